From an optimization exercise on the open Yosys and OpenROAD flow, aimed at small area and a short achievable clock period; shortcuts taken in it are not production practice.
At most, simulation tests tie the RTL to the original design; equivalence was not proved.
Order is by start time. A run may have started before the one above it ended, and the first run may already hold edits.
Some runs may be left out. An edit can pass the tests and still lose a function that they never use.
For runs 2 to 22, 24 to 30, 33, 34, 36, 37 and 44 to 51, only the layout was checked, not whether the RTL still works.
No activity file was given, so power comes from the tool's default toggle rates.

==> flow/design.v <==
module PE #(
    parameter DATA_WIDTH = 16,
    parameter SPARSITY_THRESHOLD = 16'h0010   
)(
    input wire clk,
    input wire rst,
    input wire en,
    input wire mode_residual,  
    input wire signed [DATA_WIDTH-1:0] input_data,
    input wire signed [DATA_WIDTH-1:0] weight_data,
    input wire signed [DATA_WIDTH-1:0] residual_data,
    output reg signed [DATA_WIDTH-1:0] output_data,
    output wire input_sparse,
    output wire weight_sparse,
    output wire computation_skipped,
    output reg [15:0] sparse_count,
    output reg [15:0] total_count
);
    wire input_is_zero, weight_is_zero;
    wire input_is_sparse, weight_is_sparse;
    wire skip_computation;
    wire [DATA_WIDTH-1:0] abs_input_data, abs_weight_data;
    assign abs_input_data = (input_data[DATA_WIDTH-1]) ? -input_data : input_data;
    assign abs_weight_data = (weight_data[DATA_WIDTH-1]) ? -weight_data : weight_data;
    assign input_is_zero = (input_data == 0);
    assign weight_is_zero = (weight_data == 0);
    assign input_is_sparse = (abs_input_data < SPARSITY_THRESHOLD) || input_is_zero;
    assign weight_is_sparse = (abs_weight_data < SPARSITY_THRESHOLD) || weight_is_zero;
    assign skip_computation = input_is_sparse || weight_is_sparse;
    assign input_sparse = input_is_sparse;
    assign weight_sparse = weight_is_sparse;
    assign computation_skipped = skip_computation;
    reg signed [DATA_WIDTH-1:0] mac_result;
    wire signed [DATA_WIDTH-1:0] mult_result;
    assign mult_result = skip_computation ? 0 : input_data * weight_data;
    always @(posedge clk or posedge rst) begin
        if (rst) begin
            mac_result <= 0;
            output_data <= 0;
            sparse_count <= 0;
            total_count <= 0;
        end else if (en) begin
            total_count <= total_count + 1;
            if (skip_computation)
                sparse_count <= sparse_count + 1;
            if (!skip_computation) begin
                mac_result <= mac_result + mult_result;
            end
            if (mode_residual)
                output_data <= mac_result[DATA_WIDTH-1:0] + residual_data;
            else
                output_data <= mac_result[DATA_WIDTH-1:0];
        end
    end
endmodule
module sparse_detection_unit #(
    parameter DATA_WIDTH = 16,
    parameter THRESHOLD = 16'h0010
)(
    input wire signed [DATA_WIDTH-1:0] data_in,
    output wire is_sparse,
    output wire is_zero,
    output wire [DATA_WIDTH-1:0] abs_value
);
    assign abs_value = (data_in[DATA_WIDTH-1]) ? -data_in : data_in;
    assign is_zero = (data_in == 0);
    assign is_sparse = (abs_value < THRESHOLD) || is_zero;
endmodule
==> flow/constraint.sdc <==
create_clock -name core_clock -period 8.0 [get_ports {clk}]
set_input_delay 1.6000 -clock core_clock [delete_from_list [all_inputs] [get_ports {clk}]]
set_output_delay 1.6000 -clock core_clock [all_outputs]
set_load 0.01 [all_outputs]
==> flow/run.sh <==
#!/bin/bash
# synth_recipe.tcl (not shown) runs the flow's synth.tcl, then flattens the netlist and writes it again
# the make line also repeats each setting of config.mk as NAME=value (left out here)
make -C /OpenROAD-flow-scripts/flow DESIGN_CONFIG=/design/flow/config.mk WORK_HOME=/design/flow/orfs CLKGATE_MAP_FILE= SYNTH_SCRIPT=/design/flow/synth_recipe.tcl finish
==> flow/config.mk <==
export PLATFORM = sky130hd
export DESIGN_NAME = PE
export DESIGN_NICKNAME = PE
export VERILOG_FILES = /design/flow/design.v
export SDC_FILE = /design/flow/constraint.sdc
export NUM_CORES = 4
export LEC_CHECK = 0
export CAP_MARGIN = 20
export CORE_MARGIN = 2
export CORE_UTILIZATION = 40
export PLACE_DENSITY = 0.6
export SLEW_MARGIN = 20
==> impl_results.md, run 1 <==
- Die H: 150 µm
- CP arrival: 7.87 ns
- Via/cell ratio: between 4 and 5
- Run status: timing/DRC/antenna clean
- Ys flop type: dfrtp_1
- Gr ovfl total: 0
- EDFF count, synth: 0
- Final min period: roughly 7.7 ns
- Nets: 1353
- Final HPWL DP: between 15000 and 20000 µm
- Most used cell, CP: fa_1
- Worst path slowest cell: fa_1
- Initial antenna violation count: 0
- Postcts setup bufs: 0
- Detail Route Antenna Nets: 0
- Slew Viols, Final: 0
- Drt drc: 0
- Largest net degree at the start of global routing: between 60 and 70
- CTS Buf Count: 9
- CP Max Fanout: 14
- CTS tree: yes
- Largest area contributor in the synthesized netlist: fa_1
- Synth top area share: between 10% and 20%
- Post-synthesis cell count: roughly 980
- MaxCap Viol Count: 0
- Total Routed Length: 20300 µm
- Dpl cells: 1391
- Static Leak: between 0.005 and 0.006 µW
- DP Area: 10300 µm²
- Final setup viols: 0
- Kind of critical path: input port to flip-flop
- Post-route cell area: between 10000 and 15000 µm²
- RePlAce Congestion: between 0.8 and 0.9
- Synth async-reset ratio: between 90% and 100%
- CP max stage delay: 0.56 ns
- Library cells used by synthesis: between 60 and 70
- Avg Cell Area, Syn: roughly 9 µm²
- Final core utilization: 50.7%
- Via count: between 6000 and 7000
- Worst hold path class: flip-flop to flip-flop
- H-tree depth: 3
- Crit. End Element: flip-flop
- Chip width: approximately 150 µm
- Sink Count: 64
- Total negative slack: 0 ns
- Clk Latency, worst-skew pair: roughly 0.33 ns
- Clk buf depth: 2
- Fmax: 131 MHz
- Final Cycle Share: between 90% and 100%
- Drt first pass iters: 7
- # fillers: around 2000
- Synth-to-layout area growth: 24.5%
- Clock transition at path regs: roughly 0.06 ns
- Initial DRC Count: around 390
- CTS Root Cell: clkbuf_16
- Worst VDD drop: roughly 0.43 mV
- Max Clock Skew: between 0.006 and 0.007 ns
- Non-Filler Instances: 1406
- WL/cell: around 14 µm
- GRT Total Usage: 18.7%
- Global-route wire length before repair: ~34000 µm
- Final hold viol count: 0
- Core ar.: 21000 µm²
- Number of cell rows: 53
- IO Count: just over 100
- Die area: between 20000 and 25000 µm²
- IO Port Bufs: between 100 and 150
- Vias in the first global route: 6770
- Power density cells: between 400 and 500 nW/µm²
- Post-Syn Area: ~8600 µm²
- Initial core utilization: about two fifths
- Register area share after synthesis: 18.7%
- Slew headroom: 36.2%
- Yosys reg bits: between 60 and 70
- Synth Warn #: 1
- Most area-consuming cells after synthesis: fa_1 (19%), dfrtp_1 (19%), ha_1 (14%)
- Worst-Margin Slew: 0.955 ns
- Worst setup SP type: input port
- Share of cells above drive strength 1: between 10 and 15%
- CP required: ~8.2 ns
- Diodes inserted: 0
==> metrics by stage <==
stage / setup slack (ns) / hold slack [ns] / total power (µW)
6_report: 0.344 / 0.469 / 4970
5_1_grt: -0.0214 / 0.503 / 5590
4_1_cts: 0.119 / 0.481 / 4960
3_5_place_dp: -0.229 / 0.473 / 4580
3_3_place_gp: -0.136 / 0.461 / 4530
2_1_floorplan: 0.338 / 0.450 / 3470
==> what timing repair did <==
action,CTS,global route
endpoints found under the setup margin,0,3
hold buffers,0,0
gates resized for setup,0,18
==> area by class of cell <==
| class | count | area [µm²] | area share, % |
|---|---|---|---|
| timing repair buffer | 175 | 1590 | 15.0 |
| sequential | 64 | 1600 | 15.0 |
| clock inverter | 5 | 33.8 | 0.317 |
| inverter | 145 | 544 | 5.11 |
| tap | 275 | 344 | 3.23 |
| multi-input combinational | 732 | 6300 | 59.1 |
| clock buffer | 10 | 239 | 2.24 |
==> report_power, final <==
| group | switching (µW) | internal [µW] | leakage, µW |
|---|---|---|---|
| sequential | 94.6 | 442 | 0.000806 |
| clock | 147 | 215 | 0.000130 |
| combinational | 1940 | 2130 | 0.00433 |
| total | 2190 | 2780 | 0.00527 |
==> critical path, delay by kind of cell <==
kind | cells | cell delay, ns
AO/OA/AOI/OAI | 2 | 0.49
XOR/XNOR | 4 | 0.54
adder cells (fa/ha/maj) | 8 | 3.26
buffers and inverters | 5 | 0.98
AND/OR/NAND/NOR | 7 | 0.98
==> registers in the layout (all words and copies together), names as in the netlist <==
name,flops
output_data,16
sparse_count,16
total_count,16
mac_result,16
==> routing by layer <==
layer	wire [µm]	global-route usage, %	up-vias
met5	0	0	-
met4	204	3.40	0
met3	1280	3.91	17
met2	8910	28.8	185
met1	9890	27.2	3265
li1	-	-	3455
==> logic make-up after synthesis <==
family | count (synthesis) | synth area share (%)
compound gates | 121 | 9.15
buf+inv | 180 | 8.02
xor+xnor | 92 | 9.66
mux | 17 | 2.06
fa+ha+maj | 174 | 32.5
flops | 64 | 18.7
simple gates | 328 | 19.9
==> layout by cell type (no fill, tap or decap), drive strengths merged, types with 46 or more instances in the layout <==
cell type and instances:
and2 72, ha 93, dfrtp 64, clkdlybuf4s50 92
nand2 115, fa 81, xnor2 67, buf 73
nor2 46, inv 145
==> cells in the mapped netlist, drive strengths merged (6+ instances only) <==
library cell and count:
nand3 18, xnor2 67, nor3 11, nor2 46, a21o 14, mux2i 12
dfrtp 64, inv 145, and2 72, clkbuf 28, or2 6, xor2 24
ha 93, fa 81, o21ai 26, buf 7, nor2b 12, nand2 115
and3 12, a21oi 39, nand4 10, or3 7
==> final timing paths <==
check | start | end | cells past startpoint | slack [ns]
setup / recovery | input_data[2] | mac_result[15] | 26 | 0.34
hold / removal | total_count[15] | total_count[15] | 1 | 0.47
setup reg to reg | mac_result[0] | output_data[14] | 12 | 5.03
hold reg to reg | total_count[15] | total_count[15] | 1 | 0.47
max in group asynchronous | rst | output_data[10] | 3 | 5.64
min in group asynchronous | rst | sparse_count[0] | 3 | 1.83
## Run 2: large edit since run 1, in outline
flow/design.v: 68 -> 408 lines; modules unchanged: 0
  fa: new, 4 lines
  ha: new, 4 lines
  PE: edited, 55 -> 400 lines, shown in part
  removed: sparse_detection_unit
==> module fa as of run 2 <==
module fa (input wire a, input wire b, input wire c, output wire s, output wire co);
    assign s = a ^ b ^ c;
    assign co = (a & b) | (a & c) | (b & c);
endmodule
==> module ha as of run 2 <==
module ha (input wire a, input wire b, output wire s, output wire co);
    assign s = a ^ b;
    assign co = a & b;
endmodule
==> module PE, changes in run 2, first 22 of 450 lines <==
@@ -1,55 +1,400 @@
-module PE #(
-    parameter DATA_WIDTH = 16,
-    parameter SPARSITY_THRESHOLD = 16'h0010   
-)(
-    input wire clk,
-    input wire rst,
-    input wire en,
-    input wire mode_residual,  
-    input wire signed [DATA_WIDTH-1:0] input_data,
-    input wire signed [DATA_WIDTH-1:0] weight_data,
-    input wire signed [DATA_WIDTH-1:0] residual_data,
-    output reg signed [DATA_WIDTH-1:0] output_data,
-    output wire input_sparse,
-    output wire weight_sparse,
-    output wire computation_skipped,
-    output reg [15:0] sparse_count,
-    output reg [15:0] total_count
+module PE (
+    input  wire               clk,
+    input  wire               rst,
+    input  wire               en,
--- a/flow/config.mk
+++ b/flow/config.mk
@@ -10,3 +10,5 @@
 export CORE_UTILIZATION = 40
 export PLACE_DENSITY = 0.6
 export SLEW_MARGIN = 20
+export SYNTH_HIERARCHICAL = 1
+export SYNTH_MINIMUM_KEEP_SIZE = 0
==> run 2 against run 1 <==
Effect of this change:
- clock skew down 0.00051 ns
- register-to-register slack worse by 3.7 ns
- fmax down 1.8%
- clock-buffer cell count up 2
- design area down 19%
- via count down 26%
- combinational power down 28%
- setup slack worse by 0.14 ns
==> impl_results.md, run 2 <==
- Run status: timing/DRC/antenna clean
- RePlAce Congestion: 0.882
- RSZ-0062 raised after global routing: no
- Share of cells above drive strength 1: between 10% and 20%
- Kind of critical path: input port to flip-flop
- CP max stage delay: between 0.5 and 0.6 ns
- Clock buffers: 12
- IO Count: between 100 and 150
- Worst path slowest cell: fa_1
- Initial antenna violation count: 0
- Sequential cell area: 1600 µm²
- Sink Count: 64
- ClkCell Share: under 10%
- Final HPWL DP: ~15000 µm
- IO Port Bufs: between 100 and 150
- CP required: about 8.2 ns
- Library cells used by synthesis: 41
- EDFF count, synth: 0
- Number of cell rows: 47
- Reg2reg path depth: 21
- Post-Syn Area: 6880 µm²
- Clock transition at path regs: about 0.050 ns
- Multi-input combinational area share: roughly three fifths
- Postcts setup bufs: 0
- Critical Path, Cell by Cell: dlygate4sd2_1, and2_1, fa_1, fa_2, fa_2, fa_2, fa_2, fa_2, fa_2, fa_2, fa_2, fa_2, fa_2, fa_2, fa_2, xnor2_2, xnor2_1, xnor2_1, xnor2_1, xnor2_1, xnor2_1, a21oi_1
- Final Cycle Share: a little over nine tenths
- CTS Root Cell: clkbuf_16
- Global-route wire length before repair: 29900 µm
- Gr ovfl total: 0
- Power density cells: 448 nW/µm²
- Largest area contributor in the synthesized netlist: fa_1
- GRT Total Usage: 21.4%
- Cts hold-fix bufs: 0
- Synth Warn #: 7
- Fin Hold WS: 0.467 ns
- Top-count cell post-synth: and2_1
- Final min period: between 7 and 8 ns
- # fillers: about 1500
- H-tree depth: 3
- Initial core utilization: between 40% and 50%
- Worst-Margin Slew: ~0.85 ns
- Worst setup SP type: input port
- Synth async-reset ratio: 100%
- Slew Viols, Final: 0
- Chip width: about 140 µm
- Worst VDD drop: approximately 0.5 mV
- R2R setup slack: about 1.3 ns
- Most used cell, CP: fa_2
- CP Max Fanout: 4
- Static Leak: between 0.003 and 0.004 µW
- Yosys reg bits: 64
- Detail Route Antenna Nets: 0
- Core ar.: 16700 µm²
- Largest class: multi-input gates
- Vias in the first global route: 5743
- MaxCap Viol Count: 0
- Nets: 947
- CTS tree: yes
- Final hold viol count: 0
- Worst r2r src: acc[2]
- WL/cell: ~18 µm
- Worst hold path class: flip-flop to flip-flop
- Ys flop type: dfrtp_1
- Avg Cell Area, Syn: between 10 and 15 µm²
- Via/cell ratio: about 5.1
- Fmax: 128 MHz
- Max Clock Skew: about 0.0056 ns
- Top post-synthesis cells by count: and2_1 (136), fa_1 (106), dfrtp_1 (64)
- Multi-input gate area: about 5200 µm²
- CP top delay family: adder cells
- Clk Latency, worst-skew pair: 0.33 ns
- Sequential cell area share: a little under a fifth
- Commonest non-fill, non-tap cell in the layout: and2_1
- Via count: just over 5000
- Slew headroom: 43.3%
- CP arrival: approximately 8 ns
- Register area share after synthesis: 23.3%
- Non-clk bufs: 133
- Non-clock buffer share: between 10% and 20%
- Synth-to-layout area growth: 26.1%
- Multi-input gates: 550
- Crit path buf inv count: 1
- Post-synthesis cell count: between 600 and 700
- Stages on worst setup path: 22
- CTS Buf Count: 9
- Clk buf depth: 2
- Critical register-to-register path endpoint: acc[15]
- Final setup viols: 0
- Die H: ~140 µm
- Drt drc: 0
- Worst setup path startpoint: weight_data[4]
- Synth top area share: a little under a third
- Drt first pass iters: 5
- Total negative slack: 0 ns
- N_taps: 220
- Diodes inserted: 0
- Die area: around 18000 µm²
- Initial DRC Count: approximately 300
- Most area-consuming cells after synthesis: fa_1 (31%), dfrtp_1 (23%), and2_1 (12%)
- Largest net degree at the start of global routing: 65
- Most frequent cells in the layout: and2_1 (134), clkdlybuf4s50_1 (92), fa_1 (90)
- Total Routed Length: 18100 µm
- Crit. End Element: flip-flop
- Non-clk invs: 10
- Seq cells: between 60 and 70
- Crit path to: acc[15]
## run 2: cell types whose count changed after synthesis, moves of 12 or more
cell / delta
mux2i_1: -12
nor2_1: -14
a21oi_1: -12
o21ai_0: -19
fa_1: +25
ha_1: -72
nor4_1: +13
inv_1: -135
nand2_1: -80
and2_1: +64
## run 2: through the flow
stage	cell area [µm²]	utilization, %	power [µW]	cells	setup slack [ns]
floorplan	6910	-	2700	647	0.00830
global placement	8320	49.8	3410	977	-0.613
detailed placement	8320	49.8	3450	977	-0.644
CTS	8680	52.0	3960	993	-0.0245
global route	8680	52.0	4310	993	0.0144
finish	8680	52.0	3890	993	0.206
## run 2: what timing repair did
action | 4_1_cts | 5_1_grt
gates resized for setup | 38 | 3
pin swaps | 24 | 21
gates cloned | 0 | 0
endpoints found under the setup margin | 1 | 1
## run 2: modules after synthesis, one instance, submodules excluded
module	cells	copies in the design	flip-flops and latches
fa	1	105	0
PE	542	1	64
## run 2: cells by family (layout without fill, tap and decap cells)
kind of cell | after synthesis | after routing | share of synthesized area (%)
buf+inv | 33 | 159 | 2.22
compound gates | 59 | 59 | 5.31
mux | 13 | 13 | 2.13
xor+xnor | 85 | 85 | 10.8
fa+ha+maj | 127 | 127 | 34.7
flops | 64 | 64 | 23.3
simple gates | 266 | 266 | 21.6
## run 2: worst min-delay path by stage
| stage | start | endpoint | cells after the start |
|---|---|---|---|
| 2_1_floorplan | acc[0] | acc[0] | 1 |
| 3_3_place_gp | total_count[15] | total_count[15] | 1 |
| 3_5_place_dp | total_count[15] | total_count[15] | 1 |
| 4_1_cts | total_count[15] | total_count[15] | 1 |
| 5_1_grt | total_count[15] | total_count[15] | 1 |
| 6_report | total_count[15] | total_count[15] | 1 |
## run 2: power by group
group	internal, µW	switching (µW)	total (µW)
clock network	290	138	428
logic	1570	1350	2920
registers	440	101	542
## run 2: routing by layer
layer	track usage [%]	wire length, µm	up-vias	share of wire (%)
met5	0	0	-	0
met4	6.89	497	0	2.7
met3	3.74	796	25	4.4
met2	37.1	9410	123	52
met1	27.3	7410	2594	41
li1	-	-	2365	-
==> run 3: changes to the inputs <==
--- a/flow/design.v
+++ b/flow/design.v
@@ -391,7 +391,65 @@
     wire fs119 = fc103 ^ fs118 ^ fc104;
     wire [15:0] row0 = {fs119, fs104, fs90, fs77, fs65, fs54, fs44, fs35, fs27, fs20, fs14, fs9, fs5, fs2, fs0, acc[0]};
     wire [15:0] row1 = {1'b0, 1'b0, 1'b0, 1'b0, 1'b0, 1'b0, 1'b0, 1'b0, 1'b0, 1'b0, 1'b0, 1'b0, 1'b0, 1'b0, 1'b0, pp_0_0};
-    wire [15:0] acc_nx = row0 + row1;
+    wire [15:0] g0 = row0 & row1;
+    wire [15:0] p0 = row0 ^ row1;
+    wire G0_1 = g0[1] | (p0[1] & g0[0]);
+    wire P0_1 = p0[1] & p0[0];
+    wire G0_3 = g0[3] | (p0[3] & g0[2]);
+    wire P0_3 = p0[3] & p0[2];
+    wire G0_5 = g0[5] | (p0[5] & g0[4]);
+    wire P0_5 = p0[5] & p0[4];
+    wire G0_7 = g0[7] | (p0[7] & g0[6]);
+    wire P0_7 = p0[7] & p0[6];
+    wire G0_9 = g0[9] | (p0[9] & g0[8]);
+    wire P0_9 = p0[9] & p0[8];
+    wire G0_11 = g0[11] | (p0[11] & g0[10]);
+    wire P0_11 = p0[11] & p0[10];
+    wire G0_13 = g0[13] | (p0[13] & g0[12]);
+    wire P0_13 = p0[13] & p0[12];
+    wire G1_2 = g0[2] | (p0[2] & G0_1);
+    wire P1_2 = p0[2] & P0_1;
+    wire G1_3 = G0_3 | (P0_3 & G0_1);
+    wire P1_3 = P0_3 & P0_1;
+    wire G1_6 = g0[6] | (p0[6] & G0_5);
+    wire P1_6 = p0[6] & P0_5;
+    wire G1_7 = G0_7 | (P0_7 & G0_5);
+    wire P1_7 = P0_7 & P0_5;
+    wire G1_10 = g0[10] | (p0[10] & G0_9);
+    wire P1_10 = p0[10] & P0_9;
+    wire G1_11 = G0_11 | (P0_11 & G0_9);
+    wire P1_11 = P0_11 & P0_9;
+    wire G1_14 = g0[14] | (p0[14] & G0_13);
+    wire P1_14 = p0[14] & P0_13;
+    wire G2_4 = g0[4] | (p0[4] & G1_3);
+    wire P2_4 = p0[4] & P1_3;
+    wire G2_5 = G0_5 | (P0_5 & G1_3);
+    wire P2_5 = P0_5 & P1_3;
+    wire G2_6 = G1_6 | (P1_6 & G1_3);
+    wire P2_6 = P1_6 & P1_3;
+    wire G2_7 = G1_7 | (P1_7 & G1_3);
+    wire P2_7 = P1_7 & P1_3;
+    wire G2_12 = g0[12] | (p0[12] & G1_11);
+    wire P2_12 = p0[12] & P1_11;
+    wire G2_13 = G0_13 | (P0_13 & G1_11);
+    wire P2_13 = P0_13 & P1_11;
+    wire G2_14 = G1_14 | (P1_14 & G1_11);
+    wire P2_14 = P1_14 & P1_11;
+    wire G3_8 = g0[8] | (p0[8] & G2_7);
+    wire P3_8 = p0[8] & P2_7;
+    wire G3_9 = G0_9 | (P0_9 & G2_7);
+    wire P3_9 = P0_9 & P2_7;
+    wire G3_10 = G1_10 | (P1_10 & G2_7);
+    wire P3_10 = P1_10 & P2_7;
+    wire G3_11 = G1_11 | (P1_11 & G2_7);
+    wire P3_11 = P1_11 & P2_7;
+    wire G3_12 = G2_12 | (P2_12 & G2_7);
+    wire P3_12 = P2_12 & P2_7;
+    wire G3_13 = G2_13 | (P2_13 & G2_7);
+    wire P3_13 = P2_13 & P2_7;
+    wire G3_14 = G2_14 | (P2_14 & G2_7);
+    wire P3_14 = P2_14 & P2_7;
+    wire [15:0] acc_nx = {p0[15] ^ G3_14, p0[14] ^ G3_13, p0[13] ^ G3_12, p0[12] ^ G3_11, p0[11] ^ G3_10, p0[10] ^ G3_9, p0[9] ^ G3_8, p0[8] ^ G2_7, p0[7] ^ G2_6, p0[6] ^ G2_5, p0[5] ^ G2_4, p0[4] ^ G1_3, p0[3] ^ G1_2, p0[2] ^ G0_1, p0[1] ^ g0[0], p0[0]};
     always @(posedge clk or posedge rst) begin
         if (rst) begin
             acc <= 16'd0;
==> run 3 against run 2 <==
Effect of this change:
- sequential power about the same
- critical path type unchanged
- die area decreased by 0.51%
- worst hold slack improved by 0.0037 ns
- combinational power about the same
- via count increased by 0.12%
- clock-buffer cell count decreased by 2
- non-clock buffer count increased by 5
- synthesized area decreased by 0.53%
- critical endpoint unchanged
- first-iteration DRC count decreased by 24%
- core utilization increased by 0.38 points
==> impl_results.md, run 3 <==
- CP top delay family: adder cells
- Run status: timing/DRC/antenna clean
- Final setup viols: 0
- CP arrival: between 8 and 9 ns
- IO Port Bufs: roughly 100
- Initial DRC Count: around 230
- Final hold viol count: 0
- Clock buffers: 10
- Non-clk invs: 10
- WL/cell: roughly 19 µm
- Detail Route Antenna Nets: 0
- Via count: about 5100
- Initial core utilization: around two fifths
- Final HPWL DP: about 15000 µm
- Dpl cells: slightly below 1000
- Diodes inserted: 1
- Pre-CTS WS: -0.747 ns
- Most used cell, CP: fa_2
- Synth Warn #: 7
- Slew headroom: between 30% and 40%
- Max Clock Skew: 0.00525 ns
- Fin Hold WS: 0.471 ns
- Clk buf depth: 2
- Sequential cell area: 1600 µm²
- Top post-synthesis cells by count: and2_1 (140), fa_1 (106), dfrtp_1 (64)
- Drt drc: 0
- CP required: 8.26 ns
- CTS tree: yes
- GRT Total Usage: a little over a fifth
- Most area-consuming cells after synthesis: fa_1 (31%), dfrtp_1 (23%), and2_1 (13%)
- Sink Count: 64
- Postcts setup bufs: 0
- Kind of critical path: input port to flip-flop
- Vias in the first global route: between 5000 and 6000
- Non-Filler Instances: 986
- Power Total: just under 4000 µW
- MaxCap Viol Count: 0
- Commonest non-fill, non-tap cell in the layout: and2_1
- N_taps: 220
- # fillers: about 1500
- Synth top area share: a little under a third
- Largest area contributor in the synthesized netlist: fa_1
- Share of cells above drive strength 1: 12.2%
- Worst path slowest cell: fa_1
- Global-route wire length before repair: 29500 µm
- Gr ovfl total: 0
- Power density cells: about 450 nW/µm²
- Crit. End Element: flip-flop
- Non-clock buffer share: 14.9%
- Worst hold path class: flip-flop to flip-flop
- Library cells used by synthesis: 36
- CP Max Fanout: 14
- Total Routed Length: approximately 18000 µm
- Final Cycle Share: a little over nine tenths
- Static Leak: ~0.0037 µW
- Fmax: approximately 130 MHz
- Die H: between 100 and 150 µm
- Clock transition at path regs: ~0.05 ns
- DP Area: about 8300 µm²
- Worst VDD drop: between 0.4 and 0.5 mV
- Multi-input gate area: 5160 µm²
- Register area share after synthesis: a little under a quarter
- Synth async-reset ratio: 100%
- Via/cell ratio: about 5.2
- Final core utilization: a little over half
- Final min period: a little under 8 ns
- Total negative slack: 0 ns
- Avg Cell Area, Syn: about 11 µm²
- Most frequent cells in the layout: and2_1 (140), clkdlybuf4s50_1 (93), fa_1 (90)
- ClkCell Share: around 3.9%
- Final worst slack: a little under 0.2 ns
- IO Count: 103
- Synth-to-layout area growth: 27.3%
- Largest class: multi-input gates
- Crit path buf inv count: 2
- Sequential cell area share: a little under a fifth
- CTS Root Cell: clkbuf_16
- Initial antenna violation count: 0
- Non-clk bufs: roughly 140
- CP max stage delay: roughly 0.56 ns
- Worst setup SP type: input port
- Yosys reg bits: 64
- Number of cell rows: 47
- Multi-input combinational area share: between 50 and 60%
- CTS Buf Count: 9
- Chip width: 135 µm
- Worst-Margin Slew: 0.940 ns
- Post-route cell area: between 8000 and 9000 µm²
- Die area: 18200 µm²
- Largest net degree at the start of global routing: 65
- Multi-input gates: 537
- H-tree depth: 3
- Ys flop type: dfrtp_1
- Post-synthesis cell count: around 640
- EDFF count, synth: 0
- Nets: between 900 and 1000
- Seq cells: 64
- RSZ-0062 raised after global routing: yes
- RePlAce Congestion: 0.964
- Cts hold-fix bufs: 0
- Clk Latency, worst-skew pair: between 0.3 and 0.4 ns
- Critical Path, Cell by Cell: dlygate4sd2_1, buf_6, and2_1, fa_1, fa_2, fa_2, fa_2, fa_2, fa_2, fa_2, fa_2, fa_2, fa_2, fa_2, fa_2, fa_2, xnor2_2, xnor2_1, xnor2_1, xnor2_1, xnor3_1, a21oi_2
- Post-Syn Area: just under 7000 µm²
- Top-count cell post-synth: and2_1
- Core ar.: 16600 µm²
- Slew Viols, Final: 0
- Drt first pass iters: 5
## run 3: cell count changes in the layout (fill, tap and decap cells not counted), moves of 4 or more
cell | before | now
a21o_1 | 9 | 5
buf_4 | 29 | 34
xor2_1 | 25 | 20
nand3_1 | 17 | 10
nand2_1 | 35 | 41
mux2_2 | 12 | 16
o21a_1 | 4 | 0
nor2_1 | 31 | 26
o21ai_0 | 7 | 3
and2_1 | 134 | 140
nand4_1 | 11 | 15
## run 3: metal layers
| metal | track usage [%] | vias to the layer above | part of all wire [%] |
|---|---|---|---|
| met4 | 7.78 | 0 | 2.6 |
| met1 | 27.9 | 2604 | 42 |
| met2 | 36.2 | 161 | 51 |
| met5 | 0 | - | 0 |
| li1 | - | 2318 | - |
| met3 | 3.23 | 30 | 4.6 |
## run 3: worst paths after layout
| check | endpoint | slack (ns) | from | cells past startpoint |
|---|---|---|---|---|
| worst min register to register | sparse_count[15] | 0.47 | sparse_count[15] | 1 |
| worst max-delay path | acc[15] | 0.20 | weight_data[2] | 22 |
| worst max register to register | acc[15] | 1.43 | acc[2] | 20 |
| worst min-delay path | sparse_count[15] | 0.47 | sparse_count[15] | 1 |
| min in group asynchronous | sparse_count[15] | 1.84 | rst | 3 |
| max in group asynchronous | total_count[2] | 5.64 | rst | 3 |
## run 3: cells by family (layout without fill, tap and decap cells)
family | after synthesis | after routing | share of synthesized area, %
xor+xnor | 83 | 83 | 10.8
other cells | 0 | 1 | 0
simple gates | 259 | 259 | 21.0
compound gates | 49 | 49 | 4.75
mux | 16 | 16 | 2.63
flops | 64 | 64 | 23.4
buf+inv | 34 | 164 | 1.96
fa+ha+maj | 130 | 130 | 35.4
## run 3: what timing repair did
| item | in CTS | in global routing |
|---|---|---|
| endpoints found under the setup margin | 2 | 1 |
| hold endpoints to repair | 0 | 0 |
| gates cloned | 0 | 0 |
| resized for setup | 14 | 10 |
| pin swaps | 3 | 4 |
## run 3: per-module statistics from Yosys (local to each module, per instance)
module	copies in the design	cells
PE	1	530
fa	105	1
## run 3: power breakdown
group          internal (µW)  switching, µW  leakage (µW)
Combinational           1610           1340       0.00277
Sequential               441            103      0.000800
Clock                    303            142      0.000162
Total                   2350           1590       0.00374
## Run 4: large edit since run 3, in outline
flow/design.v: 466 -> 466 lines; modules unchanged: 2
  PE: edited, 458 -> 458 lines, not shown
==> run 4 against run 3 <==
Effect of this change:
- via count increased by 0.66%
- flip-flop and latch count unchanged
- worst hold slack got worse by 0.0047 ns
- sequential power decreased by 1%
- still clean
- routed wire length decreased by 7.6%
- combinational power decreased by 26%
- sequential share of layout area increased by 0.22 points
- synthesized area increased by 2.9%
- critical path depth decreased by 9
==> impl_results.md, run 4 <==
- Run status: timing/DRC/antenna clean
- Hold path cells: 1
- Commonest non-fill, non-tap cell in the layout: and2_1
- Drt first pass iters: 4
- Library cells used by synthesis: between 40 and 50
- Worst hold path class: flip-flop to flip-flop
- Drt drc: 0
- Clock power frac: 13.7%
- Largest area contributor in the synthesized netlist: fa_1
- Slew headroom: 46.7%
- Critical Path, Cell by Cell: clkdlybuf4s50_1, and2_1, fa_1, fa_1, fa_1, fa_1, fa_1, fa_1, ha_1, and3_1, a221oi_1, xnor2_1, o21ai_0
- Share of power burned in registers: roughly 17%
- Worst-Margin Slew: 0.800 ns
- Clock transition at path regs: about 0.05 ns
- Top sig layer: met4
- WL/cell: between 15 and 20 µm
- Most frequent cells in the layout: and2_1 (137), clkdlybuf4s50_1 (102), fa_1 (96)
- Sink Count: 64
- Final setup viols: 0
- Slew Viols, Final: 0
- R2R setup slack: between 3 and 4 ns
- Kind of critical path: input port to flip-flop
- Static Leak: 0.00378 µW
- Detail Route Antenna Nets: 0
- Most area-consuming cells after synthesis: fa_1 (27%), dfrtp_1 (23%), and2_1 (12%)
- Fmax: 156 MHz
- Final HPWL DP: ~14000 µm
- Synth-to-layout area growth: 22.2%
- Top-count cell post-synth: and2_1
- CP top delay family: adder cells
- CP arrival: ~6.6 ns
- Final min period: approximately 6.4 ns
- Via count: between 5000 and 6000
- Die area: about 19000 µm²
- Total negative slack: 0 ns
- Most used cell, CP: fa_1
- Clk Latency, worst-skew pair: between 0.3 and 0.4 ns
- Met2 Usage GRT: 33.1%
- Via/cell ratio: approximately 5.2
- Initial core utilization: between 40% and 50%
- Wire length on met1: between 7000 and 8000 µm
- Initial antenna violation count: 0
- Min-delay src: sparse_count[15]
- Top post-synthesis cells by count: and2_1 (137), fa_1 (96), dfrtp_1 (64)
- Yosys reg bits: 64
- GRT Total Usage: between 10% and 20%
- Chip width: ~140 µm
- Reg2reg path depth: 12
- Stages on worst setup path: 13
- Met3 global-route usage: under 10%
- WHS Endpoint: sparse_count[15]
- Share of cells above drive strength 1: approximately 4.3%
- CTS resizes: 0
- Ys flop type: dfrtp_1
- Logic pwr share: between 60% and 70%
- Max Clock Skew: about 0.008 ns
- Initial DRC Count: around 170
- Nets: approximately 960
- MaxCap Viol Count: 0
- Synth top area share: 27.3%
- Pre-CTS WS: around 1.3 ns
- Met2 routed WL: approximately 8000 µm
- CTS Root Cell: clkbuf_16
- Postcts setup bufs: 0
- P_sw: approximately 1300 µW
- EDFF count, synth: 0
- Worst setup SP type: input port
- CP max stage delay: around 0.67 ns
- Worst VDD drop: around 0.26 mV
- Post-synthesis cell count: 675
- CTS tree: yes
- Largest net degree at the start of global routing: between 60 and 70
- Worst setup path startpoint: input_data[0]
- Wire length on met3: approximately 770 µm
- Crit. End Element: flip-flop
- # fillers: ~1600
- Critical register-to-register path endpoint: acc[15]
- Synth async-reset ratio: between 90% and 100%
- CP required: between 8 and 9 ns
- Post-Syn Area: a little over 7000 µm²
- Worst path slowest cell: clkdlybuf4s50_1
- IO Count: around 100
- Final Cycle Share: approximately four fifths
- Number of cell rows: 48
- Final worst slack: ~1.6 ns
- Crit path buf inv count: 1
- Worst r2r src: acc[8]
- Synth Warn #: 7
- Die H: roughly 140 µm
- Gr ovfl total: 0
- Grt met1 use: about a quarter
- Core ar.: around 17000 µm²
- Total Routed Length: ~17000 µm
- IO Port Bufs: ~100
- RSZ-0062 raised after global routing: no
- Power density cells: roughly 370 nW/µm²
- CTS Buf Count: 9
- Sw Ratio: about two fifths
- Internal Pwr Total: 1830 µW
- Final hold viol count: 0
- Clk buf depth: 2
- Crit path to: acc[15]
- RePlAce Congestion: 0.845
- Global-route wire length before repair: between 20000 and 30000 µm
- GRT Max-Usage Layer: met2
- Vias in the first global route: approximately 5600
- Diodes inserted: 0
- Cts hold-fix bufs: 0
- H-tree depth: 3
- Avg Cell Area, Syn: roughly 10 µm²
- CP Max Fanout: 17
- Register area share after synthesis: a little under a quarter
run 4: cell count changes after synthesis, sizes merged, moves of 6 or more:
| cell | previous run | this run |
|---|---|---|
| nand2 | 41 | 54 |
| ha | 24 | 47 |
| a21oi | 26 | 12 |
| fa | 106 | 96 |
| xnor2 | 62 | 56 |
| nor2 | 26 | 15 |
| nor2b | 0 | 6 |
| inv | 10 | 20 |
| o21ai | 5 | 28 |
run 4: cell families after synthesis:
| family | count (synthesis) | share of synthesized area [%] |
|---|---|---|
| buffers and inverters | 43 | 2.33 |
| AND/OR/NAND/NOR | 268 | 21.2 |
| flip-flops | 64 | 22.7 |
| XOR/XNOR | 79 | 9.82 |
| AO/OA/AOI/OAI | 66 | 6.38 |
| multiplexers | 12 | 1.92 |
| adder cells (fa/ha/maj) | 143 | 35.6 |
run 4: metrics by stage:
| stage | utilization [%] | hold WS [ns] | power [µW] | instance area [µm²] | std cells |
|---|---|---|---|---|---|
| final | 49.9 | 0.466 | 3150 | 8610 | 997 |
| after global routing | 49.9 | 0.503 | 3470 | 8610 | 997 |
| after CTS | 49.9 | 0.473 | 3170 | 8610 | 997 |
| after detailed placement | 48.0 | 0.463 | 2720 | 8270 | 981 |
| after global placement | 48.0 | 0.462 | 2630 | 8270 | 981 |
| after floorplan | - | 0.478 | 2150 | 7050 | 675 |
run 4: area by class of cell:
cell class                 count  area, µm²  share of cell area (%)
clock buffer                  14        274                    3.18
clock inverter                 2       60.1                   0.698
inverter                      20       75.1                   0.872
multi-input combinational    568       5280                    61.3
sequential                    64       1600                    18.6
tap                          225        282                    3.27
timing repair buffer         104       1040                    12.0
run 4: power by group through the flow:
stage	Sequential [µW]	Clock (µW)	Combinational [µW]
6_report	539	432	2180
5_1_grt	557	458	2450
4_1_cts	543	441	2190
3_5_place_dp	548	0	2170
3_3_place_gp	543	0	2090
2_1_floorplan	538	0	1610
run 4: modules after synthesis, one instance, submodules excluded:
module	area, µm²	cells inside	copies in the design	flip-flops and latches
fa	20.0	1	91	0
PE	5050	570	1	64
ha	12.5	1	14	0
==> run 5: changes to the inputs <==
--- a/flow/design.v
+++ b/flow/design.v
@@ -391,65 +391,7 @@
     wire fs104 = fc89 ^ fs90 ^ fs77;
     wire [15:0] row0 = {fc103, fc102, fc101, fc100, fc99, fc98, fc97, fs97, fc95, fc94, fc93, fc92, fc91, hc14, acc[1], acc[0]};
     wire [15:0] row1 = {fs104, fs103, fs102, fs101, fs100, fs99, fs98, fc96, fs96, fs95, fs94, fs93, fs92, fs91, hs14, pp_0_0};
-    wire [15:0] g0 = row0 & row1;
-    wire [15:0] p0 = row0 ^ row1;
-    wire G0_1 = g0[1] | (p0[1] & g0[0]);
-    wire P0_1 = p0[1] & p0[0];
-    wire G0_3 = g0[3] | (p0[3] & g0[2]);
-    wire P0_3 = p0[3] & p0[2];
-    wire G0_5 = g0[5] | (p0[5] & g0[4]);
-    wire P0_5 = p0[5] & p0[4];
-    wire G0_7 = g0[7] | (p0[7] & g0[6]);
-    wire P0_7 = p0[7] & p0[6];
-    wire G0_9 = g0[9] | (p0[9] & g0[8]);
-    wire P0_9 = p0[9] & p0[8];
-    wire G0_11 = g0[11] | (p0[11] & g0[10]);
-    wire P0_11 = p0[11] & p0[10];
-    wire G0_13 = g0[13] | (p0[13] & g0[12]);
-    wire P0_13 = p0[13] & p0[12];
-    wire G1_2 = g0[2] | (p0[2] & G0_1);
-    wire P1_2 = p0[2] & P0_1;
-    wire G1_3 = G0_3 | (P0_3 & G0_1);
-    wire P1_3 = P0_3 & P0_1;
-    wire G1_6 = g0[6] | (p0[6] & G0_5);
-    wire P1_6 = p0[6] & P0_5;
-    wire G1_7 = G0_7 | (P0_7 & G0_5);
-    wire P1_7 = P0_7 & P0_5;
-    wire G1_10 = g0[10] | (p0[10] & G0_9);
-    wire P1_10 = p0[10] & P0_9;
-    wire G1_11 = G0_11 | (P0_11 & G0_9);
-    wire P1_11 = P0_11 & P0_9;
-    wire G1_14 = g0[14] | (p0[14] & G0_13);
-    wire P1_14 = p0[14] & P0_13;
-    wire G2_4 = g0[4] | (p0[4] & G1_3);
-    wire P2_4 = p0[4] & P1_3;
-    wire G2_5 = G0_5 | (P0_5 & G1_3);
-    wire P2_5 = P0_5 & P1_3;
-    wire G2_6 = G1_6 | (P1_6 & G1_3);
-    wire P2_6 = P1_6 & P1_3;
-    wire G2_7 = G1_7 | (P1_7 & G1_3);
-    wire P2_7 = P1_7 & P1_3;
-    wire G2_12 = g0[12] | (p0[12] & G1_11);
-    wire P2_12 = p0[12] & P1_11;
-    wire G2_13 = G0_13 | (P0_13 & G1_11);
-    wire P2_13 = P0_13 & P1_11;
-    wire G2_14 = G1_14 | (P1_14 & G1_11);
-    wire P2_14 = P1_14 & P1_11;
-    wire G3_8 = g0[8] | (p0[8] & G2_7);
-    wire P3_8 = p0[8] & P2_7;
-    wire G3_9 = G0_9 | (P0_9 & G2_7);
-    wire P3_9 = P0_9 & P2_7;
-    wire G3_10 = G1_10 | (P1_10 & G2_7);
-    wire P3_10 = P1_10 & P2_7;
-    wire G3_11 = G1_11 | (P1_11 & G2_7);
-    wire P3_11 = P1_11 & P2_7;
-    wire G3_12 = G2_12 | (P2_12 & G2_7);
-    wire P3_12 = P2_12 & P2_7;
-    wire G3_13 = G2_13 | (P2_13 & G2_7);
-    wire P3_13 = P2_13 & P2_7;
-    wire G3_14 = G2_14 | (P2_14 & G2_7);
-    wire P3_14 = P2_14 & P2_7;
-    wire [15:0] acc_nx = {p0[15] ^ G3_14, p0[14] ^ G3_13, p0[13] ^ G3_12, p0[12] ^ G3_11, p0[11] ^ G3_10, p0[10] ^ G3_9, p0[9] ^ G3_8, p0[8] ^ G2_7, p0[7] ^ G2_6, p0[6] ^ G2_5, p0[5] ^ G2_4, p0[4] ^ G1_3, p0[3] ^ G1_2, p0[2] ^ G0_1, p0[1] ^ g0[0], p0[0]};
+    wire [15:0] acc_nx = row0 + row1;
     always @(posedge clk or posedge rst) begin
         if (rst) begin
             acc <= 16'd0;
==> run 5 against run 4 <==
Effect of this change:
- still clean
- via count up 1.3%
- die area rose by 1.4%
- sequential power grew 0.9%
- sequential share of layout area decreased by 0.10 points
- non-clock buffer count did not move
- core utilization is 0.064 points lower
- design area increased by 0.57%
- synthesized cell count increased by 1.3%
- final cell count rose by 0.90%
- fmax increased by 2.5%
- synthesized area is 1.5% higher
==> impl_results.md, run 5 <==
- Static Leak: about 0.0038 µW
- Nets: slightly below 1000
- Initial DRC Count: around 250
- Worst path slowest cell: clkdlybuf4s50_1
- Worst-Margin Slew: approximately 0.78 ns
- Avg Cell Area, Syn: about 10 µm²
- Via/cell ratio: 5.18
- Postcts setup bufs: 0
- EDFF count, synth: 0
- Fmax: around 160 MHz
- Die H: roughly 140 µm
- Initial antenna violation count: 0
- Final hold viol count: 0
- Crit path buf inv count: 1
- Gr ovfl total: 0
- P_sw: 1430 µW
- Critical Path, Cell by Cell: clkdlybuf4s50_1, and2_1, fa_1, fa_1, fa_1, fa_1, fa_1, fa_1, xnor2_1, xnor2_1, xnor2_1, xnor2_1, xnor2_1, xnor2_1, o21ai_1
- Power Total: around 3300 µW
- Sequential cell area: 1600 µm²
- # fillers: ~1600
- Via count: 5215
- Vias in the first global route: about 5400
- IO Port Bufs: around 100
- Library cells used by synthesis: 51
- Largest area contributor in the synthesized netlist: fa_1
- Yosys reg bits: 64
- Core ar.: between 15000 and 20000 µm²
- Share of cells above drive strength 1: between 6 and 7%
- Cts hold-fix bufs: 0
- CP max stage delay: 0.67 ns
- Dpl cells: approximately 990
- Chip width: 138 µm
- Worst hold path class: flip-flop to flip-flop
- Sink Count: 64
- Worst setup SP type: input port
- IO Count: around 100
- Internal Pwr Total: roughly 1900 µW
- Diodes inserted: 0
- Share of power burned in registers: 16.5%
- Power density cells: 380 nW/µm²
- Clk Latency, worst-skew pair: roughly 0.33 ns
- Post-synthesis cell count: 684
- CP top delay family: adder cells
- Slew headroom: 47.7%
- Largest net degree at the start of global routing: between 60 and 70
- RSZ-0062 raised after global routing: no
- Final HPWL DP: around 14000 µm
- Fin Hold WS: roughly 0.47 ns
- Final min period: 6.26 ns
- Clock power frac: a little under an eighth
- RePlAce Congestion: approximately 0.84
- Max Clock Skew: ~0.0083 ns
- CTS tree: yes
- CP Max Fanout: 17
- Total negative slack: 0 ns
- CTS resizes: 0
- Final Cycle Share: between 70% and 80%
- Logic pwr share: around 72%
- Clock transition at path regs: around 0.060 ns
- Synth async-reset ratio: 100%
- R2R setup slack: 4.20 ns
- Multi-input gate area: roughly 5400 µm²
- Commonest non-fill, non-tap cell in the layout: and2_1
- Synth top area share: 26.0%
- WL/cell: around 17 µm
- Top-count cell post-synth: and2_1
- Drt first pass iters: 5
- Initial core utilization: ~40%
- Most area-consuming cells after synthesis: fa_1 (26%), dfrtp_1 (22%), and2_1 (12%)
- CTS Root Cell: clkbuf_16
- Worst VDD drop: roughly 0.26 mV
- GRT Total Usage: about 19%
- Post-route cell area: 8660 µm²
- Number of cell rows: 48
- Top post-synthesis cells by count: and2_1 (136), fa_1 (93), dfrtp_1 (64)
- Non-Filler Instances: just over 1000
- CP arrival: ~6.5 ns
- Synth Warn #: 7
- CP required: 8.19 ns
- MaxCap Viol Count: 0
- Final setup viols: 0
- Final core utilization: 49.9%
- Total Routed Length: about 17000 µm
- Die area: 19000 µm²
- Detail Route Antenna Nets: 0
- Post-Syn Area: 7150 µm²
- Register area share after synthesis: ~22%
- DP Area: about 8400 µm²
- Ys flop type: dfrtp_1
- Pre-CTS WS: around 1.4 ns
- Global-route wire length before repair: about 28000 µm
- Drt drc: 0
- Sw Ratio: a little over two fifths
- Most frequent cells in the layout: and2_1 (136), clkdlybuf4s50_1 (102), fa_1 (93)
- Run status: timing/DRC/antenna clean
- CTS Buf Count: 9
- Slew Viols, Final: 0
- Final worst slack: about 1.7 ns
- Kind of critical path: input port to flip-flop
- Crit. End Element: flip-flop
- Synth-to-layout area growth: 21.1%
- H-tree depth: 3
- Clk buf depth: 2
## run 5: changes by cell type after synthesis, moves of 3 or more
cell / before / now
inv_1: 20 / 9
o21ai_0: 23 / 12
o21ai_1: 5 / 9
nor2_1: 15 / 19
fa_1: 96 / 93
nand2_1: 54 / 49
a21o_1: 6 / 14
a21oi_1: 11 / 19
nor3_1: 1 / 5
a21o_2: 0 / 3
a211o_1: 3 / 0
## run 5: layer usage
| metal | GRT usage (%) | vias up | part of all wire (%) |
|---|---|---|---|
| met5 | 0 | - | 0 |
| met4 | 6.07 | 0 | 1.9 |
| met3 | 2.76 | 24 | 5.2 |
| met2 | 30.3 | 157 | 44 |
| met1 | 27.9 | 2563 | 49 |
| li1 | - | 2471 | - |
## run 5: cells by family after synthesis
family / count (synthesis) / share of synthesized area (%)
AO/OA/AOI/OAI: 82 / 7.79
XOR/XNOR: 82 / 10.3
adder cells (fa/ha/maj): 141 / 34.4
buffers and inverters: 33 / 1.93
flip-flops: 64 / 22.4
multiplexers: 14 / 2.26
AND/OR/NAND/NOR: 268 / 20.9
## run 5: cell type report
class                           count  area share [%]
Multi-Input combinational cell    587            62.5
Sequential cell                    64            18.5
Timing Repair Buffer              104            12.0
Tap cell                          225            3.25
Clock buffer                       10            2.64
Clock inverter                      5           0.679
Inverter                           11           0.477
## run 5: modules after synthesis, one instance, submodules excluded
module  flops+latches  cells inside  copies in the design
PE                 64           579                     1
ha                  0             1                    14
fa                  0             1                    91
## run 5: worst paths after layout
path                                  from              end  cells past startpoint
max reg2reg                         acc[8]          acc[14]                     12
min in group asynchronous              rst  total_count[14]                      3
min reg2reg                total_count[15]  total_count[15]                      1
max in group asynchronous              rst           acc[7]                      3
max                          input_data[0]          acc[15]                     15
min                        total_count[15]  total_count[15]                      1
## run 5: power groups by stage
stage          clock network [µW]  logic [µW]  registers, µW
6_report                      375        2370            544
5_1_grt                       396        2680            561
3_3_place_gp                    0        2330            549
4_1_cts                       383        2400            546
3_5_place_dp                    0        2390            550
2_1_floorplan                   0        1830            541
--- run 6: outline of the changes from run 5 ---
flow/design.v: 408 -> 351 lines; modules unchanged: 2
  PE: edited, 400 -> 340 lines, shown in part
  bsel: new, 3 lines
==> module PE as of run 6, first 24 of 340 lines <==
module PE (
    input  wire               clk,
    input  wire               rst,
    input  wire               en,
    input  wire               mode_residual,
    input  wire signed [15:0] input_data,
    input  wire signed [15:0] weight_data,
    input  wire signed [15:0] residual_data,
    output reg  signed [15:0] output_data,
    output wire               input_sparse,
    output wire               weight_sparse,
    output wire               computation_skipped,
    output reg         [15:0] sparse_count,
    output reg         [15:0] total_count
);
    assign input_sparse  = (input_data[15:4] == 12'h000) |
                           ((input_data[15:4] == 12'hfff) & (input_data[3:0] != 4'h0));
    assign weight_sparse = (weight_data[15:4] == 12'h000) |
                           ((weight_data[15:4] == 12'hfff) & (weight_data[3:0] != 4'h0));
    assign computation_skipped = input_sparse | weight_sparse;
    wire mac = en & ~computation_skipped;
    reg  [15:0] acc;
    wire [16:0] bx = {weight_data, 1'b0};
    wire [16:0] ax = {input_data, 1'b0};
==> module bsel as of run 6 <==
module bsel (input wire one, input wire two, input wire neg, input wire a1, input wire a0, output wire p);
    assign p = ((one & a1) | (two & a0)) ^ neg;
endmodule
==> run 6 against run 5 <==
Effect of this change:
- clock power fell by 4%
- flip-flop and latch count did not move
- final cell count rose by 2.2%
- first-iteration DRC count rose by 22%
- highest routed layer unchanged
- fmax fell by 13%
==> impl_results.md, run 6 <==
- GRT Total Usage: about 20%
- Postcts setup bufs: 0
- Min-delay src: total_count[15]
- RePlAce Congestion: 0.927
- Fin Hold WS: approximately 0.47 ns
- Post-route cell area: ~9000 µm²
- Final hold viol count: 0
- Post-Syn Area: between 7000 and 8000 µm²
- Final worst slack: just under 0.8 ns
- Run status: timing/DRC/antenna clean
- Static Leak: 0.00345 µW
- Kind of critical path: input port to flip-flop
- Largest net degree at the start of global routing: 65
- Clk buf depth: 2
- Ys flop type: dfrtp_1
- IO Count: between 100 and 150
- Clk Latency, worst-skew pair: about 0.32 ns
- IO Port Bufs: a little over 100
- Nets: ~950
- Worst-Margin Slew: between 1 and 1.5 ns
- Total Routed Length: 18400 µm
- # fillers: 1526
- Power Total: 3540 µW
- Fmax: about 140 MHz
- Met3 global-route usage: ~2.6%
- Cts hold-fix bufs: 0
- WL/cell: about 18 µm
- Post-synthesis cell count: between 600 and 700
- CTS Root Cell: clkbuf_16
- Total negative slack: 0 ns
- Largest area contributor in the synthesized netlist: dfrtp_1
- Power density cells: approximately 400 nW/µm²
- Reg2reg path depth: 9
- Worst setup SP type: input port
- Max Clock Skew: 0.00675 ns
- H-tree depth: 3
- Initial antenna violation count: 1
- Pre-CTS WS: 0.478 ns
- Met2 Usage GRT: roughly 34%
- Final min period: around 7.2 ns
- MaxCap Viol Count: 0
- Register area share after synthesis: 22.8%
- Slew Viols, Final: 0
- Synth Warn #: 7
- Dpl cells: 1011
- Final core utilization: roughly half
- Yosys reg bits: 64
- Most area-consuming cells after synthesis: dfrtp_1 (23%), xnor2_1 (15%), fa_1 (15%)
- Top-count cell post-synth: xnor2_1
- Library cells used by synthesis: 58
- Sink Count: 64
- CTS Buf Count: 9
- Via/cell ratio: 5.38
- Core ar.: about 17000 µm²
- Global-route wire length before repair: 29800 µm
- Chip width: approximately 140 µm
- Worst setup path startpoint: input_data[8]
- Crit. End Element: flip-flop
- DP Area: around 8500 µm²
- Vias in the first global route: around 5700
- Synth top area share: a little under a quarter
- Via count: around 5500
- Gr ovfl total: 0
- Drt drc: 0
- Initial DRC Count: about 300
- Multi-input gate area: about 5300 µm²
- Share of cells above drive strength 1: 16.6%
- RSZ-0062 raised after global routing: no
- Slew headroom: around a third
- CP required: ~8 ns
- GRT Max-Usage Layer: met2
- Die H: roughly 140 µm
- Sequential cell area: ~1600 µm²
- Worst r2r src: acc[10]
- CTS tree: yes
- Worst hold path class: flip-flop to flip-flop
- Hold path cells: 1
- Worst VDD drop: 0.235 mV
- R2R setup slack: 4.37 ns
- Clock transition at path regs: roughly 0.050 ns
- Detail Route Antenna Nets: 0
- CP Max Fanout: 16
- CP arrival: around 7.4 ns
- Grt met1 use: a little over a quarter
- Initial core utilization: between 40 and 50%
- Commonest non-fill, non-tap cell in the layout: xnor2_1
- CTS resizes: 0
- Final setup viols: 0
- Synth-to-layout area growth: 24.6%
- Non-Filler Instances: between 1000 and 1500
- Drt first pass iters: 4
- Most frequent cells in the layout: xnor2_1 (123), clkdlybuf4s50_1 (102), a22oi_2 (71)
- Final Cycle Share: 90.2%
- Avg Cell Area, Syn: roughly 11 µm²
- Synth async-reset ratio: 100%
- EDFF count, synth: 0
- Final HPWL DP: 15000 µm
- Number of cell rows: 48
- Die area: about 19000 µm²
- Top post-synthesis cells by count: xnor2_1 (123), a22oi_2 (71), dfrtp_1 (64)
run 6: cell count changes after synthesis, sizes merged, moves of 8 or more:
cell / delta
and2: -113
a22oi: +72
xnor2: +66
fa: -42
nand2: -18
nor2: +17
clkbuf: -16
inv: +10
a21oi: +8
o21ai: -8
run 6: routing by layer:
| metal | part of all wire (%) | wire [µm] |
|---|---|---|
| met1 | 46 | 8380 |
| met2 | 48 | 8820 |
| met3 | 4.4 | 803 |
| met4 | 1.9 | 350 |
| met5 | 0 | 0 |
run 6: logic make-up after synthesis:
kind of cell	synth area share [%]
DFF	22.8
muxes	1.28
other	0.0534
buffers and inverters	1.51
adders and majority gates	23.2
AOI/OAI and AO/OA	20.7
and+or+nand+nor	12.9
xor gates and xnor gates	17.6
run 6: power by group:
group / internal [µW] / switching, µW / total, µW
Clock: 225 / 135 / 360
Combinational: 1260 / 1350 / 2620
Sequential: 468 / 90.2 / 558
Total: 1960 / 1580 / 3540
run 6: worst paths after layout:
| check | end |
|---|---|
| worst max-delay path | acc[13] |
| worst min register to register | total_count[15] |
| worst min-delay path | total_count[15] |
| max in group asynchronous | acc[6] |
| worst max register to register | acc[13] |
| min in group asynchronous | sparse_count[15] |
run 6: final cells by class:
type	instances	area share, %
flip-flops and latches	64	18.3
repair buffers	122	13.4
clock inverters	5	0.357
well taps	225	3.21
inverters	20	0.857
diodes	1	0.0286
multi-input cells	580	61.0
clock buffers	11	2.89
run 6: modules after synthesis (local to each module, per instance):
module	cells	flip-flops and latches	times used	cell area (µm²)
PE	462	64	1	4380
bsel	2	0	70	21.3
fa	1	0	49	20.0
ha	1	0	14	12.5
run 6: critical path, cell delays in order:
cell             delay (ns)
clkdlybuf4s50_1        0.87
nor4_1                 0.15
a31oi_2                0.33
nand2_1                0.16
nor2_4                 0.17
and2_4                 0.17
nor2b_4                0.56
a22oi_2                0.12
xnor2_1                0.21
fa_1                   0.46
fa_1                   0.39
fa_1                   0.50
fa_1                   0.41
ha_1                   0.38
nand2_1                0.14
o311ai_1               0.46
a21oi_1                0.17
xnor2_1                0.15
==> run 7: changes to the inputs <==
--- a/flow/design.v
+++ b/flow/design.v
@@ -22,9 +22,9 @@
     reg  [15:0] acc;
     wire [16:0] bx = {weight_data, 1'b0};
     wire [16:0] ax = {input_data, 1'b0};
-    wire one0 = (bx[1] ^ bx[0]) & mac;
-    wire two0 = ((bx[2] & ~bx[1] & ~bx[0]) | (~bx[2] & bx[1] & bx[0])) & mac;
-    wire neg0 = bx[2] & mac;
+    wire one0 = (bx[1] ^ bx[0]);
+    wire two0 = ((bx[2] & ~bx[1] & ~bx[0]) | (~bx[2] & bx[1] & bx[0]));
+    wire neg0 = bx[2];
     wire bp_0_0;
     bsel u_bs0_0 (.one(one0), .two(two0), .neg(neg0), .a1(ax[1]), .a0(ax[0]), .p(bp_0_0));
     wire bp_0_1;
@@ -57,9 +57,9 @@
     bsel u_bs0_14 (.one(one0), .two(two0), .neg(neg0), .a1(ax[15]), .a0(ax[14]), .p(bp_0_14));
     wire bp_0_15;
     bsel u_bs0_15 (.one(one0), .two(two0), .neg(neg0), .a1(ax[16]), .a0(ax[15]), .p(bp_0_15));
-    wire one1 = (bx[3] ^ bx[2]) & mac;
-    wire two1 = ((bx[4] & ~bx[3] & ~bx[2]) | (~bx[4] & bx[3] & bx[2])) & mac;
-    wire neg1 = bx[4] & mac;
+    wire one1 = (bx[3] ^ bx[2]);
+    wire two1 = ((bx[4] & ~bx[3] & ~bx[2]) | (~bx[4] & bx[3] & bx[2]));
+    wire neg1 = bx[4];
     wire bp_1_0;
     bsel u_bs1_0 (.one(one1), .two(two1), .neg(neg1), .a1(ax[1]), .a0(ax[0]), .p(bp_1_0));
     wire bp_1_1;
@@ -88,9 +88,9 @@
     bsel u_bs1_12 (.one(one1), .two(two1), .neg(neg1), .a1(ax[13]), .a0(ax[12]), .p(bp_1_12));
     wire bp_1_13;
     bsel u_bs1_13 (.one(one1), .two(two1), .neg(neg1), .a1(ax[14]), .a0(ax[13]), .p(bp_1_13));
-    wire one2 = (bx[5] ^ bx[4]) & mac;
-    wire two2 = ((bx[6] & ~bx[5] & ~bx[4]) | (~bx[6] & bx[5] & bx[4])) & mac;
-    wire neg2 = bx[6] & mac;
+    wire one2 = (bx[5] ^ bx[4]);
+    wire two2 = ((bx[6] & ~bx[5] & ~bx[4]) | (~bx[6] & bx[5] & bx[4]));
+    wire neg2 = bx[6];
     wire bp_2_0;
     bsel u_bs2_0 (.one(one2), .two(two2), .neg(neg2), .a1(ax[1]), .a0(ax[0]), .p(bp_2_0));
     wire bp_2_1;
@@ -115,9 +115,9 @@
     bsel u_bs2_10 (.one(one2), .two(two2), .neg(neg2), .a1(ax[11]), .a0(ax[10]), .p(bp_2_10));
     wire bp_2_11;
     bsel u_bs2_11 (.one(one2), .two(two2), .neg(neg2), .a1(ax[12]), .a0(ax[11]), .p(bp_2_11));
-    wire one3 = (bx[7] ^ bx[6]) & mac;
-    wire two3 = ((bx[8] & ~bx[7] & ~bx[6]) | (~bx[8] & bx[7] & bx[6])) & mac;
-    wire neg3 = bx[8] & mac;
+    wire one3 = (bx[7] ^ bx[6]);
+    wire two3 = ((bx[8] & ~bx[7] & ~bx[6]) | (~bx[8] & bx[7] & bx[6]));
+    wire neg3 = bx[8];
     wire bp_3_0;
     bsel u_bs3_0 (.one(one3), .two(two3), .neg(neg3), .a1(ax[1]), .a0(ax[0]), .p(bp_3_0));
     wire bp_3_1;
@@ -138,9 +138,9 @@
     bsel u_bs3_8 (.one(one3), .two(two3), .neg(neg3), .a1(ax[9]), .a0(ax[8]), .p(bp_3_8));
     wire bp_3_9;
     bsel u_bs3_9 (.one(one3), .two(two3), .neg(neg3), .a1(ax[10]), .a0(ax[9]), .p(bp_3_9));
-    wire one4 = (bx[9] ^ bx[8]) & mac;
-    wire two4 = ((bx[10] & ~bx[9] & ~bx[8]) | (~bx[10] & bx[9] & bx[8])) & mac;
-    wire neg4 = bx[10] & mac;
+    wire one4 = (bx[9] ^ bx[8]);
+    wire two4 = ((bx[10] & ~bx[9] & ~bx[8]) | (~bx[10] & bx[9] & bx[8]));
+    wire neg4 = bx[10];
     wire bp_4_0;
     bsel u_bs4_0 (.one(one4), .two(two4), .neg(neg4), .a1(ax[1]), .a0(ax[0]), .p(bp_4_0));
     wire bp_4_1;
@@ -157,9 +157,9 @@
     bsel u_bs4_6 (.one(one4), .two(two4), .neg(neg4), .a1(ax[7]), .a0(ax[6]), .p(bp_4_6));
     wire bp_4_7;
     bsel u_bs4_7 (.one(one4), .two(two4), .neg(neg4), .a1(ax[8]), .a0(ax[7]), .p(bp_4_7));
-    wire one5 = (bx[11] ^ bx[10]) & mac;
-    wire two5 = ((bx[12] & ~bx[11] & ~bx[10]) | (~bx[12] & bx[11] & bx[10])) & mac;
-    wire neg5 = bx[12] & mac;
+    wire one5 = (bx[11] ^ bx[10]);
+    wire two5 = ((bx[12] & ~bx[11] & ~bx[10]) | (~bx[12] & bx[11] & bx[10]));
+    wire neg5 = bx[12];
     wire bp_5_0;
     bsel u_bs5_0 (.one(one5), .two(two5), .neg(neg5), .a1(ax[1]), .a0(ax[0]), .p(bp_5_0));
     wire bp_5_1;
@@ -172,9 +172,9 @@
     bsel u_bs5_4 (.one(one5), .two(two5), .neg(neg5), .a1(ax[5]), .a0(ax[4]), .p(bp_5_4));
     wire bp_5_5;
     bsel u_bs5_5 (.one(one5), .two(two5), .neg(neg5), .a1(ax[6]), .a0(ax[5]), .p(bp_5_5));
-    wire one6 = (bx[13] ^ bx[12]) & mac;
-    wire two6 = ((bx[14] & ~bx[13] & ~bx[12]) | (~bx[14] & bx[13] & bx[12])) & mac;
-    wire neg6 = bx[14] & mac;
+    wire one6 = (bx[13] ^ bx[12]);
+    wire two6 = ((bx[14] & ~bx[13] & ~bx[12]) | (~bx[14] & bx[13] & bx[12]));
+    wire neg6 = bx[14];
     wire bp_6_0;
     bsel u_bs6_0 (.one(one6), .two(two6), .neg(neg6), .a1(ax[1]), .a0(ax[0]), .p(bp_6_0));
     wire bp_6_1;
@@ -183,9 +183,9 @@
     bsel u_bs6_2 (.one(one6), .two(two6), .neg(neg6), .a1(ax[3]), .a0(ax[2]), .p(bp_6_2));
     wire bp_6_3;
     bsel u_bs6_3 (.one(one6), .two(two6), .neg(neg6), .a1(ax[4]), .a0(ax[3]), .p(bp_6_3));
-    wire one7 = (bx[15] ^ bx[14]) & mac;
-    wire two7 = ((bx[16] & ~bx[15] & ~bx[14]) | (~bx[16] & bx[15] & bx[14])) & mac;
-    wire neg7 = bx[16] & mac;
+    wire one7 = (bx[15] ^ bx[14]);
+    wire two7 = ((bx[16] & ~bx[15] & ~bx[14]) | (~bx[16] & bx[15] & bx[14]));
+    wire neg7 = bx[16];
     wire bp_7_0 = one7 & ax[1];
     wire bp_7_1 = ((one7 & ax[2]) | (two7 & ax[1])) ^ (neg7 & one7 & ax[1]);
     wire hs0, hc0;
@@ -333,7 +333,7 @@
         end else begin
             total_count  <= total_count + {15'd0, en};
             sparse_count <= sparse_count + {15'd0, en & computation_skipped};
-            acc <= acc_nx;
+            if (mac) acc <= acc_nx;
             if (en) output_data <= acc + (mode_residual ? residual_data : 16'd0);
         end
     end
==> run 7 against run 6 <==
Effect of this change:
- total power is 14% higher
- global-route usage decreased by 0.67 points
- final cell count decreased by 0.49%
- synthesized cell count rose by 0.30%
- via count shrank 0.83%
- sequential share of layout area barely moved
- core utilization fell by 0.22 points
- clock skew is 0.0019 ns lower
==> impl_results.md, run 7 <==
- Synth async-reset ratio: 100%
- Drt drc: 0
- RSZ-0062 raised after global routing: no
- Largest family of logic cells by synthesized area: adder cells
- Kind of critical path: input port to flip-flop
- Die H: between 100 and 150 µm
- Number of cell rows: 48
- Core ar.: ~17000 µm²
- Share of power burned in registers: 13.7%
- Sink Count: between 60 and 70
- Post-synthesis compound-gate area fraction: 21.6%
- Adder-cell area share of the yosys netlist: 23.1%
- Run status: timing/DRC/antenna clean
- Largest area contributor in the synthesized netlist: dfrtp_1
- Initial core utilization: approximately two fifths
- Final setup viols: 0
- Top-count cell post-synth: xnor2_1
- Critical Path, Cell by Cell: clkdlybuf4s50_1, buf_4, xor2_1, a22oi_2, xnor2_1, fa_1, fa_1, fa_1, ha_1, a21o_1, o21a_1, o21ai_0, o21ai_0, o31a_1, o31ai_1
- Clock transition at path regs: about 0.050 ns
- Via count: 5484
- Worst VDD drop: between 0.3 and 0.4 mV
- Met2 routed WL: approximately 8000 µm
- Register area share after synthesis: 22.6%
- Clk Latency, worst-skew pair: roughly 0.32 ns
- Synth Warn #: 7
- Final hold viol count: 0
- WL/cell: about 17 µm
- Post-synthesis cell count: between 600 and 700
- Final min period: approximately 6.5 ns
- Commonest non-fill, non-tap cell in the layout: xnor2_1
- MaxCap Viol Count: 0
- Chip width: between 100 and 150 µm
- Worst r2r src: acc[8]
- Diodes inserted: 0
- RePlAce Congestion: between 0.8 and 0.9
- Logic pwr share: between 70% and 80%
- IO Count: around 100
- Most frequent cells in the layout: xnor2_1 (117), clkdlybuf4s50_1 (102), a22oi_2 (70)
- Library cells used by synthesis: 59
- Final HPWL DP: around 14000 µm
- Vias in the first global route: 5689
- Worst hold path class: flip-flop to flip-flop
- Yosys reg bits: 64
- Ys flop type: dfrtp_1
- CTS Root Cell: clkbuf_16
- Max Clock Skew: about 0.005 ns
- Wire length on met1: about 8300 µm
- Postcts setup bufs: 0
- Initial antenna violation count: 0
- Most area-consuming cells after synthesis: dfrtp_1 (23%), xnor2_1 (14%), fa_1 (14%)
- Synth top area share: between 20% and 30%
- Cts hold-fix bufs: 0
- Synth-to-layout area growth: 23.7%
- GRT Total Usage: between 10% and 20%
- Clock power frac: 8.8%
- Crit. End Element: flip-flop
- Largest net degree at the start of global routing: 65
- Fmax: approximately 150 MHz
- Clk buf depth: 2
- Gr ovfl total: 0
- Worst setup SP type: input port
- CP Max Fanout: 17
- Worst path slowest cell: xor2_1
- Most used cell, CP: fa_1
- H-tree depth: 3
- Total negative slack: 0 ns
- CTS tree: yes
- Static Leak: between 0.003 and 0.004 µW
- P_sw: roughly 1900 µW
- Top post-synthesis cells by count: xnor2_1 (117), a22oi_2 (70), dfrtp_1 (64)
- R2R setup slack: between 4 and 5 ns
- Internal Pwr Total: about 2200 µW
- CTS Buf Count: 9
- Slew headroom: between 20% and 30%
- Share of cells above drive strength 1: ~16%
- Top sig layer: met4
- Sw Ratio: a little under half
- Global-route wire length before repair: 29300 µm
- Detail Route Antenna Nets: 0
- IO Port Bufs: approximately 100
- Nets: around 940
- Power Total: roughly 4000 µW
- Wire length on met3: ~820 µm
- EDFF count, synth: 0
- Via/cell ratio: 5.36
- Final Cycle Share: 80.7%
- Avg Cell Area, Syn: 10.6 µm²
- Post-Syn Area: approximately 7100 µm²
- CP max stage delay: around 0.9 ns
- Worst-Margin Slew: roughly 1.1 ns
- Drt first pass iters: 4
- CP arrival: roughly 6.7 ns
- Xor-xnor portion of the synthesized cell area: between 10% and 20%
- Die area: ~19000 µm²
- Slew Viols, Final: 0
- Synth Area in Simple Gates: about 11%
- Worst setup path startpoint: weight_data[7]
- Power density cells: 462 nW/µm²
- Min-delay src: sparse_count[15]
- Initial DRC Count: between 200 and 300
- Total Routed Length: 17500 µm
- CTS resizes: 0
- CP required: between 8 and 9 ns
- Mux share of post-synthesis cell area: about 1.9%
## run 7: worst max-delay path: cells and delay by family
family / cells / cell delay [ns]
fa+ha+maj: 4 / 1.82
compound gates: 7 / 1.40
xor+xnor: 2 / 1.16
buf+inv: 2 / 0.72
## run 7: area by class of cell
cell class	instances	area, µm²
clock buffers	10	239
clock inverters	6	43.8
inverters	17	63.8
flip-flops and latches	64	1600
repair buffers	117	1130
fillers	1593	8550
multi-input cells	584	5390
well taps	225	282
## run 7: cells by family (layout without fill, tap and decap cells)
family | count (synthesis) | count (layout)
flops | 64 | 64
fa+ha+maj | 100 | 100
other cells | 1 | 7
compound gates | 163 | 163
xor+xnor | 144 | 144
simple gates | 158 | 158
buf+inv | 25 | 150
mux | 12 | 12
## run 7: modules after synthesis (local to each module, per instance)
module | times used | cell area, µm² | flip-flops and latches
PE | 1 | 4430 | 64
bsel | 70 | 21.3 | 0
fa | 49 | 20.0 | 0
ha | 14 | 12.5 | 0
## run 7: worst paths after layout
path / end / cells past startpoint
setup / recovery: acc[14] / 15
hold / removal: sparse_count[15] / 1
setup reg to reg: acc[14] / 11
hold reg to reg: sparse_count[15] / 1
max in group asynchronous: acc[12] / 3
min in group asynchronous: output_data[2] / 3
## run 7: power groups by stage
stage | combinational (µW) | clock, µW | sequential [µW]
5_1_grt | 3540 | 384 | 570
3_5_place_dp | 3120 | 0 | 559
6_report | 3130 | 356 | 553
4_1_cts | 3140 | 367 | 554
3_3_place_gp | 3070 | 0 | 556
2_1_floorplan | 2410 | 0 | 545
## run 7: metal layers
metal / vias up / GRT usage (%)
li1: 2658 / -
met1: 2640 / 27.6
met2: 162 / 32.4
met3: 24 / 1.89
met4: 0 / 6.07
met5: - / 0
## run 7: stage by stage
stage	setup slack, ns	instances	utilization, %	cell area (µm²)	hold WS (ns)
floorplan	1.66	673	-	7090	0.481
global placement	1.32	1007	49.0	8470	0.463
detailed placement	1.24	1007	49.0	8470	0.468
CTS	1.58	1023	50.6	8750	0.475
global route	1.19	1023	50.6	8750	0.508
finish	1.55	1023	50.6	8750	0.469
==> run 8: changes to the inputs <==
==> flow/design.v: back to that of run 6 <==
==> flow/flow/run.sh (new file) <==
#!/bin/bash
# Standard ORFS layout, with port buffers of the smallest buffer cell
# (instead of buffer_ports' default pick, clkdlybuf4s50_1).
set -euo pipefail
export BUFFER_PORTS_ARGS="-buffer_cell sky130_fd_sc_hd__buf_1"
bash standard.sh finish > standard_flow.log 2>&1
==> flow/standard.sh (new file) <==
#!/bin/bash
# synth_recipe.tcl (not shown) runs the flow's synth.tcl, then flattens the netlist and writes it again
# the make line also repeats each setting of config.mk as NAME=value (left out here)
make -C /OpenROAD-flow-scripts/flow DESIGN_CONFIG=/design/flow/config.mk WORK_HOME=/design/flow/orfs CLKGATE_MAP_FILE= SYNTH_SCRIPT=/design/flow/synth_recipe.tcl "${@:-finish}"
removed: flow/run.sh
==> run 8 against run 7 <==
Effect of this change:
- critical endpoint is now acc[15]
- sequential share of layout area grew 1.5 points
- fmax shrank 7.7%
- setup slack lost 0.54 ns
- die area shrank 0.61%
- critical path type unchanged
- flip-flop and latch count is the same
- largest power group unchanged
==> impl_results.md, run 8 <==
- Run status: timing/DRC/antenna clean
- Clk buf depth: 2
- CP Max Fanout: 18
- Crit. End Element: flip-flop
- Final worst slack: about 1 ns
- Largest net degree at the start of global routing: 65
- Max Clock Skew: around 0.0066 ns
- Kind of critical path: input port to flip-flop
- Final Cycle Share: slightly below 90%
- Initial antenna violation count: 0
- Post-synthesis compound-gate area fraction: between 20 and 25%
- Commonest non-fill, non-tap cell in the layout: xnor2_1
- Synth async-reset ratio: 100%
- Synth top area share: between 20% and 30%
- Critical register-to-register path endpoint: acc[15]
- Yosys reg bits: 64
- Reg2reg path depth: 9
- Clk Latency, worst-skew pair: roughly 0.33 ns
- Synth-to-layout area growth: 15.3%
- Sw Ratio: roughly 44%
- IO Count: a little over 100
- MaxCap Viol Count: 0
- Global-route wire length before repair: approximately 28000 µm
- Drt drc: 0
- Clock power frac: 11.4%
- Power density cells: approximately 420 nW/µm²
- Most frequent cells in the layout: xnor2_1 (123), buf_1 (102), a22oi_2 (71)
- Most area-consuming cells after synthesis: dfrtp_1 (23%), xnor2_1 (15%), fa_1 (15%)
- RSZ-0062 raised after global routing: no
- Crit path buf inv count: 2
- CTS Buf Count: 9
- Worst setup SP type: input port
- Gr ovfl total: 0
- Vias in the first global route: between 5000 and 6000
- Share of power burned in registers: between 10% and 20%
- Post-synthesis cell count: around 670
- Dpl cells: around 1000
- Detail Route Antenna Nets: 0
- Register area share after synthesis: a little under a quarter
- EDFF count, synth: 0
- Post-Syn Area: roughly 7000 µm²
- Chip width: 137 µm
- Wire length on met1: roughly 8100 µm
- Fmax: 143 MHz
- Adder-cell area share of the yosys netlist: approximately 23%
- Internal Pwr Total: approximately 1900 µW
- Initial core utilization: around 41%
- WHS Endpoint: sparse_count[15]
- Final setup viols: 0
- H-tree depth: 3
- CP arrival: 7.20 ns
- CTS tree: yes
- Die area: around 19000 µm²
- Top sig layer: met4
- Final HPWL DP: 13700 µm
- Met2 routed WL: slightly below 8000 µm
- Hold path cells: 1
- Initial DRC Count: 264
- Critical Path, Cell by Cell: buf_1, nor4_1, a31oi_2, nand2_1, nor2_4, and2_4, nor2b_4, buf_4, a22oi_2, xnor2_1, fa_1, fa_1, fa_1, ha_1, a21o_1, a21o_1, a21oi_2, a2bb2oi_2, o311ai_1, o22a_1, xnor2_1
- P_sw: ~1500 µW
- GRT Total Usage: about a fifth
- Largest area contributor in the synthesized netlist: dfrtp_1
- Core ar.: approximately 17000 µm²
- CP max stage delay: around 0.65 ns
- IO Port Bufs: ~100
- Met3 global-route usage: around 2.1%
- Wire length on met3: 867 µm
- Diodes inserted: 0
- Met2 Usage GRT: between 30% and 40%
- CTS Root Cell: clkbuf_16
- Drt first pass iters: 4
- Postcts setup bufs: 0
- Largest family of logic cells by synthesized area: adder cells
- Slew headroom: around 27%
- CP top delay family: adder cells
- R2R setup slack: ~4.4 ns
- Worst-Margin Slew: approximately 1.1 ns
- Via count: 5474
- Sink Count: 64
- Most used cell, CP: fa_1
- RePlAce Congestion: around 0.88
- Logic pwr share: 72.1%
- Worst r2r src: acc[10]
- Via/cell ratio: around 5.4
- Pre-CTS WS: just under 0.7 ns
- Ys flop type: dfrtp_1
- Worst path slowest cell: buf_1
- Avg Cell Area, Syn: between 10 and 15 µm²
- Share of cells above drive strength 1: between 10% and 20%
- Top-count cell post-synth: xnor2_1
- Min-delay src: sparse_count[15]
- Cts hold-fix bufs: 0
- Static Leak: around 0.0032 µW
- Grt met1 use: 27.5%
- Top post-synthesis cells by count: xnor2_1 (123), a22oi_2 (71), dfrtp_1 (64)
- Slew Viols, Final: 0
- Total Routed Length: 16900 µm
- Mux share of post-synthesis cell area: 1.28%
- Synth Area in Simple Gates: between 10% and 20%
- WL/cell: approximately 17 µm
- Worst VDD drop: 0.235 mV
- CTS resizes: 0
- Library cells used by synthesis: 58
- Total negative slack: 0 ns
- Xor-xnor portion of the synthesized cell area: 17.6%
- Final min period: 6.99 ns
- CP required: slightly above 8 ns
- Nets: 944
- Number of cell rows: 48
- Worst hold path class: flip-flop to flip-flop
- Synth Warn #: 7
- Clock transition at path regs: 0.05 ns
- Final hold viol count: 0
- GRT Max-Usage Layer: met2
- Die H: 137 µm
- Non-Filler Instances: 1023
==> run 8: cell count changes in the layout (fill, tap and decap cells not counted), moves of 5 or more <==
cell,change
a21oi_1,+11
buf_1,+102
clkdlybuf4s50_1,-102
nand2_1,-15
nand3b_1,+5
nor2_1,+10
nor3_1,+6
o21ai_0,-11
o21ai_1,-5
xnor2_1,+6
xor2_1,-9
==> run 8: how the worst max path moves through the flow <==
stage,start,slack (ns),cells past startpoint,to
2_1_floorplan,input_data[1],1.46,16,acc[15]
3_3_place_gp,input_data[5],0.82,21,acc[15]
3_5_place_dp,input_data[5],0.69,21,acc[15]
4_1_cts,input_data[5],1.03,21,acc[15]
5_1_grt,input_data[5],0.62,21,acc[15]
6_report,input_data[5],1.01,21,acc[15]
==> run 8: final cells by class <==
| class | count | area [µm²] |
|---|---|---|
| tap | 225 | 282 |
| timing repair buffer | 118 | 503 |
| fill | 1635 | 9130 |
| sequential | 64 | 1600 |
| clock inverter | 5 | 56.3 |
| clock buffer | 11 | 243 |
| inverter | 20 | 75.1 |
| multi-input combinational | 580 | 5340 |
==> run 8: Yosys stat by module, one instance, submodules excluded <==
module / area (µm²) / cells inside / copies in the design
bsel: 21.3 / 2 / 70
fa: 20.0 / 1 / 49
PE: 4380 / 462 / 1
ha: 12.5 / 1 / 14
==> run 8: kinds of logic after synthesis <==
logic type                 Yosys count
muxes                                8
other                                1
xor gates and xnor gates           141
AOI/OAI and AO/OA                  154
and+or+nand+nor                    170
adders and majority gates          100
DFF                                 64
buffers and inverters               27
==> run 8: stage by stage <==
stage          instance area [µm²]  utilization, %  total power, µW  hold WS, ns
2_1_floorplan                 7050               -             2530        0.504
3_3_place_gp                  7800            45.3             2950        0.455
3_5_place_dp                  7800            45.3             3000        0.460
4_1_cts                       8100            47.0             3410        0.470
5_1_grt                       8100            47.0             3750        0.485
6_report                      8100            47.0             3370        0.468
==> run 8: power by group through the flow <==
stage	sequential [µW]	combinational, µW	clock, µW
finish	556	2430	386
global route	574	2760	410
CTS	558	2450	399
detailed placement	563	2440	0
global placement	560	2390	0
floorplan	562	1970	0
==> run 9: changes to the inputs <==
==> flow/design.v: back to that of run 7 <==
--- a/flow/config.mk
+++ b/flow/config.mk
@@ -9,6 +9,7 @@
 export CORE_MARGIN = 2
 export CORE_UTILIZATION = 40
 export PLACE_DENSITY = 0.6
+export SETUP_SLACK_MARGIN = 3
 export SLEW_MARGIN = 20
 export SYNTH_HIERARCHICAL = 1
 export SYNTH_MINIMUM_KEEP_SIZE = 0
==> run 9 against run 8 <==
Effect of this change:
- critical path depth fell by 3
- final cell count grew 5.0%
- combinational power up 62%
- sequential share of layout area down 2.6 points
- clock-buffer cell count unchanged
- design area is 15% higher
- worst hold slack better by 0.0013 ns
- critical path type unchanged
- critical endpoint is now acc[14]
- highest routed layer unchanged
==> impl_results.md, run 9 <==
- Run status: timing/DRC/antenna clean
- Static Leak: 0.00368 µW
- CP required: 8.23 ns
- Xor-xnor portion of the synthesized cell area: between 10% and 20%
- Synth Warn #: 7
- Logic pwr share: about four fifths
- Met3 global-route usage: under 10%
- Final hold viol count: 0
- Kind of critical path: input port to flip-flop
- R2R setup slack: 4.45 ns
- Die area: 18800 µm²
- Fmax: ~190 MHz
- H-tree depth: 3
- Synth top area share: between 20% and 30%
- Synth-to-layout area growth: 31.6%
- Clk Latency, worst-skew pair: around 0.33 ns
- EDFF count, synth: 0
- Core ar.: 17300 µm²
- Final Cycle Share: 65.0%
- Largest family of logic cells by synthesized area: adder cells
- Initial antenna violation count: 0
- # fillers: between 1500 and 2000
- Commonest non-fill, non-tap cell in the layout: xnor2_1
- Grt met1 use: about 29%
- Hold path cells: 1
- CTS Buf Count: 9
- RePlAce Congestion: around 0.86
- Worst VDD drop: 0.495 mV
- Crit. End Element: flip-flop
- WHS Endpoint: total_count[15]
- CP arrival: 5.43 ns
- Critical register-to-register path endpoint: acc[14]
- Min-delay src: total_count[15]
- CTS tree: yes
- Diodes inserted: 0
- Mux share of post-synthesis cell area: 1.91%
- Top-count cell post-synth: xnor2_1
- Total negative slack: 0 ns
- Sink Count: 64
- Adder-cell area share of the yosys netlist: a little under a quarter
- Synth async-reset ratio: 100%
- Most area-consuming cells after synthesis: dfrtp_1 (23%), xnor2_1 (14%), fa_1 (14%)
- Internal Pwr Total: about 2700 µW
- Largest area contributor in the synthesized netlist: dfrtp_1
- CP Max Fanout: 6
- Clock transition at path regs: roughly 0.05 ns
- CTS Root Cell: clkbuf_16
- Met2 Usage GRT: roughly 33%
- Slew Viols, Final: 0
- Final min period: between 5 and 6 ns
- Worst setup SP type: input port
- Share of power burned in registers: 11.3%
- Vias in the first global route: between 5000 and 6000
- Chip width: between 100 and 150 µm
- Synth Area in Simple Gates: 11.4%
- Die H: between 100 and 150 µm
- Initial core utilization: between 40 and 50%
- Drt drc: 0
- Non-Filler Instances: around 1100
- Final core utilization: a little over half
- Total Routed Length: around 19000 µm
- Nets: 995
- Fin Hold WS: ~0.47 ns
- MaxCap Viol Count: 0
- GRT Total Usage: 20.5%
- Library cells used by synthesis: 59
- Max Clock Skew: around 0.0083 ns
- Avg Cell Area, Syn: approximately 11 µm²
- Detail Route Antenna Nets: 0
- Global-route wire length before repair: approximately 30000 µm
- Share of cells above drive strength 1: 31.3%
- Worst r2r src: acc[8]
- Clk buf depth: 2
- Final setup viols: 0
- Post-synthesis cell count: roughly 670
- Sw Ratio: about 44%
- Power density cells: 525 nW/µm²
- Worst-Margin Slew: about 0.81 ns
- Register area share after synthesis: between 20% and 30%
- Drt first pass iters: 5
- Dpl cells: 1001
- Number of cell rows: between 40 and 50
- Clock power frac: roughly 8.2%
- Final HPWL DP: between 10000 and 15000 µm
- Gr ovfl total: 0
- Yosys reg bits: 64
- P_clk: roughly 400 µW
- Reg2reg path depth: 11
- GRT Max-Usage Layer: met2
- Via count: ~5800
- Ys flop type: dfrtp_1
- IO Count: 103
- P_sw: roughly 2200 µW
- Most frequent cells in the layout: xnor2_1 (106), buf_1 (83), a22oi_2 (70)
- Post-synthesis compound-gate area fraction: between 20% and 30%
- Initial DRC Count: between 200 and 250
- Top power group: combinational logic
- Via/cell ratio: 5.43
- Combinational Power: 3930 µW
- IO Port Bufs: roughly 100
- RSZ-0062 raised after global routing: yes
- Post-Syn Area: 7070 µm²
- Slew headroom: around 46%
- Top post-synthesis cells by count: xnor2_1 (117), a22oi_2 (70), dfrtp_1 (64)
- Worst hold path class: flip-flop to flip-flop
- WL/cell: roughly 17 µm
- Largest net degree at the start of global routing: 65
- P_seq: approximately 550 µW
run 9: cell types whose count changed after synthesis, moves of 3 or more:
cell	delta
nand2_1	+15
o21ai_0	+13
a21oi_1	-11
nor2_1	-10
xor2_1	+9
nor3_1	-6
xnor2_1	-6
nand3b_1	-5
mux2_2	+4
a211o_1	-3
inv_1	-3
o21ai_1	+3
run 9: what timing repair did:
action,in CTS,in global routing
resized for setup,91,27
setup buffers,54,1
hold buffers,0,0
pin swaps,33,20
endpoints found under the setup margin,14,9
gates cloned,2,0
run 9: worst max-delay path by stage:
stage	endpoint	startpoint	slack, ns	cells after the start
floorplan	acc[14]	weight_data[2]	2.78	13
global placement	acc[15]	weight_data[7]	1.50	15
detailed placement	acc[15]	weight_data[1]	1.67	17
CTS	acc[15]	weight_data[5]	2.80	18
global route	acc[15]	weight_data[3]	2.64	18
finish	acc[14]	weight_data[5]	2.80	18
run 9: through the flow:
step,cell area (µm²),setup WS (ns),total power [µW]
after floorplan,7280,2.78,3160
after global placement,7970,1.50,3730
after detailed placement,7970,1.67,3790
after CTS,9170,2.80,4680
after global routing,9300,2.64,5330
final,9300,2.80,4890
run 9: area by class of cell:
class | count | area [µm²] | area share (%)
Multi-Input combinational cell | 584 | 5890 | 63.3
Sequential cell | 64 | 1600 | 17.2
Timing Repair Buffer | 168 | 1150 | 12.3
Tap cell | 225 | 282 | 3.03
Clock buffer | 11 | 253 | 2.72
Inverter | 17 | 63.8 | 0.686
Clock inverter | 5 | 62.6 | 0.672
run 9: worst max-delay path, cell delays in order:
cell and delay (ns):
buf_6 0.10, buf_12 0.13, nand3b_1 0.19, o21ai_4 0.10
buf_6 0.12, buf_12 0.10, a22oi_2 0.07, xnor2_2 0.16
fa_2 0.55, fa_2 0.44, fa_1 0.53, ha_4 0.22
a21o_1 0.21, a211o_1 0.30, nand2_1 0.08, o21ai_1 0.09
o31a_1 0.24, o31ai_1 0.18
run 9: routing by layer:
layer	wire length (µm)	vias to the layer above
li1	-	2756
met1	8650	2849
met2	8650	194
met3	1070	29
met4	365	0
met5	0	-
run 9: Yosys stat by module, one instance, submodules excluded:
module  times used  area, µm²
PE               1       4430
bsel            70       21.3
fa              49       20.0
ha              14       12.5
==> run 10: changes to the inputs <==
--- a/flow/config.mk
+++ b/flow/config.mk
@@ -9,7 +9,7 @@
 export CORE_MARGIN = 2
 export CORE_UTILIZATION = 40
 export PLACE_DENSITY = 0.6
-export SETUP_SLACK_MARGIN = 3
+export SETUP_SLACK_MARGIN = 2
 export SLEW_MARGIN = 20
 export SYNTH_HIERARCHICAL = 1
 export SYNTH_MINIMUM_KEEP_SIZE = 0
==> run 10 against run 9 <==
Effect of this change:
- die area unchanged
- worst hold slack better by 0.018 ns
- routed wire length down 11%
- register-to-register slack worse by 0.21 ns
- setup slack worse by 0.49 ns
- critical path depth unchanged
- via count down 7.3%
- combinational power down 23%
- sequential share of layout area up 2.3 points
- non-clock buffer count down 42
- fmax down 8.6%
==> impl_results.md, run 10 <==
- Top sig layer: met4
- Static Leak: 0.00321 µW
- Met2 Usage GRT: 29.7%
- Combinational Power: about 3000 µW
- Cts hold-fix bufs: 0
- R2R setup slack: roughly 4.2 ns
- Final hold viol count: 0
- Kind of critical path: input port to flip-flop
- Synth top area share: between 20% and 30%
- Post-Syn Area: 7070 µm²
- Diodes inserted: 0
- P_sw: 1860 µW
- Largest area contributor in the synthesized netlist: dfrtp_1
- Via/cell ratio: approximately 5.2
- Fmax: 176 MHz
- Core ar.: roughly 17000 µm²
- Largest net degree at the start of global routing: 65
- Min-delay src: sparse_count[15]
- Top power group: combinational logic
- Nets: between 900 and 1000
- Final min period: 5.69 ns
- Worst hold path class: flip-flop to flip-flop
- Top post-synthesis cells by count: xnor2_1 (117), a22oi_2 (70), dfrtp_1 (64)
- Final HPWL DP: about 13000 µm
- Critical register-to-register path endpoint: acc[14]
- EDFF count, synth: 0
- Library cells used by synthesis: ~60
- CTS Buf Count: 9
- Register area share after synthesis: a little under a quarter
- Drt first pass iters: 4
- Worst setup path startpoint: weight_data[5]
- Dpl cells: approximately 1000
- Clk Latency, worst-skew pair: between 0.3 and 0.4 ns
- Drt drc: 0
- Worst-Margin Slew: just over 0.9 ns
- GRT Max-Usage Layer: met2
- Non-Filler Instances: 1030
- MaxCap Viol Count: 0
- CP arrival: between 5 and 6 ns
- Chip width: between 100 and 150 µm
- Synth-to-layout area growth: 16.0%
- Initial antenna violation count: 0
- Share of cells above drive strength 1: between 10% and 20%
- CP Max Fanout: 14
- Via count: 5400
- Crit path to: acc[14]
- Crit. End Element: flip-flop
- Internal Pwr Total: around 2100 µW
- Share of power burned in registers: between 10% and 20%
- IO Count: about 100
- Initial DRC Count: about 210
- Number of cell rows: 48
- Total Routed Length: 16800 µm
- Clk buf depth: 2
- GRT Total Usage: a little under a fifth
- Clock power frac: 8.7%
- Wire length on met3: 602 µm
- Worst setup SP type: input port
- CTS tree: yes
- Worst r2r src: acc[8]
- Gr ovfl total: 0
- RePlAce Congestion: ~0.83
- Slew headroom: 39.3%
- Final Cycle Share: between 70% and 80%
- Most area-consuming cells after synthesis: dfrtp_1 (23%), xnor2_1 (14%), fa_1 (14%)
- CP required: approximately 8.2 ns
- RSZ-0062 raised after global routing: yes
- Avg Cell Area, Syn: about 11 µm²
- Sink Count: 64
- Worst VDD drop: approximately 0.35 mV
- H-tree depth: 3
- Yosys reg bits: between 60 and 70
- Detail Route Antenna Nets: 0
- Max Clock Skew: 0.00881 ns
- Total negative slack: 0 ns
- Sw Ratio: 47.2%
- Met3 global-route usage: under 10%
- Reg2reg path depth: 11
- Final setup viols: 0
- Power density cells: 479 nW/µm²
- Slew Viols, Final: 0
- Logic pwr share: between 70 and 80%
- Global-route wire length before repair: between 20000 and 30000 µm
- WL/cell: roughly 16 µm
- Top-count cell post-synth: xnor2_1
- IO Port Bufs: 102
- P_seq: about 550 µW
- Post-synthesis cell count: approximately 670
- Clock transition at path regs: roughly 0.05 ns
- Die area: 18800 µm²
- Vias in the first global route: ~5200
- CTS Root Cell: clkbuf_16
- Met2 routed WL: 7340 µm
- Synth async-reset ratio: 100%
- Wire length on met1: 8510 µm
- P_clk: between 300 and 400 µW
- Commonest non-fill, non-tap cell in the layout: xnor2_1
- Most frequent cells in the layout: xnor2_1 (117), buf_1 (101), a22oi_2 (70)
- Initial core utilization: approximately two fifths
- Grt met1 use: between 20% and 30%
- Ys flop type: dfrtp_1
- Die H: 137 µm
- Run status: timing/DRC/antenna clean
- Synth Warn #: 7
[run 10: area by class of cell]
cell class                 count  area (µm²)
clock buffer                  11         243
clock inverter                 3        20.0
fill                        1726        9100
inverter                      17        63.8
multi-input combinational    584        5420
sequential                    64        1600
tap                          225         282
timing repair buffer         126         573
[run 10: what timing repair did]
| item | in CTS | in global routing |
|---|---|---|
| setup buffers | 0 | 3 |
| hold endpoints to repair | 0 | 0 |
| resized for setup | 1 | 9 |
| setup endpoints to repair | 2 | 4 |
[run 10: worst min path at each step]
stage | cells past startpoint | endpoint | slack (ns)
floorplan | 2 | acc[0] | 0.48
global placement | 1 | sparse_count[15] | 0.46
detailed placement | 1 | total_count[15] | 0.46
CTS | 1 | sparse_count[15] | 0.49
global route | 1 | sparse_count[13] | 0.50
finish | 1 | sparse_count[15] | 0.49
[run 10: cell families (layout without fill, tap and decap cells)]
logic type	count (synthesis)	in the layout	share of synthesized area, %
DFF	64	64	22.6
other	1	7	0.0530
adders and majority gates	100	100	23.1
AOI/OAI and AO/OA	163	163	21.6
muxes	12	12	1.91
xor gates and xnor gates	144	144	17.8
buffers and inverters	25	157	1.49
and+or+nand+nor	158	158	11.4
[run 10: worst max-delay path, stage by stage]
cell	delay (ns)
buf_1	0.29
buf_6	0.26
nor2_1	0.10
nand2_1	0.07
o21ai_0	0.07
buf_4	0.21
a22oi_2	0.17
xnor2_1	0.11
fa_1	0.53
fa_1	0.54
fa_1	0.41
ha_1	0.35
a21o_1	0.23
o21a_1	0.18
o21ai_0	0.19
o21ai_0	0.15
o31a_1	0.26
o31ai_1	0.19
[run 10: modules after synthesis (local to each module, per instance)]
module	copies in the design	cells	flip-flops and latches	cell area [µm²]
fa	49	1	0	20.0
bsel	70	2	0	21.3
ha	14	1	0	12.5
PE	1	464	64	4430
[run 10: stage by stage]
stage	worst slack, ns	cell area, µm²	hold slack (ns)	total power, µW	util, %
after floorplan	2.05	7090	0.481	2960	-
after global placement	1.63	7880	0.459	3540	45.5
after detailed placement	1.54	7880	0.462	3580	45.5
after CTS	2.03	8140	0.489	3950	47.1
after global routing	1.97	8200	0.502	4370	47.4
final	2.31	8200	0.487	3930	47.4
--- run 11: outline of the changes from run 10 ---
flow/design.v: 351 -> 411 lines; modules unchanged: 3
  PE: edited, 340 -> 400 lines, shown in part
==> module PE as of run 11, first 27 of 400 lines <==
module PE (
    input  wire               clk,
    input  wire               rst,
    input  wire               en,
    input  wire               mode_residual,
    input  wire signed [15:0] input_data,
    input  wire signed [15:0] weight_data,
    input  wire signed [15:0] residual_data,
    output reg  signed [15:0] output_data,
    output wire               input_sparse,
    output wire               weight_sparse,
    output wire               computation_skipped,
    output reg         [15:0] sparse_count,
    output reg         [15:0] total_count
);
    assign input_sparse  = (input_data[15:4] == 12'h000) |
                           ((input_data[15:4] == 12'hfff) & (input_data[3:0] != 4'h0));
    assign weight_sparse = (weight_data[15:4] == 12'h000) |
                           ((weight_data[15:4] == 12'hfff) & (weight_data[3:0] != 4'h0));
    assign computation_skipped = input_sparse | weight_sparse;
    wire mac = en & ~computation_skipped;
    reg  [15:0] acc;
    wire pp_0_0 = input_data[0] & weight_data[0];
    wire pp_0_1 = input_data[0] & weight_data[1];
    wire pp_0_2 = input_data[0] & weight_data[2];
    wire pp_0_3 = input_data[0] & weight_data[3];
    wire pp_0_4 = input_data[0] & weight_data[4];
==> run 11 against run 10 <==
Effect of this change:
- still clean on timing, DRC and antenna
- fmax decreased by 1.1%
- first-iteration DRC count grew 40%
- final cell count is 1.5% higher
- clock-buffer cell count decreased by 2
- combinational power fell by 17%
- worst hold slack worse by 0.016 ns
- largest cell class unchanged
- highest routed layer unchanged
==> impl_results.md, run 11 <==
- CP required: approximately 8 ns
- Die area: just under 20000 µm²
- EDFF count, synth: 0
- Largest net degree at the start of global routing: 59
- Nets: roughly 1000
- Commonest non-fill, non-tap cell in the layout: and2_1
- Worst VDD drop: between 0.2 and 0.25 mV
- Sink Count: 64
- Slew Viols, Final: 0
- MaxCap Viol Count: 0
- Core ar.: roughly 18000 µm²
- Synth-to-layout area growth: 13.1%
- Non-Filler Instances: between 1000 and 1500
- IO Port Bufs: slightly above 100
- RePlAce Congestion: between 0.8 and 0.9
- Min-delay src: total_count[15]
- CP max stage delay: approximately 0.53 ns
- Largest area contributor in the synthesized netlist: fa_1
- P_sw: roughly 1600 µW
- Final min period: 5.75 ns
- Multi-input gate area: 5500 µm²
- Synth Warn #: 7
- Via/cell ratio: roughly 5.1
- Most area-consuming cells after synthesis: fa_1 (26%), dfrtp_1 (22%), and2_1 (12%)
- Number of cell rows: ~50
- Drt drc: 0
- Most frequent cells in the layout: and2_1 (138), fa_1 (93), buf_1 (92)
- Post-Syn Area: between 7000 and 8000 µm²
- Chip width: 139 µm
- Internal Pwr Total: 1950 µW
- Sw Ratio: 44.3%
- Worst setup SP type: input port
- Sequential cell area: roughly 1600 µm²
- Fin Hold WS: 0.470 ns
- Critical Path, Cell by Cell: buf_1, and2_1, fa_1, fa_1, fa_1, fa_1, fa_1, ha_1, and3_1, a21o_1, a31oi_1, o21ai_0, xnor2_1, o21ai_1
- Initial core utilization: about two fifths
- WL/cell: 16.8 µm
- P_seq: 538 µW
- Postcts setup bufs: 0
- Run status: timing/DRC/antenna clean
- Initial antenna violation count: 0
- CTS tree: yes
- P_clk: 452 µW
- Final hold viol count: 0
- Vias in the first global route: approximately 5400
- Dpl cells: roughly 1000
- Worst r2r src: acc[12]
- Worst path slowest cell: fa_1
- Ys flop type: dfrtp_1
- Worst hold path class: flip-flop to flip-flop
- Synth async-reset ratio: 100%
- CTS Buf Count: 9
- Clock transition at path regs: 0.05 ns
- Final HPWL DP: around 13000 µm
- Total Routed Length: 17500 µm
- Fmax: approximately 170 MHz
- Clock power frac: 12.9%
- Die H: ~140 µm
- WHS Endpoint: total_count[15]
- Crit path to: acc[15]
- Detail Route Antenna Nets: 0
- Avg Cell Area, Syn: 10.1 µm²
- Register area share after synthesis: between 20% and 30%
- Diodes inserted: 0
- Drt first pass iters: 5
- Cts hold-fix bufs: 0
- Logic pwr share: a little under three quarters
- Static Leak: ~0.0036 µW
- Worst-Margin Slew: 0.995 ns
- Slew headroom: ~33%
- Share of power burned in registers: 15.4%
- CP Max Fanout: 13
- Most used cell, CP: fa_1
- Final setup viols: 0
- Clk Latency, worst-skew pair: approximately 0.33 ns
- H-tree depth: 3
- IO Count: slightly above 100
- Power density cells: between 400 and 500 nW/µm²
- Worst setup path startpoint: input_data[5]
- Final Cycle Share: about 72%
- R2R setup slack: 3.65 ns
- Top-count cell post-synth: and2_1
- Share of cells above drive strength 1: about 6.1%
- Kind of critical path: input port to flip-flop
- Initial DRC Count: slightly below 300
- Combinational Power: between 2000 and 3000 µW
- Hold path cells: 1
- Top post-synthesis cells by count: and2_1 (138), fa_1 (93), dfrtp_1 (64)
- Reg2reg path depth: 13
- Total negative slack: 0 ns
- Library cells used by synthesis: 51
- Synth top area share: roughly 26%
- Post-synthesis cell count: approximately 700
- Critical register-to-register path endpoint: acc[15]
- CP arrival: 5.93 ns
- CTS Root Cell: clkbuf_16
- GRT Total Usage: between 10% and 20%
- # fillers: 1729
- Yosys reg bits: 64
- Clk buf depth: 2
- RSZ-0062 raised after global routing: no
- Gr ovfl total: 0
- Crit. End Element: flip-flop
- Top power group: combinational logic
- Via count: 5367
- Global-route wire length before repair: between 20000 and 30000 µm
- Max Clock Skew: roughly 0.0040 ns
- Power Total: 3500 µW
-- run 11: changes by cell type after synthesis, moves of 4 or more --
cell / previous run / this run
xnor2_1: 117 / 53
mux2i_1: 0 / 4
nor2_1: 24 / 29
o21ai_1: 9 / 2
a31oi_1: 1 / 6
a21oi_2: 4 / 0
a21o_1: 9 / 5
nand2_1: 48 / 62
fa_1: 51 / 93
a22oi_2: 70 / 0
clkbuf_1: 3 / 20
o21ai_0: 21 / 28
and2_1: 21 / 138
-- run 11: through the flow --
stage | util [%] | area [µm²] | setup slack (ns)
finish | 45.8 | 8200 | 2.25
global route | 45.8 | 8200 | 2.02
CTS | 45.7 | 8190 | 2.10
detailed placement | 43.8 | 7840 | 1.76
global placement | 43.8 | 7840 | 1.80
floorplan | - | 7250 | 2.37
-- run 11: kinds of logic (layout without fill, tap and decap cells) --
group	count (synthesis)	in the layout	share of synthesized area, %
buffers and inverters	38	134	2.02
AND/OR/NAND/NOR	299	299	22.6
adder cells (fa/ha/maj)	141	141	34.0
flip-flops	64	64	22.1
multiplexers	14	14	2.10
XOR/XNOR	79	79	9.73
AO/OA/AOI/OAI	85	85	7.47
-- run 11: metal layers --
| layer | global-route usage [%] | wire [µm] | up-vias |
|---|---|---|---|
| li1 | - | - | 2589 |
| met1 | 27.5 | 8420 | 2606 |
| met2 | 28.3 | 7880 | 145 |
| met3 | 3.31 | 953 | 27 |
| met4 | 5.05 | 269 | 0 |
| met5 | 0 | 0 | - |
-- run 11: repair_timing --
item                                    4_1_cts  5_1_grt
endpoints found under the setup margin        0        1
endpoints found under the hold margin         0        0
resized for setup                             0       10
-- run 11: cell type report --
cell class,instances,share of cell area [%]
Sequential cell,64,19.5
Timing Repair Buffer,104,5.01
Multi-Input combinational cell,618,67.1
Tap cell,229,3.49
Clock buffer,9,2.75
Clock inverter,7,1.45
Inverter,14,0.641
-- run 11: worst max-delay path: cells and delay by family --
kind / cells / cell delay (ns)
xor+xnor: 1 / 0.17
buf+inv: 1 / 0.48
fa+ha+maj: 6 / 2.59
simple gates: 2 / 0.47
compound gates: 4 / 0.60
-- run 11: Yosys stat by module, one instance, submodules excluded --
module / cells inside / flops+latches
fa: 1 / 0
ha: 1 / 0
PE: 615 / 64
==> run 12: changes to the inputs <==
--- a/flow/config.mk
+++ b/flow/config.mk
@@ -9,7 +9,7 @@
 export CORE_MARGIN = 2
 export CORE_UTILIZATION = 40
 export PLACE_DENSITY = 0.6
-export SETUP_SLACK_MARGIN = 2
+export SETUP_SLACK_MARGIN = 3
 export SLEW_MARGIN = 20
 export SYNTH_HIERARCHICAL = 1
 export SYNTH_MINIMUM_KEEP_SIZE = 0
==> run 12 against run 11 <==
Effect of this change:
- still clean
- via count increased by 2.3%
- non-clock buffer count increased by 12
- clock skew increased by 0.0035 ns
- core utilization increased by 2.7 points
- total power increased by 19%
- clock-buffer cell count increased by 3
- clock power decreased by 6.6%
==> impl_results.md, run 12 <==
- Commonest non-fill, non-tap cell in the layout: and2_1
- Top-count cell post-synth: and2_1
- CTS tree: yes
- Core ar.: 17900 µm²
- DP Area: slightly below 8000 µm²
- Post-route cell area: between 8000 and 9000 µm²
- Clk buf depth: 2
- Max Clock Skew: ~0.0074 ns
- Slew Viols, Final: 0
- Via/cell ratio: 5.20
- Final Cycle Share: roughly two thirds
- Post-synthesis compound-gate area fraction: 7.47%
- Final worst slack: between 2 and 3 ns
- MaxCap Viol Count: 0
- Worst hold path class: flip-flop to flip-flop
- Chip width: between 100 and 150 µm
- CP required: between 8 and 9 ns
- Gr ovfl total: 0
- CP arrival: around 5.5 ns
- Most frequent cells in the layout: and2_1 (130), fa_1 (81), buf_1 (76)
- Yosys reg bits: 64
- Post-synthesis cell count: approximately 700
- Clock transition at path regs: 0.05 ns
- Dpl cells: between 1000 and 1500
- IO Port Bufs: slightly above 100
- Worst path slowest cell: fa_1
- Final core utilization: around half
- H-tree depth: 3
- Total Routed Length: 18000 µm
- Total negative slack: 0 ns
- Avg Cell Area, Syn: 10.1 µm²
- Most used cell, CP: xnor2_1
- Initial DRC Count: about 240
- Power density cells: slightly below 500 nW/µm²
- Detail Route Antenna Nets: 0
- Initial antenna violation count: 0
- CTS Root Cell: clkbuf_16
- Final hold viol count: 0
- Worst-Margin Slew: 0.809 ns
- Final min period: between 5 and 6 ns
- Share of cells above drive strength 1: between 10% and 20%
- EDFF count, synth: 0
- Die H: 139 µm
- Drt first pass iters: 5
- Register area share after synthesis: between 20 and 25%
- RSZ-0062 raised after global routing: yes
- Clk Latency, worst-skew pair: roughly 0.33 ns
- Synth async-reset ratio: between 90% and 100%
- CP Max Fanout: 2
- Xor-xnor portion of the synthesized cell area: under 10%
- Sink Count: 64
- Post-Syn Area: 7250 µm²
- Drt drc: 0
- Synth-to-layout area growth: 19.7%
- CTS Buf Count: 9
- Adder-cell area share of the yosys netlist: 34.0%
- Static Leak: 0.00381 µW
- Crit. End Element: flip-flop
- Run status: timing/DRC/antenna clean
- Pre-CTS WS: just under 2 ns
- Diodes inserted: 0
- Nets: 1016
- Global-route wire length before repair: approximately 30000 µm
- Initial core utilization: around two fifths
- Synth top area share: approximately 26%
- GRT Total Usage: 19.3%
- Fmax: ~190 MHz
- CP max stage delay: roughly 0.54 ns
- Critical Path, Cell by Cell: buf_8, and2_4, ha_4, fa_1, fa_1, fa_2, fa_1, fa_2, xnor2_2, xnor2_1, xnor2_1, xnor2_1, xnor3_1, xnor2_1, o21ai_1
- Final HPWL DP: roughly 14000 µm
- Worst setup SP type: input port
- Mux share of post-synthesis cell area: approximately 2.1%
- Slew headroom: between 40% and 50%
- Synth Warn #: 7
- Ys flop type: dfrtp_1
- Final setup viols: 0
- Largest family of logic cells by synthesized area: adder cells
- Library cells used by synthesis: 51
- Most area-consuming cells after synthesis: fa_1 (26%), dfrtp_1 (22%), and2_1 (12%)
- Largest net degree at the start of global routing: 65
- Die area: roughly 19000 µm²
- IO Count: 103
- Via count: ~5500
- Top post-synthesis cells by count: and2_1 (138), fa_1 (93), dfrtp_1 (64)
- Largest area contributor in the synthesized netlist: fa_1
- # fillers: around 1700
- Kind of critical path: input port to flip-flop
- Synth Area in Simple Gates: 22.6%
- Vias in the first global route: approximately 5700
- WL/cell: approximately 17 µm
- Number of cell rows: between 40 and 50
- Cts hold-fix bufs: 0
- RePlAce Congestion: 0.831
- Non-Filler Instances: roughly 1100
- Worst VDD drop: ~0.27 mV
-- run 12: cell counts after synthesis --
No cell type changed its count.
-- run 12: repair_timing --
item,4_1_cts,5_1_grt
resized for setup,91,17
buffers inserted,12,0
endpoints found under the setup margin,7,6
pin swaps,34,8
hold endpoints to repair,0,0
-- run 12: through the flow --
step	hold slack, ns	total power, µW
2_1_floorplan	0.484	2700
3_3_place_gp	0.460	3250
3_5_place_dp	0.469	3290
4_1_cts	0.476	4050
5_1_grt	0.489	4590
6_report	0.467	4180
-- run 12: area by class of cell --
cell class                      instances  area (µm²)  area share [%]
Clock buffer                           12         256            2.95
Timing Repair Buffer                  116         679            7.82
Sequential cell                        64        1600            18.4
Clock inverter                          3        65.1           0.749
Inverter                               14        52.6           0.605
Multi-Input combinational cell        618        5740            66.1
Tap cell                              229         287            3.30
-- run 12: power by group --
group          internal (µW)  leakage [µW]  switching [µW]
Combinational           1630       0.00283            1580
Clock                    287      0.000159             135
Sequential               440      0.000818             103
-- run 12: cells by family after synthesis --
| logic type | Yosys count |
|---|---|
| multiplexers | 14 |
| AND/OR/NAND/NOR | 299 |
| flip-flops | 64 |
| XOR/XNOR | 79 |
| adder cells (fa/ha/maj) | 141 |
| buffers and inverters | 38 |
| AO/OA/AOI/OAI | 85 |
-- run 12: critical path, delay by kind of cell --
kind	cells	cell delay, ns
AOI/OAI and AO/OA	1	0.07
xor gates and xnor gates	6	1.09
adders and majority gates	6	2.44
buffers and inverters	1	0.10
and+or+nand+nor	1	0.15
-- run 12: path summary, 6_finish.rpt --
| path | end | slack [ns] | startpoint | cells past startpoint |
|---|---|---|---|---|
| min in group asynchronous | sparse_count[15] | 1.48 | rst | 3 |
| worst min register to register | total_count[15] | 0.47 | total_count[15] | 1 |
| max in group asynchronous | output_data[14] | 5.98 | rst | 3 |
| worst max-delay path | acc[15] | 2.74 | input_data[12] | 15 |
| worst min-delay path | total_count[15] | 0.47 | total_count[15] | 1 |
| worst max register to register | acc[15] | 3.84 | acc[14] | 12 |
-- run 12: layer usage --
metal,up-vias,routed length [µm],GRT usage (%)
li1,2621,-,-
met1,2670,8460,27.7
met2,175,8260,31.3
met3,22,1020,2.69
met4,0,269,4.84
met5,-,0,0
## Run 13: large edit since run 12, in outline
flow/design.v: 411 -> 428 lines; modules unchanged: 3
  PE: edited, 400 -> 417 lines, shown in part
==> module PE as of run 13, first 29 of 417 lines <==
module PE (
    input  wire               clk,
    input  wire               rst,
    input  wire               en,
    input  wire               mode_residual,
    input  wire signed [15:0] input_data,
    input  wire signed [15:0] weight_data,
    input  wire signed [15:0] residual_data,
    output reg  signed [15:0] output_data,
    output wire               input_sparse,
    output wire               weight_sparse,
    output wire               computation_skipped,
    output reg         [15:0] sparse_count,
    output reg         [15:0] total_count
);
    assign input_sparse  = (input_data[15:4] == 12'h000) |
                           ((input_data[15:4] == 12'hfff) & (input_data[3:0] != 4'h0));
    assign weight_sparse = (weight_data[15:4] == 12'h000) |
                           ((weight_data[15:4] == 12'hfff) & (weight_data[3:0] != 4'h0));
    assign computation_skipped = input_sparse | weight_sparse;
    wire mac = en & ~computation_skipped;
    reg  [15:0] acc_s;
    reg  [15:0] acc_c;    
    wire [16:0] bx = {weight_data, 1'b0};
    wire [16:0] ax = {input_data, 1'b0};
    wire one0 = (bx[1] ^ bx[0]);
    wire two0 = ((bx[2] & ~bx[1] & ~bx[0]) | (~bx[2] & bx[1] & bx[0]));
    wire neg0 = bx[2];
    wire bp_0_0;
==> run 13 against run 12 <==
Effect of this change:
- flip-flop and latch count increased by 15
- combinational power shrank 12%
- synthesized cell count fell by 13%
- non-clock buffer count increased by 31
- global-route usage down 0.95 points
- clock power grew 9.2%
- worst hold slack better by 0.0022 ns
- via count increased by 0.44%
- total power decreased by 4.4%
- critical endpoint is now acc_s[15]
- largest cell class unchanged
- highest routed layer unchanged
==> impl_results.md, run 13 <==
- Run status: timing/DRC/antenna clean
- Kind of critical path: input port to flip-flop
- Post-synthesis cell count: roughly 630
- Power density cells: 422 nW/µm²
- Pre-CTS WS: roughly 1.9 ns
- Top sig layer: met4
- Initial core utilization: between 40% and 50%
- H-tree depth: 3
- CTS Root Cell: clkbuf_16
- Critical Path, Cell by Cell: buf_8, buf_12, nand2b_4, o21ai_4, a22oi_2, xnor2_2, fa_2, fa_2, fa_1, fa_2, xnor2_2, xnor2_1, xnor2_1, xnor2_1, xnor2_1, o21ai_1
- Commonest non-fill, non-tap cell in the layout: xnor2_1
- Initial antenna violation count: 0
- GRT Max-Usage Layer: met2
- Non-Filler Instances: roughly 1000
- Vias in the first global route: about 5800
- Nets: 945
- CP required: 8.20 ns
- Fin Hold WS: 0.469 ns
- Synth top area share: approximately a quarter
- Drt drc: 0
- Global-route wire length before repair: about 30000 µm
- CP arrival: a little over 5 ns
- Top-count cell post-synth: xnor2_1
- Postcts setup bufs: 18
- Share of cells above drive strength 1: about 29%
- Worst setup path startpoint: weight_data[3]
- Diodes inserted: 0
- MaxCap Viol Count: 0
- Most area-consuming cells after synthesis: dfrtp_1 (26%), fa_1 (21%), xnor2_1 (13%)
- Via count: roughly 5500
- WL/cell: roughly 18 µm
- Min-delay src: total_count[15]
- EDFF count, synth: 0
- CP max stage delay: around 0.5 ns
- Sink Count: a little under 80
- Yosys reg bits: between 70 and 80
- # fillers: between 1500 and 2000
- Drt first pass iters: 4
- Grt met1 use: ~24%
- Worst r2r src: acc_c[13]
- Total negative slack: 0 ns
- Largest area contributor in the synthesized netlist: dfrtp_1
- Slew Viols, Final: 0
- Number of cell rows: 50
- Library cells used by synthesis: 47
- Wire length on met1: just over 8000 µm
- Avg Cell Area, Syn: 12.3 µm²
- Clk Latency, worst-skew pair: 0.33 ns
- Max Clock Skew: between 0.008 and 0.009 ns
- Final HPWL DP: about 14000 µm
- Detail Route Antenna Nets: 0
- Final min period: about 5.0 ns
- CP Max Fanout: 7
- Worst path slowest cell: fa_1
- Most frequent cells in the layout: xnor2_1 (105), buf_1 (84), dfrtp_1 (79)
- CTS tree: yes
- Reg2reg path depth: 11
- Final core utilization: approximately half
- CTS resizes: 33
- Die area: a little over 20000 µm²
- Total Routed Length: about 18000 µm
- Cts hold-fix bufs: 0
- Most used cell, CP: xnor2_1
- Clk buf depth: 2
- Final hold viol count: 0
- RSZ-0062 raised after global routing: yes
- IO Port Bufs: between 100 and 150
- CTS Buf Count: 9
- Core ar.: 18800 µm²
- Power Total: 3990 µW
- Worst VDD drop: slightly below 0.3 mV
- Initial DRC Count: roughly 180
- Gr ovfl total: 0
- Critical register-to-register path endpoint: acc_s[15]
- Worst hold path class: flip-flop to flip-flop
- Ys flop type: dfrtp_1
- Clock transition at path regs: 0.06 ns
- Static Leak: 0.00379 µW
- Final worst slack: 3.04 ns
- Worst setup SP type: input port
- Met3 global-route usage: between 2 and 3%
- RePlAce Congestion: approximately 0.83
- Post-Syn Area: 7670 µm²
- Worst-Margin Slew: 0.705 ns
- IO Count: slightly above 100
- R2R setup slack: ~4.4 ns
- Crit. End Element: flip-flop
- DP Area: between 8000 and 9000 µm²
- Synth Warn #: 7
- Synth async-reset ratio: 100%
- GRT Total Usage: around 18%
- Die H: 142 µm
- Top post-synthesis cells by count: xnor2_1 (115), dfrtp_1 (79), fa_1 (79)
- Synth-to-layout area growth: 23.2%
- Chip width: around 140 µm
- Slew headroom: 53.0%
- Met2 Usage GRT: between 30% and 40%
- Largest net degree at the start of global routing: 80
- Final setup viols: 0
- Hold path cells: 1
- Fmax: just over 200 MHz
- Register area share after synthesis: around a quarter
- Dpl cells: approximately 970
- Post-route cell area: approximately 9400 µm²
- Met2 routed WL: about 8600 µm
- Via/cell ratio: between 5 and 6
- Wire length on met3: 896 µm
- WHS Endpoint: total_count[15]
- Final Cycle Share: between 60% and 70%
==> run 13: changes by cell type in the layout (fill, tap and decap cells not counted), sizes merged, moves of 16 or more <==
| cell | previous run | this run |
|---|---|---|
| nand2 | 62 | 31 |
| a22oi | 0 | 70 |
| buf | 113 | 137 |
| o21ai | 30 | 14 |
| xnor2 | 53 | 115 |
| mux2 | 10 | 40 |
| and2 | 138 | 17 |
==> run 13: cell families after synthesis <==
group | Yosys count | synth area share (%)
AOI/OAI and AO/OA | 115 | 15.7
xor gates and xnor gates | 133 | 15.2
adders and majority gates | 113 | 26.1
buffers and inverters | 20 | 1.31
DFF | 79 | 25.8
muxes | 41 | 7.37
other | 1 | 0.0489
and+or+nand+nor | 124 | 8.50
==> run 13: report_power, final <==
| part | total (µW) | switching (µW) | internal [µW] | leakage [µW] |
|---|---|---|---|---|
| combinational | 2810 | 1300 | 1510 | 0.00264 |
| sequential | 719 | 153 | 566 | 0.000992 |
| clock | 461 | 157 | 304 | 0.000163 |
| total | 3990 | 1610 | 2380 | 0.00379 |
==> run 13: final cells by class <==
type | instances | area [µm²] | share of cell area (%)
multi-input cells | 533 | 5920 | 62.7
flip-flops and latches | 79 | 1980 | 20.9
repair buffers | 147 | 878 | 9.30
well taps | 234 | 293 | 3.10
clock buffers | 10 | 229 | 2.42
clock inverters | 5 | 108 | 1.14
inverters | 11 | 42.5 | 0.450
==> run 13: worst max path at each step <==
| stage | to | slack, ns | cells after the start |
|---|---|---|---|
| after global placement | acc_s[15] | 1.96 | 15 |
| after global routing | acc_s[15] | 2.86 | 16 |
| after floorplan | acc_s[15] | 3.00 | 13 |
| after CTS | acc_s[15] | 3.00 | 16 |
| after detailed placement | acc_s[15] | 1.85 | 15 |
| final | acc_s[15] | 3.04 | 16 |
==> run 13: critical path, delay by kind of cell <==
family                     cells  cell delay (ns)
buffers and inverters          2             0.23
adders and majority gates      4             1.77
xor gates and xnor gates       6             0.99
and+or+nand+nor                1             0.14
AOI/OAI and AO/OA              3             0.41
==> run 13: modules after synthesis, one instance, submodules excluded <==
module  cells  flip-flops and latches  copies in the design  cell area [µm²]
ha          1                       0                    15             12.5
bsel        2                       0                    70             21.3
fa          1                       0                    78             20.0
PE        393                      79                     1             4430
## Run 14: large edit since run 13, in outline
flow/design.v: 428 -> 492 lines; modules unchanged: 2
  PE: edited, 417 -> 484 lines, shown in part
  removed: bsel
==> module PE as of run 14, first 27 of 484 lines <==
module PE (
    input  wire               clk,
    input  wire               rst,
    input  wire               en,
    input  wire               mode_residual,
    input  wire signed [15:0] input_data,
    input  wire signed [15:0] weight_data,
    input  wire signed [15:0] residual_data,
    output reg  signed [15:0] output_data,
    output wire               input_sparse,
    output wire               weight_sparse,
    output wire               computation_skipped,
    output reg         [15:0] sparse_count,
    output reg         [15:0] total_count
);
    assign input_sparse  = (input_data[15:4] == 12'h000) |
                           ((input_data[15:4] == 12'hfff) & (input_data[3:0] != 4'h0));
    assign weight_sparse = (weight_data[15:4] == 12'h000) |
                           ((weight_data[15:4] == 12'hfff) & (weight_data[3:0] != 4'h0));
    assign computation_skipped = input_sparse | weight_sparse;
    wire mac = en & ~computation_skipped;
    reg  [15:0] acc_s;
    reg  [15:0] acc_c;    
    wire pp_0_0 = input_data[0] & weight_data[0];
    wire pp_0_1 = input_data[0] & weight_data[1];
    wire pp_0_2 = input_data[0] & weight_data[2];
    wire pp_0_3 = input_data[0] & weight_data[3];
==> run 14 against run 13 <==
Effect of this change:
- still clean
- synthesized area is 2.5% higher
- combinational power is 11% lower
- final cell count is 1.7% higher
- die area is 2.4% higher
- synthesized cell count is 8.1% higher
- global-route usage is 0.74 points higher
- sequential power hardly changed
- setup slack worse by 0.19 ns
- worst hold slack better by 0.0088 ns
- sequential share of layout area is 1.5 points higher
- critical path type unchanged
==> impl_results.md, run 14 <==
- Register area share after synthesis: 25.2%
- Crit. End Element: flip-flop
- Dpl cells: roughly 1000
- DP Area: roughly 8500 µm²
- Final min period: approximately 5 ns
- Die area: slightly above 20000 µm²
- Final worst slack: 2.85 ns
- Final Cycle Share: approximately 64%
- Most frequent cells in the layout: and2_1 (136), fa_1 (118), buf_1 (81)
- Sink Count: 79
- Via count: about 5200
- Nets: around 970
- Gr ovfl total: 0
- Final core utilization: between 40% and 50%
- Top-count cell post-synth: and2_1
- Ys flop type: dfrtp_1
- Number of cell rows: slightly above 50
- Combinational Power: 2490 µW
- Yosys reg bits: just under 80
- Power Total: around 3600 µW
- Initial core utilization: between 40% and 50%
- Avg Cell Area, Syn: roughly 12 µm²
- Kind of critical path: input port to flip-flop
- Initial DRC Count: 200
- Most area-consuming cells after synthesis: fa_1 (31%), dfrtp_1 (25%), and2_1 (11%)
- # fillers: approximately 1800
- P_seq: 719 µW
- Max Clock Skew: a little over 0.007 ns
- Internal Pwr Total: around 2100 µW
- Cts hold-fix bufs: 0
- Fmax: slightly below 200 MHz
- Largest net degree at the start of global routing: 80
- CTS tree: yes
- Final hold viol count: 0
- Top post-synthesis cells by count: and2_1 (136), fa_1 (121), dfrtp_1 (79)
- RePlAce Congestion: 0.867
- Total Routed Length: approximately 18000 µm
- Post-Syn Area: between 7000 and 8000 µm²
- Synth async-reset ratio: between 90% and 100%
- Static Leak: slightly below 0.004 µW
- Final HPWL DP: 14200 µm
- Final setup viols: 0
- Commonest non-fill, non-tap cell in the layout: and2_1
- CTS Buf Count: 9
- Pre-CTS WS: 2.05 ns
- Sw Ratio: between 40% and 50%
- Clk buf depth: 2
- H-tree depth: 3
- Global-route wire length before repair: roughly 30000 µm
- Vias in the first global route: between 5000 and 6000
- MaxCap Viol Count: 0
- Via/cell ratio: ~5.0
- Power density cells: between 400 and 500 nW/µm²
- CP Max Fanout: 5
- Logic pwr share: 68.7%
- P_sw: 1510 µW
- CP required: between 8 and 9 ns
- Diodes inserted: 0
- Slew headroom: between 50 and 60%
- IO Port Bufs: roughly 100
- Share of power burned in registers: between 10% and 20%
- WL/cell: about 18 µm
- P_clk: roughly 420 µW
- Synth top area share: 30.8%
- Top power group: combinational logic
- Worst setup SP type: input port
- Non-Filler Instances: roughly 1000
- IO Count: roughly 100
- Worst-Margin Slew: 0.719 ns
- Run status: timing/DRC/antenna clean
- Synth-to-layout area growth: 12.2%
- Slew Viols, Final: 0
- Synth Warn #: 7
- Core ar.: around 19000 µm²
- Detail Route Antenna Nets: 0
- Drt drc: 0
- Chip width: 144 µm
- RSZ-0062 raised after global routing: yes
- CTS Root Cell: clkbuf_16
- Library cells used by synthesis: 44
- Total negative slack: 0 ns
- Initial antenna violation count: 0
- Drt first pass iters: 4
- Worst hold path class: flip-flop to flip-flop
- Post-synthesis cell count: around 680
- EDFF count, synth: 0
- Largest area contributor in the synthesized netlist: fa_1
- Worst VDD drop: 0.169 mV
- Share of cells above drive strength 1: under 10%
- CP arrival: between 5 and 6 ns
- Clk Latency, worst-skew pair: 0.34 ns
- Post-route cell area: just under 9000 µm²
- GRT Total Usage: a little under a fifth
- Clock transition at path regs: about 0.060 ns
- Die H: about 140 µm
- Fin Hold WS: roughly 0.48 ns
- Clock power frac: a little under an eighth
-- run 14: layout make-up --
| class | count | area [µm²] | share of cell area (%) |
|---|---|---|---|
| timing repair buffer | 104 | 437 | 4.95 |
| multi-input combinational | 562 | 5730 | 64.9 |
| tap | 265 | 332 | 3.76 |
| clock buffer | 10 | 239 | 2.71 |
| inverter | 10 | 38.8 | 0.440 |
| clock inverter | 6 | 68.8 | 0.780 |
| sequential | 79 | 1980 | 22.4 |
-- run 14: cells by family after synthesis --
family	Yosys count	synth area share (%)
flops	79	25.2
buf+inv	36	2.05
xor+xnor	65	7.42
compound gates	56	4.81
simple gates	251	18.4
mux	36	6.11
fa+ha+maj	154	36.1
-- run 14: worst max-delay path, cell delays in order --
cell and delay [ns]:
buf_2 0.14, and2_1 0.17, fa_1 0.45, fa_1 0.51
fa_1 0.43, fa_2 0.35, fa_1 0.45, fa_2 0.35
xor2_1 0.15, xnor2_1 0.14, xnor2_1 0.19, xnor2_1 0.15
xnor3_1 0.23, o21ai_1 0.12
-- run 14: modules after synthesis, one instance, submodules excluded --
module	cells inside	cell area, µm²	copies in the design
ha	1	12.5	15
PE	542	5270	1
fa	1	20.0	120
-- run 14: worst paths after layout --
kind	end	slack [ns]	startpoint	depth (start not counted)
worst max-delay path	acc_s[15]	2.85	weight_data[13]	14
worst min register to register	total_count[15]	0.48	total_count[15]	1
worst min-delay path	total_count[15]	0.48	total_count[15]	1
min in group asynchronous	total_count[11]	1.43	rst	3
worst max register to register	acc_s[15]	3.88	acc_c[13]	12
max in group asynchronous	acc_s[7]	6.08	rst	3
-- run 14: metal layers --
| metal | share of wire, % | vias up | routed length [µm] | global-route usage, % |
|---|---|---|---|---|
| li1 | - | 2433 | - | - |
| met1 | 49 | 2630 | 8980 | 28.2 |
| met2 | 45 | 140 | 8320 | 30.3 |
| met3 | 3.8 | 19 | 697 | 1.92 |
| met4 | 1.8 | 0 | 331 | 5.47 |
| met5 | 0 | - | 0 | 0 |
-- run 14: repair_timing --
action / CTS / global route
buffers inserted: 0 / 0
pin swaps: 0 / 1
endpoints found under the setup margin: 2 / 1
gates resized for setup: 19 / 7
==> run 15: too many edits to list; what changed since run 14 <==
flow/design.v: 492 -> 423 lines; modules unchanged: 2
  PE: edited, 484 -> 415 lines, shown in part
==> module PE, changes in run 15, first 26 of 468 lines <==
@@ -19,8 +19,7 @@
                            ((weight_data[15:4] == 12'hfff) & (weight_data[3:0] != 4'h0));
     assign computation_skipped = input_sparse | weight_sparse;
     wire mac = en & ~computation_skipped;
-    reg  [15:0] acc_s;
-    reg  [15:0] acc_c;    
+    reg  [15:0] acc_s;    
     wire pp_0_0 = input_data[0] & weight_data[0];
     wire pp_0_1 = input_data[0] & weight_data[1];
     wire pp_0_2 = input_data[0] & weight_data[2];
@@ -158,245 +157,215 @@
     wire pp_14_1 = input_data[14] & weight_data[1];
     wire pp_15_0 = input_data[15] & weight_data[0];
     wire hs0, hc0;
-    ha u_ha0 (.a(acc_c[11]), .b(acc_s[11]), .s(hs0), .co(hc0));
+    ha u_ha0 (.a(acc_s[12]), .b(pp_0_12), .s(hs0), .co(hc0));
     wire fs0, fc0;
-    fa u_fa0 (.a(acc_c[12]), .b(acc_s[12]), .c(pp_0_12), .s(fs0), .co(fc0));
+    fa u_fa0 (.a(acc_s[13]), .b(pp_0_13), .c(pp_10_3), .s(fs0), .co(fc0));
     wire hs1, hc1;
-    ha u_ha1 (.a(pp_10_2), .b(pp_11_1), .s(hs1), .co(hc1));
+    ha u_ha1 (.a(pp_11_2), .b(pp_12_1), .s(hs1), .co(hc1));
     wire fs1, fc1;
-    fa u_fa1 (.a(acc_c[13]), .b(acc_s[13]), .c(pp_0_13), .s(fs1), .co(fc1));
+    fa u_fa1 (.a(acc_s[14]), .b(pp_0_14), .c(pp_10_4), .s(fs1), .co(fc1));
     wire fs2, fc2;
==> run 15 against run 14 <==
Effect of this change:
- clock power is 3% lower
- sequential power is 23% lower
- still clean on timing, DRC and antenna
- largest cell class unchanged
- critical endpoint unchanged
- flip-flop and latch count decreased by 15
- design area is 3.3% lower
- core utilization is 3.5 points higher
- highest routed layer unchanged
==> impl_results.md, run 15 <==
- Run status: timing/DRC/antenna clean
- RSZ-0062 raised after global routing: yes
- Clk buf depth: 2
- WL/cell: between 15 and 20 µm
- Clk Latency, worst-skew pair: about 0.33 ns
- Most used cell, CP: xnor2_1
- Adder-cell area share of the yosys netlist: 34.3%
- Avg Cell Area, Syn: roughly 10 µm²
- Crit. End Element: flip-flop
- CP Max Fanout: 7
- # fillers: approximately 1600
- Wire length on met3: 988 µm
- Final core utilization: about half
- Vias in the first global route: roughly 5600
- Cts hold-fix bufs: 0
- Post-synthesis compound-gate area fraction: 8.79%
- Total Routed Length: 18300 µm
- Max Clock Skew: about 0.0086 ns
- Clock transition at path regs: roughly 0.05 ns
- Critical Path, Cell by Cell: buf_2, and2_1, ha_1, fa_1, fa_1, fa_2, fa_1, fa_2, xnor2_2, xnor2_1, xnor2_1, xnor2_1, xnor3_1, xnor2_1, o21ai_1
- Ys flop type: dfrtp_1
- Final hold viol count: 0
- Most frequent cells in the layout: and2_1 (128), fa_1 (82), buf_1 (76)
- IO Port Bufs: between 100 and 150
- Synth async-reset ratio: 100%
- Most area-consuming cells after synthesis: fa_1 (26%), dfrtp_1 (22%), and2_1 (12%)
- Synth-to-layout area growth: 18.8%
- CP required: between 8 and 9 ns
- Met2 routed WL: between 8000 and 9000 µm
- GRT Max-Usage Layer: met2
- Die H: about 140 µm
- Met2 Usage GRT: roughly 32%
- R2R setup slack: about 3.9 ns
- Drt first pass iters: 4
- Power density cells: 491 nW/µm²
- IO Count: 103
- Wire length on met1: 8570 µm
- Largest area contributor in the synthesized netlist: fa_1
- Fmax: 189 MHz
- Number of cell rows: 48
- Via/cell ratio: 5.22
- Library cells used by synthesis: 43
- CTS tree: yes
- Initial antenna violation count: 0
- Mux share of post-synthesis cell area: between 1.5 and 2%
- GRT Total Usage: about 20%
- Register area share after synthesis: between 20 and 25%
- CP arrival: 5.48 ns
- Yosys reg bits: 64
- Largest family of logic cells by synthesized area: adder cells
- Drt drc: 0
- Worst-Margin Slew: around 0.93 ns
- H-tree depth: 3
- Diodes inserted: 0
- Via count: about 5400
- Slew Viols, Final: 0
- RePlAce Congestion: about 0.84
- Core ar.: 17400 µm²
- Power Total: between 4000 and 5000 µW
- Grt met1 use: slightly below 30%
- Chip width: 138 µm
- Worst path slowest cell: fa_1
- Xor-xnor portion of the synthesized cell area: about a tenth
- Final HPWL DP: between 10000 and 15000 µm
- EDFF count, synth: 0
- Total negative slack: 0 ns
- Synth Warn #: 7
- Met3 global-route usage: under 10%
- CTS Root Cell: clkbuf_16
- Final min period: roughly 5.3 ns
- Largest net degree at the start of global routing: 44
- Multi-input gate area: ~5600 µm²
- MaxCap Viol Count: 0
- Gr ovfl total: 0
- Kind of critical path: input port to flip-flop
- Final setup viols: 0
- Sequential cell area: approximately 1600 µm²
- Share of cells above drive strength 1: 14.0%
- Commonest non-fill, non-tap cell in the layout: and2_1
- Top sig layer: met4
- Post-Syn Area: around 7200 µm²
- Static Leak: 0.00376 µW
- Initial DRC Count: 274
- Synth top area share: about a quarter
- Die area: around 19000 µm²
- CTS Buf Count: 9
- Top post-synthesis cells by count: and2_1 (137), fa_1 (93), dfrtp_1 (64)
- Initial core utilization: 41.2%
- Global-route wire length before repair: about 30000 µm
- Nets: between 900 and 1000
- Post-synthesis cell count: roughly 700
- Detail Route Antenna Nets: 0
- Worst VDD drop: 0.348 mV
- Synth Area in Simple Gates: 20.9%
- Sink Count: 64
- Worst setup SP type: input port
- Worst hold path class: flip-flop to flip-flop
- Slew headroom: 38.0%
- Final Cycle Share: 66.3%
- Top-count cell post-synth: and2_1
- CP max stage delay: 0.52 ns
## run 15: cell types whose count changed in the layout (fill, tap and decap cells not counted), sizes merged, moves of 7 or more
cell,previous run,this run
a21o,3,13
a21oi,11,19
buf,101,111
dfrtp,79,64
fa,121,93
ha,33,48
mux2,36,11
nand2,40,58
nor2,12,22
o21ai,14,25
xnor2,50,57
xor2,14,22
## run 15: cell families after synthesis
| kind of cell | count (synthesis) |
|---|---|
| xor+xnor | 80 |
| buf+inv | 37 |
| mux | 11 |
| simple gates | 275 |
| flops | 64 |
| fa+ha+maj | 141 |
| compound gates | 93 |
## run 15: worst max-delay path: cells and delay by family
family          cells  cell delay [ns]
compound gates      1             0.07
xor+xnor            6             1.05
fa+ha+maj           6             2.47
buf+inv             1             0.15
simple gates        1             0.16
## run 15: final timing paths
| check | startpoint | end | depth (start not counted) |
|---|---|---|---|
| max | input_data[11] | acc_s[15] | 15 |
| min | total_count[15] | total_count[15] | 1 |
| max reg2reg | acc_s[14] | acc_s[15] | 12 |
| min reg2reg | total_count[15] | total_count[15] | 1 |
| max in group asynchronous | rst | acc_s[12] | 3 |
| min in group asynchronous | rst | total_count[2] | 2 |
## run 15: cell type report
class / count / area share (%)
timing repair buffer: 113 / 7.41
clock buffer: 12 / 3.13
multi-input combinational: 600 / 66.2
tap: 225 / 3.30
clock inverter: 4 / 0.602
inverter: 14 / 0.616
sequential: 64 / 18.8
## run 15: power by group
part	internal [µW]	switching (µW)
Combinational	1660	1570
Clock	266	139
Sequential	441	114
Total	2370	1820
## run 15: Yosys stat by module (local to each module, per instance)
module  cell area [µm²]  flops+latches  cells
ha                 12.5              0      1
PE                 5180             64    596
fa                 20.0              0      1
## run 15: what timing repair did
action                                  CTS  global route
cloned                                    1             0
pin swaps                                32            20
endpoints found under the setup margin    7             7
resized for setup                        76            17
buffers inserted                          7             1
hold endpoints to repair                  0             0
## run 15: per-stage QoR
stage / worst slack (ns) / std cells / cell area, µm² / hold WS, ns
finish: 2.70 / 1032 / 8530 / 0.475
global route: 2.52 / 1032 / 8530 / 0.503
CTS: 2.69 / 1031 / 8460 / 0.484
detailed placement: 1.99 / 1007 / 7840 / 0.471
global placement: 2.05 / 1007 / 7840 / 0.462
floorplan: 2.59 / 701 / 7270 / 0.484
## Run 16: large edit since run 15, in outline
flow/design.v: 423 -> 447 lines; modules unchanged: 2
  PE: edited, 415 -> 433 lines, shown in part
  xo2: new, 3 lines
  bsel: new, 3 lines
==> module PE as of run 16, first 21 of 433 lines <==
module PE (
    input  wire               clk,
    input  wire               rst,
    input  wire               en,
    input  wire               mode_residual,
    input  wire signed [15:0] input_data,
    input  wire signed [15:0] weight_data,
    input  wire signed [15:0] residual_data,
    output reg  signed [15:0] output_data,
    output wire               input_sparse,
    output wire               weight_sparse,
    output wire               computation_skipped,
    output reg         [15:0] sparse_count,
    output reg         [15:0] total_count
);
    assign input_sparse  = (input_data[15:4] == 12'h000) |
                           ((input_data[15:4] == 12'hfff) & (input_data[3:0] != 4'h0));
    assign weight_sparse = (weight_data[15:4] == 12'h000) |
                           ((weight_data[15:4] == 12'hfff) & (weight_data[3:0] != 4'h0));
    assign computation_skipped = input_sparse | weight_sparse;
    wire mac = en & ~computation_skipped;
==> module xo2 as of run 16 <==
module xo2 (input wire a, input wire b, output wire y);
    assign y = a ^ b;
endmodule
==> module bsel as of run 16 <==
module bsel (input wire one, input wire two, input wire neg, input wire a1, input wire a0, output wire p);
    assign p = ((one & a1) | (two & a0)) ^ neg;
endmodule
==> run 16 against run 15 <==
Effect of this change:
- still clean
- total power decreased by 10%
- setup slack improved by 0.41 ns
- final cell count decreased by 2.0%
- clock skew increased by 0.0018 ns
- combinational power decreased by 18%
- global-route usage decreased by 2.4 points
- synthesized area increased by 7.0%
==> impl_results.md, run 16 <==
- Fmax: 204 MHz
- CTS Buf Count: 9
- Core ar.: 18800 µm²
- Static Leak: 0.00362 µW
- Synth top area share: between 20 and 30%
- Largest area contributor in the synthesized netlist: dfrtp_1
- Critical register-to-register path endpoint: acc_s[15]
- Cts hold-fix bufs: 0
- Register area share after synthesis: 25.7%
- Worst setup SP type: input port
- CP max stage delay: approximately 0.69 ns
- Crit path buf inv count: 2
- CTS Root Cell: clkbuf_16
- Power density cells: 414 nW/µm²
- Largest net degree at the start of global routing: 80
- Via/cell ratio: approximately 5.4
- H-tree depth: 3
- Avg Cell Area, Syn: ~12 µm²
- Synth async-reset ratio: 100%
- Most area-consuming cells after synthesis: dfrtp_1 (26%), fa_1 (21%), xnor2_1 (12%)
- Worst-Margin Slew: a little over 1 ns
- WL/cell: around 18 µm
- Worst VDD drop: 0.215 mV
- Chip width: 143 µm
- Share of cells above drive strength 1: 24.1%
- Slew Viols, Final: 0
- Crit. End Element: output pin
- Worst hold path class: flip-flop to flip-flop
- Pre-CTS WS: 1.88 ns
- RePlAce Congestion: 0.893
- Max Clock Skew: between 0.01 and 0.015 ns
- Final core utilization: 48.3%
- Post-synthesis cell count: 627
- WHS Endpoint: total_count[15]
- Diodes inserted: 0
- Top-count cell post-synth: xnor2_1
- CP top delay family: buffers and inverters
- Total Routed Length: about 18000 µm
- GRT Total Usage: 17.8%
- Total negative slack: 0 ns
- Initial antenna violation count: 0
- Nets: approximately 940
- Final worst slack: 3.10 ns
- R2R setup slack: ~4.8 ns
- Die H: between 100 and 150 µm
- Drt drc: 0
- Kind of critical path: input port to output pin
- Clk Latency, worst-skew pair: 0.33 ns
- CTS tree: yes
- Synth Warn #: 7
- Vias in the first global route: approximately 5700
- Ys flop type: dfrtp_1
- IO Count: approximately 100
- Final HPWL DP: ~14000 µm
- Clock transition at path regs: approximately 0.060 ns
- Number of cell rows: 50
- Final min period: approximately 5 ns
- Final Cycle Share: 61.2%
- RSZ-0062 raised after global routing: no
- Initial core utilization: 40.9%
- Run status: timing/DRC/antenna clean
- Top post-synthesis cells by count: xnor2_1 (102), dfrtp_1 (79), fa_1 (79)
- Min-delay src: total_count[15]
- Die area: 20300 µm²
- MaxCap Viol Count: 0
- IO Port Bufs: 102
- Reg2reg path depth: 7
- CP required: ~6.4 ns
- Detail Route Antenna Nets: 0
- Clk buf depth: 2
- Non-Filler Instances: 1011
- EDFF count, synth: 0
- CP arrival: ~3.3 ns
- Dpl cells: 969
- CP Max Fanout: 13
- Global-route wire length before repair: between 20000 and 30000 µm
- Synth-to-layout area growth: 18.0%
- Critical Path, Cell by Cell: buf_1, nand4_1, nor4_1, a31oi_2, nand2_1, buf_1
- Commonest non-fill, non-tap cell in the layout: xnor2_1
- Gr ovfl total: 0
- Drt first pass iters: 6
- Yosys reg bits: 79
- Worst r2r src: acc_c[13]
- Via count: between 5000 and 6000
- Most frequent cells in the layout: xnor2_1 (102), buf_1 (96), fa_1 (79), dfrtp_1 (79), a22oi_2 (70)
- Hold path cells: 1
- Library cells used by synthesis: 50
- Post-Syn Area: about 7700 µm²
- Most used cell, CP: buf_1
- Slew headroom: around 33%
- Sink Count: between 70 and 80
- Initial DRC Count: about 250
- Worst path slowest cell: buf_1
- Final setup viols: 0
- Final hold viol count: 0
==> run 16: how the worst max path moves through the flow <==
| stage | from | endpoint | slack [ns] | cells past startpoint |
|---|---|---|---|---|
| CTS | input_data[2] | computation_skipped | 3.02 | 6 |
| global route | weight_data[5] | acc_s[15] | 2.99 | 14 |
| finish | input_data[5] | computation_skipped | 3.10 | 6 |
| floorplan | weight_data[5] | acc_s[15] | 3.01 | 9 |
| detailed placement | weight_data[1] | acc_s[15] | 1.88 | 11 |
| global placement | weight_data[1] | acc_s[15] | 1.95 | 11 |
==> run 16: layout make-up <==
cell class | count | area, µm²
repair buffers | 137 | 699
flip-flops and latches | 79 | 1980
fillers | 1707 | 9700
inverters | 12 | 46.3
well taps | 234 | 293
clock buffers | 12 | 256
multi-input cells | 533 | 5760
clock inverters | 4 | 30.0
==> run 16: per-layer routing <==
metal	GRT usage, %	vias to the layer above	routed length, µm
met5	0	-	0
met4	5.89	0	452
met3	2.22	36	907
met2	29.9	182	8560
met1	24.0	2676	7900
li1	-	2531	-
==> run 16: what timing repair did <==
action	4_1_cts	5_1_grt
gates resized for setup	22	7
pin swaps	2	3
setup endpoints to repair	19	4
endpoints found under the hold margin	0	0
buffers inserted	8	17
==> run 16: stage by stage <==
| step | hold WS, ns | power [µW] | cell area [µm²] |
|---|---|---|---|
| floorplan | 0.507 | 2820 | 7730 |
| global placement | 0.461 | 3290 | 8420 |
| detailed placement | 0.466 | 3380 | 8420 |
| CTS | 0.474 | 3800 | 8890 |
| global route | 0.486 | 4180 | 9070 |
| finish | 0.465 | 3760 | 9070 |
==> run 16: cell families (layout without fill, tap and decap cells) <==
kind of cell | after synthesis | count (layout) | synth area share (%)
flops | 79 | 79 | 25.7
buf+inv | 21 | 165 | 1.35
xor+xnor | 132 | 132 | 15.0
simple gates | 118 | 118 | 8.24
fa+ha+maj | 113 | 113 | 26.1
compound gates | 123 | 123 | 16.2
mux | 40 | 40 | 7.33
other cells | 1 | 7 | 0.0488
==> run 16: report_power, final <==
group	total, µW	internal (µW)	switching [µW]
sequential	728	566	162
combinational	2640	1410	1230
clock	389	228	161
--- run 17: outline of the changes from run 16 ---
flow/design.v: 447 -> 526 lines; modules unchanged: 3
  PE: edited, 433 -> 515 lines, shown in part
  removed: bsel
==> module PE as of run 17, first 27 of 515 lines <==
module PE (
    input  wire               clk,
    input  wire               rst,
    input  wire               en,
    input  wire               mode_residual,
    input  wire signed [15:0] input_data,
    input  wire signed [15:0] weight_data,
    input  wire signed [15:0] residual_data,
    output reg  signed [15:0] output_data,
    output wire               input_sparse,
    output wire               weight_sparse,
    output wire               computation_skipped,
    output reg         [15:0] sparse_count,
    output reg         [15:0] total_count
);
    assign input_sparse  = (input_data[15:4] == 12'h000) |
                           ((input_data[15:4] == 12'hfff) & (input_data[3:0] != 4'h0));
    assign weight_sparse = (weight_data[15:4] == 12'h000) |
                           ((weight_data[15:4] == 12'hfff) & (weight_data[3:0] != 4'h0));
    assign computation_skipped = input_sparse | weight_sparse;
    wire mac = en & ~computation_skipped;
    reg  [15:0] acc_s;
    reg  [15:0] acc_c;    
    wire pp_0_0 = input_data[0] & weight_data[0] & mac;
    wire pp_0_1 = input_data[0] & weight_data[1] & mac;
    wire pp_0_2 = input_data[0] & weight_data[2] & mac;
    wire pp_0_3 = input_data[0] & weight_data[3] & mac;
==> run 17 against run 16 <==
Effect of this change:
- critical endpoint is now acc_s[15]
- total power fell by 24%
- final cell count rose by 1.7%
- synthesized cell count rose by 5.4%
- synthesized area fell by 1.3%
- via count rose by 6.7%
- routed wire length rose by 16%
- design area rose by 5.3%
- global-route usage rose by 3.1 points
==> impl_results.md, run 17 <==
- Chip width: 142 µm
- Top post-synthesis cells by count: and3_1 (133), fa_1 (121), dfrtp_1 (79)
- Share of cells above drive strength 1: 26.7%
- EDFF count, synth: 0
- Clk buf depth: 2
- Worst VDD drop: about 0.13 mV
- Final core utilization: slightly above 50%
- Slew Viols, Final: 0
- Worst hold path class: flip-flop to flip-flop
- Xor-xnor portion of the synthesized cell area: a little under 8%
- Initial DRC Count: around 500
- Total Routed Length: between 20000 and 25000 µm
- RSZ-0062 raised after global routing: yes
- Worst path slowest cell: fa_1
- Synth top area share: about a third
- H-tree depth: 3
- Static Leak: approximately 0.0046 µW
- Worst setup SP type: input port
- Fmax: roughly 190 MHz
- # fillers: 1656
- Vias in the first global route: a little over 6000
- Synth async-reset ratio: between 90% and 100%
- Drt first pass iters: 5
- CTS tree: yes
- Slew headroom: just over 50%
- Commonest non-fill, non-tap cell in the layout: and3_1
- Synth-to-layout area growth: 25.8%
- Final setup viols: 0
- Post-synthesis cell count: between 600 and 700
- CTS Root Cell: clkbuf_16
- R2R setup slack: between 4 and 5 ns
- Largest area contributor in the synthesized netlist: fa_1
- Library cells used by synthesis: 50
- Yosys reg bits: 79
- Avg Cell Area, Syn: about 11 µm²
- Synth Warn #: 7
- Cts hold-fix bufs: 0
- Via count: 5791
- Register area share after synthesis: a little over a quarter
- Kind of critical path: input port to flip-flop
- CP top delay family: adder cells
- Die area: 20100 µm²
- Most area-consuming cells after synthesis: fa_1 (32%), dfrtp_1 (26%), and3_1 (11%)
- Core ar.: 18600 µm²
- Global-route wire length before repair: around 33000 µm
- Most frequent cells in the layout: and3_1 (106), dfrtp_1 (79), fa_1 (77)
- Initial core utilization: about two fifths
- Largest family of logic cells by synthesized area: adder cells
- Via/cell ratio: approximately 5.6
- Gr ovfl total: 0
- Max Clock Skew: 0.0103 ns
- CP required: ~8 ns
- Hold path cells: 1
- Clk Latency, worst-skew pair: between 0.3 and 0.4 ns
- Stages on worst setup path: 14
- Clock transition at path regs: 0.07 ns
- Mux share of post-synthesis cell area: approximately 1.2%
- Number of cell rows: 50
- Sequential cell area: approximately 2000 µm²
- Run status: timing/DRC/antenna clean
- Diodes inserted: 0
- Final hold viol count: 0
- Critical Path, Cell by Cell: buf_4, nor4_2, a31oi_2, nand2_2, buf_6, buf_4, nor2_4, and3_1, fa_1, fa_1, fa_1, fa_1, fa_2, xor2_1
- CP Max Fanout: 11
- Ys flop type: dfrtp_1
- Nets: around 1000
- GRT Total Usage: between 20% and 30%
- Worst-Margin Slew: 0.723 ns
- Crit. End Element: flip-flop
- Final min period: approximately 5.3 ns
- CTS Buf Count: 9
- Top-count cell post-synth: and3_1
- Die H: between 100 and 150 µm
- Detail Route Antenna Nets: 0
- Adder-cell area share of the yosys netlist: about 37%
- Most used cell, CP: fa_1
- Final Cycle Share: between 60% and 70%
- Drt drc: 0
- Power density cells: slightly below 300 nW/µm²
- WL/cell: 20.2 µm
- IO Port Bufs: ~100
- Initial antenna violation count: 0
- IO Count: between 100 and 150
- Multi-input gate area: just under 6000 µm²
- Largest net degree at the start of global routing: 80
- RePlAce Congestion: 0.888
- CP max stage delay: 0.59 ns
- CP arrival: around 5.5 ns
- Post-Syn Area: about 7600 µm²
- Fin Hold WS: around 0.48 ns
- Final HPWL DP: approximately 15000 µm
- Total negative slack: 0 ns
- Synth Area in Simple Gates: 20.2%
- Reg2reg path depth: 7
- Post-synthesis compound-gate area fraction: 4.21%
- Sink Count: between 70 and 80
- Crit path buf inv count: 3
- MaxCap Viol Count: 0
-- run 17: through the flow --
| step | instances | power, µW | worst slack [ns] | cell area (µm²) |
|---|---|---|---|---|
| after floorplan | 661 | 1970 | 2.40 | 7610 |
| final | 1028 | 2840 | 2.68 | 9550 |
| after detailed placement | 965 | 2380 | 1.50 | 8100 |
| after global placement | 965 | 2310 | 1.62 | 8100 |
| after CTS | 1008 | 2850 | 2.59 | 8980 |
| after global routing | 1028 | 3170 | 2.58 | 9550 |
-- run 17: logic make-up after synthesis --
kind of cell / count (synthesis)
AOI/OAI and AO/OA: 46
xor gates and xnor gates: 67
adders and majority gates: 154
buffers and inverters: 47
DFF: 79
muxes: 8
and+or+nand+nor: 260
-- run 17: final timing paths --
kind                                        from               end
worst min-delay path            sparse_count[15]  sparse_count[15]
min in group asynchronous                    rst   total_count[10]
worst min register to register  sparse_count[15]  sparse_count[15]
worst max register to register         acc_c[13]         acc_s[15]
worst max-delay path               input_data[7]         acc_s[15]
max in group asynchronous                    rst          acc_c[7]
-- run 17: timing repair --
item                                    4_1_cts  5_1_grt
cloned                                       11        3
gates resized for setup                     116       93
pin swaps                                    35       57
endpoints found under the setup margin       23       18
buffers inserted                             16       17
-- run 17: where the power goes --
part           total (µW)  internal, µW  switching (µW)
logic                1760           846             919
clock network         397           223             174
registers             683           556             126
-- run 17: area by class of cell --
class | instances | share of cell area (%)
inverter | 11 | 0.485
multi-input combinational | 545 | 61.1
sequential | 79 | 20.7
clock buffer | 10 | 2.50
tap | 234 | 3.07
clock inverter | 6 | 0.524
timing repair buffer | 143 | 11.6
-- run 17: modules after synthesis, one instance, submodules excluded --
module	copies in the design	cells	cell area, µm²
xo2	31	1	8.76
PE	1	495	4730
fa	120	1	20.0
ha	15	1	12.5
-- run 17: metal layers --
layer | wire, µm | track usage [%]
met2 | 10000 | 35.2
met5 | 0 | 0
met1 | 8740 | 28.4
met3 | 1350 | 2.83
met4 | 612 | 6.42
--- run 18: outline of the changes from run 17 ---
flow/design.v: 526 -> 529 lines; modules unchanged: 2
  PE: edited, 515 -> 515 lines, shown in part
  hai: new, 4 lines
  xn2: new, 3 lines
  removed: ha
==> module PE as of run 18, first 16 of 515 lines <==
module PE (
    input  wire               clk,
    input  wire               rst,
    input  wire               en,
    input  wire               mode_residual,
    input  wire signed [15:0] input_data,
    input  wire signed [15:0] weight_data,
    input  wire signed [15:0] residual_data,
    output reg  signed [15:0] output_data,
    output wire               input_sparse,
    output wire               weight_sparse,
    output wire               computation_skipped,
    output reg         [15:0] sparse_count,
    output reg         [15:0] total_count
);
    assign input_sparse  = (input_data[15:4] == 12'h000) |
==> module hai as of run 18 <==
module hai (input wire a, input wire b, output wire s, output wire co);
    assign s = ~(a ^ b);
    assign co = a | b;
endmodule
==> module xn2 as of run 18 <==
module xn2 (input wire a, input wire b, output wire y);
    assign y = ~(a ^ b);
endmodule
--- a/flow/config.mk
+++ b/flow/config.mk
@@ -9,7 +9,7 @@
 export CORE_MARGIN = 2
 export CORE_UTILIZATION = 40
 export PLACE_DENSITY = 0.6
-export SETUP_SLACK_MARGIN = 3
+export SETUP_SLACK_MARGIN = 4
 export SLEW_MARGIN = 20
 export SYNTH_HIERARCHICAL = 1
 export SYNTH_MINIMUM_KEEP_SIZE = 0
==> run 18 against run 17 <==
Effect of this change:
- total power up 43%
- non-clock buffer count is 7 lower
- core utilization decreased by 1.8 points
- via count up 0.19%
- register-to-register slack got worse by 0.29 ns
- global-route usage decreased by 2.7 points
- clock skew decreased by 0.0030 ns
- critical endpoint is now acc_cn[14]
- largest power group unchanged
==> impl_results.md, run 18 <==
- Run status: timing/DRC/antenna clean
- Yosys reg bits: roughly 80
- Diodes inserted: 0
- Drt first pass iters: 5
- Final worst slack: between 3 and 4 ns
- Worst VDD drop: ~0.26 mV
- Share of cells above drive strength 1: between 20% and 30%
- Wire length on met1: around 9000 µm
- Clk buf depth: 2
- CTS Buf Count: 9
- Synth Warn #: 7
- Final HPWL DP: approximately 14000 µm
- Most frequent cells in the layout: nand2_1 (162), fa_1 (90), inv_1 (88)
- Power Total: slightly above 4000 µW
- Global-route wire length before repair: approximately 31000 µm
- Final setup viols: 0
- IO Count: around 100
- DP Area: 8660 µm²
- Final min period: ~4.5 ns
- Worst setup SP type: input port
- Wire length on met3: 959 µm
- Initial core utilization: 40.9%
- Slew headroom: between 30% and 40%
- Gr ovfl total: 0
- Synth-to-layout area growth: 20.8%
- Post-synthesis cell count: around 770
- RePlAce Congestion: ~0.84
- Ys flop type: dfrtp_1
- H-tree depth: 3
- Die area: roughly 21000 µm²
- Detail Route Antenna Nets: 0
- Synth top area share: a little under a third
- Multi-input gate area: 5700 µm²
- Worst-Margin Slew: roughly 0.97 ns
- Commonest non-fill, non-tap cell in the layout: nand2_1
- Nets: roughly 1100
- Post-route cell area: around 9700 µm²
- RSZ-0062 raised after global routing: yes
- CP max stage delay: 0.55 ns
- Vias in the first global route: 5964
- Number of cell rows: 51
- MaxCap Viol Count: 0
- Most area-consuming cells after synthesis: fa_1 (30%), dfrtp_1 (15%), dfstp_2 (10%)
- Final Cycle Share: 56.0%
- Final core utilization: 49.4%
- Non-Filler Instances: approximately 1200
- Clk Latency, worst-skew pair: about 0.34 ns
- Crit. End Element: flip-flop
- Kind of critical path: input port to flip-flop
- Slew Viols, Final: 0
- Clock transition at path regs: roughly 0.06 ns
- Top-count cell post-synth: nand2_1
- Worst path slowest cell: fa_1
- CP arrival: around 4.7 ns
- Pre-CTS WS: approximately 2.5 ns
- Reg2reg path depth: 9
- IO Port Bufs: around 100
- Most used cell, CP: fa_1
- Largest area contributor in the synthesized netlist: fa_1
- Top sig layer: met4
- GRT Total Usage: between 10% and 20%
- Fmax: between 200 and 250 MHz
- Avg Cell Area, Syn: slightly above 10 µm²
- CTS tree: yes
- Via/cell ratio: ~5.0
- Post-Syn Area: 7990 µm²
- Worst hold path class: flip-flop to flip-flop
- EDFF count, synth: 0
- Final hold viol count: 0
- Hold path cells: 1
- Initial DRC Count: approximately 350
- Total Routed Length: roughly 19000 µm
- Chip width: ~150 µm
- Library cells used by synthesis: between 50 and 60
- Fin Hold WS: 0.474 ns
- Sink Count: between 70 and 80
- Drt drc: 0
- Die H: between 100 and 150 µm
- Total negative slack: 0 ns
- Met2 routed WL: approximately 8800 µm
- Dpl cells: about 1100
- Top post-synthesis cells by count: nand2_1 (174), fa_1 (121), inv_1 (94)
- WL/cell: approximately 16 µm
- Static Leak: around 0.0042 µW
- CP required: around 8.3 ns
- Initial antenna violation count: 0
- Power density cells: between 400 and 500 nW/µm²
- Critical Path, Cell by Cell: buf_1, buf_6, nand2_2, inv_2, ha_4, inv_2, fa_1, fa_1, fa_2, fa_1, fa_2, mux2_4
- Core ar.: about 20000 µm²
- # fillers: 1833
- Max Clock Skew: around 0.0074 ns
- CTS Root Cell: clkbuf_16
- Synth async-reset ratio: between 90% and 100%
- Register area share after synthesis: approximately a quarter
- Sequential cell area: roughly 2000 µm²
- CP Max Fanout: 5
- Via count: approximately 5800
- Largest net degree at the start of global routing: 80
-- run 18: final timing paths --
check | slack [ns] | end | startpoint
worst max register to register | 4.35 | acc_cn[13] | acc_sn[11]
worst min-delay path | 0.47 | sparse_count[15] | sparse_count[15]
min in group asynchronous | 1.55 | sparse_count[7] | rst
max in group asynchronous | 5.84 | output_data[13] | rst
worst min register to register | 0.47 | sparse_count[15] | sparse_count[15]
worst max-delay path | 3.52 | acc_cn[14] | weight_data[0]
-- run 18: routing by layer --
| metal | GRT usage [%] | vias to the layer above |
|---|---|---|
| met2 | 28.6 | 219 |
| met1 | 26.7 | 2877 |
| met3 | 2.11 | 25 |
| li1 | - | 2681 |
| met5 | 0 | - |
| met4 | 5.83 | 0 |
-- run 18: report_power, final --
group          leakage [µW]  internal, µW  switching, µW
Clock              0.000139           243            169
Combinational       0.00310          1490           1370
Sequential         0.000950           626            159
-- run 18: cell families (layout without fill, tap and decap cells) --
kind of cell,Yosys count,after routing,synth area share [%]
xor+xnor,64,64,7.02
buf+inv,132,247,6.77
compound gates,56,56,5.14
flops,79,79,25.2
simple gates,251,251,13.8
mux,36,36,6.49
fa+ha+maj,154,154,35.5
-- run 18: Yosys stat by module, one instance, submodules excluded --
module | area (µm²) | cells | times used
hai | 27.5 | 5 | 15
xo2 | 8.76 | 1 | 30
xn2 | 8.76 | 1 | 1
fa | 20.0 | 1 | 120
PE | 4900 | 546 | 1
-- run 18: worst max-delay path: cells and delay by family --
kind / cells / cell delay, ns
buffers and inverters: 4 / 0.29
AND/OR/NAND/NOR: 1 / 0.06
adder cells (fa/ha/maj): 6 / 2.52
multiplexers: 1 / 0.27
-- run 18: timing repair --
item	in CTS	in global routing
resized for setup	95	62
setup buffers	18	10
pin swaps	7	17
hold buffers	0	0
setup endpoints to repair	34	22
-- run 18: final cells by class --
| type | instances | share of cell area (%) |
|---|---|---|
| clock buffer | 10 | 2.37 |
| clock inverter | 6 | 0.700 |
| inverter | 95 | 3.71 |
| multi-input combinational | 561 | 59.1 |
| sequential | 79 | 20.9 |
| tap | 265 | 3.44 |
| timing repair buffer | 136 | 9.80 |
==> run 19: changes to the inputs <==
--- a/flow/config.mk
+++ b/flow/config.mk
@@ -9,7 +9,7 @@
 export CORE_MARGIN = 2
 export CORE_UTILIZATION = 40
 export PLACE_DENSITY = 0.6
-export SETUP_SLACK_MARGIN = 4
+export SETUP_SLACK_MARGIN = 3
 export SLEW_MARGIN = 20
 export SYNTH_HIERARCHICAL = 1
 export SYNTH_MINIMUM_KEEP_SIZE = 0
==> run 19 against run 18 <==
Effect of this change:
- setup slack got worse by 0.38 ns
- sequential share of layout area rose by 1.8 points
- critical path depth fell by 1
- die area did not move
- global-route usage fell by 0.46 points
- synthesized cell count did not move
- first-iteration DRC count rose by 2.0%
- combinational power fell by 5%
- clock skew rose by 0.0014 ns
- sequential power fell by 1%
- critical path type unchanged
==> impl_results.md, run 19 <==
- Diodes inserted: 0
- Final worst slack: ~3.1 ns
- Kind of critical path: input port to flip-flop
- Final core utilization: approximately 45%
- CP max stage delay: 0.54 ns
- Via/cell ratio: roughly 4.9
- Synth Area in Simple Gates: approximately 14%
- Post-synthesis compound-gate area fraction: 5.14%
- Number of cell rows: 51
- CTS Root Cell: clkbuf_16
- Max Clock Skew: between 0.008 and 0.009 ns
- Static Leak: roughly 0.0039 µW
- Largest family of logic cells by synthesized area: adder cells
- Initial core utilization: approximately two fifths
- Final setup viols: 0
- RSZ-0062 raised after global routing: no
- H-tree depth: 3
- Run status: timing/DRC/antenna clean
- Worst r2r src: acc_sn[13]
- Top-count cell post-synth: nand2_1
- Fin Hold WS: roughly 0.47 ns
- Ys flop type: dfrtp_1
- Commonest non-fill, non-tap cell in the layout: nand2_1
- Mux share of post-synthesis cell area: around 6.5%
- Nets: approximately 1100
- Worst setup SP type: input port
- Top post-synthesis cells by count: nand2_1 (174), fa_1 (121), inv_1 (94)
- WL/cell: approximately 16 µm
- Slew headroom: 36.0%
- Initial antenna violation count: 0
- Final HPWL DP: 14100 µm
- Die area: 21100 µm²
- Non-Filler Instances: around 1100
- RePlAce Congestion: about 0.89
- Synth-to-layout area growth: 11.1%
- Post-Syn Area: approximately 8000 µm²
- Worst VDD drop: about 0.15 mV
- Gr ovfl total: 0
- Clock transition at path regs: about 0.06 ns
- Library cells used by synthesis: 54
- CP Max Fanout: 17
- Total negative slack: 0 ns
- Postcts setup bufs: 0
- Clk Latency, worst-skew pair: about 0.33 ns
- MaxCap Viol Count: 0
- Total Routed Length: between 15000 and 20000 µm
- Dpl cells: 1109
- GRT Total Usage: roughly 18%
- Avg Cell Area, Syn: just over 10 µm²
- Chip width: between 100 and 150 µm
- Post-route cell area: about 9000 µm²
- Crit. End Element: flip-flop
- Synth async-reset ratio: between 90% and 100%
- Pre-CTS WS: about 2.7 ns
- Initial DRC Count: ~360
- Die H: between 100 and 150 µm
- Via count: around 5600
- Largest area contributor in the synthesized netlist: fa_1
- Fmax: just over 200 MHz
- Xor-xnor portion of the synthesized cell area: 7.02%
- Worst path slowest cell: fa_1
- Clk buf depth: 2
- Slew Viols, Final: 0
- Drt first pass iters: 5
- EDFF count, synth: 0
- Yosys reg bits: just under 80
- Min-delay src: sparse_count[15]
- Power Total: between 3000 and 4000 µW
- Final hold viol count: 0
- Final min period: slightly below 5 ns
- DP Area: approximately 8600 µm²
- CTS tree: yes
- Worst-Margin Slew: approximately 0.96 ns
- Drt drc: 0
- Sink Count: just under 80
- Adder-cell area share of the yosys netlist: between 30% and 40%
- CP required: 8.26 ns
- CTS Buf Count: 9
- Final Cycle Share: around three fifths
- Power density cells: about 440 nW/µm²
- Worst setup path startpoint: input_data[0]
- Global-route wire length before repair: just over 30000 µm
- CP arrival: 5.11 ns
- Post-synthesis cell count: 772
- Core ar.: between 15000 and 20000 µm²
- IO Port Bufs: just over 100
- Vias in the first global route: around 5700
- Largest net degree at the start of global routing: 80
- R2R setup slack: between 4 and 5 ns
- Most used cell, CP: fa_1
- Synth top area share: between 30 and 40%
- Worst hold path class: flip-flop to flip-flop
- IO Count: 103
- Register area share after synthesis: 25.2%
- Most area-consuming cells after synthesis: fa_1 (30%), dfrtp_1 (15%), dfstp_2 (10%)
- Critical Path, Cell by Cell: buf_1, buf_4, nand2_1, fa_1, fa_1, fa_1, fa_1, fa_1, fa_1, xnor2_1, mux2_4
- Most frequent cells in the layout: nand2_1 (174), fa_1 (121), buf_1 (100)
- Synth Warn #: 7
- Detail Route Antenna Nets: 0
- Share of cells above drive strength 1: between 10% and 20%
==> run 19: cell counts after synthesis <==
Identical to the previous run, type by type.
==> run 19: layer usage <==
layer | vias to the layer above | GRT usage [%] | wire length (µm)
met5 | - | 0 | 0
met2 | 197 | 27.4 | 8090
met4 | 0 | 5.34 | 388
met1 | 2716 | 26.2 | 8630
met3 | 21 | 2.61 | 1010
li1 | 2633 | - | -
==> run 19: final timing paths <==
| check | end | cells after the start |
|---|---|---|
| hold / removal | sparse_count[15] | 1 |
| hold reg to reg | sparse_count[15] | 1 |
| max in group asynchronous | output_data[4] | 3 |
| setup reg to reg | acc_sn[15] | 8 |
| min in group asynchronous | total_count[13] | 3 |
| setup / recovery | acc_sn[15] | 11 |
==> run 19: Yosys stat by module (local to each module, per instance) <==
module	cell area [µm²]	cells inside	flops+latches
hai	27.5	5	0
xn2	8.76	1	0
PE	4900	546	79
fa	20.0	1	0
xo2	8.76	1	0
==> run 19: critical path: cells and delay by family <==
| family | cells | cell delay [ns] |
|---|---|---|
| xor gates and xnor gates | 1 | 0.14 |
| adders and majority gates | 6 | 2.66 |
| buffers and inverters | 2 | 0.30 |
| muxes | 1 | 0.26 |
| and+or+nand+nor | 1 | 0.15 |
==> run 19: power breakdown <==
group | switching, µW | leakage, µW | total, µW | internal [µW]
clock | 163 | 0.000137 | 375 | 212
sequential | 152 | 0.000950 | 777 | 625
combinational | 1320 | 0.00280 | 2720 | 1390
total | 1640 | 0.00389 | 3870 | 2230
==> run 19: cell type report <==
cell class | count | area [µm²]
clock buffer | 10 | 229
inverter | 95 | 358
multi-input combinational | 561 | 5430
fill | 1928 | 10700
timing repair buffer | 110 | 465
clock inverter | 6 | 45.0
tap | 265 | 332
sequential | 79 | 2020
==> run 19: logic make-up (layout without fill, tap and decap cells) <==
group / after synthesis / count (layout)
mux: 36 / 36
xor+xnor: 64 / 64
buf+inv: 132 / 221
simple gates: 251 / 251
compound gates: 56 / 56
fa+ha+maj: 154 / 154
flops: 79 / 79
==> run 19: repair_timing <==
item	4_1_cts	5_1_grt
gates resized for setup	0	4
setup endpoints to repair	0	4
hold buffers	0	0
==> run 20: too many edits to list; what changed since run 19 <==
flow/design.v: 529 -> 526 lines; modules unchanged: 2
  PE: edited, 515 -> 515 lines, shown in part
  ha: new, 4 lines
  removed: hai, xn2
==> module PE as of run 20, first 18 of 515 lines <==
module PE (
    input  wire               clk,
    input  wire               rst,
    input  wire               en,
    input  wire               mode_residual,
    input  wire signed [15:0] input_data,
    input  wire signed [15:0] weight_data,
    input  wire signed [15:0] residual_data,
    output reg  signed [15:0] output_data,
    output wire               input_sparse,
    output wire               weight_sparse,
    output wire               computation_skipped,
    output reg         [15:0] sparse_count,
    output reg         [15:0] total_count
);
    assign input_sparse  = (input_data[15:4] == 12'h000) |
                           ((input_data[15:4] == 12'hfff) & (input_data[3:0] != 4'h0));
    assign weight_sparse = (weight_data[15:4] == 12'h000) |
==> module ha as of run 20 <==
module ha (input wire a, input wire b, output wire s, output wire co);
    assign s = a ^ b;
    assign co = a & b;
endmodule
--- a/flow/config.mk
+++ b/flow/config.mk
@@ -9,7 +9,7 @@
 export CORE_MARGIN = 2
 export CORE_UTILIZATION = 40
 export PLACE_DENSITY = 0.6
-export SETUP_SLACK_MARGIN = 3
+export SETUP_SLACK_MARGIN = 4
 export SLEW_MARGIN = 20
 export SYNTH_HIERARCHICAL = 1
 export SYNTH_MINIMUM_KEEP_SIZE = 0
==> run 20 against run 19 <==
Effect of this change:
- global-route usage rose by 1.5 points
- fmax rose by 4.4%
- largest cell class unchanged
- still clean on timing, DRC and antenna
- sequential power fell by 8.0%
- flip-flop and latch count did not move
==> impl_results.md, run 20 <==
- RePlAce Congestion: 0.874
- Final core utilization: 49.0%
- Cts hold-fix bufs: 0
- Worst hold path class: flip-flop to flip-flop
- Nets: slightly below 1000
- Final min period: around 4.6 ns
- MaxCap Viol Count: 0
- Internal Pwr Total: 2070 µW
- Avg Cell Area, Syn: roughly 12 µm²
- Top-count cell post-synth: and2_1
- CP max stage delay: 0.52 ns
- Commonest non-fill, non-tap cell in the layout: and2_1
- CTS tree: yes
- Initial antenna violation count: 0
- CP required: 8.21 ns
- Diodes inserted: 0
- Fmax: roughly 220 MHz
- Synth async-reset ratio: between 90% and 100%
- Logic pwr share: roughly 70%
- Largest area contributor in the synthesized netlist: fa_1
- Synth-to-layout area growth: 21.3%
- Static Leak: ~0.0042 µW
- Via/cell ratio: a little over 5
- # fillers: between 1500 and 2000
- Run status: timing/DRC/antenna clean
- WL/cell: about 18 µm
- Vias in the first global route: 5926
- Register area share after synthesis: 25.3%
- Final worst slack: 3.35 ns
- Sink Count: 79
- CP arrival: 4.85 ns
- Worst VDD drop: ~0.16 mV
- Crit. End Element: flip-flop
- Largest net degree at the start of global routing: 80
- Post-Syn Area: 7810 µm²
- Power density cells: ~380 nW/µm²
- Gr ovfl total: 0
- Slew Viols, Final: 0
- P_sw: 1480 µW
- Min-delay src: total_count[15]
- Total Routed Length: approximately 19000 µm
- Worst-Margin Slew: approximately 0.97 ns
- Most frequent cells in the layout: and2_1 (122), fa_1 (80), dfrtp_1 (79)
- Top post-synthesis cells by count: and2_1 (151), fa_1 (121), dfrtp_1 (79)
- GRT Total Usage: about a fifth
- CTS Root Cell: clkbuf_16
- Sw Ratio: 41.7%
- IO Port Bufs: just over 100
- Initial core utilization: between 40% and 50%
- Final setup viols: 0
- CP top delay family: adder cells
- Chip width: 144 µm
- Ys flop type: dfrtp_1
- Worst setup path startpoint: weight_data[13]
- IO Count: 103
- Clk buf depth: 2
- Clock power frac: between 10 and 15%
- Share of cells above drive strength 1: around a quarter
- Share of power burned in registers: about a fifth
- Critical Path, Cell by Cell: buf_8, and2_4, fa_1, fa_1, fa_1, fa_2, fa_1, fa_2, xor2_1, mux2_1
- Final hold viol count: 0
- CP Max Fanout: 2
- H-tree depth: 3
- Clock transition at path regs: ~0.05 ns
- Final Cycle Share: 58.1%
- RSZ-0062 raised after global routing: yes
- Library cells used by synthesis: 39
- Post-synthesis cell count: 662
- Kind of critical path: input port to flip-flop
- Pre-CTS WS: 2.49 ns
- Drt first pass iters: 6
- Yosys reg bits: between 70 and 80
- EDFF count, synth: 0
- Detail Route Antenna Nets: 0
- Global-route wire length before repair: approximately 31000 µm
- Via count: roughly 5300
- Clk Latency, worst-skew pair: 0.33 ns
- Crit path buf inv count: 1
- Synth top area share: a little under a third
- Die H: between 100 and 150 µm
- Total negative slack: 0 ns
- Die area: 20600 µm²
- Most used cell, CP: fa_1
- Number of cell rows: ~50
- Final HPWL DP: between 10000 and 15000 µm
- Core ar.: a little under 20000 µm²
- Worst r2r src: acc_c[13]
- Initial DRC Count: 307
- Drt drc: 0
- Most area-consuming cells after synthesis: fa_1 (31%), dfrtp_1 (25%), and2_1 (12%)
- Max Clock Skew: 0.00523 ns
- Synth Warn #: 7
- Slew headroom: a little over a third
- Worst path slowest cell: fa_1
- Worst setup SP type: input port
- CTS Buf Count: 9
run 20: final timing paths:
| kind | endpoint | slack, ns | cells after the start |
|---|---|---|---|
| worst min-delay path | total_count[15] | 0.47 | 1 |
| min in group asynchronous | total_count[11] | 1.34 | 3 |
| worst max register to register | acc_s[15] | 4.34 | 8 |
| worst min register to register | total_count[15] | 0.47 | 1 |
| worst max-delay path | acc_s[15] | 3.35 | 10 |
| max in group asynchronous | acc_s[3] | 6.10 | 4 |
run 20: per-module statistics from Yosys (local to each module, per instance):
module / area [µm²] / copies in the design
ha: 12.5 / 15
fa: 20.0 / 120
PE: 4940 / 1
xo2: 8.76 / 31
run 20: worst reg2reg max path: stages, from the launching register on:
cell	delay, ns
dfrtp_1	0.45
fa_1	0.57
fa_1	0.43
fa_1	0.47
fa_2	0.35
fa_1	0.46
fa_2	0.35
xor2_1	0.16
mux2_1	0.28
run 20: stage by stage:
step	instances	hold slack, ns	total power (µW)	instance area (µm²)
after floorplan	662	0.507	2620	8040
after global routing	1040	0.498	3970	9470
after CTS	1032	0.478	3580	9320
after global placement	1009	0.459	3100	8560
after detailed placement	1009	0.467	3170	8560
final	1040	0.472	3560	9470
run 20: cells by family after synthesis:
group,share of synthesized area [%]
buffers and inverters,1.88
adder cells (fa/ha/maj),36.3
XOR/XNOR,7.85
AO/OA/AOI/OAI,3.86
multiplexers,6.92
flip-flops,25.3
AND/OR/NAND/NOR,17.8
run 20: final cells by class:
type                    instances  area, µm²  area share, %
inverters                      11       42.5          0.449
repair buffers                122        865           9.13
clock buffers                  12        246           2.60
clock inverters                 1       7.51         0.0793
flip-flops and latches         79       1980           20.9
well taps                     265        332           3.50
multi-input cells             550       6000           63.3
run 20: metal layers:
layer / wire length, µm / track usage [%]
met2: 8910 / 32.5
met4: 361 / 5.68
met1: 8620 / 26.3
met5: 0 / 0
met3: 927 / 2.37
run 20: what timing repair did:
item	CTS	global route
setup endpoints to repair	43	20
resized for setup	133	21
setup buffers	10	7
pin swaps	23	22
run 20: power by group through the flow:
stage          sequential [µW]  clock, µW  combinational [µW]
4_1_cts                    718        366                2500
2_1_floorplan              709          0                1910
3_5_place_dp               725          0                2440
6_report                   715        358                2480
5_1_grt                    740        389                2840
3_3_place_gp               717          0                2380
==> run 21: changes to the inputs <==
==> flow/flow/run.sh (replaced) <==
#!/bin/bash
# Standard ORFS layout with two changes:
#  - port buffers use the smallest buffer cell (buffer_ports' default pick is clkdlybuf4s50_1);
#  - after synthesis every combinational cell starts at drive strength 1 (flow/downsize.tcl),
#    and timing repair sizes up only what the timing needs.
set -euo pipefail
export BUFFER_PORTS_ARGS="-buffer_cell sky130_fd_sc_hd__buf_1"
export POST_SYNTH_TCL="$(pwd)/flow/downsize.tcl"
bash standard.sh finish > standard_flow.log 2>&1
==> flow/flow/downsize.tcl (new file) <==
# Sourced after the synthesized netlist is loaded (POST_SYNTH_TCL): set every
# combinational cell to its smallest (_1) drive strength; the later timing repair
# sizes up the cells that need it. Flip-flops are left as synthesis made them.
set db [ord::get_db]
set n 0
foreach inst [[ord::get_db_block] getInsts] {
  set m [[$inst getMaster] getName]
  if {[regexp {^(sky130_fd_sc_hd__[a-z0-9]+)_([0-9]+)$} $m -> base d]} {
    if {[string match "*__df*" $base] || [string match "*__dl*" $base] || [string match "*__sdf*" $base]} { continue }
    if {$d > 1} {
      set nm [$db findMaster ${base}_1]
      if {$nm ne "NULL" && $nm ne ""} { $inst swapMaster $nm; incr n }
    }
  }
}
puts "downsize.tcl: set $n cells to drive strength 1"
--- a/flow/config.mk
+++ b/flow/config.mk
@@ -9,7 +9,7 @@
 export CORE_MARGIN = 2
 export CORE_UTILIZATION = 40
 export PLACE_DENSITY = 0.6
-export SETUP_SLACK_MARGIN = 4
+export SETUP_SLACK_MARGIN = 3
 export SLEW_MARGIN = 20
 export SYNTH_HIERARCHICAL = 1
 export SYNTH_MINIMUM_KEEP_SIZE = 0
==> run 21 against run 20 <==
Effect of this change:
- first-iteration DRC count down 24%
- setup slack worse by 0.28 ns
- non-clock buffer count is 16 lower
- fmax decreased by 5.8%
- clock power is 32% higher
- core utilization fell by 2.7 points
- die area decreased by 1.5%
- routed wire length shrank 3.0%
- worst hold slack got worse by 0.0045 ns
- final cell count is 4.2% lower
- clock skew is essentially flat
- global-route usage increased by 0.11 points
- highest routed layer unchanged
==> impl_results.md, run 21 <==
- CP arrival: 3.33 ns
- Clock transition at path regs: about 0.060 ns
- Synth Warn #: 7
- Final setup viols: 0
- Via count: 5225
- IO Count: 103
- Kind of critical path: input port to output pin
- H-tree depth: 3
- DP Area: a little over 8000 µm²
- Via/cell ratio: about 5.2
- CP required: approximately 6.4 ns
- Core ar.: approximately 19000 µm²
- Drt drc: 0
- CP max stage delay: ~0.67 ns
- Initial core utilization: between 40% and 50%
- Post-route cell area: around 8700 µm²
- Postcts setup bufs: 0
- Pre-CTS WS: 2.46 ns
- Slew Viols, Final: 0
- Vias in the first global route: 5886
- RSZ-0062 raised after global routing: no
- Total Routed Length: about 18000 µm
- Final min period: 4.93 ns
- Most frequent cells in the layout: and2_1 (151), fa_1 (121), buf_1 (94)
- Commonest non-fill, non-tap cell in the layout: and2_1
- Critical Path, Cell by Cell: buf_1, nor4_1, nor4_1, a31oi_1, nand2_1, buf_1
- Slew headroom: ~41%
- Fmax: slightly above 200 MHz
- Nets: approximately 960
- Largest net degree at the start of global routing: 80
- Max Clock Skew: ~0.0053 ns
- Number of cell rows: 50
- Static Leak: 0.00387 µW
- CTS Root Cell: clkbuf_16
- CTS Buf Count: 9
- Clk buf depth: 2
- Die H: 143 µm
- Chip width: 143 µm
- Final worst slack: about 3 ns
- Dpl cells: ~1000
- WL/cell: roughly 18 µm
- Initial antenna violation count: 0
- Die area: 20300 µm²
- Worst path slowest cell: a31oi_1
- Run status: timing/DRC/antenna clean
- Final hold viol count: 0
- Avg Cell Area, Syn: 11.6 µm²
- Crit. End Element: output pin
- Drt first pass iters: 5
- Final Cycle Share: 61.6%
- Worst hold path class: flip-flop to flip-flop
- Worst VDD drop: between 0.15 and 0.2 mV
- Diodes inserted: 0
- Post-Syn Area: between 7000 and 8000 µm²
- Non-Filler Instances: ~1000
- RePlAce Congestion: 0.890
- Gr ovfl total: 0
- Post-synthesis cell count: ~660
- Worst setup SP type: input port
- Sink Count: a little under 80
- Synth-to-layout area growth: 12.9%
- Detail Route Antenna Nets: 0
- Clk Latency, worst-skew pair: between 0.3 and 0.4 ns
- Worst-Margin Slew: roughly 0.88 ns
- IO Port Bufs: around 100
- Power density cells: just under 400 nW/µm²
- Global-route wire length before repair: slightly above 30000 µm
- GRT Total Usage: 19.4%
- CP Max Fanout: 14
- MaxCap Viol Count: 0
- Initial DRC Count: between 200 and 250
- Final HPWL DP: ~14000 µm
- CTS tree: yes
- Total negative slack: 0 ns
- Cts hold-fix bufs: 0
- Share of cells above drive strength 1: 3.67%
## run 21: repair_timing
action | 4_1_cts | 5_1_grt
endpoints found under the hold margin | 0 | 0
cloned | 0 | 0
setup endpoints to repair | 2 | 2
resized for setup | 3 | 6
## run 21: path summary, 6_finish.rpt
| path | slack (ns) | from | endpoint | cells after the start |
|---|---|---|---|---|
| min in group asynchronous | 1.34 | rst | output_data[9] | 3 |
| setup reg to reg | 4.25 | acc_c[13] | acc_s[15] | 8 |
| setup / recovery | 3.07 | input_data[3] | computation_skipped | 6 |
| hold / removal | 0.47 | sparse_count[15] | sparse_count[15] | 1 |
| hold reg to reg | 0.47 | sparse_count[15] | sparse_count[15] | 1 |
| max in group asynchronous | 6.08 | rst | sparse_count[6] | 4 |
## run 21: where the power goes
group | leakage, µW | internal [µW] | switching, µW
clock network | 0.000170 | 314 | 157
logic | 0.00272 | 1100 | 1140
registers | 0.000988 | 558 | 154
## run 21: final cells by class
cell class	count	area, µm²
Fill cell	1749	10100
Multi-Input combinational cell	550	5580
Sequential cell	79	1980
Timing Repair Buffer	106	438
Tap cell	234	293
Clock buffer	11	243
Clock inverter	5	104
Inverter	11	41.3
## run 21: layer usage
| metal | vias to the layer above | global-route usage, % | part of all wire [%] |
|---|---|---|---|
| met3 | 33 | 2.29 | 5.6 |
| met4 | 0 | 6.46 | 1.8 |
| met5 | - | 0 | 0 |
| met2 | 188 | 31.4 | 46 |
| met1 | 2626 | 27.3 | 47 |
| li1 | 2378 | - | - |
## run 21: worst max-delay path: cells and delay by family
family                 cells  cell delay, ns
AOI/OAI and AO/OA          1            0.67
and+or+nand+nor            3            0.60
buffers and inverters      2            0.46
## run 21: through the flow
step / util (%) / hold WS, ns / total power (µW)
6_report: 46.2 / 0.468 / 3420
5_1_grt: 46.2 / 0.487 / 3870
4_1_cts: 46.1 / 0.476 / 3470
3_5_place_dp: 44.2 / 0.464 / 2990
3_3_place_gp: 44.2 / 0.461 / 2910
2_1_floorplan: - / 0.507 / 2410
==> run 22: changes to the inputs <==
--- a/flow/design.v
+++ b/flow/design.v
@@ -481,6 +481,54 @@
     fa u_ofa14 (.a(acc_s[14]), .b(acc_c[14]), .c(res_g[14]), .s(out_s[14]), .co(out_c[15]));
     assign out_s[15] = (acc_s[15] ^ res_g[15]);
     wire [15:0] out_nx = out_s + out_c;
+    wire [15:0] acc_s_d, acc_c_d, out_d;
+    mx2 u_ms0 (.s(mac), .a1(row0[0]), .a0(acc_s[0]), .y(acc_s_d[0]));
+    mx2 u_ms1 (.s(mac), .a1(row0[1]), .a0(acc_s[1]), .y(acc_s_d[1]));
+    mx2 u_ms2 (.s(mac), .a1(row0[2]), .a0(acc_s[2]), .y(acc_s_d[2]));
+    mx2 u_ms3 (.s(mac), .a1(row0[3]), .a0(acc_s[3]), .y(acc_s_d[3]));
+    mx2 u_ms4 (.s(mac), .a1(row0[4]), .a0(acc_s[4]), .y(acc_s_d[4]));
+    mx2 u_ms5 (.s(mac), .a1(row0[5]), .a0(acc_s[5]), .y(acc_s_d[5]));
+    mx2 u_ms6 (.s(mac), .a1(row0[6]), .a0(acc_s[6]), .y(acc_s_d[6]));
+    mx2 u_ms7 (.s(mac), .a1(row0[7]), .a0(acc_s[7]), .y(acc_s_d[7]));
+    mx2 u_ms8 (.s(mac), .a1(row0[8]), .a0(acc_s[8]), .y(acc_s_d[8]));
+    mx2 u_ms9 (.s(mac), .a1(row0[9]), .a0(acc_s[9]), .y(acc_s_d[9]));
+    mx2 u_ms10 (.s(mac), .a1(row0[10]), .a0(acc_s[10]), .y(acc_s_d[10]));
+    mx2 u_ms11 (.s(mac), .a1(row0[11]), .a0(acc_s[11]), .y(acc_s_d[11]));
+    mx2 u_ms12 (.s(mac), .a1(row0[12]), .a0(acc_s[12]), .y(acc_s_d[12]));
+    mx2 u_ms13 (.s(mac), .a1(row0[13]), .a0(acc_s[13]), .y(acc_s_d[13]));
+    mx2 u_ms14 (.s(mac), .a1(row0[14]), .a0(acc_s[14]), .y(acc_s_d[14]));
+    mx2 u_ms15 (.s(mac), .a1(row0[15]), .a0(acc_s[15]), .y(acc_s_d[15]));
+    mx2 u_mc0 (.s(mac), .a1(row1[0]), .a0(acc_c[0]), .y(acc_c_d[0]));
+    mx2 u_mc1 (.s(mac), .a1(row1[1]), .a0(acc_c[1]), .y(acc_c_d[1]));
+    mx2 u_mc2 (.s(mac), .a1(row1[2]), .a0(acc_c[2]), .y(acc_c_d[2]));
+    mx2 u_mc3 (.s(mac), .a1(row1[3]), .a0(acc_c[3]), .y(acc_c_d[3]));
+    mx2 u_mc4 (.s(mac), .a1(row1[4]), .a0(acc_c[4]), .y(acc_c_d[4]));
+    mx2 u_mc5 (.s(mac), .a1(row1[5]), .a0(acc_c[5]), .y(acc_c_d[5]));
+    mx2 u_mc6 (.s(mac), .a1(row1[6]), .a0(acc_c[6]), .y(acc_c_d[6]));
+    mx2 u_mc7 (.s(mac), .a1(row1[7]), .a0(acc_c[7]), .y(acc_c_d[7]));
+    mx2 u_mc8 (.s(mac), .a1(row1[8]), .a0(acc_c[8]), .y(acc_c_d[8]));
+    mx2 u_mc9 (.s(mac), .a1(row1[9]), .a0(acc_c[9]), .y(acc_c_d[9]));
+    mx2 u_mc10 (.s(mac), .a1(row1[10]), .a0(acc_c[10]), .y(acc_c_d[10]));
+    mx2 u_mc11 (.s(mac), .a1(row1[11]), .a0(acc_c[11]), .y(acc_c_d[11]));
+    mx2 u_mc12 (.s(mac), .a1(row1[12]), .a0(acc_c[12]), .y(acc_c_d[12]));
+    mx2 u_mc13 (.s(mac), .a1(row1[13]), .a0(acc_c[13]), .y(acc_c_d[13]));
+    mx2 u_mc14 (.s(mac), .a1(row1[14]), .a0(acc_c[14]), .y(acc_c_d[14]));
+    mx2 u_mo0 (.s(en), .a1(out_nx[0]), .a0(output_data[0]), .y(out_d[0]));
+    mx2 u_mo1 (.s(en), .a1(out_nx[1]), .a0(output_data[1]), .y(out_d[1]));
+    mx2 u_mo2 (.s(en), .a1(out_nx[2]), .a0(output_data[2]), .y(out_d[2]));
+    mx2 u_mo3 (.s(en), .a1(out_nx[3]), .a0(output_data[3]), .y(out_d[3]));
+    mx2 u_mo4 (.s(en), .a1(out_nx[4]), .a0(output_data[4]), .y(out_d[4]));
+    mx2 u_mo5 (.s(en), .a1(out_nx[5]), .a0(output_data[5]), .y(out_d[5]));
+    mx2 u_mo6 (.s(en), .a1(out_nx[6]), .a0(output_data[6]), .y(out_d[6]));
+    mx2 u_mo7 (.s(en), .a1(out_nx[7]), .a0(output_data[7]), .y(out_d[7]));
+    mx2 u_mo8 (.s(en), .a1(out_nx[8]), .a0(output_data[8]), .y(out_d[8]));
+    mx2 u_mo9 (.s(en), .a1(out_nx[9]), .a0(output_data[9]), .y(out_d[9]));
+    mx2 u_mo10 (.s(en), .a1(out_nx[10]), .a0(output_data[10]), .y(out_d[10]));
+    mx2 u_mo11 (.s(en), .a1(out_nx[11]), .a0(output_data[11]), .y(out_d[11]));
+    mx2 u_mo12 (.s(en), .a1(out_nx[12]), .a0(output_data[12]), .y(out_d[12]));
+    mx2 u_mo13 (.s(en), .a1(out_nx[13]), .a0(output_data[13]), .y(out_d[13]));
+    mx2 u_mo14 (.s(en), .a1(out_nx[14]), .a0(output_data[14]), .y(out_d[14]));
+    mx2 u_mo15 (.s(en), .a1(out_nx[15]), .a0(output_data[15]), .y(out_d[15]));
     always @(posedge clk or posedge rst) begin
         if (rst) begin
             acc_s <= 16'd0;
@@ -491,25 +539,23 @@
         end else begin
             total_count  <= total_count + {15'd0, en};
             sparse_count <= sparse_count + {15'd0, en & computation_skipped};
-            if (mac) begin
-                acc_s <= row0;
-                acc_c[0] <= row1[0];
-                acc_c[1] <= row1[1];
-                acc_c[2] <= row1[2];
-                acc_c[3] <= row1[3];
-                acc_c[4] <= row1[4];
-                acc_c[5] <= row1[5];
-                acc_c[6] <= row1[6];
-                acc_c[7] <= row1[7];
-                acc_c[8] <= row1[8];
-                acc_c[9] <= row1[9];
-                acc_c[10] <= row1[10];
-                acc_c[11] <= row1[11];
-                acc_c[12] <= row1[12];
-                acc_c[13] <= row1[13];
-                acc_c[14] <= row1[14];
-            end
-            if (en) output_data <= out_nx;
+            acc_s <= acc_s_d;
+            acc_c[0] <= acc_c_d[0];
+            acc_c[1] <= acc_c_d[1];
+            acc_c[2] <= acc_c_d[2];
+            acc_c[3] <= acc_c_d[3];
+            acc_c[4] <= acc_c_d[4];
+            acc_c[5] <= acc_c_d[5];
+            acc_c[6] <= acc_c_d[6];
+            acc_c[7] <= acc_c_d[7];
+            acc_c[8] <= acc_c_d[8];
+            acc_c[9] <= acc_c_d[9];
+            acc_c[10] <= acc_c_d[10];
+            acc_c[11] <= acc_c_d[11];
+            acc_c[12] <= acc_c_d[12];
+            acc_c[13] <= acc_c_d[13];
+            acc_c[14] <= acc_c_d[14];
+            output_data <= out_d;
         end
     end
 endmodule
@@ -524,3 +570,6 @@
 module xo2 (input wire a, input wire b, output wire y);
     assign y = a ^ b;
 endmodule
+module mx2 (input wire s, input wire a1, input wire a0, output wire y);
+    assign y = s ? a1 : a0;
+endmodule
==> run 22 against run 21 <==
Effect of this change:
- sequential share of layout area down 0.14 points
- fmax is 1.0% higher
- critical path depth up 4
- register-to-register slack worse by 0.02 ns
- critical endpoint is now acc_s[15]
- die area up 0.53%
- total power rose by 2.2%
- first-iteration DRC count rose by 6.0%
==> impl_results.md, run 22 <==
- Dpl cells: 1006
- Synth-to-layout area growth: 13.0%
- Worst hold path class: flip-flop to flip-flop
- Final min period: just under 5 ns
- Share of cells above drive strength 1: under 10%
- Via count: approximately 5200
- Critical Path, Cell by Cell: clkbuf_4, and2_1, fa_1, fa_1, fa_1, fa_1, fa_1, fa_1, xor2_1, mux2_1
- Post-Syn Area: a little under 8000 µm²
- Drt drc: 0
- RSZ-0062 raised after global routing: no
- Detail Route Antenna Nets: 0
- GRT Total Usage: about a fifth
- CP arrival: 5.10 ns
- Core ar.: about 19000 µm²
- CP required: 8.22 ns
- Final hold viol count: 0
- CTS tree: yes
- Gr ovfl total: 0
- Kind of critical path: input port to flip-flop
- Sink Count: 79
- Crit. End Element: flip-flop
- Avg Cell Area, Syn: between 10 and 15 µm²
- IO Port Bufs: 102
- DP Area: between 8000 and 9000 µm²
- Drt first pass iters: 5
- Vias in the first global route: approximately 5700
- Clk buf depth: 2
- Synth Warn #: 7
- Commonest non-fill, non-tap cell in the layout: and2_1
- Clock transition at path regs: 0.06 ns
- Non-Filler Instances: roughly 1000
- CTS Buf Count: 9
- Die area: 20400 µm²
- Worst-Margin Slew: 0.958 ns
- Worst path slowest cell: fa_1
- Total Routed Length: around 19000 µm
- Initial DRC Count: between 200 and 250
- Final HPWL DP: approximately 14000 µm
- Critical register-to-register path endpoint: acc_s[15]
- Slew Viols, Final: 0
- Worst setup SP type: input port
- Most frequent cells in the layout: and2_1 (154), fa_1 (121), buf_1 (92)
- CP max stage delay: between 0.5 and 0.6 ns
- R2R setup slack: around 4.2 ns
- Run status: timing/DRC/antenna clean
- Via/cell ratio: 5.13
- Largest net degree at the start of global routing: 80
- Post-route cell area: just under 9000 µm²
- Hold path cells: 1
- Die H: about 140 µm
- Initial antenna violation count: 0
- Total negative slack: 0 ns
- Initial core utilization: between 40% and 50%
- Chip width: about 140 µm
- Power Total: approximately 3500 µW
- Postcts setup bufs: 0
- WL/cell: 18.1 µm
- Final Cycle Share: 61.0%
- WHS Endpoint: sparse_count[15]
- Power density cells: about 400 nW/µm²
- RePlAce Congestion: about 0.94
- Most used cell, CP: fa_1
- Clk Latency, worst-skew pair: approximately 0.34 ns
- MaxCap Viol Count: 0
- Max Clock Skew: around 0.008 ns
- Post-synthesis cell count: ~660
- Global-route wire length before repair: between 30000 and 40000 µm
- CP Max Fanout: 17
- H-tree depth: 3
- Min-delay src: sparse_count[15]
- CP top delay family: adder cells
- IO Count: about 100
- Final setup viols: 0
- Static Leak: a little under 0.004 µW
- Number of cell rows: 50
- Fmax: about 200 MHz
- Slew headroom: 36.1%
- Reg2reg path depth: 8
- Nets: 963
- Worst r2r src: acc_c[13]
- Crit path buf inv count: 1
- Worst VDD drop: around 0.22 mV
- Cts hold-fix bufs: 0
- CTS Root Cell: clkbuf_16
-- run 22: routing by layer --
layer  global-route usage [%]  share of wire (%)  vias to the layer above
li1                         -                  -                     2370
met1                     28.5                 47                     2668
met2                     29.5                 46                      193
met3                     2.92                5.7                       17
met4                     5.47                1.0                        0
met5                        0                  0                        -
-- run 22: power breakdown --
group / internal [µW] / leakage (µW) / total (µW) / switching, µW
Combinational: 1130 / 0.00274 / 2360 / 1230
Clock: 274 / 0.000150 / 433 / 159
Sequential: 560 / 0.000999 / 710 / 150
Total: 1970 / 0.00389 / 3500 / 1530
-- run 22: how the worst max path moves through the flow --
stage | end | slack [ns] | from | cells after the start
2_1_floorplan | acc_s[15] | 3.06 | weight_data[0] | 10
3_3_place_gp | acc_s[15] | 2.55 | input_data[0] | 10
3_5_place_dp | acc_s[15] | 2.48 | input_data[0] | 10
4_1_cts | computation_skipped | 3.05 | weight_data[3] | 6
5_1_grt | acc_s[15] | 3.01 | input_data[2] | 9
6_report | acc_s[15] | 3.12 | input_data[0] | 10
-- run 22: area by class of cell --
class / instances / area, µm²
clock inverter: 5 / 81.3
inverter: 11 / 41.3
tap: 260 / 325
clock buffer: 11 / 233
timing repair buffer: 105 / 420
antenna: 1 / 2.50
sequential: 79 / 1980
fill: 1754 / 10100
multi-input combinational: 551 / 5650
-- run 22: what timing repair did --
| action | in CTS | in global routing |
|---|---|---|
| pin swaps | 0 | 0 |
| endpoints found under the setup margin | 3 | 2 |
| gates resized for setup | 5 | 8 |
-- run 22: through the flow --
step / util, % / hold WS (ns) / worst slack (ns)
after floorplan: - / 0.504 / 3.06
after global placement: 44.5 / 0.453 / 2.55
after detailed placement: 44.5 / 0.455 / 2.48
after CTS: 46.2 / 0.467 / 3.05
after global routing: 46.4 / 0.480 / 3.01
final: 46.4 / 0.461 / 3.12
-- run 22: worst register-to-register path: cells and delay by family (launching register included) --
kind / cells / cell delay (ns)
xor+xnor: 1 / 0.18
fa+ha+maj: 6 / 2.72
mux: 1 / 0.30
flops: 1 / 0.46
--- run 23: outline of the changes from run 22 ---
flow/design.v: 575 -> 526 lines; modules unchanged: 3
  PE: edited, 561 -> 515 lines, shown in part
  removed: mx2
==> module PE as of run 23, first 22 of 515 lines <==
module PE (
    input  wire               clk,
    input  wire               rst,
    input  wire               en,
    input  wire               mode_residual,
    input  wire signed [15:0] input_data,
    input  wire signed [15:0] weight_data,
    input  wire signed [15:0] residual_data,
    output reg  signed [15:0] output_data,
    output wire               input_sparse,
    output wire               weight_sparse,
    output wire               computation_skipped,
    output reg         [15:0] sparse_count,
    output reg         [15:0] total_count
);
    assign input_sparse  = (input_data[15:4] == 12'h000) |
                           ((input_data[15:4] == 12'hfff) & (input_data[3:0] != 4'h0));
    assign weight_sparse = (weight_data[15:4] == 12'h000) |
                           ((weight_data[15:4] == 12'hfff) & (weight_data[3:0] != 4'h0));
    assign computation_skipped = input_sparse | weight_sparse;
    wire mac = en & ~computation_skipped;
    reg  [15:0] acc_s;
removed: flow/flow/downsize.tcl
==> flow/flow/run.sh (replaced) <==
#!/bin/bash
# Standard ORFS layout, with port buffers of the smallest buffer cell
# (instead of buffer_ports' default pick, clkdlybuf4s50_1).
set -euo pipefail
export BUFFER_PORTS_ARGS="-buffer_cell sky130_fd_sc_hd__buf_1"
bash standard.sh finish > standard_flow.log 2>&1
==> run 23 against run 22 <==
Effect of this change:
- still clean on timing, DRC and antenna
- clock power down 4%
- total power decreased by 1.7%
- design area grew 0.34%
- synthesized area is 1.1% higher
- clock skew grew 0.00060 ns
- register-to-register slack better by 0.05 ns
- final cell count grew 0.29%
- flip-flop and latch count stayed put
- critical path type unchanged
- largest power group unchanged
==> impl_results.md, run 23 <==
- Synth top area share: 31.0%
- Worst hold path class: flip-flop to flip-flop
- Sink Count: slightly below 80
- Reg2reg path depth: 8
- Slew Viols, Final: 0
- Crit. End Element: flip-flop
- Initial core utilization: about two fifths
- IO Count: just over 100
- Fmax: 204 MHz
- Hold path cells: 1
- Die area: 20600 µm²
- Sequential cell area: about 2000 µm²
- Vias in the first global route: 5339
- Dpl cells: between 1000 and 1500
- Total negative slack: 0 ns
- Via count: 5051
- Global-route wire length before repair: between 20000 and 30000 µm
- Min-delay src: total_count[15]
- Largest net degree at the start of global routing: 80
- H-tree depth: 3
- Worst r2r src: acc_c[13]
- Final min period: slightly below 5 ns
- Ys flop type: dfrtp_1
- Number of cell rows: between 50 and 60
- R2R setup slack: ~4.3 ns
- Largest area contributor in the synthesized netlist: fa_1
- RePlAce Congestion: between 0.8 and 0.9
- Share of cells above drive strength 1: approximately 7.5%
- Synth Warn #: 7
- Cts hold-fix bufs: 0
- Commonest non-fill, non-tap cell in the layout: and2_1
- Synth-to-layout area growth: 12.2%
- Drt drc: 0
- CTS Root Cell: clkbuf_16
- Non-Filler Instances: just over 1000
- Yosys reg bits: 79
- IO Port Bufs: approximately 100
- Max Clock Skew: 0.00860 ns
- Via/cell ratio: about 4.9
- Critical register-to-register path endpoint: acc_s[15]
- Worst-Margin Slew: about 0.96 ns
- Final hold viol count: 0
- Avg Cell Area, Syn: around 12 µm²
- Clk Latency, worst-skew pair: between 0.3 and 0.4 ns
- Die H: between 100 and 150 µm
- EDFF count, synth: 0
- # fillers: roughly 1800
- Final worst slack: about 3.1 ns
- CP Max Fanout: 13
- WHS Endpoint: total_count[15]
- Top-count cell post-synth: and2_1
- WL/cell: between 15 and 20 µm
- Total Routed Length: about 18000 µm
- RSZ-0062 raised after global routing: no
- Slew headroom: between 30% and 40%
- Postcts setup bufs: 0
- Top post-synthesis cells by count: and2_1 (151), fa_1 (121), dfrtp_1 (79)
- Synth async-reset ratio: 100%
- Worst VDD drop: around 0.19 mV
- MaxCap Viol Count: 0
- Multi-input gate area: around 5700 µm²
- Final Cycle Share: between 60 and 70%
- Nets: ~960
- Diodes inserted: 0
- CTS tree: yes
- Pre-CTS WS: between 2 and 2.5 ns
- Library cells used by synthesis: 39
- Clk buf depth: 2
- Chip width: around 140 µm
- Drt first pass iters: 4
- CTS Buf Count: 9
- Fin Hold WS: 0.467 ns
- Power density cells: 393 nW/µm²
- Initial DRC Count: 331
- Detail Route Antenna Nets: 0
- Initial antenna violation count: 1
- Final HPWL DP: between 10000 and 15000 µm
- Run status: timing/DRC/antenna clean
- Most area-consuming cells after synthesis: fa_1 (31%), dfrtp_1 (25%), and2_1 (12%)
- Most frequent cells in the layout: and2_1 (151), fa_1 (121), buf_1 (96)
- CP arrival: 5.11 ns
- Clock transition at path regs: ~0.060 ns
- Register area share after synthesis: between 20% and 30%
- Gr ovfl total: 0
- Kind of critical path: input port to flip-flop
- Static Leak: 0.00392 µW
- Core ar.: slightly below 20000 µm²
- Post-synthesis cell count: about 660
- Post-Syn Area: around 8000 µm²
- GRT Total Usage: between 10% and 20%
- CP required: roughly 8 ns
- Final setup viols: 0
- Worst setup path startpoint: input_data[5]
- Worst setup SP type: input port
## run 23: layout make-up
cell class | instances | share of cell area [%]
clock buffers | 11 | 2.88
clock inverters | 5 | 0.643
repair buffers | 105 | 4.78
inverters | 11 | 0.486
multi-input cells | 550 | 64.9
flip-flops and latches | 79 | 22.6
well taps | 265 | 3.78
## run 23: routing by layer
layer / track usage (%) / up-vias / part of all wire [%]
met5: 0 / - / 0.045
met2: 28.2 / 144 / 45
li1: - / 2376 / -
met4: 5.01 / 2 / 1.1
met3: 2.70 / 19 / 5.7
met1: 27.1 / 2510 / 48
## run 23: worst max path at each step
stage | end | cells past startpoint
finish | acc_s[15] | 9
global route | acc_s[15] | 9
CTS | acc_s[15] | 10
detailed placement | acc_s[15] | 10
global placement | acc_s[15] | 10
floorplan | acc_s[15] | 10
## run 23: per-module statistics from Yosys, one instance, submodules excluded
module  flip-flops and latches  area, µm²
ha                           0       12.5
xo2                          0       8.76
fa                           0       20.0
PE                          79       4940
## run 23: worst max-delay path, stage by stage
cell,delay [ns]
buf_1,0.54
and2_1,0.25
fa_1,0.44
fa_1,0.52
fa_1,0.44
fa_1,0.48
fa_1,0.38
xor2_1,0.16
mux2_1,0.28
## run 23: metrics by stage
stage,area [µm²],utilization [%],power [µW]
5_1_grt,8760,45.3,3870
6_report,8760,45.3,3440
2_1_floorplan,7810,-,2550
4_1_cts,8750,45.3,3510
3_5_place_dp,8440,43.6,3080
3_3_place_gp,8440,43.6,3040
## run 23: power breakdown
group	leakage [µW]	internal, µW	switching [µW]
clock network	0.000152	258	158
registers	0.000988	558	154
logic	0.00278	1200	1120
total	0.00392	2010	1430
## run 23: logic make-up (layout without fill, tap and decap cells)
family,Yosys count,in the layout,synth area share (%)
and+or+nand+nor,240,240,17.8
adders and majority gates,154,154,36.3
DFF,79,79,25.3
xor gates and xnor gates,70,70,7.85
AOI/OAI and AO/OA,45,45,3.86
muxes,41,41,6.92
buffers and inverters,33,132,1.88
## run 23: what timing repair did
item	in CTS	in global routing
setup endpoints to repair	2	3
endpoints found under the hold margin	0	0
resized for setup	2	6
## Run 24: large edit since run 23, in outline
flow/design.v: 526 -> 716 lines; modules unchanged: 3
  PE: edited, 515 -> 699 lines, shown in part
  nr2: new, 3 lines
  mx2: new, 3 lines, not shown
==> module PE as of run 24, first 4 of 699 lines <==
module PE (
    input  wire               clk,
    input  wire               rst,
    input  wire               en,
==> module nr2 as of run 24 <==
module nr2 (input wire a, input wire b, output wire y);
    assign y = ~(a | b);
endmodule
==> flow/flow/run.sh (replaced) <==
#!/bin/bash
# Standard ORFS layout with two changes:
#  - port buffers use the smallest buffer cell (buffer_ports' default pick is clkdlybuf4s50_1);
#  - after synthesis every combinational cell starts at drive strength 1 (flow/downsize.tcl),
#    and timing repair sizes up only what the timing needs.
set -euo pipefail
export BUFFER_PORTS_ARGS="-buffer_cell sky130_fd_sc_hd__buf_1"
export POST_SYNTH_TCL="$(pwd)/flow/downsize.tcl"
bash standard.sh finish > standard_flow.log 2>&1
==> flow/flow/downsize.tcl (new file) <==
# Sourced after the synthesized netlist is loaded (POST_SYNTH_TCL): set every
# combinational cell to its smallest (_1) drive strength; the later timing repair
# sizes up the cells that need it. Flip-flops are left as synthesis made them.
set db [ord::get_db]
set n 0
foreach inst [[ord::get_db_block] getInsts] {
  set m [[$inst getMaster] getName]
  if {[regexp {^(sky130_fd_sc_hd__[a-z0-9]+)_([0-9]+)$} $m -> base d]} {
    if {[string match "*__df*" $base] || [string match "*__dl*" $base] || [string match "*__sdf*" $base]} { continue }
    if {$d > 1} {
      set nm [$db findMaster ${base}_1]
      if {$nm ne "NULL" && $nm ne ""} { $inst swapMaster $nm; incr n }
    }
  }
}
puts "downsize.tcl: set $n cells to drive strength 1"
==> run 24 against run 23 <==
Effect of this change:
- still clean
- global-route usage is 0.59 points higher
- flip-flop and latch count did not move
- first-iteration DRC count is 0.91% lower
- clock skew increased by 0.0039 ns
- clock-buffer cell count fell by 2
- critical path type unchanged
- largest cell class unchanged
==> impl_results.md, run 24 <==
- Post-Syn Area: approximately 7400 µm²
- Via count: 5211
- Static Leak: about 0.0039 µW
- Min-delay src: total_count[15]
- WL/cell: roughly 17 µm
- Power density cells: about 400 nW/µm²
- CP arrival: approximately 5.1 ns
- Initial DRC Count: around 330
- CTS tree: yes
- H-tree depth: 3
- Commonest non-fill, non-tap cell in the layout: nor2_1
- P_sw: 1490 µW
- Sink Count: between 70 and 80
- Sw Ratio: 43.9%
- GRT Total Usage: 18.9%
- Nets: roughly 990
- Synth Warn #: 7
- Final HPWL DP: roughly 13000 µm
- RSZ-0062 raised after global routing: no
- Largest net degree at the start of global routing: 80
- Fmax: approximately 210 MHz
- Dpl cells: around 1000
- Worst VDD drop: approximately 0.26 mV
- Drt drc: 0
- Non-Filler Instances: between 1000 and 1500
- Reg2reg path depth: 8
- Final Cycle Share: 60.7%
- Crit. End Element: flip-flop
- Initial core utilization: about two fifths
- Initial antenna violation count: 0
- Run status: timing/DRC/antenna clean
- Worst-Margin Slew: ~0.73 ns
- R2R setup slack: 4.35 ns
- Vias in the first global route: roughly 5700
- Detail Route Antenna Nets: 0
- Worst hold path class: flip-flop to flip-flop
- Grt met1 use: around a quarter
- Final setup viols: 0
- Clock transition at path regs: 0.07 ns
- Slew Viols, Final: 0
- Total negative slack: 0 ns
- IO Port Bufs: a little over 100
- Kind of critical path: input port to flip-flop
- Met2 Usage GRT: around a third
- Clk Latency, worst-skew pair: 0.34 ns
- MaxCap Viol Count: 0
- Worst r2r src: acc_c[13]
- Worst setup SP type: input port
- Share of cells above drive strength 1: approximately 4.2%
- Post-synthesis cell count: approximately 660
- Gr ovfl total: 0
- Logic pwr share: around two thirds
- Number of cell rows: slightly below 50
- Die H: 140 µm
- CTS Root Cell: clkbuf_16
- Clock power frac: a little under an eighth
- Met3 global-route usage: under 10%
- Drt first pass iters: 22
- Share of power burned in registers: between 20% and 30%
- Total Routed Length: between 15000 and 20000 µm
- Critical register-to-register path endpoint: acc_s[15]
- Crit path to: acc_s[15]
- IO Count: around 100
- Diodes inserted: 0
- GRT Max-Usage Layer: met2
- Avg Cell Area, Syn: 11.1 µm²
- Worst setup path startpoint: input_data[1]
- CP required: just over 8 ns
- RePlAce Congestion: between 0.8 and 0.9
- Synth-to-layout area growth: 14.2%
- Slew headroom: about half
- Most frequent cells in the layout: nor2_1 (149), fa_1 (119), buf_1 (102)
- Clk buf depth: 2
- Core ar.: between 15000 and 20000 µm²
- Die area: between 15000 and 20000 µm²
- Final hold viol count: 0
- CP Max Fanout: 12
- Cts hold-fix bufs: 0
- Internal Pwr Total: approximately 1900 µW
- Via/cell ratio: between 5 and 6
- Global-route wire length before repair: 29200 µm
- Max Clock Skew: around 0.012 ns
- CTS Buf Count: 9
- Chip width: approximately 140 µm
- Final min period: 4.86 ns
-- run 24: how the worst min path moves through the flow --
stage,to,cells past startpoint
3_5_place_dp,total_count[15],1
6_report,total_count[15],1
4_1_cts,total_count[15],1
2_1_floorplan,sparse_count[15],1
3_3_place_gp,sparse_count[15],1
5_1_grt,total_count[15],1
-- run 24: cell type report --
class / count / area, µm²
Inverter: 40 / 163
Fill cell: 1705 / 9630
Sequential cell: 79 / 1980
Tap cell: 229 / 287
Multi-Input combinational cell: 544 / 5280
Timing Repair Buffer: 112 / 462
Clock buffer: 9 / 225
Clock inverter: 7 / 62.6
-- run 24: what timing repair did --
action                     4_1_cts  5_1_grt
gates resized for setup          0        2
buffers inserted                 2        5
setup endpoints to repair        2        2
-- run 24: metal layers --
layer	up-vias	wire length, µm
li1	2421	-
met1	2654	7380
met2	115	8880
met3	21	596
met4	0	304
met5	-	0
-- run 24: worst max-delay path: stages --
cell and delay [ns]:
buf_1 0.15, clkinvlp_4 0.29, nor2_1 0.16, ha_1 0.26, fa_1 0.56, fa_1 0.44
fa_2 0.35, fa_1 0.46, fa_2 0.35, xor2_1 0.16, mux2_1 0.29
-- run 24: power groups by stage --
stage / combinational [µW] / sequential [µW] / clock, µW
4_1_cts: 2320 / 713 / 419
6_report: 2270 / 706 / 406
5_1_grt: 2660 / 732 / 434
3_3_place_gp: 2260 / 716 / 0
3_5_place_dp: 2300 / 720 / 0
2_1_floorplan: 1780 / 703 / 0
-- run 24: metrics by stage --
stage | hold slack, ns | total power [µW] | setup WS (ns) | area [µm²] | util (%)
floorplan | 0.504 | 2480 | 3.03 | 7410 | -
global placement | 0.455 | 2970 | 2.62 | 8100 | 44.8
detailed placement | 0.466 | 3020 | 2.57 | 8100 | 44.8
CTS | 0.474 | 3450 | 3.08 | 8410 | 46.5
global route | 0.489 | 3830 | 3.01 | 8460 | 46.8
finish | 0.472 | 3380 | 3.14 | 8460 | 46.8
==> run 25: changes to the inputs <==
==> flow/design.v: back to that of run 22 <==
--- a/flow/config.mk
+++ b/flow/config.mk
@@ -8,6 +8,7 @@
 export CAP_MARGIN = 20
 export CORE_MARGIN = 2
 export CORE_UTILIZATION = 40
+export CTS_BUF_LIST = sky130_fd_sc_hd__clkbuf_4 sky130_fd_sc_hd__clkbuf_8
 export PLACE_DENSITY = 0.6
 export SETUP_SLACK_MARGIN = 3
 export SLEW_MARGIN = 20
==> run 25 against run 24 <==
Effect of this change:
- fmax decreased by 1.9%
- design area is 2.0% higher
- die area rose by 4.2%
- still clean on timing, DRC and antenna
- critical endpoint unchanged
- setup slack lost 0.093 ns
- total power is 0.40% higher
- register-to-register slack lost 0.13 ns
- non-clock buffer count fell by 7
- first-iteration DRC count shrank 14%
- via count rose by 0.75%
==> impl_results.md, run 25 <==
- Fin Hold WS: approximately 0.46 ns
- Most frequent cells in the layout: and2_1 (154), fa_1 (121), buf_1 (96)
- Worst VDD drop: roughly 0.23 mV
- Die area: ~20000 µm²
- Via count: 5250
- Final Cycle Share: between 60% and 70%
- CP required: ~8.2 ns
- Drt drc: 0
- Total Routed Length: between 15000 and 20000 µm
- Cts hold-fix bufs: 0
- Core ar.: between 15000 and 20000 µm²
- Largest net degree at the start of global routing: 80
- Synth Warn #: 7
- CTS Root Cell: clkbuf_8
- WL/cell: around 18 µm
- DP Area: about 8400 µm²
- Static Leak: 0.00384 µW
- Worst r2r src: acc_c[13]
- Crit path buf inv count: 1
- Hold path cells: 1
- Worst setup SP type: input port
- Vias in the first global route: about 5700
- CP max stage delay: around 0.55 ns
- Worst hold path class: flip-flop to flip-flop
- Final setup viols: 0
- Worst path slowest cell: buf_1
- Share of cells above drive strength 1: about 3.7%
- Number of cell rows: 50
- Avg Cell Area, Syn: between 10 and 15 µm²
- Drt first pass iters: 5
- Diodes inserted: 0
- Clk buf depth: 2
- Commonest non-fill, non-tap cell in the layout: and2_1
- Die H: approximately 140 µm
- Via/cell ratio: 5.14
- Max Clock Skew: 0.0104 ns
- Min-delay src: sparse_count[15]
- Clk Latency, worst-skew pair: 0.36 ns
- CP arrival: just over 5 ns
- Final HPWL DP: around 14000 µm
- Critical Path, Cell by Cell: buf_1, and2_1, fa_1, fa_1, fa_1, fa_1, fa_1, xor2_1, mux2_1
- Slew headroom: roughly a third
- CP Max Fanout: 14
- Post-Syn Area: 7720 µm²
- RePlAce Congestion: about 0.94
- Final min period: just under 5 ns
- CP top delay family: adder cells
- Crit. End Element: flip-flop
- Sink Count: between 70 and 80
- Final hold viol count: 0
- CTS tree: yes
- Detail Route Antenna Nets: 0
- Slew Viols, Final: 0
- Fmax: around 200 MHz
- Total negative slack: 0 ns
- Nets: 963
- Clock transition at path regs: about 0.08 ns
- MaxCap Viol Count: 0
- WHS Endpoint: sparse_count[15]
- Power density cells: ~390 nW/µm²
- Reg2reg path depth: 8
- Initial antenna violation count: 0
- Kind of critical path: input port to flip-flop
- RSZ-0062 raised after global routing: yes
- Chip width: about 140 µm
- Run status: timing/DRC/antenna clean
- Worst-Margin Slew: around 0.97 ns
- CTS Buf Count: 9
- Postcts setup bufs: 0
- Post-synthesis cell count: about 660
- GRT Total Usage: about a fifth
- Most used cell, CP: fa_1
- R2R setup slack: approximately 4.2 ns
- Critical register-to-register path endpoint: acc_s[15]
- H-tree depth: 3
- IO Count: 103
- Global-route wire length before repair: about 30000 µm
- Initial DRC Count: about 280
- Synth-to-layout area growth: 11.7%
- Gr ovfl total: 0
- Initial core utilization: 41.0%
- Post-route cell area: about 8600 µm²
- IO Port Bufs: ~100
[run 25: metrics by stage]
| step | worst slack, ns | utilization (%) | instances | total power, µW |
|---|---|---|---|---|
| 3_3_place_gp | 2.55 | 44.5 | 1006 | 3000 |
| 6_report | 3.05 | 45.8 | 1022 | 3400 |
| 3_5_place_dp | 2.48 | 44.5 | 1006 | 3090 |
| 5_1_grt | 2.98 | 45.8 | 1022 | 3800 |
| 2_1_floorplan | 3.06 | - | 659 | 2480 |
| 4_1_cts | 3.00 | 45.8 | 1022 | 3430 |
[run 25: cell type report]
class	instances	area [µm²]
clock buffer	11	139
clock inverter	5	81.3
fill	1770	10200
inverter	11	41.3
multi-input combinational	551	5650
sequential	79	1980
tap	260	325
timing repair buffer	105	413
[run 25: repair_timing]
action / CTS / global route
pin swaps: 0 / 0
setup endpoints to repair: 3 / 4
endpoints found under the hold margin: 0 / 0
gates cloned: 0 / 0
gates resized for setup: 4 / 4
[run 25: how the worst max path moves through the flow]
stage | slack (ns) | to | from | cells past startpoint
after floorplan | 3.06 | acc_s[15] | weight_data[0] | 10
after global placement | 2.55 | acc_s[15] | input_data[0] | 10
after detailed placement | 2.48 | acc_s[15] | input_data[0] | 10
after CTS | 3.00 | acc_s[15] | weight_data[1] | 10
after global routing | 2.98 | acc_s[15] | input_data[3] | 9
final | 3.05 | acc_s[15] | weight_data[4] | 9
[run 25: worst register-to-register path, delay by kind of cell (launching register included)]
family / cells / cell delay (ns)
xor gates and xnor gates: 1 / 0.18
adders and majority gates: 6 / 2.72
DFF: 1 / 0.47
muxes: 1 / 0.30
[run 25: per-layer routing]
layer | global-route usage (%) | wire length, µm | vias up
li1 | - | - | 2371
met1 | 28.3 | 8890 | 2657
met2 | 29.3 | 8390 | 192
met3 | 2.65 | 978 | 30
met4 | 5.78 | 258 | 0
met5 | 0 | 0 | -
[run 25: report_power, final]
| group | switching, µW | internal [µW] | total [µW] |
|---|---|---|---|
| Combinational | 1230 | 1130 | 2360 |
| Clock | 145 | 183 | 328 |
| Sequential | 151 | 559 | 710 |
==> run 26: changes to the inputs <==
--- a/flow/config.mk
+++ b/flow/config.mk
@@ -7,9 +7,8 @@
 export LEC_CHECK = 0
 export CAP_MARGIN = 20
 export CORE_MARGIN = 2
-export CORE_UTILIZATION = 40
-export CTS_BUF_LIST = sky130_fd_sc_hd__clkbuf_4 sky130_fd_sc_hd__clkbuf_8
-export PLACE_DENSITY = 0.6
+export CORE_UTILIZATION = 55
+export PLACE_DENSITY = 0.7
 export SETUP_SLACK_MARGIN = 3
 export SLEW_MARGIN = 20
 export SYNTH_HIERARCHICAL = 1
==> run 26 against run 25 <==
Effect of this change:
- sequential share of layout area increased by 0.14 points
- clock skew rose by 0.0018 ns
- die area down 27%
- synthesized area unchanged
- critical path depth increased by 1
- register-to-register slack better by 0.05 ns
- worst hold slack gained 0.017 ns
- largest power group unchanged
- highest routed layer unchanged
==> impl_results.md, run 26 <==
- Total negative slack: 0 ns
- CP required: between 8 and 9 ns
- Worst hold path class: flip-flop to flip-flop
- Worst setup SP type: input port
- Slew Viols, Final: 0
- Final worst slack: approximately 3.1 ns
- WL/cell: 18.9 µm
- Final HPWL DP: roughly 14000 µm
- Via count: approximately 5300
- Post-route cell area: 8580 µm²
- Chip width: 123 µm
- CP arrival: 5.10 ns
- Dpl cells: between 900 and 1000
- Worst-Margin Slew: 0.954 ns
- Share of power burned in registers: 20.8%
- Final hold viol count: 0
- Final min period: between 4 and 5 ns
- Die H: about 120 µm
- Crit. End Element: flip-flop
- Largest net degree at the start of global routing: 80
- GRT Total Usage: 25.9%
- Commonest non-fill, non-tap cell in the layout: and2_1
- H-tree depth: 3
- Logic pwr share: 68.5%
- Core ar.: roughly 14000 µm²
- Non-Filler Instances: approximately 940
- Final Cycle Share: between 60% and 70%
- CTS Buf Count: 9
- Initial core utilization: about 56%
- Clock power frac: a little over a tenth
- Worst VDD drop: 0.165 mV
- Number of cell rows: 43
- Run status: timing/DRC/antenna clean
- RePlAce Congestion: approximately 0.86
- Gr ovfl total: 0
- Clk Latency, worst-skew pair: roughly 0.34 ns
- CTS tree: yes
- Die area: roughly 15000 µm²
- Kind of critical path: input port to flip-flop
- Drt drc: 0
- CTS resizes: 3
- Vias in the first global route: slightly below 6000
- MaxCap Viol Count: 0
- Total Routed Length: 17800 µm
- Clk buf depth: 2
- Initial antenna violation count: 0
- Initial DRC Count: around 320
- Final core utilization: between 60 and 70%
- Clock transition at path regs: around 0.060 ns
- Sw Ratio: 44.4%
- RSZ-0062 raised after global routing: no
- Post-Syn Area: 7720 µm²
- Internal Pwr Total: between 1500 and 2000 µW
- CTS Root Cell: clkbuf_16
- Power density cells: 398 nW/µm²
- Post-synthesis cell count: between 600 and 700
- Postcts setup bufs: 0
- Slew headroom: 36.4%
- Pre-CTS WS: approximately 2.4 ns
- Drt first pass iters: 4
- Global-route wire length before repair: a little under 30000 µm
- Synth-to-layout area growth: 11.0%
- Final setup viols: 0
- P_sw: roughly 1500 µW
- Cts hold-fix bufs: 0
- Via/cell ratio: 5.61
- Diodes inserted: 0
- IO Port Bufs: 102
- IO Count: slightly above 100
- Nets: between 900 and 1000
- DP Area: between 8000 and 9000 µm²
- Avg Cell Area, Syn: approximately 12 µm²
- Most frequent cells in the layout: and2_1 (154), fa_1 (121), buf_1 (95)
- Sink Count: between 70 and 80
- Fmax: roughly 200 MHz
- Static Leak: ~0.0039 µW
- Share of cells above drive strength 1: 3.41%
- Synth Warn #: 7
- CP Max Fanout: 17
- Max Clock Skew: roughly 0.012 ns
- Detail Route Antenna Nets: 0
-- run 26: cell count changes in the layout (fill, tap and decap cells not counted), sizes merged --
cell / previous run / this run
bufinv: 2 / 0
clkinv: 1 / 5
buf: 102 / 101
inv: 12 / 10
clkbuf: 14 / 16
-- run 26: final cells by class --
| class | instances | area, µm² |
|---|---|---|
| Multi-Input combinational cell | 551 | 5640 |
| Fill cell | 1158 | 5200 |
| Sequential cell | 79 | 1980 |
| Timing Repair Buffer | 106 | 424 |
| Clock buffer | 11 | 233 |
| Tap cell | 180 | 225 |
| Inverter | 11 | 42.5 |
| Clock inverter | 5 | 35.0 |
-- run 26: worst paths after layout --
path	startpoint	cells after the start	slack, ns	endpoint
max	input_data[0]	10	3.12	acc_s[15]
min	output_data[12]	1	0.48	output_data[12]
max reg2reg	acc_c[13]	8	4.27	acc_s[15]
min in group asynchronous	rst	3	1.54	acc_s[15]
max in group asynchronous	rst	3	5.85	output_data[3]
min reg2reg	output_data[12]	1	0.48	output_data[12]
-- run 26: through the flow --
stage,hold WS (ns),total power (µW)
after floorplan,0.504,2480
after CTS,0.488,3450
final,0.481,3410
after detailed placement,0.475,3070
after global routing,0.500,3820
after global placement,0.454,2970
-- run 26: metal layers --
metal / wire length, µm / GRT usage [%]
met1: 7630 / 34.5
met3: 982 / 3.81
met2: 8720 / 43.2
met5: 0 / 0
met4: 490 / 9.55
-- run 26: worst max-delay path, cell delays in order --
cell and delay (ns):
clkbuf_4 0.24, and2_1 0.19, fa_1 0.43, fa_1 0.50, fa_1 0.43, fa_1 0.39
fa_1 0.47, fa_1 0.39, xor2_1 0.16, mux2_1 0.30
-- run 26: power groups by stage --
| stage | Combinational (µW) | Clock [µW] | Sequential, µW |
|---|---|---|---|
| 4_1_cts | 2360 | 374 | 714 |
| 6_report | 2340 | 365 | 711 |
| 2_1_floorplan | 1780 | 0 | 703 |
| 3_5_place_dp | 2350 | 0 | 721 |
| 3_3_place_gp | 2260 | 0 | 712 |
| 5_1_grt | 2690 | 394 | 735 |
==> run 27: changes to the inputs <==
==> flow/design.v: back to that of run 24 <==
==> run 27 against run 26 <==
Effect of this change:
- worst hold slack worse by 0.016 ns
- sequential share of layout area up 0.23 points
- critical endpoint is now acc_c[13]
- clock-buffer cell count down 2
- sequential power down 1%
- largest cell class unchanged
- synthesized cell count up 0.76%
- still clean
- non-clock buffer count up 12
- clock skew down 0.0030 ns
- largest power group unchanged
- global-route usage up 1.2 points
- synthesized area down 4.2%
==> impl_results.md, run 27 <==
- Multi-input gate area: roughly 5300 µm²
- Drt drc: 0
- CP top delay family: adder cells
- Nets: 998
- Total negative slack: 0 ns
- Crit. End Element: flip-flop
- Core ar.: 13200 µm²
- Run status: timing/DRC/antenna clean
- Worst path slowest cell: fa_1
- Diodes inserted: 0
- GRT Total Usage: between 20 and 30%
- Initial DRC Count: approximately 290
- RSZ-0062 raised after global routing: no
- IO Port Bufs: ~100
- Fin Hold WS: around 0.46 ns
- MaxCap Viol Count: 0
- Most frequent cells in the layout: nor2_1 (149), fa_1 (119), buf_1 (102)
- Largest net degree at the start of global routing: 80
- Crit path buf inv count: 2
- R2R setup slack: between 4 and 5 ns
- Clk buf depth: 2
- Final Cycle Share: 61.2%
- Share of cells above drive strength 1: ~5.0%
- Avg Cell Area, Syn: 11.1 µm²
- Max Clock Skew: between 0.009 and 0.01 ns
- Kind of critical path: input port to flip-flop
- Via/cell ratio: about 5.5
- Power density cells: around 410 nW/µm²
- Power Total: around 3500 µW
- H-tree depth: 3
- Gr ovfl total: 0
- Global-route wire length before repair: roughly 30000 µm
- Worst setup SP type: input port
- Slew headroom: between 40% and 50%
- # fillers: approximately 1100
- CTS Root Cell: clkbuf_16
- Post-synthesis cell count: around 660
- Clk Latency, worst-skew pair: 0.35 ns
- Sequential cell area: 1980 µm²
- Chip width: about 120 µm
- Via count: 5342
- Vias in the first global route: around 5700
- CP Max Fanout: 14
- Most used cell, CP: fa_1
- Synth Warn #: 7
- Critical Path, Cell by Cell: buf_1, inv_1, nor2_1, ha_1, fa_1, fa_1, fa_1, fa_1, fa_1, mux2_1
- Final setup viols: 0
- CP required: slightly above 8 ns
- Slew Viols, Final: 0
- CTS tree: yes
- Commonest non-fill, non-tap cell in the layout: nor2_1
- Final min period: ~4.9 ns
- Drt first pass iters: 5
- Final hold viol count: 0
- WL/cell: 18.2 µm
- CP max stage delay: 0.54 ns
- Cts hold-fix bufs: 0
- Die area: ~14000 µm²
- Post-Syn Area: 7400 µm²
- Synth-to-layout area growth: 14.7%
- Number of cell rows: 42
- Worst VDD drop: a little over 0.4 mV
- Initial antenna violation count: 0
- Clock transition at path regs: 0.06 ns
- Sink Count: approximately 80
- Initial core utilization: roughly 56%
- Final HPWL DP: approximately 14000 µm
- IO Count: roughly 100
- Static Leak: approximately 0.0040 µW
- Final core utilization: between 60% and 70%
- Worst-Margin Slew: just over 0.8 ns
- CP arrival: about 5 ns
- CTS Buf Count: 9
- RePlAce Congestion: about 0.88
- Fmax: 204 MHz
- Detail Route Antenna Nets: 0
- Die H: approximately 120 µm
- Total Routed Length: about 18000 µm
- Worst hold path class: flip-flop to flip-flop
-- run 27: per-stage QoR --
step / instances / cell area [µm²] / setup WS, ns
after floorplan: 664 / 7410 / 3.03
after global placement: 944 / 8040 / 2.64
after detailed placement: 944 / 8040 / 2.57
after CTS: 962 / 8380 / 3.12
after global routing: 973 / 8490 / 2.99
final: 973 / 8490 / 3.10
-- run 27: layout make-up --
type                       count  area share (%)
sequential                    79            23.3
clock inverter                 7            1.21
clock buffer                   9            2.65
timing repair buffer         118            6.12
multi-input combinational    544            62.2
tap                          176            2.59
inverter                      40            1.96
-- run 27: path summary, 6_finish.rpt --
kind | depth (start not counted) | end | start
worst max-delay path | 10 | acc_c[13] | weight_data[2]
worst min register to register | 1 | sparse_count[15] | sparse_count[15]
max in group asynchronous | 3 | acc_c[13] | rst
worst min-delay path | 1 | sparse_count[15] | sparse_count[15]
worst max register to register | 8 | acc_s[15] | acc_c[13]
min in group asynchronous | 3 | total_count[13] | rst
-- run 27: repair_timing --
| action | CTS | global route |
|---|---|---|
| hold endpoints to repair | 0 | 0 |
| pin swaps | 0 | 0 |
| endpoints found under the setup margin | 2 | 2 |
| buffers inserted | 2 | 11 |
| resized for setup | 0 | 3 |
-- run 27: worst register-to-register path, delay by kind of cell, from the launching register on --
family     cells  cell delay [ns]
fa+ha+maj      6             2.65
flops          1             0.45
mux            1             0.29
xor+xnor       1             0.17
-- run 27: report_power, final --
group / leakage [µW] / switching (µW) / total (µW) / internal, µW
sequential: 0.00100 / 144 / 703 / 560
clock: 0.000163 / 187 / 465 / 278
combinational: 0.00282 / 1210 / 2350 / 1140
total: 0.00398 / 1540 / 3520 / 1980
-- run 27: metal layers --
| metal | track usage (%) | up-vias | part of all wire [%] |
|---|---|---|---|
| met5 | 0 | - | 0 |
| met4 | 8.82 | 0 | 2.2 |
| met3 | 4.52 | 28 | 5.0 |
| met2 | 45.2 | 164 | 51 |
| met1 | 36.2 | 2721 | 42 |
| li1 | - | 2429 | - |
==> run 28: changes to the inputs <==
--- a/flow/config.mk
+++ b/flow/config.mk
@@ -9,7 +9,7 @@
 export CORE_MARGIN = 2
 export CORE_UTILIZATION = 55
 export PLACE_DENSITY = 0.7
-export SETUP_SLACK_MARGIN = 3
+export SETUP_SLACK_MARGIN = 3.3
 export SLEW_MARGIN = 20
 export SYNTH_HIERARCHICAL = 1
 export SYNTH_MINIMUM_KEEP_SIZE = 0
==> run 28 against run 27 <==
Effect of this change:
- routed wire length grew 4.5%
- first-iteration DRC count up 8.2%
- highest routed layer unchanged
- final cell count grew 2.5%
- via count grew 4.8%
- still clean on timing, DRC and antenna
- combinational power grew 2%
- critical endpoint is now acc_s[15]
- setup slack gained 0.21 ns
- register-to-register slack improved by 0.08 ns
- non-clock buffer count increased by 24
- flip-flop and latch count unchanged
==> impl_results.md, run 28 <==
- Run status: timing/DRC/antenna clean
- Final Cycle Share: 58.6%
- Slew headroom: about half
- Sink Count: 79
- Final setup viols: 0
- Synth-to-layout area growth: 19.0%
- Gr ovfl total: 0
- Dpl cells: around 940
- Commonest non-fill, non-tap cell in the layout: nor2_1
- CTS tree: yes
- Cts hold-fix bufs: 0
- Total Routed Length: 18500 µm
- Final min period: around 4.7 ns
- Post-synthesis cell count: between 600 and 700
- Clock power frac: between 10% and 20%
- Detail Route Antenna Nets: 0
- Final hold viol count: 0
- Chip width: between 100 and 150 µm
- Drt drc: 0
- RSZ-0062 raised after global routing: yes
- Internal Pwr Total: 2000 µW
- CTS Root Cell: clkbuf_16
- Worst VDD drop: 0.486 mV
- Total negative slack: 0 ns
- Die area: ~14000 µm²
- Nets: approximately 1000
- Clk Latency, worst-skew pair: ~0.34 ns
- Power density cells: ~400 nW/µm²
- Share of power burned in registers: 19.9%
- Largest net degree at the start of global routing: 80
- IO Count: 103
- Worst-Margin Slew: 0.724 ns
- Via/cell ratio: 5.61
- Global-route wire length before repair: approximately 31000 µm
- CP required: between 8 and 9 ns
- Post-Syn Area: about 7400 µm²
- Worst setup SP type: input port
- GRT Total Usage: approximately 28%
- H-tree depth: 3
- Fmax: approximately 210 MHz
- Sw Ratio: 43.3%
- Pre-CTS WS: 2.58 ns
- Initial DRC Count: 315
- Diodes inserted: 0
- Number of cell rows: 42
- Kind of critical path: input port to flip-flop
- Core ar.: 13200 µm²
- Final worst slack: around 3.3 ns
- RePlAce Congestion: roughly 0.98
- Die H: ~120 µm
- Via count: ~5600
- P_sw: between 1500 and 2000 µW
- Static Leak: a little over 0.004 µW
- Worst hold path class: flip-flop to flip-flop
- Avg Cell Area, Syn: ~11 µm²
- MaxCap Viol Count: 0
- Crit. End Element: flip-flop
- CP arrival: a little under 5 ns
- Initial antenna violation count: 0
- Final core utilization: between 60% and 70%
- WL/cell: between 15 and 20 µm
- Synth Warn #: 7
- Vias in the first global route: about 6000
- IO Port Bufs: between 100 and 150
- Final HPWL DP: between 10000 and 15000 µm
- CP Max Fanout: 3
- Most frequent cells in the layout: nor2_1 (136), fa_1 (116), buf_1 (88)
- Share of cells above drive strength 1: 13.3%
- Initial core utilization: between 50% and 60%
- Max Clock Skew: about 0.0062 ns
- Logic pwr share: between 60% and 70%
- Clock transition at path regs: about 0.060 ns
- Slew Viols, Final: 0
- Clk buf depth: 2
- Non-Filler Instances: ~1000
- Drt first pass iters: 5
- CTS Buf Count: 9
- # fillers: slightly above 1000
==> run 28: cell types whose count changed in the layout (fill, tap and decap cells not counted), sizes merged <==
cell and delta:
buf +12, clkbuf +12, clkinvlp +12, inv -11
bufinv -1
==> run 28: layout make-up <==
type	instances	area, µm²	area share, %
clock buffers	9	225	2.56
clock inverters	7	80.1	0.909
inverters	40	206	2.34
multi-input cells	544	5330	60.5
flip-flops and latches	79	1980	22.4
well taps	176	220	2.50
repair buffers	142	768	8.72
==> run 28: worst paths after layout <==
path / from / end / slack [ns] / depth (start not counted)
max in group asynchronous: rst / total_count[0] / 6.07 / 3
setup reg to reg: acc_s[13] / acc_s[15] / 4.41 / 8
min in group asynchronous: rst / total_count[14] / 1.43 / 3
hold reg to reg: sparse_count[15] / sparse_count[15] / 0.47 / 1
hold / removal: sparse_count[15] / sparse_count[15] / 0.47 / 1
setup / recovery: input_data[0] / acc_s[15] / 3.31 / 11
==> run 28: metal layers <==
layer / track usage, % / vias up / part of all wire [%]
li1: - / 2481 / -
met1: 35.7 / 2854 / 39
met2: 48.8 / 215 / 52
met3: 5.23 / 48 / 6.0
met4: 9.26 / 0 / 3.0
met5: 0 / - / 0
==> run 28: worst max-delay path: stages <==
cell and delay, ns:
buf_8 0.10, clkinvlp_4 0.13, nor2_4 0.04, fa_1 0.54, fa_1 0.45, fa_1 0.47, fa_2 0.35, fa_1 0.45
fa_2 0.35, xor2_1 0.16, mux2_4 0.26
==> run 28: stage by stage <==
stage / hold WS [ns] / power [µW] / instance area (µm²)
after CTS: 0.472 / 3550 / 8630
final: 0.467 / 3520 / 8810
after detailed placement: 0.460 / 3060 / 8050
after floorplan: 0.504 / 2490 / 7420
after global routing: 0.502 / 3950 / 8810
after global placement: 0.462 / 2960 / 8050
==> run 28: power by group through the flow <==
stage / sequential, µW / combinational (µW) / clock [µW]
3_5_place_dp: 714 / 2340 / 0
3_3_place_gp: 704 / 2260 / 0
6_report: 702 / 2400 / 418
2_1_floorplan: 703 / 1780 / 0
4_1_cts: 707 / 2410 / 427
5_1_grt: 730 / 2770 / 446
==> run 28: what timing repair did <==
action | 4_1_cts | 5_1_grt
setup buffers | 27 | 10
resized for setup | 15 | 35
setup endpoints to repair | 7 | 12
pin swaps | 3 | 4
--- run 29: outline of the changes from run 28 ---
flow/design.v: 716 -> 724 lines; modules unchanged: 5
  PE: edited, 699 -> 707 lines, not shown
--- a/flow/config.mk
+++ b/flow/config.mk
@@ -7,9 +7,9 @@
 export LEC_CHECK = 0
 export CAP_MARGIN = 20
 export CORE_MARGIN = 2
-export CORE_UTILIZATION = 55
-export PLACE_DENSITY = 0.7
-export SETUP_SLACK_MARGIN = 3.3
+export CORE_UTILIZATION = 40
+export PLACE_DENSITY = 0.6
+export SETUP_SLACK_MARGIN = 3
 export SLEW_MARGIN = 20
 export SYNTH_HIERARCHICAL = 1
 export SYNTH_MINIMUM_KEEP_SIZE = 0
==> run 29 against run 28 <==
Effect of this change:
- design area shrank 4.4%
- sequential share of layout area down 1.0 points
- clock power shrank 4%
- fmax shrank 5.9%
- global-route usage fell by 8.5 points
- largest cell class unchanged
- clock-buffer cell count stayed put
- synthesized area fell by 3.2%
- non-clock buffer count fell by 12
==> impl_results.md, run 29 <==
- Run status: timing/DRC/antenna clean
- Commonest non-fill, non-tap cell in the layout: nor2_1
- CTS Root Cell: clkbuf_16
- Via count: roughly 5300
- MaxCap Viol Count: 0
- Initial DRC Count: 260
- Clock power frac: 12.1%
- Largest net degree at the start of global routing: 73
- Die area: around 19000 µm²
- Critical Path, Cell by Cell: buf_8, clkinvlp_4, nor2_2, ha_1, fa_1, fa_2, fa_2, fa_2, fa_2, fa_2, fa_2, mux2_4
- # fillers: roughly 1700
- Nets: approximately 1000
- Drt drc: 0
- Worst path slowest cell: fa_1
- Kind of critical path: input port to flip-flop
- WL/cell: between 15 and 20 µm
- Sink Count: a little over 70
- Vias in the first global route: between 5000 and 6000
- Power density cells: a little under 400 nW/µm²
- RePlAce Congestion: 0.871
- Logic pwr share: between 60 and 70%
- Cts hold-fix bufs: 0
- Drt first pass iters: 4
- Synth Warn #: 7
- Share of power burned in registers: 19.1%
- Max Clock Skew: 0.0115 ns
- Number of cell rows: 48
- Total Routed Length: between 15000 and 20000 µm
- IO Count: a little over 100
- Crit path buf inv count: 2
- Clk Latency, worst-skew pair: around 0.35 ns
- CP max stage delay: between 0.4 and 0.5 ns
- Final Cycle Share: between 60 and 70%
- Fmax: between 200 and 250 MHz
- Sw Ratio: roughly 44%
- Core ar.: around 17000 µm²
- Via/cell ratio: between 5 and 6
- Gr ovfl total: 0
- IO Port Bufs: just over 100
- CTS Buf Count: 9
- CP Max Fanout: 3
- Detail Route Antenna Nets: 0
- Final HPWL DP: roughly 13000 µm
- Diodes inserted: 0
- Non-Filler Instances: roughly 1000
- Most frequent cells in the layout: nor2_1 (145), fa_1 (103), buf_1 (96)
- Dpl cells: between 900 and 1000
- Worst hold path class: flip-flop to flip-flop
- Crit. End Element: flip-flop
- Initial antenna violation count: 0
- Post-synthesis cell count: 666
- Slew Viols, Final: 0
- Share of cells above drive strength 1: 9.29%
- Avg Cell Area, Syn: approximately 11 µm²
- Synth-to-layout area growth: 17.6%
- Most used cell, CP: fa_2
- Worst setup SP type: input port
- Static Leak: between 0.003 and 0.004 µW
- Die H: between 100 and 150 µm
- Total negative slack: 0 ns
- P_sw: 1470 µW
- Worst-Margin Slew: approximately 0.95 ns
- CP required: approximately 8.2 ns
- Chip width: between 100 and 150 µm
- Internal Pwr Total: 1840 µW
- Final hold viol count: 0
- Clock transition at path regs: 0.06 ns
- GRT Total Usage: between 10% and 20%
- Post-Syn Area: roughly 7200 µm²
- CTS tree: yes
- RSZ-0062 raised after global routing: yes
- Worst VDD drop: around 0.26 mV
- Final setup viols: 0
- CP arrival: about 5.2 ns
- H-tree depth: 3
- Final min period: between 4 and 5 ns
- Slew headroom: ~37%
- Initial core utilization: 41.1%
- Global-route wire length before repair: around 28000 µm
- Clk buf depth: 2
- CP top delay family: adder cells
## run 29: final timing paths
path / start / end / slack, ns / cells past startpoint
worst max-delay path: weight_data[2] / acc_s[7] / 3.02 / 12
worst min-delay path: sparse_count[15] / sparse_count[15] / 0.47 / 1
worst max register to register: acc_s[2] / acc_s[7] / 4.07 / 9
worst min register to register: sparse_count[15] / sparse_count[15] / 0.47 / 1
max in group asynchronous: rst / sparse_count[1] / 5.86 / 3
min in group asynchronous: rst / total_count[15] / 1.51 / 3
## run 29: cell type report
class,instances,area [µm²],share of cell area (%)
Inverter,37,165,1.96
Multi-Input combinational cell,552,5250,62.4
Tap cell,225,282,3.34
Sequential cell,72,1800,21.4
Clock buffer,9,225,2.67
Clock inverter,7,62.6,0.743
Timing Repair Buffer,130,633,7.52
## run 29: through the flow
step	setup WS [ns]	area, µm²	power, µW	hold WS [ns]	utilization (%)
after CTS	3.01	8320	3360	0.477	47.8
after floorplan	2.90	7190	2400	0.489	-
after global placement	2.46	7860	2880	0.459	45.1
final	3.02	8420	3310	0.466	48.4
after detailed placement	2.44	7860	2930	0.466	45.1
after global routing	2.95	8420	3750	0.496	48.4
## run 29: power by group through the flow
| stage | combinational (µW) | sequential (µW) | clock [µW] |
|---|---|---|---|
| after floorplan | 1770 | 627 | 0 |
| after global placement | 2240 | 645 | 0 |
| after detailed placement | 2280 | 643 | 0 |
| after CTS | 2310 | 637 | 410 |
| after global routing | 2670 | 652 | 428 |
| final | 2270 | 631 | 401 |
## run 29: routing by layer
layer / wire [µm] / part of all wire [%] / track usage, % / vias up
met1: 7290 / 43 / 24.8 / 2635
met4: 411 / 2.4 / 6.92 / 0
met2: 8630 / 50 / 33.8 / 127
met3: 797 / 4.7 / 3.57 / 26
li1: - / - / - / 2470
met5: 0 / 0 / 0 / -
## run 29: repair_timing
| action | 4_1_cts | 5_1_grt |
|---|---|---|
| setup endpoints to repair | 4 | 4 |
| cloned | 0 | 0 |
| pin swaps | 0 | 8 |
| resized for setup | 3 | 26 |
| buffers inserted | 20 | 5 |
## Run 30: large edit since run 29, in outline
flow/design.v: 724 -> 712 lines; modules unchanged: 5
  PE: edited, 707 -> 695 lines, not shown
==> run 30 against run 29 <==
Effect of this change:
- clock-buffer cell count did not move
- sequential share of layout area down 0.27 points
- critical path type unchanged
- via count hardly changed
- design area fell by 1.5%
- synthesized area shrank 1.6%
- final cell count is 0.48% lower
- register-to-register slack lost 0.62 ns
- critical path depth is 2 higher
- largest power group unchanged
- non-clock buffer count is 3 lower
- total power is 3.5% lower
==> impl_results.md, run 30 <==
- Die area: 18700 µm²
- CP arrival: about 5.8 ns
- Final setup viols: 0
- CTS tree: yes
- Slew headroom: roughly two fifths
- CTS Root Cell: clkbuf_16
- Chip width: approximately 140 µm
- Worst VDD drop: roughly 0.19 mV
- Slew Viols, Final: 0
- Avg Cell Area, Syn: 10.6 µm²
- Wire length on met3: just over 600 µm
- Final min period: 5.59 ns
- Final core utilization: 48.1%
- MaxCap Viol Count: 0
- Logic pwr share: between 60 and 70%
- Most frequent cells in the layout: nor2_1 (145), fa_1 (100), buf_1 (95)
- Via/cell ratio: between 5 and 6
- Diodes inserted: 0
- Gr ovfl total: 0
- Sequential cell area: about 1800 µm²
- Worst-Margin Slew: about 0.90 ns
- # fillers: about 1600
- Commonest non-fill, non-tap cell in the layout: nor2_1
- Die H: ~140 µm
- Post-Syn Area: between 7000 and 8000 µm²
- Post-synthesis cell count: between 600 and 700
- Multi-input gate area: 5190 µm²
- H-tree depth: 3
- GRT Total Usage: 19.2%
- Total Routed Length: 16700 µm
- Initial antenna violation count: 0
- Vias in the first global route: 5385
- Top sig layer: met4
- Final hold viol count: 0
- Initial DRC Count: about 360
- CTS Buf Count: 9
- CP required: 8.22 ns
- Clock transition at path regs: 0.06 ns
- Largest net degree at the start of global routing: 71
- Number of cell rows: 48
- Via count: 5260
- CP Max Fanout: 4
- Core ar.: 17200 µm²
- RePlAce Congestion: between 0.8 and 0.9
- Clock power frac: about an eighth
- Share of power burned in registers: roughly a fifth
- IO Count: 103
- Wire length on met1: ~7500 µm
- Detail Route Antenna Nets: 0
- Nets: approximately 1000
- Drt first pass iters: 5
- Final Cycle Share: a little over two thirds
- Kind of critical path: input port to flip-flop
- Met2 routed WL: roughly 8300 µm
- Static Leak: around 0.0038 µW
- Share of cells above drive strength 1: about 10%
- Max Clock Skew: 0.00828 ns
- WL/cell: 16.3 µm
- Worst setup SP type: input port
- Internal Pwr Total: 1780 µW
- Sink Count: 70
- Worst hold path class: flip-flop to flip-flop
- Drt drc: 0
- RSZ-0062 raised after global routing: yes
- Cts hold-fix bufs: 0
- Final HPWL DP: 12900 µm
- Total negative slack: 0 ns
- Power density cells: just under 400 nW/µm²
- Fmax: around 180 MHz
- Global-route wire length before repair: between 20000 and 30000 µm
- Initial core utilization: approximately 40%
- Sw Ratio: between 40% and 50%
- Crit. End Element: flip-flop
- Synth-to-layout area growth: 17.6%
- Synth Warn #: 7
- P_sw: about 1400 µW
- IO Port Bufs: 102
- Clk buf depth: 2
- Clk Latency, worst-skew pair: ~0.34 ns
- Run status: timing/DRC/antenna clean
[run 30: cell type report]
cell class | count | area share, %
clock inverter | 7 | 0.739
tap | 225 | 3.39
sequential | 70 | 21.1
inverter | 39 | 2.13
timing repair buffer | 127 | 7.38
multi-input combinational | 550 | 62.5
clock buffer | 9 | 2.72
[run 30: worst paths after layout]
kind | startpoint | endpoint | slack (ns) | cells past startpoint
max | weight_data[2] | acc_s[9] | 2.41 | 14
min | total_count[15] | total_count[15] | 0.47 | 1
max reg2reg | acc_s[2] | acc_s[9] | 3.45 | 11
min reg2reg | total_count[15] | total_count[15] | 0.47 | 1
max in group asynchronous | rst | sparse_count[6] | 5.91 | 3
min in group asynchronous | rst | total_count[13] | 1.52 | 3
[run 30: timing repair]
| item | 4_1_cts | 5_1_grt |
|---|---|---|
| buffers inserted | 23 | 0 |
| pin swaps | 4 | 1 |
| endpoints found under the setup margin | 6 | 4 |
| gates cloned | 0 | 0 |
| gates resized for setup | 28 | 4 |
[run 30: critical path: stages]
cell and delay [ns]:
buf_6 0.08, clkinvlp_4 0.12, nor2_2 0.12, ha_1 0.27, fa_1 0.46, fa_2 0.36
fa_2 0.35, fa_2 0.36, fa_2 0.36, fa_2 0.35, fa_2 0.35, fa_2 0.34
fa_2 0.40, mux2_1 0.29
[run 30: stage by stage]
| stage | std cells | worst slack (ns) | area (µm²) | hold WS [ns] | total power, µW |
|---|---|---|---|---|---|
| 5_1_grt | 1027 | 2.36 | 8290 | 0.492 | 3600 |
| 3_5_place_dp | 988 | 1.75 | 7750 | 0.466 | 2790 |
| 3_3_place_gp | 988 | 1.77 | 7750 | 0.463 | 2750 |
| 4_1_cts | 1027 | 2.48 | 8280 | 0.475 | 3230 |
| 6_report | 1027 | 2.41 | 8290 | 0.474 | 3190 |
| 2_1_floorplan | 664 | 2.22 | 7090 | 0.489 | 2290 |
[run 30: metal layers]
metal,vias up,track usage [%]
li1,2459,-
met1,2657,26.4
met2,128,32.0
met3,16,2.41
met4,0,5.33
met5,-,0
[run 30: power by group through the flow]
stage	Combinational (µW)	Sequential (µW)	Clock [µW]
floorplan	1680	606	0
finish	2190	610	390
detailed placement	2170	621	0
global placement	2130	621	0
global route	2550	632	420
CTS	2210	616	405
==> run 31: too many edits to list; what changed since run 30 <==
flow/design.v: 712 -> 736 lines; modules unchanged: 5
  PE: edited, 695 -> 719 lines, not shown
==> run 31 against run 30 <==
Effect of this change:
- die area is 3.7% higher
- register-to-register slack better by 0.92 ns
- routed wire length increased by 1.4%
- flip-flop and latch count rose by 4
- critical path depth down 3
- design area grew 1.3%
==> impl_results.md, run 31 <==
- Logic pwr share: between 60% and 70%
- Post-synthesis cell count: between 600 and 700
- Sequential cell area: ~1900 µm²
- RePlAce Congestion: roughly 0.9
- Gr ovfl total: 0
- Min-delay src: total_count[15]
- Worst setup SP type: input port
- Multi-input gate area: roughly 5300 µm²
- Sink Count: 74
- P_sw: 1520 µW
- GRT Total Usage: 18.3%
- Worst r2r src: acc_c[13]
- Clock power frac: around an eighth
- Nets: roughly 1000
- Final Cycle Share: between 60 and 70%
- Initial core utilization: about 40%
- RSZ-0062 raised after global routing: no
- CP arrival: a little over 5 ns
- Initial antenna violation count: 0
- IO Port Bufs: 102
- Commonest non-fill, non-tap cell in the layout: nor2_1
- Critical register-to-register path endpoint: acc_s[15]
- Initial DRC Count: roughly 320
- CTS Buf Count: 9
- CTS Root Cell: clkbuf_16
- Reg2reg path depth: 8
- Post-Syn Area: around 7300 µm²
- Kind of critical path: input port to flip-flop
- Total Routed Length: 16900 µm
- Worst hold path class: flip-flop to flip-flop
- Share of power burned in registers: 18.9%
- Die H: approximately 140 µm
- # fillers: 1729
- CP max stage delay: between 0.5 and 0.6 ns
- Power density cells: between 400 and 500 nW/µm²
- Max Clock Skew: between 0.004 and 0.005 ns
- Worst path slowest cell: fa_1
- Run status: timing/DRC/antenna clean
- Most frequent cells in the layout: nor2_1 (149), fa_1 (112), buf_1 (102)
- Slew headroom: between 50% and 60%
- Critical Path, Cell by Cell: buf_1, inv_1, nor2_1, ha_1, fa_1, fa_1, fa_1, fa_1, fa_2, xor2_1, mux2_1
- CP Max Fanout: 15
- Largest net degree at the start of global routing: between 50 and 60
- Global-route wire length before repair: roughly 28000 µm
- Worst-Margin Slew: roughly 0.70 ns
- Crit. End Element: flip-flop
- Via/cell ratio: about 5
- Sw Ratio: about 44%
- H-tree depth: 3
- CTS tree: yes
- Most used cell, CP: fa_1
- WHS Endpoint: total_count[15]
- WL/cell: between 15 and 20 µm
- Via count: around 5300
- Vias in the first global route: roughly 5500
- Number of cell rows: a little under 50
- Clock transition at path regs: ~0.060 ns
- Total negative slack: 0 ns
- CP required: a little over 8 ns
- Synth Warn #: 7
- R2R setup slack: about 4.4 ns
- Worst VDD drop: around 0.34 mV
- Diodes inserted: 0
- Avg Cell Area, Syn: 10.8 µm²
- Final min period: a little under 5 ns
- Drt drc: 0
- Core ar.: between 15000 and 20000 µm²
- IO Count: just over 100
- Slew Viols, Final: 0
- Static Leak: 0.00391 µW
- Clk Latency, worst-skew pair: approximately 0.34 ns
- Fmax: a little over 200 MHz
- Share of cells above drive strength 1: between 4 and 5%
- Hold path cells: 1
- Drt first pass iters: 4
- Die area: a little under 20000 µm²
- Final worst slack: 3.12 ns
- Final hold viol count: 0
- MaxCap Viol Count: 0
- Chip width: around 140 µm
- Final HPWL DP: between 10000 and 15000 µm
- Synth-to-layout area growth: 14.8%
- Final setup viols: 0
- Clk buf depth: 2
- Detail Route Antenna Nets: 0
- Internal Pwr Total: about 1900 µW
- Pre-CTS WS: about 2.5 ns
## run 31: metrics by stage
step	power (µW)	instances	util, %	hold slack (ns)	instance area [µm²]
final	3430	1035	46.8	0.466	8400
after global routing	3880	1035	46.8	0.485	8400
after CTS	3480	1026	46.4	0.473	8330
after detailed placement	3050	1008	44.6	0.465	8010
after global placement	3000	1008	44.6	0.462	8010
after floorplan	2530	678	-	0.489	7330
## run 31: what timing repair did
item / CTS / global route
buffers inserted: 2 / 9
endpoints found under the setup margin: 2 / 1
endpoints found under the hold margin: 0 / 0
hold buffers: 0 / 0
resized for setup: 0 / 2
gates cloned: 0 / 0
## run 31: worst max path at each step
stage                         startpoint        end  slack, ns  cells after the start
after detailed placement   input_data[0]  acc_s[15]       2.55                     11
after floorplan            input_data[0]  acc_s[15]       3.03                     10
final                     weight_data[1]  acc_s[15]       3.12                     11
after CTS                 weight_data[0]  acc_s[15]       3.08                     11
after global routing      weight_data[1]  acc_s[15]       3.02                     11
after global placement     input_data[0]  acc_s[15]       2.63                     11
## run 31: per-layer routing
layer / part of all wire [%] / up-vias / track usage [%]
met4: 1.4 / 0 / 5.26
met1: 46 / 2596 / 25.9
met3: 6.1 / 19 / 3.61
met2: 46 / 179 / 29.0
met5: 0 / - / 0
li1: - / 2488 / -
## run 31: critical path, delay by kind of cell
kind / cells / cell delay, ns
xor+xnor: 1 / 0.16
simple gates: 1 / 0.12
mux: 1 / 0.29
fa+ha+maj: 6 / 2.44
buf+inv: 2 / 0.49
## run 31: power groups by stage
stage,clock (µW),sequential [µW],combinational [µW]
2_1_floorplan,0,645,1890
3_3_place_gp,0,656,2340
3_5_place_dp,0,660,2390
4_1_cts,421,654,2410
5_1_grt,440,675,2760
6_report,407,648,2370
## run 31: area by class of cell
type,count,share of cell area [%]
well taps,229,3.41
repair buffers,116,5.81
clock buffers,9,2.68
clock inverters,7,0.923
flip-flops and latches,74,22.0
inverters,40,1.92
multi-input cells,560,63.2
==> run 32: changes to the inputs <==
--- a/flow/config.mk
+++ b/flow/config.mk
@@ -9,7 +9,7 @@
 export CORE_MARGIN = 2
 export CORE_UTILIZATION = 40
 export PLACE_DENSITY = 0.6
-export SETUP_SLACK_MARGIN = 3
+export SETUP_SLACK_MARGIN = 3.3
 export SLEW_MARGIN = 20
 export SYNTH_HIERARCHICAL = 1
 export SYNTH_MINIMUM_KEEP_SIZE = 0
==> run 32 against run 31 <==
Effect of this change:
- combinational power grew 4%
- flip-flop and latch count is the same
- sequential power barely moved
- fmax is 4.2% higher
- highest routed layer unchanged
- synthesized cell count unchanged
- clock power down 7.9%
- final cell count grew 2.0%
- non-clock buffer count increased by 21
- still clean
- core utilization rose by 1.7 points
- largest power group unchanged
- total power up 1.9%
- die area did not move
- via count is 3.3% higher
==> impl_results.md, run 32 <==
- Run status: timing/DRC/antenna clean
- WL/cell: 16.9 µm
- Commonest non-fill, non-tap cell in the layout: nor2_1
- Vias in the first global route: approximately 5600
- Clock power frac: roughly a tenth
- CTS Buf Count: 9
- Power density cells: approximately 400 nW/µm²
- Avg Cell Area, Syn: approximately 11 µm²
- CP required: 8.23 ns
- Final core utilization: between 40% and 50%
- Die H: 139 µm
- Logic pwr share: between 70% and 80%
- CP arrival: 4.91 ns
- CTS Root Cell: clkbuf_16
- Final setup viols: 0
- Max Clock Skew: between 0.009 and 0.01 ns
- Final min period: 4.69 ns
- GRT Total Usage: 18.9%
- Initial core utilization: 40.8%
- Largest net degree at the start of global routing: 75
- Post-Syn Area: between 7000 and 8000 µm²
- Global-route wire length before repair: 28800 µm
- CTS tree: yes
- Sequential cell area: 1850 µm²
- Clock transition at path regs: 0.06 ns
- Total negative slack: 0 ns
- Via/cell ratio: between 5 and 6
- Detail Route Antenna Nets: 0
- Critical Path, Cell by Cell: buf_4, clkinvlp_4, buf_4, nor2_1, fa_2, fa_1, fa_1, fa_2, fa_1, fa_2, xor2_1, mux2_1
- Synth-to-layout area growth: 18.9%
- Worst hold path class: flip-flop to flip-flop
- Worst-Margin Slew: between 0.9 and 1 ns
- Chip width: 139 µm
- Most frequent cells in the layout: nor2_1 (140), fa_1 (106), buf_1 (94)
- Final HPWL DP: between 10000 and 15000 µm
- Share of power burned in registers: between 10% and 20%
- Final Cycle Share: about three fifths
- Multi-input gate area: ~5400 µm²
- Post-synthesis cell count: slightly below 700
- Drt first pass iters: 4
- Nets: 1032
- Internal Pwr Total: just under 2000 µW
- IO Count: just over 100
- Initial DRC Count: slightly above 300
- Gr ovfl total: 0
- Diodes inserted: 0
- Core ar.: ~18000 µm²
- Share of cells above drive strength 1: roughly an eighth
- RePlAce Congestion: between 0.8 and 0.9
- Worst setup SP type: input port
- MaxCap Viol Count: 0
- Initial antenna violation count: 0
- Sw Ratio: around 44%
- Clk Latency, worst-skew pair: between 0.3 and 0.4 ns
- Drt drc: 0
- Final hold viol count: 0
- Static Leak: 0.00399 µW
- P_sw: about 1600 µW
- Worst VDD drop: between 0.2 and 0.3 mV
- Kind of critical path: input port to flip-flop
- Via count: 5456
- Die area: approximately 19000 µm²
- Synth Warn #: 7
- Total Routed Length: ~18000 µm
- Crit. End Element: flip-flop
- IO Port Bufs: 102
- # fillers: around 1700
- Worst path slowest cell: fa_1
- H-tree depth: 3
- CP Max Fanout: 3
- Slew Viols, Final: 0
- Clk buf depth: 2
- CP max stage delay: ~0.52 ns
- Fmax: 213 MHz
- Sink Count: 74
- Slew headroom: a little under two fifths
- Number of cell rows: 49
- RSZ-0062 raised after global routing: yes
-- run 32: metal layers --
layer | track usage (%) | share of wire [%] | vias up
li1 | - | - | 2535
met1 | 26.8 | 45 | 2707
met2 | 29.3 | 47 | 194
met3 | 3.44 | 5.7 | 20
met4 | 6.33 | 1.8 | 0
met5 | 0 | 0 | -
-- run 32: path summary, 6_finish.rpt --
path | from | endpoint | slack [ns] | cells after the start
max in group asynchronous | rst | acc_s[10] | 5.86 | 3
worst min register to register | sparse_count[15] | sparse_count[15] | 0.47 | 1
worst max-delay path | input_data[0] | acc_s[15] | 3.31 | 12
min in group asynchronous | rst | total_count[12] | 1.52 | 3
worst min-delay path | sparse_count[15] | sparse_count[15] | 0.47 | 1
worst max register to register | acc_c[13] | acc_s[15] | 4.38 | 8
-- run 32: what timing repair did --
item	in CTS	in global routing
hold endpoints to repair	0	0
setup endpoints to repair	6	9
buffers inserted	19	13
gates resized for setup	8	39
pin swaps	1	9
hold buffers	0	0
-- run 32: cell type report --
cell class	instances	area share, %
flip-flops and latches	74	21.3
well taps	229	3.29
repair buffers	137	8.09
inverters	40	2.29
clock inverters	7	0.604
multi-input cells	560	61.9
clock buffers	9	2.59
-- run 32: power groups by stage --
stage / registers, µW / clock network [µW] / logic (µW)
floorplan: 645 / 0 / 1890
global placement: 657 / 0 / 2350
detailed placement: 660 / 0 / 2430
CTS: 655 / 392 / 2460
global route: 673 / 413 / 2860
finish: 651 / 375 / 2470
-- run 32: per-stage QoR --
step | instances | hold slack [ns] | area (µm²) | total power, µW | setup slack [ns]
floorplan | 678 | 0.489 | 7340 | 2530 | 3.03
global route | 1056 | 0.482 | 8700 | 3940 | 3.24
global placement | 1008 | 0.459 | 8020 | 3010 | 2.65
finish | 1056 | 0.467 | 8700 | 3500 | 3.31
CTS | 1043 | 0.473 | 8490 | 3510 | 3.31
detailed placement | 1008 | 0.466 | 8020 | 3090 | 2.60
-- run 32: critical path: cells and delay by family --
| family | cells | cell delay, ns |
|---|---|---|
| XOR/XNOR | 1 | 0.16 |
| adder cells (fa/ha/maj) | 6 | 2.44 |
| buffers and inverters | 3 | 0.37 |
| multiplexers | 1 | 0.28 |
| AND/OR/NAND/NOR | 1 | 0.05 |
--- run 33: outline of the changes from run 32 ---
flow/design.v: 736 -> 639 lines; modules unchanged: 5
  PE: edited, 719 -> 622 lines, not shown
--- a/flow/config.mk
+++ b/flow/config.mk
@@ -9,7 +9,7 @@
 export CORE_MARGIN = 2
 export CORE_UTILIZATION = 40
 export PLACE_DENSITY = 0.6
-export SETUP_SLACK_MARGIN = 3.3
+export SETUP_SLACK_MARGIN = 3
 export SLEW_MARGIN = 20
 export SYNTH_HIERARCHICAL = 1
 export SYNTH_MINIMUM_KEEP_SIZE = 0
==> run 33 against run 32 <==
Effect of this change:
- combinational power grew 47%
- total power grew 33%
- first-iteration DRC count grew 22%
- largest cell class unchanged
- critical path type unchanged
- die area shrank 5.2%
- critical endpoint unchanged
==> impl_results.md, run 33 <==
- Nets: 1034
- Vias in the first global route: ~6000
- WL/cell: 17.1 µm
- CTS tree: yes
- Internal Pwr Total: about 2600 µW
- RePlAce Congestion: between 0.8 and 0.9
- Max Clock Skew: roughly 0.0083 ns
- Number of cell rows: between 40 and 50
- Avg Cell Area, Syn: between 10 and 15 µm²
- Core ar.: 17100 µm²
- Clock transition at path regs: about 0.060 ns
- CP Max Fanout: 6
- Commonest non-fill, non-tap cell in the layout: nor2_1
- Initial core utilization: 40.5%
- Power Total: between 4000 and 5000 µW
- Global-route wire length before repair: ~30000 µm
- Static Leak: 0.00397 µW
- Clk buf depth: 2
- Worst r2r src: acc_s[11]
- # fillers: between 1500 and 2000
- Post-Syn Area: ~7000 µm²
- Power density cells: 533 nW/µm²
- Initial DRC Count: about 380
- Detail Route Antenna Nets: 0
- Die H: between 100 and 150 µm
- Final setup viols: 0
- Non-Filler Instances: approximately 1100
- GRT Total Usage: between 20% and 30%
- Largest net degree at the start of global routing: 65
- Diodes inserted: 0
- Worst VDD drop: about 0.57 mV
- Worst setup path startpoint: weight_data[1]
- Min-delay src: sparse_count[15]
- Chip width: between 100 and 150 µm
- Fin Hold WS: 0.482 ns
- Dpl cells: about 1000
- Kind of critical path: input port to flip-flop
- CTS Root Cell: clkbuf_16
- P_sw: just over 2000 µW
- Via count: 5579
- Gr ovfl total: 0
- Worst setup SP type: input port
- CTS Buf Count: 9
- Clock power frac: slightly above 10%
- Clk Latency, worst-skew pair: ~0.33 ns
- Sink Count: 64
- CP arrival: approximately 5.8 ns
- Most frequent cells in the layout: nor2_1 (120), buf_1 (86), fa_1 (82)
- RSZ-0062 raised after global routing: yes
- Slew Viols, Final: 0
- Drt first pass iters: 7
- Final HPWL DP: approximately 13000 µm
- Sw Ratio: between 40 and 50%
- Final min period: 5.59 ns
- Final Cycle Share: 69.8%
- Run status: timing/DRC/antenna clean
- IO Count: roughly 100
- Fmax: approximately 180 MHz
- H-tree depth: 3
- Initial antenna violation count: 0
- Crit. End Element: flip-flop
- Worst-Margin Slew: approximately 0.84 ns
- Total negative slack: 0 ns
- Slew headroom: 44.0%
- Die area: between 15000 and 20000 µm²
- Logic pwr share: 77.9%
- Synth Warn #: 7
- Post-synthesis cell count: a little under 700
- MaxCap Viol Count: 0
- Cts hold-fix bufs: 0
- CP required: between 8 and 9 ns
- IO Port Bufs: 102
- Via/cell ratio: between 5 and 6
- Share of cells above drive strength 1: between 10% and 20%
- Share of power burned in registers: roughly an eighth
- Pre-CTS WS: around 1.8 ns
- Synth-to-layout area growth: 25.9%
- Final worst slack: around 2.4 ns
- Drt drc: 0
- Worst hold path class: flip-flop to flip-flop
- Final hold viol count: 0
- Total Routed Length: 18300 µm
[run 33: critical path, stage by stage]
cell	delay [ns]
buf_4	0.10
clkinvlp_4	0.20
nor2_4	0.17
fa_1	0.43
fa_2	0.50
fa_2	0.36
fa_1	0.52
fa_1	0.56
ha_4	0.22
and3_4	0.17
a221o_1	0.35
a21oi_2	0.15
o21ai_2	0.07
xor2_1	0.14
mux2_4	0.26
[run 33: power groups by stage]
stage / Sequential [µW] / Combinational, µW / Clock [µW]
after floorplan: 551 / 2510 / 0
after global placement: 564 / 3120 / 0
after detailed placement: 567 / 3130 / 0
after CTS: 562 / 3360 / 475
after global routing: 575 / 4040 / 492
final: 561 / 3620 / 468
[run 33: per-layer routing]
layer | wire length (µm) | up-vias | global-route usage (%) | part of all wire (%)
met3 | 1000 | 40 | 3.52 | 5.5
met1 | 7730 | 2741 | 26.1 | 42
li1 | - | 2619 | - | -
met5 | 0 | - | 0 | 0
met2 | 9000 | 179 | 36.6 | 49
met4 | 543 | 0 | 7.70 | 3.0
[run 33: final cells by class]
| type | instances | area, µm² | share of cell area, % |
|---|---|---|---|
| clock inverter | 7 | 125 | 1.43 |
| timing repair inverter | 1 | 7.51 | 0.0861 |
| inverter | 42 | 213 | 2.44 |
| sequential | 64 | 1600 | 18.4 |
| clock buffer | 9 | 225 | 2.58 |
| tap | 225 | 282 | 3.23 |
| timing repair buffer | 143 | 743 | 8.52 |
| multi-input combinational | 580 | 5530 | 63.4 |
[run 33: final timing paths]
check	endpoint	slack, ns	cells past startpoint
min in group asynchronous	acc_s[6]	1.49	3
min	sparse_count[15]	0.48	1
max	acc_s[15]	2.41	15
max reg2reg	acc_s[15]	3.59	12
max in group asynchronous	acc_s[14]	5.98	3
min reg2reg	sparse_count[15]	0.48	1
[run 33: timing repair]
action                     in CTS  in global routing
cloned                          1                  0
buffers inserted               35                  4
gates resized for setup        64                 44
pin swaps                      18                 27
setup endpoints to repair       8                 10
[run 33: stage by stage]
stage	area, µm²	util [%]
2_1_floorplan	7070	-
3_3_place_gp	7740	45.2
3_5_place_dp	7740	45.2
4_1_cts	8520	49.8
5_1_grt	8720	51.0
6_report	8720	51.0
## Run 34: large edit since run 33, in outline
flow/design.v: 639 -> 528 lines; modules unchanged: 4
  PE: edited, 622 -> 511 lines, shown in part
  bsel: new, 3 lines
  removed: nr2
==> module PE as of run 34, first 25 of 511 lines <==
module PE (
    input  wire               clk,
    input  wire               rst,
    input  wire               en,
    input  wire               mode_residual,
    input  wire signed [15:0] input_data,
    input  wire signed [15:0] weight_data,
    input  wire signed [15:0] residual_data,
    output reg  signed [15:0] output_data,
    output wire               input_sparse,
    output wire               weight_sparse,
    output wire               computation_skipped,
    output reg         [15:0] sparse_count,
    output reg         [15:0] total_count
);
    assign input_sparse  = (input_data[15:4] == 12'h000) |
                           ((input_data[15:4] == 12'hfff) & (input_data[3:0] != 4'h0));
    assign weight_sparse = (weight_data[15:4] == 12'h000) |
                           ((weight_data[15:4] == 12'hfff) & (weight_data[3:0] != 4'h0));
    assign computation_skipped = input_sparse | weight_sparse;
    wire mac = en & ~computation_skipped;
    reg  [15:0] acc_s;
    reg  [15:0] acc_c;
    reg         acc_x;
    wire [16:0] bx = {weight_data, 1'b0};
==> module bsel as of run 34 <==
module bsel (input wire one, input wire two, input wire neg, input wire a1, input wire a0, output wire p);
    assign p = ((one & a1) | (two & a0)) ^ neg;
endmodule
==> run 34 against run 33 <==
Effect of this change:
- non-clock buffer count fell by 19
- setup slack improved by 0.68 ns
- first-iteration DRC count rose by 11%
- design area fell by 2.9%
- final cell count down 7.2%
- synthesized area up 3.3%
- still clean on timing, DRC and antenna
- flip-flop and latch count is 12 higher
- largest power group unchanged
- highest routed layer unchanged
- critical path depth down 9
==> impl_results.md, run 34 <==
- Power Total: ~3700 µW
- Nets: ~940
- Clk Latency, worst-skew pair: 0.33 ns
- Share of cells above drive strength 1: between 7 and 8%
- CP top delay family: buffers and inverters
- Die area: between 15000 and 20000 µm²
- Largest net degree at the start of global routing: 77
- CP arrival: between 3 and 4 ns
- Initial antenna violation count: 0
- Sequential cell area: 1900 µm²
- Worst-Margin Slew: a little under 1 ns
- Kind of critical path: input port to output pin
- Via/cell ratio: between 5 and 6
- Final HPWL DP: ~13000 µm
- Avg Cell Area, Syn: about 11 µm²
- Slew Viols, Final: 0
- IO Port Bufs: between 100 and 150
- H-tree depth: 3
- Post-Syn Area: 7160 µm²
- Clk buf depth: 2
- Diodes inserted: 0
- Run status: timing/DRC/antenna clean
- Initial DRC Count: between 400 and 500
- MaxCap Viol Count: 0
- Clock transition at path regs: approximately 0.050 ns
- Crit path buf inv count: 2
- Vias in the first global route: around 5700
- Fmax: slightly above 200 MHz
- Static Leak: ~0.0035 µW
- Drt first pass iters: 5
- CP max stage delay: roughly 0.67 ns
- CTS Buf Count: 9
- Multi-input gate area: between 5000 and 6000 µm²
- Synth-to-layout area growth: 18.3%
- GRT Total Usage: 19.3%
- Gr ovfl total: 0
- # fillers: roughly 1600
- Max Clock Skew: approximately 0.0066 ns
- Core ar.: 17400 µm²
- Post-synthesis cell count: ~630
- RSZ-0062 raised after global routing: yes
- CP required: around 6.4 ns
- Worst setup SP type: input port
- Final core utilization: between 40% and 50%
- Detail Route Antenna Nets: 0
- Final min period: 4.90 ns
- RePlAce Congestion: about 0.90
- Power density cells: 437 nW/µm²
- Total negative slack: 0 ns
- Worst path slowest cell: buf_1
- Final setup viols: 0
- Slew headroom: 35.6%
- Worst VDD drop: between 0.15 and 0.2 mV
- Sink Count: 76
- Fin Hold WS: 0.474 ns
- Final hold viol count: 0
- Final Cycle Share: between 60% and 70%
- Drt drc: 0
- Critical Path, Cell by Cell: buf_1, nor4_1, nor4_1, a31oi_2, nand2_1, buf_1
- CTS Root Cell: clkbuf_16
- Most frequent cells in the layout: xnor2_1 (96), buf_1 (96), dfrtp_1 (76)
- Die H: between 100 and 150 µm
- Synth Warn #: 7
- CTS tree: yes
- Via count: roughly 5400
- CP Max Fanout: 18
- Chip width: about 140 µm
- WL/cell: about 18 µm
- Global-route wire length before repair: roughly 28000 µm
- Crit. End Element: output pin
- Worst hold path class: flip-flop to flip-flop
- Initial core utilization: 41.1%
- Number of cell rows: 48
- Total Routed Length: around 17000 µm
- IO Count: approximately 100
## run 34: final cells by class
class                      instances  share of cell area (%)
multi-input combinational        543                    63.3
sequential                        76                    22.5
timing repair buffer             124                    6.90
tap                              225                    3.32
clock buffer                      11                    2.87
clock inverter                     5                   0.709
inverter                          10                   0.458
## run 34: routing by layer
| metal | wire length [µm] | vias up | part of all wire [%] | GRT usage [%] |
|---|---|---|---|---|
| li1 | - | 2524 | - | - |
| met3 | 770 | 19 | 4.4 | 2.21 |
| met5 | 0 | - | 0 | 0 |
| met1 | 8000 | 2651 | 46 | 25.6 |
| met2 | 8500 | 156 | 49 | 33.3 |
| met4 | 205 | 0 | 1.2 | 5.67 |
## run 34: final timing paths
check	startpoint	cells past startpoint	slack (ns)	endpoint
setup reg to reg	acc_c[13]	7	4.80	acc_s[15]
setup / recovery	input_data[0]	6	3.10	computation_skipped
hold / removal	sparse_count[15]	1	0.47	sparse_count[15]
max in group asynchronous	rst	3	5.83	total_count[0]
hold reg to reg	sparse_count[15]	1	0.47	sparse_count[15]
min in group asynchronous	rst	3	1.52	acc_c[12]
## run 34: report_power, final
part | switching [µW] | internal [µW] | total [µW]
Clock | 155 | 251 | 406
Sequential | 123 | 549 | 672
Combinational | 1350 | 1270 | 2620
Total | 1630 | 2070 | 3700
## run 34: stage by stage
stage,instances,setup slack (ns),instance area [µm²]
after floorplan,633,3.03,7180
after global placement,964,2.14,7890
after detailed placement,964,2.02,7890
after CTS,984,2.99,8340
after global routing,994,2.95,8470
final,994,3.10,8470
## run 34: timing repair
action / CTS / global route
resized for setup: 25 / 16
setup endpoints to repair: 14 / 8
pin swaps: 1 / 6
hold buffers: 0 / 0
setup buffers: 4 / 10
==> run 35: changes to the inputs <==
==> flow/design.v: back to that of run 31 <==
--- a/flow/config.mk
+++ b/flow/config.mk
@@ -9,7 +9,7 @@
 export CORE_MARGIN = 2
 export CORE_UTILIZATION = 40
 export PLACE_DENSITY = 0.6
-export SETUP_SLACK_MARGIN = 3
+export SETUP_SLACK_MARGIN = 3.6
 export SLEW_MARGIN = 20
 export SYNTH_HIERARCHICAL = 1
 export SYNTH_MINIMUM_KEEP_SIZE = 0
==> run 35 against run 34 <==
Effect of this change:
- die area grew 2.2%
- non-clock buffer count increased by 23
- clock power decreased by 5%
- design area up 6.5%
- critical endpoint is now acc_c[9]
- fmax rose by 4.5%
- highest routed layer unchanged
- setup slack better by 0.21 ns
- largest cell class unchanged
- core utilization up 1.6 points
- synthesized area up 2.3%
- final cell count increased by 7.2%
- flip-flop and latch count fell by 2
- clock skew grew 0.0044 ns
- clock-buffer cell count decreased by 2
==> impl_results.md, run 35 <==
- Run status: timing/DRC/antenna clean
- Max Clock Skew: about 0.011 ns
- Gr ovfl total: 0
- Final hold viol count: 0
- Via/cell ratio: 5.15
- Global-route wire length before repair: between 20000 and 30000 µm
- Worst-Margin Slew: roughly 0.48 ns
- Share of cells above drive strength 1: about a fifth
- Number of cell rows: 49
- Worst VDD drop: approximately 0.27 mV
- Via count: 5490
- Final Cycle Share: between 50% and 60%
- Synth Warn #: 7
- MaxCap Viol Count: 0
- Worst setup SP type: input port
- Clk buf depth: 2
- Total Routed Length: between 15000 and 20000 µm
- Chip width: between 100 and 150 µm
- Final min period: 4.69 ns
- Avg Cell Area, Syn: between 10 and 15 µm²
- Fin Hold WS: ~0.46 ns
- Power density cells: 401 nW/µm²
- CTS tree: yes
- Initial antenna violation count: 0
- Slew headroom: around two thirds
- Worst hold path class: flip-flop to flip-flop
- Nets: approximately 1000
- Synth-to-layout area growth: 23.3%
- Clock transition at path regs: about 0.070 ns
- Core ar.: around 18000 µm²
- Crit. End Element: flip-flop
- Kind of critical path: input port to flip-flop
- Sink Count: 74
- Detail Route Antenna Nets: 0
- Die H: around 140 µm
- CP Max Fanout: 7
- H-tree depth: 3
- Final HPWL DP: around 13000 µm
- Slew Viols, Final: 0
- Vias in the first global route: about 5800
- Post-Syn Area: 7320 µm²
- RSZ-0062 raised after global routing: yes
- IO Count: slightly above 100
- Initial DRC Count: between 300 and 400
- Drt drc: 0
- Final setup viols: 0
- WL/cell: ~17 µm
- Post-synthesis cell count: around 680
- CTS Root Cell: clkbuf_16
- Total negative slack: 0 ns
- IO Port Bufs: 102
- Clk Latency, worst-skew pair: between 0.3 and 0.4 ns
- Commonest non-fill, non-tap cell in the layout: nor2_1
- Drt first pass iters: 5
- CP arrival: a little under 5 ns
- Die area: between 15000 and 20000 µm²
- Diodes inserted: 0
- Initial core utilization: roughly two fifths
- Largest net degree at the start of global routing: 75
- Static Leak: 0.00406 µW
- GRT Total Usage: about a fifth
- RePlAce Congestion: roughly 0.87
- # fillers: between 1500 and 2000
- Final core utilization: about half
- Fmax: roughly 210 MHz
- CP required: approximately 8.2 ns
- CTS Buf Count: 9
- Most frequent cells in the layout: nor2_1 (121), buf_1 (86), fa_1 (80)
==> run 35: report_power, final <==
part / switching (µW) / internal (µW) / total [µW] / leakage, µW
registers: 128 / 526 / 654 / 0.000936
logic: 1290 / 1290 / 2580 / 0.00299
clock network: 172 / 215 / 387 / 0.000135
total: 1590 / 2030 / 3620 / 0.00406
==> run 35: area by class of cell <==
cell class / count / area (µm²) / area share, %
Clock buffer: 9 / 225 / 2.50
Clock inverter: 7 / 61.3 / 0.679
Inverter: 40 / 205 / 2.27
Multi-Input combinational cell: 560 / 5550 / 61.5
Sequential cell: 74 / 1850 / 20.5
Tap cell: 229 / 287 / 3.17
Timing Repair Buffer: 147 / 841 / 9.32
==> run 35: final timing paths <==
path	slack, ns	end	startpoint	cells past startpoint
setup / recovery	3.31	acc_c[9]	input_data[0]	12
hold / removal	0.46	total_count[15]	total_count[15]	1
setup reg to reg	4.37	acc_s[15]	acc_c[13]	8
hold reg to reg	0.46	total_count[15]	total_count[15]	1
max in group asynchronous	6.10	output_data[12]	rst	4
min in group asynchronous	1.32	total_count[0]	rst	3
==> run 35: per-stage QoR <==
step	instances	setup WS [ns]	power (µW)	area [µm²]
5_1_grt	1066	3.24	4070	9020
3_3_place_gp	1008	2.64	3020	8050
4_1_cts	1056	3.31	3610	8770
2_1_floorplan	678	3.03	2540	7370
6_report	1066	3.31	3620	9020
3_5_place_dp	1008	2.60	3080	8050
==> run 35: metal layers <==
layer / vias to the layer above / GRT usage [%] / wire length (µm)
li1: 2550 / - / -
met3: 31 / 3.51 / 1120
met4: 0 / 6.01 / 404
met1: 2703 / 26.4 / 8200
met2: 206 / 29.7 / 8320
met5: - / 0 / 0
==> run 35: repair_timing <==
item,in CTS,in global routing
buffers inserted,32,9
pin swaps,12,24
setup endpoints to repair,15,18
gates resized for setup,66,57
hold buffers,0,0
==> run 35: worst max-delay path, stage by stage <==
cell and delay [ns]:
buf_8 0.10, clkinvlp_4 0.12, buf_4 0.15, buf_12 0.10
buf_6 0.13, nor2_4 0.04, fa_2 0.58, fa_2 0.44
fa_2 0.35, fa_2 0.56, fa_2 0.43, mux2_1 0.30
==> run 36: changes to the inputs <==
--- a/flow/design.v
+++ b/flow/design.v
@@ -525,67 +525,67 @@
     wire fs99, fc99;
     fa u_fa99 (.a(fs74), .b(fc85), .c(fs86), .s(fs99), .co(fc99));
     wire xs0;
-    xo2 u_xo0 (.a(acc_s[15]), .b(pp_0_15), .y(xs0));
+    xo2 u_xo0 (.a(acc_c[15]), .b(acc_s[15]), .y(xs0));
     wire xs1;
-    xo2 u_xo1 (.a(pp_10_5), .b(pp_11_4), .y(xs1));
+    xo2 u_xo1 (.a(xs0), .b(pp_0_15), .y(xs1));
     wire xs2;
-    xo2 u_xo2 (.a(pp_12_3), .b(pp_13_2), .y(xs2));
+    xo2 u_xo2 (.a(pp_10_5), .b(pp_11_4), .y(xs2));
     wire xs3;
-    xo2 u_xo3 (.a(pp_14_1), .b(pp_15_0), .y(xs3));
+    xo2 u_xo3 (.a(pp_12_3), .b(pp_13_2), .y(xs3));
     wire xs4;
-    xo2 u_xo4 (.a(pp_1_14), .b(pp_2_13), .y(xs4));
+    xo2 u_xo4 (.a(pp_14_1), .b(pp_15_0), .y(xs4));
     wire xs5;
-    xo2 u_xo5 (.a(pp_3_12), .b(pp_4_11), .y(xs5));
+    xo2 u_xo5 (.a(pp_1_14), .b(pp_2_13), .y(xs5));
     wire xs6;
-    xo2 u_xo6 (.a(pp_5_10), .b(pp_6_9), .y(xs6));
+    xo2 u_xo6 (.a(pp_3_12), .b(pp_4_11), .y(xs6));
     wire xs7;
-    xo2 u_xo7 (.a(pp_7_8), .b(pp_8_7), .y(xs7));
+    xo2 u_xo7 (.a(pp_5_10), .b(pp_6_9), .y(xs7));
     wire xs8;
-    xo2 u_xo8 (.a(pp_9_6), .b(xs0), .y(xs8));
+    xo2 u_xo8 (.a(pp_7_8), .b(pp_8_7), .y(xs8));
     wire xs9;
-    xo2 u_xo9 (.a(xs1), .b(xs2), .y(xs9));
+    xo2 u_xo9 (.a(pp_9_6), .b(xs1), .y(xs9));
     wire xs10;
-    xo2 u_xo10 (.a(xs3), .b(xs4), .y(xs10));
+    xo2 u_xo10 (.a(xs2), .b(xs3), .y(xs10));
     wire xs11;
-    xo2 u_xo11 (.a(xs5), .b(xs6), .y(xs11));
+    xo2 u_xo11 (.a(xs4), .b(xs5), .y(xs11));
     wire xs12;
-    xo2 u_xo12 (.a(xs7), .b(hc3), .y(xs12));
+    xo2 u_xo12 (.a(xs6), .b(xs7), .y(xs12));
     wire xs13;
-    xo2 u_xo13 (.a(fc25), .b(fc26), .y(xs13));
+    xo2 u_xo13 (.a(xs8), .b(hc3), .y(xs13));
     wire xs14;
-    xo2 u_xo14 (.a(fc3), .b(fc4), .y(xs14));
+    xo2 u_xo14 (.a(fc25), .b(fc26), .y(xs14));
     wire xs15;
-    xo2 u_xo15 (.a(fc5), .b(xs10), .y(xs15));
+    xo2 u_xo15 (.a(fc3), .b(fc4), .y(xs15));
     wire xs16;
-    xo2 u_xo16 (.a(xs11), .b(xs8), .y(xs16));
+    xo2 u_xo16 (.a(fc5), .b(xs10), .y(xs16));
     wire xs17;
-    xo2 u_xo17 (.a(xs9), .b(xs12), .y(xs17));
+    xo2 u_xo17 (.a(xs11), .b(xs12), .y(xs17));
     wire xs18;
-    xo2 u_xo18 (.a(xs13), .b(xs14), .y(xs18));
+    xo2 u_xo18 (.a(xs9), .b(xs13), .y(xs18));
     wire xs19;
-    xo2 u_xo19 (.a(xs15), .b(xs16), .y(xs19));
+    xo2 u_xo19 (.a(xs14), .b(xs15), .y(xs19));
     wire xs20;
-    xo2 u_xo20 (.a(xs17), .b(fc27), .y(xs20));
+    xo2 u_xo20 (.a(xs16), .b(xs17), .y(xs20));
     wire xs21;
-    xo2 u_xo21 (.a(xs18), .b(xs19), .y(xs21));
+    xo2 u_xo21 (.a(xs18), .b(fc27), .y(xs21));
     wire xs22;
-    xo2 u_xo22 (.a(fc28), .b(fc51), .y(xs22));
+    xo2 u_xo22 (.a(xs19), .b(xs20), .y(xs22));
     wire xs23;
-    xo2 u_xo23 (.a(xs20), .b(xs21), .y(xs23));
+    xo2 u_xo23 (.a(fc28), .b(fc51), .y(xs23));
     wire xs24;
-    xo2 u_xo24 (.a(fc52), .b(xs22), .y(xs24));
+    xo2 u_xo24 (.a(xs21), .b(xs22), .y(xs24));
     wire xs25;
-    xo2 u_xo25 (.a(xs23), .b(xs24), .y(xs25));
+    xo2 u_xo25 (.a(fc52), .b(xs23), .y(xs25));
     wire xs26;
-    xo2 u_xo26 (.a(fc53), .b(fc73), .y(xs26));
+    xo2 u_xo26 (.a(xs24), .b(xs25), .y(xs26));
     wire xs27;
-    xo2 u_xo27 (.a(xs25), .b(xs26), .y(xs27));
+    xo2 u_xo27 (.a(fc53), .b(fc73), .y(xs27));
     wire xs28;
-    xo2 u_xo28 (.a(xs27), .b(fc74), .y(xs28));
+    xo2 u_xo28 (.a(xs26), .b(xs27), .y(xs28));
     wire xs29;
-    xo2 u_xo29 (.a(xs28), .b(fc86), .y(xs29));
+    xo2 u_xo29 (.a(xs28), .b(fc74), .y(xs29));
     wire xs30;
-    xo2 u_xo30 (.a(xs29), .b(fc99), .y(xs30));
+    xo2 u_xo30 (.a(xs29), .b(fc86), .y(xs30));
     wire hs14, hc14;
     ha u_ha14 (.a(acc_s[0]), .b(pp_0_0), .s(hs14), .co(hc14));
     wire fs100, fc100;
@@ -599,7 +599,7 @@
     wire fs104, fc104;
     fa u_fa104 (.a(fc89), .b(fs90), .c(fc103), .s(fs104), .co(fc104));
     wire [15:0] row0 = {xs30, fc98, fc97, fc96, fc95, fc94, fc93, fc92, fc91, fc90, fs104, fs103, fs102, fs101, fs100, hs14};
-    wire [15:0] row1 = {1'b0, fs99, fs98, fs97, fs96, fs95, fs94, fs93, fs92, fs91, 1'b0, 1'b0, 1'b0, 1'b0, 1'b0, 1'b0};
+    wire [15:0] row1 = {fc99, fs99, fs98, fs97, fs96, fs95, fs94, fs93, fs92, fs91, 1'b0, 1'b0, 1'b0, 1'b0, 1'b0, 1'b0};
     wire        rowx = fc104;    
     wire [15:0] res_g = residual_data & {16{mode_residual}};
     wire hs15, hc15;
@@ -639,12 +639,14 @@
     wire fs112, fc112;
     fa u_fa112 (.a(hc22), .b(hs23), .c(res_g[14]), .s(fs112), .co(fc112));
     wire xs31;
-    xo2 u_xo31 (.a(acc_s[15]), .b(hc23), .y(xs31));
+    xo2 u_xo31 (.a(acc_c[15]), .b(acc_s[15]), .y(xs31));
     wire xs32;
-    xo2 u_xo32 (.a(res_g[15]), .b(xs31), .y(xs32));
+    xo2 u_xo32 (.a(xs31), .b(hc23), .y(xs32));
     wire xs33;
-    xo2 u_xo33 (.a(xs32), .b(fc112), .y(xs33));
-    wire [15:0] out0 = {xs33, fc111, fc110, fc109, fc108, fc107, fc106, fc105, hc24, res_g[6], acc_s[5], acc_s[4], acc_s[3], acc_s[2], acc_s[1], acc_s[0]};
+    xo2 u_xo33 (.a(res_g[15]), .b(xs32), .y(xs33));
+    wire xs34;
+    xo2 u_xo34 (.a(xs33), .b(fc112), .y(xs34));
+    wire [15:0] out0 = {xs34, fc111, fc110, fc109, fc108, fc107, fc106, fc105, hc24, res_g[6], acc_s[5], acc_s[4], acc_s[3], acc_s[2], acc_s[1], acc_s[0]};
     wire [15:0] out1 = {1'b0, fs112, fs111, fs110, fs109, fs108, fs107, fs106, fs105, hs24, res_g[5], res_g[4], res_g[3], res_g[2], res_g[1], res_g[0]};
     wire [15:0] out_nx = out0 + out1;
     wire [15:0] acc_s_d, acc_c_d, out_d;
@@ -673,6 +675,7 @@
     mx2 u_mc12 (.s(mac), .a1(row1[12]), .a0(acc_c[12]), .y(acc_c_d[12]));
     mx2 u_mc13 (.s(mac), .a1(row1[13]), .a0(acc_c[13]), .y(acc_c_d[13]));
     mx2 u_mc14 (.s(mac), .a1(row1[14]), .a0(acc_c[14]), .y(acc_c_d[14]));
+    mx2 u_mc15 (.s(mac), .a1(row1[15]), .a0(acc_c[15]), .y(acc_c_d[15]));
     wire acc_x_d;
     mx2 u_mx (.s(mac), .a1(rowx), .a0(acc_x), .y(acc_x_d));
     mx2 u_mo0 (.s(en), .a1(out_nx[0]), .a0(output_data[0]), .y(out_d[0]));
@@ -712,6 +715,7 @@
             acc_c[12] <= acc_c_d[12];
             acc_c[13] <= acc_c_d[13];
             acc_c[14] <= acc_c_d[14];
+            acc_c[15] <= acc_c_d[15];
             acc_x <= acc_x_d;
             output_data <= out_d;
         end
--- a/flow/config.mk
+++ b/flow/config.mk
@@ -9,7 +9,7 @@
 export CORE_MARGIN = 2
 export CORE_UTILIZATION = 40
 export PLACE_DENSITY = 0.6
-export SETUP_SLACK_MARGIN = 3.6
+export SETUP_SLACK_MARGIN = 3.3
 export SLEW_MARGIN = 20
 export SYNTH_HIERARCHICAL = 1
 export SYNTH_MINIMUM_KEEP_SIZE = 0
==> run 36 against run 35 <==
Effect of this change:
- design area fell by 4.0%
- routed wire length fell by 3.3%
- global-route usage fell by 0.45 points
- core utilization fell by 2.2 points
- first-iteration DRC count fell by 35%
- die area rose by 0.60%
- final cell count fell by 0.94%
- flip-flop and latch count rose by 1
- clock-buffer cell count rose by 2
- total power fell by 4.6%
- critical endpoint is now acc_c[14]
==> impl_results.md, run 36 <==
- Vias in the first global route: about 5500
- Clk Latency, worst-skew pair: 0.34 ns
- Fmax: between 200 and 250 MHz
- P_sw: around 1500 µW
- Slew headroom: 36.7%
- Drt drc: 0
- Initial core utilization: roughly 41%
- Commonest non-fill, non-tap cell in the layout: nor2_1
- Final min period: roughly 4.7 ns
- Final Cycle Share: roughly three fifths
- Worst setup SP type: input port
- Crit path buf inv count: 2
- MaxCap Viol Count: 0
- Cts hold-fix bufs: 0
- Core ar.: 18000 µm²
- CP required: between 8 and 9 ns
- CTS Buf Count: 9
- Share of power burned in registers: 19.1%
- Total negative slack: 0 ns
- Avg Cell Area, Syn: approximately 11 µm²
- CP max stage delay: approximately 0.51 ns
- Number of cell rows: 49
- Sink Count: 75
- Gr ovfl total: 0
- CTS tree: yes
- Worst path slowest cell: fa_1
- WL/cell: between 15 and 20 µm
- Static Leak: between 0.003 and 0.004 µW
- Max Clock Skew: between 0.008 and 0.009 ns
- Initial DRC Count: 260
- Post-Syn Area: around 7400 µm²
- Min-delay src: total_count[15]
- Most used cell, CP: fa_1
- Clock power frac: roughly an eighth
- Non-Filler Instances: around 1100
- RePlAce Congestion: ~0.82
- CP top delay family: adder cells
- Worst r2r src: acc_c[13]
- Largest net degree at the start of global routing: between 70 and 80
- WHS Endpoint: total_count[15]
- Crit. End Element: flip-flop
- Critical Path, Cell by Cell: clkbuf_2, clkinvlp_4, nor2_2, fa_1, fa_1, fa_1, fa_2, fa_1, fa_1, mux2_1
- CP Max Fanout: 3
- R2R setup slack: ~4.4 ns
- Final hold viol count: 0
- Total Routed Length: 17400 µm
- Worst VDD drop: 0.238 mV
- Slew Viols, Final: 0
- Final setup viols: 0
- Critical register-to-register path endpoint: acc_c[14]
- Worst hold path class: flip-flop to flip-flop
- Die area: roughly 20000 µm²
- Worst-Margin Slew: 0.950 ns
- Post-synthesis cell count: between 600 and 700
- Run status: timing/DRC/antenna clean
- Via/cell ratio: about 5
- Most frequent cells in the layout: nor2_1 (143), fa_1 (110), buf_1 (94)
- Synth Warn #: 7
- IO Port Bufs: roughly 100
- # fillers: roughly 1700
- CTS Root Cell: clkbuf_16
- Chip width: 140 µm
- GRT Total Usage: between 10% and 20%
- Initial antenna violation count: 0
- Global-route wire length before repair: 28400 µm
- Sw Ratio: 43.8%
- H-tree depth: 3
- Synth-to-layout area growth: 17.6%
- Power density cells: ~400 nW/µm²
- IO Count: around 100
- Kind of critical path: input port to flip-flop
- Internal Pwr Total: between 1500 and 2000 µW
- Nets: 1032
- Share of cells above drive strength 1: 9.79%
- Final HPWL DP: 13500 µm
- Clock transition at path regs: approximately 0.060 ns
- RSZ-0062 raised after global routing: yes
- Drt first pass iters: 5
- Reg2reg path depth: 7
- Die H: ~140 µm
- Dpl cells: between 1000 and 1500
- Detail Route Antenna Nets: 0
- Hold path cells: 1
- Logic pwr share: roughly 69%
- Via count: 5433
- Clk buf depth: 2
- Diodes inserted: 0
- CP arrival: just under 5 ns
[run 36: worst max path at each step]
stage	start	endpoint	slack, ns	depth (start not counted)
after floorplan	input_data[0]	acc_c[14]	3.08	9
after global placement	input_data[0]	acc_c[14]	2.71	10
after detailed placement	input_data[0]	acc_c[14]	2.63	10
after CTS	input_data[0]	acc_c[14]	3.24	10
after global routing	input_data[0]	acc_c[14]	3.22	10
final	input_data[0]	acc_c[14]	3.30	10
[run 36: timing repair]
action,in CTS,in global routing
buffers inserted,11,15
resized for setup,3,25
pin swaps,0,3
endpoints found under the setup margin,7,11
gates cloned,0,3
[run 36: routing by layer]
metal / up-vias / part of all wire [%] / GRT usage [%]
li1: 2533 / - / -
met5: - / 0 / 0
met3: 27 / 5.9 / 4.13
met2: 171 / 46 / 28.2
met4: 0 / 2.1 / 5.11
met1: 2702 / 46 / 26.3
[run 36: cell type report]
| cell class | instances | area [µm²] | area share, % |
|---|---|---|---|
| clock buffer | 11 | 253 | 2.92 |
| clock inverter | 5 | 58.8 | 0.679 |
| inverter | 40 | 191 | 2.21 |
| multi-input combinational | 562 | 5350 | 61.8 |
| sequential | 75 | 1880 | 21.7 |
| tap | 229 | 287 | 3.31 |
| timing repair buffer | 131 | 631 | 7.28 |
| timing repair inverter | 3 | 15.0 | 0.173 |
[run 36: per-stage QoR]
| step | area (µm²) | setup WS [ns] | util, % | power (µW) | hold WS (ns) |
|---|---|---|---|---|---|
| floorplan | 7380 | 3.08 | - | 2530 | 0.489 |
| global placement | 8060 | 2.71 | 44.7 | 2990 | 0.463 |
| detailed placement | 8060 | 2.63 | 44.7 | 3060 | 0.466 |
| CTS | 8470 | 3.24 | 47.0 | 3510 | 0.474 |
| global route | 8660 | 3.22 | 48.1 | 3930 | 0.496 |
| finish | 8660 | 3.30 | 48.1 | 3460 | 0.467 |
[run 36: power groups by stage]
stage,sequential [µW],combinational [µW],clock [µW]
3_3_place_gp,669,2320,0
3_5_place_dp,671,2390,0
2_1_floorplan,655,1870,0
4_1_cts,665,2410,430
6_report,662,2380,418
5_1_grt,686,2800,448
--- run 37: outline of the changes from run 36 ---
flow/design.v: 740 -> 761 lines; modules unchanged: 4
  PE: edited, 723 -> 735 lines, shown in part
  xn2: new, 3 lines
  or2m: new, 3 lines
  nd2: new, 3 lines
  mx2i: new, 3 lines
  removed: nr2
==> module PE as of run 37, first 17 of 735 lines <==
module PE (
    input  wire               clk,
    input  wire               rst,
    input  wire               en,
    input  wire               mode_residual,
    input  wire signed [15:0] input_data,
    input  wire signed [15:0] weight_data,
    input  wire signed [15:0] residual_data,
    output reg  signed [15:0] output_data,
    output wire               input_sparse,
    output wire               weight_sparse,
    output wire               computation_skipped,
    output reg         [15:0] sparse_count,
    output reg         [15:0] total_count
);
    assign input_sparse  = (input_data[15:4] == 12'h000) |
                           ((input_data[15:4] == 12'hfff) & (input_data[3:0] != 4'h0));
==> module xn2 as of run 37 <==
module xn2 (input wire a, input wire b, output wire y);
    assign y = ~(a ^ b);
endmodule
==> module or2m as of run 37 <==
module or2m (input wire a, input wire b, output wire y);
    assign y = a | b;
endmodule
==> module nd2 as of run 37 <==
module nd2 (input wire a, input wire b, output wire y);
    assign y = ~(a & b);
endmodule
==> module mx2i as of run 37 <==
module mx2i (input wire s, input wire a1, input wire a0, output wire y);
    assign y = ~(s ? a1 : a0);
endmodule
==> run 37 against run 36 <==
Effect of this change:
- largest cell class unchanged
- non-clock buffer count fell by 17
- design area is 3.3% lower
- register-to-register slack better by 0.10 ns
- still clean
- synthesized cell count shrank 0.88%
==> impl_results.md, run 37 <==
- Static Leak: 0.00351 µW
- Nets: 993
- Die area: slightly below 20000 µm²
- Largest net degree at the start of global routing: between 70 and 80
- Slew Viols, Final: 0
- Initial DRC Count: approximately 280
- CTS Buf Count: 9
- Vias in the first global route: 5473
- Initial core utilization: approximately 41%
- Post-synthesis cell count: around 680
- Worst-Margin Slew: between 0.9 and 1 ns
- Top sig layer: met4
- Commonest non-fill, non-tap cell in the layout: nand2_1
- Drt drc: 0
- Die H: ~140 µm
- Chip width: approximately 140 µm
- Number of cell rows: between 40 and 50
- Synth Warn #: 7
- Clk Latency, worst-skew pair: 0.34 ns
- Worst VDD drop: between 0.2 and 0.25 mV
- Total negative slack: 0 ns
- GRT Total Usage: between 10% and 20%
- Met2 routed WL: roughly 7500 µm
- CTS Root Cell: clkbuf_16
- Final setup viols: 0
- Final HPWL DP: between 10000 and 15000 µm
- Final min period: 4.60 ns
- CP Max Fanout: 7
- Global-route wire length before repair: about 28000 µm
- H-tree depth: 3
- CP required: roughly 8.2 ns
- CTS tree: yes
- CP arrival: 4.81 ns
- Wire length on met1: 8190 µm
- RSZ-0062 raised after global routing: no
- Drt first pass iters: 4
- Total Routed Length: around 17000 µm
- Run status: timing/DRC/antenna clean
- Slew headroom: 39.4%
- MaxCap Viol Count: 0
- Kind of critical path: input port to flip-flop
- Final Cycle Share: 57.5%
- IO Count: a little over 100
- Diodes inserted: 0
- Worst hold path class: flip-flop to flip-flop
- Via count: between 5000 and 6000
- Share of cells above drive strength 1: between 5 and 6%
- WL/cell: 16.3 µm
- Most frequent cells in the layout: nand2_1 (152), fa_1 (111), buf_1 (90)
- Max Clock Skew: 0.00717 ns
- Via/cell ratio: 5.09
- Wire length on met3: 809 µm
- Synth-to-layout area growth: 15.5%
- Detail Route Antenna Nets: 0
- Worst setup SP type: input port
- Avg Cell Area, Syn: roughly 11 µm²
- Clk buf depth: 2
- Gr ovfl total: 0
- Initial antenna violation count: 0
- Fin Hold WS: 0.473 ns
- RePlAce Congestion: 0.842
- Fmax: about 220 MHz
- Clock transition at path regs: 0.06 ns
- Core ar.: 17900 µm²
- Final hold viol count: 0
- # fillers: about 1700
- Sink Count: 74
- IO Port Bufs: 102
- Cts hold-fix bufs: 0
- Power density cells: 423 nW/µm²
- Crit. End Element: flip-flop
- Post-Syn Area: 7250 µm²
[run 37: repair_timing]
item,4_1_cts,5_1_grt
gates resized for setup,7,13
setup endpoints to repair,4,6
pin swaps,0,1
cloned,0,1
setup buffers,0,2
endpoints found under the hold margin,0,0
[run 37: layout make-up]
type / count / area [µm²] / share of cell area [%]
sequential: 74 / 1850 / 22.1
timing repair buffer: 114 / 499 / 5.96
clock buffer: 9 / 225 / 2.69
multi-input combinational: 564 / 5280 / 63.1
clock inverter: 7 / 101 / 1.21
tap: 229 / 287 / 3.42
inverter: 35 / 131 / 1.57
[run 37: metal layers]
layer	GRT usage, %	vias to the layer above
met2	28.0	163
met4	4.94	0
li1	-	2472
met5	0	-
met3	2.38	20
met1	27.3	2595
[run 37: final timing paths]
| kind | cells after the start | endpoint | slack, ns | start |
|---|---|---|---|---|
| hold reg to reg | 1 | total_count[15] | 0.47 | total_count[15] |
| hold / removal | 1 | total_count[15] | 0.47 | total_count[15] |
| setup reg to reg | 9 | acc_s[15] | 4.52 | acc_c[13] |
| max in group asynchronous | 3 | acc_s[6] | 5.89 | rst |
| setup / recovery | 11 | acc_s[15] | 3.40 | input_data[0] |
| min in group asynchronous | 3 | sparse_count[14] | 1.52 | rst |
[run 37: worst max-delay path, cell delays in order]
cell and delay (ns):
clkbuf_2 0.13, buf_8 0.15, nand2_1 0.08, fa_1 0.50, fa_1 0.43, fa_1 0.49, fa_2 0.35, fa_1 0.47
fa_2 0.35, xnor2_1 0.17, mux2i_1 0.09
[run 37: metrics by stage]
step	utilization [%]	instance area, µm²	power, µW	worst slack (ns)	instances
6_report	46.8	8380	3550	3.40	1032
5_1_grt	46.8	8380	4000	3.31	1032
4_1_cts	46.5	8330	3600	3.28	1029
3_5_place_dp	44.6	7980	3150	2.79	1013
3_3_place_gp	44.6	7980	3090	2.85	1013
2_1_floorplan	-	7250	2560	3.39	675
[run 37: report_power, final]
group,internal (µW),switching (µW)
combinational,1200,1300
sequential,529,81.0
clock,276,166
==> run 38: changes to the inputs <==
--- a/flow/design.v
+++ b/flow/design.v
@@ -537,67 +537,67 @@
     wire fs99, fc99;
     fa u_fa99 (.a(fs74), .b(fc85), .c(fs86), .s(fs99), .co(fc99));
     wire xs0;
-    xo2 u_xo0 (.a(acc_sn[15]), .b(pp_0_15), .y(xs0));
+    xo2 u_xo0 (.a(acc_cn[15]), .b(acc_sn[15]), .y(xs0));
     wire xs1;
-    xo2 u_xo1 (.a(pp_10_5), .b(pp_11_4), .y(xs1));
+    xo2 u_xo1 (.a(xs0), .b(pp_0_15), .y(xs1));
     wire xs2;
-    xo2 u_xo2 (.a(pp_12_3), .b(pp_13_2), .y(xs2));
+    xo2 u_xo2 (.a(pp_10_5), .b(pp_11_4), .y(xs2));
     wire xs3;
-    xo2 u_xo3 (.a(pp_14_1), .b(pp_15_0), .y(xs3));
+    xo2 u_xo3 (.a(pp_12_3), .b(pp_13_2), .y(xs3));
     wire xs4;
-    xo2 u_xo4 (.a(pp_1_14), .b(pp_2_13), .y(xs4));
+    xo2 u_xo4 (.a(pp_14_1), .b(pp_15_0), .y(xs4));
     wire xs5;
-    xo2 u_xo5 (.a(pp_3_12), .b(pp_4_11), .y(xs5));
+    xo2 u_xo5 (.a(pp_1_14), .b(pp_2_13), .y(xs5));
     wire xs6;
-    xo2 u_xo6 (.a(pp_5_10), .b(pp_6_9), .y(xs6));
+    xo2 u_xo6 (.a(pp_3_12), .b(pp_4_11), .y(xs6));
     wire xs7;
-    xo2 u_xo7 (.a(pp_7_8), .b(pp_8_7), .y(xs7));
+    xo2 u_xo7 (.a(pp_5_10), .b(pp_6_9), .y(xs7));
     wire xs8;
-    xo2 u_xo8 (.a(pp_9_6), .b(xs0), .y(xs8));
+    xo2 u_xo8 (.a(pp_7_8), .b(pp_8_7), .y(xs8));
     wire xs9;
-    xo2 u_xo9 (.a(xs1), .b(xs2), .y(xs9));
+    xo2 u_xo9 (.a(pp_9_6), .b(xs1), .y(xs9));
     wire xs10;
-    xo2 u_xo10 (.a(xs3), .b(xs4), .y(xs10));
+    xo2 u_xo10 (.a(xs2), .b(xs3), .y(xs10));
     wire xs11;
-    xo2 u_xo11 (.a(xs5), .b(xs6), .y(xs11));
+    xo2 u_xo11 (.a(xs4), .b(xs5), .y(xs11));
     wire xs12;
-    xo2 u_xo12 (.a(xs7), .b(hc3), .y(xs12));
+    xo2 u_xo12 (.a(xs6), .b(xs7), .y(xs12));
     wire xs13;
-    xo2 u_xo13 (.a(fc25), .b(fc26), .y(xs13));
+    xo2 u_xo13 (.a(xs8), .b(hc3), .y(xs13));
     wire xs14;
-    xo2 u_xo14 (.a(fc3), .b(fc4), .y(xs14));
+    xo2 u_xo14 (.a(fc25), .b(fc26), .y(xs14));
     wire xs15;
-    xo2 u_xo15 (.a(fc5), .b(xs10), .y(xs15));
+    xo2 u_xo15 (.a(fc3), .b(fc4), .y(xs15));
     wire xs16;
-    xo2 u_xo16 (.a(xs11), .b(xs8), .y(xs16));
+    xo2 u_xo16 (.a(fc5), .b(xs10), .y(xs16));
     wire xs17;
-    xo2 u_xo17 (.a(xs9), .b(xs12), .y(xs17));
+    xo2 u_xo17 (.a(xs11), .b(xs12), .y(xs17));
     wire xs18;
-    xo2 u_xo18 (.a(xs13), .b(xs14), .y(xs18));
+    xo2 u_xo18 (.a(xs9), .b(xs13), .y(xs18));
     wire xs19;
-    xo2 u_xo19 (.a(xs15), .b(xs16), .y(xs19));
+    xo2 u_xo19 (.a(xs14), .b(xs15), .y(xs19));
     wire xs20;
-    xo2 u_xo20 (.a(xs17), .b(fc27), .y(xs20));
+    xo2 u_xo20 (.a(xs16), .b(xs17), .y(xs20));
     wire xs21;
-    xo2 u_xo21 (.a(xs18), .b(xs19), .y(xs21));
+    xo2 u_xo21 (.a(xs18), .b(fc27), .y(xs21));
     wire xs22;
-    xo2 u_xo22 (.a(fc28), .b(fc51), .y(xs22));
+    xo2 u_xo22 (.a(xs19), .b(xs20), .y(xs22));
     wire xs23;
-    xo2 u_xo23 (.a(xs20), .b(xs21), .y(xs23));
+    xo2 u_xo23 (.a(fc28), .b(fc51), .y(xs23));
     wire xs24;
-    xo2 u_xo24 (.a(fc52), .b(xs22), .y(xs24));
+    xo2 u_xo24 (.a(xs21), .b(xs22), .y(xs24));
     wire xs25;
-    xo2 u_xo25 (.a(xs23), .b(xs24), .y(xs25));
+    xo2 u_xo25 (.a(fc52), .b(xs23), .y(xs25));
     wire xs26;
-    xo2 u_xo26 (.a(fc53), .b(fc73), .y(xs26));
+    xo2 u_xo26 (.a(xs24), .b(xs25), .y(xs26));
     wire xs27;
-    xo2 u_xo27 (.a(xs25), .b(xs26), .y(xs27));
+    xo2 u_xo27 (.a(fc53), .b(fc73), .y(xs27));
     wire xs28;
-    xo2 u_xo28 (.a(xs27), .b(fc74), .y(xs28));
+    xo2 u_xo28 (.a(xs26), .b(xs27), .y(xs28));
     wire xs29;
-    xo2 u_xo29 (.a(xs28), .b(fc86), .y(xs29));
+    xo2 u_xo29 (.a(xs28), .b(fc74), .y(xs29));
     wire xs30;
-    xn2 u_xo30 (.a(xs29), .b(fc99), .y(xs30));
+    xn2 u_xo30 (.a(xs29), .b(fc86), .y(xs30));
     wire hs14, hc14;
     xn2 u_hs14 (.a(acc_sn[0]), .b(pp_0_0), .y(hs14));
     or2m u_hc14 (.a(acc_sn[0]), .b(pp_0_0), .y(hc14));
@@ -612,7 +612,7 @@
     wire fs104, fc104;
     fa u_fa104 (.a(fc89), .b(fs90), .c(fc103), .s(fs104), .co(fc104));
     wire [15:0] row0 = {xs30, fc98, fc97, fc96, fc95, fc94, fc93, fc92, fc91, fc90, fs104, fs103, fs102, fs101, fs100, hs14};
-    wire [15:0] row1 = {1'b0, fs99, fs98, fs97, fs96, fs95, fs94, fs93, fs92, fs91, 1'b0, 1'b0, 1'b0, 1'b0, 1'b0, 1'b0};
+    wire [15:0] row1 = {fc99, fs99, fs98, fs97, fs96, fs95, fs94, fs93, fs92, fs91, 1'b0, 1'b0, 1'b0, 1'b0, 1'b0, 1'b0};
     wire        rowx = fc104;    
     wire [15:0] res_g = residual_data & {16{mode_residual}};
     wire hs15, hc15;
@@ -652,12 +652,14 @@
     wire fs112, fc112;
     fa u_fa112 (.a(hc22), .b(hs23), .c(res_g[14]), .s(fs112), .co(fc112));
     wire xs31;
-    xo2 u_xo31 (.a(acc_s[15]), .b(hc23), .y(xs31));
+    xo2 u_xo31 (.a(acc_c[15]), .b(acc_s[15]), .y(xs31));
     wire xs32;
-    xo2 u_xo32 (.a(res_g[15]), .b(xs31), .y(xs32));
+    xo2 u_xo32 (.a(xs31), .b(hc23), .y(xs32));
     wire xs33;
-    xo2 u_xo33 (.a(xs32), .b(fc112), .y(xs33));
-    wire [15:0] out0 = {xs33, fc111, fc110, fc109, fc108, fc107, fc106, fc105, hc24, res_g[6], acc_s[5], acc_s[4], acc_s[3], acc_s[2], acc_s[1], acc_s[0]};
+    xo2 u_xo33 (.a(res_g[15]), .b(xs32), .y(xs33));
+    wire xs34;
+    xo2 u_xo34 (.a(xs33), .b(fc112), .y(xs34));
+    wire [15:0] out0 = {xs34, fc111, fc110, fc109, fc108, fc107, fc106, fc105, hc24, res_g[6], acc_s[5], acc_s[4], acc_s[3], acc_s[2], acc_s[1], acc_s[0]};
     wire [15:0] out1 = {1'b0, fs112, fs111, fs110, fs109, fs108, fs107, fs106, fs105, hs24, res_g[5], res_g[4], res_g[3], res_g[2], res_g[1], res_g[0]};
     wire [15:0] out_nx = out0 + out1;
     wire [15:0] acc_s_d, acc_c_d, out_d;
@@ -689,6 +691,7 @@
     mx2i u_mc12 (.s(mac), .a1(row1[12]), .a0(acc_cn[12]), .y(acc_c_d[12]));
     mx2i u_mc13 (.s(mac), .a1(row1[13]), .a0(acc_cn[13]), .y(acc_c_d[13]));
     mx2i u_mc14 (.s(mac), .a1(row1[14]), .a0(acc_cn[14]), .y(acc_c_d[14]));
+    mx2i u_mc15 (.s(mac), .a1(row1[15]), .a0(acc_cn[15]), .y(acc_c_d[15]));
     wire acc_x_d;
     mx2i u_mx (.s(mac), .a1(rowx), .a0(acc_xn), .y(acc_x_d));
     mx2 u_mo0 (.s(en), .a1(out_nx[0]), .a0(output_data[0]), .y(out_d[0]));
@@ -728,6 +731,7 @@
             acc_c[12] <= acc_c_d[12];
             acc_c[13] <= acc_c_d[13];
             acc_c[14] <= acc_c_d[14];
+            acc_c[15] <= acc_c_d[15];
             acc_x <= acc_x_d;
             output_data <= out_d;
         end
==> run 38 against run 37 <==
Effect of this change:
- sequential power is 2% higher
- sequential share of layout area is 0.39 points higher
- worst hold slack worse by 0.0079 ns
- highest routed layer unchanged
- global-route usage is 0.37 points higher
==> impl_results.md, run 38 <==
- Nets: around 990
- Fmax: 216 MHz
- Drt first pass iters: 5
- Slew Viols, Final: 0
- IO Count: approximately 100
- Slew headroom: 37.1%
- Largest net degree at the start of global routing: 76
- Clk Latency, worst-skew pair: 0.33 ns
- Vias in the first global route: approximately 5600
- CTS Buf Count: 9
- Sequential cell area: about 1900 µm²
- Most frequent cells in the layout: nand2_1 (156), fa_1 (113), buf_1 (84)
- Final hold viol count: 0
- Worst VDD drop: between 0.3 and 0.4 mV
- RePlAce Congestion: 0.862
- Drt drc: 0
- Final min period: about 4.6 ns
- CP arrival: 4.84 ns
- Crit. End Element: flip-flop
- GRT Total Usage: a little under a fifth
- Worst r2r src: acc_c[13]
- Worst-Margin Slew: ~0.94 ns
- H-tree depth: 3
- Worst setup path startpoint: weight_data[13]
- Final Cycle Share: 58.0%
- Max Clock Skew: roughly 0.0063 ns
- Worst hold path class: flip-flop to flip-flop
- WL/cell: between 15 and 20 µm
- Total negative slack: 0 ns
- Total Routed Length: around 17000 µm
- Die area: 19300 µm²
- Initial antenna violation count: 0
- Global-route wire length before repair: between 20000 and 30000 µm
- Synth Warn #: 7
- Diodes inserted: 0
- Via/cell ratio: ~5.2
- CP Max Fanout: 5
- Cts hold-fix bufs: 0
- Clock transition at path regs: around 0.06 ns
- CP max stage delay: roughly 0.57 ns
- CP required: between 8 and 9 ns
- MaxCap Viol Count: 0
- Power Total: 3550 µW
- Sink Count: 75
- Static Leak: 0.00352 µW
- Core ar.: between 15000 and 20000 µm²
- Run status: timing/DRC/antenna clean
- Initial DRC Count: approximately 290
- Share of cells above drive strength 1: under 10%
- Pre-CTS WS: 2.81 ns
- RSZ-0062 raised after global routing: yes
- Multi-input gate area: roughly 5300 µm²
- Final worst slack: 3.36 ns
- Die H: 139 µm
- Via count: around 5300
- Most used cell, CP: fa_1
- Post-Syn Area: 7300 µm²
- CTS tree: yes
- Initial core utilization: between 40% and 50%
- Worst path slowest cell: fa_1
- Final HPWL DP: 13300 µm
- Clk buf depth: 2
- Avg Cell Area, Syn: 10.8 µm²
- Gr ovfl total: 0
- Final setup viols: 0
- Power density cells: approximately 430 nW/µm²
- Critical Path, Cell by Cell: buf_1, nand2_1, fa_1, fa_1, fa_1, fa_2, fa_1, fa_1, mux2i_1
- # fillers: roughly 1700
- Chip width: between 100 and 150 µm
- Synth-to-layout area growth: 14.3%
- Min-delay src: sparse_count[15]
- Commonest non-fill, non-tap cell in the layout: nand2_1
- Worst setup SP type: input port
- Detail Route Antenna Nets: 0
- Post-synthesis cell count: between 600 and 700
- Kind of critical path: input port to flip-flop
- CTS Root Cell: clkbuf_16
- Number of cell rows: slightly below 50
- IO Port Bufs: between 100 and 150
run 38: worst paths after layout:
check / endpoint / slack, ns / depth (start not counted)
min in group asynchronous: sparse_count[8] / 1.54 / 3
max in group asynchronous: acc_s[0] / 5.86 / 3
min reg2reg: sparse_count[15] / 0.46 / 1
max reg2reg: acc_c[14] / 4.54 / 8
min: sparse_count[15] / 0.46 / 1
max: acc_c[14] / 3.36 / 9
run 38: critical path, delay by kind of cell:
kind                       cells  cell delay, ns
adders and majority gates      6            2.80
buffers and inverters          1            0.26
and+or+nand+nor                1            0.12
muxes                          1            0.06
run 38: what timing repair did:
action	in CTS	in global routing
cloned	0	1
gates resized for setup	9	16
pin swaps	0	1
setup buffers	0	4
setup endpoints to repair	7	9
run 38: layer usage:
layer  wire [µm]  GRT usage (%)  share of wire, %  up-vias
li1            -              -                 -     2454
met4         254           5.69               1.5        0
met1        7890           26.7                46     2662
met2        8000           28.6                46      210
met5           0              0                 0        -
met3        1120           3.49               6.5       19
run 38: layout make-up:
class	instances	area share (%)
inverter	32	1.45
clock inverter	3	0.255
multi-input combinational	564	63.4
sequential	75	22.5
timing repair buffer	111	5.68
clock buffer	13	3.24
tap	229	3.43
run 38: power by group:
group | switching [µW] | internal (µW)
sequential | 84.1 | 537
clock | 151 | 235
combinational | 1350 | 1200
run 38: metrics by stage:
step | instance area, µm² | instances | hold slack (ns) | utilization, %
5_1_grt | 8340 | 1027 | 0.492 | 46.4
4_1_cts | 8290 | 1022 | 0.472 | 46.2
2_1_floorplan | 7300 | 676 | 0.504 | -
3_3_place_gp | 7980 | 1006 | 0.458 | 44.4
6_report | 8340 | 1027 | 0.465 | 46.4
3_5_place_dp | 7980 | 1006 | 0.461 | 44.4
==> run 39: changes to the inputs <==
--- a/flow/config.mk
+++ b/flow/config.mk
@@ -9,7 +9,7 @@
 export CORE_MARGIN = 2
 export CORE_UTILIZATION = 40
 export PLACE_DENSITY = 0.6
-export SETUP_SLACK_MARGIN = 3.3
+export SETUP_SLACK_MARGIN = 3.7
 export SLEW_MARGIN = 20
 export SYNTH_HIERARCHICAL = 1
 export SYNTH_MINIMUM_KEEP_SIZE = 0
==> run 39 against run 38 <==
Effect of this change:
- still clean on timing, DRC and antenna
- die area is the same
- design area rose by 3.8%
- fmax rose by 6.0%
- first-iteration DRC count decreased by 5.9%
- global-route usage shrank 0.53 points
- largest power group unchanged
==> impl_results.md, run 39 <==
- Non-Filler Instances: slightly above 1000
- Die H: about 140 µm
- CP top delay family: buffers and inverters
- Sequential cell area: between 1500 and 2000 µm²
- Dpl cells: between 1000 and 1500
- P_sw: ~1600 µW
- Reg2reg path depth: 8
- Multi-input gate area: 5370 µm²
- GRT Total Usage: 18.0%
- Commonest non-fill, non-tap cell in the layout: nand2_1
- Initial antenna violation count: 0
- Detail Route Antenna Nets: 0
- Post-Syn Area: 7300 µm²
- Slew headroom: 38.3%
- Diodes inserted: 0
- Final Cycle Share: between 50% and 60%
- Clk Latency, worst-skew pair: 0.34 ns
- Run status: timing/DRC/antenna clean
- CP arrival: 2.78 ns
- CP Max Fanout: 14
- Clock power frac: between 10% and 20%
- Logic pwr share: between 70% and 80%
- Final min period: 4.38 ns
- R2R setup slack: ~4.6 ns
- RePlAce Congestion: between 0.8 and 0.9
- Max Clock Skew: 0.00665 ns
- Avg Cell Area, Syn: ~11 µm²
- Final hold viol count: 0
- IO Port Bufs: between 100 and 150
- Clock transition at path regs: ~0.060 ns
- Sink Count: 75
- Slew Viols, Final: 0
- Synth-to-layout area growth: 18.6%
- Crit path buf inv count: 4
- CP required: approximately 6.4 ns
- Total negative slack: 0 ns
- Final setup viols: 0
- # fillers: approximately 1700
- Share of cells above drive strength 1: around 10%
- Critical register-to-register path endpoint: acc_c[14]
- Worst hold path class: flip-flop to flip-flop
- Number of cell rows: 49
- Worst VDD drop: between 0.2 and 0.25 mV
- Internal Pwr Total: roughly 2000 µW
- Kind of critical path: input port to output pin
- WL/cell: between 15 and 20 µm
- Power Total: ~3600 µW
- Drt drc: 0
- Final HPWL DP: ~13000 µm
- Sw Ratio: ~44%
- Post-synthesis cell count: approximately 680
- Share of power burned in registers: around 17%
- Worst setup SP type: input port
- H-tree depth: 3
- CP max stage delay: 0.36 ns
- Stages on worst setup path: 6
- Chip width: between 100 and 150 µm
- Most used cell, CP: buf_4
- Total Routed Length: 16900 µm
- Worst r2r src: acc_c[13]
- IO Count: ~100
- Largest net degree at the start of global routing: 76
- Most frequent cells in the layout: nand2_1 (155), fa_1 (109), dfrtp_1 (75)
- Vias in the first global route: roughly 5600
- Gr ovfl total: 0
- Nets: about 1000
- Clk buf depth: 2
- Cts hold-fix bufs: 0
- Min-delay src: sparse_count[15]
- Core ar.: approximately 18000 µm²
- Fmax: about 230 MHz
- Global-route wire length before repair: 28000 µm
- CTS tree: yes
- Initial core utilization: slightly above 40%
- Via/cell ratio: roughly 5.2
- RSZ-0062 raised after global routing: yes
- Pre-CTS WS: between 2 and 3 ns
- Die area: about 19000 µm²
- Static Leak: roughly 0.0037 µW
- MaxCap Viol Count: 0
- CTS Buf Count: 9
- Initial DRC Count: 272
- CTS Root Cell: clkbuf_16
- Hold path cells: 1
- Drt first pass iters: 4
- WHS Endpoint: sparse_count[15]
- Worst path slowest cell: nor4_1
- Final worst slack: 3.62 ns
- Power density cells: 411 nW/µm²
- Synth Warn #: 7
- Via count: approximately 5300
- Worst-Margin Slew: just over 0.9 ns
- Crit. End Element: output pin
- Critical Path, Cell by Cell: buf_4, nor4_1, a31oi_2, buf_4, inv_1, buf_1
## run 39: cell count changes in the layout (fill, tap and decap cells not counted), sizes merged
cell / previous run / this run
bufinv: 0 / 1
clkbuf: 25 / 15
inv: 31 / 32
buf: 99 / 112
clkinv: 3 / 4
## run 39: routing by layer
layer	part of all wire (%)	GRT usage [%]	vias up	routed length (µm)
li1	-	-	2462	-
met1	46	25.4	2668	7710
met2	47	28.4	187	7860
met3	6.3	3.69	22	1060
met4	1.6	5.32	0	265
met5	0	0	-	0
## run 39: stage by stage
stage	hold WS [ns]	cell area [µm²]	utilization, %
finish	0.467	8660	48.2
global route	0.497	8660	48.2
CTS	0.479	8500	47.3
detailed placement	0.470	7980	44.4
global placement	0.458	7980	44.4
floorplan	0.504	7300	-
## run 39: what timing repair did
item                                    CTS  global route
pin swaps                                 4             4
gates resized for setup                  69            35
setup buffers                             4             6
endpoints found under the setup margin   19             9
## run 39: how the worst max path moves through the flow
stage | slack, ns | start | to
floorplan | 3.49 | input_data[0] | acc_c[14]
global placement | 2.75 | input_data[0] | acc_c[14]
detailed placement | 2.66 | input_data[0] | acc_c[14]
CTS | 3.67 | input_data[1] | computation_skipped
global route | 3.56 | input_data[0] | acc_c[14]
finish | 3.62 | weight_data[4] | weight_sparse
## run 39: power by group through the flow
stage	clock network [µW]	registers (µW)	logic, µW
final	407	620	2530
after global routing	436	642	2920
after CTS	422	623	2570
after detailed placement	0	629	2550
after global placement	0	623	2510
after floorplan	0	637	1990
## run 39: final cells by class
| class | count | area share, % |
|---|---|---|
| tap | 229 | 3.31 |
| clock inverter | 6 | 0.752 |
| sequential | 75 | 21.7 |
| multi-input combinational | 564 | 62.1 |
| clock buffer | 10 | 2.76 |
| inverter | 32 | 1.39 |
| timing repair buffer | 117 | 8.04 |
## run 39: worst reg2reg max path, cell delays in order, from the launching register on
cell and delay (ns):
dfrtp_1 0.37, inv_1 0.10, fa_1 0.56, fa_1 0.42, fa_1 0.46, fa_2 0.35, fa_1 0.45, fa_1 0.49
mux2i_1 0.07
==> run 40: changes to the inputs <==
--- a/flow/config.mk
+++ b/flow/config.mk
@@ -9,7 +9,7 @@
 export CORE_MARGIN = 2
 export CORE_UTILIZATION = 40
 export PLACE_DENSITY = 0.6
-export SETUP_SLACK_MARGIN = 3.7
+export SETUP_SLACK_MARGIN = 3.6
 export SLEW_MARGIN = 20
 export SYNTH_HIERARCHICAL = 1
 export SYNTH_MINIMUM_KEEP_SIZE = 0
==> run 40 against run 39 <==
Effect of this change:
- final cell count about the same
- critical endpoint is now input_sparse
- worst hold slack about the same
- largest power group unchanged
- combinational power about the same
- register-to-register slack about the same
- largest cell class unchanged
- still clean on timing, DRC and antenna
==> impl_results.md, run 40 <==
- Run status: timing/DRC/antenna clean
- Slew Viols, Final: 0
- Met2 routed WL: 7820 µm
- Largest net degree at the start of global routing: between 70 and 80
- Initial antenna violation count: 0
- Initial DRC Count: between 200 and 300
- Chip width: roughly 140 µm
- Final setup viols: 0
- Commonest non-fill, non-tap cell in the layout: nand2_1
- Max Clock Skew: 0.00606 ns
- Total negative slack: 0 ns
- CP Max Fanout: 13
- Core ar.: between 15000 and 20000 µm²
- MaxCap Viol Count: 0
- DP Area: 7980 µm²
- Worst setup SP type: input port
- Post-synthesis cell count: around 680
- # fillers: 1684
- Die area: 19300 µm²
- Worst VDD drop: about 0.22 mV
- Clk Latency, worst-skew pair: approximately 0.34 ns
- Worst hold path class: flip-flop to flip-flop
- CP arrival: between 2 and 3 ns
- Number of cell rows: around 50
- CTS tree: yes
- Global-route wire length before repair: between 20000 and 30000 µm
- Via count: ~5300
- Die H: roughly 140 µm
- Power density cells: slightly above 400 nW/µm²
- GRT Total Usage: 18.0%
- Final hold viol count: 0
- Min-delay src: sparse_count[15]
- Final Cycle Share: 55.7%
- Static Leak: around 0.0036 µW
- Synth-to-layout area growth: 17.1%
- Post-route cell area: around 8500 µm²
- Hold path cells: 1
- Detail Route Antenna Nets: 0
- Diodes inserted: 0
- Initial core utilization: just over 40%
- IO Port Bufs: between 100 and 150
- Synth Warn #: 7
- Vias in the first global route: approximately 5500
- Worst r2r src: acc_c[13]
- Multi-input gate area: between 5000 and 6000 µm²
- Worst setup path startpoint: input_data[5]
- Clock transition at path regs: around 0.060 ns
- Top sig layer: met4
- Most frequent cells in the layout: nand2_1 (155), fa_1 (113), dfrtp_1 (75)
- RePlAce Congestion: about 0.86
- Fmax: 224 MHz
- Gr ovfl total: 0
- Share of cells above drive strength 1: between 8 and 9%
- WHS Endpoint: sparse_count[15]
- Avg Cell Area, Syn: 10.8 µm²
- R2R setup slack: between 4 and 5 ns
- Final HPWL DP: ~13000 µm
- Post-Syn Area: 7300 µm²
- Wire length on met1: approximately 7600 µm
- Clk buf depth: 2
- IO Count: 103
- Crit. End Element: output pin
- Fin Hold WS: ~0.47 ns
- CP required: between 6 and 7 ns
- Total Routed Length: ~17000 µm
- H-tree depth: 3
- Wire length on met3: between 1000 and 1500 µm
- WL/cell: ~16 µm
- CTS Buf Count: 9
- Nets: roughly 990
- Sequential cell area: between 1500 and 2000 µm²
- Critical register-to-register path endpoint: acc_c[14]
- Kind of critical path: input port to output pin
- Worst-Margin Slew: 0.930 ns
- Via/cell ratio: around 5.1
- Reg2reg path depth: 8
- Drt first pass iters: 5
- Sink Count: 75
- Final min period: roughly 4.5 ns
- Drt drc: 0
- Power Total: 3540 µW
- Slew headroom: between 30% and 40%
- CTS Root Cell: clkbuf_16
- RSZ-0062 raised after global routing: yes
## run 40: routing by layer
| metal | global-route usage (%) | vias up |
|---|---|---|
| met5 | 0 | - |
| met4 | 5.00 | 0 |
| met3 | 3.76 | 10 |
| met2 | 28.4 | 199 |
| met1 | 25.3 | 2605 |
| li1 | - | 2464 |
## run 40: cell type report
cell class                      instances  area share, %
Inverter                               32           1.41
Sequential cell                        75           22.0
Multi-Input combinational cell        564           62.6
Clock buffer                           10           2.80
Timing Repair Buffer                  116           7.09
Clock inverter                          6          0.761
Tap cell                              229           3.35
## run 40: how the worst max path moves through the flow
stage	to	slack, ns	cells past startpoint
detailed placement	acc_c[14]	2.66	9
CTS	computation_skipped	3.59	6
floorplan	acc_c[14]	3.49	8
global route	input_sparse	3.50	7
global placement	acc_c[14]	2.75	9
finish	input_sparse	3.54	7
## run 40: worst max-delay path, cell delays in order
cell      delay [ns]
clkbuf_4        0.19
nor4_1          0.43
a31oi_2         0.14
buf_4           0.19
buf_4           0.13
inv_1           0.04
buf_1           0.14
## run 40: where the power goes
group / switching [µW] / leakage (µW) / total (µW) / internal (µW)
clock network: 157 / 0.000148 / 407 / 250
registers: 82.8 / 0.000945 / 620 / 537
logic: 1330 / 0.00251 / 2520 / 1180
## run 40: timing repair
item / in CTS / in global routing
setup buffers: 4 / 5
endpoints found under the setup margin: 18 / 5
pin swaps: 1 / 2
gates resized for setup: 44 / 33
hold buffers: 0 / 0
## run 40: per-stage QoR
stage,util [%],cells,setup WS (ns)
final,47.6,1032,3.54
after global routing,47.6,1032,3.50
after CTS,46.8,1027,3.59
after detailed placement,44.4,1007,2.66
after global placement,44.4,1007,2.75
after floorplan,-,676,3.49
==> run 41: changes to the inputs <==
--- a/flow/config.mk
+++ b/flow/config.mk
@@ -9,7 +9,7 @@
 export CORE_MARGIN = 2
 export CORE_UTILIZATION = 40
 export PLACE_DENSITY = 0.6
-export SETUP_SLACK_MARGIN = 3.6
+export SETUP_SLACK_MARGIN = 3.4
 export SLEW_MARGIN = 20
 export SYNTH_HIERARCHICAL = 1
 export SYNTH_MINIMUM_KEEP_SIZE = 0
==> run 41 against run 40 <==
Effect of this change:
- via count grew 0.30%
- critical path type unchanged
- synthesized area is the same
- synthesized cell count is the same
- fmax shrank 4.3%
- global-route usage grew 0.64 points
- flip-flop and latch count is the same
- final cell count shrank 0.78%
- largest cell class unchanged
==> impl_results.md, run 41 <==
- WL/cell: between 15 and 20 µm
- Clock transition at path regs: ~0.060 ns
- Sink Count: 75
- H-tree depth: 3
- Commonest non-fill, non-tap cell in the layout: nand2_1
- Kind of critical path: input port to output pin
- Final Cycle Share: between 50 and 60%
- GRT Total Usage: between 10% and 20%
- Total negative slack: 0 ns
- Final hold viol count: 0
- Detail Route Antenna Nets: 0
- Worst setup SP type: input port
- Post-synthesis cell count: slightly below 700
- Slew Viols, Final: 0
- Final HPWL DP: ~13000 µm
- Final min period: ~4.7 ns
- CP arrival: 3.06 ns
- Worst VDD drop: roughly 0.37 mV
- Drt first pass iters: 5
- Gr ovfl total: 0
- Share of cells above drive strength 1: 5.41%
- IO Count: slightly above 100
- Die area: approximately 19000 µm²
- Nets: about 990
- Initial DRC Count: around 300
- Static Leak: approximately 0.0035 µW
- Largest net degree at the start of global routing: 76
- Crit. End Element: output pin
- Diodes inserted: 0
- Drt drc: 0
- Number of cell rows: 49
- Non-Filler Instances: approximately 1000
- Fmax: 215 MHz
- Via/cell ratio: between 5 and 6
- CTS Buf Count: 9
- Global-route wire length before repair: ~29000 µm
- Worst hold path class: flip-flop to flip-flop
- Total Routed Length: about 17000 µm
- CTS Root Cell: clkbuf_16
- Core ar.: about 18000 µm²
- Clk buf depth: 2
- Synth-to-layout area growth: 14.0%
- Synth Warn #: 7
- Avg Cell Area, Syn: approximately 11 µm²
- Max Clock Skew: 0.00633 ns
- Initial core utilization: approximately 41%
- Most frequent cells in the layout: nand2_1 (156), fa_1 (113), buf_1 (84)
- IO Port Bufs: 102
- Via count: ~5300
- Dpl cells: a little over 1000
- Vias in the first global route: 5623
- Chip width: roughly 140 µm
- CP Max Fanout: 8
- MaxCap Viol Count: 0
- Final setup viols: 0
- CTS tree: yes
- RePlAce Congestion: about 0.86
- RSZ-0062 raised after global routing: yes
- Clk Latency, worst-skew pair: 0.33 ns
- Slew headroom: a little under two fifths
- Initial antenna violation count: 0
- Post-Syn Area: roughly 7300 µm²
- Power density cells: between 400 and 500 nW/µm²
- Run status: timing/DRC/antenna clean
- Die H: 139 µm
- Worst-Margin Slew: around 0.94 ns
- CP required: roughly 6.4 ns
-- run 41: what timing repair did --
item	CTS	global route
buffers inserted	2	0
setup endpoints to repair	13	7
pin swaps	0	0
gates resized for setup	21	4
hold buffers	0	0
-- run 41: worst paths after layout --
check | start | to | slack, ns | cells after the start
setup / recovery | weight_data[10] | computation_skipped | 3.34 | 6
hold / removal | sparse_count[15] | sparse_count[15] | 0.46 | 1
setup reg to reg | acc_s[13] | acc_c[14] | 4.54 | 8
hold reg to reg | sparse_count[15] | sparse_count[15] | 0.46 | 1
max in group asynchronous | rst | acc_s[0] | 5.86 | 3
min in group asynchronous | rst | sparse_count[8] | 1.54 | 3
-- run 41: metal layers --
layer  routed length (µm)  vias to the layer above  GRT usage, %
li1                     -                     2451             -
met1                 7940                     2638          26.8
met2                 7960                      188          28.8
met3                 1020                       17          3.45
met4                  272                        0          5.95
met5                    0                        -             0
-- run 41: critical path, stage by stage --
cell and delay (ns):
buf_1 0.40, nand4_1 0.16, nor4_1 0.37, a31oi_2 0.15, nand2_1 0.19, buf_1 0.18
-- run 41: metrics by stage --
stage          total power [µW]  hold WS (ns)  utilization, %  worst slack (ns)  instance area [µm²]
2_1_floorplan              2620         0.504               -              3.45                 7300
3_3_place_gp               3140         0.458            44.4              2.89                 7980
3_5_place_dp               3210         0.461            44.4              2.81                 7980
4_1_cts                    3610         0.472            46.3              3.39                 8320
5_1_grt                    4010         0.492            46.3              3.37                 8320
6_report                   3560         0.463            46.3              3.34                 8320
-- run 41: power breakdown --
| group | leakage, µW | switching (µW) | internal (µW) |
|---|---|---|---|
| registers | 0.000945 | 84.1 | 537 |
| clock network | 0.000142 | 151 | 235 |
| logic | 0.00242 | 1350 | 1200 |
| total | 0.00350 | 1590 | 1970 |
-- run 41: layout make-up --
cell class / instances / area [µm²]
clock buffers: 13 / 270
clock inverters: 3 / 21.3
fillers: 1749 / 9640
inverters: 32 / 121
multi-input cells: 564 / 5290
flip-flops and latches: 75 / 1880
well taps: 229 / 287
repair buffers: 108 / 454
==> run 42: changes to the inputs <==
--- a/flow/config.mk
+++ b/flow/config.mk
@@ -7,9 +7,9 @@
 export LEC_CHECK = 0
 export CAP_MARGIN = 20
 export CORE_MARGIN = 2
-export CORE_UTILIZATION = 40
-export PLACE_DENSITY = 0.6
-export SETUP_SLACK_MARGIN = 3.4
+export CORE_UTILIZATION = 55
+export PLACE_DENSITY = 0.7
+export SETUP_SLACK_MARGIN = 3.5
 export SLEW_MARGIN = 20
 export SYNTH_HIERARCHICAL = 1
 export SYNTH_MINIMUM_KEEP_SIZE = 0
==> run 42 against run 41 <==
Effect of this change:
- core utilization is 17 points higher
- fmax is 4.3% higher
- synthesized area stayed put
- largest cell class unchanged
==> impl_results.md, run 42 <==
- Post-Syn Area: around 7300 µm²
- Initial core utilization: 55.8%
- Initial antenna violation count: 0
- Drt first pass iters: 5
- Detail Route Antenna Nets: 0
- Static Leak: approximately 0.0035 µW
- Most frequent cells in the layout: nand2_1 (155), fa_1 (113), buf_1 (78)
- Power density cells: ~450 nW/µm²
- Worst hold path class: flip-flop to flip-flop
- Final core utilization: a little under two thirds
- Clk buf depth: 2
- Dpl cells: ~950
- Critical Path, Cell by Cell: buf_6, buf_6, nand2_2, fa_1, fa_1, fa_1, fa_2, fa_1, fa_1, mux2i_1
- Drt drc: 0
- Via/cell ratio: around 5.6
- Commonest non-fill, non-tap cell in the layout: nand2_1
- H-tree depth: 3
- # fillers: around 1100
- IO Count: a little over 100
- Chip width: 119 µm
- WL/cell: between 15 and 20 µm
- Worst setup SP type: input port
- Diodes inserted: 0
- CTS Buf Count: 9
- CP arrival: 4.68 ns
- Die H: ~120 µm
- DP Area: ~7900 µm²
- Share of cells above drive strength 1: about 6.5%
- CP max stage delay: between 0.5 and 0.6 ns
- Post-route cell area: roughly 8300 µm²
- Sink Count: 75
- Post-synthesis cell count: approximately 680
- IO Port Bufs: slightly above 100
- Final setup viols: 0
- Clock transition at path regs: 0.06 ns
- Max Clock Skew: about 0.0079 ns
- Global-route wire length before repair: 29400 µm
- Gr ovfl total: 0
- Synth-to-layout area growth: 14.0%
- Worst VDD drop: approximately 0.44 mV
- Fmax: between 200 and 250 MHz
- CTS tree: yes
- Run status: timing/DRC/antenna clean
- Number of cell rows: between 40 and 50
- Core ar.: ~13000 µm²
- Final HPWL DP: between 10000 and 15000 µm
- RSZ-0062 raised after global routing: yes
- Final Cycle Share: 55.8%
- Synth Warn #: 7
- Vias in the first global route: just under 6000
- Initial DRC Count: approximately 360
- Total Routed Length: between 15000 and 20000 µm
- Non-Filler Instances: about 970
- Final min period: about 4.5 ns
- Avg Cell Area, Syn: approximately 11 µm²
- Slew Viols, Final: 0
- MaxCap Viol Count: 0
- RePlAce Congestion: between 0.9 and 1
- Cts hold-fix bufs: 0
- CP required: about 8.2 ns
- Die area: 14200 µm²
- Total negative slack: 0 ns
- GRT Total Usage: a little over a quarter
- Nets: 986
- CTS Root Cell: clkbuf_16
- Most used cell, CP: fa_1
- Largest net degree at the start of global routing: 76
- CP Max Fanout: 4
- Worst-Margin Slew: 0.945 ns
- Clk Latency, worst-skew pair: approximately 0.35 ns
- Slew headroom: a little under two fifths
- Final hold viol count: 0
- Kind of critical path: input port to flip-flop
- Via count: 5475
- Worst path slowest cell: fa_1
- R2R setup slack: around 4.5 ns
- Crit. End Element: flip-flop
[run 42: layer usage]
layer | wire, µm | vias to the layer above | global-route usage [%]
met2 | 8880 | 230 | 44.1
met1 | 6800 | 2750 | 33.9
li1 | - | 2453 | -
met5 | 0 | - | 0
met3 | 1320 | 42 | 6.42
met4 | 591 | 0 | 10.9
[run 42: metrics by stage]
stage	hold slack (ns)	setup WS [ns]	power, µW
floorplan	0.504	3.49	2620
global placement	0.456	2.96	3160
detailed placement	0.464	2.87	3280
CTS	0.477	3.45	3760
global route	0.492	3.46	4130
finish	0.471	3.53	3710
[run 42: final timing paths]
| path | start | to | cells after the start |
|---|---|---|---|
| max | input_data[0] | acc_c[14] | 10 |
| min in group asynchronous | rst | total_count[14] | 3 |
| min reg2reg | total_count[15] | total_count[15] | 1 |
| min | total_count[15] | total_count[15] | 1 |
| max reg2reg | acc_c[13] | acc_c[14] | 8 |
| max in group asynchronous | rst | acc_c[12] | 3 |
[run 42: cell type report]
class | instances | area [µm²] | share of cell area (%)
clock buffers | 9 | 225 | 2.71
clock inverters | 7 | 98.8 | 1.19
inverters | 32 | 120 | 1.44
multi-input cells | 564 | 5300 | 63.6
flip-flops and latches | 75 | 1880 | 22.5
well taps | 176 | 220 | 2.65
repair buffers | 109 | 487 | 5.85
[run 42: repair_timing]
item,in CTS,in global routing
endpoints found under the setup margin,14,16
gates cloned,0,0
buffers inserted,3,0
gates resized for setup,17,16
[run 42: report_power, final]
part	internal [µW]	switching, µW	leakage (µW)	total, µW
combinational	1210	1430	0.00244	2650
sequential	537	81.3	0.000945	618
clock	275	170	0.000156	445
total	2020	1690	0.00355	3710
[run 42: critical path, delay by kind of cell]
| kind | cells | cell delay [ns] |
|---|---|---|
| adders and majority gates | 6 | 2.72 |
| buffers and inverters | 2 | 0.21 |
| muxes | 1 | 0.06 |
| and+or+nand+nor | 1 | 0.07 |
==> run 43: changes to the inputs <==
--- a/flow/config.mk
+++ b/flow/config.mk
@@ -7,8 +7,8 @@
 export LEC_CHECK = 0
 export CAP_MARGIN = 20
 export CORE_MARGIN = 2
-export CORE_UTILIZATION = 55
-export PLACE_DENSITY = 0.7
+export CORE_UTILIZATION = 40
+export PLACE_DENSITY = 0.6
 export SETUP_SLACK_MARGIN = 3.5
 export SLEW_MARGIN = 20
 export SYNTH_HIERARCHICAL = 1
==> run 43 against run 42 <==
Effect of this change:
- clock skew is 0.00073 ns lower
- design area is 0.39% higher
- flip-flop and latch count stayed put
- synthesized area stayed put
- critical endpoint is now computation_skipped
- still clean on timing, DRC and antenna
- clock power is 8.3% lower
- via count is 4.3% lower
- setup slack better by 0.025 ns
==> impl_results.md, run 43 <==
- Worst path slowest cell: a31oi_2
- Commonest non-fill, non-tap cell in the layout: nand2_1
- Most frequent cells in the layout: nand2_1 (155), fa_1 (113), dfrtp_1 (75), buf_1 (75), xor2_1 (46)
- Crit. End Element: output pin
- Fin Hold WS: 0.467 ns
- Worst-Margin Slew: 0.927 ns
- Final core utilization: 46.5%
- Dpl cells: 1007
- Most used cell, CP: nor4_1
- CP arrival: between 2 and 3 ns
- R2R setup slack: between 4 and 5 ns
- IO Count: ~100
- Final worst slack: between 3 and 4 ns
- Initial core utilization: approximately two fifths
- RSZ-0062 raised after global routing: yes
- Critical Path, Cell by Cell: clkbuf_4, nor4_1, nor4_1, a31oi_2, nand2_2, buf_1
- Non-Filler Instances: slightly above 1000
- Synth-to-layout area growth: 14.5%
- Fmax: ~230 MHz
- Drt drc: 0
- # fillers: ~1700
- Largest net degree at the start of global routing: 76
- CTS Buf Count: 9
- Initial antenna violation count: 0
- Initial DRC Count: 310
- Gr ovfl total: 0
- Synth Warn #: 7
- IO Port Bufs: 102
- Core ar.: around 18000 µm²
- Share of cells above drive strength 1: ~6.8%
- Post-Syn Area: between 7000 and 8000 µm²
- Die H: between 100 and 150 µm
- Static Leak: 0.00354 µW
- Met3 global-route usage: under 10%
- Grt met1 use: 25.3%
- Die area: slightly below 20000 µm²
- Final min period: 4.44 ns
- CTS Root Cell: clkbuf_16
- Kind of critical path: input port to output pin
- Worst setup SP type: input port
- Power density cells: around 420 nW/µm²
- CP top delay family: simple AND/OR/NAND/NOR gates
- Slew headroom: a little under two fifths
- Max Clock Skew: roughly 0.007 ns
- Sink Count: 75
- GRT Total Usage: roughly 18%
- WL/cell: ~16 µm
- GRT Max-Usage Layer: met2
- Final setup viols: 0
- Pre-CTS WS: 2.66 ns
- RePlAce Congestion: approximately 0.86
- Chip width: 139 µm
- Clk Latency, worst-skew pair: about 0.34 ns
- Drt first pass iters: 6
- Clock transition at path regs: around 0.060 ns
- Diodes inserted: 0
- Worst hold path class: flip-flop to flip-flop
- Total negative slack: 0 ns
- Number of cell rows: 49
- CTS tree: yes
- CP required: around 6.4 ns
- Avg Cell Area, Syn: approximately 11 µm²
- Final HPWL DP: about 13000 µm
- Detail Route Antenna Nets: 0
- Total Routed Length: 16600 µm
- Worst VDD drop: ~0.23 mV
- Vias in the first global route: around 5500
- Slew Viols, Final: 0
- CP max stage delay: around 0.35 ns
- Post-synthesis cell count: 676
- CP Max Fanout: 17
- Met2 Usage GRT: ~28%
- MaxCap Viol Count: 0
- Crit path buf inv count: 2
- Final hold viol count: 0
- Nets: between 900 and 1000
- Final Cycle Share: approximately 56%
- Global-route wire length before repair: 27800 µm
- Run status: timing/DRC/antenna clean
- H-tree depth: 3
- Via/cell ratio: ~5
- Clk buf depth: 2
- Via count: roughly 5200
run 43: metal layers:
layer  share of wire (%)  up-vias
li1                    -     2446
met1                  45     2584
met2                  47      195
met3                 6.8       16
met4                 1.2        0
met5                   0        -
run 43: worst paths after layout:
kind                             startpoint                  end  cells past startpoint
setup reg to reg                  acc_c[13]            acc_c[14]                      8
max in group asynchronous               rst            acc_s[10]                      3
hold / removal             sparse_count[15]     sparse_count[15]                      1
setup / recovery             weight_data[0]  computation_skipped                      6
min in group asynchronous               rst      total_count[15]                      3
hold reg to reg            sparse_count[15]     sparse_count[15]                      1
run 43: worst register-to-register path: cells and delay by family (launching register included):
kind	cells	cell delay, ns
adders and majority gates	6	2.73
buffers and inverters	1	0.10
DFF	1	0.37
muxes	1	0.07
run 43: layout make-up:
| type | instances | area (µm²) | share of cell area (%) |
|---|---|---|---|
| Multi-Input combinational cell | 564 | 5300 | 63.4 |
| Tap cell | 229 | 287 | 3.43 |
| Clock buffer | 10 | 239 | 2.86 |
| Sequential cell | 75 | 1880 | 22.5 |
| Clock inverter | 6 | 65.1 | 0.779 |
| Timing Repair Buffer | 108 | 473 | 5.66 |
| Inverter | 32 | 120 | 1.44 |
run 43: what timing repair did:
item                       CTS  global route
setup buffers                0             1
setup endpoints to repair   18             6
hold buffers                 0             0
gates resized for setup     23            17
run 43: per-stage QoR:
stage               power (µW)  area [µm²]
floorplan                 2620        7300
global placement          3130        7980
detailed placement        3180        7980
CTS                       3600        8320
global route              3980        8360
finish                    3540        8360
run 43: power by group:
group          internal, µW  switching (µW)
combinational          1180            1330
sequential              537            82.6
clock                   250             158
## Run 44: large edit since run 43, in outline
flow/design.v: 765 -> 759 lines; modules unchanged: 8
  PE: edited, 739 -> 733 lines, not shown
==> run 44 against run 43 <==
Effect of this change:
- clock skew increased by 0.0025 ns
- non-clock buffer count decreased by 2
- worst hold slack improved by 0.00096 ns
- critical path depth increased by 3
- still clean on timing, DRC and antenna
- critical endpoint is now acc_s[6]
- design area increased by 0.40%
- largest power group unchanged
- final cell count increased by 0.78%
- clock power decreased by 2%
==> impl_results.md, run 44 <==
- Core ar.: around 18000 µm²
- Crit path to: acc_s[6]
- Largest family of logic cells by synthesized area: adder cells
- Library cells used by synthesis: between 40 and 50
- Final min period: ~4.4 ns
- Ys flop type: dfrtp_1
- Combinational Power: ~2500 µW
- Top post-synthesis cells by count: nand2_1 (153), fa_1 (113), dfrtp_1 (74)
- Largest net degree at the start of global routing: 75
- Max Clock Skew: 0.00969 ns
- Power Total: 3470 µW
- Drt first pass iters: 5
- Run status: timing/DRC/antenna clean
- P_clk: between 400 and 500 µW
- Sw Ratio: 44.1%
- CP Max Fanout: 14
- Kind of critical path: input port to flip-flop
- Nets: 993
- Non-Filler Instances: approximately 1000
- Total negative slack: 0 ns
- Clk Latency, worst-skew pair: between 0.3 and 0.4 ns
- # fillers: 1716
- Register area share after synthesis: between 20% and 30%
- Top-count cell post-synth: nand2_1
- IO Port Bufs: 102
- Fmax: between 200 and 250 MHz
- Post-synthesis compound-gate area fraction: around 3.7%
- Yosys reg bits: 74
- Xor-xnor portion of the synthesized cell area: approximately 10%
- Via/cell ratio: roughly 5.2
- CTS Buf Count: 9
- CTS Root Cell: clkbuf_16
- Final hold viol count: 0
- Chip width: 139 µm
- Cts hold-fix bufs: 0
- RSZ-0062 raised after global routing: yes
- Multi-input gate area: between 5000 and 6000 µm²
- Sink Count: 74
- EDFF count, synth: 0
- P_sw: ~1500 µW
- MaxCap Viol Count: 0
- Worst-Margin Slew: ~0.94 ns
- Avg Cell Area, Syn: ~11 µm²
- Yosys synthesis chip area: approximately 7400 µm²
- Final setup viols: 0
- Die area: 19300 µm²
- GRT Total Usage: between 15 and 20%
- R2R setup slack: 4.60 ns
- Crit. End Element: flip-flop
- CTS tree: yes
- CP arrival: roughly 4.6 ns
- Worst r2r src: acc_c[13]
- Static Leak: around 0.0035 µW
- P_seq: 611 µW
- Sequential cell area: roughly 1900 µm²
- Initial DRC Count: between 300 and 400
- Top power group: combinational logic
- Initial core utilization: about two fifths
- WL/cell: 16.4 µm
- Final Cycle Share: a little under three fifths
- Critical register-to-register path endpoint: acc_c[14]
- Mux share of post-synthesis cell area: ~6.8%
- Reg2reg path depth: 8
- Most frequent cells in the layout: nand2_1 (153), fa_1 (110), buf_1 (77)
- Synth async-reset ratio: 100%
- Slew Viols, Final: 0
- Largest area contributor in the synthesized netlist: fa_1
- Synth top area share: between 30% and 40%
- Synth Area in Simple Gates: between 15 and 20%
- Worst hold path class: flip-flop to flip-flop
- Power density cells: around 410 nW/µm²
- Number of cell rows: between 40 and 50
- Logic pwr share: between 70% and 80%
- Vias in the first global route: ~5600
- Share of power burned in registers: 17.6%
- Post-synthesis cell count: 686
- Total Routed Length: 16900 µm
- Fin Hold WS: between 0.4 and 0.5 ns
- Global-route wire length before repair: 28400 µm
- Worst setup path startpoint: input_data[3]
- Worst VDD drop: 0.207 mV
- Initial antenna violation count: 0
- Pre-CTS WS: 2.66 ns
- Synth-to-layout area growth: 14.9%
- Die H: approximately 140 µm
- CP required: 8.20 ns
- Via count: ~5400
- Drt drc: 0
- Slew headroom: 37.6%
- Clock transition at path regs: ~0.05 ns
- Worst setup SP type: input port
- Dpl cells: 1017
- Commonest non-fill, non-tap cell in the layout: nand2_1
- RePlAce Congestion: 0.885
- Internal Pwr Total: 1940 µW
- Clk buf depth: 2
- Post-Syn Area: ~7300 µm²
- Most area-consuming cells after synthesis: fa_1 (31%), dfrtp_1 (25%), nand2_1 (7.8%)
- H-tree depth: 3
- Share of cells above drive strength 1: under 10%
- Final HPWL DP: 13200 µm
- Gr ovfl total: 0
- Final worst slack: around 3.6 ns
- Adder-cell area share of the yosys netlist: roughly 35%
- Diodes inserted: 0
- Clock power frac: ~12%
- Detail Route Antenna Nets: 0
- IO Count: between 100 and 150
- Synth Warn #: 7
[run 44: changes by cell type in the layout (fill, tap and decap cells not counted), moves of 3 or more]
cell and change:
fa_1 -3, a31oi_1 -3, buf_6 +3, nand3_1 +5, xor2_1 -3, clkbuf_2 -4
nor3_1 +5, buf_2 -3
[run 44: logic make-up (layout without fill, tap and decap cells)]
family	after synthesis	after routing
AO/OA/AOI/OAI	41	41
XOR/XNOR	87	87
adder cells (fa/ha/maj)	141	141
buffers and inverters	37	154
flip-flops	74	74
multiplexers	42	42
AND/OR/NAND/NOR	264	264
[run 44: routing by layer]
layer	part of all wire (%)	vias to the layer above	track usage [%]	routed length, µm
met3	5.7	21	3.38	967
met2	46	199	28.3	7820
met1	46	2696	26.5	7830
met4	1.7	0	5.74	295
li1	-	2496	-	-
met5	0	-	0	0
[run 44: worst min-delay path by stage]
stage	to	slack [ns]	start	cells past startpoint
after floorplan	sparse_count[15]	0.51	sparse_count[15]	1
after global placement	total_count[15]	0.46	total_count[15]	1
after detailed placement	total_count[15]	0.47	total_count[15]	1
after CTS	total_count[15]	0.47	total_count[15]	1
after global routing	sparse_count[15]	0.48	sparse_count[15]	1
final	sparse_count[15]	0.47	sparse_count[15]	1
[run 44: critical path: stages]
cell	delay, ns
clkbuf_4	0.25
nand2_1	0.10
fa_1	0.50
fa_1	0.44
fa_2	0.37
fa_1	0.38
fa_1	0.41
fa_1	0.50
mux2i_1	0.07
[run 44: area by class of cell]
cell class,count,area share (%)
Clock buffer,12,3.06
Clock inverter,2,0.447
Inverter,34,1.52
Multi-Input combinational cell,575,63.7
Sequential cell,74,22.1
Tap cell,229,3.42
Timing Repair Buffer,106,5.80
[run 44: what timing repair did]
item | in CTS | in global routing
resized for setup | 23 | 27
pin swaps | 0 | 1
hold endpoints to repair | 0 | 0
buffers inserted | 0 | 1
setup endpoints to repair | 19 | 11
[run 44: Yosys stat by module, one instance, submodules excluded]
module,copies in the design,cells
PE,1,322
fa,112,1
ha,9,1
mx2,16,1
mx2i,26,1
nd2,136,1
or2m,15,1
xn2,16,1
xo2,34,1
[run 44: metrics by stage]
stage               instance area [µm²]  util [%]
floorplan                          7310         -
global placement                   7990      44.5
detailed placement                 7990      44.5
CTS                                8320      46.3
global route                       8390      46.7
finish                             8390      46.7
## Run 45: large edit since run 44, in outline
flow/design.v: 759 -> 770 lines; modules unchanged: 8
  PE: edited, 733 -> 741 lines, shown in part
  spdet: new, 3 lines
==> module PE, changes in run 45, first 25 of 448 lines <==
@@ -13,12 +13,14 @@
     output reg         [15:0] sparse_count,
     output reg         [15:0] total_count
 );
-    assign input_sparse  = (input_data[15:4] == 12'h000) |
-                           ((input_data[15:4] == 12'hfff) & (input_data[3:0] != 4'h0));
-    assign weight_sparse = (weight_data[15:4] == 12'h000) |
-                           ((weight_data[15:4] == 12'hfff) & (weight_data[3:0] != 4'h0));
+    spdet u_isp (.x(input_data), .s(input_sparse));
+    spdet u_wsp (.x(weight_data), .s(weight_sparse));
     assign computation_skipped = input_sparse | weight_sparse;
-    wire mac = en & ~computation_skipped;
+    wire isp_c, wsp_c;
+    spdet u_isp_c (.x(input_data), .s(isp_c));
+    spdet u_wsp_c (.x(weight_data), .s(wsp_c));
+    wire skip = isp_c | wsp_c;
+    wire mac = en & ~skip;
     reg  [15:0] acc_s;
     reg  [15:0] acc_c;
     reg         acc_x;
@@ -318,29 +320,32 @@
     wire hs3, hc3;
     xn2 u_hs3 (.a(pp_2_12), .b(pp_3_11), .y(hs3));
     or2m u_hc3 (.a(pp_2_12), .b(pp_3_11), .y(hc3));
+    wire hs4, hc4;
==> module spdet as of run 45 <==
module spdet (input wire [15:0] x, output wire s);
    assign s = (x[15:4] == 12'h000) | ((x[15:4] == 12'hfff) & (x[3:0] != 4'h0));
endmodule
==> run 45 against run 44 <==
Effect of this change:
- global-route usage rose by 0.083 points
- clock skew fell by 0.00070 ns
- synthesized area rose by 1.0%
- design area rose by 1.1%
- die area rose by 0.98%
- core utilization rose by 0.35 points
- first-iteration DRC count did not move
- critical path depth rose by 1
- combinational power fell by 2%
- flip-flop and latch count rose by 1
- setup slack got worse by 0.051 ns
- final cell count rose by 1.1%
- critical endpoint is now acc_c[14]
==> impl_results.md, run 45 <==
- Run status: timing/DRC/antenna clean
- Cts hold-fix bufs: 0
- Met2 Usage GRT: 27.9%
- Nets: about 1000
- Global-route wire length before repair: a little under 30000 µm
- Final setup viols: 0
- Synth Warn #: 7
- Post-Syn Area: around 7400 µm²
- DP Area: about 8100 µm²
- H-tree depth: 3
- Core ar.: between 15000 and 20000 µm²
- Most frequent cells in the layout: nand2_1 (158), fa_1 (113), buf_1 (79)
- Slew headroom: a little over a third
- Worst VDD drop: 0.201 mV
- Clk buf depth: 2
- GRT Total Usage: 18.5%
- Avg Cell Area, Syn: ~11 µm²
- Power density cells: about 410 nW/µm²
- CP required: 8.20 ns
- Worst setup SP type: input port
- MaxCap Viol Count: 0
- Initial DRC Count: between 300 and 400
- Fmax: ~220 MHz
- Final hold viol count: 0
- CP Max Fanout: 5
- CTS Root Cell: clkbuf_16
- Drt drc: 0
- Kind of critical path: input port to flip-flop
- RSZ-0062 raised after global routing: yes
- Commonest non-fill, non-tap cell in the layout: nand2_1
- Power Total: 3450 µW
- Post-route cell area: between 8000 and 9000 µm²
- Grt met1 use: approximately 28%
- CP arrival: around 4.7 ns
- Static Leak: about 0.0035 µW
- Die area: between 15000 and 20000 µm²
- IO Port Bufs: 102
- IO Count: 103
- Via/cell ratio: ~5.2
- Final Cycle Share: 55.8%
- Total negative slack: 0 ns
- Worst-Margin Slew: 0.974 ns
- Met3 global-route usage: between 3 and 4%
- Clk Latency, worst-skew pair: between 0.3 and 0.4 ns
- Max Clock Skew: around 0.009 ns
- Drt first pass iters: 5
- Total Routed Length: around 17000 µm
- Crit. End Element: flip-flop
- Synth-to-layout area growth: 15.0%
- Final HPWL DP: roughly 13000 µm
- Slew Viols, Final: 0
- GRT Max-Usage Layer: met2
- CTS Buf Count: 9
- Share of cells above drive strength 1: roughly 6.4%
- Gr ovfl total: 0
- CTS tree: yes
- Die H: 140 µm
- RePlAce Congestion: ~0.84
- Chip width: 140 µm
- Sink Count: 75
- Diodes inserted: 0
- Final min period: between 4 and 5 ns
- Number of cell rows: ~50
- WL/cell: roughly 17 µm
- Via count: ~5400
- Initial core utilization: 40.9%
- Vias in the first global route: around 5600
- Largest net degree at the start of global routing: 76
- Clock transition at path regs: approximately 0.060 ns
- Worst hold path class: flip-flop to flip-flop
- Initial antenna violation count: 0
- Post-synthesis cell count: 688
- Detail Route Antenna Nets: 0
==> run 45: changes by cell type in the layout (fill, tap and decap cells not counted), moves of 4 or more <==
cell	before	now
nand4_1	14	18
o21ai_1	0	4
o21ai_0	7	2
nand2_1	153	158
nor3_1	6	1
buf_4	5	9
nor4_1	8	19
buf_2	8	14
xor2_1	43	50
a31o_1	1	5
inv_1	33	29
==> run 45: routing by layer <==
layer / wire [µm] / part of all wire, % / vias to the layer above
met5: 0 / 0 / -
li1: - / - / 2536
met1: 8280 / 48 / 2724
met4: 284 / 1.6 / 0
met2: 7870 / 45 / 163
met3: 893 / 5.2 / 22
==> run 45: final timing paths <==
kind                            startpoint              end  slack (ns)  cells past startpoint
max                          input_data[0]        acc_c[14]        3.54                     10
min                        total_count[15]  total_count[15]        0.47                      1
max reg2reg                      acc_c[13]        acc_c[14]        4.57                      8
min reg2reg                total_count[15]  total_count[15]        0.47                      1
max in group asynchronous              rst         acc_c[6]        5.82                      3
min in group asynchronous              rst  sparse_count[8]        1.52                      3
==> run 45: what timing repair did <==
action / 4_1_cts / 5_1_grt
setup endpoints to repair: 15 / 9
buffers inserted: 3 / 0
pin swaps: 0 / 0
resized for setup: 20 / 11
==> run 45: per-stage QoR <==
step	hold WS (ns)	util (%)	cells	setup slack (ns)
finish	0.472	47.0	1043	3.54
global route	0.494	47.0	1043	3.41
CTS	0.474	46.9	1043	3.48
detailed placement	0.465	45.0	1024	2.85
global placement	0.460	45.0	1024	2.88
floorplan	0.507	-	688	3.46
==> run 45: area by class of cell <==
class                      instances  area [µm²]
fill                            1720        9540
multi-input combinational        581        5410
sequential                        75        1880
timing repair buffer             112         495
tap                              229         287
clock buffer                      10         229
inverter                          30         114
clock inverter                     6        72.6
==> run 45: worst max-delay path: stages <==
cell and delay (ns):
buf_1 0.08, buf_6 0.13, nand2_1 0.07, fa_1 0.46, fa_1 0.51, fa_1 0.43
fa_2 0.35, fa_1 0.45, fa_1 0.50, mux2i_1 0.07
==> run 45: power breakdown <==
group / leakage [µW] / switching, µW / total (µW) / internal (µW)
clock: 0.000144 / 167 / 412 / 245
combinational: 0.00245 / 1290 / 2420 / 1130
sequential: 0.000944 / 83.0 / 620 / 537
==> run 46: changes to the inputs <==
--- a/flow/config.mk
+++ b/flow/config.mk
@@ -9,7 +9,7 @@
 export CORE_MARGIN = 2
 export CORE_UTILIZATION = 40
 export PLACE_DENSITY = 0.6
-export SETUP_SLACK_MARGIN = 3.5
+export SETUP_SLACK_MARGIN = 3.7
 export SLEW_MARGIN = 20
 export SYNTH_HIERARCHICAL = 1
 export SYNTH_MINIMUM_KEEP_SIZE = 0
==> run 46 against run 45 <==
Effect of this change:
- via count grew 2.8%
- design area grew 5.6%
- fmax shrank 0.17%
- register-to-register slack is essentially flat
- sequential power is essentially flat
- final cell count grew 2.8%
==> impl_results.md, run 46 <==
- WHS Endpoint: total_count[15]
- Post-route cell area: 8960 µm²
- Share of power burned in registers: 17.6%
- Initial core utilization: between 40% and 50%
- Sw Ratio: 44.5%
- GRT Max-Usage Layer: met2
- Fmax: 224 MHz
- Worst path slowest cell: fa_1
- Most used cell, CP: fa_1
- Initial DRC Count: between 300 and 400
- Worst hold path class: flip-flop to flip-flop
- Internal Pwr Total: 1960 µW
- Slew Viols, Final: 0
- Via count: 5596
- Clk buf depth: 2
- Total negative slack: 0 ns
- Final worst slack: 3.53 ns
- WL/cell: between 15 and 20 µm
- CP required: between 8 and 9 ns
- Worst VDD drop: about 0.2 mV
- CP Max Fanout: 5
- CP max stage delay: roughly 0.51 ns
- R2R setup slack: 4.56 ns
- RSZ-0062 raised after global routing: yes
- Dpl cells: between 1000 and 1500
- Clock transition at path regs: ~0.06 ns
- Min-delay src: total_count[15]
- Grt met1 use: about 28%
- IO Count: slightly above 100
- Number of cell rows: 49
- Final Cycle Share: 55.9%
- Clock power frac: a little under an eighth
- Synth-to-layout area growth: 21.5%
- Commonest non-fill, non-tap cell in the layout: nand2_1
- Avg Cell Area, Syn: 10.7 µm²
- CTS Root Cell: clkbuf_16
- P_sw: around 1600 µW
- Global-route wire length before repair: approximately 29000 µm
- Logic pwr share: a little over two thirds
- Met2 Usage GRT: between 20% and 30%
- Crit. End Element: flip-flop
- DP Area: 8100 µm²
- Final min period: around 4.5 ns
- Met3 global-route usage: 3.37%
- Worst r2r src: acc_c[13]
- Detail Route Antenna Nets: 0
- Slew headroom: between 30% and 40%
- Max Clock Skew: ~0.010 ns
- MaxCap Viol Count: 0
- Synth Warn #: 7
- Nets: 1033
- CTS Buf Count: 9
- Clk Latency, worst-skew pair: about 0.33 ns
- Share of cells above drive strength 1: between 10 and 15%
- IO Port Bufs: a little over 100
- Drt first pass iters: 4
- Total Routed Length: between 15000 and 20000 µm
- Die H: roughly 140 µm
- CP arrival: 4.67 ns
- Diodes inserted: 0
- Run status: timing/DRC/antenna clean
- Most frequent cells in the layout: nand2_1 (151), fa_1 (91), dfrtp_1 (75)
- RePlAce Congestion: around 0.84
- H-tree depth: 3
- Initial antenna violation count: 0
- Pre-CTS WS: ~2.9 ns
- Largest net degree at the start of global routing: between 70 and 80
- Critical register-to-register path endpoint: acc_c[14]
- Reg2reg path depth: 8
- Core ar.: ~18000 µm²
- Via/cell ratio: between 5 and 6
- Die area: 19500 µm²
- Non-Filler Instances: about 1100
- Vias in the first global route: about 5600
- CTS tree: yes
- Final HPWL DP: 13100 µm
- Final hold viol count: 0
- GRT Total Usage: 18.5%
- Post-Syn Area: around 7400 µm²
- Worst setup SP type: input port
- Sink Count: between 70 and 80
- Power density cells: just under 400 nW/µm²
- Hold path cells: 1
- Drt drc: 0
- Worst-Margin Slew: around 0.97 ns
- Static Leak: between 0.003 and 0.004 µW
- Critical Path, Cell by Cell: buf_1, buf_6, nand2_1, fa_1, fa_1, fa_1, fa_2, fa_1, fa_1, mux2i_1
- Kind of critical path: input port to flip-flop
- Post-synthesis cell count: a little under 700
- Cts hold-fix bufs: 0
- Gr ovfl total: 0
- Final setup viols: 0
- Power Total: about 3500 µW
- Chip width: about 140 µm
-- run 46: power groups by stage --
| stage | Clock, µW | Sequential (µW) | Combinational, µW |
|---|---|---|---|
| 2_1_floorplan | 0 | 637 | 1900 |
| 3_3_place_gp | 0 | 625 | 2390 |
| 3_5_place_dp | 0 | 628 | 2450 |
| 4_1_cts | 428 | 623 | 2460 |
| 5_1_grt | 444 | 642 | 2920 |
| 6_report | 413 | 621 | 2490 |
-- run 46: worst max-delay path by stage --
stage,start,endpoint,slack (ns),cells past startpoint
finish,input_data[0],acc_c[14],3.53,10
global route,input_data[0],acc_c[14],3.41,10
CTS,input_data[0],acc_c[14],3.54,10
detailed placement,input_data[1],acc_c[14],2.85,9
global placement,weight_data[1],acc_c[14],2.88,9
floorplan,input_data[0],acc_c[14],3.46,8
-- run 46: per-layer routing --
metal | share of wire [%] | vias to the layer above
met5 | 0 | -
met4 | 1.3 | 0
met3 | 5.7 | 16
met2 | 46 | 177
met1 | 47 | 2804
li1 | - | 2599
-- run 46: stage by stage --
| stage | hold slack, ns | utilization [%] |
|---|---|---|
| 6_report | 0.472 | 49.7 |
| 5_1_grt | 0.494 | 49.7 |
| 4_1_cts | 0.474 | 47.1 |
| 3_5_place_dp | 0.465 | 45.0 |
| 3_3_place_gp | 0.460 | 45.0 |
| 2_1_floorplan | 0.507 | - |
-- run 46: final cells by class --
cell class / instances / area [µm²]
fillers: 1668 / 9070
clock inverters: 6 / 72.6
flip-flops and latches: 75 / 1880
well taps: 229 / 287
repair buffers: 141 / 868
multi-input cells: 581 / 5510
inverters: 30 / 114
clock buffers: 10 / 229
-- run 46: worst max-delay path, delay by kind of cell --
| family | cells | cell delay [ns] |
|---|---|---|
| AND/OR/NAND/NOR | 1 | 0.07 |
| adder cells (fa/ha/maj) | 6 | 2.70 |
| buffers and inverters | 2 | 0.21 |
| multiplexers | 1 | 0.07 |
-- run 46: repair_timing --
item,in CTS,in global routing
gates cloned,0,2
endpoints found under the setup margin,19,16
gates resized for setup,35,91
pin swaps,0,24
setup buffers,3,27
==> run 47: changes to the inputs <==
==> flow/design.v: back to that of run 44 <==
--- a/flow/config.mk
+++ b/flow/config.mk
@@ -8,8 +8,8 @@
 export CAP_MARGIN = 20
 export CORE_MARGIN = 2
 export CORE_UTILIZATION = 40
-export PLACE_DENSITY = 0.6
-export SETUP_SLACK_MARGIN = 3.7
+export PLACE_DENSITY = 0.5
+export SETUP_SLACK_MARGIN = 3.5
 export SLEW_MARGIN = 20
 export SYNTH_HIERARCHICAL = 1
 export SYNTH_MINIMUM_KEEP_SIZE = 0
==> run 47 against run 46 <==
Effect of this change:
- first-iteration DRC count down 13%
- clock-buffer cell count shrank 1
- register-to-register slack improved by 0.04 ns
- sequential share of layout area grew 0.86 points
- clock skew decreased by 0.0014 ns
- worst hold slack gained 0.0023 ns
- final cell count down 3.3%
- critical endpoint is now computation_skipped
==> impl_results.md, run 47 <==
- Run status: timing/DRC/antenna clean
- Most area-consuming cells after synthesis: fa_1 (31%), dfrtp_1 (25%), nand2_1 (7.8%)
- Sink Count: 74
- Worst setup SP type: input port
- CP required: 6.40 ns
- Clock transition at path regs: roughly 0.06 ns
- Diodes inserted: 0
- Crit path buf inv count: 4
- Postcts setup bufs: 4
- Initial antenna violation count: 0
- Yosys reg bits: 74
- IO Count: 103
- GRT Total Usage: between 10% and 20%
- Clk buf depth: 2
- Fmax: 222 MHz
- CTS resizes: 28
- Drt first pass iters: 5
- CP Max Fanout: 8
- Slew headroom: about 54%
- Synth Warn #: 7
- Share of cells above drive strength 1: under 10%
- Total Routed Length: roughly 18000 µm
- Post-route cell area: ~8500 µm²
- RSZ-0062 raised after global routing: yes
- Nets: ~1000
- Global-route wire length before repair: roughly 30000 µm
- CP arrival: between 2 and 3 ns
- Initial DRC Count: between 200 and 300
- CP max stage delay: between 0.3 and 0.4 ns
- Top post-synthesis cells by count: nand2_1 (153), fa_1 (113), dfrtp_1 (74)
- Most frequent cells in the layout: nand2_1 (152), fa_1 (104), buf_1 (78)
- CTS Root Cell: clkbuf_16
- CTS tree: yes
- Via/cell ratio: about 5.2
- Detail Route Antenna Nets: 0
- IO Port Bufs: approximately 100
- Via count: 5394
- R2R setup slack: between 4 and 5 ns
- Pre-CTS WS: 2.68 ns
- Power density cells: between 400 and 500 nW/µm²
- CP top delay family: simple AND/OR/NAND/NOR gates
- WHS Endpoint: sparse_count[15]
- Synth-to-layout area growth: 16.3%
- WL/cell: ~18 µm
- Commonest non-fill, non-tap cell in the layout: nand2_1
- Ys flop type: dfrtp_1
- Final hold viol count: 0
- Avg Cell Area, Syn: between 10 and 15 µm²
- Number of cell rows: 49
- Sequential cell area: ~1900 µm²
- DP Area: roughly 8000 µm²
- Power Total: around 3600 µW
- EDFF count, synth: 0
- # fillers: around 1700
- Reg2reg path depth: 8
- Most used cell, CP: buf_6
- Drt drc: 0
- Core ar.: 18000 µm²
- Slew Viols, Final: 0
- Multi-input gate area: around 5400 µm²
- Crit. End Element: output pin
- Final setup viols: 0
- Critical register-to-register path endpoint: acc_c[14]
- Dpl cells: slightly above 1000
- Worst-Margin Slew: a little under 0.7 ns
- Top-count cell post-synth: nand2_1
- Largest net degree at the start of global routing: 75
- Chip width: roughly 140 µm
- Critical Path, Cell by Cell: buf_1, buf_6, buf_4, nor4_4, nor4_2, a31oi_2, nand2_1, buf_6
- Post-Syn Area: 7300 µm²
- RePlAce Congestion: roughly 0.9
- Final worst slack: 3.50 ns
- Final Cycle Share: between 50% and 60%
- H-tree depth: 3
- Synth top area share: a little under a third
- Max Clock Skew: between 0.008 and 0.009 ns
- Initial core utilization: about 41%
- Final min period: around 4.5 ns
- Register area share after synthesis: 25.1%
- Final core utilization: a little under half
- Worst r2r src: acc_c[13]
- Clk Latency, worst-skew pair: approximately 0.34 ns
- Static Leak: around 0.0035 µW
- Library cells used by synthesis: 41
- Die area: between 15000 and 20000 µm²
- Gr ovfl total: 0
- Kind of critical path: input port to output pin
- Total negative slack: 0 ns
- Worst VDD drop: around 0.32 mV
- CTS Buf Count: 9
- Min-delay src: sparse_count[15]
- Worst path slowest cell: nor4_4
- MaxCap Viol Count: 0
- Post-synthesis cell count: 686
- Largest area contributor in the synthesized netlist: fa_1
- Fin Hold WS: 0.474 ns
- Non-Filler Instances: around 1000
- Vias in the first global route: between 5000 and 6000
- Worst hold path class: flip-flop to flip-flop
- Hold path cells: 1
- Synth async-reset ratio: 100%
- Final HPWL DP: between 10000 and 15000 µm
- Die H: approximately 140 µm
- Yosys synthesis chip area: about 7400 µm²
- Cts hold-fix bufs: 0
==> run 47: power breakdown <==
| part | total (µW) | internal (µW) | leakage (µW) | switching, µW |
|---|---|---|---|---|
| clock | 471 | 305 | 0.000162 | 167 |
| combinational | 2490 | 1160 | 0.00244 | 1330 |
| sequential | 609 | 529 | 0.000930 | 80.4 |
| total | 3570 | 2000 | 0.00353 | 1570 |
==> run 47: modules after synthesis, one instance, submodules excluded <==
module | flops+latches | copies in the design | cell area, µm² | cells inside
nd2 | 0 | 136 | 3.75 | 1
PE | 74 | 1 | 3470 | 322
or2m | 0 | 15 | 6.26 | 1
ha | 0 | 9 | 12.5 | 1
xn2 | 0 | 16 | 8.76 | 1
xo2 | 0 | 34 | 8.76 | 1
fa | 0 | 112 | 20.0 | 1
mx2i | 0 | 26 | 10.0 | 1
mx2 | 0 | 16 | 15.0 | 1
==> run 47: routing by layer <==
layer  GRT usage, %  share of wire, %  routed length (µm)  up-vias
met5              0                 0                   0        -
met4           5.48               1.0                 193        0
met3           2.87               5.2                 950       16
met2           30.7                48                8800      170
met1           28.6                46                8450     2713
li1               -                 -                   -     2495
==> run 47: worst register-to-register path: cells and delay by family, from the launching register on <==
family,cells,cell delay [ns]
buf+inv,1,0.08
mux,1,0.06
fa+ha+maj,6,2.77
flops,1,0.36
==> run 47: cell families (layout without fill, tap and decap cells) <==
group	Yosys count	after routing	synth area share (%)
simple gates	264	264	16.7
mux	42	42	6.79
flops	74	74	25.1
buf+inv	37	159	1.89
fa+ha+maj	141	141	35.5
xor+xnor	87	87	10.3
compound gates	41	41	3.65
==> run 47: worst max-delay path by stage <==
stage | startpoint | to | slack, ns | cells past startpoint
2_1_floorplan | input_data[0] | acc_c[14] | 3.49 | 8
3_3_place_gp | weight_data[2] | acc_s[6] | 2.77 | 10
3_5_place_dp | weight_data[0] | acc_s[6] | 2.68 | 10
4_1_cts | input_data[1] | acc_s[6] | 3.48 | 9
5_1_grt | input_data[0] | acc_c[14] | 3.46 | 10
6_report | input_data[0] | computation_skipped | 3.50 | 8
==> run 47: final cells by class <==
cell class	count	share of cell area, %
well taps	229	3.38
inverters	34	1.50
clock inverters	6	1.36
repair buffers	110	5.91
flip-flops and latches	74	21.8
clock buffers	9	2.65
multi-input cells	575	63.4
==> run 48: changes to the inputs <==
--- a/flow/config.mk
+++ b/flow/config.mk
@@ -8,7 +8,7 @@
 export CAP_MARGIN = 20
 export CORE_MARGIN = 2
 export CORE_UTILIZATION = 40
-export PLACE_DENSITY = 0.5
+export PLACE_DENSITY = 0.7
 export SETUP_SLACK_MARGIN = 3.5
 export SLEW_MARGIN = 20
 export SYNTH_HIERARCHICAL = 1
==> run 48 against run 47 <==
Effect of this change:
- still clean on timing, DRC and antenna
- combinational power about the same
- synthesized cell count unchanged
- first-iteration DRC count increased by 39%
- total power decreased by 0.92%
- setup slack improved by 0.018 ns
- global-route usage decreased by 1.1 points
- synthesized area unchanged
- design area decreased by 0.69%
- critical path depth increased by 1
- non-clock buffer count decreased by 2
- sequential power increased by 1%
- clock skew increased by 0.00064 ns
- highest routed layer unchanged
==> impl_results.md, run 48 <==
- Worst setup path startpoint: input_data[3]
- Library cells used by synthesis: roughly 40
- IO Port Bufs: 102
- Final hold viol count: 0
- DP Area: around 8000 µm²
- Clock power frac: 12.7%
- RSZ-0062 raised after global routing: yes
- WHS Endpoint: total_count[15]
- Clk buf depth: 2
- Met3 global-route usage: under 10%
- Run status: timing/DRC/antenna clean
- Worst-Margin Slew: roughly 0.92 ns
- P_sw: approximately 1600 µW
- Post-route cell area: about 8400 µm²
- Via count: approximately 5500
- Chip width: approximately 140 µm
- CTS Root Cell: clkbuf_16
- Largest family of logic cells by synthesized area: adder cells
- Ys flop type: dfrtp_1
- Die H: between 100 and 150 µm
- Share of power burned in registers: 17.4%
- MaxCap Viol Count: 0
- Worst VDD drop: between 0.2 and 0.25 mV
- Internal Pwr Total: around 2000 µW
- Yosys synthesis chip area: 7370 µm²
- Synth async-reset ratio: 100%
- Detail Route Antenna Nets: 0
- Total negative slack: 0 ns
- EDFF count, synth: 0
- Initial antenna violation count: 0
- Final Cycle Share: 56.0%
- Crit path buf inv count: 1
- Via/cell ratio: approximately 5.3
- Most area-consuming cells after synthesis: fa_1 (31%), dfrtp_1 (25%), nand2_1 (7.8%)
- Synth Area in Simple Gates: around 17%
- Avg Cell Area, Syn: 10.6 µm²
- Post-synthesis cell count: around 700
- CP top delay family: adder cells
- Number of cell rows: 49
- Reg2reg path depth: 8
- Sw Ratio: 44.1%
- CTS tree: yes
- Kind of critical path: input port to flip-flop
- CP Max Fanout: 14
- Slew headroom: 38.7%
- Most frequent cells in the layout: nand2_1 (152), fa_1 (110), buf_1 (77)
- Drt first pass iters: 6
- Top-count cell post-synth: nand2_1
- CP required: between 8 and 9 ns
- Max Clock Skew: 0.00960 ns
- R2R setup slack: about 4.6 ns
- Min-delay src: total_count[15]
- Fmax: about 220 MHz
- Non-Filler Instances: approximately 1000
- Hold path cells: 1
- Grt met1 use: roughly a quarter
- Final min period: 4.48 ns
- RePlAce Congestion: about 0.86
- Worst path slowest cell: fa_1
- GRT Max-Usage Layer: met2
- Diodes inserted: 0
- IO Count: 103
- Critical Path, Cell by Cell: buf_2, nand2_1, fa_1, fa_1, fa_2, fa_1, fa_1, fa_1, mux2i_1
- Post-synthesis compound-gate area fraction: 3.65%
- Drt drc: 0
- CTS Buf Count: 9
- Logic pwr share: roughly 70%
- Nets: 995
- Global-route wire length before repair: around 29000 µm
- Mux share of post-synthesis cell area: 6.79%
- Die area: ~19000 µm²
- Synth-to-layout area growth: 15.5%
- Yosys reg bits: 74
- Synth top area share: roughly 30%
- Critical register-to-register path endpoint: acc_c[14]
- GRT Total Usage: 18.5%
- Final HPWL DP: approximately 13000 µm
- Worst hold path class: flip-flop to flip-flop
- Share of cells above drive strength 1: between 6 and 7%
- Vias in the first global route: around 5700
- CP arrival: between 4 and 5 ns
- Initial core utilization: 40.6%
- Slew Viols, Final: 0
- Synth Warn #: 7
- Clk Latency, worst-skew pair: around 0.34 ns
- Dpl cells: 1017
- Xor-xnor portion of the synthesized cell area: ~10%
- Crit. End Element: flip-flop
- Worst r2r src: acc_c[13]
- Gr ovfl total: 0
- Largest area contributor in the synthesized netlist: fa_1
- WL/cell: about 17 µm
- CP max stage delay: about 0.51 ns
- Worst setup SP type: input port
- Top post-synthesis cells by count: nand2_1 (153), fa_1 (113), dfrtp_1 (74)
- Met2 Usage GRT: around 29%
- H-tree depth: 3
- Largest net degree at the start of global routing: 75
- Static Leak: around 0.0035 µW
- Commonest non-fill, non-tap cell in the layout: nand2_1
- Post-Syn Area: between 7000 and 8000 µm²
- Final setup viols: 0
- Most used cell, CP: fa_1
- Initial DRC Count: just under 400
- Adder-cell area share of the yosys netlist: between 30% and 40%
- Sink Count: 74
- Register area share after synthesis: 25.1%
- Core ar.: between 15000 and 20000 µm²
- Power density cells: ~420 nW/µm²
- Total Routed Length: around 17000 µm
- Clock transition at path regs: about 0.06 ns
==> run 48: cell counts after synthesis <==
No cell type changed its count.
==> run 48: power groups by stage <==
stage / Combinational [µW] / Clock (µW) / Sequential, µW
2_1_floorplan: 1930 / 0 / 628
3_3_place_gp: 2410 / 0 / 615
3_5_place_dp: 2500 / 0 / 625
4_1_cts: 2510 / 462 / 618
5_1_grt: 2860 / 477 / 637
6_report: 2470 / 449 / 616
==> run 48: how the worst max path moves through the flow <==
| stage | end | depth (start not counted) |
|---|---|---|
| floorplan | acc_c[14] | 8 |
| global placement | acc_s[6] | 10 |
| detailed placement | acc_s[6] | 10 |
| CTS | acc_s[6] | 10 |
| global route | acc_s[6] | 10 |
| finish | acc_s[6] | 9 |
==> run 48: per-module statistics from Yosys (local to each module, per instance), excerpt <==
module	cells inside	cell area [µm²]	times used	flops+latches
PE	322	3470	1	74
xn2	1	8.76	16	0
ha	1	12.5	9	0
mx2	1	15.0	16	0
or2m	1	6.26	15	0
nd2	1	3.75	136	0
mx2i	1	10.0	26	0
==> run 48: timing repair <==
action,4_1_cts,5_1_grt
buffers inserted,1,2
setup endpoints to repair,18,8
hold buffers,0,0
resized for setup,20,20
==> run 48: through the flow <==
step	hold slack (ns)	setup slack, ns	power (µW)	util [%]
after CTS	0.477	3.45	3590	46.6
final	0.472	3.52	3540	46.9
after global routing	0.491	3.43	3970	46.9
after global placement	0.459	2.75	3030	44.5
after detailed placement	0.465	2.69	3120	44.5
after floorplan	0.507	3.49	2560	-
==> run 48: cell type report <==
class	count	area, µm²
Clock buffer	11	253
Clock inverter	5	83.8
Fill cell	1661	9530
Inverter	34	128
Multi-Input combinational cell	575	5350
Sequential cell	74	1850
Tap cell	229	287
Timing Repair Buffer	108	483
==> run 48: logic make-up after synthesis <==
logic type               after synthesis
XOR/XNOR                              87
flip-flops                            74
buffers and inverters                 37
multiplexers                          42
adder cells (fa/ha/maj)              141
AND/OR/NAND/NOR                      264
AO/OA/AOI/OAI                         41
==> run 48: routing by layer <==
metal	wire, µm	part of all wire [%]
met5	0	0
met4	275	1.6
met3	1460	8.5
met2	7900	46
met1	7510	44
==> run 49: changes to the inputs <==
--- a/flow/config.mk
+++ b/flow/config.mk
@@ -8,7 +8,8 @@
 export CAP_MARGIN = 20
 export CORE_MARGIN = 2
 export CORE_UTILIZATION = 40
-export PLACE_DENSITY = 0.7
+export CTS_BUF_LIST = sky130_fd_sc_hd__clkbuf_8
+export PLACE_DENSITY = 0.6
 export SETUP_SLACK_MARGIN = 3.5
 export SLEW_MARGIN = 20
 export SYNTH_HIERARCHICAL = 1
==> run 49 against run 48 <==
Effect of this change:
- still clean
- worst hold slack got worse by 0.0014 ns
- clock skew up 0.0041 ns
- fmax rose by 0.77%
- clock power shrank 35%
- core utilization fell by 0.79 points
- setup slack better by 0.034 ns
- first-iteration DRC count down 19%
- die area stayed put
- flip-flop and latch count unchanged
- total power fell by 5.1%
- clock-buffer cell count did not move
- critical endpoint is now computation_skipped
- largest cell class unchanged
- largest power group unchanged
==> impl_results.md, run 49 <==
- Slew Viols, Final: 0
- Commonest non-fill, non-tap cell in the layout: nand2_1
- Number of cell rows: roughly 50
- Via/cell ratio: ~5.2
- # fillers: about 1700
- IO Port Bufs: 102
- Final HPWL DP: 13200 µm
- Run status: timing/DRC/antenna clean
- EDFF count, synth: 0
- Yosys reg bits: 74
- Global-route wire length before repair: ~28000 µm
- Avg Cell Area, Syn: around 11 µm²
- Crit path buf inv count: 2
- RePlAce Congestion: a little under 0.9
- Worst path slowest cell: a31oi_2
- Top post-synthesis cells by count: nand2_1 (153), fa_1 (113), dfrtp_1 (74)
- Nets: around 1000
- CTS tree: yes
- CTS Root Cell: clkbuf_8
- Non-Filler Instances: slightly above 1000
- Total negative slack: 0 ns
- Pre-CTS WS: around 2.7 ns
- Synth async-reset ratio: 100%
- CP arrival: about 2.9 ns
- Most area-consuming cells after synthesis: fa_1 (31%), dfrtp_1 (25%), nand2_1 (7.8%)
- Final min period: between 4 and 5 ns
- Crit. End Element: output pin
- Kind of critical path: input port to output pin
- Vias in the first global route: approximately 5600
- Worst r2r src: acc_c[13]
- Sequential cell area share: between 20% and 30%
- N_taps: about 230
- Final Cycle Share: a little under three fifths
- Largest net degree at the start of global routing: 75
- Most used cell, CP: nor4_1
- Most frequent cells in the layout: nand2_1 (153), fa_1 (110), buf_1 (77)
- Die H: 139 µm
- Via count: about 5400
- Multi-input gates: ~580
- Synth Warn #: 7
- Non-clk bufs: between 100 and 150
- Gr ovfl total: 0
- Sequential cell area: around 1900 µm²
- Critical Path, Cell by Cell: clkbuf_4, nor4_1, nor4_1, a31oi_2, nand2_1, buf_1
- Static Leak: between 0.003 and 0.004 µW
- Die area: approximately 19000 µm²
- Drt first pass iters: 5
- Non-clock buffer share: under 10%
- Post-synthesis cell count: approximately 700
- Detail Route Antenna Nets: 0
- Diodes inserted: 0
- Final setup viols: 0
- Chip width: ~140 µm
- Initial antenna violation count: 0
- Clk Latency, worst-skew pair: ~0.36 ns
- ClkCell Share: under 10%
- Fmax: around 220 MHz
- Worst VDD drop: 0.206 mV
- Worst hold path class: flip-flop to flip-flop
- Synth-to-layout area growth: 13.5%
- Worst setup path startpoint: weight_data[1]
- RSZ-0062 raised after global routing: yes
- Worst setup SP type: input port
- Slew headroom: ~38%
- WL/cell: 16.3 µm
- Sink Count: between 70 and 80
- Multi-input gate area: 5350 µm²
- Library cells used by synthesis: between 40 and 50
- Max Clock Skew: around 0.014 ns
- Clock transition at path regs: around 0.070 ns
- H-tree depth: 3
- Initial core utilization: ~41%
- Cts hold-fix bufs: 0
- Final worst slack: 3.55 ns
- Largest class: multi-input gates
- Post-Syn Area: between 7000 and 8000 µm²
- Min-delay src: sparse_count[15]
- Register area share after synthesis: around 25%
- Drt drc: 0
- Seq cells: between 70 and 80
- Final core utilization: around 46%
- GRT Total Usage: 18.3%
- Final hold viol count: 0
- IO Count: 103
- Yosys synthesis chip area: around 7400 µm²
- Core ar.: 18000 µm²
- Dpl cells: around 1000
- Synth top area share: 30.7%
- Total Routed Length: 16900 µm
- Share of cells above drive strength 1: 6.23%
- Multi-input combinational area share: between 60 and 70%
- Initial DRC Count: approximately 320
- CTS Buf Count: 9
- Clock buffers: 11
- Non-clk invs: 34
- Largest area contributor in the synthesized netlist: fa_1
- Power density cells: ~410 nW/µm²
- MaxCap Viol Count: 0
- CP max stage delay: 0.31 ns
- CP required: roughly 6.4 ns
- Ys flop type: dfrtp_1
- Clk buf depth: 2
- CP Max Fanout: 16
- Worst-Margin Slew: 0.934 ns
- CP top delay family: simple AND/OR/NAND/NOR gates
- Top-count cell post-synth: nand2_1
## run 49: changes by cell type in the layout (fill, tap and decap cells not counted), sizes merged
cell      before  now
clkinvlp       2    1
clkbuf        25   23
bufinv         2    1
## run 49: metrics by stage
stage,hold slack [ns],total power [µW],cell area (µm²)
6_report,0.471,3360,8290
4_1_cts,0.475,3410,8220
3_5_place_dp,0.465,3100,7990
2_1_floorplan,0.507,2560,7310
3_3_place_gp,0.459,3070,7990
5_1_grt,0.485,3810,8290
## run 49: cell families (layout without fill, tap and decap cells)
| family | Yosys count | after routing | share of synthesized area (%) |
|---|---|---|---|
| multiplexers | 42 | 42 | 6.79 |
| AND/OR/NAND/NOR | 264 | 264 | 16.7 |
| flip-flops | 74 | 74 | 25.1 |
| adder cells (fa/ha/maj) | 141 | 141 | 35.5 |
| XOR/XNOR | 87 | 87 | 10.3 |
| buffers and inverters | 37 | 154 | 1.89 |
| AO/OA/AOI/OAI | 41 | 41 | 3.65 |
## run 49: per-module statistics from Yosys (local to each module, per instance), excerpt
module	copies in the design	flops+latches	cells inside	cell area, µm²
xo2	34	0	1	8.76
nd2	136	0	1	3.75
mx2	16	0	1	15.0
fa	112	0	1	20.0
PE	1	74	322	3470
ha	9	0	1	12.5
mx2i	26	0	1	10.0
or2m	15	0	1	6.26
## run 49: report_power, final
group,internal (µW),switching (µW)
Sequential,528,81.5
Combinational,1150,1300
Clock,157,136
## run 49: per-layer routing
| layer | vias to the layer above | track usage (%) | wire, µm |
|---|---|---|---|
| li1 | 2492 | - | - |
| met1 | 2673 | 26.4 | 7710 |
| met2 | 202 | 28.1 | 7730 |
| met3 | 22 | 3.69 | 1100 |
| met4 | 0 | 5.58 | 311 |
| met5 | - | 0 | 0 |
## run 49: final timing paths
path                                        to  slack, ns  cells after the start
setup / recovery           computation_skipped       3.55                      6
hold / removal                sparse_count[15]       0.47                      1
setup reg to reg                     acc_c[14]       4.60                      8
hold reg to reg               sparse_count[15]       0.47                      1
max in group asynchronous            acc_s[12]       5.89                      3
min in group asynchronous     sparse_count[15]       1.50                      3
## run 49: timing repair
item                                    4_1_cts  5_1_grt
buffers inserted                              0        1
endpoints found under the setup margin       19        9
gates resized for setup                      22       27
==> run 50: changes to the inputs <==
--- a/flow/config.mk
+++ b/flow/config.mk
@@ -10,7 +10,7 @@
 export CORE_UTILIZATION = 40
 export CTS_BUF_LIST = sky130_fd_sc_hd__clkbuf_8
 export PLACE_DENSITY = 0.6
-export SETUP_SLACK_MARGIN = 3.5
+export SETUP_SLACK_MARGIN = 3.4
 export SLEW_MARGIN = 20
 export SYNTH_HIERARCHICAL = 1
 export SYNTH_MINIMUM_KEEP_SIZE = 0
==> run 50 against run 49 <==
Effect of this change:
- still clean
- worst hold slack gained 0.00078 ns
- global-route usage shrank 0.22 points
- first-iteration DRC count shrank 14%
- final cell count is essentially flat
- combinational power is essentially flat
- clock-buffer cell count is the same
- total power is essentially flat
- synthesized area is the same
- sequential share of layout area grew 0.14 points
- sequential power is essentially flat
- critical endpoint unchanged
- largest cell class unchanged
- largest power group unchanged
==> impl_results.md, run 50 <==
- # fillers: around 1700
- Fmax: ~220 MHz
- CTS Root Cell: clkbuf_8
- Die H: roughly 140 µm
- Synth async-reset ratio: 100%
- Commonest non-fill, non-tap cell in the layout: nand2_1
- CP required: roughly 6.4 ns
- Crit. End Element: output pin
- CTS tree: yes
- Chip width: ~140 µm
- Drt first pass iters: 5
- Detail Route Antenna Nets: 0
- Gr ovfl total: 0
- Final min period: ~4.6 ns
- Max Clock Skew: between 0.01 and 0.015 ns
- CP max stage delay: between 0.3 and 0.4 ns
- Clock transition at path regs: ~0.07 ns
- Via count: about 5400
- Worst VDD drop: around 0.22 mV
- Synth-to-layout area growth: 12.8%
- Final HPWL DP: 13300 µm
- Total Routed Length: 16900 µm
- CP top delay family: simple AND/OR/NAND/NOR gates
- Xor-xnor portion of the synthesized cell area: roughly a tenth
- Adder-cell area share of the yosys netlist: a little over a third
- Postcts setup bufs: 0
- MaxCap Viol Count: 0
- Post-synthesis compound-gate area fraction: between 3 and 4%
- Top post-synthesis cells by count: nand2_1 (153), fa_1 (113), dfrtp_1 (74)
- CP Max Fanout: 8
- Worst setup SP type: input port
- Worst setup path startpoint: weight_data[10]
- Final hold viol count: 0
- Most area-consuming cells after synthesis: fa_1 (31%), dfrtp_1 (25%), nand2_1 (7.8%)
- Yosys synthesis chip area: 7370 µm²
- Static Leak: between 0.003 and 0.004 µW
- Min-delay src: total_count[15]
- Final Cycle Share: a little under three fifths
- Largest area contributor in the synthesized netlist: fa_1
- Worst path slowest cell: nor4_1
- Kind of critical path: input port to output pin
- EDFF count, synth: 0
- Synth top area share: between 30% and 40%
- Vias in the first global route: roughly 5600
- Nets: 992
- Initial antenna violation count: 0
- Synth Warn #: 7
- Total negative slack: 0 ns
- Library cells used by synthesis: just over 40
- Largest net degree at the start of global routing: 75
- Drt drc: 0
- Worst r2r src: acc_s[13]
- Avg Cell Area, Syn: between 10 and 15 µm²
- Initial core utilization: a little over 40%
- Global-route wire length before repair: roughly 28000 µm
- Share of cells above drive strength 1: under 10%
- Clk Latency, worst-skew pair: 0.35 ns
- Core ar.: 18000 µm²
- Crit path buf inv count: 2
- Ys flop type: dfrtp_1
- Number of cell rows: just under 50
- H-tree depth: 3
- Clk buf depth: 2
- Run status: timing/DRC/antenna clean
- Yosys reg bits: between 70 and 80
- Final setup viols: 0
- Largest family of logic cells by synthesized area: adder cells
- WL/cell: between 15 and 20 µm
- Critical Path, Cell by Cell: buf_1, nand4_1, nor4_1, a31oi_2, nand2_1, buf_1
- Worst hold path class: flip-flop to flip-flop
- Post-synthesis cell count: roughly 690
- Synth Area in Simple Gates: between 10% and 20%
- Slew headroom: between 30% and 40%
- Power density cells: approximately 410 nW/µm²
- CP arrival: 2.95 ns
- GRT Total Usage: between 15 and 20%
- Slew Viols, Final: 0
- IO Port Bufs: ~100
- Register area share after synthesis: between 20 and 30%
- Cts hold-fix bufs: 0
- Power Total: around 3400 µW
- Die area: 19300 µm²
- Initial DRC Count: around 270
- Sink Count: 74
- Most frequent cells in the layout: nand2_1 (153), fa_1 (113), buf_1 (82)
- Diodes inserted: 0
- Most used cell, CP: buf_1
- RePlAce Congestion: about 0.9
- Top-count cell post-synth: nand2_1
- Worst-Margin Slew: about 0.93 ns
- Via/cell ratio: between 5 and 6
- Final core utilization: between 40% and 50%
- Post-Syn Area: between 7000 and 8000 µm²
- RSZ-0062 raised after global routing: yes
- Mux share of post-synthesis cell area: a little under 7%
- IO Count: approximately 100
- CTS Buf Count: 9
run 50: cell families after synthesis:
| kind of cell | Yosys count |
|---|---|
| XOR/XNOR | 87 |
| AND/OR/NAND/NOR | 264 |
| buffers and inverters | 37 |
| flip-flops | 74 |
| adder cells (fa/ha/maj) | 141 |
| multiplexers | 42 |
| AO/OA/AOI/OAI | 41 |
run 50: final cells by class:
type / count / area [µm²] / area share (%)
multi-input combinational: 575 / 5320 / 64.6
sequential: 74 / 1850 / 22.5
timing repair buffer: 105 / 455 / 5.53
tap: 229 / 287 / 3.48
clock buffer: 11 / 151 / 1.84
inverter: 34 / 128 / 1.55
clock inverter: 3 / 41.3 / 0.501
run 50: timing repair:
item,4_1_cts,5_1_grt
setup endpoints to repair,13,5
gates resized for setup,24,14
pin swaps,0,0
cloned,0,0
run 50: path summary, 6_finish.rpt:
path | slack [ns] | end | cells after the start
max in group asynchronous | 5.89 | acc_s[6] | 3
min in group asynchronous | 1.52 | total_count[6] | 3
setup reg to reg | 4.58 | acc_c[14] | 8
hold / removal | 0.47 | total_count[15] | 1
setup / recovery | 3.45 | computation_skipped | 6
hold reg to reg | 0.47 | total_count[15] | 1
run 50: modules after synthesis (local to each module, per instance), a selection:
module,flip-flops and latches,cells inside
PE,74,322
fa,0,1
ha,0,1
mx2,0,1
mx2i,0,1
or2m,0,1
xn2,0,1
xo2,0,1
run 50: metal layers:
metal  vias to the layer above  track usage, %  part of all wire, %
met2                       205            28.6                   46
li1                       2493               -                    -
met4                         0            4.68                  1.3
met5                         -               0                    0
met3                        14            2.83                  7.2
met1                      2642            26.3                   46
run 50: where the power goes:
group	switching [µW]	internal, µW
clock network	136	157
registers	85.0	528
logic	1300	1150
run 50: through the flow:
| stage | setup slack [ns] | instance area (µm²) | std cells | hold WS [ns] |
|---|---|---|---|---|
| after floorplan | 3.44 | 7300 | 686 | 0.507 |
| after global placement | 2.65 | 7980 | 1017 | 0.459 |
| after detailed placement | 2.56 | 7980 | 1017 | 0.461 |
| after CTS | 3.39 | 8210 | 1031 | 0.475 |
| after global routing | 3.39 | 8240 | 1031 | 0.490 |
| final | 3.45 | 8240 | 1031 | 0.472 |
==> run 51: changes to the inputs <==
--- a/flow/config.mk
+++ b/flow/config.mk
@@ -10,7 +10,7 @@
 export CORE_UTILIZATION = 40
 export CTS_BUF_LIST = sky130_fd_sc_hd__clkbuf_8
 export PLACE_DENSITY = 0.6
-export SETUP_SLACK_MARGIN = 3.4
+export SETUP_SLACK_MARGIN = 3.6
 export SLEW_MARGIN = 20
 export SYNTH_HIERARCHICAL = 1
 export SYNTH_MINIMUM_KEEP_SIZE = 0
==> run 51 against run 50 <==
Effect of this change:
- non-clock buffer count is 1 higher
- fmax is 4.3% higher
- worst hold slack lost 0.0022 ns
- sequential share of layout area is 0.49 points lower
- highest routed layer unchanged
- critical endpoint is now acc_c[14]
==> impl_results.md, run 51 <==
- Run status: timing/DRC/antenna clean
- Max Clock Skew: around 0.011 ns
- # fillers: between 1500 and 2000
- Sink Count: 74
- Fmax: around 230 MHz
- RSZ-0062 raised after global routing: yes
- H-tree depth: 3
- Post-route cell area: 8420 µm²
- Via/cell ratio: approximately 5.3
- Drt drc: 0
- Ys flop type: dfrtp_1
- Synth async-reset ratio: 100%
- Commonest non-fill, non-tap cell in the layout: nand2_1
- WL/cell: 16.7 µm
- Nets: between 900 and 1000
- Via count: between 5000 and 6000
- Slew headroom: between 30% and 40%
- Clock power frac: around a tenth
- Crit. End Element: flip-flop
- CTS Root Cell: clkbuf_8
- GRT Max-Usage Layer: met2
- Clock transition at path regs: 0.08 ns
- Top-count cell post-synth: nand2_1
- Slew Viols, Final: 0
- Library cells used by synthesis: about 40
- P_clk: between 300 and 400 µW
- Multi-input gate area: between 5000 and 6000 µm²
- Met2 Usage GRT: between 20% and 30%
- Kind of critical path: input port to flip-flop
- Grt met1 use: a little over a quarter
- Final HPWL DP: 13400 µm
- Static Leak: 0.00351 µW
- Total negative slack: 0 ns
- Sw Ratio: between 40% and 50%
- Vias in the first global route: ~5500
- Top sig layer: met4
- RePlAce Congestion: approximately 0.89
- P_sw: between 1500 and 2000 µW
- Share of cells above drive strength 1: approximately 8.0%
- Combinational Power: 2490 µW
- Share of power burned in registers: about 18%
- Initial DRC Count: about 340
- Largest net degree at the start of global routing: 75
- Worst setup SP type: input port
- Internal Pwr Total: about 1900 µW
- IO Count: 103
- Core ar.: 18000 µm²
- Diodes inserted: 0
- Met2 routed WL: approximately 8000 µm
- Yosys synthesis chip area: between 7000 and 8000 µm²
- Drt first pass iters: 5
- Global-route wire length before repair: between 20000 and 30000 µm
- Post-Syn Area: 7300 µm²
- Die area: 19300 µm²
- CTS tree: yes
- Most frequent cells in the layout: nand2_1 (151), fa_1 (107), dfrtp_1 (74)
- CP Max Fanout: 17
- Initial core utilization: between 40% and 50%
- EDFF count, synth: 0
- Final setup viols: 0
- Total Routed Length: 17300 µm
- Avg Cell Area, Syn: roughly 11 µm²
- P_seq: about 610 µW
- Worst VDD drop: approximately 0.19 mV
- Power density cells: about 410 nW/µm²
- Most area-consuming cells after synthesis: fa_1 (31%), dfrtp_1 (25%), nand2_1 (7.8%)
- Yosys reg bits: 74
- Final min period: ~4.4 ns
- Synth-to-layout area growth: 15.3%
- MaxCap Viol Count: 0
- Final hold viol count: 0
- Worst hold path class: flip-flop to flip-flop
- Synth Warn #: 7
- Worst-Margin Slew: 0.941 ns
- Top power group: combinational logic
- Sequential cell area: 1850 µm²
- Register area share after synthesis: between 20% and 30%
- Number of cell rows: between 40 and 50
- Post-synthesis cell count: roughly 700
- Wire length on met3: roughly 1200 µm
- Final Cycle Share: between 50 and 60%
- Clk buf depth: 2
- DP Area: roughly 8000 µm²
- Wire length on met1: roughly 7600 µm
- Initial antenna violation count: 0
- Synth top area share: a little under a third
- IO Port Bufs: approximately 100
- Clk Latency, worst-skew pair: approximately 0.35 ns
- Gr ovfl total: 0
- CTS Buf Count: 9
- Cts hold-fix bufs: 0
- Detail Route Antenna Nets: 0
- GRT Total Usage: 18.3%
- Top post-synthesis cells by count: nand2_1 (153), fa_1 (113), dfrtp_1 (74)
- Die H: ~140 µm
- CP arrival: between 4 and 5 ns
- Logic pwr share: between 70% and 80%
- Chip width: 139 µm
- CP required: between 8 and 9 ns
- Met3 global-route usage: 2.66%
- Largest area contributor in the synthesized netlist: fa_1
==> run 51: cell counts after synthesis <==
Identical to the previous run, type by type.
==> run 51: cell families (layout without fill, tap and decap cells) <==
kind of cell               after synthesis  in the layout  share of synthesized area [%]
AOI/OAI and AO/OA                       41             41                           3.65
muxes                                   42             42                           6.79
and+or+nand+nor                        264            264                           16.7
xor gates and xnor gates                87             87                           10.3
adders and majority gates              141            141                           35.5
buffers and inverters                   37            156                           1.89
DFF                                     74             74                           25.1
==> run 51: stage by stage <==
step           cells  hold slack, ns  power, µW  util (%)  worst slack (ns)
3_3_place_gp    1017           0.458       3060      44.5              2.68
6_report        1034           0.470       3430      46.9              3.64
3_5_place_dp    1017           0.465       3130      44.5              2.58
4_1_cts         1034           0.476       3480      46.2              3.59
2_1_floorplan    686           0.507       2560         -              3.51
5_1_grt         1034           0.501       3860      46.9              3.58
==> run 51: worst max-delay path, cell delays in order <==
cell and delay (ns):
buf_8 0.15, nand2_4 0.06, fa_1 0.46, fa_1 0.52, fa_1 0.43, fa_2 0.35
fa_1 0.45, fa_1 0.49, mux2i_1 0.07
==> run 51: final timing paths <==
path	to	cells after the start	slack [ns]	start
max	acc_c[14]	9	3.64	input_data[0]
min	sparse_count[15]	1	0.47	sparse_count[15]
max reg2reg	acc_c[14]	8	4.58	acc_c[13]
min reg2reg	sparse_count[15]	1	0.47	sparse_count[15]
max in group asynchronous	acc_s[10]	3	5.88	rst
min in group asynchronous	sparse_count[15]	3	1.52	rst
==> run 51: what timing repair did <==
item,4_1_cts,5_1_grt
pin swaps,0,3
setup endpoints to repair,19,10
buffers inserted,1,0
hold endpoints to repair,0,0
resized for setup,47,36
==> run 51: Yosys stat by module (local to each module, per instance) <==
module | times used | flip-flops and latches | cells inside
PE | 1 | 74 | 322
fa | 112 | 0 | 1
mx2 | 16 | 0 | 1
ha | 9 | 0 | 1
mx2i | 26 | 0 | 1
xn2 | 16 | 0 | 1
xo2 | 34 | 0 | 1
or2m | 15 | 0 | 1
nd2 | 136 | 0 | 1
==> run 51: final cells by class <==
class                      count  area share, %
tap                          229           3.40
inverter                      34           1.52
sequential                    74           22.0
multi-input combinational    575           63.9
clock buffer                  10           1.63
timing repair buffer         106           6.49
clock inverter                 6           1.04
==> run 52: changes to the inputs <==
==> flow/design.v: back to that of run 38 <==
--- a/flow/config.mk
+++ b/flow/config.mk
@@ -10,7 +10,7 @@
 export CORE_UTILIZATION = 40
 export CTS_BUF_LIST = sky130_fd_sc_hd__clkbuf_8
 export PLACE_DENSITY = 0.6
-export SETUP_SLACK_MARGIN = 3.6
+export SETUP_SLACK_MARGIN = 3.5
 export SLEW_MARGIN = 20
 export SYNTH_HIERARCHICAL = 1
 export SYNTH_MINIMUM_KEEP_SIZE = 0
==> run 52 against run 51 <==
Effect of this change:
- core utilization shrank 0.94 points
- total power shrank 0.22%
- flip-flop and latch count grew 1
- worst hold slack gained 0.00067 ns
- synthesized area is essentially flat
- clock-buffer cell count is the same
- sequential share of layout area grew 0.75 points
- non-clock buffer count grew 2
- critical path type is now input port to output pin
- largest power group unchanged
- highest routed layer unchanged
==> impl_results.md, run 52 <==
- Run status: timing/DRC/antenna clean
- Power density cells: ~410 nW/µm²
- Detail Route Antenna Nets: 0
- Core ar.: roughly 18000 µm²
- Vias in the first global route: around 5500
- Total negative slack: 0 ns
- Final HPWL DP: 12900 µm
- Internal Pwr Total: ~1900 µW
- Initial DRC Count: ~270
- MaxCap Viol Count: 0
- WL/cell: between 15 and 20 µm
- Post-route cell area: a little over 8000 µm²
- Drt first pass iters: 4
- Share of cells above drive strength 1: 6.79%
- Die area: 19300 µm²
- Slew Viols, Final: 0
- CP Max Fanout: 16
- Clk buf depth: 2
- Sink Count: 75
- H-tree depth: 3
- Initial core utilization: roughly two fifths
- Largest net degree at the start of global routing: 76
- Final Cycle Share: between 50% and 60%
- CTS Root Cell: clkbuf_8
- Final setup viols: 0
- CP required: 6.40 ns
- Avg Cell Area, Syn: ~11 µm²
- Global-route wire length before repair: about 28000 µm
- Number of cell rows: ~50
- RePlAce Congestion: between 0.8 and 0.9
- P_sw: 1560 µW
- Via count: approximately 5200
- Synth Warn #: 7
- Final min period: 4.44 ns
- Via/cell ratio: 5.10
- Crit. End Element: output pin
- Total Routed Length: ~17000 µm
- Worst hold path class: flip-flop to flip-flop
- Commonest non-fill, non-tap cell in the layout: nand2_1
- Power Total: ~3400 µW
- Gr ovfl total: 0
- Nets: just under 1000
- Static Leak: about 0.0035 µW
- Worst setup SP type: input port
- # fillers: between 1500 and 2000
- Clock power frac: 8.7%
- Fmax: approximately 230 MHz
- GRT Total Usage: 17.9%
- R2R setup slack: roughly 4.6 ns
- CTS Buf Count: 9
- Most frequent cells in the layout: nand2_1 (155), fa_1 (113), dfrtp_1 (75), buf_1 (75), xor2_1 (46)
- Clock transition at path regs: approximately 0.08 ns
- Clk Latency, worst-skew pair: around 0.36 ns
- Max Clock Skew: 0.0129 ns
- Logic pwr share: ~73%
- Initial antenna violation count: 0
- Slew headroom: between 30% and 40%
- CTS tree: yes
- Sw Ratio: 45.5%
- Die H: between 100 and 150 µm
- Post-synthesis cell count: 676
- CP arrival: between 2 and 3 ns
- Synth-to-layout area growth: 13.0%
- RSZ-0062 raised after global routing: yes
- Worst-Margin Slew: between 0.9 and 1 ns
- Share of power burned in registers: approximately 18%
- Worst VDD drop: ~0.23 mV
- Post-Syn Area: between 7000 and 8000 µm²
- IO Count: about 100
- Diodes inserted: 0
- Final hold viol count: 0
- IO Port Bufs: 102
- Kind of critical path: input port to output pin
- Chip width: 139 µm
- Drt drc: 0
- DP Area: 7980 µm²
[run 52: final timing paths]
path	endpoint	from	cells past startpoint
max reg2reg	acc_c[14]	acc_c[13]	8
min in group asynchronous	total_count[15]	rst	3
min	sparse_count[15]	sparse_count[15]	1
max in group asynchronous	acc_c[11]	rst	3
min reg2reg	sparse_count[15]	sparse_count[15]	1
max	computation_skipped	weight_data[1]	6
[run 52: layout make-up]
type / instances / area, µm² / share of cell area (%)
clock inverter: 6 / 65.1 / 0.788
multi-input combinational: 564 / 5300 / 64.2
sequential: 75 / 1880 / 22.7
inverter: 32 / 120 / 1.46
tap: 229 / 287 / 3.47
clock buffer: 10 / 138 / 1.67
timing repair buffer: 108 / 470 / 5.70
[run 52: power by group through the flow]
| stage | combinational, µW | clock (µW) | sequential [µW] |
|---|---|---|---|
| floorplan | 1990 | 0 | 637 |
| global placement | 2510 | 0 | 623 |
| detailed placement | 2550 | 0 | 629 |
| CTS | 2560 | 311 | 621 |
| global route | 2900 | 324 | 641 |
| finish | 2510 | 297 | 618 |
[run 52: layer usage]
metal  global-route usage [%]  vias up  share of wire [%]
met5                        0        -                  0
met4                     4.57        0                1.3
met3                     4.01       14                6.8
met2                     28.1      192                 46
met1                     25.3     2580                 46
li1                         -     2439                  -
[run 52: per-stage QoR]
step | hold slack (ns) | worst slack (ns) | utilization (%) | cells
after floorplan | 0.504 | 3.49 | - | 676
after global placement | 0.458 | 2.75 | 44.4 | 1007
after detailed placement | 0.470 | 2.66 | 44.4 | 1007
after CTS | 0.483 | 3.46 | 45.7 | 1023
after global routing | 0.501 | 3.48 | 45.9 | 1024
final | 0.470 | 3.56 | 45.9 | 1024
[run 52: worst max-delay path, cell delays in order]
cell	delay, ns
buf_2	0.21
nor4_1	0.30
nor4_1	0.10
a31oi_2	0.34
nand2_2	0.12
buf_1	0.15
[run 52: what timing repair did]
| action | CTS | global route |
|---|---|---|
| pin swaps | 0 | 0 |
| resized for setup | 22 | 18 |
| setup buffers | 0 | 1 |
| setup endpoints to repair | 18 | 5 |
| hold buffers | 0 | 0 |
==> run 53: changes to the inputs <==
--- a/flow/design.v
+++ b/flow/design.v
@@ -18,7 +18,8 @@
     assign weight_sparse = (weight_data[15:4] == 12'h000) |
                            ((weight_data[15:4] == 12'hfff) & (weight_data[3:0] != 4'h0));
     assign computation_skipped = input_sparse | weight_sparse;
-    wire mac = en & ~computation_skipped;
+    wire skip = computation_skipped;
+    wire mac = en & ~skip;
     reg  [15:0] acc_s;
     reg  [15:0] acc_c;
     reg         acc_x;
@@ -720,7 +721,7 @@
             total_count <= 16'd0;
         end else begin
             total_count  <= total_count + {15'd0, en};
-            sparse_count <= sparse_count + {15'd0, en & computation_skipped};
+            sparse_count <= sparse_count + {15'd0, en & skip};
             acc_s <= acc_s_d;
             acc_c[6] <= acc_c_d[6];
             acc_c[7] <= acc_c_d[7];
==> run 53 against run 52 <==
Effect of this change:
- sequential share of layout area unchanged
- combinational power about the same
- non-clock buffer count unchanged
- first-iteration DRC count unchanged
- fmax unchanged
- clock-buffer cell count unchanged
- worst hold slack unchanged
- total power unchanged
- final cell count unchanged
- largest power group unchanged
==> impl_results.md, run 53 <==
- Post-synthesis cell count: between 600 and 700
- Global-route wire length before repair: roughly 28000 µm
- CTS Root Cell: clkbuf_8
- P_sw: 1560 µW
- Clock power frac: 8.7%
- Worst path slowest cell: a31oi_2
- Critical Path, Cell by Cell: buf_2, nor4_1, nor4_1, a31oi_2, nand2_2, buf_1
- Run status: timing/DRC/antenna clean
- Final hold viol count: 0
- Worst r2r src: acc_c[13]
- Final Cycle Share: a little under three fifths
- Worst setup SP type: input port
- Total Routed Length: 16600 µm
- Power Total: between 3000 and 4000 µW
- Clk Latency, worst-skew pair: approximately 0.36 ns
- Cts hold-fix bufs: 0
- Worst VDD drop: around 0.23 mV
- CTS Buf Count: 9
- Worst setup path startpoint: weight_data[1]
- Clk buf depth: 2
- Final min period: between 4 and 5 ns
- # fillers: ~1700
- Commonest non-fill, non-tap cell in the layout: nand2_1
- Detail Route Antenna Nets: 0
- Number of cell rows: 49
- Worst-Margin Slew: about 0.93 ns
- Share of cells above drive strength 1: roughly 6.8%
- RePlAce Congestion: 0.863
- Power density cells: ~410 nW/µm²
- Chip width: roughly 140 µm
- IO Port Bufs: roughly 100
- Static Leak: around 0.0035 µW
- Final core utilization: between 40 and 50%
- Most frequent cells in the layout: nand2_1 (155), fa_1 (113), dfrtp_1 (75), buf_1 (75), xor2_1 (46)
- Fin Hold WS: approximately 0.47 ns
- Synth-to-layout area growth: 13.0%
- Final setup viols: 0
- CP required: between 6 and 7 ns
- Fmax: 225 MHz
- CP arrival: approximately 2.8 ns
- Clock transition at path regs: approximately 0.08 ns
- Initial DRC Count: 267
- Vias in the first global route: 5471
- Most used cell, CP: nor4_1
- WL/cell: 16.2 µm
- Critical register-to-register path endpoint: acc_c[14]
- IO Count: approximately 100
- Total negative slack: 0 ns
- Largest net degree at the start of global routing: 76
- GRT Total Usage: 17.9%
- R2R setup slack: around 4.6 ns
- Core ar.: 18000 µm²
- Via count: 5225
- MaxCap Viol Count: 0
- Reg2reg path depth: 8
- Sw Ratio: 45.5%
- Sink Count: 75
- Kind of critical path: input port to output pin
- Crit path to: computation_skipped
- Final HPWL DP: 12900 µm
- Worst hold path class: flip-flop to flip-flop
- Post-Syn Area: 7300 µm²
- Share of power burned in registers: a little under a fifth
- Die area: a little under 20000 µm²
- CP max stage delay: between 0.3 and 0.4 ns
- Gr ovfl total: 0
- CP Max Fanout: 16
- Synth Warn #: 7
- Drt first pass iters: 4
- Initial core utilization: around two fifths
- Diodes inserted: 0
- Max Clock Skew: 0.0129 ns
- Slew Viols, Final: 0
- Drt drc: 0
- Crit. End Element: output pin
- RSZ-0062 raised after global routing: yes
- Avg Cell Area, Syn: 10.8 µm²
- CTS tree: yes
- Logic pwr share: between 70 and 80%
- H-tree depth: 3
- Initial antenna violation count: 0
- Die H: 139 µm
- Slew headroom: 37.9%
- Nets: between 900 and 1000
- Internal Pwr Total: between 1500 and 2000 µW
- Via/cell ratio: around 5.1
run 53: final cells by class:
cell class	count	area [µm²]	share of cell area, %
multi-input combinational	564	5300	64.2
sequential	75	1880	22.7
timing repair buffer	108	470	5.70
tap	229	287	3.47
clock buffer	10	138	1.67
inverter	32	120	1.46
clock inverter	6	65.1	0.788
run 53: critical path, delay by kind of cell:
family / cells / cell delay [ns]
AND/OR/NAND/NOR: 3 / 0.52
buffers and inverters: 2 / 0.36
AO/OA/AOI/OAI: 1 / 0.34
run 53: worst min-delay path by stage:
stage | from | end | slack, ns | cells after the start
final | sparse_count[15] | sparse_count[15] | 0.47 | 1
after global routing | sparse_count[15] | sparse_count[15] | 0.50 | 1
after CTS | sparse_count[15] | sparse_count[15] | 0.48 | 1
after detailed placement | sparse_count[15] | sparse_count[15] | 0.47 | 1
after global placement | sparse_count[15] | sparse_count[15] | 0.46 | 1
after floorplan | sparse_count[15] | sparse_count[15] | 0.50 | 1
run 53: per-stage QoR:
| stage | instances | setup slack, ns | cell area, µm² |
|---|---|---|---|
| finish | 1024 | 3.56 | 8250 |
| global route | 1024 | 3.48 | 8250 |
| CTS | 1023 | 3.46 | 8220 |
| detailed placement | 1007 | 2.66 | 7980 |
| global placement | 1007 | 2.75 | 7980 |
| floorplan | 676 | 3.49 | 7300 |
run 53: power by group through the flow:
stage / Combinational [µW] / Clock (µW) / Sequential, µW
4_1_cts: 2560 / 311 / 621
6_report: 2510 / 297 / 618
3_3_place_gp: 2510 / 0 / 623
5_1_grt: 2900 / 324 / 641
2_1_floorplan: 1990 / 0 / 637
3_5_place_dp: 2550 / 0 / 629
run 53: what timing repair did:
action                                  in CTS  in global routing
gates resized for setup                     22                 18
endpoints found under the setup margin      18                  5
hold endpoints to repair                     0                  0
buffers inserted                             0                  1
run 53: layer usage:
| metal | vias up | track usage, % | share of wire, % |
|---|---|---|---|
| li1 | 2439 | - | - |
| met3 | 14 | 4.01 | 6.8 |
| met1 | 2580 | 25.3 | 46 |
| met5 | - | 0 | 0 |
| met4 | 0 | 4.57 | 1.3 |
| met2 | 192 | 28.1 | 46 |
==> run 54: changes to the inputs <==
--- a/flow/config.mk
+++ b/flow/config.mk
@@ -9,6 +9,8 @@
 export CORE_MARGIN = 2
 export CORE_UTILIZATION = 40
 export CTS_BUF_LIST = sky130_fd_sc_hd__clkbuf_8
+export CTS_CLUSTER_DIAMETER = 150
+export CTS_CLUSTER_SIZE = 50
 export PLACE_DENSITY = 0.6
 export SETUP_SLACK_MARGIN = 3.5
 export SLEW_MARGIN = 20
==> run 54 against run 53 <==
Effect of this change:
- still clean
- setup slack did not move
- flip-flop and latch count did not move
- via count did not move
- total power did not move
- clock power barely moved
- routed wire length did not move
- sequential share of layout area did not move
- worst hold slack did not move
- clock skew did not move
- global-route usage did not move
- die area did not move
- synthesized cell count did not move
==> impl_results.md, run 54 <==
- Power density cells: 415 nW/µm²
- Run status: timing/DRC/antenna clean
- Gr ovfl total: 0
- Post-Syn Area: roughly 7300 µm²
- CP required: 6.40 ns
- Total Routed Length: approximately 17000 µm
- Pre-CTS WS: between 2 and 3 ns
- Reg2reg path depth: 8
- Initial antenna violation count: 0
- CTS Root Cell: clkbuf_8
- Slew headroom: between 30% and 40%
- Critical register-to-register path endpoint: acc_c[14]
- Worst hold path class: flip-flop to flip-flop
- WHS Endpoint: sparse_count[15]
- Sink Count: between 70 and 80
- RSZ-0062 raised after global routing: yes
- Multi-input gate area: approximately 5300 µm²
- Min-delay src: sparse_count[15]
- Slew Viols, Final: 0
- Worst r2r src: acc_c[13]
- WL/cell: 16.2 µm
- Die area: ~19000 µm²
- Synth-to-layout area growth: 13.0%
- Avg Cell Area, Syn: ~11 µm²
- Core ar.: roughly 18000 µm²
- CP max stage delay: roughly 0.34 ns
- Via count: 5225
- Vias in the first global route: 5471
- # fillers: 1717
- Final setup viols: 0
- Kind of critical path: input port to output pin
- Clock power frac: about 8.7%
- Chip width: about 140 µm
- Crit. End Element: output pin
- CP top delay family: simple AND/OR/NAND/NOR gates
- Sequential cell area: about 1900 µm²
- MaxCap Viol Count: 0
- Power Total: about 3400 µW
- Final hold viol count: 0
- Crit path buf inv count: 2
- Clk buf depth: 2
- H-tree depth: 3
- CTS tree: yes
- Initial DRC Count: 267
- P_sw: roughly 1600 µW
- Logic pwr share: roughly 73%
- Number of cell rows: between 40 and 50
- CP Max Fanout: 16
- Worst VDD drop: about 0.23 mV
- Via/cell ratio: about 5
- Largest net degree at the start of global routing: 76
- Global-route wire length before repair: 27800 µm
- Synth Warn #: 7
- Sw Ratio: ~45%
- Worst path slowest cell: a31oi_2
- Share of power burned in registers: a little under a fifth
- Hold path cells: 1
- Dpl cells: a little over 1000
- Static Leak: between 0.003 and 0.004 µW
- Share of cells above drive strength 1: between 6 and 7%
- Detail Route Antenna Nets: 0
- Worst setup SP type: input port
- Initial core utilization: 40.6%
- Max Clock Skew: between 0.01 and 0.015 ns
- Final Cycle Share: a little under three fifths
- R2R setup slack: approximately 4.6 ns
- CTS Buf Count: 9
- Final worst slack: about 3.6 ns
- GRT Total Usage: approximately 18%
- RePlAce Congestion: 0.863
- Final HPWL DP: ~13000 µm
- IO Port Bufs: 102
- Clock transition at path regs: 0.08 ns
- Most used cell, CP: nor4_1
- Drt first pass iters: 4
- Total negative slack: 0 ns
- Diodes inserted: 0
- Critical Path, Cell by Cell: buf_2, nor4_1, nor4_1, a31oi_2, nand2_2, buf_1
- Non-Filler Instances: just over 1000
- Commonest non-fill, non-tap cell in the layout: nand2_1
- Post-synthesis cell count: a little under 700
- Worst-Margin Slew: ~0.93 ns
- Most frequent cells in the layout: nand2_1 (155), fa_1 (113), dfrtp_1 (75), buf_1 (75), xor2_1 (46)
- Die H: 139 µm
- Drt drc: 0
- IO Count: 103
- Internal Pwr Total: approximately 1900 µW
- Fmax: ~230 MHz
- Clk Latency, worst-skew pair: around 0.36 ns
- Final min period: approximately 4.4 ns
- CP arrival: roughly 2.8 ns
- Nets: slightly below 1000
==> run 54: final cells by class <==
cell class                      instances  area share, %
Inverter                               32           1.46
Clock buffer                           10           1.67
Tap cell                              229           3.47
Timing Repair Buffer                  108           5.70
Multi-Input combinational cell        564           64.2
Sequential cell                        75           22.7
Clock inverter                          6          0.788
==> run 54: power groups by stage <==
stage | registers, µW | clock network [µW] | logic (µW)
4_1_cts | 621 | 311 | 2560
3_5_place_dp | 629 | 0 | 2550
2_1_floorplan | 637 | 0 | 1990
5_1_grt | 641 | 324 | 2900
6_report | 618 | 297 | 2510
3_3_place_gp | 623 | 0 | 2510
==> run 54: timing repair <==
item | in CTS | in global routing
setup buffers | 0 | 1
hold buffers | 0 | 0
gates resized for setup | 22 | 18
endpoints found under the setup margin | 18 | 5
pin swaps | 0 | 0
==> run 54: worst max path at each step <==
stage | start | endpoint | slack [ns] | cells after the start
final | weight_data[1] | computation_skipped | 3.56 | 6
after floorplan | input_data[0] | acc_c[14] | 3.49 | 8
after CTS | input_data[0] | acc_c[14] | 3.46 | 9
after detailed placement | input_data[0] | acc_c[14] | 2.66 | 9
after global routing | weight_data[1] | acc_c[14] | 3.48 | 9
after global placement | input_data[0] | acc_c[14] | 2.75 | 9
==> run 54: layer usage <==
metal	wire (µm)	global-route usage [%]	vias up
met5	0	0	-
met4	220	4.57	0
met3	1130	4.01	14
met2	7640	28.1	192
met1	7590	25.3	2580
li1	-	-	2439
==> run 54: metrics by stage <==
stage	cell area [µm²]	util [%]	hold slack, ns
2_1_floorplan	7300	-	0.504
3_3_place_gp	7980	44.4	0.458
3_5_place_dp	7980	44.4	0.470
4_1_cts	8220	45.7	0.483
5_1_grt	8250	45.9	0.501
6_report	8250	45.9	0.470
==> run 55: changes to the inputs <==
--- a/flow/config.mk
+++ b/flow/config.mk
@@ -9,10 +9,9 @@
 export CORE_MARGIN = 2
 export CORE_UTILIZATION = 40
 export CTS_BUF_LIST = sky130_fd_sc_hd__clkbuf_8
-export CTS_CLUSTER_DIAMETER = 150
-export CTS_CLUSTER_SIZE = 50
 export PLACE_DENSITY = 0.6
 export SETUP_SLACK_MARGIN = 3.5
 export SLEW_MARGIN = 20
 export SYNTH_HIERARCHICAL = 1
 export SYNTH_MINIMUM_KEEP_SIZE = 0
+export TNS_END_PERCENT = 50
==> run 55 against run 54 <==
Effect of this change:
- first-iteration DRC count unchanged
- flip-flop and latch count unchanged
- synthesized area unchanged
- critical path type unchanged
- worst hold slack stayed put
- die area stayed put
- total power did not move
- largest power group unchanged
- global-route usage unchanged
- register-to-register slack about the same
- sequential power hardly changed
- clock power hardly changed
- critical path depth unchanged
- largest cell class unchanged
==> impl_results.md, run 55 <==
- Commonest non-fill, non-tap cell in the layout: nand2_1
- Clk buf depth: 2
- Worst r2r src: acc_c[13]
- Most used cell, CP: nor4_1
- Post-Syn Area: between 7000 and 8000 µm²
- IO Count: approximately 100
- P_sw: between 1500 and 2000 µW
- Met3 global-route usage: roughly 4.0%
- Power density cells: about 410 nW/µm²
- Final Cycle Share: 55.5%
- RSZ-0062 raised after global routing: yes
- Max Clock Skew: 0.0129 ns
- Cts hold-fix bufs: 0
- MaxCap Viol Count: 0
- Initial core utilization: around 40%
- WHS Endpoint: sparse_count[15]
- CTS tree: yes
- Final hold viol count: 0
- CP arrival: roughly 2.8 ns
- Initial DRC Count: approximately 270
- R2R setup slack: between 4 and 5 ns
- Clock power frac: slightly below 9%
- GRT Total Usage: 17.9%
- Run status: timing/DRC/antenna clean
- Vias in the first global route: ~5500
- Fin Hold WS: between 0.4 and 0.5 ns
- Avg Cell Area, Syn: 10.8 µm²
- Gr ovfl total: 0
- Worst VDD drop: between 0.2 and 0.25 mV
- Final worst slack: 3.56 ns
- CTS Root Cell: clkbuf_8
- Clk Latency, worst-skew pair: between 0.3 and 0.4 ns
- Critical Path, Cell by Cell: buf_2, nor4_1, nor4_1, a31oi_2, nand2_2, buf_1
- Reg2reg path depth: 8
- Logic pwr share: roughly 73%
- Die area: about 19000 µm²
- CP max stage delay: between 0.3 and 0.4 ns
- H-tree depth: 3
- Worst hold path class: flip-flop to flip-flop
- Crit. End Element: output pin
- CP top delay family: simple AND/OR/NAND/NOR gates
- Global-route wire length before repair: 27800 µm
- Met2 Usage GRT: about 28%
- GRT Max-Usage Layer: met2
- Critical register-to-register path endpoint: acc_c[14]
- Post-synthesis cell count: around 680
- Drt first pass iters: 4
- Total negative slack: 0 ns
- CTS Buf Count: 9
- Pre-CTS WS: ~2.7 ns
- Most frequent cells in the layout: nand2_1 (155), fa_1 (113), dfrtp_1 (75), buf_1 (75), xor2_1 (46)
- Initial antenna violation count: 0
- Worst path slowest cell: a31oi_2
- RePlAce Congestion: ~0.86
- Total Routed Length: around 17000 µm
- Fmax: roughly 230 MHz
- Grt met1 use: between 20% and 30%
- Clock transition at path regs: 0.08 ns
- Core ar.: around 18000 µm²
- Largest net degree at the start of global routing: between 70 and 80
- Diodes inserted: 0
- Power Total: approximately 3400 µW
- CP Max Fanout: 16
- WL/cell: 16.2 µm
- Drt drc: 0
- Die H: around 140 µm
- Detail Route Antenna Nets: 0
- Worst-Margin Slew: 0.932 ns
- Synth-to-layout area growth: 13.0%
- Via/cell ratio: about 5.1
- Min-delay src: sparse_count[15]
- Internal Pwr Total: ~1900 µW
- Chip width: roughly 140 µm
- Crit path buf inv count: 2
- Slew Viols, Final: 0
- Worst setup SP type: input port
- Number of cell rows: 49
- Nets: a little under 1000
- Final min period: roughly 4.4 ns
- Share of cells above drive strength 1: 6.79%
- Share of power burned in registers: a little under a fifth
- Final setup viols: 0
- Sink Count: 75
- Sw Ratio: between 40% and 50%
- Via count: approximately 5200
- Slew headroom: 37.9%
- Kind of critical path: input port to output pin
- Synth Warn #: 7
- IO Port Bufs: about 100
- Static Leak: between 0.003 and 0.004 µW
- Hold path cells: 1
- CP required: between 6 and 7 ns
- Final HPWL DP: 12900 µm
==> run 55: worst max-delay path by stage <==
stage	start	to	slack [ns]	cells after the start
2_1_floorplan	input_data[0]	acc_c[14]	3.49	8
3_3_place_gp	input_data[0]	acc_c[14]	2.75	9
3_5_place_dp	input_data[0]	acc_c[14]	2.66	9
4_1_cts	input_data[0]	acc_c[14]	3.46	9
5_1_grt	weight_data[1]	acc_c[14]	3.48	9
6_report	weight_data[1]	computation_skipped	3.56	6
==> run 55: layout make-up <==
type                            instances  area, µm²
Clock buffer                           10        138
Clock inverter                          6       65.1
Fill cell                            1717       9710
Inverter                               32        120
Multi-Input combinational cell        564       5300
Sequential cell                        75       1880
Tap cell                              229        287
Timing Repair Buffer                  108        470
==> run 55: metal layers <==
metal  share of wire [%]  up-vias
met5                   0        -
met4                 1.3        0
met3                 6.8       14
met2                  46      192
met1                  46     2580
li1                    -     2439
==> run 55: what timing repair did <==
item                                    4_1_cts  5_1_grt
endpoints found under the setup margin       18        5
endpoints found under the hold margin         0        0
gates resized for setup                      22       18
buffers inserted                              0        1
==> run 55: through the flow <==
step           cell area (µm²)  utilization (%)  cells
3_3_place_gp              7980             44.4   1007
2_1_floorplan             7300                -    676
6_report                  8250             45.9   1024
5_1_grt                   8250             45.9   1024
4_1_cts                   8220             45.7   1023
3_5_place_dp              7980             44.4   1007
==> run 55: power by group through the flow <==
stage / Combinational [µW] / Sequential, µW / Clock (µW)
after CTS: 2560 / 621 / 311
after detailed placement: 2550 / 629 / 0
after floorplan: 1990 / 637 / 0
after global routing: 2900 / 641 / 324
after global placement: 2510 / 623 / 0
final: 2510 / 618 / 297
==> run 56: changes to the inputs <==
--- a/flow/config.mk
+++ b/flow/config.mk
@@ -8,10 +8,9 @@
 export CAP_MARGIN = 20
 export CORE_MARGIN = 2
 export CORE_UTILIZATION = 40
-export CTS_BUF_LIST = sky130_fd_sc_hd__clkbuf_8
+export CTS_BUF_LIST = sky130_fd_sc_hd__clkbuf_4 sky130_fd_sc_hd__clkbuf_8
 export PLACE_DENSITY = 0.6
 export SETUP_SLACK_MARGIN = 3.5
 export SLEW_MARGIN = 20
 export SYNTH_HIERARCHICAL = 1
 export SYNTH_MINIMUM_KEEP_SIZE = 0
-export TNS_END_PERCENT = 50
==> run 56 against run 55 <==
Effect of this change:
- combinational power about the same
- still clean on timing, DRC and antenna
- design area is the same
- highest routed layer unchanged
- final cell count unchanged
- non-clock buffer count did not move
- critical endpoint unchanged
==> impl_results.md, run 56 <==
- Worst hold path class: flip-flop to flip-flop
- Run status: timing/DRC/antenna clean
- Synth-to-layout area growth: 13.0%
- Sw Ratio: 45.5%
- CTS Buf Count: 9
- H-tree depth: 3
- Kind of critical path: input port to output pin
- Max Clock Skew: ~0.013 ns
- Largest net degree at the start of global routing: 76
- Met2 Usage GRT: roughly 28%
- Sink Count: 75
- Internal Pwr Total: between 1500 and 2000 µW
- Initial core utilization: 40.6%
- Synth Warn #: 7
- Worst path slowest cell: a31oi_2
- GRT Max-Usage Layer: met2
- Crit path buf inv count: 2
- Drt first pass iters: 4
- Chip width: roughly 140 µm
- Post-Syn Area: around 7300 µm²
- Clk Latency, worst-skew pair: ~0.36 ns
- Slew headroom: ~38%
- Worst VDD drop: ~0.23 mV
- Clk buf depth: 2
- CP required: between 6 and 7 ns
- Critical Path, Cell by Cell: buf_2, nor4_1, nor4_1, a31oi_2, nand2_2, buf_1
- Initial antenna violation count: 0
- Power Total: around 3400 µW
- Total Routed Length: about 17000 µm
- Global-route wire length before repair: 27800 µm
- Final Cycle Share: a little under three fifths
- Avg Cell Area, Syn: between 10 and 15 µm²
- Final hold viol count: 0
- Die H: about 140 µm
- Nets: just under 1000
- CP Max Fanout: 16
- Worst-Margin Slew: a little over 0.9 ns
- Post-route cell area: slightly above 8000 µm²
- Vias in the first global route: around 5500
- P_sw: about 1600 µW
- Commonest non-fill, non-tap cell in the layout: nand2_1
- Via/cell ratio: about 5.1
- IO Port Bufs: 102
- Share of power burned in registers: 18.1%
- RePlAce Congestion: 0.863
- Fin Hold WS: 0.470 ns
- Fmax: 225 MHz
- Crit. End Element: output pin
- Slew Viols, Final: 0
- Most used cell, CP: nor4_1
- Power density cells: ~410 nW/µm²
- CP arrival: ~2.8 ns
- Diodes inserted: 0
- CP max stage delay: roughly 0.34 ns
- Static Leak: 0.00349 µW
- IO Count: a little over 100
- # fillers: approximately 1700
- Final setup viols: 0
- Clock power frac: around 8.7%
- Final min period: around 4.4 ns
- DP Area: 7980 µm²
- Detail Route Antenna Nets: 0
- Initial DRC Count: about 270
- GRT Total Usage: between 10% and 20%
- Drt drc: 0
- CTS tree: yes
- Total negative slack: 0 ns
- Met3 global-route usage: around 4%
- Logic pwr share: 73.3%
- Grt met1 use: between 20% and 30%
- Dpl cells: 1007
- Non-Filler Instances: roughly 1000
- Share of cells above drive strength 1: under 10%
- Most frequent cells in the layout: nand2_1 (155), fa_1 (113), dfrtp_1 (75), buf_1 (75), xor2_1 (46)
- Core ar.: about 18000 µm²
- MaxCap Viol Count: 0
- Worst setup SP type: input port
- CP top delay family: simple AND/OR/NAND/NOR gates
- Clock transition at path regs: ~0.08 ns
- WL/cell: around 16 µm
- RSZ-0062 raised after global routing: yes
- Die area: about 19000 µm²
- CTS Root Cell: clkbuf_8
- Post-synthesis cell count: between 600 and 700
- Final HPWL DP: between 10000 and 15000 µm
- Number of cell rows: 49
- Gr ovfl total: 0
- Via count: around 5200
## run 56: cell counts in the layout (fill, tap and decap cells not counted)
Identical to the previous run, type by type.
## run 56: path summary, 6_finish.rpt
path | from | end | slack [ns] | cells past startpoint
worst max-delay path | weight_data[1] | computation_skipped | 3.56 | 6
worst min-delay path | sparse_count[15] | sparse_count[15] | 0.47 | 1
worst max register to register | acc_c[13] | acc_c[14] | 4.60 | 8
worst min register to register | sparse_count[15] | sparse_count[15] | 0.47 | 1
max in group asynchronous | rst | acc_c[11] | 5.89 | 3
min in group asynchronous | rst | total_count[15] | 1.51 | 3
## run 56: power by group through the flow
stage | Clock (µW) | Sequential, µW | Combinational [µW]
2_1_floorplan | 0 | 637 | 1990
3_3_place_gp | 0 | 623 | 2510
3_5_place_dp | 0 | 629 | 2550
4_1_cts | 311 | 621 | 2560
5_1_grt | 324 | 641 | 2900
6_report | 297 | 618 | 2510
## run 56: per-layer routing
layer  part of all wire, %  wire length, µm
met1                    46             7590
met3                   6.8             1130
met5                     0                0
met4                   1.3              220
met2                    46             7640
## run 56: final cells by class
type / instances / area (µm²) / share of cell area [%]
timing repair buffer: 108 / 470 / 5.70
clock inverter: 6 / 65.1 / 0.788
tap: 229 / 287 / 3.47
inverter: 32 / 120 / 1.46
clock buffer: 10 / 138 / 1.67
multi-input combinational: 564 / 5300 / 64.2
sequential: 75 / 1880 / 22.7
## run 56: what timing repair did
item	4_1_cts	5_1_grt
endpoints found under the hold margin	0	0
endpoints found under the setup margin	18	5
resized for setup	22	18
hold buffers	0	0
setup buffers	0	1
## run 56: worst register-to-register path: cells and delay by family (launching register included)
| kind | cells | cell delay [ns] |
|---|---|---|
| DFF | 1 | 0.38 |
| muxes | 1 | 0.07 |
| adders and majority gates | 6 | 2.73 |
| buffers and inverters | 1 | 0.10 |
## run 56: per-stage QoR
step / setup WS (ns) / util [%]
final: 3.56 / 45.9
after detailed placement: 2.66 / 44.4
after CTS: 3.46 / 45.7
after global placement: 2.75 / 44.4
after floorplan: 3.49 / -
after global routing: 3.48 / 45.9
==> run 57: changes to the inputs <==
--- a/flow/design.v
+++ b/flow/design.v
@@ -23,6 +23,9 @@
     reg  [15:0] acc_s;
     reg  [15:0] acc_c;
     reg         acc_x;
+    wire [15:0] acc_sn = ~acc_s;
+    wire [15:0] acc_cn = ~acc_c;
+    wire        acc_xn = ~acc_x;
     wire pp_0_0;    
     nd2 u_pp0_0 (.a(input_data[0]), .b(weight_data[0]), .y(pp_0_0));
     wire pp_0_1;    
@@ -664,9 +667,6 @@
     wire [15:0] out1 = {1'b0, fs112, fs111, fs110, fs109, fs108, fs107, fs106, fs105, hs24, res_g[5], res_g[4], res_g[3], res_g[2], res_g[1], res_g[0]};
     wire [15:0] out_nx = out0 + out1;
     wire [15:0] acc_s_d, acc_c_d, out_d;
-    wire [15:0] acc_sn = ~acc_s;
-    wire [15:0] acc_cn = ~acc_c;
-    wire acc_xn = ~acc_x;
     mx2i u_ms0 (.s(mac), .a1(row0[0]), .a0(acc_sn[0]), .y(acc_s_d[0]));
     mx2i u_ms1 (.s(mac), .a1(row0[1]), .a0(acc_sn[1]), .y(acc_s_d[1]));
     mx2i u_ms2 (.s(mac), .a1(row0[2]), .a0(acc_sn[2]), .y(acc_s_d[2]));
--- a/flow/config.mk
+++ b/flow/config.mk
@@ -8,7 +8,7 @@
 export CAP_MARGIN = 20
 export CORE_MARGIN = 2
 export CORE_UTILIZATION = 40
-export CTS_BUF_LIST = sky130_fd_sc_hd__clkbuf_4 sky130_fd_sc_hd__clkbuf_8
+export CTS_BUF_LIST = sky130_fd_sc_hd__clkbuf_8
 export PLACE_DENSITY = 0.6
 export SETUP_SLACK_MARGIN = 3.5
 export SLEW_MARGIN = 20
==> run 57 against run 56 <==
Effect of this change:
- clock-buffer cell count grew 1
- setup slack got worse by 0.046 ns
- clock power down about 10%
- combinational power barely moved
- global-route usage rose by 0.31 points
- routed wire length up 0.73%
- fmax decreased by 1.0%
- non-clock buffer count rose by 1
- sequential share of layout area grew 0.055 points
- critical path type unchanged
- largest cell class unchanged
==> impl_results.md, run 57 <==
- Run status: timing/DRC/antenna clean
- Met3 global-route usage: between 3 and 4%
- Core ar.: 18000 µm²
- Non-Filler Instances: 1025
- Sink Count: between 70 and 80
- CTS tree: yes
- Drt drc: 0
- H-tree depth: 3
- Max Clock Skew: ~0.011 ns
- Most frequent cells in the layout: nand2_1 (155), fa_1 (113), buf_1 (82)
- GRT Max-Usage Layer: met2
- Initial antenna violation count: 0
- Kind of critical path: input port to output pin
- IO Port Bufs: between 100 and 150
- Die H: about 140 µm
- WL/cell: roughly 16 µm
- CP required: between 6 and 7 ns
- Commonest non-fill, non-tap cell in the layout: nand2_1
- Nets: approximately 990
- Post-Syn Area: 7300 µm²
- Initial DRC Count: approximately 340
- Grt met1 use: 26.0%
- Pre-CTS WS: around 2.6 ns
- Clk buf depth: 2
- Met2 Usage GRT: between 20% and 30%
- Global-route wire length before repair: about 28000 µm
- Vias in the first global route: ~5500
- Gr ovfl total: 0
- Power density cells: roughly 410 nW/µm²
- Final HPWL DP: between 10000 and 15000 µm
- MaxCap Viol Count: 0
- Via/cell ratio: between 5 and 6
- Detail Route Antenna Nets: 0
- Largest net degree at the start of global routing: 76
- RSZ-0062 raised after global routing: yes
- CP arrival: between 2 and 3 ns
- Share of cells above drive strength 1: roughly 6%
- Fmax: between 200 and 250 MHz
- Worst VDD drop: around 0.27 mV
- Clk Latency, worst-skew pair: approximately 0.35 ns
- Cts hold-fix bufs: 0
- Final hold viol count: 0
- CTS Root Cell: clkbuf_8
- Slew headroom: around two fifths
- Multi-input gate area: approximately 5300 µm²
- Dpl cells: just over 1000
- Crit. End Element: output pin
- Final worst slack: approximately 3.5 ns
- Final min period: ~4.5 ns
- Worst-Margin Slew: around 0.93 ns
- Static Leak: 0.00347 µW
- Worst setup path startpoint: input_data[12]
- Sequential cell area: 1880 µm²
- Min-delay src: total_count[15]
- Avg Cell Area, Syn: around 11 µm²
- GRT Total Usage: a little under a fifth
- CP Max Fanout: 6
- Number of cell rows: 49
- Total negative slack: 0 ns
- CTS Buf Count: 9
- # fillers: 1751
- Worst hold path class: flip-flop to flip-flop
- Worst r2r src: acc_s[13]
- Synth-to-layout area growth: 12.8%
- Synth Warn #: 7
- Die area: 19300 µm²
- IO Count: between 100 and 150
- Final setup viols: 0
- Clock transition at path regs: about 0.070 ns
- Drt first pass iters: 5
- Initial core utilization: 40.6%
- Slew Viols, Final: 0
- Diodes inserted: 0
- Final core utilization: a little under half
- Via count: 5287
- Total Routed Length: 16700 µm
- Final Cycle Share: between 50% and 60%
- Worst setup SP type: input port
- RePlAce Congestion: roughly 0.87
- Post-synthesis cell count: between 600 and 700
- Chip width: roughly 140 µm
[run 57: path summary, 6_finish.rpt]
check,end,slack (ns),depth (start not counted)
hold reg to reg,total_count[15],0.47,1
hold / removal,total_count[15],0.47,1
setup / recovery,computation_skipped,3.51,7
setup reg to reg,acc_c[14],4.62,8
min in group asynchronous,sparse_count[0],1.52,3
max in group asynchronous,acc_c[11],5.89,3
[run 57: through the flow]
stage	hold WS [ns]	total power (µW)	area, µm²
3_3_place_gp	0.459	3130	7990
3_5_place_dp	0.460	3170	7990
6_report	0.466	3400	8230
5_1_grt	0.487	3850	8230
4_1_cts	0.475	3450	8200
2_1_floorplan	0.504	2620	7300
[run 57: critical path: stages]
cell,delay (ns)
buf_1,0.29
nand4_1,0.14
nor4_1,0.37
a31oi_2,0.06
buf_4,0.18
nand2_2,0.08
buf_1,0.17
[run 57: layout make-up]
cell class | instances | share of cell area, %
flip-flops and latches | 75 | 22.8
repair buffers | 109 | 5.67
multi-input cells | 564 | 64.4
clock inverters | 5 | 0.350
inverters | 32 | 1.46
clock buffers | 11 | 1.84
well taps | 229 | 3.48
[run 57: timing repair]
item                       4_1_cts  5_1_grt
gates resized for setup         19       10
setup endpoints to repair       18        6
buffers inserted                 0        1
[run 57: metal layers]
layer  vias up  wire length [µm]
li1       2450                 -
met1      2599              7570
met2       219              7700
met3        19              1120
met4         0               303
met5         -                 0
[run 57: power breakdown]
group	switching (µW)	internal (µW)
Sequential	82.0	536
Clock	140	127
Combinational	1330	1180
Total	1550	1840

afterwards: timing with drivers on the ports:
The results above use ideal ports. As a check the final layouts listed here were re-extracted and re-timed, cells and wires unchanged. Step 1 assumes that a clkbuf_16 drives the clock port and a buf_2 every other input. Step 2 moves the port delays by t, midway between the first and last clock arrival at a register: inputs arrive t later, outputs are due t later. That takes back most of the time a late clock gives input paths. Slacks: no drivers / after step 1 / after step 2; pairs: no drivers / after step 1.
| run | t, ns | slack for setup (ns) | worst setup path after step 2 | clock arrival spread, ns | pins driven straight from the clock port |
|---|---|---|---|---|---|
| run 1 | 0.369 | 0.344 / 0.357 / -0.013 | input to register | 0.007 / 0.007 | 1 |
| run 2 | 0.363 | 0.206 / 0.224 / -0.139 | input to register | 0.006 / 0.006 | 1 |
| run 3 | 0.368 | 0.196 / 0.214 / -0.155 | input to register | 0.007 / 0.007 | 1 |
| run 4 | 0.364 | 1.580 / 1.591 / 1.227 | input to register | 0.008 / 0.008 | 1 |
| run 5 | 0.366 | 1.738 / 1.755 / 1.389 | input to register | 0.010 / 0.010 | 1 |
| run 6 | 0.357 | 0.788 / 0.803 / 0.446 | input to register | 0.008 / 0.007 | 1 |
| run 7 | 0.362 | 1.546 / 1.565 / 1.203 | input to register | 0.006 / 0.007 | 1 |
| run 8 | 0.360 | 1.009 / 1.019 / 0.658 | input to register | 0.007 / 0.007 | 1 |
| run 9 | 0.362 | 2.800 / 2.803 / 2.440 | input to register | 0.009 / 0.009 | 1 |
| run 10 | 0.361 | 2.309 / 2.313 / 1.952 | input to register | 0.009 / 0.009 | 1 |
| run 11 | 0.363 | 2.247 / 2.259 / 1.896 | input to register | 0.004 / 0.004 | 1 |
| run 12 | 0.363 | 2.735 / 2.725 / 2.361 | input to register | 0.009 / 0.009 | 1 |
| run 13 | 0.363 | 3.044 / 3.042 / 2.679 | input to register | 0.009 / 0.009 | 1 |
| run 14 | 0.372 | 2.851 / 2.866 / 2.493 | input to register | 0.008 / 0.007 | 1 |
| run 15 | 0.360 | 2.697 / 2.705 / 2.345 | input to register | 0.009 / 0.009 | 1 |
| run 16 | 0.365 | 3.102 / 3.072 / 2.796 | input to register | 0.011 / 0.011 | 1 |
| run 17 | 0.371 | 2.684 / 2.677 / 2.305 | input to register | 0.010 / 0.011 | 1 |
| run 18 | 0.373 | 3.524 / 3.494 / 3.121 | input to register | 0.009 / 0.009 | 1 |
| run 19 | 0.364 | 3.149 / 3.158 / 2.794 | input to register | 0.010 / 0.009 | 1 |
| run 20 | 0.360 | 3.353 / 3.349 / 2.989 | input to register | 0.006 / 0.007 | 1 |
| run 21 | 0.366 | 3.069 / 3.048 / 2.740 | input to register | 0.005 / 0.005 | 1 |
| run 22 | 0.371 | 3.119 / 3.092 / 2.764 | input to register | 0.008 / 0.008 | 1 |
| run 23 | 0.363 | 3.106 / 3.116 / 2.752 | input to register | 0.009 / 0.009 | 1 |
| run 24 | 0.377 | 3.142 / 3.151 / 2.774 | input to register | 0.013 / 0.013 | 1 |
| run 25 | 0.384 | 3.049 / 3.056 / 2.672 | input to register | 0.011 / 0.010 | 1 |
| run 26 | 0.370 | 3.115 / 3.131 / 2.761 | input to register | 0.012 / 0.012 | 1 |
| run 27 | 0.389 | 3.102 / 3.122 / 2.733 | input to register | 0.010 / 0.010 | 1 |
| run 28 | 0.381 | 3.314 / 3.309 / 2.929 | input to register | 0.006 / 0.007 | 1 |
| run 29 | 0.393 | 3.017 / 3.003 / 2.611 | input to register | 0.014 / 0.015 | 1 |
| run 30 | 0.380 | 2.411 / 2.401 / 2.022 | input to register | 0.010 / 0.011 | 1 |
| run 31 | 0.380 | 3.117 / 3.134 / 2.754 | input to register | 0.006 / 0.005 | 1 |
| run 32 | 0.380 | 3.314 / 3.331 / 2.951 | input to register | 0.010 / 0.010 | 1 |
| run 33 | 0.362 | 2.414 / 2.412 / 2.049 | input to register | 0.009 / 0.009 | 1 |
| run 34 | 0.365 | 3.098 / 3.071 / 2.753 | input to register | 0.008 / 0.008 | 1 |
| run 35 | 0.374 | 3.309 / 3.299 / 2.925 | input to register | 0.011 / 0.012 | 1 |
| run 36 | 0.378 | 3.299 / 3.316 / 2.938 | input to register | 0.009 / 0.009 | 1 |
| run 37 | 0.372 | 3.401 / 3.386 / 3.041 | input to register | 0.009 / 0.009 | 1 |
| run 38 | 0.368 | 3.361 / 3.369 / 3.011 | input to register | 0.006 / 0.007 | 1 |
| run 39 | 0.372 | 3.624 / 3.603 / 3.257 | input to register | 0.007 / 0.007 | 1 |
| run 40 | 0.372 | 3.540 / 3.514 / 3.253 | input to register | 0.007 / 0.007 | 1 |
| run 41 | 0.369 | 3.340 / 3.316 / 3.138 | input to register | 0.007 / 0.007 | 1 |
| run 42 | 0.389 | 3.534 / 3.536 / 3.147 | input to register | 0.009 / 0.009 | 1 |
| run 43 | 0.373 | 3.559 / 3.536 / 3.217 | input to register | 0.008 / 0.007 | 1 |
| run 44 | 0.371 | 3.587 / 3.569 / 3.228 | input to register | 0.009 / 0.010 | 1 |
| run 45 | 0.367 | 3.536 / 3.544 / 3.182 | input to register | 0.011 / 0.010 | 1 |
| run 46 | 0.366 | 3.529 / 3.542 / 3.175 | input to register | 0.012 / 0.011 | 1 |
| run 47 | 0.377 | 3.499 / 3.479 / 3.146 | input to register | 0.011 / 0.011 | 1 |
| run 48 | 0.380 | 3.517 / 3.518 / 3.158 | input to register | 0.010 / 0.009 | 1 |
| run 49 | 0.394 | 3.551 / 3.529 / 3.212 | input to register | 0.014 / 0.014 | 1 |
| run 50 | 0.383 | 3.449 / 3.420 / 3.116 | input to register | 0.011 / 0.011 | 1 |
| run 51 | 0.382 | 3.636 / 3.616 / 3.234 | input to register | 0.011 / 0.011 | 1 |
| run 52 | 0.388 | 3.559 / 3.538 / 3.200 | input to register | 0.012 / 0.013 | 1 |
| run 53 | 0.388 | 3.559 / 3.538 / 3.200 | input to register | 0.012 / 0.013 | 1 |
| run 54 | 0.388 | 3.559 / 3.538 / 3.200 | input to register | 0.012 / 0.013 | 1 |
| run 55 | 0.388 | 3.559 / 3.538 / 3.200 | input to register | 0.012 / 0.013 | 1 |
| run 56 | 0.388 | 3.559 / 3.538 / 3.200 | input to register | 0.012 / 0.013 | 1 |
| run 57 | 0.382 | 3.513 / 3.491 / 3.195 | input to register | 0.011 / 0.011 | 1 |
With both steps, setup timing fails in run 1, run 2 and run 3, where it was met with ideal ports. The setup slack of run 29, which loses most, moves by -0.014 ns with the drivers and by -0.406 ns with both steps.
